What follows belongs to an exercise in optimizing a design on an open flow for small area, a short achievable clock period and few clock cycles; a production flow would make more cautious choices.
RTL that was checked went through simulation tests only; none was proved equivalent to the original.
Order is by start time. A run may have started before the one above it ended, and the first run may already hold edits.
The series may have gaps, and a smaller design here may also do less where the tests do not look.
For runs 5 to 7, 19 and 22, only the layout was checked, not whether the RTL still works.

### flow/run.sh
#!/bin/bash
# synth_recipe.tcl (not shown) runs the flow's synth.tcl, then flattens the netlist and writes it again
# the make line also repeats each setting of config.mk as NAME=value (left out here)
make -C /OpenROAD-flow-scripts/flow DESIGN_CONFIG=/design/flow/config.mk WORK_HOME=/design/flow/orfs CLKGATE_MAP_FILE= SYNTH_SCRIPT=/design/flow/synth_recipe.tcl finish
### flow/config.mk
export PLATFORM = sky130hd
export DESIGN_NAME = hex2dec
export DESIGN_NICKNAME = hex2dec
export VERILOG_FILES = /design/flow/design.v
export SDC_FILE = /design/flow/constraint.sdc
export NUM_CORES = 4
export LEC_CHECK = 0
export CAP_MARGIN = 20
export CORE_MARGIN = 2
export CORE_UTILIZATION = 40
export SLEW_MARGIN = 20
### flow/constraint.sdc
create_clock -name core_clock -period 6.0 [get_ports {clk}]
set_input_delay 1.2000 -clock core_clock [delete_from_list [all_inputs] [get_ports {clk}]]
set_output_delay 1.2000 -clock core_clock [all_outputs]
set_load 0.01 [all_outputs]
### flow/design.v
`timescale 1 ns / 100 ps
module div10 (
    input ap_clk,
    input ap_rst,
    input ap_start,
    output reg ap_done,
    output reg ap_idle,
    output reg ap_ready,
    input [31:0] n,
    output [31:0] ap_return
);
parameter    ap_ST_fsm_state1 = 3'd1;
parameter    ap_ST_fsm_state2 = 3'd2;
parameter    ap_ST_fsm_state3 = 3'd4;
reg   [2:0] ap_CS_fsm;
wire    ap_CS_fsm_state1;
wire   [31:0] q_2_fu_122_p2;
reg   [31:0] q_2_reg_214;
reg   [15:0] tmp_4_reg_219;
wire   [28:0] tmp_12_fu_146_p4;
reg   [28:0] tmp_12_reg_224;
wire    ap_CS_fsm_state2;
wire   [31:0] r_fu_181_p2;
reg   [31:0] r_reg_229;
wire   [30:0] tmp_fu_54_p4;
wire   [29:0] tmp_1_fu_68_p4;
wire   [31:0] tmp_5_fu_64_p1;
wire   [31:0] tmp_8_fu_78_p1;
wire   [31:0] q_fu_82_p2;
wire   [27:0] tmp_2_fu_88_p4;
wire   [31:0] tmp_s_fu_98_p1;
wire   [31:0] q_1_fu_102_p2;
wire   [23:0] tmp_3_fu_108_p4;
wire   [31:0] tmp_10_fu_118_p1;
wire   [31:0] tmp_11_fu_138_p1;
wire   [31:0] q_3_fu_141_p2;
wire   [29:0] tmp_6_fu_156_p3;
wire   [31:0] q_assign_3_mask_fu_168_p3;
wire   [31:0] p_neg1_fu_176_p2;
wire   [31:0] tmp_6_cast_fu_164_p1;
wire    ap_CS_fsm_state3;
wire   [0:0] tmp_7_fu_190_p2;
wire   [29:0] q_4_cast_fu_187_p1;
wire   [29:0] tmp_8_cast_fu_195_p1;
wire   [29:0] tmp_9_fu_199_p2;
reg   [2:0] ap_NS_fsm;
always @ (posedge ap_clk) begin
    if (ap_rst == 1'b1) begin
        ap_CS_fsm <= ap_ST_fsm_state1;
    end else begin
        ap_CS_fsm <= ap_NS_fsm;
    end
end
always @ (posedge ap_clk) begin
    if (((ap_start == 1'b1) & (1'b1 == ap_CS_fsm_state1))) begin
        q_2_reg_214 <= q_2_fu_122_p2;
        tmp_4_reg_219 <= {{q_2_fu_122_p2[31:16]}};
    end
end
always @ (posedge ap_clk) begin
    if ((1'b1 == ap_CS_fsm_state2)) begin
        r_reg_229 <= r_fu_181_p2;
        tmp_12_reg_224 <= {{q_3_fu_141_p2[31:3]}};
    end
end
always @ (*) begin
    if ((1'b1 == ap_CS_fsm_state3)) begin
        ap_done = 1'b1;
    end else begin
        ap_done = 1'b0;
    end
end
always @ (*) begin
    if (((ap_start == 1'b0) & (1'b1 == ap_CS_fsm_state1))) begin
        ap_idle = 1'b1;
    end else begin
        ap_idle = 1'b0;
    end
end
always @ (*) begin
    if ((1'b1 == ap_CS_fsm_state3)) begin
        ap_ready = 1'b1;
    end else begin
        ap_ready = 1'b0;
    end
end
always @ (*) begin
    case (ap_CS_fsm)
        ap_ST_fsm_state1 : begin
            if (((ap_start == 1'b1) & (1'b1 == ap_CS_fsm_state1))) begin
                ap_NS_fsm = ap_ST_fsm_state2;
            end else begin
                ap_NS_fsm = ap_ST_fsm_state1;
            end
        end
        ap_ST_fsm_state2 : begin
            ap_NS_fsm = ap_ST_fsm_state3;
        end
        ap_ST_fsm_state3 : begin
            ap_NS_fsm = ap_ST_fsm_state1;
        end
        default : begin
            ap_NS_fsm = 'bx;
        end
    endcase
end
assign ap_CS_fsm_state1 = ap_CS_fsm[32'd0];
assign ap_CS_fsm_state2 = ap_CS_fsm[32'd1];
assign ap_CS_fsm_state3 = ap_CS_fsm[32'd2];
assign ap_return = tmp_9_fu_199_p2;
assign p_neg1_fu_176_p2 = (n - q_assign_3_mask_fu_168_p3);
assign q_1_fu_102_p2 = (tmp_s_fu_98_p1 + q_fu_82_p2);
assign q_2_fu_122_p2 = (tmp_10_fu_118_p1 + q_1_fu_102_p2);
assign q_3_fu_141_p2 = (tmp_11_fu_138_p1 + q_2_reg_214);
assign q_4_cast_fu_187_p1 = tmp_12_reg_224;
assign q_assign_3_mask_fu_168_p3 = {{tmp_12_fu_146_p4}, {3'd0}};
assign q_fu_82_p2 = (tmp_5_fu_64_p1 + tmp_8_fu_78_p1);
assign r_fu_181_p2 = (p_neg1_fu_176_p2 - tmp_6_cast_fu_164_p1);
assign tmp_10_fu_118_p1 = tmp_3_fu_108_p4;
assign tmp_11_fu_138_p1 = tmp_4_reg_219;
assign tmp_12_fu_146_p4 = {{q_3_fu_141_p2[31:3]}};
assign tmp_1_fu_68_p4 = {{n[31:2]}};
assign tmp_2_fu_88_p4 = {{q_fu_82_p2[31:4]}};
assign tmp_3_fu_108_p4 = {{q_1_fu_102_p2[31:8]}};
assign tmp_5_fu_64_p1 = tmp_fu_54_p4;
assign tmp_6_cast_fu_164_p1 = tmp_6_fu_156_p3;
assign tmp_6_fu_156_p3 = {{tmp_12_fu_146_p4}, {1'd0}};
assign tmp_7_fu_190_p2 = ((r_reg_229 > 32'd9) ? 1'b1 : 1'b0);
assign tmp_8_cast_fu_195_p1 = tmp_7_fu_190_p2;
assign tmp_8_fu_78_p1 = tmp_1_fu_68_p4;
assign tmp_9_fu_199_p2 = (q_4_cast_fu_187_p1 + tmp_8_cast_fu_195_p1);
assign tmp_fu_54_p4 = {{n[31:1]}};
assign tmp_s_fu_98_p1 = tmp_2_fu_88_p4;
endmodule  
`timescale 1 ns / 100 ps
module mul10(
    input ap_clk,
    input ap_rst,
    input ap_start,
    output reg ap_ready,
    output reg ap_done,
    input [15:0] n,
    output reg [31:0] ap_return
);
    logic [19:0] mul8;
    logic [16:0] mul2;
    logic [1:0]mul_state;
    always @(posedge ap_clk or posedge ap_rst)
        if(ap_rst) begin
            ap_ready <= 1'b0;
            ap_return <= 32'h00000000;
            mul_state <= 2'b00;
            ap_done <= 1'b0;
        end else begin
            case (mul_state)
                2'b00 : begin
                    if(ap_start) begin
                        ap_ready <= 1'b0;
                        mul8 <= n*8;
                        mul2 <= n*2;
                        mul_state <= 2'b01;
                    end else
                        ap_ready <= 1'b1;
                end
                2'b01 : begin
                    ap_return <= mul8 + mul2;
                    mul_state <= 2'b10;
                end
                2'b10, 2'b11 : begin
                    if(ap_start == 0) begin
                        mul_state <= 2'b00;
                        ap_done <= 1'b0;
                    end else
                        ap_done <= 1'b1;
                end
            endcase
        end
endmodule
`timescale 1 ns / 100 ps
module hex2dec (
    input start,
    input [15:0] hex_data,
    output reg [7:0] ascii_data,
    output reg valid,
    output reg ready,
    input clk,
    input rstn
);
    reg div10_start;
    wire div10_done;
    wire div10_idle, div10_ready;
    reg [31:0] div10_data_in;
    wire [31:0] div10_data_out;
    div10 div10_instance(
        .ap_clk(clk),
        .ap_rst(!rstn),
        .ap_start(div10_start),
        .ap_done(div10_done),
        .ap_idle(div10_idle),
        .ap_ready(div10_ready),
        .n(div10_data_in),
        .ap_return(div10_data_out)
    );
    reg mul10_start;
    reg [15:0] mul10_data_in;
    wire [31:0] mul10_data_out;
    wire mul10_ready;
    wire mul10_done;
    mul10 mul10_instance(
        .ap_clk(clk),
        .ap_rst(!rstn),
        .ap_ready(mul10_ready),
        .ap_start(mul10_start),
        .ap_done(mul10_done),
        .n(mul10_data_in),
        .ap_return(mul10_data_out)
    );
    localparam IDLE = 3'd0;
    localparam DIV_STATE_INIT = 3'd1;
    localparam DIV_STATE_WAIT = 3'd2;
    localparam MUL10_STATE_INIT = 3'd3;
    localparam MUL10_STATE_WAIT = 3'd4;
    localparam CALC_COMPLETE = 3'd5;
    logic [2:0] h2d_state;
    logic [15:0] temp16;
    logic [2:0] div_count;
    logic [7:0] ascii_buf [0:4];
    logic [7:0]substraction;
    always @(posedge clk or negedge rstn) begin
        if(!rstn) begin
            h2d_state <= IDLE;
            ready <= 1'b0;
            div10_start <= 1'b0;
            mul10_start <= 1'b0;
            ascii_buf[0] <= 8'h00;
            ascii_buf[1] <= 8'h00;
            ascii_buf[2] <= 8'h00;
            ascii_buf[3] <= 8'h00;
            ascii_buf[4] <= 8'h00;
        end else begin
            case (h2d_state)
                IDLE : begin
                    if(start && ready) begin
                        temp16 <= hex_data;
                        h2d_state <= DIV_STATE_INIT;
                        div_count <= 0;
                        ready <= 1'b0;
                    end else
                        ready <= 1'b1;
                end
                DIV_STATE_INIT: begin
                    if(div10_idle) begin
                        div10_data_in <= {16'h00000, temp16};
                        div10_start <= 1'b1;
                        h2d_state <= DIV_STATE_WAIT;
                    end
                end
                DIV_STATE_WAIT: begin
                    if(div10_done)begin
                        div10_start <= 1'b0;
                        h2d_state <= MUL10_STATE_INIT;
                        mul10_data_in <= div10_data_out;
                    end
                end
                MUL10_STATE_INIT : begin
                    if(mul10_ready) begin
                        mul10_start <= 1'b1;
                        h2d_state <= MUL10_STATE_WAIT;
                    end
                end
                MUL10_STATE_WAIT : begin
                    if(mul10_done) begin
                        mul10_start <= 1'b0;
                        ascii_buf[div_count] <= (temp16 - mul10_data_out) + 8'h30;
                        substraction <= temp16 - mul10_data_out;
                        div_count <= div_count + 1'b1;
                        temp16 <= div10_data_out;
                        h2d_state <= div_count >= 4 ? CALC_COMPLETE : DIV_STATE_INIT;
                    end
                end
                CALC_COMPLETE : begin
                    if(div_count > 0)
                        div_count <= div_count - 1'b1;
                    else begin
                        h2d_state <= IDLE;
                        ready <= 1'b1;
                    end
                end
            endcase
        end
    end
    always @(posedge clk or negedge rstn)
        if(!rstn)
            valid <= 1'b0;
        else if(h2d_state == CALC_COMPLETE)
            valid <= (div_count > 0) ? 1'b1 : 1'b0;
        else
            valid <= 1'b0;
    always @(posedge clk)
        if(h2d_state == CALC_COMPLETE)
            ascii_data <= ascii_buf[div_count-1'b1];
endmodule
==> tab_implementation.tex, run 1 <==
\begin{tabular}{lr}
\hline
Metric & Value \\
\hline
\multicolumn{2}{l}{\textbf{Timing}} \\
Hold violation count in the final report & 0 \\
Crit path setup slack, layout & 0.365 ns \\
Post-Route Skew & 0.0195 ns \\
Pins Over Slew Limit & 0 \\
Min Tclk post-route & roughly 5.6 ns \\
RSZ-0062 raised after global routing & yes \\
Fmax & roughly 180 MHz \\
WHS & around 0.42 ns \\
Relative slew slack & 0.293 \\
Transition time of the tightest slew-check pin & 1.06 ns \\
Final setup violation count & 0 \\
Part of the cycle the worst path needs & 0.939 \\
\multicolumn{2}{l}{\textbf{Global routing}} \\
Total Routing Usage GR & 0.172 \\
Global-route wire length before repair & 38700 um \\
Number of antenna violations at the first check in global routing & 0 \\
Gr ovfl total & 0 \\
Largest net degree at the start of global routing & 49 \\
Vias in the first global route & 7355 \\
\multicolumn{2}{l}{\textbf{Placement}} \\
Detailed Place HPWL & 18600 um \\
Port-buffer cells & 28 \\
Placed cell areas & 11700 sq um \\
Routability-driven placement congestion ratio & 0.899 \\
Worst slack at placement & 0.233 ns \\
\multicolumn{2}{l}{\textbf{Job}} \\
Max\_cap viols & 0 \\
\multicolumn{2}{l}{\textbf{Detailed routing}} \\
Total Wirelength & 23900 um \\
Avg Vias per Cell & 5.30 \\
Number of DRC violations after detailed routing & 0 \\
Routed via count & 7432 \\
Initial drt markers & around 480 \\
Routed len/inst & 17.1 um \\
Number of optimization iterations in the first detailed-route pass & 5 \\
Count of antenna-violating nets left after detailed routing & 0 \\
\multicolumn{2}{l}{\textbf{Clock tree}} \\
Level count of the clock H-tree & 4 \\
Root buf cell & sky130\_fd\_sc\_hd\_\_clkbuf\_16 \\
Clock Path Buffers & 2 \\
Clock tree from TritonCTS & built \\
Num CTS Buffers & 17 \\
Source-to-sink clock delay at the later pin of the worst-skew pair & 0.44 ns \\
\# clock sinks & 183 \\
Clock transition at the register clock pins on the worst setup and hold paths after CTS & 0.08 ns \\
Total of hold buffers inserted after clock tree synthesis & 0 \\
\multicolumn{2}{l}{\textbf{Layout}} \\
Net count reported at finish & 1168 \\
Layout cell share with drive strength beyond 1 & 0.0991 \\
Final standard cell area without fillers & 12300 sq um \\
\# diodes & 0 \\
Top library cells by usage in the layout, fill and taps aside & 122 x sky130\_fd\_sc\_hd\_\_edfxtp\_1, 84 x sky130\_fd\_sc\_hd\_\_ha\_1, 82 x sky130\_fd\_sc\_hd\_\_nor2\_1 \\
Share of the core filled with cells in the final layout & 0.457 \\
Relative area change from synthesis to final layout & 12.4\% \\
Most common cell after layout, fill and taps aside & sky130\_fd\_sc\_hd\_\_edfxtp\_1 \\
\multicolumn{2}{l}{\textbf{Setup path}} \\
Origin of the critical flop-to-flop path & div10\_data\_in[1]\$\_DFFE\_PP\_ \\
Crit end category & flip-flop \\
CP max stage cell & sky130\_fd\_sc\_hd\_\_edfxtp\_1 \\
Reg2Reg Depth & 25 \\
Family with the most delay on the worst path & compound AO/OA/AOI/OAI gates \\
Worst-path fanout max & 8 \\
CP Class & reg2reg \\
Sort of element at the start of the critical path & flip-flop \\
Peak per-stage delay on the critical path & 0.39 ns \\
Signal arrival time at the worst endpoint & around 5.8 ns \\
Sum of buffers and inverters on the critical path & 3 \\
Reg-to-reg slack, setup & 0.37 ns \\
Terminus of the critical flop-to-flop path & div10\_instance.q\_2\_reg\_214[14]\$\_DFFE\_PP\_ \\
Req. time, crit path & approximately 6.2 ns \\
\multicolumn{2}{l}{\textbf{Logic synthesis}} \\
Number of flops mapped to enable cells by yosys & about 120 \\
Number of distinct library cells after synthesis & 73 \\
Part of the Yosys area used for sequential elements & 0.472 \\
Post-synthesis sequential element count & 183 \\
Async set-or-reset flop fraction in the synthesized netlist & 0.317 \\
Total standard cell area after synthesis & roughly 11000 sq um \\
Post-Synthesis Mean Instance Area & 10.9 sq um \\
Yosys warnings & 4 \\
Post-synthesis instance total & 1011 \\
Main synth FF type & sky130\_fd\_sc\_hd\_\_edfxtp\_1 \\
\multicolumn{2}{l}{\textbf{Floorplan}} \\
Height of the die & 170 um \\
Die area & 28800 sq um \\
Floorplan die width & 170 um \\
Top-Level Pins & 29 \\
Cell Rows & 60 \\
Std-Cell Core Area & 27000 sq um \\
Starting density of the core & 0.407 \\
\multicolumn{2}{l}{\textbf{Min path}} \\
Endpoint, Worst Hold & mul10\_instance.mul8[4]\$\_DFFE\_PP\_ \\
Startpoint of the worst hold path & mul10\_data\_in[1]\$\_DFFE\_PP\_ \\
Hold path cells & 0 \\
Path type of the worst min-delay path & reg2reg \\
\multicolumn{2}{l}{\textbf{Status}} \\
Run status & timing/DRC/antenna clean \\
\hline
\end{tabular}
[worst reg2reg max path: stages, from the launching register on]
cell and delay (ns):
sky130_fd_sc_hd__edfxtp_1 0.39, sky130_fd_sc_hd__ha_1 0.21, sky130_fd_sc_hd__inv_1 0.06, sky130_fd_sc_hd__fa_1 0.39, sky130_fd_sc_hd__nand2b_1 0.19, sky130_fd_sc_hd__a21oi_2 0.21
sky130_fd_sc_hd__nor2_1 0.07, sky130_fd_sc_hd__nor2_1 0.12, sky130_fd_sc_hd__o21ai_0 0.10, sky130_fd_sc_hd__nand2b_1 0.12, sky130_fd_sc_hd__xor2_1 0.25, sky130_fd_sc_hd__ha_1 0.33
sky130_fd_sc_hd__o21a_1 0.19, sky130_fd_sc_hd__a2111oi_4 0.39, sky130_fd_sc_hd__o21ai_1 0.15, sky130_fd_sc_hd__a31o_1 0.23, sky130_fd_sc_hd__a21oi_2 0.18, sky130_fd_sc_hd__xor2_2 0.26
sky130_fd_sc_hd__inv_2 0.14, sky130_fd_sc_hd__ha_1 0.35, sky130_fd_sc_hd__inv_1 0.05, sky130_fd_sc_hd__o21bai_1 0.15, sky130_fd_sc_hd__a21oi_1 0.11, sky130_fd_sc_hd__nand2b_1 0.23
sky130_fd_sc_hd__o41a_1 0.39, sky130_fd_sc_hd__xnor2_1 0.14
[flip-flops by register name, indices dropped and copies added (netlist names), 2 cells and up]
signal / count
div10_data_in: 16
temp16: 16
div_count: 3
div10_instance.tmp_12_reg_224: 16
div10_instance.q_2_reg_214: 18
mul10_instance.mul_state: 2
ascii_buf: 40
h2d_state: 3
div10_instance.ap_CS_fsm: 3
mul10_instance.mul8: 7
ascii_data: 8
mul10_data_in: 7
div10_instance.r_reg_229: 31
mul10_instance.ap_return: 7
[per-stage QoR]
step	cells	setup TNS, ns
floorplan	1011	0
global placement	1367	0
detailed placement	1367	0
CTS	1399	0
global route	1401	-0.0989
finish	1401	0
[cell type report]
| cell class | count | area [sq um] |
|---|---|---|
| fill | 2466 | 14600 |
| multi-input combinational | 737 | 5510 |
| sequential | 183 | 5180 |
| tap | 341 | 427 |
| clock buffer | 17 | 425 |
| timing repair buffer | 38 | 350 |
| inverter | 70 | 263 |
| clock inverter | 15 | 174 |
[cells by family (layout without fill, tap and decap cells)]
logic type               Yosys count  in the layout  synth area share
other                              1              1          0.000342
multiplexers                      30             30            0.0308
AND/OR/NAND/NOR                  287            287             0.128
XOR/XNOR                          91             91            0.0744
flip-flops                       183            183             0.472
buffers and inverters             91            140            0.0312
AO/OA/AOI/OAI                    226            226             0.135
adder cells (fa/ha/maj)          102            102             0.129
[timing repair]
item | CTS | global route
gates resized for setup | 0 | 8
endpoints found under the setup margin | 0 | 10
setup buffers | 0 | 2
[layer usage]
metal  track usage  wire length (um)  vias to the layer above
met4        0.0386               272                        0
met2         0.296             11900                       91
li1              -                 -                     3725
met1         0.231             11300                     3599
met3        0.0229               472                       17
met5             0                 0                        -
[how the worst max path moves through the flow]
stage	slack, ns	depth (start not counted)	startpoint	to
2_1_floorplan	0.71	24	div10_data_in[1]$_DFFE_PP_	div10_instance.q_2_reg_214[15]$_DFFE_PP_
3_3_place_gp	0.36	25	div10_data_in[1]$_DFFE_PP_	div10_instance.q_2_reg_214[14]$_DFFE_PP_
3_5_place_dp	0.23	25	div10_data_in[2]$_DFFE_PP_	div10_instance.q_2_reg_214[14]$_DFFE_PP_
4_1_cts	0.19	25	div10_data_in[2]$_DFFE_PP_	div10_instance.q_2_reg_214[14]$_DFFE_PP_
5_1_grt	-0.06	25	div10_data_in[1]$_DFFE_PP_	div10_instance.q_2_reg_214[14]$_DFFE_PP_
6_report	0.37	25	div10_data_in[1]$_DFFE_PP_	div10_instance.q_2_reg_214[14]$_DFFE_PP_
[synth_stat cells (17+ instances only)]
| cell | count | area share |
|---|---|---|
| sky130_fd_sc_hd__xor2_1 | 39 | 0.031 |
| sky130_fd_sc_hd__a21oi_1 | 71 | 0.032 |
| sky130_fd_sc_hd__nor2_1 | 82 | 0.028 |
| sky130_fd_sc_hd__inv_1 | 68 | 0.023 |
| sky130_fd_sc_hd__nand2_1 | 72 | 0.025 |
| sky130_fd_sc_hd__ha_1 | 84 | 0.096 |
| sky130_fd_sc_hd__edfxtp_1 | 122 | 0.33 |
| sky130_fd_sc_hd__o21ai_0 | 38 | 0.017 |
| sky130_fd_sc_hd__nand3_1 | 27 | 0.012 |
| sky130_fd_sc_hd__mux2_2 | 30 | 0.031 |
| sky130_fd_sc_hd__dfrtp_1 | 58 | 0.13 |
| sky130_fd_sc_hd__a21o_1 | 17 | 0.012 |
| sky130_fd_sc_hd__fa_1 | 18 | 0.033 |
| sky130_fd_sc_hd__nor3_1 | 19 | 0.0087 |
| sky130_fd_sc_hd__xnor2_1 | 51 | 0.041 |
| sky130_fd_sc_hd__clkbuf_1 | 18 | 0.0062 |
Testbench counts, summed over its fixed seeds: cycles 19,968.
Power of run 1 is not shown: the default activity estimate is doubtful for this run.
==> run 2: changes to the inputs <==
==> flow/design.v (replaced) <==
`timescale 1 ns / 100 ps
module hex2dec (
    input start,
    input [15:0] hex_data,
    output [7:0] ascii_data,
    output reg valid,
    output reg ready,
    input clk,
    input rstn
);
    reg [16:0] r;
    reg [3:0]  dig;
    reg [2:0]  ph;       
    wire accept = start & ready;
    wire [12:0] rh = r[16:4];
    wire [3:0] q = (rh >= 13'd5625) ? 4'd9 :
                   (rh >= 13'd5000) ? 4'd8 :
                   (rh >= 13'd4375) ? 4'd7 :
                   (rh >= 13'd3750) ? 4'd6 :
                   (rh >= 13'd3125) ? 4'd5 :
                   (rh >= 13'd2500) ? 4'd4 :
                   (rh >= 13'd1875) ? 4'd3 :
                   (rh >= 13'd1250) ? 4'd2 :
                   (rh >= 13'd625)  ? 4'd1 : 4'd0;
    wire [9:0]  mh = rh[9:0] - q * 10'd625;
    wire [13:0] m  = {mh, r[3:0]};
    wire [16:0] r_next = {m, 1'b0} + {m, 3'b000};
    always @(posedge clk)
        r <= accept ? {1'b0, hex_data} : r_next;
    always @(posedge clk)
        dig <= q;
    always @(posedge clk or negedge rstn)
        if (!rstn) begin
            ph <= 3'd7;
            valid <= 1'b0;
            ready <= 1'b0;
        end else begin
            valid <= (ph != 3'd7);
            if (accept)
                ph <= 3'd0;
            else if (ph == 3'd4)
                ph <= 3'd7;
            else if (ph != 3'd7)
                ph <= ph + 3'd1;
            ready <= ~accept & (ph == 3'd3 || ph == 3'd4 || ph == 3'd7);
        end
    assign ascii_data = {4'h3, dig};
endmodule
==> run 2 against run 1 <==
  * Utilization decreased by 0.35 points
  * Maximum frequency increased by 2.9%
  * Die area is 75% lower
  * Critical path type unchanged
  * Critical endpoint is now r[15]$_DFF_P_
  * Largest cell class unchanged
==> tab_implementation.tex, run 2 <==
\begin{tabular}{lr}
\hline
Metric & Value \\
\hline
\multicolumn{2}{l}{\textbf{Status}} \\
Run status & timing/DRC/antenna clean \\
\multicolumn{2}{l}{\textbf{Layout}} \\
Final std cells w/o fill & 403 \\
Most common cell after layout, fill and taps aside & sky130\_fd\_sc\_hd\_\_inv\_1 \\
Net count reported at finish & 386 \\
Top library cells by usage in the layout, fill and taps aside & 37 x sky130\_fd\_sc\_hd\_\_inv\_1, 32 x sky130\_fd\_sc\_hd\_\_ha\_1, 24 x sky130\_fd\_sc\_hd\_\_clkdlybuf4s50\_1 \\
Register containing the most flip-flops in the final layout & r \\
\# diodes & 0 \\
Relative area change from synthesis to final layout & 9.93\% \\
Biggest regs & r: 17 flops, dig: 4 flops, ph: 3 flops \\
Layout cell share with drive strength beyond 1 & 0.0644 \\
Max reg flops & 17 \\
\multicolumn{2}{l}{\textbf{Logic synthesis}} \\
Post-Synth Simple-Gate Area & 0.158 \\
Top post-synthesis cells by area & sky130\_fd\_sc\_hd\_\_dfxtp\_1 16\%, sky130\_fd\_sc\_hd\_\_ha\_1 15\%, sky130\_fd\_sc\_hd\_\_fa\_1 6.1\% \\
Mux share of post-synthesis cell area & 0.0254 \\
Top cells by count, synth & 37 x sky130\_fd\_sc\_hd\_\_inv\_1, 32 x sky130\_fd\_sc\_hd\_\_ha\_1, 21 x sky130\_fd\_sc\_hd\_\_dfxtp\_1, 21 x sky130\_fd\_sc\_hd\_\_nand2\_1 \\
Main combinational cell family by area after synthesis & compound AO/OA/AOI/OAI gates \\
Number of distinct library cells after synthesis & 58 \\
Post-synth top area cell & sky130\_fd\_sc\_hd\_\_dfxtp\_1 \\
Number of flops mapped to enable cells by yosys & 0 \\
Post-Synthesis Mean Instance Area & approximately 8.3 sq um \\
Part of the Yosys area used for sequential elements & 0.211 \\
Adder and majority cell fraction of the synthesized area & 0.215 \\
Yosys warnings & 1 \\
Most frequent cell after synthesis & sky130\_fd\_sc\_hd\_\_inv\_1 \\
Post-synthesis instance total & approximately 320 \\
Total standard cell area after synthesis & 2610 sq um \\
Yosys top cell area share & 0.161 \\
Main synth FF type & sky130\_fd\_sc\_hd\_\_dfxtp\_1 \\
Post-synthesis sequential element count & 26 \\
Xor-xnor portion of the synthesized cell area & 0.0672 \\
Async set-or-reset flop fraction in the synthesized netlist & 0.192 \\
Synthesized-area fraction occupied by ao, oa, aoi and oai cells & 0.217 \\
\multicolumn{2}{l}{\textbf{Placement}} \\
Detailed Place HPWL & 4630 um \\
Worst slack at placement & 0.377 ns \\
Routability-driven placement congestion ratio & 0.906 \\
Port-buffer cells & 24 \\
Number of placed instances, taps included & between 300 and 400 \\
\multicolumn{2}{l}{\textbf{Setup path}} \\
Req. time, crit path & 6.13 ns \\
Crit end category & flip-flop \\
Origin of the critical flop-to-flop path & r[13]\$\_DFF\_P\_ \\
WP depth & 22 \\
Worst-path fanout max & 11 \\
CP Class & reg2reg \\
Signal arrival time at the worst endpoint & around 5.6 ns \\
Peak per-stage delay on the critical path & $\sim$0.56 ns \\
Terminus of the critical flop-to-flop path & r[15]\$\_DFF\_P\_ \\
Family with the most delay on the worst path & adder cells \\
Sum of buffers and inverters on the critical path & 3 \\
Reg-to-reg slack, setup & $\sim$0.53 ns \\
Reg2Reg Depth & 22 \\
Sort of element at the start of the critical path & flip-flop \\
Start point of the critical path & r[13]\$\_DFF\_P\_ \\
CP max stage cell & sky130\_fd\_sc\_hd\_\_dfxtp\_1 \\
Worst setup path end & r[15]\$\_DFF\_P\_ \\
CP Cell Sequence & nand3\_1 > o21ai\_1 > and2\_1 > inv\_1 > o21ai\_1 > inv\_1 > fa\_1 > ha\_1 > fa\_1 > inv\_1 > ha\_1 > or2\_2 > a21oi\_1 > a21oi\_2 > xnor2\_1 > xnor2\_1 > ha\_1 > o21ai\_0 > a22oi\_1 > a41oi\_1 > xor2\_1 > o21ai\_0 \\
\multicolumn{2}{l}{\textbf{Timing}} \\
Relative slew slack & 0.470 \\
Crit path setup slack, layout & 0.525 ns \\
Fmax & 183 MHz \\
Post-Route Skew & 0.00449 ns \\
Final setup violation count & 0 \\
Part of the cycle the worst path needs & 0.912 \\
Pins Over Slew Limit & 0 \\
Transition time of the tightest slew-check pin & 0.795 ns \\
Min Tclk post-route & 5.47 ns \\
RSZ-0062 raised after global routing & no \\
Setup Total Neg Slack & 0 ns \\
Hold violation count in the final report & 0 \\
\multicolumn{2}{l}{\textbf{Clock tree}} \\
Root buf cell & sky130\_fd\_sc\_hd\_\_clkbuf\_8 \\
Clock transition at the register clock pins on the worst setup and hold paths after CTS & 0.09 ns \\
Level count of the clock H-tree & 1 \\
Clock Path Buffers & 2 \\
\# clock sinks & 26 \\
Clock tree from TritonCTS & built \\
Source-to-sink clock delay at the later pin of the worst-skew pair & roughly 0.27 ns \\
Num CTS Buffers & 3 \\
Total of hold buffers inserted after clock tree synthesis & 0 \\
\multicolumn{2}{l}{\textbf{Global routing}} \\
Vias in the first global route & roughly 2200 \\
Total Routing Usage GR & 0.166 \\
Global route hottest layer & met2 \\
Met3 Resource Use GR & 0.0305 \\
Number of antenna violations at the first check in global routing & 0 \\
Global-route met2 utilization & 0.283 \\
Gr ovfl total & 0 \\
Global-route wire length before repair & a little under 10000 um \\
Largest net degree at the start of global routing & 26 \\
Grt met1 use & 0.218 \\
\multicolumn{2}{l}{\textbf{Job}} \\
Max\_cap viols & 0 \\
\multicolumn{2}{l}{\textbf{Detailed routing}} \\
Routed via count & 2146 \\
Avg Vias per Cell & 5.33 \\
Count of antenna-violating nets left after detailed routing & 0 \\
Routed len/inst & between 10 and 15 um \\
Number of optimization iterations in the first detailed-route pass & 4 \\
Initial drt markers & 64 \\
Number of DRC violations after detailed routing & 0 \\
Total Wirelength & 5630 um \\
\multicolumn{2}{l}{\textbf{Floorplan}} \\
Std-Cell Core Area & 6310 sq um \\
Height of the die & 84.7 um \\
Starting density of the core & 0.413 \\
Die area & 7180 sq um \\
Floorplan die width & 84.7 um \\
Top-Level Pins & 29 \\
Cell Rows & 29 \\
\multicolumn{2}{l}{\textbf{Min path}} \\
Path type of the worst min-delay path & reg2reg \\
\hline
\end{tabular}
-- run 2: cell count changes in the layout (fill, tap and decap cells not counted), sizes merged, moves of 48 or more --
cell / delta
ha: -52
nand2: -51
edfxtp: -122
dfrtp: -56
nor2: -64
a21oi: -48
-- run 2: metal layers --
| layer | part of all wire | wire length [um] | vias to the layer above |
|---|---|---|---|
| met5 | 0 | 0 | - |
| met4 | 0.016 | 90 | 0 |
| met3 | 0.026 | 146 | 8 |
| met2 | 0.46 | 2600 | 26 |
| met1 | 0.50 | 2790 | 1004 |
| li1 | - | - | 1108 |
-- run 2: logic make-up (layout without fill, tap and decap cells) --
kind of cell / count (synthesis) / after routing
buffers and inverters: 56 / 65
AOI/OAI and AO/OA: 84 / 84
and+or+nand+nor: 81 / 81
muxes: 6 / 6
other: 2 / 4
adders and majority gates: 40 / 40
DFF: 26 / 26
xor gates and xnor gates: 20 / 20
-- run 2: what timing repair did --
item / CTS / global route
endpoints found under the setup margin: 0 / 2
hold endpoints to repair: 0 / 0
setup buffers: 0 / 0
gates resized for setup: 0 / 3
-- run 2: tightest hold or removal path: cells and delay by family, from the launching register on --
| kind | cells | cell delay [ns] |
|---|---|---|
| flops | 1 | 0.33 |
| simple gates | 2 | 0.10 |
-- run 2: worst min path at each step --
stage	to	slack, ns	start	cells after the start
final	r[1]$_DFF_P_	0.47	r[0]$_SDFF_PN0_	2
after global routing	r[1]$_DFF_P_	0.48	r[0]$_SDFF_PN0_	2
after CTS	r[1]$_DFF_P_	0.48	r[0]$_SDFF_PN0_	2
after detailed placement	r[1]$_DFF_P_	0.46	r[0]$_SDFF_PN0_	2
after global placement	r[1]$_DFF_P_	0.46	r[0]$_SDFF_PN0_	2
after floorplan	r[1]$_DFF_P_	0.43	r[0]$_SDFF_PN0_	2
-- run 2: stage by stage --
step | hold slack [ns] | util | cell area, sq um
after floorplan | 0.427 | - | 2620
after global placement | 0.463 | 0.447 | 2820
after detailed placement | 0.460 | 0.447 | 2820
after CTS | 0.476 | 0.454 | 2870
after global routing | 0.484 | 0.454 | 2870
final | 0.468 | 0.454 | 2870
-- run 2: final cells by class --
type / count / area, sq um
sequential: 26 / 551
inverter: 37 / 139
multi-input combinational: 235 / 1800
fill: 659 / 3450
tap: 77 / 96.3
clock buffer: 4 / 45.0
timing repair buffer: 24 / 240
Testbench counts for the RTL of run 2, summed over its fixed seeds: cycles 1,936.
Power of run 2 is left out: the tool's default activity adds up to more than one toggle a clock period on the data nets, which glitch-free logic cannot reach.
==> run 3: changes to the inputs <==
--- a/flow/design.v
+++ b/flow/design.v
@@ -9,21 +9,25 @@
     input rstn
 );
-    reg [16:0] r;
     reg [3:0]  dig;
     reg [2:0]  ph;       
     wire accept = start & ready;
+    reg [16:0] r;        
     wire [12:0] rh = r[16:4];
-    wire [3:0] q = (rh >= 13'd5625) ? 4'd9 :
-                   (rh >= 13'd5000) ? 4'd8 :
-                   (rh >= 13'd4375) ? 4'd7 :
-                   (rh >= 13'd3750) ? 4'd6 :
-                   (rh >= 13'd3125) ? 4'd5 :
-                   (rh >= 13'd2500) ? 4'd4 :
-                   (rh >= 13'd1875) ? 4'd3 :
-                   (rh >= 13'd1250) ? 4'd2 :
-                   (rh >= 13'd625)  ? 4'd1 : 4'd0;
-    wire [9:0]  mh = rh[9:0] - q * 10'd625;
-    wire [13:0] m  = {mh, r[3:0]};
-    wire [16:0] r_next = {m, 1'b0} + {m, 3'b000};
+    reg [3:0] q;
+    reg [11:0] c;        
+    always @(*) begin
+        if      (rh >= 13'd5625) begin q = 4'd9; c = 12'(9*3125); end
+        else if (rh >= 13'd5000) begin q = 4'd8; c = 12'(8*3125); end
+        else if (rh >= 13'd4375) begin q = 4'd7; c = 12'(7*3125); end
+        else if (rh >= 13'd3750) begin q = 4'd6; c = 12'(6*3125); end
+        else if (rh >= 13'd3125) begin q = 4'd5; c = 12'(5*3125); end
+        else if (rh >= 13'd2500) begin q = 4'd4; c = 12'(4*3125); end
+        else if (rh >= 13'd1875) begin q = 4'd3; c = 12'(3*3125); end
+        else if (rh >= 13'd1250) begin q = 4'd2; c = 12'(2*3125); end
+        else if (rh >= 13'd625)  begin q = 4'd1; c = 12'(1*3125); end
+        else                     begin q = 4'd0; c = 12'd0; end
+    end
+    wire [16:0] t = {r[15:0], 1'b0} + {r[13:0], 3'b000};    
+    wire [16:0] r_next = {t[16:5] - c, t[4:0]};
     always @(posedge clk)
         r <= accept ? {1'b0, hex_data} : r_next;
==> run 3 against run 2 <==
  * Via count is 0.84% lower
  * Still clean
  * Highest routed layer unchanged
  * Global-route usage is 1.9 points higher
  * Register-to-register slack better by 1.6 ns
  * Clock skew up 0.0039 ns
  * Synthesized area decreased by 9.7%
  * Largest cell class unchanged
  * Routed wire length down 1.5%
==> tab_implementation.tex, run 3 <==
\begin{tabular}{lr}
\hline
Metric & Value \\
\hline
\multicolumn{2}{l}{\textbf{Clock tree}} \\
Clock tree from TritonCTS & built \\
Num CTS Buffers & 3 \\
Level count of the clock H-tree & 1 \\
Source-to-sink clock delay at the later pin of the worst-skew pair & 0.28 ns \\
\# clock sinks & 26 \\
Clock transition at the register clock pins on the worst setup and hold paths after CTS & 0.10 ns \\
CTS-repair resized insts & 0 \\
Root buf cell & sky130\_fd\_sc\_hd\_\_clkbuf\_8 \\
Total of hold buffers inserted after clock tree synthesis & 0 \\
Post-CTS setup buffer count & 0 \\
Clock Path Buffers & 2 \\
\multicolumn{2}{l}{\textbf{Logic synthesis}} \\
Xor-xnor portion of the synthesized cell area & 0.0707 \\
Post-Synthesis Mean Instance Area & between 8 and 9 sq um \\
Number of distinct library cells after synthesis & between 50 and 60 \\
Mux share of post-synthesis cell area & 0.00851 \\
Main combinational cell family by area after synthesis & compound AO/OA/AOI/OAI gates \\
Post-synthesis sequential element count & 26 \\
Post-Synth Simple-Gate Area & 0.188 \\
Async set-or-reset flop fraction in the synthesized netlist & 0.192 \\
Most frequent cell after synthesis & sky130\_fd\_sc\_hd\_\_a21oi\_1 \\
Post-synth top area cell & sky130\_fd\_sc\_hd\_\_dfxtp\_1 \\
Top post-synthesis cells by area & sky130\_fd\_sc\_hd\_\_dfxtp\_1 18\%, sky130\_fd\_sc\_hd\_\_ha\_1 14\%, sky130\_fd\_sc\_hd\_\_a21oi\_1 6.0\% \\
Yosys top cell area share & 0.179 \\
Post-synthesis instance total & just under 300 \\
Synthesized-area fraction occupied by ao, oa, aoi and oai cells & 0.265 \\
Top cells by count, synth & 28 x sky130\_fd\_sc\_hd\_\_a21oi\_1, 27 x sky130\_fd\_sc\_hd\_\_nor2\_1, 26 x sky130\_fd\_sc\_hd\_\_ha\_1 \\
Total standard cell area after synthesis & 2350 sq um \\
Yosys warnings & 1 \\
Main synth FF type & sky130\_fd\_sc\_hd\_\_dfxtp\_1 \\
Number of flops mapped to enable cells by yosys & 0 \\
Part of the Yosys area used for sequential elements & 0.233 \\
Adder and majority cell fraction of the synthesized area & 0.155 \\
\multicolumn{2}{l}{\textbf{Floorplan}} \\
Top-Level Pins & 29 \\
Height of the die & 80.7 um \\
Floorplan die width & roughly 81 um \\
Die area & $\sim$6500 sq um \\
Std-Cell Core Area & 5610 sq um \\
Cell Rows & 27 \\
Starting density of the core & 0.420 \\
\multicolumn{2}{l}{\textbf{Detailed routing}} \\
Routed len/inst & between 10 and 15 um \\
Total Wirelength & 5540 um \\
Avg Vias per Cell & 5.63 \\
Number of optimization iterations in the first detailed-route pass & 4 \\
Count of antenna-violating nets left after detailed routing & 0 \\
Number of DRC violations after detailed routing & 0 \\
Initial drt markers & roughly 210 \\
Routed via count & 2128 \\
\multicolumn{2}{l}{\textbf{Timing}} \\
Final setup violation count & 0 \\
Relative slew slack & 0.604 \\
Setup Total Neg Slack & 0 ns \\
Pins Over Slew Limit & 0 \\
Fmax & about 260 MHz \\
Hold violation count in the final report & 0 \\
RSZ-0062 raised after global routing & no \\
Transition time of the tightest slew-check pin & 0.593 ns \\
Part of the cycle the worst path needs & 0.647 \\
Post-Route Skew & 0.00837 ns \\
Min Tclk post-route & 3.88 ns \\
\multicolumn{2}{l}{\textbf{Placement}} \\
Detailed Place HPWL & $\sim$4300 um \\
Port-buffer cells & 24 \\
Routability-driven placement congestion ratio & roughly 0.86 \\
Number of placed instances, taps included & 374 \\
\multicolumn{2}{l}{\textbf{Setup path}} \\
Reg-to-reg slack, setup & roughly 2.1 ns \\
Req. time, crit path & 6.19 ns \\
Crit end category & flip-flop \\
CP Class & reg2reg \\
Signal arrival time at the worst endpoint & 4.07 ns \\
Sort of element at the start of the critical path & flip-flop \\
Worst-path fanout max & 10 \\
\multicolumn{2}{l}{\textbf{Layout}} \\
Share of the core filled with cells in the final layout & 0.466 \\
\# diodes & 0 \\
Net count reported at finish & approximately 350 \\
Final std cells w/o fill & 378 \\
Register containing the most flip-flops in the final layout & r \\
Biggest regs & r: 17 flops, dig: 4 flops, ph: 3 flops \\
Most common cell after layout, fill and taps aside & sky130\_fd\_sc\_hd\_\_a21oi\_1 \\
Relative area change from synthesis to final layout & 11.1\% \\
Top library cells by usage in the layout, fill and taps aside & 28 x sky130\_fd\_sc\_hd\_\_a21oi\_1, 27 x sky130\_fd\_sc\_hd\_\_nor2\_1, 26 x sky130\_fd\_sc\_hd\_\_ha\_1 \\
Max reg flops & 17 \\
Layout cell share with drive strength beyond 1 & 0.0588 \\
\multicolumn{2}{l}{\textbf{Status}} \\
Run status & timing/DRC/antenna clean \\
\multicolumn{2}{l}{\textbf{Job}} \\
Max\_cap viols & 0 \\
\multicolumn{2}{l}{\textbf{Global routing}} \\
Largest net degree at the start of global routing & 20 \\
Number of antenna violations at the first check in global routing & 0 \\
Gr ovfl total & 0 \\
Total Routing Usage GR & 0.185 \\
Vias in the first global route & about 2000 \\
Global-route wire length before repair & 9340 um \\
\multicolumn{2}{l}{\textbf{Min path}} \\
Path type of the worst min-delay path & reg2reg \\
\hline
\end{tabular}
==> run 3: routing by layer <==
layer | global-route usage | up-vias | share of wire | wire, um
li1 | - | 1072 | - | -
met1 | 0.254 | 977 | 0.48 | 2640
met2 | 0.303 | 69 | 0.47 | 2580
met3 | 0.0202 | 10 | 0.043 | 240
met4 | 0.0610 | 0 | 0.016 | 86
met5 | 0 | - | 0 | 0
==> run 3: stage by stage <==
step           hold slack [ns]  setup slack, ns  instance area (sq um)
5_1_grt                  0.497             1.87                   2610
3_5_place_dp             0.450             2.19                   2570
4_1_cts                  0.464             2.17                   2610
6_report                 0.458             2.12                   2610
2_1_floorplan            0.427             2.63                   2360
3_3_place_gp             0.452             2.22                   2570
==> run 3: cells by family after synthesis <==
family	count (synthesis)
other	2
xor gates and xnor gates	19
muxes	2
adders and majority gates	28
buffers and inverters	29
DFF	26
and+or+nand+nor	91
AOI/OAI and AO/OA	93
==> run 3: final timing paths <==
check	start	endpoint	cells after the start
worst min-delay path	r[0]$_SDFF_PN0_	r[1]$_DFF_P_	2
worst max register to register	r[6]$_DFF_P_	r[15]$_DFF_P_	15
worst max-delay path	r[6]$_DFF_P_	r[15]$_DFF_P_	15
min in group asynchronous	rstn	valid$_DFF_PN0_	1
worst min register to register	r[0]$_SDFF_PN0_	r[1]$_DFF_P_	2
max in group asynchronous	rstn	ph[0]$_DFFE_PN1P_	1
==> run 3: area by class of cell <==
type                    count  area [sq um]
clock buffers               4          45.0
fillers                   594          2990
inverters                  15          56.3
multi-input cells         237          1630
flip-flops and latches     26           549
well taps                  72          90.1
repair buffers             24           240
==> run 3: worst max-delay path: stages, from the launching register on <==
cell,delay (ns)
sky130_fd_sc_hd__dfxtp_1,0.43
sky130_fd_sc_hd__a211o_1,0.33
sky130_fd_sc_hd__a21o_1,0.19
sky130_fd_sc_hd__a21o_1,0.17
sky130_fd_sc_hd__a31oi_1,0.42
sky130_fd_sc_hd__o21ai_1,0.17
sky130_fd_sc_hd__a21boi_0,0.31
sky130_fd_sc_hd__ha_1,0.33
sky130_fd_sc_hd__nor2b_1,0.15
sky130_fd_sc_hd__o21ai_1,0.15
sky130_fd_sc_hd__a21boi_1,0.11
sky130_fd_sc_hd__o311a_1,0.31
sky130_fd_sc_hd__o21ai_1,0.15
sky130_fd_sc_hd__a21oi_1,0.12
sky130_fd_sc_hd__o31a_1,0.25
sky130_fd_sc_hd__o31ai_1,0.21
Testbench counts for the RTL of run 3, summed over its fixed seeds: cycles 1,936.
Power of run 3 is left out for the same reason.
==> run 4: changes to the inputs <==
--- a/flow/config.mk
+++ b/flow/config.mk
@@ -6,4 +6,5 @@
 export NUM_CORES = 4
 export LEC_CHECK = 0
+export ABC_AREA = 1
 export CAP_MARGIN = 20
 export CORE_MARGIN = 2
==> run 4 against run 3 <==
  * Maximum frequency grew 18%
  * First-iteration DRC count shrank 41%
  * Die area grew 11%
  * Worst setup slack gained 0.59 ns
  * Routed wire length grew 19%
  * Largest cell class unchanged
==> tab_implementation.tex, run 4 <==
\begin{tabular}{lr}
\hline
Metric & Value \\
\hline
\multicolumn{2}{l}{\textbf{Clock tree}} \\
Post-CTS setup buffer count & 0 \\
CTS-repair resized insts & 0 \\
\# clock sinks & 26 \\
Root buf cell & sky130\_fd\_sc\_hd\_\_clkbuf\_8 \\
Clock Path Buffers & 2 \\
Level count of the clock H-tree & 1 \\
Source-to-sink clock delay at the later pin of the worst-skew pair & 0.27 ns \\
Clock transition at the register clock pins on the worst setup and hold paths after CTS & 0.09 ns \\
Total of hold buffers inserted after clock tree synthesis & 0 \\
Clock tree from TritonCTS & built \\
Num CTS Buffers & 3 \\
\multicolumn{2}{l}{\textbf{Layout}} \\
Relative area change from synthesis to final layout & 13.7\% \\
Biggest regs & r: 17 flops, dig: 4 flops, ph: 3 flops \\
Register containing the most flip-flops in the final layout & r \\
Max reg flops & 17 \\
Top library cells by usage in the layout, fill and taps aside & 137 x sky130\_fd\_sc\_hd\_\_nand2\_1, 63 x sky130\_fd\_sc\_hd\_\_inv\_1, 38 x sky130\_fd\_sc\_hd\_\_nor2\_1 \\
Most common cell after layout, fill and taps aside & sky130\_fd\_sc\_hd\_\_nand2\_1 \\
Layout cell share with drive strength beyond 1 & 0.0664 \\
Net count reported at finish & 500 \\
\# diodes & 0 \\
Number of inserted filler cells in the final layout & 684 \\
\multicolumn{2}{l}{\textbf{Setup path}} \\
Origin of the critical flop-to-flop path & r[0]\$\_SDFF\_PN0\_ \\
Family with the most delay on the worst path & simple AND/OR/NAND/NOR gates \\
Signal arrival time at the worst endpoint & roughly 3.5 ns \\
CP dominant cell by count & sky130\_fd\_sc\_hd\_\_nand2\_1 \\
Terminus of the critical flop-to-flop path & r[16]\$\_SDFF\_PP0\_ \\
Crit end category & flip-flop \\
WP depth & 25 \\
Peak per-stage delay on the critical path & 0.40 ns \\
CP Class & reg2reg \\
Worst setup path end & r[16]\$\_SDFF\_PP0\_ \\
Sum of buffers and inverters on the critical path & 3 \\
Sort of element at the start of the critical path & flip-flop \\
Reg-to-reg slack, setup & between 2 and 3 ns \\
Worst-path fanout max & 4 \\
Reg2Reg Depth & 25 \\
Req. time, crit path & a little over 6 ns \\
Start point of the critical path & r[0]\$\_SDFF\_PN0\_ \\
CP max stage cell & sky130\_fd\_sc\_hd\_\_fa\_1 \\
\multicolumn{2}{l}{\textbf{Timing}} \\
Min Tclk post-route & 3.30 ns \\
Transition time of the tightest slew-check pin & 0.583 ns \\
Crit path setup slack, layout & 2.70 ns \\
Setup Total Neg Slack & 0 ns \\
Relative slew slack & 0.611 \\
Hold violation count in the final report & 0 \\
Post-Route Skew & 0.00234 ns \\
RSZ-0062 raised after global routing & no \\
Final setup violation count & 0 \\
Fmax & 303 MHz \\
Part of the cycle the worst path needs & 0.549 \\
Pins Over Slew Limit & 0 \\
\multicolumn{2}{l}{\textbf{Placement}} \\
Worst slack at placement & 2.76 ns \\
Detailed Place HPWL & 5460 um \\
Port-buffer cells & 24 \\
Routability-driven placement congestion ratio & 0.892 \\
\multicolumn{2}{l}{\textbf{Logic synthesis}} \\
Main synth FF type & sky130\_fd\_sc\_hd\_\_dfxtp\_1 \\
Most frequent cell after synthesis & sky130\_fd\_sc\_hd\_\_nand2\_1 \\
Async set-or-reset flop fraction in the synthesized netlist & 0.192 \\
Post-Synthesis Mean Instance Area & roughly 6.1 sq um \\
Top post-synthesis cells by area & sky130\_fd\_sc\_hd\_\_nand2\_1 20\%, sky130\_fd\_sc\_hd\_\_dfxtp\_1 16\%, sky130\_fd\_sc\_hd\_\_ha\_1 12\% \\
Yosys warnings & 1 \\
Total standard cell area after synthesis & 2630 sq um \\
Post-synthesis sequential element count & 26 \\
Number of flops mapped to enable cells by yosys & 0 \\
Part of the Yosys area used for sequential elements & 0.209 \\
Post-synthesis instance total & 430 \\
Top cells by count, synth & 137 x sky130\_fd\_sc\_hd\_\_nand2\_1, 63 x sky130\_fd\_sc\_hd\_\_inv\_1, 38 x sky130\_fd\_sc\_hd\_\_nor2\_1 \\
Yosys top cell area share & 0.196 \\
Post-synth top area cell & sky130\_fd\_sc\_hd\_\_nand2\_1 \\
Number of distinct library cells after synthesis & 39 \\
\multicolumn{2}{l}{\textbf{Floorplan}} \\
Cell Rows & 29 \\
Die area & between 7000 and 8000 sq um \\
Std-Cell Core Area & 6350 sq um \\
Top-Level Pins & 29 \\
Floorplan die width & 85.0 um \\
Starting density of the core & 0.414 \\
Height of the die & roughly 85 um \\
\multicolumn{2}{l}{\textbf{Detailed routing}} \\
Routed len/inst & 12.5 um \\
Initial drt markers & 125 \\
Routed via count & 2648 \\
Number of DRC violations after detailed routing & 0 \\
Total Wirelength & 6620 um \\
Avg Vias per Cell & $\sim$5.0 \\
Count of antenna-violating nets left after detailed routing & 0 \\
Number of optimization iterations in the first detailed-route pass & 4 \\
\multicolumn{2}{l}{\textbf{Min path}} \\
Path type of the worst min-delay path & reg2reg \\
\multicolumn{2}{l}{\textbf{Global routing}} \\
Gr ovfl total & 0 \\
Total Routing Usage GR & 0.193 \\
Number of antenna violations at the first check in global routing & 0 \\
Global-route met2 utilization & 0.337 \\
Vias in the first global route & approximately 2500 \\
Global-route wire length before repair & 11300 um \\
Grt met1 use & 0.249 \\
Largest net degree at the start of global routing & 23 \\
Global route hottest layer & met2 \\
Met3 Resource Use GR & 0.0224 \\
\multicolumn{2}{l}{\textbf{Job}} \\
Max\_cap viols & 0 \\
\multicolumn{2}{l}{\textbf{Status}} \\
Run status & timing/DRC/antenna clean \\
\hline
\end{tabular}
-- run 4: worst min-delay path by stage --
stage | startpoint | to | slack (ns) | cells after the start
finish | r[0]$_SDFF_PN0_ | r[1]$_DFF_P_ | 0.48 | 2
global placement | r[0]$_SDFF_PN0_ | r[1]$_DFF_P_ | 0.45 | 2
detailed placement | r[0]$_SDFF_PN0_ | r[1]$_DFF_P_ | 0.46 | 2
CTS | r[0]$_SDFF_PN0_ | r[1]$_DFF_P_ | 0.48 | 2
global route | r[0]$_SDFF_PN0_ | r[1]$_DFF_P_ | 0.50 | 2
floorplan | r[0]$_SDFF_PN0_ | r[1]$_DFF_P_ | 0.43 | 2
-- run 4: cells by family after synthesis --
kind of cell               count (synthesis)  synth area share
DFF                                       26             0.209
xor gates and xnor gates                  11            0.0367
adders and majority gates                 28             0.139
buffers and inverters                     82             0.128
and+or+nand+nor                          213             0.337
AOI/OAI and AO/OA                         68             0.147
other                                      2           0.00286
-- run 4: final cells by class --
class	instances	area [sq um]	share of cell area
multi-input combinational	324	1750	0.586
sequential	26	549	0.184
inverter	74	280	0.0939
timing repair buffer	24	240	0.0805
tap	77	96.3	0.0323
clock buffer	3	41.3	0.0138
clock inverter	1	30.0	0.0101
-- run 4: stage by stage --
stage | cells | hold WS (ns) | cell area, sq um | util
floorplan | 432 | 0.432 | 2630 | -
global placement | 525 | 0.455 | 2910 | 0.459
detailed placement | 525 | 0.464 | 2910 | 0.459
CTS | 529 | 0.479 | 2990 | 0.470
global route | 529 | 0.497 | 2990 | 0.470
finish | 529 | 0.477 | 2990 | 0.470
-- run 4: worst register-to-register path, cell delays in order (launching register included) --
cell,delay [ns]
sky130_fd_sc_hd__dfxtp_1,0.35
sky130_fd_sc_hd__ha_1,0.17
sky130_fd_sc_hd__inv_1,0.06
sky130_fd_sc_hd__fa_1,0.40
sky130_fd_sc_hd__o21ai_1,0.27
sky130_fd_sc_hd__nand2_1,0.08
sky130_fd_sc_hd__nand2_1,0.07
sky130_fd_sc_hd__a21oi_1,0.08
sky130_fd_sc_hd__o21ai_1,0.19
sky130_fd_sc_hd__nand2_1,0.09
sky130_fd_sc_hd__nand2_1,0.07
sky130_fd_sc_hd__nand2_1,0.04
sky130_fd_sc_hd__nand2_1,0.06
sky130_fd_sc_hd__inv_1,0.04
sky130_fd_sc_hd__ha_1,0.33
sky130_fd_sc_hd__nand2_1,0.10
sky130_fd_sc_hd__inv_1,0.04
sky130_fd_sc_hd__a21oi_1,0.14
sky130_fd_sc_hd__nand2_1,0.06
sky130_fd_sc_hd__nor2_1,0.13
sky130_fd_sc_hd__nand3_1,0.11
sky130_fd_sc_hd__nand2_1,0.07
sky130_fd_sc_hd__nand2_1,0.06
sky130_fd_sc_hd__nand2_1,0.06
sky130_fd_sc_hd__nand2_1,0.04
sky130_fd_sc_hd__nor2_1,0.10
-- run 4: metal layers --
layer | share of wire | vias to the layer above | routed length (um)
met1 | 0.47 | 1176 | 3100
met3 | 0.031 | 15 | 206
met2 | 0.47 | 55 | 3140
met4 | 0.026 | 0 | 173
met5 | 0 | - | 0
li1 | - | 1402 | -
Power of run 4 is left out for the same reason.
==> run 5: changes to the inputs <==
==> flow/design.v (replaced) <==
`timescale 1 ns / 100 ps
module hex2dec (
    input start,
    input [15:0] hex_data,
    output [7:0] ascii_data,
    output valid,
    output ready,
    input clk,
    input rstn
);
    localparam IDLE = 3'd5;
    reg [16:0] r;
    reg [2:0]  ph;       
    assign ready = ph[2];                  
    assign valid = (ph != IDLE);
    wire accept = start & ready;
    function automatic [16:0] padd(input [16:0] a, input [16:0] b, input cin);
        reg [16:0] g, p, gg, pp;
        integer i, d;
        begin
            g = a & b;
            p = a ^ b;
            gg = g;
            pp = p;
            for (d = 1; d < 17; d = d * 2)
                for (i = 0; i < 17; i = i + 1)
                    if ((i / d) % 2 == 1) begin
                        gg[i] = gg[i] | (pp[i] & gg[(i / d) * d - 1]);
                        pp[i] = pp[i] & pp[(i / d) * d - 1];
                    end
            padd = p ^ {gg[15:0] | (pp[15:0] & {16{cin}}), cin};
        end
    endfunction
    wire [12:0] rh = r[16:4];
    reg [3:0] q;
    reg [11:0] c;        
    always @(*) begin
        if      (rh >= 13'd5625) begin q = 4'd9; c = 12'(9*3125); end
        else if (rh >= 13'd5000) begin q = 4'd8; c = 12'(8*3125); end
        else if (rh >= 13'd4375) begin q = 4'd7; c = 12'(7*3125); end
        else if (rh >= 13'd3750) begin q = 4'd6; c = 12'(6*3125); end
        else if (rh >= 13'd3125) begin q = 4'd5; c = 12'(5*3125); end
        else if (rh >= 13'd2500) begin q = 4'd4; c = 12'(4*3125); end
        else if (rh >= 13'd1875) begin q = 4'd3; c = 12'(3*3125); end
        else if (rh >= 13'd1250) begin q = 4'd2; c = 12'(2*3125); end
        else if (rh >= 13'd625)  begin q = 4'd1; c = 12'(1*3125); end
        else                     begin q = 4'd0; c = 12'd0; end
    end
    wire [16:0] t = padd({r[15:0], 1'b0}, {r[13:0], 3'b000}, 1'b0);
    wire [16:0] s = padd({5'd0, t[16:5]}, {5'h1f, ~c}, 1'b1);
    wire [16:0] r_next = {s[11:0], t[4:0]};
    always @(posedge clk)
        r <= accept ? {1'b0, hex_data} : r_next;
    always @(posedge clk or negedge rstn)
        if (!rstn)
            ph <= IDLE;
        else if (accept)
            ph <= 3'd0;
        else if (ph == 3'd4)
            ph <= IDLE;
        else if (ph != IDLE)
            ph <= ph + 3'd1;
    assign ascii_data = {4'h3, q};
endmodule
--- a/flow/config.mk
+++ b/flow/config.mk
@@ -10,3 +10,4 @@
 export CORE_MARGIN = 2
 export CORE_UTILIZATION = 40
+export SETUP_SLACK_MARGIN = 3.5
 export SLEW_MARGIN = 20
==> run 5 against run 4 <==
  * Design area rose by 17%
  * Utilization rose by 16 points
  * First-iteration DRC count rose by 9.6%
  * Global-route usage rose by 2.9 points
  * Die area fell by 12%
  * Worst hold slack got worse by 0.025 ns
  * Via count fell by 1.7%
  * Worst setup slack improved by 0.30 ns
  * Clock-buffer cell count rose by 1
==> tab_implementation.tex, run 5 <==
\begin{tabular}{lr}
\hline
Metric & Value \\
\hline
\multicolumn{2}{l}{\textbf{Logic synthesis}} \\
Part of the Yosys area used for sequential elements & 0.181 \\
Post-Synth Simple-Gate Area & 0.368 \\
Number of distinct library cells after synthesis & 39 \\
Post-Synthesis Mean Instance Area & 6.07 sq um \\
Synthesized-area fraction occupied by ao, oa, aoi and oai cells & 0.132 \\
Number of flops mapped to enable cells by yosys & 0 \\
Post-synthesis instance total & 380 \\
Post-synthesis sequential element count & 20 \\
Adder and majority cell fraction of the synthesized area & 0.164 \\
Post-synth top area cell & sky130\_fd\_sc\_hd\_\_nand2\_1 \\
Main synth FF type & sky130\_fd\_sc\_hd\_\_dfxtp\_1 \\
Total standard cell area after synthesis & roughly 2300 sq um \\
Async set-or-reset flop fraction in the synthesized netlist & 0.150 \\
Xor-xnor portion of the synthesized cell area & 0.0493 \\
Yosys warnings & 1 \\
Mux share of post-synthesis cell area & 0 \\
Top post-synthesis cells by area & sky130\_fd\_sc\_hd\_\_nand2\_1 20\%, sky130\_fd\_sc\_hd\_\_dfxtp\_1 15\%, sky130\_fd\_sc\_hd\_\_ha\_1 15\% \\
Yosys top cell area share & 0.205 \\
Top cells by count, synth & 126 x sky130\_fd\_sc\_hd\_\_nand2\_1, 48 x sky130\_fd\_sc\_hd\_\_inv\_1, 42 x sky130\_fd\_sc\_hd\_\_nor2\_1 \\
Most frequent cell after synthesis & sky130\_fd\_sc\_hd\_\_nand2\_1 \\
Main combinational cell family by area after synthesis & simple AND/OR/NAND/NOR gates \\
\multicolumn{2}{l}{\textbf{Global routing}} \\
Largest net degree at the start of global routing & 19 \\
Number of antenna violations at the first check in global routing & 0 \\
Global-route wire length before repair & between 10000 and 15000 um \\
Total Routing Usage GR & 0.222 \\
Vias in the first global route & 2560 \\
Gr ovfl total & 0 \\
\multicolumn{2}{l}{\textbf{Status}} \\
Run status & timing/DRC/antenna clean \\
\multicolumn{2}{l}{\textbf{Clock tree}} \\
Num CTS Buffers & 3 \\
Root buf cell & sky130\_fd\_sc\_hd\_\_clkbuf\_8 \\
Clock Path Buffers & 2 \\
Total of hold buffers inserted after clock tree synthesis & 0 \\
Level count of the clock H-tree & 1 \\
Clock tree from TritonCTS & built \\
\# clock sinks & 20 \\
Source-to-sink clock delay at the later pin of the worst-skew pair & 0.26 ns \\
Clock transition at the register clock pins on the worst setup and hold paths after CTS & 0.08 ns \\
\multicolumn{2}{l}{\textbf{Placement}} \\
Detailed Place HPWL & 4750 um \\
Number of placed instances, taps included & 471 \\
Routability-driven placement congestion ratio & 0.878 \\
Port-buffer cells & 24 \\
\multicolumn{2}{l}{\textbf{Timing}} \\
Fmax & about 330 MHz \\
Part of the cycle the worst path needs & 0.500 \\
Final setup violation count & 0 \\
RSZ-0062 raised after global routing & yes \\
Setup Total Neg Slack & 0 ns \\
Min Tclk post-route & roughly 3.0 ns \\
Hold violation count in the final report & 0 \\
Post-Route Skew & 0.00239 ns \\
Pins Over Slew Limit & 0 \\
\multicolumn{2}{l}{\textbf{Setup path}} \\
Signal arrival time at the worst endpoint & $\sim$1.8 ns \\
Worst-path fanout max & 7 \\
Start point of the critical path & r[6]\$\_DFF\_P\_ \\
CP Class & reg2out \\
Sort of element at the start of the critical path & flip-flop \\
Origin of the critical flop-to-flop path & r[4]\$\_DFF\_P\_ \\
Req. time, crit path & approximately 4.8 ns \\
Crit end category & output pin \\
\multicolumn{2}{l}{\textbf{Floorplan}} \\
Height of the die & around 80 um \\
Cell Rows & 27 \\
Starting density of the core & 0.416 \\
Top-Level Pins & 29 \\
Std-Cell Core Area & 5540 sq um \\
Floorplan die width & 79.9 um \\
Die area & 6390 sq um \\
\multicolumn{2}{l}{\textbf{Layout}} \\
Most common cell after layout, fill and taps aside & sky130\_fd\_sc\_hd\_\_nand2\_1 \\
Area used by sequential logic in the layout & 473 sq um \\
Net count reported at finish & 496 \\
Biggest regs & r: 17 flops, ph: 3 flops \\
Top library cells by usage in the layout, fill and taps aside & 97 x sky130\_fd\_sc\_hd\_\_nand2\_1, 37 x sky130\_fd\_sc\_hd\_\_inv\_1, 37 x sky130\_fd\_sc\_hd\_\_buf\_4 \\
Register containing the most flip-flops in the final layout & r \\
Layout cell share with drive strength beyond 1 & 0.398 \\
Multi-input gate area in the final layout & 2090 sq um \\
\# diodes & 0 \\
Number of inserted filler cells in the final layout & 520 \\
Relative area change from synthesis to final layout & 51.6\% \\
Max reg flops & 17 \\
Final std cells w/o fill & 519 \\
\multicolumn{2}{l}{\textbf{Detailed routing}} \\
Avg Vias per Cell & about 5.0 \\
Number of DRC violations after detailed routing & 0 \\
Count of antenna-violating nets left after detailed routing & 0 \\
Initial drt markers & around 140 \\
Number of optimization iterations in the first detailed-route pass & 6 \\
Routed via count & 2603 \\
Total Wirelength & 7070 um \\
Routed len/inst & 13.6 um \\
\multicolumn{2}{l}{\textbf{Min path}} \\
Path type of the worst min-delay path & reg2reg \\
Startpoint of the worst hold path & r[0]\$\_SDFF\_PN0\_ \\
\multicolumn{2}{l}{\textbf{Job}} \\
Max\_cap viols & 0 \\
\hline
\end{tabular}
[run 5: cell types whose count changed after synthesis, moves of 4 or more]
cell	change
sky130_fd_sc_hd__o21ai_1	-5
sky130_fd_sc_hd__inv_2	-7
sky130_fd_sc_hd__a21oi_1	-7
sky130_fd_sc_hd__nor2_1	+4
sky130_fd_sc_hd__o21ai_0	-7
sky130_fd_sc_hd__dfxtp_1	-4
sky130_fd_sc_hd__inv_1	-15
sky130_fd_sc_hd__xnor2_1	+5
sky130_fd_sc_hd__nand2_1	-11
[run 5: cells by family after synthesis]
group                    count (synthesis)
AND/OR/NAND/NOR                        206
XOR/XNOR                                13
adder cells (fa/ha/maj)                 29
buffers and inverters                   59
flip-flops                              20
AO/OA/AOI/OAI                           51
other                                    2
[run 5: per-stage QoR]
step                utilization  hold slack [ns]  instance area [sq um]  worst slack [ns]
floorplan                     -            0.432                   2400              3.24
global placement          0.485            0.449                   2690              2.70
finish                    0.631            0.451                   3500              3.00
global route              0.631            0.460                   3500              2.84
CTS                       0.572            0.457                   3170              3.03
detailed placement        0.485            0.452                   2690              2.71
[run 5: layer usage]
metal	share of wire	vias to the layer above	GRT usage	wire length [um]
met5	0	-	0	0
met2	0.51	44	0.393	3630
met3	0.026	11	0.0215	185
met1	0.45	1212	0.282	3160
li1	-	1336	-	-
met4	0.014	0	0.0678	97
[run 5: final timing paths]
kind                                     endpoint  slack (ns)  depth (start not counted)
worst max-delay path                ascii_data[0]        3.00                         11
worst min-delay path                 r[1]$_DFF_P_        0.45                          2
worst max register to register   r[16]$_SDFF_PP0_        3.02                         18
worst min register to register       r[1]$_DFF_P_        0.45                          2
max in group asynchronous       ph[2]$_DFFE_PN1P_        4.66                          1
min in group asynchronous       ph[1]$_DFFE_PN0P_        1.11                          1
[run 5: worst max-delay path, stage by stage, from the launching register on]
cell                      delay, ns
sky130_fd_sc_hd__dfxtp_4       0.40
sky130_fd_sc_hd__nor2_4        0.11
sky130_fd_sc_hd__nor2_1        0.05
sky130_fd_sc_hd__nor2_1        0.12
sky130_fd_sc_hd__nor2_2        0.05
sky130_fd_sc_hd__nor2_2        0.13
sky130_fd_sc_hd__nand2_2       0.08
sky130_fd_sc_hd__a21oi_2       0.18
sky130_fd_sc_hd__nor2_2        0.07
sky130_fd_sc_hd__nor2_4        0.15
sky130_fd_sc_hd__inv_2         0.05
sky130_fd_sc_hd__buf_2         0.13
[run 5: final cells by class]
type	instances	share of cell area
Inverter	52	0.0569
Sequential cell	20	0.135
Tap cell	72	0.0258
Clock buffer	4	0.0157
Multi-Input combinational cell	303	0.599
Timing Repair Buffer	68	0.167
[run 5: timing repair]
item | CTS | global route
pin swaps | 29 | 24
endpoints found under the setup margin | 23 | 15
resized for setup | 79 | 71
buffers inserted | 33 | 11
Power of run 5 is left out for the same reason.
==> run 6: changes to the inputs <==
--- a/flow/config.mk
+++ b/flow/config.mk
@@ -10,4 +10,3 @@
 export CORE_MARGIN = 2
 export CORE_UTILIZATION = 40
-export SETUP_SLACK_MARGIN = 3.5
 export SLEW_MARGIN = 20
==> run 6 against run 5 <==
  * Sequential cell count is the same
  * Largest cell class unchanged
  * Die area unchanged
  * Synthesized area stayed put
  * Sequential share of layout area rose by 2.2 points
  * Via count shrank 12%
  * Worst setup slack worse by 0.79 ns
  * Register-to-register slack worse by 0.20 ns
  * Maximum frequency fell by 21%
  * First-iteration DRC count is 39% lower
  * Clock skew decreased by 0.00092 ns
  * Non-clock buffer count down 44
  * Synthesized cell count unchanged
  * Critical endpoint unchanged
==> tab_implementation.tex, run 6 <==
\begin{tabular}{lr}
\hline
Metric & Value \\
\hline
\multicolumn{2}{l}{\textbf{Setup path}} \\
Worst-path fanout max & 9 \\
CP Class & reg2out \\
Crit end category & output pin \\
Signal arrival time at the worst endpoint & 2.58 ns \\
Sort of element at the start of the critical path & flip-flop \\
Req. time, crit path & 4.80 ns \\
\multicolumn{2}{l}{\textbf{Timing}} \\
RSZ-0062 raised after global routing & no \\
Setup Total Neg Slack & 0 ns \\
Part of the cycle the worst path needs & 0.631 \\
Post-Route Skew & 0.00147 ns \\
Relative slew slack & 0.589 \\
Transition time of the tightest slew-check pin & 0.615 ns \\
Fmax & between 200 and 300 MHz \\
Min Tclk post-route & 3.78 ns \\
Pins Over Slew Limit & 0 \\
Final setup violation count & 0 \\
Hold violation count in the final report & 0 \\
\multicolumn{2}{l}{\textbf{Layout}} \\
Biggest regs & r: 17 flops, ph: 3 flops \\
Max reg flops & 17 \\
\# diodes & 0 \\
Layout cell share with drive strength beyond 1 & 0.0546 \\
Number of inserted filler cells in the final layout & around 580 \\
Most common cell after layout, fill and taps aside & sky130\_fd\_sc\_hd\_\_nand2\_1 \\
Top library cells by usage in the layout, fill and taps aside & 126 x sky130\_fd\_sc\_hd\_\_nand2\_1, 48 x sky130\_fd\_sc\_hd\_\_inv\_1, 42 x sky130\_fd\_sc\_hd\_\_nor2\_1 \\
Register containing the most flip-flops in the final layout & r \\
Net count reported at finish & about 450 \\
Relative area change from synthesis to final layout & 15.2\% \\
\multicolumn{2}{l}{\textbf{Clock tree}} \\
Clock transition at the register clock pins on the worst setup and hold paths after CTS & around 0.080 ns \\
Level count of the clock H-tree & 1 \\
Source-to-sink clock delay at the later pin of the worst-skew pair & 0.27 ns \\
Clock Path Buffers & 2 \\
CTS-repair resized insts & 0 \\
Root buf cell & sky130\_fd\_sc\_hd\_\_clkbuf\_8 \\
Total of hold buffers inserted after clock tree synthesis & 0 \\
Post-CTS setup buffer count & 0 \\
Num CTS Buffers & 3 \\
Clock tree from TritonCTS & built \\
\# clock sinks & 20 \\
\multicolumn{2}{l}{\textbf{Logic synthesis}} \\
Most frequent cell after synthesis & sky130\_fd\_sc\_hd\_\_nand2\_1 \\
Total standard cell area after synthesis & $\sim$2300 sq um \\
Main synth FF type & sky130\_fd\_sc\_hd\_\_dfxtp\_1 \\
Post-synthesis sequential element count & 20 \\
Top post-synthesis cells by area & sky130\_fd\_sc\_hd\_\_nand2\_1 20\%, sky130\_fd\_sc\_hd\_\_dfxtp\_1 15\%, sky130\_fd\_sc\_hd\_\_ha\_1 15\% \\
Post-synth top area cell & sky130\_fd\_sc\_hd\_\_nand2\_1 \\
Post-Synthesis Mean Instance Area & 6.07 sq um \\
Post-synthesis instance total & 380 \\
Part of the Yosys area used for sequential elements & 0.181 \\
Top cells by count, synth & 126 x sky130\_fd\_sc\_hd\_\_nand2\_1, 48 x sky130\_fd\_sc\_hd\_\_inv\_1, 42 x sky130\_fd\_sc\_hd\_\_nor2\_1 \\
Number of distinct library cells after synthesis & 39 \\
Number of flops mapped to enable cells by yosys & 0 \\
Async set-or-reset flop fraction in the synthesized netlist & 0.150 \\
Yosys warnings & 1 \\
Yosys top cell area share & 0.205 \\
\multicolumn{2}{l}{\textbf{Detailed routing}} \\
Number of optimization iterations in the first detailed-route pass & 4 \\
Routed len/inst & approximately 12 um \\
Routed via count & 2287 \\
Total Wirelength & 5650 um \\
Initial drt markers & 83 \\
Avg Vias per Cell & 4.81 \\
Count of antenna-violating nets left after detailed routing & 0 \\
Number of DRC violations after detailed routing & 0 \\
\multicolumn{2}{l}{\textbf{Floorplan}} \\
Floorplan die width & 79.9 um \\
Height of the die & about 80 um \\
Top-Level Pins & 29 \\
Cell Rows & 27 \\
Die area & 6390 sq um \\
Starting density of the core & 0.416 \\
Std-Cell Core Area & 5540 sq um \\
\multicolumn{2}{l}{\textbf{Placement}} \\
Detailed Place HPWL & 4690 um \\
Routability-driven placement congestion ratio & 0.958 \\
Port-buffer cells & 24 \\
\multicolumn{2}{l}{\textbf{Global routing}} \\
Vias in the first global route & between 2000 and 2500 \\
Global-route wire length before repair & 10100 um \\
Total Routing Usage GR & 0.199 \\
Largest net degree at the start of global routing & 19 \\
Number of antenna violations at the first check in global routing & 0 \\
Gr ovfl total & 0 \\
\multicolumn{2}{l}{\textbf{Status}} \\
Run status & timing/DRC/antenna clean \\
\multicolumn{2}{l}{\textbf{Job}} \\
Max\_cap viols & 0 \\
\multicolumn{2}{l}{\textbf{Min path}} \\
Path type of the worst min-delay path & reg2reg \\
\hline
\end{tabular}
[run 6: cell counts after synthesis]
No cell type changed its count.
[run 6: logic make-up after synthesis]
family,Yosys count,synth area share
simple gates,206,0.368
buf+inv,59,0.103
compound gates,51,0.132
fa+ha+maj,29,0.164
flops,20,0.181
xor+xnor,13,0.0493
other cells,2,0.00326
[run 6: final timing paths]
path | start | to | slack [ns] | cells past startpoint
worst max-delay path | r[12]$_DFF_P_ | ascii_data[0] | 2.22 | 8
worst min-delay path | r[0]$_SDFF_PN0_ | r[1]$_DFF_P_ | 0.48 | 2
worst max register to register | r[4]$_DFF_P_ | r[11]$_DFF_P_ | 2.82 | 13
worst min register to register | r[0]$_SDFF_PN0_ | r[1]$_DFF_P_ | 0.48 | 2
max in group asynchronous | rstn | ph[0]$_DFFE_PN1P_ | 4.67 | 1
min in group asynchronous | rstn | ph[1]$_DFFE_PN0P_ | 1.11 | 1
[run 6: critical path: stages (launching register included)]
cell and delay [ns]:
sky130_fd_sc_hd__dfxtp_1 0.56, sky130_fd_sc_hd__nand2_2 0.14, sky130_fd_sc_hd__inv_1 0.10, sky130_fd_sc_hd__nand2_1 0.06, sky130_fd_sc_hd__a21oi_1 0.47, sky130_fd_sc_hd__o21ai_2 0.16
sky130_fd_sc_hd__nor2_2 0.28, sky130_fd_sc_hd__inv_2 0.07, sky130_fd_sc_hd__clkdlybuf4s50_1 0.48
[run 6: cell type report]
type                       instances  area (sq um)  share of cell area
clock buffer                       4          55.1              0.0207
inverter                          52           195              0.0734
multi-input combinational        303          1660               0.624
sequential                        20           418               0.157
tap                               72          90.1              0.0339
timing repair buffer              24           240              0.0904
[run 6: stage by stage]
step | std cells | utilization | setup WS, ns | area, sq um | hold slack, ns
2_1_floorplan | 382 | - | 3.11 | 2310 | 0.432
3_3_place_gp | 471 | 0.470 | 2.48 | 2600 | 0.466
3_5_place_dp | 471 | 0.470 | 2.55 | 2600 | 0.467
4_1_cts | 475 | 0.480 | 2.24 | 2660 | 0.481
5_1_grt | 475 | 0.480 | 2.00 | 2660 | 0.519
6_report | 475 | 0.480 | 2.22 | 2660 | 0.479
[run 6: metal layers]
| layer | wire length (um) | global-route usage | vias to the layer above |
|---|---|---|---|
| met5 | 0 | 0 | - |
| met4 | 98 | 0.0542 | 0 |
| met3 | 154 | 0.0170 | 10 |
| met2 | 2600 | 0.341 | 45 |
| met1 | 2800 | 0.265 | 979 |
| li1 | - | - | 1253 |
Power of run 6 is left out for the same reason.
==> run 7: changes to the inputs <==
==> flow/flow/run.sh (new file) <==
#!/bin/bash
# Own layout flow: the standard synthesis, then its combinational logic mapped
# again by ABC for area (flip-flops kept as the standard synthesis made them:
# same instances, names and cells), then the standard flow from floorplan on.
set -euo pipefail
W=$(pwd)
R=$W/orfs/results/$FLOW_PLATFORM/hex2dec/base
L=$W/orfs/logs/$FLOW_PLATFORM/hex2dec/base
LIB=$FLOW_HOME/platforms/$FLOW_PLATFORM/lib/sky130_fd_sc_hd__tt_025C_1v80.lib
YOSYS=yosys
[[ -x $FLOW_HOME/../tools/install/yosys/bin/yosys ]] && YOSYS=$FLOW_HOME/../tools/install/yosys/bin/yosys
ABC_ARGS=${ABC_ARGS:-}
[[ -f $W/flow/abc_args ]] && ABC_ARGS=$(cat $W/flow/abc_args)

bash standard.sh synth > $W/log_standard_synth.txt 2>&1
cp $R/1_2_yosys.v $W/standard_1_2_yosys.v

$YOSYS -q -l $W/log_cells.txt -p "read_liberty -ignore_miss_func $LIB; write_verilog -noattr $W/cells_all.v" > /dev/null
python3 $W/flow/comb_cells.py $W/cells_all.v $W/cells_comb.v

DU=$(grep -o -- "-dont_use [^ ]*" $L/1_2_yosys.log | sort -u | tr '\n' ' ')
cat > $W/resynth.ys <<EOY
read_liberty -lib $LIB
read_verilog $W/standard_1_2_yosys.v
hierarchy -top $FLOW_TOP
techmap -map $W/cells_comb.v
techmap
opt -fast
opt -purge
abc $ABC_ARGS -liberty $LIB $DU
opt_clean -purge
hilomap -singleton -hicell sky130_fd_sc_hd__conb_1 HI -locell sky130_fd_sc_hd__conb_1 LO
insbuf -buf sky130_fd_sc_hd__buf_4 A X
opt_clean -purge
stat -liberty $LIB
check -assert -mapped
write_verilog -noattr -nohex -nodec $W/resynth.v
EOY
$YOSYS -l $W/log_resynth.txt $W/resynth.ys > /dev/null
cp $W/resynth.v $R/1_2_yosys.v
rm -f $R/1_synth.odb
bash standard.sh finish > $W/log_standard_finish.txt 2>&1
==> flow/flow/comb_cells.py (new file) <==
# Keep the combinational cells from Yosys's functional models of the
# library (read_liberty output): no flip-flops, latches, tie or tristate cells.
import re, sys
src = open(sys.argv[1]).read()
out = []
for body, name in re.findall(r'(module (\S+?)\(.*?endmodule)', src, re.S):
    if 'always' in body or ' reg ' in body or 'conb' in name or "'z" in body or 'bz' in body:
        continue
    if 'assign' not in body:
        continue
    out.append(body)
open(sys.argv[2], 'w').write('\n\n'.join(out) + '\n')
==> flow/standard.sh (new file) <==
#!/bin/bash
# synth_recipe.tcl (not shown) runs the flow's synth.tcl, then flattens the netlist and writes it again
# the make line also repeats each setting of config.mk as NAME=value (left out here)
make -C /OpenROAD-flow-scripts/flow DESIGN_CONFIG=/design/flow/config.mk WORK_HOME=/design/flow/orfs CLKGATE_MAP_FILE= SYNTH_SCRIPT=/design/flow/synth_recipe.tcl "${@:-finish}"
--- a/flow/config.mk
+++ b/flow/config.mk
@@ -6,5 +6,4 @@
 export NUM_CORES = 4
 export LEC_CHECK = 0
-export ABC_AREA = 1
 export CAP_MARGIN = 20
 export CORE_MARGIN = 2
removed: flow/run.sh
==> run 7 against run 6 <==
  * Still clean on timing, DRC and antenna
  * Critical path depth up 6
  * Global-route usage down 1.4 points
  * Clock-buffer cell count unchanged
  * Non-clock buffer count unchanged
  * Design area down 20%
  * Die area down 20%
  * Register-to-register slack worse by 1.2 ns
  * Maximum frequency down 13%
  * First-iteration DRC count up 130%
  * Routed wire length down 22%
  * Worst hold slack better by 0.056 ns
  * Highest routed layer unchanged
==> tab_implementation.tex, run 7 <==
\begin{tabular}{lr}
\hline
Metric & Value \\
\hline
\multicolumn{2}{l}{\textbf{Status}} \\
Run status & timing/DRC/antenna clean \\
\multicolumn{2}{l}{\textbf{Global routing}} \\
Vias in the first global route & 1630 \\
Total Routing Usage GR & 0.185 \\
Global-route wire length before repair & between 7000 and 8000 um \\
Largest net degree at the start of global routing & 27 \\
Number of antenna violations at the first check in global routing & 0 \\
Gr ovfl total & 0 \\
\multicolumn{2}{l}{\textbf{Clock tree}} \\
Post-CTS setup buffer count & 0 \\
Root buf cell & sky130\_fd\_sc\_hd\_\_clkbuf\_8 \\
Clock Path Buffers & 2 \\
Num CTS Buffers & 3 \\
\# clock sinks & 20 \\
Clock tree from TritonCTS & built \\
Level count of the clock H-tree & 1 \\
Source-to-sink clock delay at the later pin of the worst-skew pair & 0.26 ns \\
CTS-repair resized insts & 0 \\
Total of hold buffers inserted after clock tree synthesis & 0 \\
Clock transition at the register clock pins on the worst setup and hold paths after CTS & 0.08 ns \\
\multicolumn{2}{l}{\textbf{Timing}} \\
RSZ-0062 raised after global routing & no \\
Relative slew slack & 0.405 \\
Post-Route Skew & 0.00201 ns \\
Fmax & about 230 MHz \\
Hold violation count in the final report & 0 \\
Part of the cycle the worst path needs & 0.723 \\
Min Tclk post-route & 4.34 ns \\
Transition time of the tightest slew-check pin & 0.890 ns \\
Setup Total Neg Slack & 0 ns \\
Pins Over Slew Limit & 0 \\
Final setup violation count & 0 \\
WHS & 0.535 ns \\
\multicolumn{2}{l}{\textbf{Floorplan}} \\
Floorplan die width & slightly above 70 um \\
Top-Level Pins & 29 \\
Cell Rows & 24 \\
Std-Cell Core Area & about 4400 sq um \\
Die area & 5090 sq um \\
Height of the die & 71.4 um \\
Starting density of the core & 0.417 \\
\multicolumn{2}{l}{\textbf{Detailed routing}} \\
Initial drt markers & 194 \\
Avg Vias per Cell & 5.51 \\
Routed len/inst & 13.9 um \\
Routed via count & 1748 \\
Total Wirelength & roughly 4400 um \\
Number of optimization iterations in the first detailed-route pass & 4 \\
Count of antenna-violating nets left after detailed routing & 0 \\
Number of DRC violations after detailed routing & 0 \\
\multicolumn{2}{l}{\textbf{Layout}} \\
Layout cell share with drive strength beyond 1 & 0.0189 \\
Relative area change from synthesis to final layout & 16.4\% \\
Most common cell after layout, fill and taps aside & sky130\_fd\_sc\_hd\_\_nor2\_1 \\
\# diodes & 0 \\
Net count reported at finish & 285 \\
Share of the core filled with cells in the final layout & 0.485 \\
Biggest regs & r: 17 flops, ph: 3 flops \\
Final std cells w/o fill & 317 \\
Max reg flops & 17 \\
Register containing the most flip-flops in the final layout & r \\
Top library cells by usage in the layout, fill and taps aside & 36 x sky130\_fd\_sc\_hd\_\_nor2\_1, 24 x sky130\_fd\_sc\_hd\_\_clkdlybuf4s50\_1, 23 x sky130\_fd\_sc\_hd\_\_xnor2\_1 \\
\multicolumn{2}{l}{\textbf{Setup path}} \\
Signal arrival time at the worst endpoint & 4.45 ns \\
Reg2Reg Depth & 14 \\
Reg-to-reg slack, setup & 1.66 ns \\
Terminus of the critical flop-to-flop path & r[15]\$\_DFF\_P\_ \\
Start point of the critical path & r[12]\$\_DFF\_P\_ \\
CP Class & reg2reg \\
Sort of element at the start of the critical path & flip-flop \\
Req. time, crit path & 6.11 ns \\
Crit end category & flip-flop \\
Worst setup path end & r[15]\$\_DFF\_P\_ \\
Worst-path fanout max & 15 \\
Origin of the critical flop-to-flop path & r[12]\$\_DFF\_P\_ \\
\multicolumn{2}{l}{\textbf{Job}} \\
Max\_cap viols & 0 \\
\multicolumn{2}{l}{\textbf{Logic synthesis}} \\
Yosys warnings & 1 \\
Post-Synthesis Mean Instance Area & 7.47 sq um \\
Total standard cell area after synthesis & 1820 sq um \\
Post-synthesis instance total & approximately 240 \\
\multicolumn{2}{l}{\textbf{Placement}} \\
Port-buffer cells & 24 \\
Number of placed instances, taps included & 313 \\
Detailed Place HPWL & $\sim$3300 um \\
Routability-driven placement congestion ratio & 0.902 \\
\multicolumn{2}{l}{\textbf{Min path}} \\
Path type of the worst min-delay path & reg2reg \\
\hline
\end{tabular}
-- run 7: layer usage --
layer	global-route usage	wire length [um]
met1	0.259	2180
met2	0.284	1910
met3	0.0323	246
met4	0.0671	73
met5	0	0
-- run 7: critical path, cell delays in order (launching register included) --
cell and delay [ns]:
sky130_fd_sc_hd__dfxtp_1 0.62, sky130_fd_sc_hd__nand2_1 0.19, sky130_fd_sc_hd__o311ai_0 0.60, sky130_fd_sc_hd__nand2_1 0.17, sky130_fd_sc_hd__o22ai_1 0.24, sky130_fd_sc_hd__o21ba_1 0.23, sky130_fd_sc_hd__o41ai_1 0.14, sky130_fd_sc_hd__o211ai_1 0.23
sky130_fd_sc_hd__a31oi_1 0.17, sky130_fd_sc_hd__maj3_1 0.44, sky130_fd_sc_hd__o21a_1 0.23, sky130_fd_sc_hd__maj3_1 0.42, sky130_fd_sc_hd__o211ai_1 0.26, sky130_fd_sc_hd__xor2_1 0.17, sky130_fd_sc_hd__a21oi_1 0.08
-- run 7: stage by stage --
step / setup WS, ns / area, sq um
2_1_floorplan: 2.11 / 1820
3_3_place_gp: 1.82 / 2070
3_5_place_dp: 1.75 / 2070
4_1_cts: 1.72 / 2110
5_1_grt: 1.31 / 2110
6_report: 1.66 / 2110
-- run 7: how the worst min path moves through the flow --
stage	slack [ns]	cells past startpoint	startpoint	to
2_1_floorplan	0.49	2	ph[0]$_DFFE_PN1P_	ph[2]$_DFFE_PN1P_
3_3_place_gp	0.53	2	ph[0]$_DFFE_PN1P_	ph[2]$_DFFE_PN1P_
3_5_place_dp	0.52	2	ph[0]$_DFFE_PN1P_	ph[2]$_DFFE_PN1P_
4_1_cts	0.54	2	ph[0]$_DFFE_PN1P_	ph[2]$_DFFE_PN1P_
5_1_grt	0.59	2	ph[0]$_DFFE_PN1P_	ph[2]$_DFFE_PN1P_
6_report	0.53	2	ph[0]$_DFFE_PN1P_	ph[2]$_DFFE_PN1P_
-- run 7: area by class of cell --
| type | instances | area [sq um] |
|---|---|---|
| tap | 52 | 65.1 |
| timing repair buffer | 24 | 240 |
| clock buffer | 4 | 45.0 |
| multi-input combinational | 212 | 1330 |
| inverter | 5 | 18.8 |
| sequential | 20 | 418 |
| fill | 426 | 2240 |
Power of run 7 is left out for the same reason.
==> run 8: changes to the inputs <==
==> flow/design.v (replaced) <==
`timescale 1 ns / 100 ps
module hex2dec (
    input start,
    input [15:0] hex_data,
    output [7:0] ascii_data,
    output reg valid,
    output reg ready,
    input clk,
    input rstn
);
    reg [3:0]  dig;
    reg [2:0]  ph;       
    wire accept = start & ready;
    reg [16:0] r;        
    wire [12:0] rh = r[16:4];
    reg [3:0] q;
    reg [11:0] c;        
    always @(*) begin
        if      (rh >= 13'd5625) begin q = 4'd9; c = 12'(9*3125); end
        else if (rh >= 13'd5000) begin q = 4'd8; c = 12'(8*3125); end
        else if (rh >= 13'd4375) begin q = 4'd7; c = 12'(7*3125); end
        else if (rh >= 13'd3750) begin q = 4'd6; c = 12'(6*3125); end
        else if (rh >= 13'd3125) begin q = 4'd5; c = 12'(5*3125); end
        else if (rh >= 13'd2500) begin q = 4'd4; c = 12'(4*3125); end
        else if (rh >= 13'd1875) begin q = 4'd3; c = 12'(3*3125); end
        else if (rh >= 13'd1250) begin q = 4'd2; c = 12'(2*3125); end
        else if (rh >= 13'd625)  begin q = 4'd1; c = 12'(1*3125); end
        else                     begin q = 4'd0; c = 12'd0; end
    end
    wire [16:0] t = {r[15:0], 1'b0} + {r[13:0], 3'b000};    
    wire [16:0] r_next = {t[16:5] - c, t[4:0]};
    always @(posedge clk)
        r <= accept ? {1'b0, hex_data} : r_next;
    always @(posedge clk)
        dig <= q;
    always @(posedge clk or negedge rstn)
        if (!rstn) begin
            ph <= 3'd7;
            valid <= 1'b0;
            ready <= 1'b0;
        end else begin
            valid <= (ph != 3'd7);
            if (accept)
                ph <= 3'd0;
            else if (ph == 3'd4)
                ph <= 3'd7;
            else if (ph != 3'd7)
                ph <= ph + 3'd1;
            ready <= ~accept & (ph == 3'd3 || ph == 3'd4 || ph == 3'd7);
        end
    assign ascii_data = {4'h3, dig};
endmodule
--- a/flow/flow/run.sh
+++ b/flow/flow/run.sh
@@ -10,6 +10,6 @@
 YOSYS=yosys
 [[ -x $FLOW_HOME/../tools/install/yosys/bin/yosys ]] && YOSYS=$FLOW_HOME/../tools/install/yosys/bin/yosys
-ABC_ARGS=${ABC_ARGS:-}
-[[ -f $W/flow/abc_args ]] && ABC_ARGS=$(cat $W/flow/abc_args)
+# ABC script for the second mapping: delay-targeted mapping with gate sizing
+ABC_ARGS="-script $W/flow/abc.script"
 
 bash standard.sh synth > $W/log_standard_synth.txt 2>&1
==> flow/flow/abc.script (new file) <==
strash
dch -f
map -D 2000
buffer
upsize -D 2000
dnsize -D 2000
==> run 8 against run 7 <==
  * Still clean on timing, DRC and antenna
  * Maximum frequency up 34%
  * Synthesized cell count up 49%
  * Non-clock buffer count up 1
  * Die area up 22%
  * Synthesized area up 23%
  * Worst setup slack better by 1.1 ns
  * Global-route usage up 0.79 points
  * Clock skew about the same
  * Sequential cell count up 6
  * Worst hold slack worse by 0.035 ns
  * Clock-buffer cell count unchanged
  * Critical endpoint is now r[16]$_SDFF_PP0_
==> tab_implementation.tex, run 8 <==
\begin{tabular}{lr}
\hline
Metric & Value \\
\hline
\multicolumn{2}{l}{\textbf{Clock tree}} \\
Level count of the clock H-tree & 1 \\
Total of hold buffers inserted after clock tree synthesis & 0 \\
Post-CTS setup buffer count & 0 \\
Clock tree from TritonCTS & built \\
CTS-repair resized insts & 0 \\
Clock transition at the register clock pins on the worst setup and hold paths after CTS & around 0.09 ns \\
\# clock sinks & 26 \\
Clock Path Buffers & 2 \\
Source-to-sink clock delay at the later pin of the worst-skew pair & between 0.2 and 0.3 ns \\
Root buf cell & sky130\_fd\_sc\_hd\_\_clkbuf\_8 \\
Num CTS Buffers & 3 \\
\multicolumn{2}{l}{\textbf{Setup path}} \\
Origin of the critical flop-to-flop path & r[13]\$\_DFF\_P\_ \\
Start point of the critical path & r[13]\$\_DFF\_P\_ \\
Crit end category & flip-flop \\
Req. time, crit path & 6.16 ns \\
CP Class & reg2reg \\
Worst-path fanout max & 6 \\
Sort of element at the start of the critical path & flip-flop \\
Signal arrival time at the worst endpoint & 3.40 ns \\
\multicolumn{2}{l}{\textbf{Layout}} \\
\# diodes & 0 \\
Biggest regs & r: 17 flops, dig: 4 flops, ph: 3 flops \\
Relative area change from synthesis to final layout & 15.5\% \\
Layout cell share with drive strength beyond 1 & 0.0909 \\
Register containing the most flip-flops in the final layout & r \\
Number of inserted filler cells in the final layout & 579 \\
Most common cell after layout, fill and taps aside & sky130\_fd\_sc\_hd\_\_nand2\_1 \\
Max reg flops & 17 \\
Top library cells by usage in the layout, fill and taps aside & 90 x sky130\_fd\_sc\_hd\_\_nand2\_1, 60 x sky130\_fd\_sc\_hd\_\_nor2\_1, 48 x sky130\_fd\_sc\_hd\_\_inv\_1 \\
Net count reported at finish & 405 \\
Area used by sequential logic in the layout & 549 sq um \\
Multi-input gate area in the final layout & 1470 sq um \\
\multicolumn{2}{l}{\textbf{Placement}} \\
Routability-driven placement congestion ratio & about 0.92 \\
Detailed Place HPWL & 4680 um \\
Port-buffer cells & 24 \\
\multicolumn{2}{l}{\textbf{Logic synthesis}} \\
Post-Synthesis Mean Instance Area & just over 6 sq um \\
Post-synthesis instance total & roughly 360 \\
Total standard cell area after synthesis & 2240 sq um \\
Yosys warnings & 1 \\
\multicolumn{2}{l}{\textbf{Floorplan}} \\
Die area & 6210 sq um \\
Std-Cell Core Area & 5440 sq um \\
Cell Rows & 27 \\
Floorplan die width & around 79 um \\
Starting density of the core & 0.412 \\
Top-Level Pins & 29 \\
Height of the die & 78.8 um \\
\multicolumn{2}{l}{\textbf{Timing}} \\
Fmax & 309 MHz \\
Part of the cycle the worst path needs & 0.540 \\
Hold violation count in the final report & 0 \\
Setup Total Neg Slack & 0 ns \\
Final setup violation count & 0 \\
Pins Over Slew Limit & 0 \\
Post-Route Skew & 0.00190 ns \\
Min Tclk post-route & 3.24 ns \\
RSZ-0062 raised after global routing & no \\
\multicolumn{2}{l}{\textbf{Global routing}} \\
Total Routing Usage GR & 0.192 \\
Number of antenna violations at the first check in global routing & 0 \\
Gr ovfl total & 0 \\
Vias in the first global route & 2142 \\
Largest net degree at the start of global routing & 26 \\
Global-route wire length before repair & 9650 um \\
\multicolumn{2}{l}{\textbf{Status}} \\
Run status & timing/DRC/antenna clean \\
\multicolumn{2}{l}{\textbf{Min path}} \\
Path type of the worst min-delay path & reg2reg \\
Startpoint of the worst hold path & r[1]\$\_DFF\_P\_ \\
\multicolumn{2}{l}{\textbf{Detailed routing}} \\
Avg Vias per Cell & 5.01 \\
Routed via count & 2290 \\
Initial drt markers & roughly 160 \\
Routed len/inst & 12.4 um \\
Count of antenna-violating nets left after detailed routing & 0 \\
Number of optimization iterations in the first detailed-route pass & 4 \\
Total Wirelength & 5660 um \\
Number of DRC violations after detailed routing & 0 \\
\multicolumn{2}{l}{\textbf{Job}} \\
Max\_cap viols & 0 \\
\hline
\end{tabular}
[run 8: layout make-up]
cell class,instances,share of cell area
flip-flops and latches,26,0.212
well taps,72,0.0348
clock buffers,4,0.0174
inverters,48,0.0697
repair buffers,25,0.0958
multi-input cells,282,0.570
[run 8: through the flow]
step	setup slack [ns]	hold slack [ns]	std cells	instance area, sq um	util
2_1_floorplan	3.32	0.454	363	2250	-
6_report	2.76	0.500	457	2590	0.476
3_5_place_dp	2.80	0.492	453	2540	0.467
5_1_grt	2.45	0.531	457	2590	0.476
4_1_cts	2.78	0.509	457	2590	0.476
3_3_place_gp	2.87	0.488	453	2540	0.467
[run 8: critical path, stage by stage (launching register included)]
cell and delay, ns:
sky130_fd_sc_hd__dfxtp_1 0.53, sky130_fd_sc_hd__nand2_8 0.09, sky130_fd_sc_hd__nor2_4 0.12, sky130_fd_sc_hd__nand2_1 0.05
sky130_fd_sc_hd__a21oi_1 0.35, sky130_fd_sc_hd__inv_1 0.17, sky130_fd_sc_hd__a21oi_2 0.24, sky130_fd_sc_hd__inv_1 0.06
sky130_fd_sc_hd__nor2_1 0.21, sky130_fd_sc_hd__a21oi_1 0.12, sky130_fd_sc_hd__nor3_1 0.29, sky130_fd_sc_hd__o2111ai_2 0.22
sky130_fd_sc_hd__a41oi_4 0.25, sky130_fd_sc_hd__nand2_2 0.11, sky130_fd_sc_hd__nand3_2 0.10, sky130_fd_sc_hd__nand2_1 0.07
sky130_fd_sc_hd__nand4_1 0.06, sky130_fd_sc_hd__o21ai_0 0.08
[run 8: final timing paths]
check,slack (ns),cells after the start,to
worst max-delay path,2.76,17,r[16]$_SDFF_PP0_
worst min-delay path,0.50,2,r[2]$_DFF_P_
worst max register to register,2.76,17,r[16]$_SDFF_PP0_
worst min register to register,0.50,2,r[2]$_DFF_P_
max in group asynchronous,4.62,1,ph[0]$_DFFE_PN1P_
min in group asynchronous,1.13,1,ready$_DFF_PN0_
[run 8: per-layer routing]
metal  track usage  wire (um)
met5             0          0
met4        0.0386         50
met3        0.0227        284
met2         0.326       2570
met1         0.264       2750
Testbench counts for the RTL of run 8, summed over its fixed seeds: cycles 1,936.
Power of run 8 is left out for the same reason.
==> run 9: changes to the inputs <==
--- a/flow/config.mk
+++ b/flow/config.mk
@@ -9,3 +9,4 @@
 export CORE_MARGIN = 2
 export CORE_UTILIZATION = 40
+export SETUP_SLACK_MARGIN = 3.5
 export SLEW_MARGIN = 20
==> run 9 against run 8 <==
  * Still clean
  * First-iteration DRC count fell by 9.9%
  * Global-route usage rose by 2.6 points
  * Synthesized area did not move
  * Synthesized cell count did not move
  * Die area did not move
  * Sequential share of layout area fell by 3.9 points
  * Clock-buffer cell count did not move
  * Largest cell class unchanged
==> tab_implementation.tex, run 9 <==
\begin{tabular}{lr}
\hline
Metric & Value \\
\hline
\multicolumn{2}{l}{\textbf{Setup path}} \\
Signal arrival time at the worst endpoint & 2.97 ns \\
CP Cell Sequence & nand2\_4 > o21a\_1 > nand2\_1 > nand4\_1 > nand2\_2 > nand2\_2 > a21oi\_4 > nor2\_4 > a21oi\_4 > o211ai\_1 > a21o\_1 > nand2\_1 > nand2\_2 > a41oi\_4 > nand2\_2 > nand3\_4 > nand2\_4 > nand4\_1 > o21ai\_1 \\
CP dominant cell by count & sky130\_fd\_sc\_hd\_\_nand2\_2 \\
CP Class & reg2reg \\
Peak per-stage delay on the critical path & about 0.38 ns \\
Worst-path fanout max & 4 \\
Req. time, crit path & 6.16 ns \\
CP max stage cell & sky130\_fd\_sc\_hd\_\_dfxtp\_4 \\
Reg2Reg Depth & 19 \\
Crit end category & flip-flop \\
Sort of element at the start of the critical path & flip-flop \\
\multicolumn{2}{l}{\textbf{Status}} \\
Run status & timing/DRC/antenna clean \\
\multicolumn{2}{l}{\textbf{Floorplan}} \\
Die area & between 6000 and 7000 sq um \\
Floorplan die width & 78.8 um \\
Top-Level Pins & 29 \\
Cell Rows & 27 \\
Height of the die & 78.8 um \\
Starting density of the core & 0.412 \\
Std-Cell Core Area & roughly 5400 sq um \\
\multicolumn{2}{l}{\textbf{Detailed routing}} \\
Total Wirelength & approximately 7100 um \\
Number of DRC violations after detailed routing & 0 \\
Avg Vias per Cell & 5.23 \\
Count of antenna-violating nets left after detailed routing & 0 \\
Routed len/inst & 14.0 um \\
Number of optimization iterations in the first detailed-route pass & 6 \\
Routed via count & 2665 \\
Initial drt markers & 145 \\
\multicolumn{2}{l}{\textbf{Global routing}} \\
Gr ovfl total & 0 \\
Global-route wire length before repair & roughly 11000 um \\
Number of antenna violations at the first check in global routing & 0 \\
Vias in the first global route & $\sim$2500 \\
Largest net degree at the start of global routing & 26 \\
Total Routing Usage GR & 0.219 \\
\multicolumn{2}{l}{\textbf{Min path}} \\
Hold path cells & 2 \\
Path type of the worst min-delay path & reg2reg \\
\multicolumn{2}{l}{\textbf{Timing}} \\
Part of the cycle the worst path needs & 0.468 \\
Fmax & 356 MHz \\
RSZ-0062 raised after global routing & yes \\
Post-Route Skew & 0.00289 ns \\
Final setup violation count & 0 \\
Hold violation count in the final report & 0 \\
Setup Total Neg Slack & 0 ns \\
Min Tclk post-route & 2.81 ns \\
Pins Over Slew Limit & 0 \\
\multicolumn{2}{l}{\textbf{Layout}} \\
Area used by sequential logic in the layout & 599 sq um \\
Register containing the most flip-flops in the final layout & r \\
Biggest regs & r: 17 flops, dig: 4 flops, ph: 3 flops \\
Layout cell share with drive strength beyond 1 & 0.388 \\
Net count reported at finish & between 400 and 500 \\
Top library cells by usage in the layout, fill and taps aside & 76 x sky130\_fd\_sc\_hd\_\_nand2\_1, 48 x sky130\_fd\_sc\_hd\_\_nor2\_1, 48 x sky130\_fd\_sc\_hd\_\_buf\_4 \\
\# diodes & 0 \\
Number of inserted filler cells in the final layout & 464 \\
Most common cell after layout, fill and taps aside & sky130\_fd\_sc\_hd\_\_nand2\_1 \\
Max reg flops & 17 \\
Multi-input gate area in the final layout & 1850 sq um \\
Relative area change from synthesis to final layout & 54.1\% \\
\multicolumn{2}{l}{\textbf{Clock tree}} \\
Clock transition at the register clock pins on the worst setup and hold paths after CTS & 0.09 ns \\
Level count of the clock H-tree & 1 \\
Source-to-sink clock delay at the later pin of the worst-skew pair & 0.27 ns \\
Root buf cell & sky130\_fd\_sc\_hd\_\_clkbuf\_8 \\
\# clock sinks & 26 \\
Num CTS Buffers & 3 \\
Clock Path Buffers & 2 \\
Total of hold buffers inserted after clock tree synthesis & 0 \\
Clock tree from TritonCTS & built \\
\multicolumn{2}{l}{\textbf{Logic synthesis}} \\
Post-Synthesis Mean Instance Area & 6.20 sq um \\
Yosys warnings & 1 \\
Post-synthesis instance total & $\sim$360 \\
Total standard cell area after synthesis & 2240 sq um \\
\multicolumn{2}{l}{\textbf{Placement}} \\
Port-buffer cells & 24 \\
Detailed Place HPWL & 4570 um \\
Routability-driven placement congestion ratio & between 0.9 and 1 \\
\multicolumn{2}{l}{\textbf{Job}} \\
Max\_cap viols & 0 \\
\hline
\end{tabular}
## run 9: area by class of cell
class,count,share of cell area
multi-input combinational,282,0.536
timing repair buffer,78,0.194
sequential,26,0.174
inverter,48,0.0540
tap,72,0.0261
clock buffer,4,0.0160
## run 9: critical path: cells and delay by family, from the launching register on
| family | cells | cell delay [ns] |
|---|---|---|
| DFF | 1 | 0.38 |
| and+or+nand+nor | 12 | 0.99 |
| AOI/OAI and AO/OA | 7 | 1.32 |
## run 9: metrics by stage
stage / util / setup slack (ns) / area [sq um] / instances / hold WS, ns
5_1_grt: 0.634 / 3.04 / 3450 / 510 / 0.515
2_1_floorplan: - / 3.49 / 2280 / 363 / 0.454
4_1_cts: 0.574 / 3.25 / 3120 / 490 / 0.490
3_5_place_dp: 0.474 / 2.93 / 2580 / 453 / 0.480
3_3_place_gp: 0.474 / 2.87 / 2580 / 453 / 0.477
6_report: 0.634 / 3.19 / 3450 / 510 / 0.500
## run 9: layer usage
metal | GRT usage | vias to the layer above | wire (um)
li1 | - | 1319 | -
met1 | 0.277 | 1211 | 3020
met2 | 0.387 | 115 | 3530
met3 | 0.0205 | 20 | 429
met4 | 0.0737 | 0 | 163
met5 | 0 | - | 0
## run 9: worst paths after layout
| path | start | endpoint | slack (ns) |
|---|---|---|---|
| min in group asynchronous | rstn | ready$_DFF_PN0_ | 1.14 |
| min | r[1]$_DFF_P_ | r[2]$_DFF_P_ | 0.50 |
| max | r[2]$_DFF_P_ | r[16]$_SDFF_PP0_ | 3.19 |
| max in group asynchronous | rstn | ph[2]$_DFFE_PN1P_ | 4.61 |
| max reg2reg | r[2]$_DFF_P_ | r[16]$_SDFF_PP0_ | 3.19 |
| min reg2reg | r[1]$_DFF_P_ | r[2]$_DFF_P_ | 0.50 |
## run 9: what timing repair did
| action | in CTS | in global routing |
|---|---|---|
| gates resized for setup | 74 | 54 |
| pin swaps | 38 | 38 |
| setup endpoints to repair | 11 | 11 |
| setup buffers | 33 | 20 |
Power of run 9 is left out for the same reason.
==> run 10: changes to the inputs <==
--- a/flow/config.mk
+++ b/flow/config.mk
@@ -9,4 +9,4 @@
 export CORE_MARGIN = 2
 export CORE_UTILIZATION = 40
-export SETUP_SLACK_MARGIN = 3.5
+export SETUP_SLACK_MARGIN = 3.0
 export SLEW_MARGIN = 20
==> run 10 against run 9 <==
  * Still clean
  * Utilization shrank 11 points
  * Maximum frequency down 2.4%
  * Global-route usage decreased by 2.5 points
  * Non-clock buffer count decreased by 43
  * Synthesized cell count unchanged
  * Design area down 17%
  * Sequential share of layout area grew 2.9 points
==> tab_implementation.tex, run 10 <==
\begin{tabular}{lr}
\hline
Metric & Value \\
\hline
\multicolumn{2}{l}{\textbf{Status}} \\
Run status & timing/DRC/antenna clean \\
\multicolumn{2}{l}{\textbf{Setup path}} \\
Worst-path fanout max & 4 \\
Sum of buffers and inverters on the critical path & 1 \\
CP Class & reg2reg \\
Crit end category & flip-flop \\
Peak per-stage delay on the critical path & 0.38 ns \\
CP max stage cell & sky130\_fd\_sc\_hd\_\_dfxtp\_4 \\
CP dominant cell by count & sky130\_fd\_sc\_hd\_\_nand2\_1 \\
CP Cell Sequence & nand2\_4 > o21a\_1 > nand2\_1 > nand4\_1 > nand2\_2 > nand2\_4 > a21oi\_4 > nor2\_4 > a21oi\_4 > o211ai\_1 > a21o\_1 > nand2\_1 > nand2\_1 > a41oi\_4 > nand2\_2 > buf\_4 > nand2\_1 > o21ai\_1 > a31oi\_1 \\
Sort of element at the start of the critical path & flip-flop \\
Req. time, crit path & between 6 and 7 ns \\
Signal arrival time at the worst endpoint & 3.07 ns \\
Family with the most delay on the worst path & compound AO/OA/AOI/OAI gates \\
\multicolumn{2}{l}{\textbf{Layout}} \\
Biggest regs & r: 17 flops, dig: 4 flops, ph: 3 flops \\
Max reg flops & 17 \\
Register containing the most flip-flops in the final layout & r \\
Relative area change from synthesis to final layout & 28.0\% \\
Final standard cell area without fillers & 2870 sq um \\
\# diodes & 0 \\
Most common cell after layout, fill and taps aside & sky130\_fd\_sc\_hd\_\_nand2\_1 \\
Net count reported at finish & $\sim$420 \\
Layout cell share with drive strength beyond 1 & 0.225 \\
Top library cells by usage in the layout, fill and taps aside & 85 x sky130\_fd\_sc\_hd\_\_nand2\_1, 51 x sky130\_fd\_sc\_hd\_\_nor2\_1, 47 x sky130\_fd\_sc\_hd\_\_inv\_1 \\
\multicolumn{2}{l}{\textbf{Clock tree}} \\
Clock Path Buffers & 2 \\
\# clock sinks & 26 \\
Num CTS Buffers & 3 \\
Source-to-sink clock delay at the later pin of the worst-skew pair & between 0.2 and 0.3 ns \\
Root buf cell & sky130\_fd\_sc\_hd\_\_clkbuf\_8 \\
Level count of the clock H-tree & 1 \\
Clock tree from TritonCTS & built \\
Clock transition at the register clock pins on the worst setup and hold paths after CTS & roughly 0.090 ns \\
Total of hold buffers inserted after clock tree synthesis & 0 \\
\multicolumn{2}{l}{\textbf{Logic synthesis}} \\
Yosys warnings & 1 \\
Total standard cell area after synthesis & 2240 sq um \\
Post-Synthesis Mean Instance Area & 6.20 sq um \\
Post-synthesis instance total & 361 \\
\multicolumn{2}{l}{\textbf{Global routing}} \\
Largest net degree at the start of global routing & 26 \\
Number of antenna violations at the first check in global routing & 0 \\
Global-route wire length before repair & roughly 9700 um \\
Gr ovfl total & 0 \\
Total Routing Usage GR & 0.194 \\
Vias in the first global route & 2164 \\
\multicolumn{2}{l}{\textbf{Floorplan}} \\
Std-Cell Core Area & 5440 sq um \\
Cell Rows & 27 \\
Height of the die & 78.8 um \\
Starting density of the core & 0.412 \\
Top-Level Pins & 29 \\
Die area & 6210 sq um \\
Floorplan die width & 78.8 um \\
\multicolumn{2}{l}{\textbf{Placement}} \\
Detailed Place HPWL & 4680 um \\
Placed cell areas & 2540 sq um \\
Port-buffer cells & 24 \\
Routability-driven placement congestion ratio & 0.923 \\
\multicolumn{2}{l}{\textbf{Timing}} \\
Post-Route Skew & 0.00406 ns \\
Setup Total Neg Slack & 0 ns \\
Fmax & 348 MHz \\
Pins Over Slew Limit & 0 \\
Final setup violation count & 0 \\
Hold violation count in the final report & 0 \\
Part of the cycle the worst path needs & 0.479 \\
Min Tclk post-route & between 2 and 3 ns \\
RSZ-0062 raised after global routing & no \\
\multicolumn{2}{l}{\textbf{Detailed routing}} \\
Number of DRC violations after detailed routing & 0 \\
Initial drt markers & 118 \\
Count of antenna-violating nets left after detailed routing & 0 \\
Number of optimization iterations in the first detailed-route pass & 4 \\
Total Wirelength & $\sim$6200 um \\
Routed via count & about 2400 \\
Avg Vias per Cell & $\sim$5 \\
Routed len/inst & approximately 13 um \\
\multicolumn{2}{l}{\textbf{Min path}} \\
Path type of the worst min-delay path & reg2reg \\
\multicolumn{2}{l}{\textbf{Job}} \\
Max\_cap viols & 0 \\
\hline
\end{tabular}
-- run 10: area by class of cell --
| type | instances | area [sq um] |
|---|---|---|
| Fill cell | 575 | 2570 |
| Multi-Input combinational cell | 282 | 1650 |
| Sequential cell | 26 | 582 |
| Timing Repair Buffer | 35 | 323 |
| Inverter | 48 | 180 |
| Tap cell | 72 | 90.1 |
| Clock buffer | 4 | 45.0 |
-- run 10: timing repair --
item	4_1_cts	5_1_grt
setup endpoints to repair	7	9
endpoints found under the hold margin	0	0
pin swaps	0	17
gates resized for setup	5	59
cloned	0	0
buffers inserted	0	10
-- run 10: worst paths after layout --
kind                              start                 to  slack (ns)  depth (start not counted)
hold / removal             r[1]$_DFF_P_       r[2]$_DFF_P_        0.49                          2
min in group asynchronous          rstn    valid$_DFF_PN0_        1.13                          1
max in group asynchronous          rstn  ph[1]$_DFFE_PN1P_        4.62                          1
setup reg to reg           r[2]$_DFF_P_      r[14]$_DFF_P_        3.13                         19
setup / recovery           r[2]$_DFF_P_      r[14]$_DFF_P_        3.13                         19
hold reg to reg            r[1]$_DFF_P_       r[2]$_DFF_P_        0.49                          2
-- run 10: stage by stage --
step / hold slack (ns) / worst slack (ns) / cells / utilization
floorplan: 0.454 / 3.32 / 363 / -
detailed placement: 0.492 / 2.80 / 453 / 0.467
global route: 0.523 / 2.94 / 467 / 0.527
finish: 0.490 / 3.13 / 467 / 0.527
global placement: 0.488 / 2.87 / 453 / 0.467
CTS: 0.509 / 3.00 / 457 / 0.478
-- run 10: routing by layer --
| metal | wire length (um) | share of wire | global-route usage |
|---|---|---|---|
| met1 | 2840 | 0.46 | 0.265 |
| met2 | 2900 | 0.47 | 0.326 |
| met3 | 308 | 0.050 | 0.0205 |
| met4 | 110 | 0.018 | 0.0474 |
| met5 | 0 | 0 | 0 |
-- run 10: worst min-delay path: cells and delay by family, from the launching register on --
kind                   cells  cell delay [ns]
flip-flops                 1             0.34
AO/OA/AOI/OAI              1             0.06
buffers and inverters      1             0.05
Power of run 10 is left out for the same reason.
==> run 11: changes to the inputs <==
--- a/flow/design.v
+++ b/flow/design.v
@@ -9,22 +9,36 @@
     input rstn
 );
+    reg [16:0] r;
     reg [3:0]  dig;
     reg [2:0]  ph;       
     wire accept = start & ready;
-    reg [16:0] r;        
+    function automatic ge(input [12:0] x, input [12:0] k);
+        integer i;
+        begin
+            ge = 1'b1;
+            for (i = 0; i < 13; i = i + 1)
+                ge = k[i] ? (x[i] & ge) : (x[i] | ge);
+        end
+    endfunction
     wire [12:0] rh = r[16:4];
-    reg [3:0] q;
+    wire [9:0] g;
+    assign g[0] = 1'b1;
+    genvar k;
+    generate
+        for (k = 1; k < 10; k = k + 1) begin : cmp
+            assign g[k] = ge(rh, 625 * k);
+        end
+    endgenerate
+    wire [9:0] oh = g & ~{1'b0, g[9:1]};     
+    reg [3:0]  q;
     reg [11:0] c;        
+    integer j;
     always @(*) begin
-        if      (rh >= 13'd5625) begin q = 4'd9; c = 12'(9*3125); end
-        else if (rh >= 13'd5000) begin q = 4'd8; c = 12'(8*3125); end
-        else if (rh >= 13'd4375) begin q = 4'd7; c = 12'(7*3125); end
-        else if (rh >= 13'd3750) begin q = 4'd6; c = 12'(6*3125); end
-        else if (rh >= 13'd3125) begin q = 4'd5; c = 12'(5*3125); end
-        else if (rh >= 13'd2500) begin q = 4'd4; c = 12'(4*3125); end
-        else if (rh >= 13'd1875) begin q = 4'd3; c = 12'(3*3125); end
-        else if (rh >= 13'd1250) begin q = 4'd2; c = 12'(2*3125); end
-        else if (rh >= 13'd625)  begin q = 4'd1; c = 12'(1*3125); end
-        else                     begin q = 4'd0; c = 12'd0; end
+        q = 4'd0;
+        c = 12'd0;
+        for (j = 1; j < 10; j = j + 1) begin
+            q = q | ({4{oh[j]}} & j[3:0]);
+            c = c | ({12{oh[j]}} & 12'((j * 3125) % 4096));
+        end
     end
     wire [16:0] t = {r[15:0], 1'b0} + {r[13:0], 3'b000};    
--- a/flow/config.mk
+++ b/flow/config.mk
@@ -9,4 +9,3 @@
 export CORE_MARGIN = 2
 export CORE_UTILIZATION = 40
-export SETUP_SLACK_MARGIN = 3.0
 export SLEW_MARGIN = 20
==> run 11 against run 10 <==
  * Sequential cell count unchanged
  * Die area shrank 4.4%
  * Design area is 13% lower
  * Maximum frequency shrank 7.2%
  * Synthesized area decreased by 4.6%
  * Non-clock buffer count decreased by 11
  * Critical path depth shrank 4
  * Register-to-register slack worse by 0.22 ns
  * First-iteration DRC count up 120%
  * Routed wire length fell by 6.4%
  * Worst setup slack got worse by 0.22 ns
  * Utilization decreased by 4.0 points
  * Critical path type unchanged
  * Critical endpoint is now r[16]$_SDFF_PP0_
  * Highest routed layer unchanged
==> tab_implementation.tex, run 11 <==
\begin{tabular}{lr}
\hline
Metric & Value \\
\hline
\multicolumn{2}{l}{\textbf{Status}} \\
Run status & timing/DRC/antenna clean \\
\multicolumn{2}{l}{\textbf{Min path}} \\
Endpoint, Worst Hold & valid\$\_DFF\_PN0\_ \\
Path type of the worst min-delay path & reg2reg \\
Startpoint of the worst hold path & ph[2]\$\_DFFE\_PN1P\_ \\
Hold path cells & 1 \\
\multicolumn{2}{l}{\textbf{Setup path}} \\
Signal arrival time at the worst endpoint & 3.28 ns \\
Terminus of the critical flop-to-flop path & r[16]\$\_SDFF\_PP0\_ \\
CP max stage cell & sky130\_fd\_sc\_hd\_\_dfxtp\_1 \\
Req. time, crit path & 6.18 ns \\
Peak per-stage delay on the critical path & 0.49 ns \\
Sum of buffers and inverters on the critical path & 1 \\
Worst-path fanout max & 7 \\
Sort of element at the start of the critical path & flip-flop \\
Crit end category & flip-flop \\
Reg-to-reg slack, setup & around 2.9 ns \\
Origin of the critical flop-to-flop path & r[7]\$\_DFF\_P\_ \\
Family with the most delay on the worst path & simple AND/OR/NAND/NOR gates \\
CP dominant cell by count & sky130\_fd\_sc\_hd\_\_nor2\_1 \\
CP Class & reg2reg \\
CP Cell Sequence & inv\_1 > nor2\_1 > nand2\_1 > a311oi\_1 > or2\_2 > nor2\_1 > nor3\_1 > nor2\_1 > nand2\_1 > o21ai\_2 > and3\_4 > o2111ai\_2 > nand4\_1 > a21oi\_1 > nor2\_1 \\
Reg2Reg Depth & 15 \\
\multicolumn{2}{l}{\textbf{Timing}} \\
Final setup violation count & 0 \\
Part of the cycle the worst path needs & 0.516 \\
Fmax & 323 MHz \\
Post-Route Skew & $\sim$0.0035 ns \\
Pins Over Slew Limit & 0 \\
RSZ-0062 raised after global routing & no \\
Setup Total Neg Slack & 0 ns \\
Relative slew slack & 0.612 \\
Min Tclk post-route & 3.10 ns \\
Hold violation count in the final report & 0 \\
Transition time of the tightest slew-check pin & 0.580 ns \\
\multicolumn{2}{l}{\textbf{Layout}} \\
Biggest regs & r: 17 flops, dig: 4 flops, ph: 3 flops \\
Layout cell share with drive strength beyond 1 & 0.0604 \\
Max reg flops & 17 \\
\# diodes & 0 \\
Relative area change from synthesis to final layout & 17.1\% \\
Net count reported at finish & approximately 400 \\
Top library cells by usage in the layout, fill and taps aside & 88 x sky130\_fd\_sc\_hd\_\_nand2\_1, 62 x sky130\_fd\_sc\_hd\_\_nor2\_1, 41 x sky130\_fd\_sc\_hd\_\_inv\_1 \\
Most common cell after layout, fill and taps aside & sky130\_fd\_sc\_hd\_\_nand2\_1 \\
Register containing the most flip-flops in the final layout & r \\
\multicolumn{2}{l}{\textbf{Global routing}} \\
Global-route wire length before repair & slightly below 10000 um \\
Grt met1 use & 0.288 \\
Largest net degree at the start of global routing & 21 \\
Gr ovfl total & 0 \\
Vias in the first global route & around 2200 \\
Global route hottest layer & met2 \\
Total Routing Usage GR & 0.203 \\
Met3 Resource Use GR & 0.0318 \\
Global-route met2 utilization & 0.324 \\
Number of antenna violations at the first check in global routing & 0 \\
\multicolumn{2}{l}{\textbf{Placement}} \\
Routability-driven placement congestion ratio & a little under 0.9 \\
Detailed Place HPWL & 4720 um \\
Port-buffer cells & 24 \\
\multicolumn{2}{l}{\textbf{Detailed routing}} \\
Initial drt markers & about 260 \\
Routed len/inst & 12.8 um \\
Number of optimization iterations in the first detailed-route pass & 5 \\
Routed via count & around 2400 \\
Total Wirelength & just under 6000 um \\
Number of DRC violations after detailed routing & 0 \\
Avg Vias per Cell & 5.27 \\
Count of antenna-violating nets left after detailed routing & 0 \\
\multicolumn{2}{l}{\textbf{Floorplan}} \\
Height of the die & 77.1 um \\
Top-Level Pins & 29 \\
Starting density of the core & 0.416 \\
Cell Rows & 26 \\
Die area & 5940 sq um \\
Std-Cell Core Area & 5140 sq um \\
Floorplan die width & 77.1 um \\
\multicolumn{2}{l}{\textbf{Clock tree}} \\
Source-to-sink clock delay at the later pin of the worst-skew pair & 0.28 ns \\
Root buf cell & sky130\_fd\_sc\_hd\_\_clkbuf\_8 \\
\# clock sinks & 26 \\
Clock Path Buffers & 2 \\
Num CTS Buffers & 3 \\
Post-CTS setup buffer count & 0 \\
CTS-repair resized insts & 0 \\
Total of hold buffers inserted after clock tree synthesis & 0 \\
Clock tree from TritonCTS & built \\
Clock transition at the register clock pins on the worst setup and hold paths after CTS & $\sim$0.1 ns \\
Level count of the clock H-tree & 1 \\
\multicolumn{2}{l}{\textbf{Job}} \\
Max\_cap viols & 0 \\
\multicolumn{2}{l}{\textbf{Logic synthesis}} \\
Post-Synthesis Mean Instance Area & 5.97 sq um \\
Total standard cell area after synthesis & 2140 sq um \\
Post-synthesis instance total & $\sim$360 \\
Yosys warnings & 1 \\
\hline
\end{tabular}
## run 11: final cells by class
type,count,area [sq um]
well taps,70,87.6
clock buffers,3,41.3
inverters,45,169
fillers,548,2640
repair buffers,24,240
flip-flops and latches,26,549
clock inverters,1,30.0
multi-input cells,282,1380
## run 11: how the worst max path moves through the flow
stage                            start               end  slack [ns]  cells past startpoint
after CTS                 r[7]$_DFF_P_  r[16]$_SDFF_PP0_        2.97                     16
after detailed placement         start      r[8]$_DFF_P_        2.89                      4
after global routing      r[7]$_DFF_P_  r[16]$_SDFF_PP0_        2.54                     16
after global placement           start      r[8]$_DFF_P_        2.86                      4
after floorplan           r[6]$_DFF_P_     r[15]$_DFF_P_        3.46                     15
final                     r[7]$_DFF_P_  r[16]$_SDFF_PP0_        2.90                     15
## run 11: metal layers
layer / routed length [um] / part of all wire
met4: 74 / 0.013
met5: 0 / 0
met2: 2510 / 0.43
met1: 2780 / 0.48
met3: 404 / 0.070
## run 11: metrics by stage
step / worst slack (ns) / util / cell area (sq um) / cells / hold slack (ns)
finish: 2.90 / 0.487 / 2500 / 451 / 0.500
CTS: 2.97 / 0.487 / 2500 / 451 / 0.500
detailed placement: 2.89 / 0.473 / 2430 / 447 / 0.474
global placement: 2.86 / 0.473 / 2430 / 447 / 0.474
global route: 2.54 / 0.487 / 2500 / 451 / 0.523
floorplan: 3.46 / - / 2140 / 360 / 0.444
Testbench counts for the RTL of run 11, summed over its fixed seeds: cycles 1,936.
Power of run 11 is left out for the same reason.
==> run 12: changes to the inputs <==
==> flow/flow/abc.script (replaced) <==
strash
dch -f
map -D 1800
buffer
upsize -D 1800
dnsize -D 1800
==> run 12 against run 11 <==
  * Critical path depth fell by 1
  * First-iteration DRC count fell by 43%
  * Routed wire length rose by 6.0%
  * Worst setup slack improved by 0.12 ns
  * Utilization fell by 1.4 points
  * Critical path type unchanged
  * Critical endpoint is now r[12]$_DFF_P_
  * Highest routed layer unchanged
==> tab_implementation.tex, run 12 <==
\begin{tabular}{lr}
\hline
Metric & Value \\
\hline
\multicolumn{2}{l}{\textbf{Timing}} \\
Final setup violation count & 0 \\
Relative slew slack & 0.609 \\
Transition time of the tightest slew-check pin & roughly 0.58 ns \\
Part of the cycle the worst path needs & 0.497 \\
Pins Over Slew Limit & 0 \\
Min Tclk post-route & 2.98 ns \\
Hold violation count in the final report & 0 \\
Setup Total Neg Slack & 0 ns \\
Post-Route Skew & 0.00492 ns \\
RSZ-0062 raised after global routing & no \\
Fmax & 335 MHz \\
\multicolumn{2}{l}{\textbf{Setup path}} \\
Signal arrival time at the worst endpoint & 3.15 ns \\
Reg-to-reg slack, setup & 3.02 ns \\
Reg2Reg Depth & 14 \\
Terminus of the critical flop-to-flop path & r[12]\$\_DFF\_P\_ \\
CP Class & reg2reg \\
Crit end category & flip-flop \\
Origin of the critical flop-to-flop path & r[6]\$\_DFF\_P\_ \\
Worst-path fanout max & 5 \\
Sort of element at the start of the critical path & flip-flop \\
Req. time, crit path & 6.17 ns \\
\multicolumn{2}{l}{\textbf{Layout}} \\
Relative area change from synthesis to final layout & 15.7\% \\
Max reg flops & 17 \\
Top library cells by usage in the layout, fill and taps aside & 91 x sky130\_fd\_sc\_hd\_\_nand2\_1, 59 x sky130\_fd\_sc\_hd\_\_nor2\_1, 43 x sky130\_fd\_sc\_hd\_\_inv\_1 \\
Biggest regs & r: 17 flops, dig: 4 flops, ph: 3 flops \\
Layout cell share with drive strength beyond 1 & 0.0685 \\
\# diodes & 0 \\
Most common cell after layout, fill and taps aside & sky130\_fd\_sc\_hd\_\_nand2\_1 \\
Net count reported at finish & 414 \\
Register containing the most flip-flops in the final layout & r \\
\multicolumn{2}{l}{\textbf{Global routing}} \\
Gr ovfl total & 0 \\
Total Routing Usage GR & 0.204 \\
Largest net degree at the start of global routing & 21 \\
Vias in the first global route & 2279 \\
Number of antenna violations at the first check in global routing & 0 \\
Global-route wire length before repair & 10300 um \\
\multicolumn{2}{l}{\textbf{Logic synthesis}} \\
Yosys warnings & 1 \\
Post-Synthesis Mean Instance Area & 5.99 sq um \\
Post-synthesis instance total & 371 \\
Total standard cell area after synthesis & $\sim$2200 sq um \\
\multicolumn{2}{l}{\textbf{Floorplan}} \\
Height of the die & 78.5 um \\
Floorplan die width & 78.5 um \\
Top-Level Pins & 29 \\
Die area & 6160 sq um \\
Cell Rows & 27 \\
Starting density of the core & 0.408 \\
Std-Cell Core Area & 5440 sq um \\
\multicolumn{2}{l}{\textbf{Detailed routing}} \\
Avg Vias per Cell & 5.15 \\
Total Wirelength & 6110 um \\
Count of antenna-violating nets left after detailed routing & 0 \\
Routed via count & 2402 \\
Number of DRC violations after detailed routing & 0 \\
Routed len/inst & 13.1 um \\
Number of optimization iterations in the first detailed-route pass & 4 \\
Initial drt markers & 148 \\
\multicolumn{2}{l}{\textbf{Min path}} \\
Startpoint of the worst hold path & r[1]\$\_DFF\_P\_ \\
Endpoint, Worst Hold & r[2]\$\_DFF\_P\_ \\
Path type of the worst min-delay path & reg2reg \\
Hold path cells & 2 \\
\multicolumn{2}{l}{\textbf{Status}} \\
Run status & timing/DRC/antenna clean \\
\multicolumn{2}{l}{\textbf{Clock tree}} \\
Clock transition at the register clock pins on the worst setup and hold paths after CTS & 0.09 ns \\
Root buf cell & sky130\_fd\_sc\_hd\_\_clkbuf\_8 \\
Clock Path Buffers & 2 \\
Post-CTS setup buffer count & 0 \\
CTS-repair resized insts & 0 \\
Total of hold buffers inserted after clock tree synthesis & 0 \\
Source-to-sink clock delay at the later pin of the worst-skew pair & 0.27 ns \\
\# clock sinks & 26 \\
Level count of the clock H-tree & 1 \\
Clock tree from TritonCTS & built \\
Num CTS Buffers & 3 \\
\multicolumn{2}{l}{\textbf{Placement}} \\
Routability-driven placement congestion ratio & approximately 0.95 \\
Port-buffer cells & 24 \\
Detailed Place HPWL & 5070 um \\
\multicolumn{2}{l}{\textbf{Job}} \\
Max\_cap viols & 0 \\
\hline
\end{tabular}
==> run 12: critical path, cell delays in order (launching register included) <==
cell and delay (ns):
sky130_fd_sc_hd__dfxtp_1 0.51, sky130_fd_sc_hd__inv_2 0.08, sky130_fd_sc_hd__nor2_1 0.19, sky130_fd_sc_hd__o211ai_1 0.13, sky130_fd_sc_hd__a311oi_1 0.39, sky130_fd_sc_hd__or2_4 0.23, sky130_fd_sc_hd__o21ai_1 0.13, sky130_fd_sc_hd__nor3_1 0.29
sky130_fd_sc_hd__o21ai_2 0.14, sky130_fd_sc_hd__nand3_1 0.12, sky130_fd_sc_hd__nand3b_1 0.15, sky130_fd_sc_hd__nand3_1 0.12, sky130_fd_sc_hd__nor2_1 0.16, sky130_fd_sc_hd__nor2_1 0.05, sky130_fd_sc_hd__a22o_1 0.20
==> run 12: how the worst max path moves through the flow <==
stage          cells past startpoint    startpoint            end
3_5_place_dp                       5         start  r[13]$_DFF_P_
5_1_grt                           14  r[6]$_DFF_P_  r[12]$_DFF_P_
6_report                          14  r[6]$_DFF_P_  r[12]$_DFF_P_
4_1_cts                           14  r[6]$_DFF_P_  r[12]$_DFF_P_
3_3_place_gp                       5         start  r[13]$_DFF_P_
2_1_floorplan                     14  r[6]$_DFF_P_  r[12]$_DFF_P_
==> run 12: per-layer routing <==
layer	routed length [um]	vias to the layer above	GRT usage	part of all wire
li1	-	1259	-	-
met1	3020	1078	0.274	0.49
met2	2830	61	0.355	0.46
met3	213	4	0.0207	0.035
met4	50	0	0.0421	0.0082
met5	0	-	0	0
==> run 12: final cells by class <==
class                      instances  area (sq um)
clock buffer                       4          55.1
sequential                        26           549
tap                               72          90.1
fill                             585          2870
multi-input combinational        291          1450
inverter                          49           184
timing repair buffer              24           240
==> run 12: metrics by stage <==
step	area, sq um	utilization	worst slack, ns	cells	hold slack (ns)
global route	2570	0.472	2.74	466	0.508
CTS	2570	0.472	3.03	466	0.476
global placement	2510	0.462	2.92	462	0.460
floorplan	2230	-	3.58	373	0.433
detailed placement	2510	0.462	2.93	462	0.462
finish	2570	0.472	3.02	466	0.473
Power of run 12 is left out for the same reason.
==> run 13: changes to the inputs <==
--- a/flow/flow/run.sh
+++ b/flow/flow/run.sh
@@ -40,3 +40,3 @@
 cp $W/resynth.v $R/1_2_yosys.v
 rm -f $R/1_synth.odb
-bash standard.sh finish > $W/log_standard_finish.txt 2>&1
+bash standard.sh "BUFFER_PORTS_ARGS=-buffer_cell sky130_fd_sc_hd__buf_1" finish > $W/log_standard_finish.txt 2>&1
==> run 13 against run 12 <==
  * Synthesized cell count unchanged
  * Clock-buffer cell count stayed put
  * Clock skew down 0.0014 ns
  * Sequential cell count is the same
  * Critical path type unchanged
==> tab_implementation.tex, run 13 <==
\begin{tabular}{lr}
\hline
Metric & Value \\
\hline
\multicolumn{2}{l}{\textbf{Status}} \\
Run status & timing/DRC/antenna clean \\
\multicolumn{2}{l}{\textbf{Clock tree}} \\
\# clock sinks & 26 \\
Total of hold buffers inserted after clock tree synthesis & 0 \\
Clock Path Buffers & 2 \\
Root buf cell & sky130\_fd\_sc\_hd\_\_clkbuf\_8 \\
Post-CTS setup buffer count & 0 \\
Source-to-sink clock delay at the later pin of the worst-skew pair & around 0.27 ns \\
Clock tree from TritonCTS & built \\
CTS-repair resized insts & 0 \\
Num CTS Buffers & 3 \\
Level count of the clock H-tree & 1 \\
Clock transition at the register clock pins on the worst setup and hold paths after CTS & $\sim$0.090 ns \\
\multicolumn{2}{l}{\textbf{Global routing}} \\
Number of antenna violations at the first check in global routing & 0 \\
Global-route wire length before repair & slightly above 10000 um \\
Vias in the first global route & 2222 \\
Gr ovfl total & 0 \\
Total Routing Usage GR & 0.205 \\
Largest net degree at the start of global routing & 21 \\
\multicolumn{2}{l}{\textbf{Floorplan}} \\
Cell Rows & 27 \\
Top-Level Pins & 29 \\
Std-Cell Core Area & 5440 sq um \\
Starting density of the core & 0.408 \\
Floorplan die width & 78.5 um \\
Die area & 6160 sq um \\
Height of the die & a little under 80 um \\
\multicolumn{2}{l}{\textbf{Timing}} \\
Part of the cycle the worst path needs & 0.502 \\
RSZ-0062 raised after global routing & no \\
Relative slew slack & 0.616 \\
Fmax & approximately 330 MHz \\
Post-Route Skew & 0.00352 ns \\
Final setup violation count & 0 \\
Pins Over Slew Limit & 0 \\
Min Tclk post-route & 3.01 ns \\
Transition time of the tightest slew-check pin & 0.576 ns \\
Setup Total Neg Slack & 0 ns \\
Hold violation count in the final report & 0 \\
\multicolumn{2}{l}{\textbf{Layout}} \\
Most common cell after layout, fill and taps aside & sky130\_fd\_sc\_hd\_\_nand2\_1 \\
\# diodes & 0 \\
Biggest regs & r: 17 flops, dig: 4 flops, ph: 3 flops \\
Max reg flops & 17 \\
Register containing the most flip-flops in the final layout & r \\
Layout cell share with drive strength beyond 1 & 0.0685 \\
Net count reported at finish & 414 \\
Relative area change from synthesis to final layout & 8.90\% \\
Top library cells by usage in the layout, fill and taps aside & 91 x sky130\_fd\_sc\_hd\_\_nand2\_1, 59 x sky130\_fd\_sc\_hd\_\_nor2\_1, 43 x sky130\_fd\_sc\_hd\_\_inv\_1 \\
\multicolumn{2}{l}{\textbf{Placement}} \\
Detailed Place HPWL & roughly 5000 um \\
Routability-driven placement congestion ratio & 0.862 \\
Port-buffer cells & 24 \\
\multicolumn{2}{l}{\textbf{Detailed routing}} \\
Avg Vias per Cell & 5.30 \\
Total Wirelength & 6050 um \\
Count of antenna-violating nets left after detailed routing & 0 \\
Number of optimization iterations in the first detailed-route pass & 5 \\
Routed len/inst & roughly 13 um \\
Number of DRC violations after detailed routing & 0 \\
Initial drt markers & $\sim$230 \\
Routed via count & 2468 \\
\multicolumn{2}{l}{\textbf{Min path}} \\
Path type of the worst min-delay path & reg2reg \\
Hold path cells & 2 \\
\multicolumn{2}{l}{\textbf{Logic synthesis}} \\
Post-synthesis instance total & between 300 and 400 \\
Yosys warnings & 1 \\
Total standard cell area after synthesis & 2220 sq um \\
Post-Synthesis Mean Instance Area & 5.99 sq um \\
\multicolumn{2}{l}{\textbf{Setup path}} \\
Terminus of the critical flop-to-flop path & r[15]\$\_DFF\_P\_ \\
Start point of the critical path & r[6]\$\_DFF\_P\_ \\
Crit end category & flip-flop \\
Worst setup path end & r[15]\$\_DFF\_P\_ \\
Sort of element at the start of the critical path & flip-flop \\
Reg-to-reg slack, setup & 2.99 ns \\
CP Class & reg2reg \\
Worst-path fanout max & 5 \\
Signal arrival time at the worst endpoint & 3.19 ns \\
Req. time, crit path & 6.17 ns \\
Origin of the critical flop-to-flop path & r[6]\$\_DFF\_P\_ \\
Reg2Reg Depth & 15 \\
\multicolumn{2}{l}{\textbf{Job}} \\
Max\_cap viols & 0 \\
\hline
\end{tabular}
run 13: stage by stage:
stage | hold slack (ns) | worst slack (ns) | utilization | cell area (sq um) | std cells
after floorplan | 0.433 | 3.58 | - | 2230 | 373
after global placement | 0.454 | 3.00 | 0.435 | 2360 | 462
after detailed placement | 0.455 | 3.05 | 0.435 | 2360 | 462
after CTS | 0.468 | 3.01 | 0.445 | 2420 | 466
after global routing | 0.494 | 2.67 | 0.445 | 2420 | 466
final | 0.464 | 2.99 | 0.445 | 2420 | 466
run 13: cell type report:
type	instances	area (sq um)
fill	587	3020
multi-input combinational	291	1450
sequential	26	549
inverter	49	184
timing repair buffer	24	90.1
tap	72	90.1
clock buffer	4	55.1
run 13: worst min-delay path by stage:
| stage | from | end | slack [ns] |
|---|---|---|---|
| after global routing | r[1]$_DFF_P_ | r[2]$_DFF_P_ | 0.49 |
| after global placement | r[1]$_DFF_P_ | r[2]$_DFF_P_ | 0.45 |
| after floorplan | r[1]$_DFF_P_ | r[2]$_DFF_P_ | 0.43 |
| after detailed placement | r[1]$_DFF_P_ | r[2]$_DFF_P_ | 0.45 |
| final | r[1]$_DFF_P_ | r[2]$_DFF_P_ | 0.46 |
| after CTS | r[1]$_DFF_P_ | r[2]$_DFF_P_ | 0.47 |
run 13: metal layers:
layer	part of all wire	GRT usage
met1	0.47	0.281
met2	0.46	0.344
met3	0.048	0.0161
met4	0.020	0.0614
met5	0	0
run 13: critical path, stage by stage, from the launching register on:
cell	delay [ns]
sky130_fd_sc_hd__dfxtp_1	0.54
sky130_fd_sc_hd__inv_2	0.07
sky130_fd_sc_hd__nor2_1	0.20
sky130_fd_sc_hd__o211ai_1	0.15
sky130_fd_sc_hd__a311oi_1	0.34
sky130_fd_sc_hd__or2_4	0.21
sky130_fd_sc_hd__o21ai_1	0.12
sky130_fd_sc_hd__nor3_1	0.33
sky130_fd_sc_hd__o21ai_2	0.15
sky130_fd_sc_hd__nand3_1	0.13
sky130_fd_sc_hd__nand3b_1	0.15
sky130_fd_sc_hd__nand4_1	0.17
sky130_fd_sc_hd__nand3_1	0.13
sky130_fd_sc_hd__nand3_1	0.08
sky130_fd_sc_hd__nand3_1	0.08
sky130_fd_sc_hd__nand2_1	0.06
Power of run 13 is left out for the same reason.
==> run 14: changes to the inputs <==
--- a/flow/flow/run.sh
+++ b/flow/flow/run.sh
@@ -40,3 +40,3 @@
 cp $W/resynth.v $R/1_2_yosys.v
 rm -f $R/1_synth.odb
-bash standard.sh "BUFFER_PORTS_ARGS=-buffer_cell sky130_fd_sc_hd__buf_1" finish > $W/log_standard_finish.txt 2>&1
+bash standard.sh "BUFFER_PORTS_ARGS=-buffer_cell sky130_fd_sc_hd__buf_2" finish > $W/log_standard_finish.txt 2>&1
==> run 14 against run 13 <==
  * Synthesized area did not move
  * Routed wire length rose by 1.0%
  * Critical path depth fell by 1
  * Clock-buffer cell count did not move
  * Worst hold slack improved by 0.011 ns
  * Clock skew rose by 0.0042 ns
  * Via count rose by 1.8%
  * Utilization rose by 0.37 points
  * Maximum frequency rose by 0.71%
  * Highest routed layer unchanged
==> tab_implementation.tex, run 14 <==
\begin{tabular}{lr}
\hline
Metric & Value \\
\hline
\multicolumn{2}{l}{\textbf{Setup path}} \\
CP dominant cell by count & sky130\_fd\_sc\_hd\_\_nor2\_1 \\
Crit end category & flip-flop \\
Signal arrival time at the worst endpoint & between 3 and 4 ns \\
Worst-path fanout max & 5 \\
CP Class & reg2reg \\
CP Cell Sequence & inv\_2 > nor2\_1 > nand3\_1 > a32oi\_1 > o21ai\_1 > a21boi\_1 > a22oi\_1 > nor2\_1 > nand4\_1 > nand3b\_1 > nand3\_1 > nor2\_1 > nor2\_1 > a22o\_1 \\
Origin of the critical flop-to-flop path & r[6]\$\_DFF\_P\_ \\
CP max stage cell & sky130\_fd\_sc\_hd\_\_dfxtp\_1 \\
Req. time, crit path & 6.17 ns \\
Terminus of the critical flop-to-flop path & r[12]\$\_DFF\_P\_ \\
Sort of element at the start of the critical path & flip-flop \\
Peak per-stage delay on the critical path & 0.54 ns \\
Sum of buffers and inverters on the critical path & 1 \\
Family with the most delay on the worst path & simple AND/OR/NAND/NOR gates \\
Reg2Reg Depth & 14 \\
Reg-to-reg slack, setup & around 3 ns \\
\multicolumn{2}{l}{\textbf{Clock tree}} \\
Level count of the clock H-tree & 1 \\
Clock Path Buffers & 2 \\
Num CTS Buffers & 3 \\
Clock transition at the register clock pins on the worst setup and hold paths after CTS & about 0.09 ns \\
Post-CTS setup buffer count & 0 \\
Clock tree from TritonCTS & built \\
CTS-repair resized insts & 0 \\
\# clock sinks & 26 \\
Source-to-sink clock delay at the later pin of the worst-skew pair & 0.27 ns \\
Total of hold buffers inserted after clock tree synthesis & 0 \\
Root buf cell & sky130\_fd\_sc\_hd\_\_clkbuf\_8 \\
\multicolumn{2}{l}{\textbf{Layout}} \\
Max reg flops & 17 \\
\# diodes & 0 \\
Biggest regs & r: 17 flops, dig: 4 flops, ph: 3 flops \\
Relative area change from synthesis to final layout & 9.80\% \\
Net count reported at finish & 414 \\
Most common cell after layout, fill and taps aside & sky130\_fd\_sc\_hd\_\_nand2\_1 \\
Top library cells by usage in the layout, fill and taps aside & 91 x sky130\_fd\_sc\_hd\_\_nand2\_1, 59 x sky130\_fd\_sc\_hd\_\_nor2\_1, 43 x sky130\_fd\_sc\_hd\_\_inv\_1 \\
Register containing the most flip-flops in the final layout & r \\
Layout cell share with drive strength beyond 1 & 0.127 \\
\multicolumn{2}{l}{\textbf{Global routing}} \\
Largest net degree at the start of global routing & 21 \\
Global-route wire length before repair & 9960 um \\
Vias in the first global route & 2228 \\
Total Routing Usage GR & 0.203 \\
Number of antenna violations at the first check in global routing & 0 \\
Gr ovfl total & 0 \\
\multicolumn{2}{l}{\textbf{Floorplan}} \\
Floorplan die width & around 80 um \\
Die area & 6160 sq um \\
Std-Cell Core Area & around 5400 sq um \\
Starting density of the core & 0.408 \\
Height of the die & 78.5 um \\
Cell Rows & 27 \\
Top-Level Pins & 29 \\
\multicolumn{2}{l}{\textbf{Logic synthesis}} \\
Post-synthesis instance total & 371 \\
Post-Synthesis Mean Instance Area & 5.99 sq um \\
Total standard cell area after synthesis & 2220 sq um \\
Yosys warnings & 1 \\
\multicolumn{2}{l}{\textbf{Timing}} \\
Hold violation count in the final report & 0 \\
Part of the cycle the worst path needs & 0.499 \\
Relative slew slack & 0.597 \\
Post-Route Skew & 0.00772 ns \\
Min Tclk post-route & 2.99 ns \\
Fmax & 334 MHz \\
Setup Total Neg Slack & 0 ns \\
Final setup violation count & 0 \\
RSZ-0062 raised after global routing & no \\
Transition time of the tightest slew-check pin & 0.603 ns \\
Pins Over Slew Limit & 0 \\
\multicolumn{2}{l}{\textbf{Min path}} \\
Hold path cells & 2 \\
Startpoint of the worst hold path & r[1]\$\_DFF\_P\_ \\
Path type of the worst min-delay path & reg2reg \\
Endpoint, Worst Hold & r[2]\$\_DFF\_P\_ \\
\multicolumn{2}{l}{\textbf{Placement}} \\
Routability-driven placement congestion ratio & about 0.87 \\
Detailed Place HPWL & between 4000 and 5000 um \\
Port-buffer cells & 24 \\
\multicolumn{2}{l}{\textbf{Detailed routing}} \\
Count of antenna-violating nets left after detailed routing & 0 \\
Number of DRC violations after detailed routing & 0 \\
Number of optimization iterations in the first detailed-route pass & 5 \\
Total Wirelength & about 6100 um \\
Routed via count & between 2000 and 3000 \\
Routed len/inst & 13.1 um \\
Initial drt markers & 214 \\
Avg Vias per Cell & 5.39 \\
\multicolumn{2}{l}{\textbf{Job}} \\
Max\_cap viols & 0 \\
\multicolumn{2}{l}{\textbf{Status}} \\
Run status & timing/DRC/antenna clean \\
\hline
\end{tabular}
## run 14: tightest hold or removal path: cells and delay by family, from the launching register on
family / cells / cell delay, ns
buffers and inverters: 1 / 0.05
AOI/OAI and AO/OA: 1 / 0.05
DFF: 1 / 0.34
## run 14: routing by layer
layer	global-route usage	vias up	wire length (um)
li1	-	1263	-
met1	0.267	1120	2750
met2	0.344	118	2830
met3	0.0172	12	395
met4	0.0754	0	138
met5	0	-	0
## run 14: layout make-up
class	count	area (sq um)
multi-input combinational	291	1450
timing repair buffer	24	120
sequential	26	549
tap	72	90.1
clock buffer	4	45.0
inverter	49	184
fill	573	3000
## run 14: worst max-delay path by stage
| stage | to | slack, ns | cells past startpoint | from |
|---|---|---|---|---|
| detailed placement | r[15]$_DFF_P_ | 3.11 | 15 | r[6]$_DFF_P_ |
| global route | r[15]$_DFF_P_ | 2.69 | 15 | r[11]$_DFF_P_ |
| floorplan | r[12]$_DFF_P_ | 3.58 | 14 | r[6]$_DFF_P_ |
| CTS | r[15]$_DFF_P_ | 3.07 | 15 | r[6]$_DFF_P_ |
| global placement | r[15]$_DFF_P_ | 3.05 | 15 | r[6]$_DFF_P_ |
| finish | r[12]$_DFF_P_ | 3.01 | 14 | r[6]$_DFF_P_ |
## run 14: through the flow
stage                      util  instance area (sq um)  hold WS, ns  setup WS [ns]  cells
final                     0.448                   2440        0.475           3.01    466
after global routing      0.448                   2440        0.510           2.69    466
after CTS                 0.448                   2440        0.475           3.07    466
after detailed placement  0.440                   2390        0.462           3.11    462
after global placement    0.440                   2390        0.459           3.05    462
after floorplan               -                   2230        0.433           3.58    373
Power of run 14 is left out for the same reason.
==> run 15: changes to the inputs <==
--- a/flow/flow/run.sh
+++ b/flow/flow/run.sh
@@ -40,3 +40,3 @@
 cp $W/resynth.v $R/1_2_yosys.v
 rm -f $R/1_synth.odb
-bash standard.sh "BUFFER_PORTS_ARGS=-buffer_cell sky130_fd_sc_hd__buf_2" finish > $W/log_standard_finish.txt 2>&1
+bash standard.sh "BUFFER_PORTS_ARGS=-buffer_cell sky130_fd_sc_hd__buf_1" finish > $W/log_standard_finish.txt 2>&1
==> flow/flow/abc.script (replaced) <==
strash
ifraig
balance
rewrite
refactor
balance
rewrite
rewrite -z
balance
refactor -z
rewrite -z
balance
dch -f
map -D 2000
buffer
upsize -D 2000
dnsize -D 2000
==> run 15 against run 14 <==
  * Still clean
  * Via count down 13%
  * Design area is 9.6% lower
  * Worst hold slack improved by 0.020 ns
  * Routed wire length fell by 15%
  * Die area is 8.6% lower
  * Sequential cell count did not move
  * Maximum frequency is 4.4% lower
  * Global-route usage is 0.11 points higher
  * Final cell count is 8.8% lower
  * Synthesized cell count fell by 9.7%
  * Critical path type unchanged
  * Critical endpoint is now r[14]$_DFF_P_
  * Highest routed layer unchanged
==> tab_implementation.tex, run 15 <==
\begin{tabular}{lr}
\hline
Metric & Value \\
\hline
\multicolumn{2}{l}{\textbf{Timing}} \\
Hold violation count in the final report & 0 \\
Post-Route Skew & 0.00295 ns \\
WHS & roughly 0.50 ns \\
Setup Total Neg Slack & 0 ns \\
RSZ-0062 raised after global routing & no \\
Transition time of the tightest slew-check pin & 0.611 ns \\
Final setup violation count & 0 \\
Min Tclk post-route & around 3.1 ns \\
Pins Over Slew Limit & 0 \\
Fmax & 320 MHz \\
Part of the cycle the worst path needs & 0.521 \\
Relative slew slack & 0.592 \\
\multicolumn{2}{l}{\textbf{Clock tree}} \\
Level count of the clock H-tree & 1 \\
CTS-repair resized insts & 0 \\
Clock Path Buffers & 2 \\
Clock transition at the register clock pins on the worst setup and hold paths after CTS & 0.09 ns \\
Num CTS Buffers & 3 \\
Source-to-sink clock delay at the later pin of the worst-skew pair & 0.27 ns \\
Root buf cell & sky130\_fd\_sc\_hd\_\_clkbuf\_8 \\
\# clock sinks & 26 \\
Post-CTS setup buffer count & 0 \\
Total of hold buffers inserted after clock tree synthesis & 0 \\
Clock tree from TritonCTS & built \\
\multicolumn{2}{l}{\textbf{Placement}} \\
Number of placed instances, taps included & 421 \\
Detailed Place HPWL & 4250 um \\
Port-buffer cells & 24 \\
Routability-driven placement congestion ratio & 0.875 \\
\multicolumn{2}{l}{\textbf{Setup path}} \\
Reg-to-reg slack, setup & 2.87 ns \\
WP depth & 21 \\
CP Cell Sequence & inv\_1 > nor2\_1 > inv\_1 > a211oi\_1 > o21ai\_1 > nand2\_1 > nand3\_1 > nor2\_2 > nor2\_1 > nor2\_1 > nor2\_1 > nor2\_1 > nand2\_1 > nand3\_1 > nand3\_1 > nand4\_1 > nand4\_2 > nand2\_1 > a21oi\_1 > o21ai\_0 > nand2\_1 \\
Family with the most delay on the worst path & simple AND/OR/NAND/NOR gates \\
Worst-path fanout max & 5 \\
CP dominant cell by count & sky130\_fd\_sc\_hd\_\_nor2\_1 \\
Crit end category & flip-flop \\
Req. time, crit path & 6.16 ns \\
CP Class & reg2reg \\
Peak per-stage delay on the critical path & 0.47 ns \\
Reg2Reg Depth & 21 \\
Sum of buffers and inverters on the critical path & 2 \\
Sort of element at the start of the critical path & flip-flop \\
Origin of the critical flop-to-flop path & r[10]\$\_DFF\_P\_ \\
Signal arrival time at the worst endpoint & 3.29 ns \\
Terminus of the critical flop-to-flop path & r[14]\$\_DFF\_P\_ \\
CP max stage cell & sky130\_fd\_sc\_hd\_\_dfxtp\_1 \\
\multicolumn{2}{l}{\textbf{Floorplan}} \\
Die area & around 5600 sq um \\
Height of the die & 75.1 um \\
Floorplan die width & between 70 and 80 um \\
Std-Cell Core Area & approximately 4800 sq um \\
Top-Level Pins & 29 \\
Cell Rows & 25 \\
Starting density of the core & 0.422 \\
\multicolumn{2}{l}{\textbf{Min path}} \\
Hold path cells & 2 \\
Endpoint, Worst Hold & r[1]\$\_DFF\_P\_ \\
Startpoint of the worst hold path & r[0]\$\_SDFF\_PN0\_ \\
Path type of the worst min-delay path & reg2reg \\
\multicolumn{2}{l}{\textbf{Detailed routing}} \\
Initial drt markers & 129 \\
Number of optimization iterations in the first detailed-route pass & 4 \\
Count of antenna-violating nets left after detailed routing & 0 \\
Avg Vias per Cell & slightly above 5 \\
Routed via count & 2179 \\
Number of DRC violations after detailed routing & 0 \\
Routed len/inst & 12.2 um \\
Total Wirelength & 5190 um \\
\multicolumn{2}{l}{\textbf{Global routing}} \\
Global-route wire length before repair & 8850 um \\
Largest net degree at the start of global routing & 23 \\
Number of antenna violations at the first check in global routing & 0 \\
Vias in the first global route & 2006 \\
Total Routing Usage GR & 0.204 \\
Gr ovfl total & 0 \\
\multicolumn{2}{l}{\textbf{Logic synthesis}} \\
Total standard cell area after synthesis & 2020 sq um \\
Yosys warnings & 1 \\
Post-Synthesis Mean Instance Area & between 6 and 7 sq um \\
Post-synthesis instance total & 335 \\
\multicolumn{2}{l}{\textbf{Layout}} \\
Final std cells w/o fill & 425 \\
Most common cell after layout, fill and taps aside & sky130\_fd\_sc\_hd\_\_nand2\_1 \\
Net count reported at finish & between 300 and 400 \\
Top library cells by usage in the layout, fill and taps aside & 79 x sky130\_fd\_sc\_hd\_\_nand2\_1, 58 x sky130\_fd\_sc\_hd\_\_nor2\_1, 38 x sky130\_fd\_sc\_hd\_\_inv\_1 \\
Share of the core filled with cells in the final layout & 0.461 \\
Max reg flops & 17 \\
Number of inserted filler cells in the final layout & 537 \\
Register containing the most flip-flops in the final layout & r \\
Biggest regs & r: 17 flops, dig: 4 flops, ph: 3 flops \\
\# diodes & 0 \\
Relative area change from synthesis to final layout & 9.17\% \\
Layout cell share with drive strength beyond 1 & 0.0503 \\
\multicolumn{2}{l}{\textbf{Status}} \\
Run status & timing/DRC/antenna clean \\
\multicolumn{2}{l}{\textbf{Job}} \\
Max\_cap viols & 0 \\
\hline
\end{tabular}
run 15: worst max-delay path by stage:
| stage | slack (ns) | start | end |
|---|---|---|---|
| CTS | 2.89 | r[8]$_DFF_P_ | r[14]$_DFF_P_ |
| floorplan | 3.50 | r[7]$_DFF_P_ | r[16]$_SDFF_PP0_ |
| detailed placement | 2.91 | r[10]$_DFF_P_ | r[14]$_DFF_P_ |
| global placement | 2.94 | r[8]$_DFF_P_ | r[14]$_DFF_P_ |
| finish | 2.87 | r[10]$_DFF_P_ | r[14]$_DFF_P_ |
| global route | 2.37 | r[8]$_DFF_P_ | r[14]$_DFF_P_ |
run 15: metal layers:
layer,GRT usage,vias to the layer above,share of wire
met5,0,-,0
met2,0.334,57,0.46
met4,0.0615,0,0.018
li1,-,1140,-
met3,0.0228,9,0.050
met1,0.282,973,0.48
run 15: worst reg2reg max path: stages, from the launching register on:
cell                       delay [ns]
sky130_fd_sc_hd__dfxtp_1         0.47
sky130_fd_sc_hd__inv_1           0.10
sky130_fd_sc_hd__nor2_1          0.13
sky130_fd_sc_hd__inv_1           0.10
sky130_fd_sc_hd__a211oi_1        0.23
sky130_fd_sc_hd__o21ai_1         0.15
sky130_fd_sc_hd__nand2_1         0.16
sky130_fd_sc_hd__nand3_1         0.11
sky130_fd_sc_hd__nor2_2          0.20
sky130_fd_sc_hd__nor2_1          0.09
sky130_fd_sc_hd__nor2_1          0.14
sky130_fd_sc_hd__nor2_1          0.06
sky130_fd_sc_hd__nor2_1          0.12
sky130_fd_sc_hd__nand2_1         0.10
sky130_fd_sc_hd__nand3_1         0.10
sky130_fd_sc_hd__nand3_1         0.11
sky130_fd_sc_hd__nand4_1         0.16
sky130_fd_sc_hd__nand4_2         0.14
sky130_fd_sc_hd__nand2_1         0.11
sky130_fd_sc_hd__a21oi_1         0.06
sky130_fd_sc_hd__o21ai_0         0.10
sky130_fd_sc_hd__nand2_1         0.09
run 15: per-stage QoR:
step	setup WS [ns]	instance area (sq um)
6_report	2.87	2200
5_1_grt	2.37	2200
4_1_cts	2.89	2200
3_5_place_dp	2.91	2160
3_3_place_gp	2.94	2160
2_1_floorplan	3.50	2030
run 15: cell type report:
type | instances | area, sq um | share of cell area
multi-input cells | 262 | 1280 | 0.579
well taps | 67 | 83.8 | 0.0380
clock buffers | 4 | 45.0 | 0.0204
inverters | 42 | 159 | 0.0721
flip-flops and latches | 26 | 549 | 0.249
repair buffers | 24 | 90.1 | 0.0409
Power of run 15 is left out for the same reason.
==> run 16: changes to the inputs <==
--- a/flow/config.mk
+++ b/flow/config.mk
@@ -9,3 +9,4 @@
 export CORE_MARGIN = 2
 export CORE_UTILIZATION = 40
+export SETUP_SLACK_MARGIN = 3.2
 export SLEW_MARGIN = 20
==> run 16 against run 15 <==
  * Routed wire length grew 17%
  * Sequential cell count unchanged
  * Final cell count up 6.1%
  * Critical path type unchanged
  * Highest routed layer unchanged
==> tab_implementation.tex, run 16 <==
\begin{tabular}{lr}
\hline
Metric & Value \\
\hline
\multicolumn{2}{l}{\textbf{Setup path}} \\
Start point of the critical path & r[10]\$\_DFF\_P\_ \\
Crit end category & flip-flop \\
Sort of element at the start of the critical path & flip-flop \\
Req. time, crit path & 6.16 ns \\
Worst-path fanout max & 5 \\
Signal arrival time at the worst endpoint & between 2 and 3 ns \\
CP Class & reg2reg \\
Origin of the critical flop-to-flop path & r[10]\$\_DFF\_P\_ \\
Reg2Reg Depth & 19 \\
\multicolumn{2}{l}{\textbf{Placement}} \\
Detailed Place HPWL & between 4000 and 5000 um \\
Routability-driven placement congestion ratio & 0.875 \\
Number of placed instances, taps included & 421 \\
Port-buffer cells & 24 \\
\multicolumn{2}{l}{\textbf{Floorplan}} \\
Cell Rows & 25 \\
Top-Level Pins & 29 \\
Starting density of the core & 0.422 \\
Std-Cell Core Area & 4790 sq um \\
Height of the die & 75.1 um \\
Die area & 5630 sq um \\
Floorplan die width & 75.1 um \\
\multicolumn{2}{l}{\textbf{Logic synthesis}} \\
Post-synthesis instance total & 335 \\
Yosys warnings & 1 \\
Post-Synthesis Mean Instance Area & 6.03 sq um \\
Total standard cell area after synthesis & 2020 sq um \\
\multicolumn{2}{l}{\textbf{Timing}} \\
Transition time of the tightest slew-check pin & 0.641 ns \\
Pins Over Slew Limit & 0 \\
Relative slew slack & 0.572 \\
Min Tclk post-route & 2.76 ns \\
Fmax & $\sim$360 MHz \\
Setup Total Neg Slack & 0 ns \\
Final setup violation count & 0 \\
RSZ-0062 raised after global routing & yes \\
Part of the cycle the worst path needs & 0.460 \\
Post-Route Skew & 0.00215 ns \\
Hold violation count in the final report & 0 \\
\multicolumn{2}{l}{\textbf{Clock tree}} \\
Root buf cell & sky130\_fd\_sc\_hd\_\_clkbuf\_8 \\
Clock transition at the register clock pins on the worst setup and hold paths after CTS & around 0.09 ns \\
Clock tree from TritonCTS & built \\
Total of hold buffers inserted after clock tree synthesis & 0 \\
Level count of the clock H-tree & 1 \\
Num CTS Buffers & 3 \\
\# clock sinks & 26 \\
Clock Path Buffers & 2 \\
Source-to-sink clock delay at the later pin of the worst-skew pair & 0.27 ns \\
\multicolumn{2}{l}{\textbf{Detailed routing}} \\
Number of DRC violations after detailed routing & 0 \\
Initial drt markers & 160 \\
Number of optimization iterations in the first detailed-route pass & 4 \\
Count of antenna-violating nets left after detailed routing & 0 \\
Routed via count & 2386 \\
Total Wirelength & 6060 um \\
Routed len/inst & about 13 um \\
Avg Vias per Cell & approximately 5.3 \\
\multicolumn{2}{l}{\textbf{Layout}} \\
Most common cell after layout, fill and taps aside & sky130\_fd\_sc\_hd\_\_nand2\_1 \\
Final std cells w/o fill & 451 \\
Layout cell share with drive strength beyond 1 & 0.349 \\
Register containing the most flip-flops in the final layout & r \\
Biggest regs & r: 17 flops, dig: 4 flops, ph: 3 flops \\
\# diodes & 0 \\
Top library cells by usage in the layout, fill and taps aside & 65 x sky130\_fd\_sc\_hd\_\_nand2\_1, 40 x sky130\_fd\_sc\_hd\_\_nor2\_1, 32 x sky130\_fd\_sc\_hd\_\_inv\_1 \\
Net count reported at finish & 404 \\
Max reg flops & 17 \\
Share of the core filled with cells in the final layout & 0.586 \\
Relative area change from synthesis to final layout & 38.9\% \\
\multicolumn{2}{l}{\textbf{Job}} \\
Max\_cap viols & 0 \\
\multicolumn{2}{l}{\textbf{Status}} \\
Run status & timing/DRC/antenna clean \\
\multicolumn{2}{l}{\textbf{Global routing}} \\
Global-route wire length before repair & between 9000 and 10000 um \\
Gr ovfl total & 0 \\
Total Routing Usage GR & 0.217 \\
Vias in the first global route & 2144 \\
Number of antenna violations at the first check in global routing & 0 \\
Largest net degree at the start of global routing & 23 \\
\multicolumn{2}{l}{\textbf{Min path}} \\
Startpoint of the worst hold path & r[0]\$\_SDFF\_PN0\_ \\
Hold path cells & 2 \\
Path type of the worst min-delay path & reg2reg \\
\hline
\end{tabular}
## run 16: stage by stage
stage | setup WS (ns) | hold WS (ns) | area (sq um)
2_1_floorplan | 3.50 | 0.454 | 2030
3_3_place_gp | 2.94 | 0.478 | 2160
3_5_place_dp | 2.91 | 0.484 | 2160
4_1_cts | 3.18 | 0.477 | 2400
5_1_grt | 2.97 | 0.502 | 2810
6_report | 3.24 | 0.474 | 2810
## run 16: layer usage
layer / vias up / track usage / share of wire / wire length [um]
met4: 0 / 0.0794 / 0.031 / 185
met3: 17 / 0.0281 / 0.048 / 289
met1: 1118 / 0.282 / 0.44 / 2650
met5: - / 0 / 0 / 0
met2: 62 / 0.369 / 0.49 / 2940
li1: 1189 / - / - / -
## run 16: repair_timing
item | in CTS | in global routing
gates resized for setup | 39 | 87
pin swaps | 10 | 35
setup buffers | 12 | 14
cloned | 0 | 0
setup endpoints to repair | 7 | 8
## run 16: final cells by class
cell class / instances / area, sq um
multi-input combinational: 262 / 1620
fill: 482 / 1980
tap: 67 / 83.8
timing repair buffer: 50 / 289
sequential: 26 / 597
clock buffer: 4 / 45.0
inverter: 42 / 173
## run 16: critical path, cell delays in order (launching register included)
cell and delay (ns):
sky130_fd_sc_hd__dfxtp_4 0.41, sky130_fd_sc_hd__inv_4 0.05, sky130_fd_sc_hd__nor2_4 0.12, sky130_fd_sc_hd__inv_2 0.07, sky130_fd_sc_hd__a211oi_2 0.24, sky130_fd_sc_hd__o21ai_2 0.11, sky130_fd_sc_hd__nand2_2 0.11, sky130_fd_sc_hd__buf_6 0.14
sky130_fd_sc_hd__nand2_4 0.05, sky130_fd_sc_hd__nor3_4 0.26, sky130_fd_sc_hd__xor2_2 0.19, sky130_fd_sc_hd__nand2_2 0.09, sky130_fd_sc_hd__nand3_2 0.08, sky130_fd_sc_hd__nand3_2 0.08, sky130_fd_sc_hd__nand4_1 0.16, sky130_fd_sc_hd__nand4_4 0.14
sky130_fd_sc_hd__nand2_2 0.11, sky130_fd_sc_hd__a21oi_2 0.05, sky130_fd_sc_hd__o21ai_1 0.10, sky130_fd_sc_hd__nand2_1 0.08
## run 16: path summary, 6_finish.rpt
kind / to / slack (ns)
min: r[1]$_DFF_P_ / 0.47
min reg2reg: r[1]$_DFF_P_ / 0.47
min in group asynchronous: ready$_DFF_PN0_ / 0.76
max reg2reg: r[14]$_DFF_P_ / 3.24
max in group asynchronous: ph[1]$_DFFE_PN1P_ / 4.97
max: r[14]$_DFF_P_ / 3.24
Power of run 16 is left out for the same reason.
==> run 17: changes to the inputs <==
==> flow/flow/abc.script (replaced) <==
strash
balance
rewrite
refactor
balance
rewrite
rewrite -z
balance
refactor -z
rewrite -z
balance
balance
rewrite
refactor
balance
rewrite
rewrite -z
balance
refactor -z
rewrite -z
balance
dch -f
map -D 1800
buffer
upsize -D 1800
dnsize -D 1800
--- a/flow/config.mk
+++ b/flow/config.mk
@@ -9,4 +9,3 @@
 export CORE_MARGIN = 2
 export CORE_UTILIZATION = 40
-export SETUP_SLACK_MARGIN = 3.2
 export SLEW_MARGIN = 20
==> run 17 against run 16 <==
  * Via count down 5.2%
  * Sequential share of layout area rose by 2.4 points
  * Global-route usage decreased by 2.7 points
  * Utilization fell by 13 points
  * Critical path type unchanged
  * Worst setup slack got worse by 0.15 ns
  * Synthesized area increased by 4.8%
  * Final cell count shrank 1.6%
==> tab_implementation.tex, run 17 <==
\begin{tabular}{lr}
\hline
Metric & Value \\
\hline
\multicolumn{2}{l}{\textbf{Clock tree}} \\
\# clock sinks & 26 \\
Clock Path Buffers & 2 \\
Clock transition at the register clock pins on the worst setup and hold paths after CTS & around 0.09 ns \\
Level count of the clock H-tree & 1 \\
Post-CTS setup buffer count & 0 \\
CTS-repair resized insts & 0 \\
Source-to-sink clock delay at the later pin of the worst-skew pair & 0.28 ns \\
Num CTS Buffers & 3 \\
Root buf cell & sky130\_fd\_sc\_hd\_\_clkbuf\_8 \\
Clock tree from TritonCTS & built \\
Total of hold buffers inserted after clock tree synthesis & 0 \\
\multicolumn{2}{l}{\textbf{Logic synthesis}} \\
Post-synthesis instance total & 350 \\
Total standard cell area after synthesis & 2120 sq um \\
Post-Synthesis Mean Instance Area & 6.05 sq um \\
Yosys warnings & 1 \\
\multicolumn{2}{l}{\textbf{Global routing}} \\
Vias in the first global route & approximately 2100 \\
Number of antenna violations at the first check in global routing & 0 \\
Largest net degree at the start of global routing & 19 \\
Total Routing Usage GR & 0.191 \\
Global-route wire length before repair & 9160 um \\
Gr ovfl total & 0 \\
\multicolumn{2}{l}{\textbf{Layout}} \\
Relative area change from synthesis to final layout & 9.52\% \\
Layout cell share with drive strength beyond 1 & 0.0722 \\
Max reg flops & 17 \\
Biggest regs & r: 17 flops, dig: 4 flops, ph: 3 flops \\
Net count reported at finish & between 300 and 400 \\
Top library cells by usage in the layout, fill and taps aside & 102 x sky130\_fd\_sc\_hd\_\_nand2\_1, 49 x sky130\_fd\_sc\_hd\_\_nor2\_1, 40 x sky130\_fd\_sc\_hd\_\_inv\_1 \\
Most common cell after layout, fill and taps aside & sky130\_fd\_sc\_hd\_\_nand2\_1 \\
\# diodes & 0 \\
Register containing the most flip-flops in the final layout & r \\
\multicolumn{2}{l}{\textbf{Placement}} \\
Routability-driven placement congestion ratio & 0.900 \\
Port-buffer cells & 24 \\
Detailed Place HPWL & about 4500 um \\
\multicolumn{2}{l}{\textbf{Detailed routing}} \\
Count of antenna-violating nets left after detailed routing & 0 \\
Routed len/inst & between 10 and 15 um \\
Routed wire length on met3 & 302 um \\
Total Wirelength & 5490 um \\
Metal1 wirelength & 2720 um \\
Avg Vias per Cell & 5.09 \\
Number of DRC violations after detailed routing & 0 \\
Routed via count & 2261 \\
Detail Route met2 WL & 2440 um \\
Initial drt markers & between 150 and 200 \\
Number of optimization iterations in the first detailed-route pass & 4 \\
Uppermost signal routing layer after detailed routing & met4 \\
\multicolumn{2}{l}{\textbf{Setup path}} \\
Reg2Reg Depth & 16 \\
Worst-path fanout max & 6 \\
CP Class & reg2reg \\
Worst setup path end & r[15]\$\_DFF\_P\_ \\
Crit end category & flip-flop \\
Terminus of the critical flop-to-flop path & r[15]\$\_DFF\_P\_ \\
Sort of element at the start of the critical path & flip-flop \\
Signal arrival time at the worst endpoint & between 3 and 4 ns \\
Start point of the critical path & r[12]\$\_DFF\_P\_ \\
Req. time, crit path & 6.16 ns \\
Reg-to-reg slack, setup & 3.09 ns \\
Origin of the critical flop-to-flop path & r[12]\$\_DFF\_P\_ \\
\multicolumn{2}{l}{\textbf{Floorplan}} \\
Height of the die & 76.7 um \\
Die area & 5890 sq um \\
Cell Rows & 26 \\
Floorplan die width & 76.7 um \\
Starting density of the core & 0.414 \\
Top-Level Pins & 29 \\
Std-Cell Core Area & 5110 sq um \\
\multicolumn{2}{l}{\textbf{Timing}} \\
Fmax & roughly 340 MHz \\
Hold violation count in the final report & 0 \\
Final setup violation count & 0 \\
Post-Route Skew & 0.00907 ns \\
RSZ-0062 raised after global routing & no \\
Pins Over Slew Limit & 0 \\
Setup Total Neg Slack & 0 ns \\
Min Tclk post-route & 2.91 ns \\
Relative slew slack & 0.595 \\
Part of the cycle the worst path needs & 0.485 \\
Transition time of the tightest slew-check pin & 0.606 ns \\
\multicolumn{2}{l}{\textbf{Min path}} \\
Hold path cells & 1 \\
Path type of the worst min-delay path & reg2reg \\
\multicolumn{2}{l}{\textbf{Status}} \\
Run status & timing/DRC/antenna clean \\
\multicolumn{2}{l}{\textbf{Job}} \\
Max\_cap viols & 0 \\
\hline
\end{tabular}
-- run 17: worst max-delay path, stage by stage (launching register included) --
cell                        delay (ns)
sky130_fd_sc_hd__dfxtp_1          0.49
sky130_fd_sc_hd__nand2_1          0.15
sky130_fd_sc_hd__nor2_1           0.18
sky130_fd_sc_hd__o2111ai_1        0.14
sky130_fd_sc_hd__a21oi_1          0.29
sky130_fd_sc_hd__inv_1            0.13
sky130_fd_sc_hd__and3_4           0.21
sky130_fd_sc_hd__nand3_2          0.14
sky130_fd_sc_hd__nand3_2          0.10
sky130_fd_sc_hd__nand4_1          0.12
sky130_fd_sc_hd__nand3_1          0.13
sky130_fd_sc_hd__a21oi_2          0.24
sky130_fd_sc_hd__o21bai_2         0.09
sky130_fd_sc_hd__nand4_2          0.10
sky130_fd_sc_hd__nand2_1          0.09
sky130_fd_sc_hd__a21oi_1          0.13
sky130_fd_sc_hd__a21oi_1          0.08
-- run 17: how the worst min path moves through the flow --
stage | slack (ns) | from | to
after CTS | 0.49 | ph[2]$_DFFE_PN1P_ | valid$_DFF_PN0_
after detailed placement | 0.47 | ph[2]$_DFFE_PN1P_ | valid$_DFF_PN0_
after global placement | 0.47 | ph[2]$_DFFE_PN1P_ | valid$_DFF_PN0_
after floorplan | 0.44 | ph[2]$_DFFE_PN1P_ | valid$_DFF_PN0_
after global routing | 0.50 | ph[2]$_DFFE_PN1P_ | valid$_DFF_PN0_
final | 0.49 | ph[2]$_DFFE_PN1P_ | valid$_DFF_PN0_
-- run 17: layout make-up --
cell class / instances / area (sq um)
well taps: 70 / 87.6
inverters: 43 / 161
multi-input cells: 277 / 1370
repair buffers: 24 / 90.1
fillers: 556 / 2790
flip-flops and latches: 26 / 549
clock buffers: 4 / 55.1
-- run 17: layer usage --
| metal | global-route usage | vias up |
|---|---|---|
| li1 | - | 1196 |
| met1 | 0.276 | 1007 |
| met2 | 0.300 | 56 |
| met3 | 0.0235 | 2 |
| met4 | 0.0491 | 0 |
| met5 | 0 | - |
-- run 17: stage by stage --
step	utilization	hold WS, ns	cells	instance area, sq um	worst slack, ns
floorplan	-	0.438	352	2120	3.61
global placement	0.443	0.472	440	2260	3.11
detailed placement	0.443	0.472	440	2260	3.06
CTS	0.454	0.494	444	2320	3.12
global route	0.454	0.504	444	2320	2.75
finish	0.454	0.488	444	2320	3.09
Power of run 17 is left out for the same reason.
==> run 18: changes to the inputs <==
--- a/flow/config.mk
+++ b/flow/config.mk
@@ -9,3 +9,4 @@
 export CORE_MARGIN = 2
 export CORE_UTILIZATION = 40
+export PLACE_DENSITY = 0.85
 export SLEW_MARGIN = 20
==> run 18 against run 17 <==
  * Clock-buffer cell count unchanged
  * Routed wire length decreased by 0.38%
  * Worst hold slack got worse by 0.020 ns
  * Via count increased by 3.8%
  * Critical endpoint is now r[16]$_SDFF_PP0_
  * Still clean on timing, DRC and antenna
  * Highest routed layer unchanged
==> tab_implementation.tex, run 18 <==
\begin{tabular}{lr}
\hline
Metric & Value \\
\hline
\multicolumn{2}{l}{\textbf{Detailed routing}} \\
Number of DRC violations after detailed routing & 0 \\
Total Wirelength & 5470 um \\
Number of optimization iterations in the first detailed-route pass & 5 \\
Avg Vias per Cell & 5.29 \\
Routed via count & roughly 2300 \\
Initial drt markers & 207 \\
Count of antenna-violating nets left after detailed routing & 0 \\
Routed len/inst & 12.3 um \\
\multicolumn{2}{l}{\textbf{Timing}} \\
Pins Over Slew Limit & 0 \\
Final setup violation count & 0 \\
Transition time of the tightest slew-check pin & 0.596 ns \\
Min Tclk post-route & 2.88 ns \\
Setup Total Neg Slack & 0 ns \\
RSZ-0062 raised after global routing & no \\
Post-Route Skew & approximately 0.0016 ns \\
Part of the cycle the worst path needs & 0.480 \\
Hold violation count in the final report & 0 \\
Relative slew slack & 0.602 \\
Fmax & 347 MHz \\
\multicolumn{2}{l}{\textbf{Setup path}} \\
Origin of the critical flop-to-flop path & r[13]\$\_DFF\_P\_ \\
Terminus of the critical flop-to-flop path & r[16]\$\_SDFF\_PP0\_ \\
Signal arrival time at the worst endpoint & $\sim$3.1 ns \\
Reg-to-reg slack, setup & 3.12 ns \\
Worst-path fanout max & 8 \\
Worst setup path end & r[16]\$\_SDFF\_PP0\_ \\
Reg2Reg Depth & 18 \\
Crit end category & flip-flop \\
Sort of element at the start of the critical path & flip-flop \\
CP Class & reg2reg \\
Req. time, crit path & approximately 6.2 ns \\
Start point of the critical path & r[13]\$\_DFF\_P\_ \\
\multicolumn{2}{l}{\textbf{Clock tree}} \\
Post-CTS setup buffer count & 0 \\
\# clock sinks & 26 \\
Source-to-sink clock delay at the later pin of the worst-skew pair & 0.27 ns \\
Root buf cell & sky130\_fd\_sc\_hd\_\_clkbuf\_8 \\
CTS-repair resized insts & 0 \\
Total of hold buffers inserted after clock tree synthesis & 0 \\
Clock Path Buffers & 2 \\
Clock tree from TritonCTS & built \\
Level count of the clock H-tree & 1 \\
Num CTS Buffers & 3 \\
Clock transition at the register clock pins on the worst setup and hold paths after CTS & 0.09 ns \\
\multicolumn{2}{l}{\textbf{Floorplan}} \\
Die area & about 5900 sq um \\
Std-Cell Core Area & $\sim$5000 sq um \\
Top-Level Pins & 29 \\
Floorplan die width & 76.7 um \\
Cell Rows & 26 \\
Starting density of the core & 0.414 \\
Height of the die & 76.7 um \\
\multicolumn{2}{l}{\textbf{Global routing}} \\
Global-route wire length before repair & a little over 9000 um \\
Total Routing Usage GR & 0.185 \\
Largest net degree at the start of global routing & 19 \\
Global-route met2 utilization & 0.325 \\
Grt met1 use & 0.239 \\
Met3 Resource Use GR & 0.0188 \\
Vias in the first global route & 2142 \\
Gr ovfl total & 0 \\
Number of antenna violations at the first check in global routing & 0 \\
Global route hottest layer & met2 \\
\multicolumn{2}{l}{\textbf{Logic synthesis}} \\
Post-Synthesis Mean Instance Area & 6.05 sq um \\
Post-synthesis instance total & 350 \\
Total standard cell area after synthesis & 2120 sq um \\
Yosys warnings & 1 \\
\multicolumn{2}{l}{\textbf{Placement}} \\
Detailed Place HPWL & $\sim$4400 um \\
Port-buffer cells & 24 \\
Routability-driven placement congestion ratio & 1.02 \\
\multicolumn{2}{l}{\textbf{Layout}} \\
Relative area change from synthesis to final layout & 9.52\% \\
\# diodes & 0 \\
Net count reported at finish & between 300 and 400 \\
Register containing the most flip-flops in the final layout & r \\
Layout cell share with drive strength beyond 1 & 0.0722 \\
Max reg flops & 17 \\
Top library cells by usage in the layout, fill and taps aside & 102 x sky130\_fd\_sc\_hd\_\_nand2\_1, 49 x sky130\_fd\_sc\_hd\_\_nor2\_1, 40 x sky130\_fd\_sc\_hd\_\_inv\_1 \\
Biggest regs & r: 17 flops, dig: 4 flops, ph: 3 flops \\
Share of the core filled with cells in the final layout & 0.454 \\
Most common cell after layout, fill and taps aside & sky130\_fd\_sc\_hd\_\_nand2\_1 \\
\multicolumn{2}{l}{\textbf{Min path}} \\
Path type of the worst min-delay path & reg2reg \\
\multicolumn{2}{l}{\textbf{Job}} \\
Max\_cap viols & 0 \\
\multicolumn{2}{l}{\textbf{Status}} \\
Run status & timing/DRC/antenna clean \\
\hline
\end{tabular}
run 18: layer usage:
metal  vias up  share of wire
met3        16          0.067
met2        98           0.46
met4         0          0.022
li1       1192              -
met5         -              0
met1      1041           0.45
run 18: area by class of cell:
type / instances / area (sq um)
multi-input cells: 277 / 1370
fillers: 529 / 2790
well taps: 70 / 87.6
flip-flops and latches: 26 / 549
clock buffers: 4 / 55.1
inverters: 43 / 161
repair buffers: 24 / 90.1
run 18: critical path: stages (launching register included):
cell                       delay, ns
sky130_fd_sc_hd__dfxtp_1        0.51
sky130_fd_sc_hd__inv_1          0.10
sky130_fd_sc_hd__nor2_1         0.24
sky130_fd_sc_hd__a31oi_1        0.18
sky130_fd_sc_hd__inv_1          0.08
sky130_fd_sc_hd__nand2_1        0.10
sky130_fd_sc_hd__nand2_1        0.08
sky130_fd_sc_hd__nand3_1        0.13
sky130_fd_sc_hd__or2_1          0.30
sky130_fd_sc_hd__nand3_2        0.09
sky130_fd_sc_hd__nand4_1        0.13
sky130_fd_sc_hd__nand3_1        0.15
sky130_fd_sc_hd__a21oi_2        0.10
sky130_fd_sc_hd__o21bai_2       0.16
sky130_fd_sc_hd__nand4_2        0.14
sky130_fd_sc_hd__nand3_1        0.13
sky130_fd_sc_hd__nand3_1        0.07
sky130_fd_sc_hd__nand2_1        0.07
sky130_fd_sc_hd__nor2_1         0.05
run 18: metrics by stage:
stage                     worst slack (ns)  hold slack (ns)  instance area, sq um  std cells
after floorplan                       3.61            0.438                  2120        352
after global placement                3.18            0.448                  2260        440
after detailed placement              3.12            0.448                  2260        440
after CTS                             3.18            0.470                  2320        444
after global routing                  2.85            0.486                  2320        444
final                                 3.12            0.468                  2320        444
run 18: how the worst min path moves through the flow:
stage / from / endpoint / depth (start not counted) / slack, ns
finish: ph[2]$_DFFE_PN1P_ / valid$_DFF_PN0_ / 1 / 0.47
floorplan: ph[2]$_DFFE_PN1P_ / valid$_DFF_PN0_ / 1 / 0.44
global route: ph[2]$_DFFE_PN1P_ / valid$_DFF_PN0_ / 1 / 0.49
global placement: ph[2]$_DFFE_PN1P_ / valid$_DFF_PN0_ / 1 / 0.45
CTS: ph[2]$_DFFE_PN1P_ / valid$_DFF_PN0_ / 1 / 0.47
detailed placement: ph[2]$_DFFE_PN1P_ / valid$_DFF_PN0_ / 1 / 0.45
Power of run 18 is left out for the same reason.
==> run 19: changes to the inputs <==
--- a/flow/design.v
+++ b/flow/design.v
@@ -5,5 +5,5 @@
     output [7:0] ascii_data,
     output reg valid,
-    output reg ready,
+    output ready,
     input clk,
     input rstn
@@ -12,4 +12,5 @@
     reg [3:0]  dig;
     reg [2:0]  ph;       
+    assign ready = (ph == 3'd4) || (ph == 3'd7);
     wire accept = start & ready;
     function automatic ge(input [12:0] x, input [12:0] k);
@@ -50,16 +51,14 @@
     always @(posedge clk or negedge rstn)
         if (!rstn) begin
-            ph <= 3'd7;
+            ph <= 3'd6;
             valid <= 1'b0;
-            ready <= 1'b0;
         end else begin
-            valid <= (ph != 3'd7);
+            valid <= (ph <= 3'd4);
             if (accept)
                 ph <= 3'd0;
-            else if (ph == 3'd4)
+            else if (ph >= 3'd4)
                 ph <= 3'd7;
-            else if (ph != 3'd7)
+            else
                 ph <= ph + 3'd1;
-            ready <= ~accept & (ph == 3'd3 || ph == 3'd4 || ph == 3'd7);
         end
     assign ascii_data = {4'h3, dig};
--- a/flow/config.mk
+++ b/flow/config.mk
@@ -9,4 +9,3 @@
 export CORE_MARGIN = 2
 export CORE_UTILIZATION = 40
-export PLACE_DENSITY = 0.85
 export SLEW_MARGIN = 20
==> run 19 against run 18 <==
  * Synthesized cell count decreased by 2.0%
  * Clock skew up 0.00073 ns
  * Die area up 1.6%
  * Design area up 0.76%
  * Still clean on timing, DRC and antenna
  * Synthesized area grew 1.7%
  * Worst hold slack better by 0.00059 ns
  * Via count shrank 5.5%
  * Routed wire length rose by 2.0%
  * Critical path depth down 1
  * Sequential cell count decreased by 1
==> tab_implementation.tex, run 19 <==
\begin{tabular}{lr}
\hline
Metric & Value \\
\hline
\multicolumn{2}{l}{\textbf{Detailed routing}} \\
Routed len/inst & about 13 um \\
Total Wirelength & 5580 um \\
Number of optimization iterations in the first detailed-route pass & 4 \\
Initial drt markers & 119 \\
Number of DRC violations after detailed routing & 0 \\
Count of antenna-violating nets left after detailed routing & 0 \\
Routed via count & 2219 \\
Avg Vias per Cell & 5.10 \\
\multicolumn{2}{l}{\textbf{Timing}} \\
Final setup violation count & 0 \\
WHS & between 0.4 and 0.5 ns \\
Relative slew slack & 0.518 \\
Pins Over Slew Limit & 0 \\
RSZ-0062 raised after global routing & no \\
Hold violation count in the final report & 0 \\
Part of the cycle the worst path needs & 0.498 \\
Transition time of the tightest slew-check pin & 0.721 ns \\
Fmax & approximately 330 MHz \\
Min Tclk post-route & between 2 and 3 ns \\
Setup Total Neg Slack & 0 ns \\
Crit path setup slack, layout & 3.01 ns \\
Post-Route Skew & 0.00232 ns \\
\multicolumn{2}{l}{\textbf{Clock tree}} \\
Total of hold buffers inserted after clock tree synthesis & 0 \\
\# clock sinks & 25 \\
Root buf cell & sky130\_fd\_sc\_hd\_\_clkbuf\_8 \\
Clock tree from TritonCTS & built \\
Post-CTS setup buffer count & 0 \\
Clock transition at the register clock pins on the worst setup and hold paths after CTS & 0.10 ns \\
Level count of the clock H-tree & 1 \\
Num CTS Buffers & 3 \\
CTS-repair resized insts & 0 \\
Clock Path Buffers & 2 \\
Source-to-sink clock delay at the later pin of the worst-skew pair & 0.28 ns \\
\multicolumn{2}{l}{\textbf{Layout}} \\
Max reg flops & 17 \\
\# diodes & 0 \\
Biggest regs & r: 17 flops, dig: 4 flops, ph: 3 flops \\
Net count reported at finish & slightly below 400 \\
Number of inserted filler cells in the final layout & a little under 600 \\
Layout cell share with drive strength beyond 1 & 0.101 \\
Final std cells w/o fill & 435 \\
Relative area change from synthesis to final layout & 8.55\% \\
Register containing the most flip-flops in the final layout & r \\
Top library cells by usage in the layout, fill and taps aside & 87 x sky130\_fd\_sc\_hd\_\_nand2\_1, 52 x sky130\_fd\_sc\_hd\_\_nor2\_1, 40 x sky130\_fd\_sc\_hd\_\_inv\_1 \\
Most common cell after layout, fill and taps aside & sky130\_fd\_sc\_hd\_\_nand2\_1 \\
\multicolumn{2}{l}{\textbf{Floorplan}} \\
Std-Cell Core Area & around 5100 sq um \\
Starting density of the core & 0.418 \\
Cell Rows & 26 \\
Height of the die & 77.3 um \\
Top-Level Pins & 29 \\
Floorplan die width & 77.3 um \\
Die area & 5980 sq um \\
\multicolumn{2}{l}{\textbf{Global routing}} \\
Vias in the first global route & 2061 \\
Gr ovfl total & 0 \\
Global-route wire length before repair & between 9000 and 10000 um \\
Largest net degree at the start of global routing & 21 \\
Number of antenna violations at the first check in global routing & 0 \\
Total Routing Usage GR & 0.198 \\
\multicolumn{2}{l}{\textbf{Setup path}} \\
CP max stage cell & sky130\_fd\_sc\_hd\_\_dfxtp\_1 \\
CP Cell Sequence & nand2\_2 > nor2\_1 > o21ai\_1 > a31o\_2 > nand3\_1 > nand4\_2 > or2\_1 > nand2\_1 > nand4\_2 > nand3\_2 > nand3\_4 > nand2\_1 > nand3\_2 > nand3\_1 > nand3\_1 > nand2\_1 > o22ai\_1 \\
Crit end category & flip-flop \\
Worst-path fanout max & 7 \\
CP Class & reg2reg \\
Reg-to-reg slack, setup & about 3.0 ns \\
Signal arrival time at the worst endpoint & 3.14 ns \\
Sort of element at the start of the critical path & flip-flop \\
Req. time, crit path & a little over 6 ns \\
Peak per-stage delay on the critical path & 0.60 ns \\
\multicolumn{2}{l}{\textbf{Placement}} \\
Number of placed instances, taps included & about 430 \\
Detailed Place HPWL & 4540 um \\
Port-buffer cells & 24 \\
Worst slack at placement & approximately 3.0 ns \\
Routability-driven placement congestion ratio & a little over 0.9 \\
\multicolumn{2}{l}{\textbf{Logic synthesis}} \\
Total standard cell area after synthesis & approximately 2200 sq um \\
Yosys warnings & 1 \\
Post-synthesis instance total & around 340 \\
Post-Synthesis Mean Instance Area & about 6.3 sq um \\
\multicolumn{2}{l}{\textbf{Min path}} \\
Path type of the worst min-delay path & reg2reg \\
\multicolumn{2}{l}{\textbf{Job}} \\
Max\_cap viols & 0 \\
\multicolumn{2}{l}{\textbf{Status}} \\
Run status & timing/DRC/antenna clean \\
\hline
\end{tabular}
[run 19: cell count changes in the layout (fill, tap and decap cells not counted), moves of 3 or more]
cell / change
sky130_fd_sc_hd__a21oi_1: +3
sky130_fd_sc_hd__a22oi_1: -3
sky130_fd_sc_hd__inv_2: +3
sky130_fd_sc_hd__nand2_1: -15
sky130_fd_sc_hd__nand3b_1: -3
sky130_fd_sc_hd__nor2_1: +3
sky130_fd_sc_hd__o21ai_0: -8
sky130_fd_sc_hd__xor2_1: +3
[run 19: metrics by stage]
stage | utilization | cell area [sq um]
final | 0.454 | 2330
after floorplan | - | 2160
after detailed placement | 0.445 | 2290
after CTS | 0.454 | 2330
after global routing | 0.454 | 2330
after global placement | 0.445 | 2290
[run 19: critical path: cells and delay by family (launching register included)]
kind | cells | cell delay, ns
AO/OA/AOI/OAI | 3 | 0.40
flip-flops | 1 | 0.60
AND/OR/NAND/NOR | 14 | 1.86
[run 19: final timing paths]
check / from / to / depth (start not counted)
max: r[12]$_DFF_P_ / r[15]$_DFF_P_ / 17
min: ph[2]$_DFF_PN1_ / valid$_DFF_PN0_ / 1
max reg2reg: r[12]$_DFF_P_ / r[15]$_DFF_P_ / 17
min reg2reg: ph[2]$_DFF_PN1_ / valid$_DFF_PN0_ / 1
max in group asynchronous: rstn / ph[1]$_DFF_PN1_ / 1
min in group asynchronous: rstn / valid$_DFF_PN0_ / 1
[run 19: cell type report]
class / instances / area (sq um) / area share
multi-input cells: 265 / 1400 / 0.601
inverters: 47 / 181 / 0.0777
well taps: 70 / 87.6 / 0.0375
clock buffers: 3 / 41.3 / 0.0177
repair buffers: 24 / 90.1 / 0.0386
clock inverters: 1 / 7.51 / 0.00322
flip-flops and latches: 25 / 523 / 0.224
[run 19: routing by layer]
layer,track usage,up-vias,wire (um)
li1,-,1171,-
met2,0.345,55,2650
met3,0.0233,15,270
met5,0,-,0
met4,0.0679,0,174
met1,0.253,978,2490
Power of run 19 is left out for the same reason.
==> run 20: changes to the inputs <==
--- a/flow/design.v
+++ b/flow/design.v
@@ -5,5 +5,5 @@
     output [7:0] ascii_data,
     output reg valid,
-    output ready,
+    output reg ready,
     input clk,
     input rstn
@@ -12,5 +12,4 @@
     reg [3:0]  dig;
     reg [2:0]  ph;       
-    assign ready = (ph == 3'd4) || (ph == 3'd7);
     wire accept = start & ready;
     function automatic ge(input [12:0] x, input [12:0] k);
@@ -51,14 +50,16 @@
     always @(posedge clk or negedge rstn)
         if (!rstn) begin
-            ph <= 3'd6;
+            ph <= 3'd7;
             valid <= 1'b0;
+            ready <= 1'b0;
         end else begin
-            valid <= (ph <= 3'd4);
+            valid <= (ph != 3'd7);
             if (accept)
                 ph <= 3'd0;
-            else if (ph >= 3'd4)
+            else if (ph == 3'd4)
                 ph <= 3'd7;
-            else
+            else if (ph != 3'd7)
                 ph <= ph + 3'd1;
+            ready <= ~accept & (ph == 3'd3 || ph == 3'd4 || ph == 3'd7);
         end
     assign ascii_data = {4'h3, dig};
--- a/flow/flow/abc.script
+++ b/flow/flow/abc.script
@@ -21,6 +21,6 @@
 balance
 dch -f
-map -D 1800
+map -D 2200
 buffer
-upsize -D 1800
-dnsize -D 1800
+upsize -D 2200
+dnsize -D 2200
==> run 20 against run 19 <==
  * Sequential cell count rose by 1
  * Utilization is 0.23 points higher
  * Final cell count is 3.4% lower
  * Worst hold slack better by 0.012 ns
  * Synthesized cell count shrank 3.8%
  * Register-to-register slack got worse by 0.33 ns
  * Critical path type unchanged
  * Critical endpoint is now r[13]$_DFF_P_
  * Largest cell class unchanged
==> tab_implementation.tex, run 20 <==
\begin{tabular}{lr}
\hline
Metric & Value \\
\hline
\multicolumn{2}{l}{\textbf{Layout}} \\
\# diodes & 0 \\
Layout cell share with drive strength beyond 1 & 0.0425 \\
Most common cell after layout, fill and taps aside & sky130\_fd\_sc\_hd\_\_nand2\_1 \\
Relative area change from synthesis to final layout & 9.81\% \\
Number of inserted filler cells in the final layout & 521 \\
Max reg flops & 17 \\
Top library cells by usage in the layout, fill and taps aside & 89 x sky130\_fd\_sc\_hd\_\_nand2\_1, 59 x sky130\_fd\_sc\_hd\_\_nor2\_1, 37 x sky130\_fd\_sc\_hd\_\_inv\_1 \\
Register containing the most flip-flops in the final layout & r \\
Biggest regs & r: 17 flops, dig: 4 flops, ph: 3 flops \\
Net count reported at finish & $\sim$370 \\
\multicolumn{2}{l}{\textbf{Setup path}} \\
Worst-path fanout max & 5 \\
Reg-to-reg slack, setup & around 2.7 ns \\
Crit end category & flip-flop \\
CP max stage cell & sky130\_fd\_sc\_hd\_\_dfxtp\_1 \\
Peak per-stage delay on the critical path & 0.42 ns \\
CP dominant cell by count & sky130\_fd\_sc\_hd\_\_nor2\_1 \\
Terminus of the critical flop-to-flop path & r[13]\$\_DFF\_P\_ \\
Start point of the critical path & r[9]\$\_DFF\_P\_ \\
Reg2Reg Depth & 21 \\
Origin of the critical flop-to-flop path & r[9]\$\_DFF\_P\_ \\
CP Cell Sequence & inv\_1 > nor2\_1 > o211ai\_1 > a21oi\_1 > a311oi\_1 > nor2\_1 > nand2\_1 > nor2\_1 > nor2\_1 > nand2\_1 > nand2\_1 > nor2\_1 > nor2\_1 > nor2\_1 > inv\_1 > a21oi\_1 > nor2\_1 > o211ai\_1 > nand3\_1 > nand2\_1 > o21ai\_0 \\
Sort of element at the start of the critical path & flip-flop \\
Worst setup path end & r[13]\$\_DFF\_P\_ \\
Req. time, crit path & 6.15 ns \\
Signal arrival time at the worst endpoint & 3.47 ns \\
CP Class & reg2reg \\
\multicolumn{2}{l}{\textbf{Detailed routing}} \\
Count of antenna-violating nets left after detailed routing & 0 \\
Routed len/inst & roughly 12 um \\
Total Wirelength & 4870 um \\
Routed via count & between 2000 and 2500 \\
Avg Vias per Cell & just under 5 \\
Initial drt markers & 160 \\
Number of optimization iterations in the first detailed-route pass & 6 \\
Number of DRC violations after detailed routing & 0 \\
\multicolumn{2}{l}{\textbf{Timing}} \\
Post-Route Skew & 0.00269 ns \\
Final setup violation count & 0 \\
Setup Total Neg Slack & 0 ns \\
Relative slew slack & 0.603 \\
RSZ-0062 raised after global routing & no \\
Transition time of the tightest slew-check pin & 0.595 ns \\
Part of the cycle the worst path needs & 0.553 \\
Hold violation count in the final report & 0 \\
Crit path setup slack, layout & roughly 2.7 ns \\
Pins Over Slew Limit & 0 \\
Min Tclk post-route & 3.32 ns \\
Fmax & 301 MHz \\
\multicolumn{2}{l}{\textbf{Clock tree}} \\
Num CTS Buffers & 3 \\
Root buf cell & sky130\_fd\_sc\_hd\_\_clkbuf\_8 \\
Clock Path Buffers & 2 \\
Clock tree from TritonCTS & built \\
Post-CTS setup buffer count & 0 \\
Level count of the clock H-tree & 1 \\
Clock transition at the register clock pins on the worst setup and hold paths after CTS & 0.09 ns \\
Total of hold buffers inserted after clock tree synthesis & 0 \\
CTS-repair resized insts & 0 \\
\# clock sinks & 26 \\
Source-to-sink clock delay at the later pin of the worst-skew pair & 0.27 ns \\
\multicolumn{2}{l}{\textbf{Floorplan}} \\
Top-Level Pins & 29 \\
Floorplan die width & 74.3 um \\
Starting density of the core & 0.416 \\
Die area & 5520 sq um \\
Std-Cell Core Area & 4750 sq um \\
Cell Rows & 25 \\
Height of the die & 74.3 um \\
\multicolumn{2}{l}{\textbf{Global routing}} \\
Total Routing Usage GR & 0.198 \\
Gr ovfl total & 0 \\
Global-route wire length before repair & 8490 um \\
Largest net degree at the start of global routing & 22 \\
Number of antenna violations at the first check in global routing & 0 \\
Vias in the first global route & between 1500 and 2000 \\
\multicolumn{2}{l}{\textbf{Logic synthesis}} \\
Yosys warnings & 1 \\
Post-Synthesis Mean Instance Area & between 5 and 6 sq um \\
Total standard cell area after synthesis & 1980 sq um \\
Post-synthesis instance total & 330 \\
\multicolumn{2}{l}{\textbf{Min path}} \\
Path type of the worst min-delay path & reg2reg \\
\multicolumn{2}{l}{\textbf{Job}} \\
Max\_cap viols & 0 \\
\multicolumn{2}{l}{\textbf{Placement}} \\
Worst slack at placement & approximately 2.8 ns \\
Routability-driven placement congestion ratio & $\sim$0.9 \\
Detailed Place HPWL & 3920 um \\
Port-buffer cells & 24 \\
\multicolumn{2}{l}{\textbf{Status}} \\
Run status & timing/DRC/antenna clean \\
\hline
\end{tabular}
## run 20: cell type report
type                    count  area (sq um)  share of cell area
clock buffers               4          55.1              0.0254
flip-flops and latches     26           549               0.253
well taps                  67          83.8              0.0386
inverters                  37           139              0.0640
multi-input cells         262          1250               0.578
repair buffers             24          90.1              0.0415
## run 20: metrics by stage
stage	area, sq um	hold slack, ns	utilization	cells
finish	2170	0.481	0.457	420
detailed placement	2120	0.466	0.445	416
global placement	2120	0.455	0.445	416
CTS	2170	0.482	0.457	420
global route	2170	0.500	0.457	420
floorplan	1980	0.438	-	332
## run 20: how the worst min path moves through the flow
stage                       from              end  slack, ns  cells after the start
3_5_place_dp   ph[2]$_DFFE_PN1P_  valid$_DFF_PN0_       0.47                      1
3_3_place_gp   ph[2]$_DFFE_PN1P_  valid$_DFF_PN0_       0.46                      1
5_1_grt        ph[2]$_DFFE_PN1P_  valid$_DFF_PN0_       0.50                      1
6_report         r[0]$_SDFF_PN0_     r[1]$_DFF_P_       0.48                      2
2_1_floorplan  ph[2]$_DFFE_PN1P_  valid$_DFF_PN0_       0.44                      1
4_1_cts          r[0]$_SDFF_PN0_     r[1]$_DFF_P_       0.48                      2
## run 20: metal layers
layer / global-route usage / part of all wire
met5: 0 / 0
met3: 0.0217 / 0.069
met4: 0.0675 / 0.020
met1: 0.277 / 0.48
met2: 0.318 / 0.43
## run 20: worst max-delay path: cells and delay by family (launching register included)
kind / cells / cell delay [ns]
AND/OR/NAND/NOR: 13 / 1.63
flip-flops: 1 / 0.42
AO/OA/AOI/OAI: 6 / 0.96
buffers and inverters: 2 / 0.18
Testbench counts for the RTL of run 20, summed over its fixed seeds: cycles 1,936.
Power of run 20 is left out for the same reason.
==> run 21: changes to the inputs <==
--- a/flow/flow/abc.script
+++ b/flow/flow/abc.script
@@ -21,6 +21,6 @@
 balance
 dch -f
-map -D 2200
+map -D 1600
 buffer
-upsize -D 2200
-dnsize -D 2200
+upsize -D 1600
+dnsize -D 1600
==> run 21 against run 20 <==
  * Still clean on timing, DRC and antenna
  * Clock skew is 0.0070 ns higher
  * Utilization decreased by 0.30 points
  * Global-route usage grew 0.69 points
  * Critical path type unchanged
  * Largest cell class unchanged
==> tab_implementation.tex, run 21 <==
\begin{tabular}{lr}
\hline
Metric & Value \\
\hline
\multicolumn{2}{l}{\textbf{Logic synthesis}} \\
Post-Synthesis Mean Instance Area & 6.64 sq um \\
Total standard cell area after synthesis & 2480 sq um \\
Yosys warnings & 1 \\
Post-synthesis instance total & 373 \\
\multicolumn{2}{l}{\textbf{Setup path}} \\
CP max stage cell & sky130\_fd\_sc\_hd\_\_dfxtp\_1 \\
Req. time, crit path & 6.17 ns \\
Sum of buffers and inverters on the critical path & 0 \\
CP Cell Sequence & nand2\_1 > nor3\_1 > o21ai\_2 > nand2\_1 > nand2\_2 > nand4\_2 > nand3\_2 > nand4\_2 > nand3\_1 > a21oi\_2 > o21bai\_2 > nand3\_2 > nand2\_1 > o21ai\_0 \\
Sort of element at the start of the critical path & flip-flop \\
CP Class & reg2reg \\
Crit end category & flip-flop \\
CP dominant cell by count & sky130\_fd\_sc\_hd\_\_nand2\_1 \\
Worst-path fanout max & 7 \\
Signal arrival time at the worst endpoint & 3.10 ns \\
Peak per-stage delay on the critical path & 0.67 ns \\
Family with the most delay on the worst path & simple AND/OR/NAND/NOR gates \\
\multicolumn{2}{l}{\textbf{Floorplan}} \\
Cell Rows & 28 \\
Std-Cell Core Area & between 5000 and 6000 sq um \\
Height of the die & roughly 83 um \\
Top-Level Pins & 29 \\
Starting density of the core & 0.416 \\
Floorplan die width & 82.7 um \\
Die area & 6840 sq um \\
\multicolumn{2}{l}{\textbf{Timing}} \\
Pins Over Slew Limit & 0 \\
RSZ-0062 raised after global routing & no \\
Post-Route Skew & 0.00968 ns \\
Transition time of the tightest slew-check pin & between 0.6 and 0.7 ns \\
Relative slew slack & 0.584 \\
Setup Total Neg Slack & 0 ns \\
Min Tclk post-route & about 2.9 ns \\
Final setup violation count & 0 \\
Part of the cycle the worst path needs & 0.488 \\
Hold violation count in the final report & 0 \\
Fmax & between 300 and 400 MHz \\
\multicolumn{2}{l}{\textbf{Placement}} \\
Port-buffer cells & 24 \\
Detailed Place HPWL & 5340 um \\
Routability-driven placement congestion ratio & 0.953 \\
\multicolumn{2}{l}{\textbf{Min path}} \\
Path type of the worst min-delay path & reg2reg \\
\multicolumn{2}{l}{\textbf{Clock tree}} \\
Root buf cell & sky130\_fd\_sc\_hd\_\_clkbuf\_8 \\
Source-to-sink clock delay at the later pin of the worst-skew pair & 0.28 ns \\
Num CTS Buffers & 3 \\
CTS-repair resized insts & 0 \\
Level count of the clock H-tree & 1 \\
Total of hold buffers inserted after clock tree synthesis & 0 \\
\# clock sinks & 26 \\
Clock Path Buffers & 2 \\
Clock tree from TritonCTS & built \\
Post-CTS setup buffer count & 0 \\
Clock transition at the register clock pins on the worst setup and hold paths after CTS & 0.11 ns \\
\multicolumn{2}{l}{\textbf{Detailed routing}} \\
Number of optimization iterations in the first detailed-route pass & 4 \\
Routed len/inst & 13.8 um \\
Number of DRC violations after detailed routing & 0 \\
Avg Vias per Cell & 5.40 \\
Routed via count & about 2500 \\
Total Wirelength & 6510 um \\
Count of antenna-violating nets left after detailed routing & 0 \\
Initial drt markers & approximately 170 \\
\multicolumn{2}{l}{\textbf{Layout}} \\
Most common cell after layout, fill and taps aside & sky130\_fd\_sc\_hd\_\_nand2\_1 \\
Top library cells by usage in the layout, fill and taps aside & 95 x sky130\_fd\_sc\_hd\_\_nand2\_1, 35 x sky130\_fd\_sc\_hd\_\_nor2\_1, 34 x sky130\_fd\_sc\_hd\_\_inv\_1 \\
Area used by sequential logic in the layout & 549 sq um \\
Relative area change from synthesis to final layout & 9.04\% \\
Register containing the most flip-flops in the final layout & r \\
Multi-input gate area in the final layout & 1740 sq um \\
Layout cell share with drive strength beyond 1 & 0.171 \\
Biggest regs & r: 17 flops, dig: 4 flops, ph: 3 flops \\
Max reg flops & 17 \\
Net count reported at finish & 417 \\
Number of inserted filler cells in the final layout & about 640 \\
\# diodes & 0 \\
\multicolumn{2}{l}{\textbf{Global routing}} \\
Global-route wire length before repair & 10900 um \\
Number of antenna violations at the first check in global routing & 0 \\
Vias in the first global route & $\sim$2300 \\
Total Routing Usage GR & 0.205 \\
Largest net degree at the start of global routing & 20 \\
Gr ovfl total & 0 \\
\multicolumn{2}{l}{\textbf{Status}} \\
Run status & timing/DRC/antenna clean \\
\multicolumn{2}{l}{\textbf{Job}} \\
Max\_cap viols & 0 \\
\hline
\end{tabular}
[run 21: worst paths after layout]
kind / from / to / slack [ns] / depth (start not counted)
worst min register to register: ph[2]$_DFFE_PN1P_ / valid$_DFF_PN0_ / 0.47 / 1
worst max register to register: r[12]$_DFF_P_ / r[13]$_DFF_P_ / 3.07 / 14
max in group asynchronous: rstn / ph[1]$_DFFE_PN1P_ / 4.99 / 1
min in group asynchronous: rstn / ready$_DFF_PN0_ / 0.75 / 1
worst max-delay path: r[12]$_DFF_P_ / r[13]$_DFF_P_ / 3.07 / 14
worst min-delay path: ph[2]$_DFFE_PN1P_ / valid$_DFF_PN0_ / 0.47 / 1
[run 21: through the flow]
step | utilization | instances | instance area [sq um] | hold WS [ns] | worst slack, ns
2_1_floorplan | - | 375 | 2480 | 0.438 | 3.62
3_3_place_gp | 0.442 | 468 | 2630 | 0.447 | 3.05
5_1_grt | 0.454 | 472 | 2700 | 0.485 | 2.77
6_report | 0.454 | 472 | 2700 | 0.474 | 3.07
4_1_cts | 0.454 | 472 | 2700 | 0.474 | 3.07
3_5_place_dp | 0.442 | 468 | 2630 | 0.450 | 3.09
[run 21: area by class of cell]
cell class                      count  area share
Clock buffer                        3      0.0153
Clock inverter                      1      0.0111
Inverter                           41      0.0588
Multi-Input combinational cell    302       0.643
Sequential cell                    26       0.203
Tap cell                           75      0.0347
Timing Repair Buffer               24      0.0333
[run 21: worst reg2reg max path: cells and delay by family (launching register included)]
family,cells,cell delay [ns]
and+or+nand+nor,10,1.44
AOI/OAI and AO/OA,4,0.72
DFF,1,0.67
[run 21: metal layers]
metal | track usage | routed length, um | part of all wire
met1 | 0.290 | 3150 | 0.48
met5 | 0 | 0 | 0
met2 | 0.328 | 2950 | 0.45
met4 | 0.0459 | 94 | 0.014
met3 | 0.0293 | 315 | 0.048
Power of run 21 is left out for the same reason.
==> run 22: changes to the inputs <==
--- a/flow/design.v
+++ b/flow/design.v
@@ -10,5 +10,4 @@
 );
     reg [16:0] r;
-    reg [3:0]  dig;
     reg [2:0]  ph;       
     wire accept = start & ready;
@@ -46,6 +45,12 @@
     always @(posedge clk)
         r <= accept ? {1'b0, hex_data} : r_next;
-    always @(posedge clk)
-        dig <= q;
+    reg [2:0] ph_next;
+    always @(*)
+        if (accept)
+            ph_next = 3'd0;
+        else if (ph >= 3'd4)
+            ph_next = 3'd7;
+        else
+            ph_next = ph + 3'd1;
     always @(posedge clk or negedge rstn)
         if (!rstn) begin
@@ -54,13 +59,8 @@
             ready <= 1'b0;
         end else begin
-            valid <= (ph != 3'd7);
-            if (accept)
-                ph <= 3'd0;
-            else if (ph == 3'd4)
-                ph <= 3'd7;
-            else if (ph != 3'd7)
-                ph <= ph + 3'd1;
-            ready <= ~accept & (ph == 3'd3 || ph == 3'd4 || ph == 3'd7);
+            ph <= ph_next;
+            valid <= (ph_next != 3'd7);
+            ready <= (ph_next == 3'd4) || (ph_next == 3'd7);
         end
-    assign ascii_data = {4'h3, dig};
+    assign ascii_data = {4'h3, q};
 endmodule
--- a/flow/flow/abc.script
+++ b/flow/flow/abc.script
@@ -21,6 +21,6 @@
 balance
 dch -f
-map -D 1600
+map -D 1800
 buffer
-upsize -D 1600
-dnsize -D 1600
+upsize -D 1800
+dnsize -D 1800
==> run 22 against run 21 <==
  * Worst setup slack worse by 0.51 ns
  * Global-route usage is 0.45 points lower
  * Largest cell class unchanged
  * Design area is 13% lower
==> tab_implementation.tex, run 22 <==
\begin{tabular}{lr}
\hline
Metric & Value \\
\hline
\multicolumn{2}{l}{\textbf{Setup path}} \\
CP dominant cell by count & sky130\_fd\_sc\_hd\_\_nand3\_1 \\
CP max stage cell & sky130\_fd\_sc\_hd\_\_dfxtp\_1 \\
Reg-to-reg slack, setup & 2.94 ns \\
Worst-path fanout max & 7 \\
Sort of element at the start of the critical path & flip-flop \\
Crit end category & output pin \\
CP Class & reg2out \\
CP Cell Sequence & nand2\_1 > nand3\_1 > nand3\_1 > a311oi\_2 > nor2\_2 > a22oi\_2 > nand3\_1 > buf\_1 \\
Signal arrival time at the worst endpoint & 2.23 ns \\
Peak per-stage delay on the critical path & about 0.60 ns \\
Req. time, crit path & 4.80 ns \\
\multicolumn{2}{l}{\textbf{Min path}} \\
Path type of the worst min-delay path & reg2reg \\
\multicolumn{2}{l}{\textbf{Detailed routing}} \\
Metal1 wirelength & $\sim$2800 um \\
Number of DRC violations after detailed routing & 0 \\
Avg Vias per Cell & 5.12 \\
Total Wirelength & 5750 um \\
Initial drt markers & 140 \\
Count of antenna-violating nets left after detailed routing & 0 \\
Routed len/inst & 13.0 um \\
Number of optimization iterations in the first detailed-route pass & 4 \\
Uppermost signal routing layer after detailed routing & met4 \\
Routed wire length on met3 & roughly 300 um \\
Routed via count & 2266 \\
Detail Route met2 WL & 2530 um \\
\multicolumn{2}{l}{\textbf{Layout}} \\
Top library cells by usage in the layout, fill and taps aside & 88 x sky130\_fd\_sc\_hd\_\_nand2\_1, 57 x sky130\_fd\_sc\_hd\_\_nor2\_1, 42 x sky130\_fd\_sc\_hd\_\_inv\_1 \\
Register containing the most flip-flops in the final layout & r \\
Biggest regs & r: 17 flops, ph: 3 flops \\
Max reg flops & 17 \\
Most common cell after layout, fill and taps aside & sky130\_fd\_sc\_hd\_\_nand2\_1 \\
Relative area change from synthesis to final layout & 7.62\% \\
Net count reported at finish & between 300 and 400 \\
Number of inserted filler cells in the final layout & 571 \\
Layout cell share with drive strength beyond 1 & 0.0938 \\
\# diodes & 0 \\
\multicolumn{2}{l}{\textbf{Global routing}} \\
Vias in the first global route & 2154 \\
Gr ovfl total & 0 \\
Number of antenna violations at the first check in global routing & 0 \\
Total Routing Usage GR & 0.200 \\
Global-route wire length before repair & around 10000 um \\
Largest net degree at the start of global routing & 23 \\
\multicolumn{2}{l}{\textbf{Clock tree}} \\
Level count of the clock H-tree & 1 \\
Source-to-sink clock delay at the later pin of the worst-skew pair & 0.26 ns \\
Num CTS Buffers & 3 \\
Clock Path Buffers & 2 \\
Clock transition at the register clock pins on the worst setup and hold paths after CTS & around 0.08 ns \\
Clock tree from TritonCTS & built \\
\# clock sinks & 22 \\
Total of hold buffers inserted after clock tree synthesis & 0 \\
Post-CTS setup buffer count & 0 \\
Root buf cell & sky130\_fd\_sc\_hd\_\_clkbuf\_8 \\
CTS-repair resized insts & 0 \\
\multicolumn{2}{l}{\textbf{Logic synthesis}} \\
Post-synthesis instance total & between 300 and 400 \\
Post-Synthesis Mean Instance Area & roughly 6.2 sq um \\
Total standard cell area after synthesis & 2180 sq um \\
Yosys warnings & 1 \\
\multicolumn{2}{l}{\textbf{Timing}} \\
Hold violation count in the final report & 0 \\
Part of the cycle the worst path needs & 0.572 \\
Pins Over Slew Limit & 0 \\
RSZ-0062 raised after global routing & no \\
Post-Route Skew & 0.00341 ns \\
Setup Total Neg Slack & 0 ns \\
Fmax & 291 MHz \\
Relative slew slack & 0.548 \\
Min Tclk post-route & 3.43 ns \\
Transition time of the tightest slew-check pin & between 0.6 and 0.7 ns \\
Final setup violation count & 0 \\
\multicolumn{2}{l}{\textbf{Floorplan}} \\
Floorplan die width & 77.9 um \\
Std-Cell Core Area & around 5200 sq um \\
Die area & slightly above 6000 sq um \\
Top-Level Pins & 29 \\
Cell Rows & 26 \\
Height of the die & 77.9 um \\
Starting density of the core & 0.420 \\
\multicolumn{2}{l}{\textbf{Job}} \\
Max\_cap viols & 0 \\
\multicolumn{2}{l}{\textbf{Placement}} \\
Routability-driven placement congestion ratio & slightly above 0.9 \\
Port-buffer cells & 24 \\
Detailed Place HPWL & 4850 um \\
\multicolumn{2}{l}{\textbf{Status}} \\
Run status & timing/DRC/antenna clean \\
\hline
\end{tabular}
==> run 22: stage by stage <==
step / cells / setup WS (ns) / area [sq um] / utilization / hold slack, ns
2_1_floorplan: 355 / 3.22 / 2190 / - / 0.440
3_3_place_gp: 439 / 2.84 / 2310 / 0.443 / 0.457
3_5_place_dp: 439 / 2.90 / 2310 / 0.443 / 0.463
4_1_cts: 443 / 2.58 / 2350 / 0.452 / 0.476
5_1_grt: 443 / 2.38 / 2350 / 0.452 / 0.494
6_report: 443 / 2.57 / 2350 / 0.452 / 0.468
==> run 22: worst max-delay path, delay by kind of cell (launching register included) <==
kind / cells / cell delay, ns
AND/OR/NAND/NOR: 5 / 0.59
buffers and inverters: 1 / 0.15
flip-flops: 1 / 0.60
AO/OA/AOI/OAI: 2 / 0.62
==> run 22: layout make-up <==
class | count | area, sq um | share of cell area
clock buffer | 4 | 45.0 | 0.0192
multi-input combinational | 276 | 1480 | 0.628
timing repair buffer | 25 | 97.6 | 0.0415
sequential | 22 | 469 | 0.200
tap | 70 | 87.6 | 0.0373
inverter | 46 | 175 | 0.0745
==> run 22: worst paths after layout <==
check / from / end / depth (start not counted)
max in group asynchronous: rstn / ph[2]$_DFF_PN1_ / 1
min reg2reg: r[1]$_DFF_P_ / r[2]$_DFF_P_ / 2
min: r[1]$_DFF_P_ / r[2]$_DFF_P_ / 2
max: r[5]$_DFF_P_ / ascii_data[2] / 8
min in group asynchronous: rstn / valid$_DFF_PN0_ / 1
max reg2reg: r[5]$_DFF_P_ / r[14]$_DFF_P_ / 15
==> run 22: per-layer routing <==
| layer | up-vias | GRT usage |
|---|---|---|
| li1 | 1192 | - |
| met1 | 1009 | 0.282 |
| met2 | 59 | 0.324 |
| met3 | 6 | 0.0267 |
| met4 | 0 | 0.0456 |
| met5 | - | 0 |
Power of run 22 is left out for the same reason.
==> run 23: changes to the inputs <==
--- a/flow/design.v
+++ b/flow/design.v
@@ -10,4 +10,5 @@
 );
     reg [16:0] r;
+    reg [3:0]  dig;
     reg [2:0]  ph;       
     wire accept = start & ready;
@@ -45,12 +46,6 @@
     always @(posedge clk)
         r <= accept ? {1'b0, hex_data} : r_next;
-    reg [2:0] ph_next;
-    always @(*)
-        if (accept)
-            ph_next = 3'd0;
-        else if (ph >= 3'd4)
-            ph_next = 3'd7;
-        else
-            ph_next = ph + 3'd1;
+    always @(posedge clk)
+        dig <= q;
     always @(posedge clk or negedge rstn)
         if (!rstn) begin
@@ -59,8 +54,13 @@
             ready <= 1'b0;
         end else begin
-            ph <= ph_next;
-            valid <= (ph_next != 3'd7);
-            ready <= (ph_next == 3'd4) || (ph_next == 3'd7);
+            valid <= (ph != 3'd7);
+            if (accept)
+                ph <= 3'd0;
+            else if (ph == 3'd4)
+                ph <= 3'd7;
+            else if (ph != 3'd7)
+                ph <= ph + 3'd1;
+            ready <= ~accept & (ph == 3'd3 || ph == 3'd4 || ph == 3'd7);
         end
-    assign ascii_data = {4'h3, q};
+    assign ascii_data = {4'h3, dig};
 endmodule
--- a/flow/config.mk
+++ b/flow/config.mk
@@ -9,3 +9,4 @@
 export CORE_MARGIN = 2
 export CORE_UTILIZATION = 40
+export GPL_TIMING_DRIVEN = 0
 export SLEW_MARGIN = 20
==> run 23 against run 22 <==
  * Non-clock buffer count up 5
  * Global-route usage down 0.32 points
  * Maximum frequency up 15%
  * Synthesized area down 3.2%
  * Critical endpoint is now r[16]$_SDFF_PP0_
==> tab_implementation.tex, run 23 <==
\begin{tabular}{lr}
\hline
Metric & Value \\
\hline
\multicolumn{2}{l}{\textbf{Status}} \\
Run status & timing/DRC/antenna clean \\
\multicolumn{2}{l}{\textbf{Clock tree}} \\
CTS-repair resized insts & 0 \\
Post-CTS setup buffer count & 0 \\
\# clock sinks & 26 \\
Clock tree from TritonCTS & built \\
Clock Path Buffers & 2 \\
Level count of the clock H-tree & 1 \\
Source-to-sink clock delay at the later pin of the worst-skew pair & 0.28 ns \\
Num CTS Buffers & 3 \\
Total of hold buffers inserted after clock tree synthesis & 0 \\
Clock transition at the register clock pins on the worst setup and hold paths after CTS & about 0.1 ns \\
Root buf cell & sky130\_fd\_sc\_hd\_\_clkbuf\_8 \\
\multicolumn{2}{l}{\textbf{Floorplan}} \\
Cell Rows & 26 \\
Top-Level Pins & 29 \\
Floorplan die width & 76.7 um \\
Die area & 5890 sq um \\
Std-Cell Core Area & 5110 sq um \\
Height of the die & about 77 um \\
Starting density of the core & 0.414 \\
\multicolumn{2}{l}{\textbf{Job}} \\
Max\_cap viols & 0 \\
\multicolumn{2}{l}{\textbf{Global routing}} \\
Largest net degree at the start of global routing & 16 \\
Total Routing Usage GR & 0.197 \\
Gr ovfl total & 0 \\
Met3 Resource Use GR & 0.0188 \\
Grt met1 use & 0.273 \\
Global route hottest layer & met2 \\
Global-route wire length before repair & 9490 um \\
Number of antenna violations at the first check in global routing & 0 \\
Global-route met2 utilization & 0.329 \\
Vias in the first global route & around 2100 \\
\multicolumn{2}{l}{\textbf{Detailed routing}} \\
Total Wirelength & 5610 um \\
Routed len/inst & 12.5 um \\
Number of DRC violations after detailed routing & 0 \\
Count of antenna-violating nets left after detailed routing & 0 \\
Routed via count & 2276 \\
Avg Vias per Cell & 5.06 \\
Number of optimization iterations in the first detailed-route pass & 5 \\
Initial drt markers & 200 \\
\multicolumn{2}{l}{\textbf{Logic synthesis}} \\
Post-Synthesis Mean Instance Area & 6.05 sq um \\
Yosys warnings & 1 \\
Total standard cell area after synthesis & 2120 sq um \\
Post-synthesis instance total & 350 \\
\multicolumn{2}{l}{\textbf{Timing}} \\
Min Tclk post-route & 3.00 ns \\
Final setup violation count & 0 \\
Hold violation count in the final report & 0 \\
Relative slew slack & 0.625 \\
RSZ-0062 raised after global routing & no \\
Fmax & 333 MHz \\
Transition time of the tightest slew-check pin & 0.548 ns \\
Part of the cycle the worst path needs & 0.500 \\
Setup Total Neg Slack & 0 ns \\
Pins Over Slew Limit & 0 \\
Post-Route Skew & 0.00650 ns \\
\multicolumn{2}{l}{\textbf{Placement}} \\
Detailed Place HPWL & approximately 4600 um \\
Port-buffer cells & 24 \\
Routability-driven placement congestion ratio & 0.907 \\
\multicolumn{2}{l}{\textbf{Layout}} \\
Register containing the most flip-flops in the final layout & r \\
Net count reported at finish & 400 \\
Multi-input gate area in the final layout & 1370 sq um \\
Most common cell after layout, fill and taps aside & sky130\_fd\_sc\_hd\_\_nand2\_1 \\
\# diodes & 0 \\
Area used by sequential logic in the layout & 549 sq um \\
Top library cells by usage in the layout, fill and taps aside & 102 x sky130\_fd\_sc\_hd\_\_nand2\_1, 49 x sky130\_fd\_sc\_hd\_\_nor2\_1, 40 x sky130\_fd\_sc\_hd\_\_inv\_1 \\
Biggest regs & r: 17 flops, dig: 4 flops, ph: 3 flops \\
Max reg flops & 17 \\
Relative area change from synthesis to final layout & 12.1\% \\
Number of inserted filler cells in the final layout & 561 \\
Layout cell share with drive strength beyond 1 & 0.0842 \\
\multicolumn{2}{l}{\textbf{Setup path}} \\
CP dominant cell by count & sky130\_fd\_sc\_hd\_\_nand3\_1 \\
Crit end category & flip-flop \\
CP Cell Sequence & nand2\_1 > nor2\_1 > a2111oi\_0 > nor2\_1 > nand3\_1 > nand3\_2 > nand3\_2 > nand4\_1 > nand3\_1 > a21oi\_2 > o21bai\_2 > nand4\_2 > nand3\_1 > nand3\_1 > nand2\_1 > nor2\_1 \\
Signal arrival time at the worst endpoint & between 3 and 4 ns \\
CP max stage cell & sky130\_fd\_sc\_hd\_\_a2111oi\_0 \\
CP Class & reg2reg \\
Req. time, crit path & a little over 6 ns \\
Peak per-stage delay on the critical path & 0.51 ns \\
Worst-path fanout max & 6 \\
Sort of element at the start of the critical path & flip-flop \\
\multicolumn{2}{l}{\textbf{Min path}} \\
Path type of the worst min-delay path & reg2reg \\
\hline
\end{tabular}
[run 23: per-layer routing]
layer	wire, um	up-vias
met3	230	7
li1	-	1209
met5	0	-
met4	61	0
met1	2790	1010
met2	2530	50
[run 23: area by class of cell]
class                           instances  area share
Buffer                                  6      0.0164
Clock buffer                            3      0.0174
Clock inverter                          1      0.0127
Inverter                               43      0.0680
Multi-Input combinational cell        277       0.579
Sequential cell                        26       0.232
Tap cell                               70      0.0369
Timing Repair Buffer                   24      0.0380
[run 23: worst paths after layout]
path / startpoint / endpoint / slack [ns] / depth (start not counted)
max in group asynchronous: rstn / ph[0]$_DFFE_PN1P_ / 5.00 / 1
max reg2reg: r[8]$_DFF_P_ / r[16]$_SDFF_PP0_ / 3.00 / 16
min in group asynchronous: rstn / ready$_DFF_PN0_ / 0.74 / 1
min reg2reg: ph[2]$_DFFE_PN1P_ / valid$_DFF_PN0_ / 0.49 / 1
max: r[8]$_DFF_P_ / r[16]$_SDFF_PP0_ / 3.00 / 16
min: ph[2]$_DFFE_PN1P_ / valid$_DFF_PN0_ / 0.49 / 1
[run 23: worst max-delay path, delay by kind of cell (launching register included)]
family           cells  cell delay [ns]
flip-flops           1             0.41
AO/OA/AOI/OAI        3             0.76
AND/OR/NAND/NOR     13             1.73
[run 23: stage by stage]
step,std cells,hold slack [ns],util,setup WS (ns),instance area [sq um]
after floorplan,352,0.438,-,3.61,2120
after global placement,446,0.464,0.451,3.08,2300
after detailed placement,446,0.454,0.451,3.06,2300
after CTS,450,0.484,0.464,3.04,2370
after global routing,450,0.500,0.464,2.67,2370
final,450,0.486,0.464,3.00,2370
Testbench counts for the RTL of run 23, summed over its fixed seeds: cycles 1,936.
Power of run 23 is left out for the same reason.
==> run 24: changes to the inputs <==
--- a/flow/config.mk
+++ b/flow/config.mk
@@ -8,5 +8,4 @@
 export CAP_MARGIN = 20
 export CORE_MARGIN = 2
-export CORE_UTILIZATION = 40
-export GPL_TIMING_DRIVEN = 0
+export CORE_UTILIZATION = 50
 export SLEW_MARGIN = 20
==> run 24 against run 23 <==
  * Maximum frequency rose by 2.8%
  * Utilization rose by 10 points
  * Clock skew up 0.0012 ns
  * Sequential share of layout area is 0.81 points higher
  * Synthesized area is the same
  * Final cell count down 5.8%
  * Die area is 19% lower
  * Still clean
  * Critical endpoint unchanged
  * Via count up 1.5%
  * Sequential cell count did not move
==> tab_implementation.tex, run 24 <==
\begin{tabular}{lr}
\hline
Metric & Value \\
\hline
\multicolumn{2}{l}{\textbf{Timing}} \\
RSZ-0062 raised after global routing & no \\
Transition time of the tightest slew-check pin & 0.600 ns \\
Pins Over Slew Limit & 0 \\
Crit path setup slack, layout & 3.08 ns \\
Relative slew slack & 0.599 \\
Min Tclk post-route & 2.92 ns \\
Final setup violation count & 0 \\
Hold violation count in the final report & 0 \\
Post-Route Skew & between 0.007 and 0.008 ns \\
Part of the cycle the worst path needs & 0.486 \\
Setup Total Neg Slack & 0 ns \\
Fmax & between 300 and 400 MHz \\
\multicolumn{2}{l}{\textbf{Layout}} \\
Share of the core filled with cells in the final layout & 0.569 \\
Net count reported at finish & 394 \\
Max reg flops & 17 \\
Layout cell share with drive strength beyond 1 & 0.0722 \\
Biggest regs & r: 17 flops, dig: 4 flops, ph: 3 flops \\
\# diodes & 0 \\
Register containing the most flip-flops in the final layout & r \\
Relative area change from synthesis to final layout & 8.34\% \\
Top library cells by usage in the layout, fill and taps aside & 102 x sky130\_fd\_sc\_hd\_\_nand2\_1, 49 x sky130\_fd\_sc\_hd\_\_nor2\_1, 40 x sky130\_fd\_sc\_hd\_\_inv\_1 \\
Final standard cell area without fillers & around 2300 sq um \\
Most common cell after layout, fill and taps aside & sky130\_fd\_sc\_hd\_\_nand2\_1 \\
\multicolumn{2}{l}{\textbf{Logic synthesis}} \\
Yosys warnings & 1 \\
Post-synthesis instance total & 350 \\
Post-Synthesis Mean Instance Area & 6.05 sq um \\
Total standard cell area after synthesis & 2120 sq um \\
\multicolumn{2}{l}{\textbf{Global routing}} \\
Global-route wire length before repair & between 9000 and 10000 um \\
Gr ovfl total & 0 \\
Vias in the first global route & 2159 \\
Largest net degree at the start of global routing & 19 \\
Number of antenna violations at the first check in global routing & 0 \\
Total Routing Usage GR & 0.241 \\
\multicolumn{2}{l}{\textbf{Placement}} \\
Placed cell areas & 2240 sq um \\
Worst slack at placement & 3.10 ns \\
Detailed Place HPWL & 4440 um \\
Routability-driven placement congestion ratio & 0.956 \\
Port-buffer cells & 24 \\
\multicolumn{2}{l}{\textbf{Detailed routing}} \\
Total Wirelength & 5430 um \\
Count of antenna-violating nets left after detailed routing & 0 \\
Number of DRC violations after detailed routing & 0 \\
Routed len/inst & 12.8 um \\
Avg Vias per Cell & 5.45 \\
Initial drt markers & 139 \\
Number of optimization iterations in the first detailed-route pass & 5 \\
Routed via count & 2311 \\
\multicolumn{2}{l}{\textbf{Floorplan}} \\
Std-Cell Core Area & 4030 sq um \\
Floorplan die width & 69.1 um \\
Cell Rows & 23 \\
Die area & between 4000 and 5000 sq um \\
Height of the die & 69.1 um \\
Starting density of the core & 0.525 \\
Top-Level Pins & 29 \\
\multicolumn{2}{l}{\textbf{Clock tree}} \\
Clock tree from TritonCTS & built \\
Source-to-sink clock delay at the later pin of the worst-skew pair & 0.28 ns \\
Root buf cell & sky130\_fd\_sc\_hd\_\_clkbuf\_8 \\
Total of hold buffers inserted after clock tree synthesis & 0 \\
Post-CTS setup buffer count & 0 \\
Clock Path Buffers & 2 \\
\# clock sinks & 26 \\
Level count of the clock H-tree & 1 \\
Clock transition at the register clock pins on the worst setup and hold paths after CTS & 0.09 ns \\
Num CTS Buffers & 3 \\
CTS-repair resized insts & 0 \\
\multicolumn{2}{l}{\textbf{Setup path}} \\
CP Class & reg2reg \\
Signal arrival time at the worst endpoint & 3.09 ns \\
Req. time, crit path & 6.17 ns \\
Sort of element at the start of the critical path & flip-flop \\
Reg-to-reg slack, setup & 3.08 ns \\
Crit end category & flip-flop \\
Worst-path fanout max & 6 \\
\multicolumn{2}{l}{\textbf{Min path}} \\
Path type of the worst min-delay path & reg2reg \\
\multicolumn{2}{l}{\textbf{Job}} \\
Max\_cap viols & 0 \\
\multicolumn{2}{l}{\textbf{Status}} \\
Run status & timing/DRC/antenna clean \\
\hline
\end{tabular}
-- run 24: critical path: stages, from the launching register on --
cell and delay (ns):
sky130_fd_sc_hd__dfxtp_1 0.41, sky130_fd_sc_hd__nand2_1 0.23, sky130_fd_sc_hd__nor2_1 0.08, sky130_fd_sc_hd__a2111oi_0 0.48, sky130_fd_sc_hd__nor2_1 0.11, sky130_fd_sc_hd__nand3_1 0.19
sky130_fd_sc_hd__nand3_2 0.21, sky130_fd_sc_hd__nand3_2 0.13, sky130_fd_sc_hd__nand4_1 0.13, sky130_fd_sc_hd__nand3_1 0.14, sky130_fd_sc_hd__a21oi_2 0.10, sky130_fd_sc_hd__o21bai_2 0.15
sky130_fd_sc_hd__nand4_2 0.14, sky130_fd_sc_hd__nand3_1 0.13, sky130_fd_sc_hd__nand3_1 0.07, sky130_fd_sc_hd__nand2_1 0.06, sky130_fd_sc_hd__nor2_1 0.05
-- run 24: final timing paths --
path | startpoint | endpoint | cells after the start
max | r[8]$_DFF_P_ | r[16]$_SDFF_PP0_ | 16
min | ph[2]$_DFFE_PN1P_ | valid$_DFF_PN0_ | 1
max reg2reg | r[8]$_DFF_P_ | r[16]$_SDFF_PP0_ | 16
min reg2reg | ph[2]$_DFFE_PN1P_ | valid$_DFF_PN0_ | 1
max in group asynchronous | rstn | ph[2]$_DFFE_PN1P_ | 1
min in group asynchronous | rstn | valid$_DFF_PN0_ | 1
-- run 24: per-layer routing --
metal / GRT usage / vias to the layer above / part of all wire / wire [um]
met2: 0.375 / 76 / 0.42 / 2300
met4: 0.0850 / 0 / 0.018 / 99
li1: - / 1197 / - / -
met5: 0 / - / 0 / 0
met3: 0.0234 / 9 / 0.049 / 267
met1: 0.346 / 1029 / 0.51 / 2770
-- run 24: per-stage QoR --
step / instances / hold slack (ns)
finish: 424 / 0.471
global route: 424 / 0.500
CTS: 424 / 0.478
detailed placement: 420 / 0.456
global placement: 420 / 0.449
floorplan: 352 / 0.438
-- run 24: area by class of cell --
cell class	count	area (sq um)
tap	50	62.6
sequential	26	549
inverter	43	161
timing repair buffer	24	90.1
multi-input combinational	277	1370
fill	427	1740
clock buffer	4	55.1
Power of run 24 is left out for the same reason.
==> run 25: changes to the inputs <==
--- a/flow/config.mk
+++ b/flow/config.mk
@@ -8,4 +8,6 @@
 export CAP_MARGIN = 20
 export CORE_MARGIN = 2
-export CORE_UTILIZATION = 50
+export CORE_UTILIZATION = 40
+export CTS_CLUSTER_DIAMETER = 100
+export CTS_CLUSTER_SIZE = 30
 export SLEW_MARGIN = 20
==> run 25 against run 24 <==
  * Non-clock buffer count unchanged
  * Highest routed layer unchanged
  * Global-route usage decreased by 5.0 points
  * Sequential cell count unchanged
  * Maximum frequency increased by 0.20%
  * Utilization decreased by 12 points
  * Largest cell class unchanged
  * Critical path depth unchanged
  * Via count decreased by 2.2%
  * Final cell count increased by 4.7%
  * Synthesized cell count unchanged
  * Clock skew increased by 0.0013 ns
  * Critical path type unchanged
  * Die area increased by 23%
==> tab_implementation.tex, run 25 <==
\begin{tabular}{lr}
\hline
Metric & Value \\
\hline
\multicolumn{2}{l}{\textbf{Status}} \\
Run status & timing/DRC/antenna clean \\
\multicolumn{2}{l}{\textbf{Logic synthesis}} \\
Post-Synthesis Mean Instance Area & 6.05 sq um \\
Post-synthesis instance total & 350 \\
Total standard cell area after synthesis & 2120 sq um \\
Yosys warnings & 1 \\
\multicolumn{2}{l}{\textbf{Layout}} \\
Share of the core filled with cells in the final layout & 0.454 \\
Most common cell after layout, fill and taps aside & sky130\_fd\_sc\_hd\_\_nand2\_1 \\
Max reg flops & 17 \\
Layout cell share with drive strength beyond 1 & 0.0722 \\
Net count reported at finish & 394 \\
Register containing the most flip-flops in the final layout & r \\
Relative area change from synthesis to final layout & 9.52\% \\
Final std cells w/o fill & 444 \\
Biggest regs & r: 17 flops, dig: 4 flops, ph: 3 flops \\
Number of inserted filler cells in the final layout & 556 \\
Top library cells by usage in the layout, fill and taps aside & 102 x sky130\_fd\_sc\_hd\_\_nand2\_1, 49 x sky130\_fd\_sc\_hd\_\_nor2\_1, 40 x sky130\_fd\_sc\_hd\_\_inv\_1 \\
\# diodes & 0 \\
\multicolumn{2}{l}{\textbf{Min path}} \\
Startpoint of the worst hold path & ph[2]\$\_DFFE\_PN1P\_ \\
Hold path cells & 1 \\
Path type of the worst min-delay path & reg2reg \\
\multicolumn{2}{l}{\textbf{Placement}} \\
Number of placed instances, taps included & 440 \\
Detailed Place HPWL & 4520 um \\
Worst slack at placement & 3.06 ns \\
Port-buffer cells & 24 \\
Routability-driven placement congestion ratio & approximately 0.9 \\
\multicolumn{2}{l}{\textbf{Clock tree}} \\
Num CTS Buffers & 3 \\
Level count of the clock H-tree & 1 \\
Clock Path Buffers & 2 \\
Clock transition at the register clock pins on the worst setup and hold paths after CTS & 0.09 ns \\
\# clock sinks & 26 \\
Clock tree from TritonCTS & built \\
Source-to-sink clock delay at the later pin of the worst-skew pair & 0.28 ns \\
Total of hold buffers inserted after clock tree synthesis & 0 \\
Post-CTS setup buffer count & 0 \\
CTS-repair resized insts & 0 \\
Root buf cell & sky130\_fd\_sc\_hd\_\_clkbuf\_8 \\
\multicolumn{2}{l}{\textbf{Detailed routing}} \\
Detail Route met2 WL & 2440 um \\
Avg Vias per Cell & 5.09 \\
Uppermost signal routing layer after detailed routing & met4 \\
Routed len/inst & 12.4 um \\
Initial drt markers & 165 \\
Number of DRC violations after detailed routing & 0 \\
Routed via count & 2261 \\
Routed wire length on met3 & 302 um \\
Metal1 wirelength & 2720 um \\
Total Wirelength & 5490 um \\
Number of optimization iterations in the first detailed-route pass & 4 \\
Count of antenna-violating nets left after detailed routing & 0 \\
\multicolumn{2}{l}{\textbf{Global routing}} \\
Largest net degree at the start of global routing & 19 \\
Gr ovfl total & 0 \\
Global-route wire length before repair & 9160 um \\
Total Routing Usage GR & 0.191 \\
Number of antenna violations at the first check in global routing & 0 \\
Vias in the first global route & 2069 \\
\multicolumn{2}{l}{\textbf{Timing}} \\
Fmax & 344 MHz \\
Setup Total Neg Slack & 0 ns \\
Transition time of the tightest slew-check pin & slightly above 0.6 ns \\
Pins Over Slew Limit & 0 \\
Crit path setup slack, layout & 3.09 ns \\
RSZ-0062 raised after global routing & no \\
Relative slew slack & 0.595 \\
Hold violation count in the final report & 0 \\
Part of the cycle the worst path needs & 0.485 \\
Post-Route Skew & between 0.009 and 0.01 ns \\
Final setup violation count & 0 \\
Min Tclk post-route & 2.91 ns \\
\multicolumn{2}{l}{\textbf{Setup path}} \\
Peak per-stage delay on the critical path & 0.49 ns \\
CP Class & reg2reg \\
CP Cell Sequence & nand2\_1 > nor2\_1 > o2111ai\_1 > a21oi\_1 > inv\_1 > and3\_4 > nand3\_2 > nand3\_2 > nand4\_1 > nand3\_1 > a21oi\_2 > o21bai\_2 > nand4\_2 > nand2\_1 > a21oi\_1 > a21oi\_1 \\
CP max stage cell & sky130\_fd\_sc\_hd\_\_dfxtp\_1 \\
CP dominant cell by count & sky130\_fd\_sc\_hd\_\_a21oi\_1 \\
Crit end category & flip-flop \\
Sort of element at the start of the critical path & flip-flop \\
Signal arrival time at the worst endpoint & 3.07 ns \\
Req. time, crit path & 6.16 ns \\
Reg2Reg Depth & 16 \\
Worst-path fanout max & 6 \\
Start point of the critical path & r[12]\$\_DFF\_P\_ \\
Origin of the critical flop-to-flop path & r[12]\$\_DFF\_P\_ \\
\multicolumn{2}{l}{\textbf{Floorplan}} \\
Top-Level Pins & 29 \\
Cell Rows & 26 \\
Floorplan die width & around 77 um \\
Std-Cell Core Area & 5110 sq um \\
Die area & approximately 6000 sq um \\
Starting density of the core & 0.414 \\
Height of the die & around 77 um \\
\multicolumn{2}{l}{\textbf{Job}} \\
Max\_cap viols & 0 \\
\hline
\end{tabular}
## run 25: per-stage QoR
stage	hold slack, ns	cell area [sq um]
2_1_floorplan	0.438	2120
3_3_place_gp	0.472	2260
3_5_place_dp	0.472	2260
4_1_cts	0.494	2320
5_1_grt	0.504	2320
6_report	0.488	2320
## run 25: critical path, delay by kind of cell, from the launching register on
family                 cells  cell delay (ns)
and+or+nand+nor            9             1.22
AOI/OAI and AO/OA          6             0.97
DFF                        1             0.49
buffers and inverters      1             0.13
## run 25: final cells by class
| type | count | area [sq um] | share of cell area |
|---|---|---|---|
| Inverter | 43 | 161 | 0.0697 |
| Sequential cell | 26 | 549 | 0.237 |
| Tap cell | 70 | 87.6 | 0.0378 |
| Multi-Input combinational cell | 277 | 1370 | 0.593 |
| Clock buffer | 4 | 55.1 | 0.0238 |
| Timing Repair Buffer | 24 | 90.1 | 0.0389 |
## run 25: path summary, 6_finish.rpt
kind / slack, ns / endpoint
worst min register to register: 0.49 / valid$_DFF_PN0_
worst max register to register: 3.09 / r[15]$_DFF_P_
worst max-delay path: 3.09 / r[15]$_DFF_P_
worst min-delay path: 0.49 / valid$_DFF_PN0_
min in group asynchronous: 0.75 / valid$_DFF_PN0_
max in group asynchronous: 4.99 / ph[0]$_DFFE_PN1P_
## run 25: layer usage
layer,up-vias,global-route usage
li1,1196,-
met1,1007,0.276
met4,0,0.0491
met3,2,0.0235
met2,56,0.300
met5,-,0
Power of run 25 is left out for the same reason.
==> run 26: changes to the inputs <==
--- a/flow/flow/run.sh
+++ b/flow/flow/run.sh
@@ -11,5 +11,6 @@
 [[ -x $FLOW_HOME/../tools/install/yosys/bin/yosys ]] && YOSYS=$FLOW_HOME/../tools/install/yosys/bin/yosys
 # ABC script for the second mapping: delay-targeted mapping with gate sizing
-ABC_ARGS="-script $W/flow/abc.script"
+printf 'set_driving_cell sky130_fd_sc_hd__dfxtp_1\nset_load 10\n' > $W/abc.constr
+ABC_ARGS="-script $W/flow/abc.script -constr $W/abc.constr"
 
 bash standard.sh synth > $W/log_standard_synth.txt 2>&1
--- a/flow/config.mk
+++ b/flow/config.mk
@@ -9,5 +9,3 @@
 export CORE_MARGIN = 2
 export CORE_UTILIZATION = 40
-export CTS_CLUSTER_DIAMETER = 100
-export CTS_CLUSTER_SIZE = 30
 export SLEW_MARGIN = 20
==> run 26 against run 25 <==
  * Synthesized area rose by 15%
  * Worst hold slack worse by 0.0066 ns
  * Clock-buffer cell count down 1
  * Die area up 14%
  * Critical path depth is 1 lower
  * Via count up 0.66%
  * Final cell count grew 1.1%
  * Worst setup slack gained 0.018 ns
  * Utilization fell by 0.37 points
  * Largest cell class unchanged
==> tab_implementation.tex, run 26 <==
\begin{tabular}{lr}
\hline
Metric & Value \\
\hline
\multicolumn{2}{l}{\textbf{Timing}} \\
RSZ-0062 raised after global routing & no \\
Fmax & 346 MHz \\
Pins Over Slew Limit & 0 \\
WHS & 0.481 ns \\
Setup Total Neg Slack & 0 ns \\
Min Tclk post-route & a little under 3 ns \\
Post-Route Skew & 0.0209 ns \\
Final setup violation count & 0 \\
Relative slew slack & 0.560 \\
Hold violation count in the final report & 0 \\
Part of the cycle the worst path needs & 0.482 \\
Transition time of the tightest slew-check pin & roughly 0.65 ns \\
\multicolumn{2}{l}{\textbf{Logic synthesis}} \\
Post-Synthesis Mean Instance Area & 6.94 sq um \\
Total standard cell area after synthesis & approximately 2400 sq um \\
Post-synthesis instance total & 350 \\
Yosys warnings & 1 \\
\multicolumn{2}{l}{\textbf{Clock tree}} \\
Clock tree from TritonCTS & built \\
Clock transition at the register clock pins on the worst setup and hold paths after CTS & around 0.12 ns \\
Source-to-sink clock delay at the later pin of the worst-skew pair & 0.29 ns \\
Root buf cell & sky130\_fd\_sc\_hd\_\_clkbuf\_8 \\
Post-CTS setup buffer count & 0 \\
Level count of the clock H-tree & 1 \\
Clock Path Buffers & 2 \\
\# clock sinks & 26 \\
Total of hold buffers inserted after clock tree synthesis & 0 \\
Num CTS Buffers & 3 \\
CTS-repair resized insts & 0 \\
\multicolumn{2}{l}{\textbf{Layout}} \\
Biggest regs & r: 17 flops, dig: 4 flops, ph: 3 flops \\
Most common cell after layout, fill and taps aside & sky130\_fd\_sc\_hd\_\_nand2\_1 \\
Top library cells by usage in the layout, fill and taps aside & 96 x sky130\_fd\_sc\_hd\_\_nand2\_1, 39 x sky130\_fd\_sc\_hd\_\_nor2\_1, 26 x sky130\_fd\_sc\_hd\_\_inv\_1 \\
Share of the core filled with cells in the final layout & 0.450 \\
Max reg flops & 17 \\
Layout cell share with drive strength beyond 1 & 0.222 \\
Net count reported at finish & 394 \\
Final std cells w/o fill & 449 \\
Register containing the most flip-flops in the final layout & r \\
Number of inserted filler cells in the final layout & roughly 630 \\
\# diodes & 0 \\
Relative area change from synthesis to final layout & 9.12\% \\
\multicolumn{2}{l}{\textbf{Job}} \\
Max\_cap viols & 0 \\
\multicolumn{2}{l}{\textbf{Setup path}} \\
Reg2Reg Depth & 15 \\
CP Cell Sequence & nand2\_2 > nor2\_1 > a2111oi\_2 > nor2\_1 > nand2\_1 > a22oi\_4 > nand3\_2 > a21o\_4 > o211a\_2 > a21oi\_4 > o21bai\_4 > nand4\_4 > nand3\_2 > a21oi\_1 > nor2\_2 \\
Req. time, crit path & 6.18 ns \\
Worst-path fanout max & 6 \\
CP Class & reg2reg \\
Sort of element at the start of the critical path & flip-flop \\
Signal arrival time at the worst endpoint & 3.07 ns \\
Crit end category & flip-flop \\
Peak per-stage delay on the critical path & 0.65 ns \\
CP max stage cell & sky130\_fd\_sc\_hd\_\_dfxtp\_1 \\
\multicolumn{2}{l}{\textbf{Detailed routing}} \\
Count of antenna-violating nets left after detailed routing & 0 \\
Routed via count & 2276 \\
Avg Vias per Cell & 5.07 \\
Routed len/inst & 12.8 um \\
Number of DRC violations after detailed routing & 0 \\
Number of optimization iterations in the first detailed-route pass & 4 \\
Total Wirelength & approximately 5700 um \\
Initial drt markers & $\sim$160 \\
\multicolumn{2}{l}{\textbf{Placement}} \\
Port-buffer cells & 24 \\
Detailed Place HPWL & 4710 um \\
Number of placed instances, taps included & 445 \\
Routability-driven placement congestion ratio & 0.895 \\
\multicolumn{2}{l}{\textbf{Floorplan}} \\
Height of the die & between 80 and 90 um \\
Starting density of the core & 0.412 \\
Floorplan die width & 81.9 um \\
Top-Level Pins & 29 \\
Std-Cell Core Area & a little under 6000 sq um \\
Die area & 6710 sq um \\
Cell Rows & 28 \\
\multicolumn{2}{l}{\textbf{Min path}} \\
Path type of the worst min-delay path & reg2reg \\
Hold path cells & 1 \\
\multicolumn{2}{l}{\textbf{Global routing}} \\
Gr ovfl total & 0 \\
Total Routing Usage GR & 0.184 \\
Number of antenna violations at the first check in global routing & 0 \\
Vias in the first global route & 2073 \\
Largest net degree at the start of global routing & 19 \\
Global-route wire length before repair & 9540 um \\
\multicolumn{2}{l}{\textbf{Status}} \\
Run status & timing/DRC/antenna clean \\
\hline
\end{tabular}
-- run 26: path summary, 6_finish.rpt --
path	from	to	slack [ns]
setup / recovery	r[8]$_DFF_P_	r[16]$_SDFF_PP0_	3.11
hold / removal	ph[2]$_DFFE_PN1P_	valid$_DFF_PN0_	0.48
setup reg to reg	r[8]$_DFF_P_	r[16]$_SDFF_PP0_	3.11
hold reg to reg	ph[2]$_DFFE_PN1P_	valid$_DFF_PN0_	0.48
max in group asynchronous	rstn	ph[0]$_DFFE_PN1P_	4.98
min in group asynchronous	rstn	ready$_DFF_PN0_	0.73
-- run 26: cell type report --
| class | count | area (sq um) | share of cell area |
|---|---|---|---|
| clock buffer | 3 | 41.3 | 0.0156 |
| clock inverter | 1 | 30.0 | 0.0113 |
| inverter | 43 | 171 | 0.0647 |
| multi-input combinational | 277 | 1670 | 0.632 |
| sequential | 26 | 549 | 0.207 |
| tap | 75 | 93.8 | 0.0354 |
| timing repair buffer | 24 | 90.1 | 0.0340 |
-- run 26: metal layers --
layer | global-route usage | routed length [um] | vias up
li1 | - | - | 1203
met3 | 0.0220 | 242 | 4
met5 | 0 | 0 | -
met1 | 0.270 | 2880 | 1027
met4 | 0.0367 | 51 | 0
met2 | 0.289 | 2570 | 42
-- run 26: per-stage QoR --
| stage | cell area, sq um | setup slack (ns) |
|---|---|---|
| 2_1_floorplan | 2430 | 3.45 |
| 3_3_place_gp | 2580 | 3.11 |
| 6_report | 2650 | 3.11 |
| 3_5_place_dp | 2580 | 3.01 |
| 4_1_cts | 2650 | 3.13 |
| 5_1_grt | 2650 | 2.84 |
-- run 26: critical path: cells and delay by family, from the launching register on --
family | cells | cell delay [ns]
compound gates | 7 | 1.08
flops | 1 | 0.65
simple gates | 8 | 1.04
Power of run 26 is left out for the same reason.
==> run 27: changes to the inputs <==
==> flow/design.v (replaced) <==
`timescale 1 ns / 100 ps
module hex2dec (
    input start,
    input [15:0] hex_data,
    output [7:0] ascii_data,
    output reg valid,
    output reg ready,
    input clk,
    input rstn
);
    reg [16:0] r;
    reg [3:0]  q;
    reg [2:0]  ph;       
    wire accept = start & ready;
    function automatic ge(input [15:0] x, input [15:0] k);
        integer i;
        begin
            ge = 1'b1;
            for (i = 0; i < 16; i = i + 1)
                ge = k[i] ? (x[i] & ge) : (x[i] | ge);
        end
    endfunction
    reg [9:0] c;
    integer j;
    always @(*) begin
        c = 10'd0;
        for (j = 1; j < 10; j = j + 1)
            if (q == j[3:0])
                c = 10'((j * 625) % 1024);
    end
    wire [13:0] m = {r[13:4] - c, r[3:0]};
    wire [16:0] r_step = {2'b00, m, 1'b0} + {m, 3'b000};
    wire [9:0] gm;
    wire [6:0] gx;
    assign gm[0] = 1'b1;
    assign gx[0] = 1'b1;
    genvar k;
    generate
        for (k = 1; k < 10; k = k + 1) begin : cmpm
            assign gm[k] = ge({5'd0, m[13:3]}, 125 * k);
        end
        for (k = 1; k < 7; k = k + 1) begin : cmpx
            assign gx[k] = ge({4'd0, hex_data[15:4]}, 625 * k);
        end
    endgenerate
    wire [9:0] ohm = gm & ~{1'b0, gm[9:1]};
    wire [6:0] ohx = gx & ~{1'b0, gx[6:1]};
    reg [3:0] qm, qx;
    always @(*) begin
        qm = 4'd0;
        qx = 4'd0;
        for (j = 1; j < 10; j = j + 1)
            qm = qm | ({4{ohm[j]}} & j[3:0]);
        for (j = 1; j < 7; j = j + 1)
            qx = qx | ({4{ohx[j]}} & j[3:0]);
    end
    always @(posedge clk) begin
        r <= accept ? {1'b0, hex_data} : r_step;
        q <= accept ? qx : qm;
    end
    reg [2:0] ph_next;
    always @(*)
        if (accept)
            ph_next = 3'd0;
        else if (ph >= 3'd4)
            ph_next = 3'd7;
        else
            ph_next = ph + 3'd1;
    always @(posedge clk or negedge rstn)
        if (!rstn) begin
            ph <= 3'd7;
            valid <= 1'b0;
            ready <= 1'b0;
        end else begin
            ph <= ph_next;
            valid <= (ph_next != 3'd7);
            ready <= (ph_next == 3'd4) || (ph_next == 3'd7);
        end
    assign ascii_data = {4'h3, q};
endmodule
--- a/flow/flow/run.sh
+++ b/flow/flow/run.sh
@@ -11,6 +11,5 @@
 [[ -x $FLOW_HOME/../tools/install/yosys/bin/yosys ]] && YOSYS=$FLOW_HOME/../tools/install/yosys/bin/yosys
 # ABC script for the second mapping: delay-targeted mapping with gate sizing
-printf 'set_driving_cell sky130_fd_sc_hd__dfxtp_1\nset_load 10\n' > $W/abc.constr
-ABC_ARGS="-script $W/flow/abc.script -constr $W/abc.constr"
+ABC_ARGS="-script $W/flow/abc.script"
 
 bash standard.sh synth > $W/log_standard_synth.txt 2>&1
==> run 27 against run 26 <==
  * Clock skew shrank 0.011 ns
  * Utilization down 0.97 points
  * Worst hold slack got worse by 0.0056 ns
==> tab_implementation.tex, run 27 <==
\begin{tabular}{lr}
\hline
Metric & Value \\
\hline
\multicolumn{2}{l}{\textbf{Status}} \\
Run status & timing/DRC/antenna clean \\
\multicolumn{2}{l}{\textbf{Timing}} \\
Min Tclk post-route & 2.88 ns \\
Part of the cycle the worst path needs & 0.481 \\
Fmax & 347 MHz \\
Relative slew slack & 0.441 \\
Transition time of the tightest slew-check pin & 0.836 ns \\
Hold violation count in the final report & 0 \\
Pins Over Slew Limit & 0 \\
Crit path setup slack, layout & 3.12 ns \\
Post-Route Skew & around 0.0097 ns \\
Setup Total Neg Slack & 0 ns \\
Final setup violation count & 0 \\
RSZ-0062 raised after global routing & no \\
\multicolumn{2}{l}{\textbf{Layout}} \\
Final std cells w/o fill & $\sim$450 \\
Top library cells by usage in the layout, fill and taps aside & 79 x sky130\_fd\_sc\_hd\_\_nand2\_1, 44 x sky130\_fd\_sc\_hd\_\_inv\_1, 38 x sky130\_fd\_sc\_hd\_\_nor2\_1 \\
Biggest regs & r: 14 flops, q: 4 flops, ph: 3 flops \\
Number of inserted filler cells in the final layout & 572 \\
Register containing the most flip-flops in the final layout & r \\
Layout cell share with drive strength beyond 1 & 0.114 \\
Net count reported at finish & 396 \\
Relative area change from synthesis to final layout & 8.14\% \\
Most common cell after layout, fill and taps aside & sky130\_fd\_sc\_hd\_\_nand2\_1 \\
Max reg flops & 14 \\
\# diodes & 0 \\
\multicolumn{2}{l}{\textbf{Detailed routing}} \\
Number of optimization iterations in the first detailed-route pass & 6 \\
Uppermost signal routing layer after detailed routing & met4 \\
Avg Vias per Cell & about 5.3 \\
Total Wirelength & 5720 um \\
Routed wire length on met3 & 338 um \\
Count of antenna-violating nets left after detailed routing & 0 \\
Initial drt markers & 183 \\
Routed via count & 2352 \\
Number of DRC violations after detailed routing & 0 \\
Metal1 wirelength & 2840 um \\
Routed len/inst & 12.8 um \\
Detail Route met2 WL & 2480 um \\
\multicolumn{2}{l}{\textbf{Floorplan}} \\
Starting density of the core & 0.407 \\
Floorplan die width & 78.4 um \\
Top-Level Pins & 29 \\
Height of the die & 78.4 um \\
Die area & between 6000 and 7000 sq um \\
Cell Rows & 27 \\
Std-Cell Core Area & 5440 sq um \\
\multicolumn{2}{l}{\textbf{Logic synthesis}} \\
Yosys warnings & 1 \\
Post-Synthesis Mean Instance Area & slightly above 6 sq um \\
Post-synthesis instance total & roughly 360 \\
Total standard cell area after synthesis & 2210 sq um \\
\multicolumn{2}{l}{\textbf{Clock tree}} \\
Clock tree from TritonCTS & built \\
Post-CTS setup buffer count & 0 \\
Clock transition at the register clock pins on the worst setup and hold paths after CTS & 0.10 ns \\
Root buf cell & sky130\_fd\_sc\_hd\_\_clkbuf\_8 \\
Num CTS Buffers & 3 \\
Level count of the clock H-tree & 1 \\
Source-to-sink clock delay at the later pin of the worst-skew pair & 0.28 ns \\
CTS-repair resized insts & 0 \\
Total of hold buffers inserted after clock tree synthesis & 0 \\
\# clock sinks & 23 \\
Clock Path Buffers & 2 \\
\multicolumn{2}{l}{\textbf{Setup path}} \\
Signal arrival time at the worst endpoint & between 3 and 4 ns \\
CP Cell Sequence & inv\_2 > nor2\_2 > nand2\_2 > a21oi\_4 > nand2\_2 > nand3\_1 > a31o\_4 > nand2\_1 > nand2\_2 > nand3\_1 > a21oi\_1 > o21ai\_0 > nand2\_1 > nand2\_1 > nand2\_1 > nand4\_1 > a31oi\_1 \\
Worst-path fanout max & 6 \\
Peak per-stage delay on the critical path & 0.46 ns \\
CP dominant cell by count & sky130\_fd\_sc\_hd\_\_nand2\_1 \\
Crit end category & flip-flop \\
Req. time, crit path & 6.18 ns \\
CP max stage cell & sky130\_fd\_sc\_hd\_\_dfxtp\_1 \\
Sort of element at the start of the critical path & flip-flop \\
CP Class & reg2reg \\
\multicolumn{2}{l}{\textbf{Global routing}} \\
Total Routing Usage GR & 0.195 \\
Number of antenna violations at the first check in global routing & 0 \\
Gr ovfl total & 0 \\
Largest net degree at the start of global routing & 27 \\
Vias in the first global route & 2040 \\
Global-route wire length before repair & between 9000 and 10000 um \\
\multicolumn{2}{l}{\textbf{Placement}} \\
Port-buffer cells & 24 \\
Worst slack at placement & 2.93 ns \\
Detailed Place HPWL & $\sim$4600 um \\
Number of placed instances, taps included & about 440 \\
Routability-driven placement congestion ratio & 0.941 \\
\multicolumn{2}{l}{\textbf{Job}} \\
Max\_cap viols & 0 \\
\multicolumn{2}{l}{\textbf{Min path}} \\
Path type of the worst min-delay path & reg2reg \\
\hline
\end{tabular}
==> run 27: area by class of cell <==
type                    instances  area, sq um  share of cell area
flip-flops and latches         23          489               0.204
clock buffers                   3         41.3              0.0172
repair buffers                 24         90.1              0.0376
inverters                      49          184              0.0768
well taps                      72         90.1              0.0376
multi-input cells             276         1490               0.623
clock inverters                 1         7.51             0.00313
==> run 27: metal layers <==
metal	GRT usage	vias up
met1	0.292	1044
li1	-	1222
met3	0.0207	11
met2	0.299	75
met5	0	-
met4	0.0491	0
==> run 27: critical path: cells and delay by family, from the launching register on <==
family | cells | cell delay, ns
flops | 1 | 0.46
simple gates | 11 | 1.29
compound gates | 5 | 1.00
buf+inv | 1 | 0.06
==> run 27: worst paths after layout <==
path                                       from               to  slack (ns)  cells after the start
worst min-delay path            ph[2]$_DFF_PN1_  ph[0]$_DFF_PN1_        0.48                      2
worst min register to register  ph[2]$_DFF_PN1_  ph[0]$_DFF_PN1_        0.48                      2
worst max-delay path               q[1]$_DFF_P_     q[1]$_DFF_P_        3.12                     17
worst max register to register     q[1]$_DFF_P_     q[1]$_DFF_P_        3.12                     17
max in group asynchronous                  rstn  ph[2]$_DFF_PN1_        5.00                      1
min in group asynchronous                  rstn  valid$_DFF_PN0_        0.74                      1
==> run 27: per-stage QoR <==
step | utilization | area [sq um] | hold slack, ns
global route | 0.440 | 2390 | 0.510
CTS | 0.440 | 2390 | 0.483
global placement | 0.431 | 2350 | 0.468
finish | 0.440 | 2390 | 0.475
detailed placement | 0.431 | 2350 | 0.468
floorplan | - | 2220 | 0.445
Testbench counts for the RTL of run 27, summed over its fixed seeds: cycles 1,928.
Power of run 27 is left out for the same reason.
==> run 28: changes to the inputs <==
==> flow/flow/abc.script (replaced) <==
strash
ifraig
balance
rewrite
refactor
balance
rewrite
rewrite -z
balance
refactor -z
rewrite -z
balance
dch -f
map -D 2000
buffer
upsize -D 2000
dnsize -D 2000
==> run 28 against run 27 <==
  * First-iteration DRC count is 14% lower
  * Synthesized area is 6.1% lower
  * Via count is 5.9% lower
  * Clock skew is 0.0070 ns lower
  * Design area is 5.9% lower
  * Maximum frequency is 7.4% lower
  * Global-route usage is 0.48 points lower
  * Final cell count is 3.3% lower
  * Routed wire length is 6.7% lower
  * Worst setup slack worse by 0.23 ns
  * Worst hold slack worse by 0.0033 ns
  * Critical path type unchanged
  * Highest routed layer unchanged
==> tab_implementation.tex, run 28 <==
\begin{tabular}{lr}
\hline
Metric & Value \\
\hline
\multicolumn{2}{l}{\textbf{Timing}} \\
Hold violation count in the final report & 0 \\
Final setup violation count & 0 \\
WHS & 0.472 ns \\
RSZ-0062 raised after global routing & no \\
Fmax & between 300 and 400 MHz \\
Transition time of the tightest slew-check pin & 0.814 ns \\
Post-Route Skew & 0.00269 ns \\
Min Tclk post-route & 3.12 ns \\
Part of the cycle the worst path needs & 0.519 \\
Relative slew slack & 0.456 \\
Setup Total Neg Slack & 0 ns \\
Pins Over Slew Limit & 0 \\
\multicolumn{2}{l}{\textbf{Layout}} \\
Number of inserted filler cells in the final layout & 570 \\
Multi-input gate area in the final layout & 1350 sq um \\
Layout cell share with drive strength beyond 1 & 0.0634 \\
Register containing the most flip-flops in the final layout & r \\
Top library cells by usage in the layout, fill and taps aside & 75 x sky130\_fd\_sc\_hd\_\_nand2\_1, 50 x sky130\_fd\_sc\_hd\_\_inv\_1, 44 x sky130\_fd\_sc\_hd\_\_nor2\_1 \\
\# diodes & 0 \\
Most common cell after layout, fill and taps aside & sky130\_fd\_sc\_hd\_\_nand2\_1 \\
Final std cells w/o fill & approximately 430 \\
Relative area change from synthesis to final layout & 8.42\% \\
Biggest regs & r: 14 flops, q: 4 flops, ph: 3 flops \\
Max reg flops & 14 \\
Area used by sequential logic in the layout & 489 sq um \\
Net count reported at finish & 383 \\
\multicolumn{2}{l}{\textbf{Setup path}} \\
Req. time, crit path & $\sim$6.2 ns \\
CP dominant cell by count & sky130\_fd\_sc\_hd\_\_nor2\_1 \\
CP Class & reg2reg \\
CP Cell Sequence & inv\_1 > nor2\_1 > nor2\_1 > o21bai\_1 > xnor2\_1 > inv\_1 > nand2\_1 > nand3\_1 > a31oi\_1 > o21ai\_0 > o21ai\_1 > nor2\_1 > nor3\_1 > nor2\_1 > and3\_1 > o31ai\_1 \\
CP max stage cell & sky130\_fd\_sc\_hd\_\_dfxtp\_1 \\
Reg-to-reg slack, setup & 2.88 ns \\
Reg2Reg Depth & 16 \\
Crit end category & flip-flop \\
Signal arrival time at the worst endpoint & 3.30 ns \\
Sort of element at the start of the critical path & flip-flop \\
Terminus of the critical flop-to-flop path & r[13]\$\_DFF\_P\_ \\
Worst-path fanout max & 9 \\
Peak per-stage delay on the critical path & 0.45 ns \\
Family with the most delay on the worst path & simple AND/OR/NAND/NOR gates \\
Sum of buffers and inverters on the critical path & 2 \\
Origin of the critical flop-to-flop path & q[1]\$\_DFF\_P\_ \\
\multicolumn{2}{l}{\textbf{Global routing}} \\
Global-route wire length before repair & between 9000 and 10000 um \\
Total Routing Usage GR & 0.190 \\
Number of antenna violations at the first check in global routing & 0 \\
Met3 Resource Use GR & 0.0237 \\
Global-route met2 utilization & 0.308 \\
Gr ovfl total & 0 \\
Grt met1 use & 0.271 \\
Largest net degree at the start of global routing & 26 \\
Vias in the first global route & $\sim$2000 \\
Global route hottest layer & met2 \\
\multicolumn{2}{l}{\textbf{Detailed routing}} \\
Routed via count & 2214 \\
Initial drt markers & between 150 and 200 \\
Routed len/inst & approximately 12 um \\
Avg Vias per Cell & roughly 5.1 \\
Number of optimization iterations in the first detailed-route pass & 5 \\
Total Wirelength & about 5300 um \\
Count of antenna-violating nets left after detailed routing & 0 \\
Number of DRC violations after detailed routing & 0 \\
\multicolumn{2}{l}{\textbf{Clock tree}} \\
Source-to-sink clock delay at the later pin of the worst-skew pair & 0.26 ns \\
Total of hold buffers inserted after clock tree synthesis & 0 \\
Post-CTS setup buffer count & 0 \\
Clock transition at the register clock pins on the worst setup and hold paths after CTS & around 0.08 ns \\
Clock tree from TritonCTS & built \\
Num CTS Buffers & 3 \\
\# clock sinks & 23 \\
Root buf cell & sky130\_fd\_sc\_hd\_\_clkbuf\_8 \\
Clock Path Buffers & 2 \\
CTS-repair resized insts & 0 \\
Level count of the clock H-tree & 1 \\
\multicolumn{2}{l}{\textbf{Logic synthesis}} \\
Total standard cell area after synthesis & 2080 sq um \\
Post-Synthesis Mean Instance Area & between 6 and 7 sq um \\
Post-synthesis instance total & 342 \\
Yosys warnings & 1 \\
\multicolumn{2}{l}{\textbf{Floorplan}} \\
Top-Level Pins & 29 \\
Floorplan die width & 76.1 um \\
Cell Rows & 26 \\
Die area & 5790 sq um \\
Std-Cell Core Area & 5070 sq um \\
Starting density of the core & 0.410 \\
Height of the die & 76.1 um \\
\multicolumn{2}{l}{\textbf{Placement}} \\
Routability-driven placement congestion ratio & 0.901 \\
Detailed Place HPWL & approximately 4300 um \\
Port-buffer cells & 24 \\
Number of placed instances, taps included & 429 \\
\multicolumn{2}{l}{\textbf{Min path}} \\
Endpoint, Worst Hold & ph[0]\$\_DFF\_PN1\_ \\
Hold path cells & 2 \\
Path type of the worst min-delay path & reg2reg \\
Startpoint of the worst hold path & ph[2]\$\_DFF\_PN1\_ \\
\multicolumn{2}{l}{\textbf{Job}} \\
Max\_cap viols & 0 \\
\multicolumn{2}{l}{\textbf{Status}} \\
Run status & timing/DRC/antenna clean \\
\hline
\end{tabular}
run 28: final cells by class:
| type | count | area share |
|---|---|---|
| inverter | 51 | 0.0849 |
| clock buffer | 3 | 0.0183 |
| sequential | 23 | 0.217 |
| clock inverter | 1 | 0.00222 |
| multi-input combinational | 261 | 0.599 |
| tap | 70 | 0.0388 |
| timing repair buffer | 24 | 0.0400 |
run 28: how the worst max path moves through the flow:
stage | start | depth (start not counted) | endpoint | slack [ns]
after floorplan | q[3]$_SDFF_PP0_ | 15 | q[0]$_DFF_P_ | 3.40
after global placement | start | 6 | q[0]$_DFF_P_ | 2.81
after detailed placement | start | 6 | q[0]$_DFF_P_ | 2.84
after CTS | q[1]$_DFF_P_ | 15 | r[13]$_DFF_P_ | 2.91
after global routing | q[1]$_DFF_P_ | 16 | r[12]$_DFF_P_ | 2.50
final | q[1]$_DFF_P_ | 16 | r[13]$_DFF_P_ | 2.88
run 28: stage by stage:
stage,cell area (sq um),util,setup slack (ns)
floorplan,2090,-,3.40
global placement,2210,0.435,2.81
detailed placement,2210,0.435,2.84
CTS,2250,0.444,2.91
global route,2250,0.444,2.50
finish,2250,0.444,2.88
run 28: metal layers:
metal  wire (um)  up-vias
met2        2330       64
met4          81        0
li1            -     1175
met3         255       10
met1        2670      965
met5           0        -
run 28: worst min-delay path, stage by stage, from the launching register on:
cell	delay (ns)
sky130_fd_sc_hd__dfstp_2	0.38
sky130_fd_sc_hd__inv_1	0.04
sky130_fd_sc_hd__a21oi_1	0.06
Power of run 28 is left out for the same reason.
==> run 29: changes to the inputs <==
==> flow/design.v (replaced) <==
`timescale 1 ns / 100 ps
module hex2dec (
    input start,
    input [15:0] hex_data,
    output [7:0] ascii_data,
    output reg valid,
    output reg ready,
    input clk,
    input rstn
);
    reg [16:0] r;
    reg [3:0]  dig;
    reg [2:0]  ph;       
    wire accept = start & ready;
    function automatic ge(input [12:0] x, input [12:0] k);
        integer i;
        begin
            ge = 1'b1;
            for (i = 0; i < 13; i = i + 1)
                ge = k[i] ? (x[i] & ge) : (x[i] | ge);
        end
    endfunction
    wire [12:0] rh = r[16:4];
    wire [9:0] g;
    assign g[0] = 1'b1;
    genvar k;
    generate
        for (k = 1; k < 10; k = k + 1) begin : cmp
            assign g[k] = ge(rh, 625 * k);
        end
    endgenerate
    wire [9:0] oh = g & ~{1'b0, g[9:1]};     
    reg [3:0]  q;
    reg [11:0] c;        
    integer j;
    always @(*) begin
        q = 4'd0;
        c = 12'd0;
        for (j = 1; j < 10; j = j + 1) begin
            q = q | ({4{oh[j]}} & j[3:0]);
            c = c | ({12{oh[j]}} & 12'((j * 3125) % 4096));
        end
    end
    wire [16:0] t = {r[15:0], 1'b0} + {r[13:0], 3'b000};    
    wire [16:0] r_next = {t[16:5] - c, t[4:0]};
    always @(posedge clk)
        r <= accept ? {1'b0, hex_data} : r_next;
    always @(posedge clk)
        dig <= q;
    always @(posedge clk or negedge rstn)
        if (!rstn) begin
            ph <= 3'd7;
            valid <= 1'b0;
            ready <= 1'b0;
        end else begin
            valid <= (ph != 3'd7);
            if (accept)
                ph <= 3'd0;
            else if (ph == 3'd4)
                ph <= 3'd7;
            else if (ph != 3'd7)
                ph <= ph + 3'd1;
            ready <= ~accept & (ph == 3'd3 || ph == 3'd4 || ph == 3'd7);
        end
    assign ascii_data = {4'h3, dig};
endmodule
==> flow/flow/abc.script (replaced) <==
strash
balance
rewrite
refactor
balance
rewrite
rewrite -z
balance
refactor -z
rewrite -z
balance
balance
rewrite
refactor
balance
rewrite
rewrite -z
balance
refactor -z
rewrite -z
balance
dch -f
map -D 1800
buffer
upsize -D 1800
dnsize -D 1800
--- a/flow/config.mk
+++ b/flow/config.mk
@@ -9,3 +9,4 @@
 export CORE_MARGIN = 2
 export CORE_UTILIZATION = 40
+export SETUP_SLACK_MARGIN = 3.2
 export SLEW_MARGIN = 20
==> run 29 against run 28 <==
  * Die area is 1.7% higher
  * Synthesized area grew 1.7%
  * Clock-buffer cell count rose by 1
  * Largest cell class unchanged
  * Register-to-register slack improved by 0.44 ns
  * First-iteration DRC count down 14%
  * Worst setup slack improved by 0.44 ns
  * Critical path type unchanged
  * Via count increased by 7.2%
==> tab_implementation.tex, run 29 <==
\begin{tabular}{lr}
\hline
Metric & Value \\
\hline
\multicolumn{2}{l}{\textbf{Timing}} \\
Relative slew slack & 0.553 \\
Post-Route Skew & 0.00455 ns \\
Crit path setup slack, layout & between 3 and 4 ns \\
Fmax & around 370 MHz \\
Hold violation count in the final report & 0 \\
RSZ-0062 raised after global routing & no \\
Min Tclk post-route & 2.67 ns \\
Setup Total Neg Slack & 0 ns \\
Part of the cycle the worst path needs & 0.446 \\
Pins Over Slew Limit & 0 \\
Final setup violation count & 0 \\
Transition time of the tightest slew-check pin & 0.670 ns \\
\multicolumn{2}{l}{\textbf{Placement}} \\
Worst slack at placement & 3.06 ns \\
Detailed Place HPWL & 4520 um \\
Routability-driven placement congestion ratio & 0.900 \\
Number of placed instances, taps included & 440 \\
Port-buffer cells & 24 \\
\multicolumn{2}{l}{\textbf{Layout}} \\
Biggest regs & r: 17 flops, dig: 4 flops, ph: 3 flops \\
Multi-input gate area in the final layout & 1520 sq um \\
Number of inserted filler cells in the final layout & 539 \\
\# diodes & 0 \\
Final std cells w/o fill & $\sim$450 \\
Top library cells by usage in the layout, fill and taps aside & 98 x sky130\_fd\_sc\_hd\_\_nand2\_1, 40 x sky130\_fd\_sc\_hd\_\_nor2\_1, 39 x sky130\_fd\_sc\_hd\_\_inv\_1 \\
Max reg flops & 17 \\
Area used by sequential logic in the layout & 582 sq um \\
Net count reported at finish & 403 \\
Most common cell after layout, fill and taps aside & sky130\_fd\_sc\_hd\_\_nand2\_1 \\
Register containing the most flip-flops in the final layout & r \\
Relative area change from synthesis to final layout & 21.5\% \\
Layout cell share with drive strength beyond 1 & 0.206 \\
\multicolumn{2}{l}{\textbf{Setup path}} \\
Sort of element at the start of the critical path & flip-flop \\
Terminus of the critical flop-to-flop path & r[14]\$\_DFF\_P\_ \\
Reg2Reg Depth & 16 \\
Start point of the critical path & r[11]\$\_DFF\_P\_ \\
CP Cell Sequence & inv\_2 > nor2\_2 > o21ai\_2 > a31o\_2 > nand2\_2 > and3\_4 > nand3\_4 > nand3\_2 > nand4\_1 > nor2\_2 > nand2\_1 > nand3\_1 > nand4\_1 > nand3\_1 > nand3\_1 > a31oi\_1 \\
Peak per-stage delay on the critical path & 0.40 ns \\
CP dominant cell by count & sky130\_fd\_sc\_hd\_\_nand3\_1 \\
Worst-path fanout max & 7 \\
Crit end category & flip-flop \\
Signal arrival time at the worst endpoint & 2.87 ns \\
Origin of the critical flop-to-flop path & r[11]\$\_DFF\_P\_ \\
CP Class & reg2reg \\
Req. time, crit path & 6.19 ns \\
Reg-to-reg slack, setup & around 3.3 ns \\
CP max stage cell & sky130\_fd\_sc\_hd\_\_dfxtp\_1 \\
\multicolumn{2}{l}{\textbf{Min path}} \\
Path type of the worst min-delay path & reg2reg \\
Startpoint of the worst hold path & r[1]\$\_DFF\_P\_ \\
Hold path cells & 2 \\
Endpoint, Worst Hold & r[2]\$\_DFF\_P\_ \\
\multicolumn{2}{l}{\textbf{Global routing}} \\
Total Routing Usage GR & 0.192 \\
Number of antenna violations at the first check in global routing & 0 \\
Vias in the first global route & 2089 \\
Largest net degree at the start of global routing & 19 \\
Global-route wire length before repair & a little over 9000 um \\
Gr ovfl total & 0 \\
\multicolumn{2}{l}{\textbf{Detailed routing}} \\
Routed len/inst & 13.3 um \\
Number of optimization iterations in the first detailed-route pass & 4 \\
Routed via count & 2374 \\
Number of DRC violations after detailed routing & 0 \\
Avg Vias per Cell & 5.24 \\
Total Wirelength & 6010 um \\
Initial drt markers & 135 \\
Count of antenna-violating nets left after detailed routing & 0 \\
\multicolumn{2}{l}{\textbf{Logic synthesis}} \\
Total standard cell area after synthesis & 2120 sq um \\
Post-synthesis instance total & between 300 and 400 \\
Yosys warnings & 1 \\
Post-Synthesis Mean Instance Area & approximately 6 sq um \\
\multicolumn{2}{l}{\textbf{Clock tree}} \\
Total of hold buffers inserted after clock tree synthesis & 0 \\
\# clock sinks & 26 \\
Level count of the clock H-tree & 1 \\
Num CTS Buffers & 3 \\
Clock tree from TritonCTS & built \\
Clock Path Buffers & 2 \\
Root buf cell & sky130\_fd\_sc\_hd\_\_clkbuf\_8 \\
Source-to-sink clock delay at the later pin of the worst-skew pair & 0.28 ns \\
Clock transition at the register clock pins on the worst setup and hold paths after CTS & 0.10 ns \\
\multicolumn{2}{l}{\textbf{Floorplan}} \\
Starting density of the core & 0.414 \\
Die area & between 5000 and 6000 sq um \\
Floorplan die width & 76.7 um \\
Top-Level Pins & 29 \\
Height of the die & around 77 um \\
Std-Cell Core Area & just over 5000 sq um \\
Cell Rows & 26 \\
\multicolumn{2}{l}{\textbf{Status}} \\
Run status & timing/DRC/antenna clean \\
\multicolumn{2}{l}{\textbf{Job}} \\
Max\_cap viols & 0 \\
\hline
\end{tabular}
==> run 29: through the flow <==
stage                     hold slack (ns)   util  area, sq um
after floorplan                     0.438      -         2120
after global placement              0.472  0.443         2260
after detailed placement            0.472  0.443         2260
after CTS                           0.494  0.456         2330
after global routing                0.504  0.503         2570
final                               0.478  0.503         2570
==> run 29: critical path: cells and delay by family, from the launching register on <==
kind	cells	cell delay, ns
flip-flops	1	0.40
AO/OA/AOI/OAI	3	0.52
AND/OR/NAND/NOR	12	1.54
buffers and inverters	1	0.12
==> run 29: worst max path at each step <==
stage / endpoint / cells past startpoint
6_report: r[14]$_DFF_P_ / 16
4_1_cts: r[16]$_SDFF_PP0_ / 16
3_5_place_dp: ready$_DFF_PN0_ / 5
5_1_grt: r[16]$_SDFF_PP0_ / 17
2_1_floorplan: r[16]$_SDFF_PP0_ / 15
3_3_place_gp: ready$_DFF_PN0_ / 5
==> run 29: final cells by class <==
cell class,count,share of cell area
Sequential cell,26,0.226
Timing Repair Buffer,33,0.0613
Multi-Input combinational cell,277,0.593
Tap cell,70,0.0341
Inverter,43,0.0642
Clock buffer,4,0.0214
==> run 29: what timing repair did <==
| item | CTS | global route |
|---|---|---|
| buffers inserted | 0 | 9 |
| setup endpoints to repair | 3 | 10 |
| pin swaps | 0 | 11 |
| gates resized for setup | 5 | 55 |
==> run 29: per-layer routing <==
| metal | vias up | GRT usage | part of all wire |
|---|---|---|---|
| met1 | 1088 | 0.277 | 0.48 |
| met2 | 62 | 0.303 | 0.46 |
| li1 | 1218 | - | - |
| met4 | 0 | 0.0509 | 0.0082 |
| met3 | 6 | 0.0235 | 0.057 |
| met5 | - | 0 | 0 |
Testbench counts for the RTL of run 29, summed over its fixed seeds: cycles 1,936.
Power of run 29 is left out for the same reason.
==> run 30: changes to the inputs <==
--- a/flow/config.mk
+++ b/flow/config.mk
@@ -9,4 +9,4 @@
 export CORE_MARGIN = 2
 export CORE_UTILIZATION = 40
-export SETUP_SLACK_MARGIN = 3.2
+export SETUP_SLACK_MARGIN = 3.3
 export SLEW_MARGIN = 20
==> run 30 against run 29 <==
  * Still clean on timing, DRC and antenna
  * Via count rose by 1.2%
  * Clock skew rose by 0.0011 ns
  * Sequential share of layout area fell by 0.29 points
  * Sequential cell count did not move
  * First-iteration DRC count rose by 14%
==> tab_implementation.tex, run 30 <==
\begin{tabular}{lr}
\hline
Metric & Value \\
\hline
\multicolumn{2}{l}{\textbf{Status}} \\
Run status & timing/DRC/antenna clean \\
\multicolumn{2}{l}{\textbf{Clock tree}} \\
\# clock sinks & 26 \\
Clock transition at the register clock pins on the worst setup and hold paths after CTS & 0.09 ns \\
Source-to-sink clock delay at the later pin of the worst-skew pair & between 0.2 and 0.3 ns \\
Root buf cell & sky130\_fd\_sc\_hd\_\_clkbuf\_8 \\
Clock tree from TritonCTS & built \\
Clock Path Buffers & 2 \\
Total of hold buffers inserted after clock tree synthesis & 0 \\
Num CTS Buffers & 3 \\
Level count of the clock H-tree & 1 \\
\multicolumn{2}{l}{\textbf{Detailed routing}} \\
Total Wirelength & 6050 um \\
Initial drt markers & 154 \\
Routed via count & 2402 \\
Avg Vias per Cell & approximately 5.3 \\
Routed len/inst & 13.3 um \\
Count of antenna-violating nets left after detailed routing & 0 \\
Number of optimization iterations in the first detailed-route pass & 5 \\
Number of DRC violations after detailed routing & 0 \\
\multicolumn{2}{l}{\textbf{Timing}} \\
Pins Over Slew Limit & 0 \\
Final setup violation count & 0 \\
Crit path setup slack, layout & $\sim$3.3 ns \\
RSZ-0062 raised after global routing & yes \\
Part of the cycle the worst path needs & 0.450 \\
Min Tclk post-route & 2.70 ns \\
Fmax & about 370 MHz \\
Setup Total Neg Slack & 0 ns \\
Hold violation count in the final report & 0 \\
Relative slew slack & 0.562 \\
Transition time of the tightest slew-check pin & 0.650 ns \\
Post-Route Skew & 0.00567 ns \\
\multicolumn{2}{l}{\textbf{Floorplan}} \\
Starting density of the core & 0.414 \\
Height of the die & 76.7 um \\
Std-Cell Core Area & 5110 sq um \\
Top-Level Pins & 29 \\
Floorplan die width & about 77 um \\
Die area & 5890 sq um \\
Cell Rows & 26 \\
\multicolumn{2}{l}{\textbf{Logic synthesis}} \\
Yosys warnings & 1 \\
Total standard cell area after synthesis & 2120 sq um \\
Post-Synthesis Mean Instance Area & between 6 and 7 sq um \\
Post-synthesis instance total & 350 \\
\multicolumn{2}{l}{\textbf{Placement}} \\
Worst slack at placement & 3.06 ns \\
Routability-driven placement congestion ratio & 0.900 \\
Detailed Place HPWL & 4520 um \\
Placed cell areas & 2260 sq um \\
Port-buffer cells & 24 \\
\multicolumn{2}{l}{\textbf{Setup path}} \\
Sum of buffers and inverters on the critical path & 1 \\
Req. time, crit path & 6.19 ns \\
Peak per-stage delay on the critical path & 0.38 ns \\
Origin of the critical flop-to-flop path & r[12]\$\_DFF\_P\_ \\
Sort of element at the start of the critical path & flip-flop \\
WP depth & 16 \\
CP max stage cell & sky130\_fd\_sc\_hd\_\_dfxtp\_4 \\
Family with the most delay on the worst path & simple AND/OR/NAND/NOR gates \\
Reg-to-reg slack, setup & 3.30 ns \\
Crit end category & flip-flop \\
CP Class & reg2reg \\
Worst-path fanout max & 6 \\
Signal arrival time at the worst endpoint & 2.89 ns \\
Reg2Reg Depth & 16 \\
CP Cell Sequence & nor2\_2 > inv\_1 > o21ai\_1 > nand2\_1 > nand2\_1 > nand3\_2 > or2\_4 > nand3\_2 > nand4\_1 > nor2\_2 > nand2\_1 > nand3\_2 > nand4\_1 > nand3\_1 > nand3\_1 > a31oi\_1 \\
Terminus of the critical flop-to-flop path & r[14]\$\_DFF\_P\_ \\
\multicolumn{2}{l}{\textbf{Layout}} \\
Top library cells by usage in the layout, fill and taps aside & 97 x sky130\_fd\_sc\_hd\_\_nand2\_1, 40 x sky130\_fd\_sc\_hd\_\_nor2\_1, 38 x sky130\_fd\_sc\_hd\_\_inv\_1 \\
Most common cell after layout, fill and taps aside & sky130\_fd\_sc\_hd\_\_nand2\_1 \\
Share of the core filled with cells in the final layout & 0.510 \\
Register containing the most flip-flops in the final layout & r \\
\# diodes & 0 \\
Relative area change from synthesis to final layout & 23.1\% \\
Net count reported at finish & 403 \\
Max reg flops & 17 \\
Layout cell share with drive strength beyond 1 & 0.217 \\
Final standard cell area without fillers & about 2600 sq um \\
Biggest regs & r: 17 flops, dig: 4 flops, ph: 3 flops \\
\multicolumn{2}{l}{\textbf{Global routing}} \\
Largest net degree at the start of global routing & 19 \\
Gr ovfl total & 0 \\
Global-route wire length before repair & between 9000 and 10000 um \\
Total Routing Usage GR & 0.196 \\
Vias in the first global route & between 2000 and 2500 \\
Number of antenna violations at the first check in global routing & 0 \\
\multicolumn{2}{l}{\textbf{Min path}} \\
Endpoint, Worst Hold & r[2]\$\_DFF\_P\_ \\
Hold path cells & 2 \\
Path type of the worst min-delay path & reg2reg \\
Startpoint of the worst hold path & r[1]\$\_DFF\_P\_ \\
\multicolumn{2}{l}{\textbf{Job}} \\
Max\_cap viols & 0 \\
\hline
\end{tabular}
## run 30: metrics by stage
| stage | hold WS (ns) | cells |
|---|---|---|
| 3_3_place_gp | 0.472 | 440 |
| 2_1_floorplan | 0.438 | 352 |
| 3_5_place_dp | 0.472 | 440 |
| 4_1_cts | 0.488 | 445 |
| 5_1_grt | 0.504 | 453 |
| 6_report | 0.477 | 453 |
## run 30: timing repair
action,CTS,global route
buffers inserted,1,8
endpoints found under the setup margin,4,14
pin swaps,2,18
resized for setup,18,52
## run 30: worst max path at each step
| stage | from | end | slack (ns) |
|---|---|---|---|
| 6_report | r[12]$_DFF_P_ | r[14]$_DFF_P_ | 3.30 |
| 5_1_grt | r[12]$_DFF_P_ | r[14]$_DFF_P_ | 3.15 |
| 4_1_cts | r[9]$_DFF_P_ | r[16]$_SDFF_PP0_ | 3.30 |
| 3_5_place_dp | start | ready$_DFF_PN0_ | 3.06 |
| 3_3_place_gp | start | ready$_DFF_PN0_ | 3.11 |
| 2_1_floorplan | r[6]$_DFF_P_ | r[16]$_SDFF_PP0_ | 3.61 |
## run 30: cell type report
cell class              instances  area (sq um)
fillers                       541          2500
multi-input cells             277          1560
flip-flops and latches         26           582
inverters                      43           168
repair buffers                 33           158
well taps                      70          87.6
clock buffers                   4          55.1
## run 30: layer usage
layer / part of all wire / track usage
met2: 0.45 / 0.313
met5: 0 / 0
met4: 0.017 / 0.0491
met1: 0.49 / 0.280
met3: 0.049 / 0.0235
## run 30: tightest hold or removal path: cells and delay by family, from the launching register on
kind | cells | cell delay (ns)
flip-flops | 1 | 0.33
AND/OR/NAND/NOR | 2 | 0.12
Power of run 30 is left out for the same reason.
==> run 31: changes to the inputs <==
--- a/flow/config.mk
+++ b/flow/config.mk
@@ -9,4 +9,4 @@
 export CORE_MARGIN = 2
 export CORE_UTILIZATION = 40
-export SETUP_SLACK_MARGIN = 3.3
+export SETUP_SLACK_MARGIN = 3.1
 export SLEW_MARGIN = 20
==> run 31 against run 30 <==
  * Worst setup slack worse by 0.0076 ns
  * Synthesized area unchanged
  * Die area unchanged
  * Maximum frequency down 0.28%
  * Still clean
==> tab_implementation.tex, run 31 <==
\begin{tabular}{lr}
\hline
Metric & Value \\
\hline
\multicolumn{2}{l}{\textbf{Timing}} \\
Final setup violation count & 0 \\
Hold violation count in the final report & 0 \\
Min Tclk post-route & between 2 and 3 ns \\
Part of the cycle the worst path needs & 0.451 \\
RSZ-0062 raised after global routing & no \\
Fmax & 369 MHz \\
Pins Over Slew Limit & 0 \\
Relative slew slack & 0.595 \\
Setup Total Neg Slack & 0 ns \\
Transition time of the tightest slew-check pin & 0.607 ns \\
Post-Route Skew & between 0.009 and 0.01 ns \\
\multicolumn{2}{l}{\textbf{Floorplan}} \\
Starting density of the core & 0.414 \\
Floorplan die width & 76.7 um \\
Cell Rows & 26 \\
Die area & 5890 sq um \\
Height of the die & about 77 um \\
Top-Level Pins & 29 \\
Std-Cell Core Area & 5110 sq um \\
\multicolumn{2}{l}{\textbf{Placement}} \\
Routability-driven placement congestion ratio & 0.900 \\
Detailed Place HPWL & 4520 um \\
Port-buffer cells & 24 \\
\multicolumn{2}{l}{\textbf{Logic synthesis}} \\
Yosys warnings & 1 \\
Total standard cell area after synthesis & 2120 sq um \\
Post-synthesis instance total & 350 \\
Post-Synthesis Mean Instance Area & slightly above 6 sq um \\
\multicolumn{2}{l}{\textbf{Layout}} \\
Max reg flops & 17 \\
Most common cell after layout, fill and taps aside & sky130\_fd\_sc\_hd\_\_nand2\_1 \\
Layout cell share with drive strength beyond 1 & 0.159 \\
Net count reported at finish & 397 \\
Relative area change from synthesis to final layout & 16.0\% \\
\# diodes & 0 \\
Top library cells by usage in the layout, fill and taps aside & 99 x sky130\_fd\_sc\_hd\_\_nand2\_1, 43 x sky130\_fd\_sc\_hd\_\_nor2\_1, 40 x sky130\_fd\_sc\_hd\_\_inv\_1 \\
Biggest regs & r: 17 flops, dig: 4 flops, ph: 3 flops \\
Register containing the most flip-flops in the final layout & r \\
\multicolumn{2}{l}{\textbf{Global routing}} \\
Total Routing Usage GR & 0.191 \\
Gr ovfl total & 0 \\
Number of antenna violations at the first check in global routing & 0 \\
Global-route wire length before repair & about 9000 um \\
Vias in the first global route & roughly 2100 \\
Largest net degree at the start of global routing & 19 \\
\multicolumn{2}{l}{\textbf{Detailed routing}} \\
Avg Vias per Cell & $\sim$5.2 \\
Routed via count & 2318 \\
Number of DRC violations after detailed routing & 0 \\
Initial drt markers & between 150 and 200 \\
Number of optimization iterations in the first detailed-route pass & 4 \\
Routed len/inst & 12.8 um \\
Total Wirelength & 5730 um \\
Count of antenna-violating nets left after detailed routing & 0 \\
\multicolumn{2}{l}{\textbf{Setup path}} \\
Worst-path fanout max & 5 \\
Start point of the critical path & r[4]\$\_DFF\_P\_ \\
Crit end category & flip-flop \\
Sort of element at the start of the critical path & flip-flop \\
CP Class & reg2reg \\
Reg2Reg Depth & 15 \\
Reg-to-reg slack, setup & $\sim$3.3 ns \\
Origin of the critical flop-to-flop path & r[4]\$\_DFF\_P\_ \\
Terminus of the critical flop-to-flop path & r[15]\$\_DFF\_P\_ \\
Worst setup path end & r[15]\$\_DFF\_P\_ \\
Signal arrival time at the worst endpoint & 2.87 ns \\
Req. time, crit path & 6.16 ns \\
\multicolumn{2}{l}{\textbf{Clock tree}} \\
Source-to-sink clock delay at the later pin of the worst-skew pair & roughly 0.28 ns \\
Level count of the clock H-tree & 1 \\
Clock transition at the register clock pins on the worst setup and hold paths after CTS & around 0.1 ns \\
Root buf cell & sky130\_fd\_sc\_hd\_\_clkbuf\_8 \\
Num CTS Buffers & 3 \\
Clock Path Buffers & 2 \\
\# clock sinks & 26 \\
Clock tree from TritonCTS & built \\
\multicolumn{2}{l}{\textbf{Min path}} \\
Path type of the worst min-delay path & reg2reg \\
\multicolumn{2}{l}{\textbf{Job}} \\
Max\_cap viols & 0 \\
\multicolumn{2}{l}{\textbf{Status}} \\
Run status & timing/DRC/antenna clean \\
\hline
\end{tabular}
[run 31: layer usage]
metal,vias up,GRT usage,wire length (um)
met1,1033,0.276,2720
li1,1203,-,-
met3,8,0.0235,402
met2,74,0.300,2540
met5,-,0,0
met4,0,0.0491,68
[run 31: per-stage QoR]
stage | hold WS (ns) | cell area, sq um | instances | util | setup WS (ns)
5_1_grt | 0.504 | 2450 | 447 | 0.480 | 3.09
3_3_place_gp | 0.472 | 2260 | 440 | 0.443 | 3.11
4_1_cts | 0.494 | 2320 | 444 | 0.454 | 3.12
3_5_place_dp | 0.472 | 2260 | 440 | 0.443 | 3.06
2_1_floorplan | 0.438 | 2120 | 352 | - | 3.61
6_report | 0.485 | 2450 | 447 | 0.480 | 3.29
[run 31: how the worst min path moves through the flow]
stage                 endpoint              start  slack (ns)  cells after the start
6_report          r[2]$_DFF_P_       r[1]$_DFF_P_        0.49                      2
3_3_place_gp   valid$_DFF_PN0_  ph[2]$_DFFE_PN1P_        0.47                      1
4_1_cts        valid$_DFF_PN0_  ph[2]$_DFFE_PN1P_        0.49                      1
2_1_floorplan  valid$_DFF_PN0_  ph[2]$_DFFE_PN1P_        0.44                      1
3_5_place_dp   valid$_DFF_PN0_  ph[2]$_DFFE_PN1P_        0.47                      1
5_1_grt        valid$_DFF_PN0_  ph[2]$_DFFE_PN1P_        0.50                      1
[run 31: timing repair]
item                                    in CTS  in global routing
hold buffers                                 0                  0
buffers inserted                             0                  3
gates resized for setup                      0                 41
endpoints found under the setup margin       0                  6
[run 31: cell type report]
class / count / area [sq um]
Clock buffer: 4 / 55.1
Timing Repair Buffer: 27 / 113
Tap cell: 70 / 87.6
Inverter: 43 / 161
Fill cell: 544 / 2650
Multi-Input combinational cell: 277 / 1460
Sequential cell: 26 / 573
[run 31: critical path: stages, from the launching register on]
cell and delay (ns):
sky130_fd_sc_hd__dfxtp_2 0.42, sky130_fd_sc_hd__inv_1 0.07, sky130_fd_sc_hd__o211ai_1 0.19, sky130_fd_sc_hd__nand3_1 0.12
sky130_fd_sc_hd__a31oi_2 0.20, sky130_fd_sc_hd__nor2_1 0.13, sky130_fd_sc_hd__a22oi_2 0.27, sky130_fd_sc_hd__nand3_1 0.14
sky130_fd_sc_hd__a21o_1 0.21, sky130_fd_sc_hd__o211a_1 0.16, sky130_fd_sc_hd__a21oi_4 0.19, sky130_fd_sc_hd__o21bai_2 0.09
sky130_fd_sc_hd__nand4_2 0.11, sky130_fd_sc_hd__nand2_2 0.07, sky130_fd_sc_hd__a21oi_1 0.12, sky130_fd_sc_hd__a21oi_1 0.08
Power of run 31 is left out for the same reason.
==> run 32: changes to the inputs <==
--- a/flow/config.mk
+++ b/flow/config.mk
@@ -9,4 +9,4 @@
 export CORE_MARGIN = 2
 export CORE_UTILIZATION = 40
-export SETUP_SLACK_MARGIN = 3.1
+export SETUP_SLACK_MARGIN = 3.0
 export SLEW_MARGIN = 20
==> run 32 against run 31 <==
  * Still clean on timing, DRC and antenna
  * Synthesized area unchanged
  * Utilization down 1.5 points
  * Die area unchanged
  * Clock-buffer cell count unchanged
  * Synthesized cell count did not move
  * Via count down 1.6%
==> tab_implementation.tex, run 32 <==
\begin{tabular}{lr}
\hline
Metric & Value \\
\hline
\multicolumn{2}{l}{\textbf{Status}} \\
Run status & timing/DRC/antenna clean \\
\multicolumn{2}{l}{\textbf{Placement}} \\
Detailed Place HPWL & 4520 um \\
Number of placed instances, taps included & 440 \\
Port-buffer cells & 24 \\
Routability-driven placement congestion ratio & 0.900 \\
\multicolumn{2}{l}{\textbf{Floorplan}} \\
Height of the die & between 70 and 80 um \\
Cell Rows & 26 \\
Die area & 5890 sq um \\
Std-Cell Core Area & 5110 sq um \\
Starting density of the core & 0.414 \\
Top-Level Pins & 29 \\
Floorplan die width & 76.7 um \\
\multicolumn{2}{l}{\textbf{Layout}} \\
Biggest regs & r: 17 flops, dig: 4 flops, ph: 3 flops \\
Max reg flops & 17 \\
Net count reported at finish & about 390 \\
Top library cells by usage in the layout, fill and taps aside & 102 x sky130\_fd\_sc\_hd\_\_nand2\_1, 46 x sky130\_fd\_sc\_hd\_\_nor2\_1, 40 x sky130\_fd\_sc\_hd\_\_inv\_1 \\
Final std cells w/o fill & 444 \\
Layout cell share with drive strength beyond 1 & 0.126 \\
Most common cell after layout, fill and taps aside & sky130\_fd\_sc\_hd\_\_nand2\_1 \\
Register containing the most flip-flops in the final layout & r \\
Relative area change from synthesis to final layout & 12.2\% \\
\# diodes & 0 \\
\multicolumn{2}{l}{\textbf{Detailed routing}} \\
Total Wirelength & 5670 um \\
Avg Vias per Cell & 5.14 \\
Initial drt markers & $\sim$170 \\
Routed via count & 2282 \\
Number of optimization iterations in the first detailed-route pass & 4 \\
Count of antenna-violating nets left after detailed routing & 0 \\
Routed len/inst & approximately 13 um \\
Number of DRC violations after detailed routing & 0 \\
\multicolumn{2}{l}{\textbf{Clock tree}} \\
Source-to-sink clock delay at the later pin of the worst-skew pair & 0.28 ns \\
Level count of the clock H-tree & 1 \\
Clock Path Buffers & 2 \\
Num CTS Buffers & 3 \\
Clock transition at the register clock pins on the worst setup and hold paths after CTS & 0.10 ns \\
Clock tree from TritonCTS & built \\
Root buf cell & sky130\_fd\_sc\_hd\_\_clkbuf\_8 \\
\# clock sinks & 26 \\
Total of hold buffers inserted after clock tree synthesis & 0 \\
\multicolumn{2}{l}{\textbf{Setup path}} \\
Sum of buffers and inverters on the critical path & 0 \\
CP Class & reg2reg \\
Family with the most delay on the worst path & simple AND/OR/NAND/NOR gates \\
CP Cell Sequence & nand2\_1 > nor2\_1 > o21ai\_1 > a31o\_2 > nand2\_1 > and3\_4 > nand3\_2 > nand3\_2 > nand4\_1 > nor2\_2 > nand2\_1 > nand3\_1 > nand4\_1 > nand3\_1 > nand3\_1 > a31oi\_1 \\
Signal arrival time at the worst endpoint & 2.96 ns \\
Reg-to-reg slack, setup & 3.23 ns \\
Worst-path fanout max & 6 \\
Terminus of the critical flop-to-flop path & r[14]\$\_DFF\_P\_ \\
Req. time, crit path & 6.18 ns \\
Peak per-stage delay on the critical path & 0.41 ns \\
Origin of the critical flop-to-flop path & r[12]\$\_DFF\_P\_ \\
CP max stage cell & sky130\_fd\_sc\_hd\_\_dfxtp\_2 \\
Crit end category & flip-flop \\
Sort of element at the start of the critical path & flip-flop \\
Reg2Reg Depth & 16 \\
\multicolumn{2}{l}{\textbf{Min path}} \\
Startpoint of the worst hold path & r[1]\$\_DFF\_P\_ \\
Path type of the worst min-delay path & reg2reg \\
Endpoint, Worst Hold & r[2]\$\_DFF\_P\_ \\
Hold path cells & 2 \\
\multicolumn{2}{l}{\textbf{Logic synthesis}} \\
Post-Synthesis Mean Instance Area & 6.05 sq um \\
Post-synthesis instance total & 350 \\
Yosys warnings & 1 \\
Total standard cell area after synthesis & 2120 sq um \\
\multicolumn{2}{l}{\textbf{Timing}} \\
Pins Over Slew Limit & 0 \\
Relative slew slack & 0.591 \\
Final setup violation count & 0 \\
Setup Total Neg Slack & 0 ns \\
RSZ-0062 raised after global routing & yes \\
Min Tclk post-route & 2.77 ns \\
Fmax & roughly 360 MHz \\
Part of the cycle the worst path needs & 0.462 \\
Transition time of the tightest slew-check pin & between 0.6 and 0.7 ns \\
Post-Route Skew & 0.00998 ns \\
Hold violation count in the final report & 0 \\
\multicolumn{2}{l}{\textbf{Global routing}} \\
Total Routing Usage GR & 0.191 \\
Global-route wire length before repair & 9160 um \\
Number of antenna violations at the first check in global routing & 0 \\
Gr ovfl total & 0 \\
Vias in the first global route & 2069 \\
Largest net degree at the start of global routing & 19 \\
\multicolumn{2}{l}{\textbf{Job}} \\
Max\_cap viols & 0 \\
\hline
\end{tabular}
[run 32: metal layers]
metal / vias to the layer above / wire, um / GRT usage
met5: - / 0 / 0
met2: 57 / 2490 / 0.300
met1: 1026 / 2840 / 0.276
met4: 0 / 88 / 0.0491
met3: 6 / 252 / 0.0235
li1: 1193 / - / -
[run 32: layout make-up]
type / count / area [sq um]
repair buffers: 24 / 90.1
flip-flops and latches: 26 / 564
inverters: 43 / 161
clock buffers: 4 / 55.1
fillers: 552 / 2730
well taps: 70 / 87.6
multi-input cells: 277 / 1420
[run 32: per-stage QoR]
stage                     utilization  setup WS [ns]  hold WS [ns]  cell area [sq um]
after floorplan                     -           3.61         0.438               2120
after global placement          0.443           3.11         0.472               2260
after detailed placement        0.443           3.06         0.472               2260
after CTS                       0.454           3.12         0.494               2320
after global routing            0.465           2.98         0.504               2370
final                           0.465           3.23         0.480               2370
[run 32: tightest hold or removal path, stage by stage (launching register included)]
cell and delay [ns]:
sky130_fd_sc_hd__dfxtp_1 0.34, sky130_fd_sc_hd__nand2_1 0.07, sky130_fd_sc_hd__nand2_1 0.05
[run 32: repair_timing]
action	CTS	global route
endpoints found under the hold margin	0	0
buffers inserted	0	0
gates resized for setup	0	22
setup endpoints to repair	0	5
[run 32: worst max-delay path by stage]
stage	from	endpoint	slack, ns	cells past startpoint
2_1_floorplan	r[6]$_DFF_P_	r[16]$_SDFF_PP0_	3.61	15
3_3_place_gp	start	ready$_DFF_PN0_	3.11	5
5_1_grt	r[12]$_DFF_P_	r[16]$_SDFF_PP0_	2.98	17
4_1_cts	r[12]$_DFF_P_	r[15]$_DFF_P_	3.12	16
6_report	r[12]$_DFF_P_	r[14]$_DFF_P_	3.23	16
3_5_place_dp	start	ready$_DFF_PN0_	3.06	5
Power of run 32 is left out for the same reason.
==> run 33: changes to the inputs <==
--- a/flow/flow/abc.script
+++ b/flow/flow/abc.script
@@ -21,6 +21,6 @@
 balance
 dch -f
-map -D 1800
+map -D 2200
 buffer
-upsize -D 1800
-dnsize -D 1800
+upsize -D 2200
+dnsize -D 2200
--- a/flow/config.mk
+++ b/flow/config.mk
@@ -9,4 +9,4 @@
 export CORE_MARGIN = 2
 export CORE_UTILIZATION = 40
-export SETUP_SLACK_MARGIN = 3.0
+export SETUP_SLACK_MARGIN = 3.1
 export SLEW_MARGIN = 20
==> run 33 against run 32 <==
  * Routed wire length is 8.5% higher
  * Sequential cell count unchanged
  * Critical endpoint is now r[16]$_SDFF_PP0_
  * Final cell count decreased by 0.23%
  * Utilization grew 13 points
  * Maximum frequency shrank 6.2%
  * Non-clock buffer count rose by 23
  * Register-to-register slack got worse by 0.18 ns
==> tab_implementation.tex, run 33 <==
\begin{tabular}{lr}
\hline
Metric & Value \\
\hline
\multicolumn{2}{l}{\textbf{Min path}} \\
Path type of the worst min-delay path & reg2reg \\
Hold path cells & 2 \\
\multicolumn{2}{l}{\textbf{Placement}} \\
Routability-driven placement congestion ratio & 0.910 \\
Port-buffer cells & 24 \\
Detailed Place HPWL & 3920 um \\
\multicolumn{2}{l}{\textbf{Setup path}} \\
WP depth & 20 \\
Sum of buffers and inverters on the critical path & 3 \\
CP Class & reg2reg \\
Crit end category & flip-flop \\
CP max stage cell & sky130\_fd\_sc\_hd\_\_dfxtp\_4 \\
Family with the most delay on the worst path & simple AND/OR/NAND/NOR gates \\
Worst-path fanout max & 4 \\
Peak per-stage delay on the critical path & 0.39 ns \\
CP Cell Sequence & inv\_4 > o211ai\_1 > nand3\_2 > a31oi\_4 > nor2\_4 > inv\_2 > o2111ai\_2 > or2\_1 > or2\_4 > nand2\_4 > inv\_2 > nand4\_1 > nand3\_2 > nand3\_4 > a21oi\_4 > nor2\_4 > nand2\_1 > nand3\_1 > nand2\_1 > nor2\_1 \\
Sort of element at the start of the critical path & flip-flop \\
Reg2Reg Depth & 20 \\
Req. time, crit path & 6.22 ns \\
Signal arrival time at the worst endpoint & $\sim$3.2 ns \\
\multicolumn{2}{l}{\textbf{Detailed routing}} \\
Routed len/inst & 13.9 um \\
Initial drt markers & 150 \\
Total Wirelength & just over 6000 um \\
Routed via count & 2342 \\
Avg Vias per Cell & 5.29 \\
Number of optimization iterations in the first detailed-route pass & 5 \\
Count of antenna-violating nets left after detailed routing & 0 \\
Number of DRC violations after detailed routing & 0 \\
\multicolumn{2}{l}{\textbf{Layout}} \\
\# diodes & 0 \\
Layout cell share with drive strength beyond 1 & 0.362 \\
Most common cell after layout, fill and taps aside & sky130\_fd\_sc\_hd\_\_nand2\_1 \\
Biggest regs & r: 17 flops, dig: 4 flops, ph: 3 flops \\
Top library cells by usage in the layout, fill and taps aside & 70 x sky130\_fd\_sc\_hd\_\_nand2\_1, 42 x sky130\_fd\_sc\_hd\_\_nor2\_1, 26 x sky130\_fd\_sc\_hd\_\_inv\_1 \\
Net count reported at finish & 396 \\
Relative area change from synthesis to final layout & 43.1\% \\
Multi-input gate area in the final layout & 1680 sq um \\
Max reg flops & 17 \\
Register containing the most flip-flops in the final layout & r \\
Number of inserted filler cells in the final layout & 434 \\
Area used by sequential logic in the layout & 592 sq um \\
\multicolumn{2}{l}{\textbf{Global routing}} \\
Number of antenna violations at the first check in global routing & 0 \\
Vias in the first global route & 2102 \\
Global-route wire length before repair & 9240 um \\
Total Routing Usage GR & 0.216 \\
Largest net degree at the start of global routing & 22 \\
Gr ovfl total & 0 \\
\multicolumn{2}{l}{\textbf{Timing}} \\
Final setup violation count & 0 \\
Transition time of the tightest slew-check pin & just over 0.6 ns \\
Min Tclk post-route & 2.96 ns \\
Post-Route Skew & 0.00317 ns \\
Pins Over Slew Limit & 0 \\
Hold violation count in the final report & 0 \\
RSZ-0062 raised after global routing & yes \\
Fmax & 338 MHz \\
Relative slew slack & 0.594 \\
Setup Total Neg Slack & 0 ns \\
Part of the cycle the worst path needs & 0.493 \\
\multicolumn{2}{l}{\textbf{Clock tree}} \\
\# clock sinks & 26 \\
Root buf cell & sky130\_fd\_sc\_hd\_\_clkbuf\_8 \\
Clock transition at the register clock pins on the worst setup and hold paths after CTS & 0.09 ns \\
Level count of the clock H-tree & 1 \\
Num CTS Buffers & 3 \\
Clock tree from TritonCTS & built \\
Source-to-sink clock delay at the later pin of the worst-skew pair & approximately 0.27 ns \\
Clock Path Buffers & 2 \\
\multicolumn{2}{l}{\textbf{Logic synthesis}} \\
Yosys warnings & 1 \\
Post-synthesis instance total & 330 \\
Post-Synthesis Mean Instance Area & 5.99 sq um \\
Total standard cell area after synthesis & 1980 sq um \\
\multicolumn{2}{l}{\textbf{Floorplan}} \\
Starting density of the core & 0.416 \\
Height of the die & 74.3 um \\
Cell Rows & 25 \\
Die area & 5520 sq um \\
Std-Cell Core Area & 4750 sq um \\
Floorplan die width & 74.3 um \\
Top-Level Pins & 29 \\
\multicolumn{2}{l}{\textbf{Status}} \\
Run status & timing/DRC/antenna clean \\
\multicolumn{2}{l}{\textbf{Job}} \\
Max\_cap viols & 0 \\
\hline
\end{tabular}
## run 33: changes by cell type in the layout (fill, tap and decap cells not counted), moves of 5 or more
cell	change
sky130_fd_sc_hd__buf_4	+22
sky130_fd_sc_hd__nand3_1	-16
sky130_fd_sc_hd__nor2_4	+8
sky130_fd_sc_hd__dfxtp_4	+9
sky130_fd_sc_hd__nand2_2	+13
sky130_fd_sc_hd__nand2_1	-32
sky130_fd_sc_hd__dfxtp_2	-5
sky130_fd_sc_hd__inv_1	-14
## run 33: final timing paths
kind | end | slack, ns | startpoint
max | r[16]$_SDFF_PP0_ | 3.04 | r[6]$_DFF_P_
min | r[2]$_DFF_P_ | 0.47 | r[1]$_DFF_P_
max reg2reg | r[16]$_SDFF_PP0_ | 3.04 | r[6]$_DFF_P_
min reg2reg | r[2]$_DFF_P_ | 0.47 | r[1]$_DFF_P_
max in group asynchronous | ph[0]$_DFFE_PN1P_ | 5.00 | rstn
min in group asynchronous | ready$_DFF_PN0_ | 0.75 | rstn
## run 33: per-layer routing
| layer | vias up | part of all wire | GRT usage | wire, um |
|---|---|---|---|---|
| li1 | 1154 | - | - | - |
| met1 | 1052 | 0.43 | 0.284 | 2650 |
| met2 | 112 | 0.48 | 0.354 | 2960 |
| met3 | 24 | 0.060 | 0.0352 | 371 |
| met4 | 0 | 0.029 | 0.0853 | 181 |
| met5 | - | 0 | 0 | 0 |
## run 33: layout make-up
type                    instances  area share
well taps                      67      0.0296
multi-input cells             262       0.592
clock buffers                   4      0.0195
inverters                      37      0.0553
repair buffers                 47      0.0942
flip-flops and latches         26       0.209
## run 33: worst reg2reg max path, cell delays in order (launching register included)
cell	delay [ns]
sky130_fd_sc_hd__dfxtp_4	0.39
sky130_fd_sc_hd__inv_4	0.06
sky130_fd_sc_hd__o211ai_1	0.26
sky130_fd_sc_hd__nand3_2	0.15
sky130_fd_sc_hd__a31oi_4	0.25
sky130_fd_sc_hd__nor2_4	0.05
sky130_fd_sc_hd__inv_2	0.08
sky130_fd_sc_hd__o2111ai_2	0.16
sky130_fd_sc_hd__or2_1	0.28
sky130_fd_sc_hd__or2_4	0.26
sky130_fd_sc_hd__nand2_4	0.07
sky130_fd_sc_hd__inv_2	0.05
sky130_fd_sc_hd__nand4_1	0.11
sky130_fd_sc_hd__nand3_2	0.14
sky130_fd_sc_hd__nand3_4	0.10
sky130_fd_sc_hd__a21oi_4	0.07
sky130_fd_sc_hd__nor2_4	0.11
sky130_fd_sc_hd__nand2_1	0.07
sky130_fd_sc_hd__nand3_1	0.07
sky130_fd_sc_hd__nand2_1	0.06
sky130_fd_sc_hd__nor2_1	0.11
## run 33: metrics by stage
stage	std cells	utilization	hold slack [ns]	area (sq um)	setup slack (ns)
after floorplan	332	-	0.438	1980	3.30
after detailed placement	416	0.445	0.466	2120	2.78
final	443	0.595	0.471	2830	3.04
after CTS	429	0.495	0.475	2350	3.11
after global placement	416	0.445	0.455	2120	2.77
after global routing	443	0.595	0.494	2830	2.84
## run 33: timing repair
action	4_1_cts	5_1_grt
pin swaps	10	44
gates resized for setup	43	104
buffers inserted	9	14
endpoints found under the setup margin	6	8
hold buffers	0	0
Power of run 33 is left out for the same reason.
==> run 34: changes to the inputs <==
==> flow/design.v (replaced) <==
`timescale 1 ns / 100 ps
module hex2dec (
    input start,
    input [15:0] hex_data,
    output [7:0] ascii_data,
    output reg valid,
    output reg ready,
    input clk,
    input rstn
);
    reg [16:0] r;
    reg [3:0]  q;
    reg [2:0]  ph;       
    wire accept = start & ready;
    function automatic ge(input [15:0] x, input [15:0] k);
        integer i;
        begin
            ge = 1'b1;
            for (i = 0; i < 16; i = i + 1)
                ge = k[i] ? (x[i] & ge) : (x[i] | ge);
        end
    endfunction
    reg [9:0] c;
    integer j;
    always @(*) begin
        c = 10'd0;
        for (j = 1; j < 10; j = j + 1)
            if (q == j[3:0])
                c = 10'((j * 625) % 1024);
    end
    wire [13:0] m = {r[13:4] - c, r[3:0]};
    wire [16:0] r_step = {2'b00, m, 1'b0} + {m, 3'b000};
    wire [9:0] gm;
    wire [6:0] gx;
    assign gm[0] = 1'b1;
    assign gx[0] = 1'b1;
    genvar k;
    generate
        for (k = 1; k < 10; k = k + 1) begin : cmpm
            assign gm[k] = ge({5'd0, m[13:3]}, 125 * k);
        end
        for (k = 1; k < 7; k = k + 1) begin : cmpx
            assign gx[k] = ge({4'd0, hex_data[15:4]}, 625 * k);
        end
    endgenerate
    wire [9:0] ohm = gm & ~{1'b0, gm[9:1]};
    wire [6:0] ohx = gx & ~{1'b0, gx[6:1]};
    reg [3:0] qm, qx;
    always @(*) begin
        qm = 4'd0;
        qx = 4'd0;
        for (j = 1; j < 10; j = j + 1)
            qm = qm | ({4{ohm[j]}} & j[3:0]);
        for (j = 1; j < 7; j = j + 1)
            qx = qx | ({4{ohx[j]}} & j[3:0]);
    end
    always @(posedge clk) begin
        r <= accept ? {1'b0, hex_data} : r_step;
        q <= accept ? qx : qm;
    end
    reg [2:0] ph_next;
    always @(*)
        if (accept)
            ph_next = 3'd0;
        else if (ph >= 3'd4)
            ph_next = 3'd7;
        else
            ph_next = ph + 3'd1;
    always @(posedge clk or negedge rstn)
        if (!rstn) begin
            ph <= 3'd7;
            valid <= 1'b0;
            ready <= 1'b0;
        end else begin
            ph <= ph_next;
            valid <= (ph_next != 3'd7);
            ready <= (ph_next == 3'd4) || (ph_next == 3'd7);
        end
    assign ascii_data = {4'h3, q};
endmodule
--- a/flow/flow/abc.script
+++ b/flow/flow/abc.script
@@ -21,6 +21,6 @@
 balance
 dch -f
-map -D 2200
+map -D 1800
 buffer
-upsize -D 2200
-dnsize -D 2200
+upsize -D 1800
+dnsize -D 1800
==> run 34 against run 33 <==
  * Design area decreased by 14%
  * Register-to-register slack improved by 0.25 ns
  * Worst setup slack improved by 0.25 ns
  * Global-route usage decreased by 2.0 points
  * Clock-buffer cell count decreased by 1
  * Non-clock buffer count decreased by 22
  * Die area increased by 11%
  * Via count increased by 1.3%
  * Final cell count increased by 1.4%
  * Sequential share of layout area decreased by 0.67 points
  * Sequential cell count decreased by 3
  * Critical path depth decreased by 2
==> tab_implementation.tex, run 34 <==
\begin{tabular}{lr}
\hline
Metric & Value \\
\hline
\multicolumn{2}{l}{\textbf{Min path}} \\
Path type of the worst min-delay path & reg2reg \\
Hold path cells & 2 \\
\multicolumn{2}{l}{\textbf{Layout}} \\
Layout cell share with drive strength beyond 1 & 0.141 \\
Most common cell after layout, fill and taps aside & sky130\_fd\_sc\_hd\_\_nand2\_1 \\
\# diodes & 0 \\
Relative area change from synthesis to final layout & 10.2\% \\
Net count reported at finish & 397 \\
Area used by sequential logic in the layout & 494 sq um \\
Number of inserted filler cells in the final layout & 567 \\
Register containing the most flip-flops in the final layout & r \\
Top library cells by usage in the layout, fill and taps aside & 77 x sky130\_fd\_sc\_hd\_\_nand2\_1, 43 x sky130\_fd\_sc\_hd\_\_inv\_1, 37 x sky130\_fd\_sc\_hd\_\_nor2\_1 \\
Max reg flops & 14 \\
Biggest regs & r: 14 flops, q: 4 flops, ph: 3 flops \\
Multi-input gate area in the final layout & 1520 sq um \\
\multicolumn{2}{l}{\textbf{Floorplan}} \\
Std-Cell Core Area & 5440 sq um \\
Height of the die & 78.4 um \\
Floorplan die width & around 78 um \\
Top-Level Pins & 29 \\
Cell Rows & 27 \\
Die area & 6150 sq um \\
Starting density of the core & 0.407 \\
\multicolumn{2}{l}{\textbf{Timing}} \\
Fmax & 369 MHz \\
Part of the cycle the worst path needs & 0.452 \\
Transition time of the tightest slew-check pin & 0.510 ns \\
RSZ-0062 raised after global routing & no \\
Final setup violation count & 0 \\
Min Tclk post-route & 2.71 ns \\
Pins Over Slew Limit & 0 \\
Post-Route Skew & 0.0114 ns \\
Setup Total Neg Slack & 0 ns \\
Relative slew slack & 0.659 \\
Hold violation count in the final report & 0 \\
\multicolumn{2}{l}{\textbf{Global routing}} \\
Number of antenna violations at the first check in global routing & 0 \\
Largest net degree at the start of global routing & 27 \\
Global-route wire length before repair & 9630 um \\
Gr ovfl total & 0 \\
Vias in the first global route & approximately 2000 \\
Total Routing Usage GR & 0.195 \\
\multicolumn{2}{l}{\textbf{Setup path}} \\
Reg2Reg Depth & 18 \\
Req. time, crit path & 6.18 ns \\
Sort of element at the start of the critical path & flip-flop \\
Crit end category & flip-flop \\
Worst-path fanout max & 6 \\
Signal arrival time at the worst endpoint & 2.89 ns \\
CP Class & reg2reg \\
\multicolumn{2}{l}{\textbf{Logic synthesis}} \\
Post-synthesis instance total & 355 \\
Total standard cell area after synthesis & roughly 2200 sq um \\
Post-Synthesis Mean Instance Area & 6.24 sq um \\
Yosys warnings & 1 \\
\multicolumn{2}{l}{\textbf{Clock tree}} \\
Level count of the clock H-tree & 1 \\
Root buf cell & sky130\_fd\_sc\_hd\_\_clkbuf\_8 \\
Source-to-sink clock delay at the later pin of the worst-skew pair & 0.28 ns \\
Clock transition at the register clock pins on the worst setup and hold paths after CTS & 0.10 ns \\
Clock Path Buffers & 2 \\
Num CTS Buffers & 3 \\
\# clock sinks & 23 \\
Clock tree from TritonCTS & built \\
\multicolumn{2}{l}{\textbf{Detailed routing}} \\
Number of DRC violations after detailed routing & 0 \\
Routed len/inst & approximately 13 um \\
Number of optimization iterations in the first detailed-route pass & 5 \\
Routed via count & roughly 2400 \\
Count of antenna-violating nets left after detailed routing & 0 \\
Total Wirelength & 5810 um \\
Initial drt markers & about 130 \\
Avg Vias per Cell & around 5.3 \\
\multicolumn{2}{l}{\textbf{Status}} \\
Run status & timing/DRC/antenna clean \\
\multicolumn{2}{l}{\textbf{Placement}} \\
Port-buffer cells & 24 \\
Routability-driven placement congestion ratio & 0.941 \\
Detailed Place HPWL & 4620 um \\
\multicolumn{2}{l}{\textbf{Job}} \\
Max\_cap viols & 0 \\
\hline
\end{tabular}
-- run 34: final timing paths --
check / start / endpoint / slack [ns]
min in group asynchronous: rstn / valid$_DFF_PN0_ / 0.74
worst min-delay path: ph[2]$_DFF_PN1_ / ph[0]$_DFF_PN1_ / 0.48
worst max-delay path: q[3]$_SDFF_PP0_ / q[0]$_DFF_P_ / 3.29
worst max register to register: q[3]$_SDFF_PP0_ / q[0]$_DFF_P_ / 3.29
max in group asynchronous: rstn / ph[2]$_DFF_PN1_ / 4.99
worst min register to register: ph[2]$_DFF_PN1_ / ph[0]$_DFF_PN1_ / 0.48
-- run 34: per-stage QoR --
stage	hold WS (ns)	utilization	instance area, sq um	setup slack (ns)	std cells
2_1_floorplan	0.445	-	2220	3.57	357
4_1_cts	0.483	0.440	2390	3.18	448
3_5_place_dp	0.468	0.431	2350	2.93	444
6_report	0.476	0.449	2440	3.29	449
3_3_place_gp	0.468	0.431	2350	3.11	444
5_1_grt	0.510	0.449	2440	3.10	449
-- run 34: per-layer routing --
layer / vias to the layer above / share of wire / track usage
li1: 1225 / - / -
met1: 1058 / 0.50 / 0.292
met2: 81 / 0.43 / 0.299
met3: 9 / 0.055 / 0.0207
met4: 0 / 0.012 / 0.0491
met5: - / 0 / 0
-- run 34: timing repair --
action / CTS / global route
hold buffers: 0 / 0
buffers inserted: 0 / 1
gates resized for setup: 0 / 11
endpoints found under the setup margin: 0 / 8
-- run 34: worst max-delay path, stage by stage, from the launching register on --
cell and delay [ns]:
sky130_fd_sc_hd__dfxtp_2 0.42, sky130_fd_sc_hd__o21ai_2 0.09, sky130_fd_sc_hd__nand2_2 0.11, sky130_fd_sc_hd__inv_2 0.04, sky130_fd_sc_hd__nand2_2 0.10, sky130_fd_sc_hd__a21oi_4 0.07
sky130_fd_sc_hd__nand2_2 0.07, sky130_fd_sc_hd__and3_4 0.20, sky130_fd_sc_hd__nor2_2 0.05, sky130_fd_sc_hd__or2_2 0.29, sky130_fd_sc_hd__nand2_2 0.14, sky130_fd_sc_hd__nand3_1 0.14
sky130_fd_sc_hd__a21oi_1 0.20, sky130_fd_sc_hd__o21ai_0 0.14, sky130_fd_sc_hd__nand2_1 0.10, sky130_fd_sc_hd__nand2_1 0.05, sky130_fd_sc_hd__nand2_1 0.06, sky130_fd_sc_hd__nand4_1 0.11
sky130_fd_sc_hd__a41oi_1 0.23
-- run 34: layout make-up --
type | instances | share of cell area
well taps | 72 | 0.0369
inverters | 49 | 0.0769
clock inverters | 1 | 0.00308
clock buffers | 3 | 0.0169
repair buffers | 25 | 0.0400
flip-flops and latches | 23 | 0.202
multi-input cells | 276 | 0.624
Testbench counts for the RTL of run 34, summed over its fixed seeds: cycles 1,928.
Power of run 34 is left out for the same reason.
==> run 35: changes to the inputs <==
==> flow/design.v (replaced) <==
`timescale 1 ns / 100 ps
module hex2dec (
    input start,
    input [15:0] hex_data,
    output [7:0] ascii_data,
    output reg valid,
    output reg ready,
    input clk,
    input rstn
);
    reg [16:0] r;
    reg [3:0]  dig;
    reg [2:0]  ph;       
    wire accept = start & ready;
    function automatic ge(input [12:0] x, input [12:0] k);
        integer i;
        begin
            ge = 1'b1;
            for (i = 0; i < 13; i = i + 1)
                ge = k[i] ? (x[i] & ge) : (x[i] | ge);
        end
    endfunction
    wire [12:0] rh = r[16:4];
    wire [9:0] g;
    assign g[0] = 1'b1;
    genvar k;
    generate
        for (k = 1; k < 10; k = k + 1) begin : cmp
            assign g[k] = ge(rh, 625 * k);
        end
    endgenerate
    wire [9:0] oh = g & ~{1'b0, g[9:1]};     
    reg [3:0]  q;
    reg [11:0] c;        
    integer j;
    always @(*) begin
        q = 4'd0;
        c = 12'd0;
        for (j = 1; j < 10; j = j + 1) begin
            q = q | ({4{oh[j]}} & j[3:0]);
            c = c | ({12{oh[j]}} & 12'((j * 3125) % 4096));
        end
    end
    wire [16:0] t = {r[15:0], 1'b0} + {r[13:0], 3'b000};    
    wire [16:0] r_next = {t[16:5] - c, t[4:0]};
    always @(posedge clk)
        r <= accept ? {1'b0, hex_data} : r_next;
    always @(posedge clk)
        dig <= q;
    always @(posedge clk or negedge rstn)
        if (!rstn) begin
            ph <= 3'd7;
            valid <= 1'b0;
            ready <= 1'b0;
        end else begin
            valid <= (ph != 3'd7);
            if (accept)
                ph <= 3'd0;
            else if (ph == 3'd4)
                ph <= 3'd7;
            else if (ph != 3'd7)
                ph <= ph + 3'd1;
            ready <= ~accept & (ph == 3'd3 || ph == 3'd4 || ph == 3'd7);
        end
    assign ascii_data = {4'h3, dig};
endmodule
--- a/flow/flow/abc.script
+++ b/flow/flow/abc.script
@@ -22,5 +22,2 @@
 dch -f
 map -D 1800
-buffer
-upsize -D 1800
-dnsize -D 1800
==> run 35 against run 34 <==
  * Final cell count up 0.89%
  * Non-clock buffer count up 8
  * First-iteration DRC count is 83% higher
  * Sequential share of layout area rose by 2.5 points
  * Clock-buffer cell count increased by 1
  * Synthesized cell count fell by 2.0%
  * Clock skew barely moved
  * Maximum frequency shrank 7.1%
  * Global-route usage increased by 0.62 points
  * Synthesized area down 7.6%
  * Utilization rose by 6.2 points
  * Register-to-register slack worse by 0.21 ns
==> tab_implementation.tex, run 35 <==
\begin{tabular}{lr}
\hline
Metric & Value \\
\hline
\multicolumn{2}{l}{\textbf{Clock tree}} \\
Root buf cell & sky130\_fd\_sc\_hd\_\_clkbuf\_8 \\
Clock tree from TritonCTS & built \\
\# clock sinks & 26 \\
Clock Path Buffers & 2 \\
Total of hold buffers inserted after clock tree synthesis & 0 \\
Source-to-sink clock delay at the later pin of the worst-skew pair & $\sim$0.28 ns \\
Num CTS Buffers & 3 \\
Clock transition at the register clock pins on the worst setup and hold paths after CTS & 0.10 ns \\
Level count of the clock H-tree & 1 \\
\multicolumn{2}{l}{\textbf{Placement}} \\
Port-buffer cells & 24 \\
Routability-driven placement congestion ratio & 0.904 \\
Placed cell areas & 2200 sq um \\
Worst slack at placement & 2.89 ns \\
Detailed Place HPWL & 4420 um \\
\multicolumn{2}{l}{\textbf{Layout}} \\
Max reg flops & 17 \\
Most common cell after layout, fill and taps aside & sky130\_fd\_sc\_hd\_\_nand2\_1 \\
Number of inserted filler cells in the final layout & 536 \\
Relative area change from synthesis to final layout & 25.1\% \\
Top library cells by usage in the layout, fill and taps aside & 98 x sky130\_fd\_sc\_hd\_\_nand2\_1, 42 x sky130\_fd\_sc\_hd\_\_nor2\_1, 36 x sky130\_fd\_sc\_hd\_\_clkinv\_1 \\
Biggest regs & r: 17 flops, dig: 4 flops, ph: 3 flops \\
\# diodes & 0 \\
Net count reported at finish & between 400 and 500 \\
Layout cell share with drive strength beyond 1 & 0.211 \\
Register containing the most flip-flops in the final layout & r \\
Final standard cell area without fillers & $\sim$2600 sq um \\
\multicolumn{2}{l}{\textbf{Timing}} \\
RSZ-0062 raised after global routing & yes \\
Crit path setup slack, layout & 3.08 ns \\
Fmax & $\sim$340 MHz \\
Part of the cycle the worst path needs & 0.486 \\
Pins Over Slew Limit & 0 \\
Hold violation count in the final report & 0 \\
Relative slew slack & 0.587 \\
Final setup violation count & 0 \\
Min Tclk post-route & roughly 2.9 ns \\
Transition time of the tightest slew-check pin & 0.619 ns \\
Post-Route Skew & 0.0116 ns \\
Setup Total Neg Slack & 0 ns \\
\multicolumn{2}{l}{\textbf{Global routing}} \\
Largest net degree at the start of global routing & 19 \\
Number of antenna violations at the first check in global routing & 0 \\
Total Routing Usage GR & 0.201 \\
Global-route wire length before repair & 8920 um \\
Gr ovfl total & 0 \\
Vias in the first global route & $\sim$2100 \\
\multicolumn{2}{l}{\textbf{Floorplan}} \\
Cell Rows & 26 \\
Std-Cell Core Area & 5010 sq um \\
Top-Level Pins & 29 \\
Starting density of the core & 0.408 \\
Height of the die & 75.5 um \\
Die area & 5700 sq um \\
Floorplan die width & 75.5 um \\
\multicolumn{2}{l}{\textbf{Setup path}} \\
CP Class & reg2reg \\
Crit end category & flip-flop \\
Worst-path fanout max & 5 \\
CP Cell Sequence & clkinvlp\_4 > o211ai\_1 > nand3\_1 > a31oi\_4 > nor2\_4 > a22oi\_2 > nand3b\_1 > nand4\_1 > nand3\_2 > a21oi\_4 > o21bai\_1 > nand4\_1 > nand2\_1 > a21oi\_1 > a21oi\_1 \\
Sort of element at the start of the critical path & flip-flop \\
CP max stage cell & sky130\_fd\_sc\_hd\_\_dfxtp\_4 \\
Peak per-stage delay on the critical path & 0.41 ns \\
Signal arrival time at the worst endpoint & between 3 and 4 ns \\
Req. time, crit path & 6.17 ns \\
\multicolumn{2}{l}{\textbf{Detailed routing}} \\
Number of DRC violations after detailed routing & 0 \\
Count of antenna-violating nets left after detailed routing & 0 \\
Number of optimization iterations in the first detailed-route pass & 5 \\
Total Wirelength & 5940 um \\
Avg Vias per Cell & 5.28 \\
Routed via count & 2393 \\
Routed len/inst & 13.1 um \\
Initial drt markers & 229 \\
\multicolumn{2}{l}{\textbf{Min path}} \\
Path type of the worst min-delay path & reg2reg \\
\multicolumn{2}{l}{\textbf{Logic synthesis}} \\
Post-Synthesis Mean Instance Area & 5.88 sq um \\
Total standard cell area after synthesis & 2050 sq um \\
Yosys warnings & 1 \\
Post-synthesis instance total & $\sim$350 \\
\multicolumn{2}{l}{\textbf{Job}} \\
Max\_cap viols & 0 \\
\multicolumn{2}{l}{\textbf{Status}} \\
Run status & timing/DRC/antenna clean \\
\hline
\end{tabular}
run 35: cell count changes in the layout (fill, tap and decap cells not counted), moves of 8 or more:
cell / delta
sky130_fd_sc_hd__buf_4: +8
sky130_fd_sc_hd__clkinv_1: +36
sky130_fd_sc_hd__inv_1: -43
sky130_fd_sc_hd__nand2_1: +21
sky130_fd_sc_hd__nand3_2: +9
sky130_fd_sc_hd__o21ai_0: -9
run 35: stage by stage:
stage | cells | hold WS [ns] | utilization
after global routing | 453 | 0.503 | 0.511
final | 453 | 0.470 | 0.511
after CTS | 444 | 0.480 | 0.458
after detailed placement | 440 | 0.465 | 0.439
after floorplan | 350 | 0.440 | -
after global placement | 440 | 0.466 | 0.439
run 35: final timing paths:
kind | startpoint | end | slack, ns | depth (start not counted)
max | r[6]$_DFF_P_ | r[15]$_DFF_P_ | 3.08 | 15
min | r[1]$_DFF_P_ | r[2]$_DFF_P_ | 0.47 | 2
max reg2reg | r[6]$_DFF_P_ | r[15]$_DFF_P_ | 3.08 | 15
min reg2reg | r[1]$_DFF_P_ | r[2]$_DFF_P_ | 0.47 | 2
max in group asynchronous | rstn | ph[0]$_DFFE_PN1P_ | 4.99 | 1
min in group asynchronous | rstn | valid$_DFF_PN0_ | 0.75 | 1
run 35: worst max-delay path: cells and delay by family (launching register included):
kind / cells / cell delay (ns)
AO/OA/AOI/OAI: 7 / 1.25
flip-flops: 1 / 0.41
buffers and inverters: 1 / 0.12
AND/OR/NAND/NOR: 7 / 1.04
run 35: cell type report:
class                           instances  area (sq um)  area share
Clock buffer                            4          45.0      0.0176
Inverter                               43           173      0.0674
Multi-Input combinational cell        277          1520       0.592
Sequential cell                        26           582       0.227
Tap cell                               70          87.6      0.0342
Timing Repair Buffer                   33           158      0.0616
run 35: per-layer routing:
metal  track usage  part of all wire  vias up  wire length [um]
li1              -                 -     1225                 -
met1         0.288              0.46     1064              2710
met2         0.323              0.47       83              2770
met3        0.0172             0.050       21               298
met4        0.0604             0.028        0               165
met5             0                 0        -                 0
run 35: repair_timing:
| action | 4_1_cts | 5_1_grt |
|---|---|---|
| buffers inserted | 0 | 9 |
| setup endpoints to repair | 4 | 5 |
| gates resized for setup | 22 | 60 |
| pin swaps | 2 | 29 |
Testbench counts for the RTL of run 35, summed over its fixed seeds: cycles 1,936.
Power of run 35 is left out for the same reason.
==> run 36: changes to the inputs <==
==> flow/design.v (replaced) <==
`timescale 1 ns / 100 ps
module hex2dec (
    input start,
    input [15:0] hex_data,
    output [7:0] ascii_data,
    output reg valid,
    output reg ready,
    input clk,
    input rstn
);
    reg [16:0] r;
    reg [3:0]  q;
    reg [2:0]  ph;       
    wire accept = start & ready;
    function automatic ge(input [15:0] x, input [15:0] k);
        integer i;
        begin
            ge = 1'b1;
            for (i = 0; i < 16; i = i + 1)
                ge = k[i] ? (x[i] & ge) : (x[i] | ge);
        end
    endfunction
    reg [9:0] c;
    integer j;
    always @(*) begin
        c = 10'd0;
        for (j = 1; j < 10; j = j + 1)
            if (q == j[3:0])
                c = 10'((j * 625) % 1024);
    end
    wire [13:0] m = {r[13:4] - c, r[3:0]};
    wire [16:0] r_step = {2'b00, m, 1'b0} + {m, 3'b000};
    wire [9:0] gm;
    wire [6:0] gx;
    assign gm[0] = 1'b1;
    assign gx[0] = 1'b1;
    genvar k;
    generate
        for (k = 1; k < 10; k = k + 1) begin : cmpm
            assign gm[k] = ge({5'd0, m[13:3]}, 125 * k);
        end
        for (k = 1; k < 7; k = k + 1) begin : cmpx
            assign gx[k] = ge({4'd0, hex_data[15:4]}, 625 * k);
        end
    endgenerate
    wire [9:0] ohm = gm & ~{1'b0, gm[9:1]};
    wire [6:0] ohx = gx & ~{1'b0, gx[6:1]};
    reg [3:0] qm, qx;
    always @(*) begin
        qm = 4'd0;
        qx = 4'd0;
        for (j = 1; j < 10; j = j + 1)
            qm = qm | ({4{ohm[j]}} & j[3:0]);
        for (j = 1; j < 7; j = j + 1)
            qx = qx | ({4{ohx[j]}} & j[3:0]);
    end
    always @(posedge clk) begin
        r <= accept ? {1'b0, hex_data} : r_step;
        q <= accept ? qx : qm;
    end
    reg [2:0] ph_next;
    always @(*)
        if (accept)
            ph_next = 3'd0;
        else if (ph >= 3'd4)
            ph_next = 3'd7;
        else
            ph_next = ph + 3'd1;
    always @(posedge clk or negedge rstn)
        if (!rstn) begin
            ph <= 3'd7;
            valid <= 1'b0;
            ready <= 1'b0;
        end else begin
            ph <= ph_next;
            valid <= (ph_next != 3'd7);
            ready <= (ph_next == 3'd4) || (ph_next == 3'd7);
        end
    assign ascii_data = {4'h3, q};
endmodule
--- a/flow/flow/abc.script
+++ b/flow/flow/abc.script
@@ -22,2 +22,5 @@
 dch -f
 map -D 1800
+buffer
+upsize -D 1800
+dnsize -D 1800
--- a/flow/config.mk
+++ b/flow/config.mk
@@ -9,4 +9,4 @@
 export CORE_MARGIN = 2
 export CORE_UTILIZATION = 40
-export SETUP_SLACK_MARGIN = 3.1
+export SETUP_SLACK_MARGIN = 3.2
 export SLEW_MARGIN = 20
==> run 36 against run 35 <==
  * Still clean
  * Register-to-register slack improved by 0.19 ns
  * Die area rose by 7.8%
  * Global-route usage fell by 0.54 points
  * Maximum frequency rose by 7.1%
  * Synthesized area rose by 8.3%
  * Highest routed layer unchanged
==> tab_implementation.tex, run 36 <==
\begin{tabular}{lr}
\hline
Metric & Value \\
\hline
\multicolumn{2}{l}{\textbf{Status}} \\
Run status & timing/DRC/antenna clean \\
\multicolumn{2}{l}{\textbf{Detailed routing}} \\
Count of antenna-violating nets left after detailed routing & 0 \\
Routed via count & 2461 \\
Initial drt markers & 177 \\
Avg Vias per Cell & 5.37 \\
Number of DRC violations after detailed routing & 0 \\
Total Wirelength & approximately 6000 um \\
Routed len/inst & between 10 and 15 um \\
Number of optimization iterations in the first detailed-route pass & 5 \\
\multicolumn{2}{l}{\textbf{Clock tree}} \\
Root buf cell & sky130\_fd\_sc\_hd\_\_clkbuf\_8 \\
Total of hold buffers inserted after clock tree synthesis & 0 \\
Num CTS Buffers & 3 \\
Clock transition at the register clock pins on the worst setup and hold paths after CTS & 0.10 ns \\
Level count of the clock H-tree & 1 \\
Source-to-sink clock delay at the later pin of the worst-skew pair & 0.28 ns \\
Clock tree from TritonCTS & built \\
\# clock sinks & 23 \\
Clock Path Buffers & 2 \\
\multicolumn{2}{l}{\textbf{Logic synthesis}} \\
Post-synthesis instance total & 355 \\
Yosys warnings & 1 \\
Total standard cell area after synthesis & 2210 sq um \\
Post-Synthesis Mean Instance Area & 6.24 sq um \\
\multicolumn{2}{l}{\textbf{Global routing}} \\
Gr ovfl total & 0 \\
Global-route met2 utilization & 0.302 \\
Total Routing Usage GR & 0.196 \\
Met3 Resource Use GR & 0.0207 \\
Global route hottest layer & met2 \\
Global-route wire length before repair & 9670 um \\
Number of antenna violations at the first check in global routing & 0 \\
Vias in the first global route & approximately 2000 \\
Largest net degree at the start of global routing & 27 \\
Grt met1 use & 0.292 \\
\multicolumn{2}{l}{\textbf{Job}} \\
Max\_cap viols & 0 \\
\multicolumn{2}{l}{\textbf{Timing}} \\
Part of the cycle the worst path needs & 0.454 \\
Min Tclk post-route & approximately 2.7 ns \\
Relative slew slack & 0.652 \\
Final setup violation count & 0 \\
Transition time of the tightest slew-check pin & between 0.5 and 0.6 ns \\
Pins Over Slew Limit & 0 \\
Post-Route Skew & a little under 0.008 ns \\
RSZ-0062 raised after global routing & yes \\
Setup Total Neg Slack & 0 ns \\
Hold violation count in the final report & 0 \\
Fmax & 367 MHz \\
\multicolumn{2}{l}{\textbf{Setup path}} \\
Worst-path fanout max & 6 \\
CP Cell Sequence & o21ai\_2 > nand2\_2 > inv\_2 > nand2\_4 > a21oi\_4 > nand2\_2 > nand3\_1 > a31o\_4 > o21ai\_4 > nand2\_1 > nand2\_1 > or2\_1 > and2\_4 > o21ai\_0 > nand3\_1 > a31oi\_2 \\
CP max stage cell & sky130\_fd\_sc\_hd\_\_dfxtp\_4 \\
Req. time, crit path & 6.19 ns \\
Crit end category & flip-flop \\
Sort of element at the start of the critical path & flip-flop \\
Signal arrival time at the worst endpoint & 2.91 ns \\
Peak per-stage delay on the critical path & 0.38 ns \\
CP Class & reg2reg \\
\multicolumn{2}{l}{\textbf{Layout}} \\
Register containing the most flip-flops in the final layout & r \\
Biggest regs & r: 14 flops, q: 4 flops, ph: 3 flops \\
Number of inserted filler cells in the final layout & $\sim$560 \\
Relative area change from synthesis to final layout & 16.4\% \\
\# diodes & 0 \\
Most common cell after layout, fill and taps aside & sky130\_fd\_sc\_hd\_\_nand2\_1 \\
Area used by sequential logic in the layout & 502 sq um \\
Multi-input gate area in the final layout & 1580 sq um \\
Top library cells by usage in the layout, fill and taps aside & 72 x sky130\_fd\_sc\_hd\_\_nand2\_1, 43 x sky130\_fd\_sc\_hd\_\_inv\_1, 37 x sky130\_fd\_sc\_hd\_\_nor2\_1 \\
Net count reported at finish & 406 \\
Max reg flops & 14 \\
Layout cell share with drive strength beyond 1 & 0.189 \\
\multicolumn{2}{l}{\textbf{Floorplan}} \\
Cell Rows & 27 \\
Floorplan die width & 78.4 um \\
Height of the die & 78.4 um \\
Starting density of the core & 0.407 \\
Std-Cell Core Area & around 5400 sq um \\
Die area & 6150 sq um \\
Top-Level Pins & 29 \\
\multicolumn{2}{l}{\textbf{Placement}} \\
Routability-driven placement congestion ratio & 0.941 \\
Detailed Place HPWL & roughly 4600 um \\
Port-buffer cells & 24 \\
\multicolumn{2}{l}{\textbf{Min path}} \\
Path type of the worst min-delay path & reg2reg \\
\hline
\end{tabular}
run 36: final timing paths:
kind | startpoint | endpoint | slack, ns | cells past startpoint
worst max register to register | q[2]$_DFF_P_ | q[1]$_DFF_P_ | 3.28 | 16
worst max-delay path | q[2]$_DFF_P_ | q[1]$_DFF_P_ | 3.28 | 16
max in group asynchronous | rstn | ph[2]$_DFF_PN1_ | 4.99 | 1
worst min-delay path | ph[2]$_DFF_PN1_ | ph[0]$_DFF_PN1_ | 0.48 | 2
worst min register to register | ph[2]$_DFF_PN1_ | ph[0]$_DFF_PN1_ | 0.48 | 2
min in group asynchronous | rstn | valid$_DFF_PN0_ | 0.75 | 1
run 36: metal layers:
layer,part of all wire,routed length [um]
met5,0,0
met4,0.013,77
met3,0.063,377
met2,0.45,2710
met1,0.48,2870
run 36: what timing repair did:
item                       CTS  global route
pin swaps                    0             9
setup buffers                0            10
setup endpoints to repair    1             8
resized for setup            2            25
run 36: worst max-delay path: cells and delay by family (launching register included):
kind            cells  cell delay [ns]
compound gates      6             1.06
buf+inv             1             0.08
flops               1             0.38
simple gates        9             1.11
run 36: layout make-up:
cell class / count / area share
inverter: 49 / 0.0728
tap: 72 / 0.0350
clock inverter: 1 / 0.00291
timing repair buffer: 34 / 0.0641
multi-input combinational: 276 / 0.615
clock buffer: 3 / 0.0160
sequential: 23 / 0.195
run 36: per-stage QoR:
step           worst slack [ns]  std cells  hold slack, ns  instance area (sq um)  utilization
4_1_cts                    3.21        448           0.483                   2400        0.441
6_report                   3.28        458           0.475                   2580        0.474
3_5_place_dp               2.93        444           0.468                   2350        0.431
5_1_grt                    3.13        458           0.510                   2580        0.474
2_1_floorplan              3.57        357           0.445                   2220            -
3_3_place_gp               3.11        444           0.468                   2350        0.431
Testbench counts for the RTL of run 36, summed over its fixed seeds: cycles 1,928.
Power of run 36 is left out for the same reason.
==> run 37: changes to the inputs <==
--- a/flow/config.mk
+++ b/flow/config.mk
@@ -9,4 +9,4 @@
 export CORE_MARGIN = 2
 export CORE_UTILIZATION = 40
-export SETUP_SLACK_MARGIN = 3.2
+export SETUP_SLACK_MARGIN = 3.0
 export SLEW_MARGIN = 20
==> run 37 against run 36 <==
  * Maximum frequency fell by 2.1%
  * Via count fell by 4.6%
  * Synthesized area did not move
  * Die area did not move
  * Utilization fell by 3.2 points
  * Routed wire length fell by 4.9%
  * Clock skew rose by 0.0023 ns
  * Critical path depth rose by 2
  * Worst setup slack got worse by 0.059 ns
  * Register-to-register slack got worse by 0.06 ns
==> tab_implementation.tex, run 37 <==
\begin{tabular}{lr}
\hline
Metric & Value \\
\hline
\multicolumn{2}{l}{\textbf{Job}} \\
Max\_cap viols & 0 \\
\multicolumn{2}{l}{\textbf{Setup path}} \\
Reg-to-reg slack, setup & 3.22 ns \\
Reg2Reg Depth & 18 \\
Start point of the critical path & q[1]\$\_DFF\_P\_ \\
CP Class & reg2reg \\
CP dominant cell by count & sky130\_fd\_sc\_hd\_\_nand2\_2 \\
Sort of element at the start of the critical path & flip-flop \\
Family with the most delay on the worst path & simple AND/OR/NAND/NOR gates \\
CP max stage cell & sky130\_fd\_sc\_hd\_\_dfxtp\_1 \\
Signal arrival time at the worst endpoint & 2.96 ns \\
CP Cell Sequence & o21ai\_2 > nand2\_2 > inv\_2 > nand2\_2 > a21oi\_4 > nand2\_2 > and3\_4 > nor2\_2 > or2\_2 > nand2\_2 > nand3\_1 > a21oi\_1 > o21ai\_0 > nand2\_1 > nand2\_1 > nand2\_1 > nand4\_1 > a31oi\_1 \\
Crit end category & flip-flop \\
Sum of buffers and inverters on the critical path & 1 \\
Peak per-stage delay on the critical path & 0.46 ns \\
Req. time, crit path & around 6.2 ns \\
Terminus of the critical flop-to-flop path & q[1]\$\_DFF\_P\_ \\
Worst-path fanout max & 6 \\
Origin of the critical flop-to-flop path & q[1]\$\_DFF\_P\_ \\
\multicolumn{2}{l}{\textbf{Layout}} \\
Share of the core filled with cells in the final layout & 0.442 \\
Net count reported at finish & 396 \\
Top library cells by usage in the layout, fill and taps aside & 79 x sky130\_fd\_sc\_hd\_\_nand2\_1, 44 x sky130\_fd\_sc\_hd\_\_inv\_1, 37 x sky130\_fd\_sc\_hd\_\_nor2\_1 \\
Multi-input gate area in the final layout & roughly 1500 sq um \\
Final standard cell area without fillers & between 2000 and 2500 sq um \\
Most common cell after layout, fill and taps aside & sky130\_fd\_sc\_hd\_\_nand2\_1 \\
\# diodes & 0 \\
Register containing the most flip-flops in the final layout & r \\
Relative area change from synthesis to final layout & 8.59\% \\
Number of inserted filler cells in the final layout & between 500 and 600 \\
Max reg flops & 14 \\
Layout cell share with drive strength beyond 1 & 0.122 \\
Area used by sequential logic in the layout & 492 sq um \\
Biggest regs & r: 14 flops, q: 4 flops, ph: 3 flops \\
\multicolumn{2}{l}{\textbf{Placement}} \\
Detailed Place HPWL & 4620 um \\
Placed cell areas & 2350 sq um \\
Routability-driven placement congestion ratio & 0.941 \\
Port-buffer cells & 24 \\
Worst slack at placement & 2.93 ns \\
\multicolumn{2}{l}{\textbf{Min path}} \\
Path type of the worst min-delay path & reg2reg \\
Endpoint, Worst Hold & ph[0]\$\_DFF\_PN1\_ \\
Hold path cells & 2 \\
Startpoint of the worst hold path & ph[2]\$\_DFF\_PN1\_ \\
\multicolumn{2}{l}{\textbf{Logic synthesis}} \\
Post-synthesis instance total & 355 \\
Total standard cell area after synthesis & 2210 sq um \\
Post-Synthesis Mean Instance Area & 6.24 sq um \\
Yosys warnings & 1 \\
\multicolumn{2}{l}{\textbf{Timing}} \\
Hold violation count in the final report & 0 \\
Pins Over Slew Limit & 0 \\
Setup Total Neg Slack & 0 ns \\
Min Tclk post-route & 2.78 ns \\
Final setup violation count & 0 \\
Crit path setup slack, layout & 3.22 ns \\
Post-Route Skew & 0.0102 ns \\
Relative slew slack & 0.437 \\
Part of the cycle the worst path needs & 0.464 \\
RSZ-0062 raised after global routing & no \\
Fmax & 359 MHz \\
Transition time of the tightest slew-check pin & 0.843 ns \\
\multicolumn{2}{l}{\textbf{Global routing}} \\
Largest net degree at the start of global routing & 27 \\
Vias in the first global route & 2040 \\
Total Routing Usage GR & 0.195 \\
Number of antenna violations at the first check in global routing & 0 \\
Gr ovfl total & 0 \\
Global-route wire length before repair & 9630 um \\
\multicolumn{2}{l}{\textbf{Detailed routing}} \\
Uppermost signal routing layer after detailed routing & met4 \\
Routed len/inst & 12.8 um \\
Routed via count & 2347 \\
Initial drt markers & 149 \\
Detail Route met2 WL & around 2500 um \\
Routed wire length on met3 & 323 um \\
Number of DRC violations after detailed routing & 0 \\
Avg Vias per Cell & around 5.2 \\
Count of antenna-violating nets left after detailed routing & 0 \\
Metal1 wirelength & between 2000 and 3000 um \\
Number of optimization iterations in the first detailed-route pass & 5 \\
Total Wirelength & 5740 um \\
\multicolumn{2}{l}{\textbf{Clock tree}} \\
Post-CTS setup buffer count & 0 \\
Root buf cell & sky130\_fd\_sc\_hd\_\_clkbuf\_8 \\
Clock tree from TritonCTS & built \\
Clock transition at the register clock pins on the worst setup and hold paths after CTS & $\sim$0.10 ns \\
Source-to-sink clock delay at the later pin of the worst-skew pair & $\sim$0.28 ns \\
Level count of the clock H-tree & 1 \\
Clock Path Buffers & 2 \\
\# clock sinks & 23 \\
Num CTS Buffers & 3 \\
\multicolumn{2}{l}{\textbf{Floorplan}} \\
Height of the die & 78.4 um \\
Cell Rows & 27 \\
Std-Cell Core Area & 5440 sq um \\
Floorplan die width & 78.4 um \\
Starting density of the core & 0.407 \\
Die area & 6150 sq um \\
Top-Level Pins & 29 \\
\multicolumn{2}{l}{\textbf{Status}} \\
Run status & timing/DRC/antenna clean \\
\hline
\end{tabular}
==> run 37: worst min-delay path, cell delays in order (launching register included) <==
cell	delay, ns
sky130_fd_sc_hd__dfstp_2	0.38
sky130_fd_sc_hd__inv_1	0.04
sky130_fd_sc_hd__a21oi_1	0.06
==> run 37: how the worst max path moves through the flow <==
stage	depth (start not counted)	slack, ns	to
finish	18	3.22	q[1]$_DFF_P_
global route	17	2.99	r[13]$_DFF_P_
CTS	15	3.18	r[13]$_DFF_P_
detailed placement	6	2.93	q[0]$_DFF_P_
global placement	6	3.11	q[0]$_DFF_P_
floorplan	16	3.57	r[13]$_DFF_P_
==> run 37: cell type report <==
type / instances / share of cell area
multi-input combinational: 276 / 0.624
inverter: 49 / 0.0765
tap: 72 / 0.0375
clock buffer: 3 / 0.0172
sequential: 23 / 0.204
clock inverter: 1 / 0.00312
timing repair buffer: 24 / 0.0375
==> run 37: per-stage QoR <==
| stage | hold WS, ns | instances |
|---|---|---|
| final | 0.475 | 448 |
| after global routing | 0.510 | 448 |
| after CTS | 0.483 | 448 |
| after detailed placement | 0.468 | 444 |
| after global placement | 0.468 | 444 |
| after floorplan | 0.445 | 357 |
==> run 37: routing by layer <==
metal,up-vias,GRT usage
li1,1223,-
met2,72,0.299
met5,-,0
met4,0,0.0491
met1,1043,0.292
met3,9,0.0207
==> run 37: repair_timing <==
action / CTS / global route
hold buffers: 0 / 0
setup endpoints to repair: 0 / 6
resized for setup: 0 / 4
Power of run 37 is left out for the same reason.
==> run 38: changes to the inputs <==
--- a/flow/design.v
+++ b/flow/design.v
@@ -4,6 +4,6 @@
     input [15:0] hex_data,
     output [7:0] ascii_data,
-    output reg valid,
-    output reg ready,
+    output valid,
+    output ready,
     input clk,
     input rstn
@@ -12,4 +12,6 @@
     reg [3:0]  q;
     reg [2:0]  ph;       
+    assign valid = (ph <= 3'd4);
+    assign ready = (ph == 3'd4) || (ph == 3'd7);
     wire accept = start & ready;
     function automatic ge(input [15:0] x, input [15:0] k);
@@ -68,13 +70,8 @@
             ph_next = ph + 3'd1;
     always @(posedge clk or negedge rstn)
-        if (!rstn) begin
-            ph <= 3'd7;
-            valid <= 1'b0;
-            ready <= 1'b0;
-        end else begin
+        if (!rstn)
+            ph <= 3'd6;
+        else
             ph <= ph_next;
-            valid <= (ph_next != 3'd7);
-            ready <= (ph_next == 3'd4) || (ph_next == 3'd7);
-        end
     assign ascii_data = {4'h3, q};
 endmodule
--- a/flow/config.mk
+++ b/flow/config.mk
@@ -9,4 +9,4 @@
 export CORE_MARGIN = 2
 export CORE_UTILIZATION = 40
-export SETUP_SLACK_MARGIN = 3.0
+export SETUP_SLACK_MARGIN = 3.1
 export SLEW_MARGIN = 20
==> run 38 against run 37 <==
  * Still clean
  * Synthesized area fell by 3.2%
  * Non-clock buffer count grew 4
  * Via count up 3.1%
  * Design area rose by 0.21%
  * Critical path type unchanged
  * Critical endpoint is now r[12]$_DFF_P_
==> tab_implementation.tex, run 38 <==
\begin{tabular}{lr}
\hline
Metric & Value \\
\hline
\multicolumn{2}{l}{\textbf{Status}} \\
Run status & timing/DRC/antenna clean \\
\multicolumn{2}{l}{\textbf{Timing}} \\
Transition time of the tightest slew-check pin & 0.777 ns \\
Pins Over Slew Limit & 0 \\
Hold violation count in the final report & 0 \\
Final setup violation count & 0 \\
RSZ-0062 raised after global routing & no \\
Min Tclk post-route & 2.74 ns \\
Setup Total Neg Slack & 0 ns \\
Post-Route Skew & 0.00810 ns \\
Fmax & 365 MHz \\
Part of the cycle the worst path needs & 0.457 \\
Relative slew slack & 0.481 \\
\multicolumn{2}{l}{\textbf{Clock tree}} \\
\# clock sinks & 21 \\
Level count of the clock H-tree & 1 \\
Clock Path Buffers & 2 \\
Clock tree from TritonCTS & built \\
Num CTS Buffers & 3 \\
Total of hold buffers inserted after clock tree synthesis & 0 \\
Source-to-sink clock delay at the later pin of the worst-skew pair & 0.27 ns \\
Root buf cell & sky130\_fd\_sc\_hd\_\_clkbuf\_8 \\
Clock transition at the register clock pins on the worst setup and hold paths after CTS & 0.08 ns \\
\multicolumn{2}{l}{\textbf{Layout}} \\
Number of inserted filler cells in the final layout & a little under 600 \\
\# diodes & 0 \\
Area used by sequential logic in the layout & between 400 and 500 sq um \\
Biggest regs & r: 14 flops, q: 4 flops, ph: 3 flops \\
Relative area change from synthesis to final layout & 12.4\% \\
Layout cell share with drive strength beyond 1 & 0.113 \\
Most common cell after layout, fill and taps aside & sky130\_fd\_sc\_hd\_\_nand2\_1 \\
Multi-input gate area in the final layout & 1510 sq um \\
Top library cells by usage in the layout, fill and taps aside & 88 x sky130\_fd\_sc\_hd\_\_nand2\_1, 60 x sky130\_fd\_sc\_hd\_\_nor2\_1, 48 x sky130\_fd\_sc\_hd\_\_inv\_1 \\
Net count reported at finish & $\sim$420 \\
Register containing the most flip-flops in the final layout & r \\
Max reg flops & 14 \\
\multicolumn{2}{l}{\textbf{Floorplan}} \\
Height of the die & 77.2 um \\
Starting density of the core & 0.417 \\
Die area & 5960 sq um \\
Cell Rows & 26 \\
Std-Cell Core Area & slightly above 5000 sq um \\
Floorplan die width & 77.2 um \\
Top-Level Pins & 29 \\
\multicolumn{2}{l}{\textbf{Setup path}} \\
CP Class & reg2reg \\
Reg2Reg Depth & 14 \\
Sort of element at the start of the critical path & flip-flop \\
Crit end category & flip-flop \\
Signal arrival time at the worst endpoint & 2.87 ns \\
Req. time, crit path & 6.12 ns \\
Worst-path fanout max & 7 \\
\multicolumn{2}{l}{\textbf{Global routing}} \\
Largest net degree at the start of global routing & 22 \\
Vias in the first global route & 2196 \\
Global-route wire length before repair & 9760 um \\
Total Routing Usage GR & 0.200 \\
Gr ovfl total & 0 \\
Number of antenna violations at the first check in global routing & 0 \\
\multicolumn{2}{l}{\textbf{Placement}} \\
Routability-driven placement congestion ratio & 0.828 \\
Port-buffer cells & 24 \\
Detailed Place HPWL & between 4000 and 5000 um \\
\multicolumn{2}{l}{\textbf{Logic synthesis}} \\
Total standard cell area after synthesis & 2140 sq um \\
Yosys warnings & 1 \\
Post-Synthesis Mean Instance Area & 5.72 sq um \\
Post-synthesis instance total & 375 \\
\multicolumn{2}{l}{\textbf{Job}} \\
Max\_cap viols & 0 \\
\multicolumn{2}{l}{\textbf{Detailed routing}} \\
Count of antenna-violating nets left after detailed routing & 0 \\
Avg Vias per Cell & around 5.2 \\
Number of optimization iterations in the first detailed-route pass & 4 \\
Number of DRC violations after detailed routing & 0 \\
Total Wirelength & 5690 um \\
Routed via count & 2420 \\
Initial drt markers & 140 \\
Routed len/inst & 12.2 um \\
\multicolumn{2}{l}{\textbf{Min path}} \\
Path type of the worst min-delay path & reg2reg \\
Hold path cells & 2 \\
\hline
\end{tabular}
[run 38: final timing paths]
| kind | start | end | slack [ns] |
|---|---|---|---|
| max reg2reg | q[3]$_SDFF_PP0_ | r[12]$_DFF_P_ | 3.26 |
| max | q[3]$_SDFF_PP0_ | r[12]$_DFF_P_ | 3.26 |
| min in group asynchronous | rstn | ph[0]$_DFF_PN0_ | 0.72 |
| max in group asynchronous | rstn | ph[2]$_DFF_PN1_ | 5.06 |
| min reg2reg | r[1]$_DFF_P_ | r[2]$_DFF_P_ | 0.48 |
| min | r[1]$_DFF_P_ | r[2]$_DFF_P_ | 0.48 |
[run 38: layout make-up]
| cell class | instances | area share |
|---|---|---|
| Clock inverter | 1 | 0.00208 |
| Multi-Input combinational cell | 293 | 0.626 |
| Tap cell | 70 | 0.0363 |
| Inverter | 52 | 0.0836 |
| Sequential cell | 21 | 0.185 |
| Clock buffer | 3 | 0.0171 |
| Timing Repair Buffer | 28 | 0.0498 |
[run 38: critical path, cell delays in order (launching register included)]
cell	delay, ns
sky130_fd_sc_hd__dfxtp_4	0.38
sky130_fd_sc_hd__inv_2	0.09
sky130_fd_sc_hd__nand2_2	0.08
sky130_fd_sc_hd__or2_1	0.25
sky130_fd_sc_hd__nand4_1	0.12
sky130_fd_sc_hd__nand2_2	0.14
sky130_fd_sc_hd__inv_1	0.14
sky130_fd_sc_hd__nand2_2	0.11
sky130_fd_sc_hd__a311oi_2	0.32
sky130_fd_sc_hd__a21oi_2	0.12
sky130_fd_sc_hd__o311ai_2	0.33
sky130_fd_sc_hd__o21a_1	0.20
sky130_fd_sc_hd__inv_1	0.07
sky130_fd_sc_hd__a21oi_1	0.16
sky130_fd_sc_hd__o22ai_2	0.10
[run 38: through the flow]
step | cell area, sq um | instances | hold WS [ns] | util | worst slack, ns
floorplan | 2150 | 377 | 0.445 | - | 3.68
global placement | 2260 | 460 | 0.458 | 0.439 | 3.02
detailed placement | 2260 | 460 | 0.464 | 0.439 | 3.05
CTS | 2300 | 464 | 0.472 | 0.448 | 3.13
global route | 2410 | 468 | 0.493 | 0.469 | 3.08
finish | 2410 | 468 | 0.476 | 0.469 | 3.26
[run 38: timing repair]
item                                    4_1_cts  5_1_grt
endpoints found under the setup margin        0        7
gates resized for setup                       0       26
setup buffers                                 0        4
[run 38: routing by layer]
layer	global-route usage	wire length [um]	vias to the layer above	share of wire
met4	0.0589	94	0	0.017
li1	-	-	1276	-
met3	0.0235	292	10	0.051
met1	0.267	2680	1069	0.47
met5	0	0	-	0
met2	0.337	2620	65	0.46
Testbench counts for the RTL of run 38, summed over its fixed seeds: cycles 1,928.
Power of run 38 is left out for the same reason.
==> run 39: changes to the inputs <==
--- a/flow/config.mk
+++ b/flow/config.mk
@@ -9,4 +9,3 @@
 export CORE_MARGIN = 2
 export CORE_UTILIZATION = 40
-export SETUP_SLACK_MARGIN = 3.1
 export SLEW_MARGIN = 20
==> run 39 against run 38 <==
  * Design area shrank 4.4%
  * Routed wire length is 3.2% lower
  * Clock-buffer cell count unchanged
  * Non-clock buffer count is 4 lower
  * Sequential cell count did not move
  * Maximum frequency down 5.6%
  * Worst setup slack got worse by 0.16 ns
  * Sequential share of layout area rose by 0.53 points
  * Via count decreased by 2.0%
  * Clock skew down 0.0047 ns
  * First-iteration DRC count unchanged
==> tab_implementation.tex, run 39 <==
\begin{tabular}{lr}
\hline
Metric & Value \\
\hline
\multicolumn{2}{l}{\textbf{Timing}} \\
WHS & 0.471 ns \\
Fmax & 344 MHz \\
Transition time of the tightest slew-check pin & 0.661 ns \\
Post-Route Skew & 0.00343 ns \\
Pins Over Slew Limit & 0 \\
Part of the cycle the worst path needs & 0.484 \\
Hold violation count in the final report & 0 \\
Setup Total Neg Slack & 0 ns \\
RSZ-0062 raised after global routing & no \\
Relative slew slack & 0.558 \\
Final setup violation count & 0 \\
Min Tclk post-route & between 2 and 3 ns \\
\multicolumn{2}{l}{\textbf{Global routing}} \\
Global-route met2 utilization & 0.337 \\
Global-route wire length before repair & 9760 um \\
Number of antenna violations at the first check in global routing & 0 \\
Total Routing Usage GR & 0.200 \\
Met3 Resource Use GR & 0.0235 \\
Largest net degree at the start of global routing & 22 \\
Grt met1 use & 0.267 \\
Gr ovfl total & 0 \\
Global route hottest layer & met2 \\
Vias in the first global route & 2196 \\
\multicolumn{2}{l}{\textbf{Logic synthesis}} \\
Yosys warnings & 1 \\
Post-synthesis instance total & 375 \\
Post-Synthesis Mean Instance Area & 5.72 sq um \\
Total standard cell area after synthesis & 2140 sq um \\
\multicolumn{2}{l}{\textbf{Floorplan}} \\
Die area & 5960 sq um \\
Top-Level Pins & 29 \\
Cell Rows & 26 \\
Std-Cell Core Area & 5140 sq um \\
Starting density of the core & 0.417 \\
Floorplan die width & 77.2 um \\
Height of the die & 77.2 um \\
\multicolumn{2}{l}{\textbf{Clock tree}} \\
Level count of the clock H-tree & 1 \\
Clock transition at the register clock pins on the worst setup and hold paths after CTS & 0.08 ns \\
Total of hold buffers inserted after clock tree synthesis & 0 \\
Post-CTS setup buffer count & 0 \\
\# clock sinks & 21 \\
Num CTS Buffers & 3 \\
Clock tree from TritonCTS & built \\
Source-to-sink clock delay at the later pin of the worst-skew pair & 0.26 ns \\
CTS-repair resized insts & 0 \\
Root buf cell & sky130\_fd\_sc\_hd\_\_clkbuf\_8 \\
Clock Path Buffers & 2 \\
\multicolumn{2}{l}{\textbf{Layout}} \\
Net count reported at finish & 414 \\
Relative area change from synthesis to final layout & 7.47\% \\
Top library cells by usage in the layout, fill and taps aside & 91 x sky130\_fd\_sc\_hd\_\_nand2\_1, 65 x sky130\_fd\_sc\_hd\_\_nor2\_1, 50 x sky130\_fd\_sc\_hd\_\_inv\_1 \\
Biggest regs & r: 14 flops, q: 4 flops, ph: 3 flops \\
Max reg flops & 14 \\
Register containing the most flip-flops in the final layout & r \\
Number of inserted filler cells in the final layout & 584 \\
Area used by sequential logic in the layout & 438 sq um \\
Layout cell share with drive strength beyond 1 & 0.0584 \\
Multi-input gate area in the final layout & 1450 sq um \\
\# diodes & 0 \\
Share of the core filled with cells in the final layout & 0.448 \\
Most common cell after layout, fill and taps aside & sky130\_fd\_sc\_hd\_\_nand2\_1 \\
\multicolumn{2}{l}{\textbf{Setup path}} \\
Worst-path fanout max & 7 \\
Origin of the critical flop-to-flop path & q[3]\$\_SDFF\_PP0\_ \\
CP Class & reg2reg \\
Start point of the critical path & q[3]\$\_SDFF\_PP0\_ \\
Req. time, crit path & $\sim$6.1 ns \\
Signal arrival time at the worst endpoint & approximately 3 ns \\
Crit end category & flip-flop \\
Sort of element at the start of the critical path & flip-flop \\
\multicolumn{2}{l}{\textbf{Detailed routing}} \\
Number of optimization iterations in the first detailed-route pass & 4 \\
Routed via count & 2371 \\
Initial drt markers & 140 \\
Avg Vias per Cell & 5.11 \\
Count of antenna-violating nets left after detailed routing & 0 \\
Number of DRC violations after detailed routing & 0 \\
Routed len/inst & 11.9 um \\
Total Wirelength & 5510 um \\
\multicolumn{2}{l}{\textbf{Min path}} \\
Path type of the worst min-delay path & reg2reg \\
Startpoint of the worst hold path & r[1]\$\_DFF\_P\_ \\
\multicolumn{2}{l}{\textbf{Placement}} \\
Port-buffer cells & 24 \\
Detailed Place HPWL & 4530 um \\
Routability-driven placement congestion ratio & 0.828 \\
\multicolumn{2}{l}{\textbf{Status}} \\
Run status & timing/DRC/antenna clean \\
\multicolumn{2}{l}{\textbf{Job}} \\
Max\_cap viols & 0 \\
\hline
\end{tabular}
[run 39: cell count changes in the layout (fill, tap and decap cells not counted), moves of 2 or more]
| cell | delta |
|---|---|
| sky130_fd_sc_hd__nand2_1 | +3 |
| sky130_fd_sc_hd__dfxtp_2 | -3 |
| sky130_fd_sc_hd__inv_1 | +2 |
| sky130_fd_sc_hd__nor2_2 | -2 |
| sky130_fd_sc_hd__buf_4 | -4 |
| sky130_fd_sc_hd__nor2_4 | -3 |
| sky130_fd_sc_hd__nand2_2 | -3 |
| sky130_fd_sc_hd__dfxtp_1 | +4 |
| sky130_fd_sc_hd__o21ai_0 | +2 |
| sky130_fd_sc_hd__nor2_1 | +5 |
[run 39: final timing paths]
| kind | to | slack (ns) | cells after the start |
|---|---|---|---|
| worst max-delay path | r[12]$_DFF_P_ | 3.10 | 16 |
| worst min-delay path | r[2]$_DFF_P_ | 0.47 | 2 |
| worst max register to register | r[12]$_DFF_P_ | 3.10 | 16 |
| worst min register to register | r[2]$_DFF_P_ | 0.47 | 2 |
| max in group asynchronous | ph[2]$_DFF_PN1_ | 5.06 | 1 |
| min in group asynchronous | ph[0]$_DFF_PN0_ | 0.72 | 1 |
[run 39: worst max-delay path, stage by stage (launching register included)]
cell                       delay, ns
sky130_fd_sc_hd__dfxtp_1        0.51
sky130_fd_sc_hd__inv_2          0.10
sky130_fd_sc_hd__nand2_1        0.16
sky130_fd_sc_hd__or2_1          0.17
sky130_fd_sc_hd__nand2_1        0.11
sky130_fd_sc_hd__nand2_1        0.09
sky130_fd_sc_hd__nand2_2        0.12
sky130_fd_sc_hd__inv_1          0.12
sky130_fd_sc_hd__nand2_2        0.09
sky130_fd_sc_hd__a311oi_1       0.31
sky130_fd_sc_hd__a21oi_1        0.16
sky130_fd_sc_hd__o22ai_1        0.13
sky130_fd_sc_hd__nand2_1        0.14
sky130_fd_sc_hd__o21ai_0        0.27
sky130_fd_sc_hd__nand3_1        0.11
sky130_fd_sc_hd__nand2_1        0.07
sky130_fd_sc_hd__o22ai_1        0.10
[run 39: metal layers]
layer	vias up	share of wire
met4	0	0.013
li1	1269	-
met3	6	0.040
met5	-	0
met1	1034	0.50
met2	62	0.45
[run 39: per-stage QoR]
step	instance area, sq um	worst slack, ns	instances
final	2300	3.10	464
after global routing	2300	2.74	464
after CTS	2300	3.13	464
after detailed placement	2260	3.05	460
after global placement	2260	3.02	460
after floorplan	2150	3.68	377
[run 39: final cells by class]
type | count | area share
Tap cell | 70 | 0.0380
Multi-Input combinational cell | 293 | 0.628
Timing Repair Buffer | 24 | 0.0391
Inverter | 52 | 0.0847
Clock buffer | 3 | 0.0179
Clock inverter | 1 | 0.00217
Sequential cell | 21 | 0.190
Power of run 39 is left out for the same reason.
==> run 40: changes to the inputs <==
--- a/flow/config.mk
+++ b/flow/config.mk
@@ -9,3 +9,4 @@
 export CORE_MARGIN = 2
 export CORE_UTILIZATION = 40
+export SETUP_SLACK_MARGIN = 2.9
 export SLEW_MARGIN = 20
==> run 40 against run 39 <==
  * Critical path depth rose by 1
  * First-iteration DRC count decreased by 0.71%
  * Worst setup slack improved by 0.15 ns
  * Critical endpoint is now q[2]$_DFF_P_
  * Die area stayed put
  * Highest routed layer unchanged
==> tab_implementation.tex, run 40 <==
\begin{tabular}{lr}
\hline
Metric & Value \\
\hline
\multicolumn{2}{l}{\textbf{Global routing}} \\
Total Routing Usage GR & 0.200 \\
Vias in the first global route & 2196 \\
Largest net degree at the start of global routing & 22 \\
Number of antenna violations at the first check in global routing & 0 \\
Global-route wire length before repair & 9760 um \\
Gr ovfl total & 0 \\
\multicolumn{2}{l}{\textbf{Timing}} \\
Hold violation count in the final report & 0 \\
Post-Route Skew & around 0.007 ns \\
Transition time of the tightest slew-check pin & 0.660 ns \\
Setup Total Neg Slack & 0 ns \\
Final setup violation count & 0 \\
Pins Over Slew Limit & 0 \\
Part of the cycle the worst path needs & 0.459 \\
Min Tclk post-route & 2.75 ns \\
Fmax & roughly 360 MHz \\
RSZ-0062 raised after global routing & no \\
Relative slew slack & 0.559 \\
\multicolumn{2}{l}{\textbf{Layout}} \\
Final std cells w/o fill & $\sim$460 \\
Net count reported at finish & a little over 400 \\
Max reg flops & 14 \\
Relative area change from synthesis to final layout & 8.00\% \\
Biggest regs & r: 14 flops, q: 4 flops, ph: 3 flops \\
Register containing the most flip-flops in the final layout & r \\
Top library cells by usage in the layout, fill and taps aside & 91 x sky130\_fd\_sc\_hd\_\_nand2\_1, 64 x sky130\_fd\_sc\_hd\_\_nor2\_1, 49 x sky130\_fd\_sc\_hd\_\_inv\_1 \\
Share of the core filled with cells in the final layout & 0.450 \\
Final standard cell area without fillers & 2310 sq um \\
Most common cell after layout, fill and taps aside & sky130\_fd\_sc\_hd\_\_nand2\_1 \\
\# diodes & 0 \\
Layout cell share with drive strength beyond 1 & 0.0711 \\
\multicolumn{2}{l}{\textbf{Setup path}} \\
Start point of the critical path & q[1]\$\_DFF\_P\_ \\
Reg2Reg Depth & 17 \\
Sum of buffers and inverters on the critical path & 1 \\
Crit end category & flip-flop \\
Sort of element at the start of the critical path & flip-flop \\
Peak per-stage delay on the critical path & 0.43 ns \\
Reg-to-reg slack, setup & 3.25 ns \\
CP Cell Sequence & nand2\_1 > or2\_1 > nand2\_1 > nand2\_1 > nand2\_1 > nand2\_1 > nand3\_1 > and2\_1 > nand2\_1 > a31o\_2 > nand2\_1 > nand2\_1 > inv\_2 > nand2\_1 > o21ai\_0 > nand4\_1 > o21ai\_0 \\
CP dominant cell by count & sky130\_fd\_sc\_hd\_\_nand2\_1 \\
WP depth & 17 \\
Family with the most delay on the worst path & simple AND/OR/NAND/NOR gates \\
Terminus of the critical flop-to-flop path & q[2]\$\_DFF\_P\_ \\
Origin of the critical flop-to-flop path & q[1]\$\_DFF\_P\_ \\
Worst-path fanout max & 6 \\
Req. time, crit path & between 6 and 7 ns \\
Worst setup path end & q[2]\$\_DFF\_P\_ \\
Signal arrival time at the worst endpoint & a little under 3 ns \\
CP Class & reg2reg \\
CP max stage cell & sky130\_fd\_sc\_hd\_\_dfxtp\_1 \\
\multicolumn{2}{l}{\textbf{Clock tree}} \\
Level count of the clock H-tree & 1 \\
Clock Path Buffers & 2 \\
Num CTS Buffers & 3 \\
Root buf cell & sky130\_fd\_sc\_hd\_\_clkbuf\_8 \\
\# clock sinks & 21 \\
Source-to-sink clock delay at the later pin of the worst-skew pair & about 0.26 ns \\
Clock transition at the register clock pins on the worst setup and hold paths after CTS & around 0.080 ns \\
Clock tree from TritonCTS & built \\
Total of hold buffers inserted after clock tree synthesis & 0 \\
\multicolumn{2}{l}{\textbf{Min path}} \\
Hold path cells & 2 \\
Startpoint of the worst hold path & r[1]\$\_DFF\_P\_ \\
Path type of the worst min-delay path & reg2reg \\
\multicolumn{2}{l}{\textbf{Floorplan}} \\
Cell Rows & 26 \\
Top-Level Pins & 29 \\
Floorplan die width & 77.2 um \\
Die area & 5960 sq um \\
Starting density of the core & 0.417 \\
Height of the die & 77.2 um \\
Std-Cell Core Area & 5140 sq um \\
\multicolumn{2}{l}{\textbf{Placement}} \\
Detailed Place HPWL & between 4000 and 5000 um \\
Number of placed instances, taps included & 460 \\
Placed cell areas & 2260 sq um \\
Port-buffer cells & 24 \\
Routability-driven placement congestion ratio & 0.828 \\
\multicolumn{2}{l}{\textbf{Detailed routing}} \\
Number of DRC violations after detailed routing & 0 \\
Count of antenna-violating nets left after detailed routing & 0 \\
Total Wirelength & 5530 um \\
Initial drt markers & 139 \\
Routed len/inst & 11.9 um \\
Number of optimization iterations in the first detailed-route pass & 4 \\
Routed via count & 2384 \\
Avg Vias per Cell & roughly 5 \\
\multicolumn{2}{l}{\textbf{Logic synthesis}} \\
Yosys warnings & 1 \\
Post-Synthesis Mean Instance Area & 5.72 sq um \\
Total standard cell area after synthesis & 2140 sq um \\
Post-synthesis instance total & roughly 380 \\
\multicolumn{2}{l}{\textbf{Job}} \\
Max\_cap viols & 0 \\
\multicolumn{2}{l}{\textbf{Status}} \\
Run status & timing/DRC/antenna clean \\
\hline
\end{tabular}
-- run 40: worst reg2reg max path: cells and delay by family (launching register included) --
family	cells	cell delay, ns
and+or+nand+nor	13	1.48
AOI/OAI and AO/OA	3	0.56
DFF	1	0.43
buffers and inverters	1	0.16
-- run 40: cell type report --
cell class                      count  area [sq um]
Fill cell                         578          2830
Multi-Input combinational cell    293          1460
Tap cell                           70          87.6
Inverter                           52           195
Clock inverter                      1          5.00
Sequential cell                    21           440
Clock buffer                        3          41.3
Timing Repair Buffer               24          90.1
-- run 40: routing by layer --
metal	vias up	GRT usage	routed length [um]	part of all wire
met5	-	0	0	0
met4	0	0.0589	72	0.013
met3	6	0.0235	235	0.043
met2	55	0.337	2500	0.45
met1	1055	0.267	2710	0.49
li1	1268	-	-	-
-- run 40: metrics by stage --
step	hold slack [ns]	setup WS, ns
4_1_cts	0.472	3.13
3_3_place_gp	0.458	3.02
3_5_place_dp	0.464	3.05
6_report	0.472	3.25
2_1_floorplan	0.445	3.68
5_1_grt	0.494	2.91
-- run 40: timing repair --
action	CTS	global route
setup buffers	0	0
setup endpoints to repair	0	6
gates resized for setup	0	5
-- run 40: worst min-delay path by stage --
stage                     slack (ns)      endpoint
after global routing            0.49  r[2]$_DFF_P_
after CTS                       0.47  r[2]$_DFF_P_
after global placement          0.46  r[1]$_DFF_P_
after floorplan                 0.44  r[1]$_DFF_P_
final                           0.47  r[2]$_DFF_P_
after detailed placement        0.46  r[1]$_DFF_P_
Power of run 40 is left out for the same reason.
==> run 41: changes to the inputs <==
--- a/flow/config.mk
+++ b/flow/config.mk
@@ -9,4 +9,4 @@
 export CORE_MARGIN = 2
 export CORE_UTILIZATION = 40
-export SETUP_SLACK_MARGIN = 2.9
+export SETUP_SLACK_MARGIN = 3.0
 export SLEW_MARGIN = 20
==> run 41 against run 40 <==
  * Worst setup slack better by 0.038 ns
  * Clock skew down 0.00062 ns
  * Routed wire length up 1.3%
  * Sequential cell count unchanged
  * Design area up 1.5%
  * Maximum frequency up 1.4%
  * Global-route usage unchanged
  * Non-clock buffer count up 3
  * Register-to-register slack better by 0.04 ns
  * Worst hold slack better by 0.0026 ns
==> tab_implementation.tex, run 41 <==
\begin{tabular}{lr}
\hline
Metric & Value \\
\hline
\multicolumn{2}{l}{\textbf{Layout}} \\
Layout cell share with drive strength beyond 1 & 0.0882 \\
Top library cells by usage in the layout, fill and taps aside & 90 x sky130\_fd\_sc\_hd\_\_nand2\_1, 63 x sky130\_fd\_sc\_hd\_\_nor2\_1, 48 x sky130\_fd\_sc\_hd\_\_inv\_1 \\
Relative area change from synthesis to final layout & 9.63\% \\
Register containing the most flip-flops in the final layout & r \\
Net count reported at finish & 417 \\
\# diodes & 0 \\
Max reg flops & 14 \\
Biggest regs & r: 14 flops, q: 4 flops, ph: 3 flops \\
Most common cell after layout, fill and taps aside & sky130\_fd\_sc\_hd\_\_nand2\_1 \\
Final std cells w/o fill & 467 \\
\multicolumn{2}{l}{\textbf{Clock tree}} \\
Clock transition at the register clock pins on the worst setup and hold paths after CTS & $\sim$0.080 ns \\
\# clock sinks & 21 \\
Level count of the clock H-tree & 1 \\
Clock tree from TritonCTS & built \\
Root buf cell & sky130\_fd\_sc\_hd\_\_clkbuf\_8 \\
Clock Path Buffers & 2 \\
Source-to-sink clock delay at the later pin of the worst-skew pair & 0.26 ns \\
Total of hold buffers inserted after clock tree synthesis & 0 \\
Num CTS Buffers & 3 \\
\multicolumn{2}{l}{\textbf{Setup path}} \\
Family with the most delay on the worst path & compound AO/OA/AOI/OAI gates \\
Reg-to-reg slack, setup & roughly 3.3 ns \\
CP Cell Sequence & inv\_2 > nand2\_1 > or2\_1 > nand2\_1 > nand2\_1 > nand2\_2 > inv\_1 > nand2\_2 > a311oi\_2 > a21oi\_1 > o311ai\_2 > o21a\_1 > inv\_1 > a21oi\_1 > o22ai\_1 \\
CP Class & reg2reg \\
Crit end category & flip-flop \\
CP max stage cell & sky130\_fd\_sc\_hd\_\_dfxtp\_2 \\
Sort of element at the start of the critical path & flip-flop \\
Req. time, crit path & 6.11 ns \\
Sum of buffers and inverters on the critical path & 3 \\
Origin of the critical flop-to-flop path & q[3]\$\_SDFF\_PP0\_ \\
Peak per-stage delay on the critical path & 0.43 ns \\
Signal arrival time at the worst endpoint & about 2.8 ns \\
Worst-path fanout max & 7 \\
Start point of the critical path & q[3]\$\_SDFF\_PP0\_ \\
Reg2Reg Depth & 15 \\
Terminus of the critical flop-to-flop path & r[12]\$\_DFF\_P\_ \\
CP dominant cell by count & sky130\_fd\_sc\_hd\_\_nand2\_1 \\
\multicolumn{2}{l}{\textbf{Detailed routing}} \\
Number of DRC violations after detailed routing & 0 \\
Routed wire length on met3 & 252 um \\
Uppermost signal routing layer after detailed routing & met4 \\
Detail Route met2 WL & 2530 um \\
Routed via count & 2391 \\
Metal1 wirelength & 2730 um \\
Number of optimization iterations in the first detailed-route pass & 4 \\
Total Wirelength & $\sim$5600 um \\
Avg Vias per Cell & approximately 5.1 \\
Initial drt markers & 104 \\
Routed len/inst & 12.0 um \\
Count of antenna-violating nets left after detailed routing & 0 \\
\multicolumn{2}{l}{\textbf{Logic synthesis}} \\
Post-synthesis instance total & 375 \\
Total standard cell area after synthesis & 2140 sq um \\
Post-Synthesis Mean Instance Area & about 5.7 sq um \\
Yosys warnings & 1 \\
\multicolumn{2}{l}{\textbf{Timing}} \\
Fmax & 368 MHz \\
Pins Over Slew Limit & 0 \\
Final setup violation count & 0 \\
Setup Total Neg Slack & 0 ns \\
Relative slew slack & 0.501 \\
Crit path setup slack, layout & approximately 3.3 ns \\
Hold violation count in the final report & 0 \\
Part of the cycle the worst path needs & 0.453 \\
Min Tclk post-route & 2.72 ns \\
Transition time of the tightest slew-check pin & 0.747 ns \\
RSZ-0062 raised after global routing & yes \\
Post-Route Skew & 0.00650 ns \\
WHS & between 0.4 and 0.5 ns \\
\multicolumn{2}{l}{\textbf{Floorplan}} \\
Height of the die & 77.2 um \\
Floorplan die width & $\sim$77 um \\
Cell Rows & 26 \\
Top-Level Pins & 29 \\
Starting density of the core & 0.417 \\
Die area & just under 6000 sq um \\
Std-Cell Core Area & 5140 sq um \\
\multicolumn{2}{l}{\textbf{Min path}} \\
Startpoint of the worst hold path & r[0]\$\_SDFF\_PN0\_ \\
Hold path cells & 2 \\
Path type of the worst min-delay path & reg2reg \\
Endpoint, Worst Hold & r[1]\$\_DFF\_P\_ \\
\multicolumn{2}{l}{\textbf{Global routing}} \\
Total Routing Usage GR & 0.200 \\
Largest net degree at the start of global routing & 22 \\
Vias in the first global route & 2196 \\
Global-route wire length before repair & 9760 um \\
Number of antenna violations at the first check in global routing & 0 \\
Gr ovfl total & 0 \\
\multicolumn{2}{l}{\textbf{Placement}} \\
Routability-driven placement congestion ratio & slightly above 0.8 \\
Number of placed instances, taps included & 460 \\
Detailed Place HPWL & around 4500 um \\
Worst slack at placement & 3.05 ns \\
Port-buffer cells & 24 \\
\multicolumn{2}{l}{\textbf{Status}} \\
Run status & timing/DRC/antenna clean \\
\multicolumn{2}{l}{\textbf{Job}} \\
Max\_cap viols & 0 \\
\hline
\end{tabular}
[run 41: cell count changes in the layout (fill, tap and decap cells not counted)]
cell,before,now
sky130_fd_sc_hd__nor2_1,64,63
sky130_fd_sc_hd__nand2_2,6,7
sky130_fd_sc_hd__clkinvlp_4,0,1
sky130_fd_sc_hd__buf_4,0,3
sky130_fd_sc_hd__nor2_2,3,4
sky130_fd_sc_hd__nand2_1,91,90
sky130_fd_sc_hd__o21ai_0,25,23
sky130_fd_sc_hd__inv_1,49,48
sky130_fd_sc_hd__o21ai_2,1,2
sky130_fd_sc_hd__o21ai_1,0,1
[run 41: how the worst max path moves through the flow]
stage | cells past startpoint | slack [ns] | end
final | 15 | 3.28 | r[12]$_DFF_P_
after global placement | 7 | 3.02 | q[0]$_DFF_P_
after detailed placement | 7 | 3.05 | q[0]$_DFF_P_
after CTS | 16 | 3.13 | r[12]$_DFF_P_
after floorplan | 19 | 3.68 | q[0]$_DFF_P_
after global routing | 18 | 2.99 | q[0]$_DFF_P_
[run 41: area by class of cell]
class,count,area (sq um)
fillers,580,2790
flip-flops and latches,21,440
inverters,52,199
clock inverters,1,5.00
clock buffers,3,41.3
multi-input cells,293,1460
repair buffers,27,113
well taps,70,87.6
[run 41: metal layers]
metal  vias up  global-route usage
met5         -                   0
met4         0              0.0589
met3         8              0.0235
met2        57               0.337
met1      1053               0.267
li1       1273                   -
[run 41: through the flow]
step                       util  area, sq um
final                     0.457         2350
after global routing      0.457         2350
after CTS                 0.448         2300
after detailed placement  0.439         2260
after global placement    0.439         2260
after floorplan               -         2150
[run 41: worst reg2reg max path, stage by stage (launching register included)]
cell and delay, ns:
sky130_fd_sc_hd__dfxtp_2 0.43, sky130_fd_sc_hd__inv_2 0.08, sky130_fd_sc_hd__nand2_1 0.15, sky130_fd_sc_hd__or2_1 0.17
sky130_fd_sc_hd__nand2_1 0.11, sky130_fd_sc_hd__nand2_1 0.09, sky130_fd_sc_hd__nand2_2 0.11, sky130_fd_sc_hd__inv_1 0.12
sky130_fd_sc_hd__nand2_2 0.10, sky130_fd_sc_hd__a311oi_2 0.25, sky130_fd_sc_hd__a21oi_1 0.14, sky130_fd_sc_hd__o311ai_2 0.31
sky130_fd_sc_hd__o21a_1 0.20, sky130_fd_sc_hd__inv_1 0.06, sky130_fd_sc_hd__a21oi_1 0.13, sky130_fd_sc_hd__o22ai_1 0.11
[run 41: timing repair]
action / 4_1_cts / 5_1_grt
endpoints found under the hold margin: 0 / 0
gates resized for setup: 0 / 11
setup endpoints to repair: 0 / 6
setup buffers: 0 / 3
Power of run 41 is left out for the same reason.
==> run 42: changes to the inputs <==
--- a/flow/flow/abc.script
+++ b/flow/flow/abc.script
@@ -21,6 +21,6 @@
 balance
 dch -f
-map -D 1800
+map -D 2000
 buffer
-upsize -D 1800
-dnsize -D 1800
+upsize -D 2000
+dnsize -D 2000
==> run 42 against run 41 <==
  * Synthesized cell count down 5.9%
  * Critical endpoint is now q[1]$_DFF_P_
  * Die area is 4.4% lower
  * Still clean on timing, DRC and antenna
  * First-iteration DRC count grew 76%
==> tab_implementation.tex, run 42 <==
\begin{tabular}{lr}
\hline
Metric & Value \\
\hline
\multicolumn{2}{l}{\textbf{Layout}} \\
Max reg flops & 14 \\
Share of the core filled with cells in the final layout & 0.480 \\
Number of inserted filler cells in the final layout & around 540 \\
Net count reported at finish & roughly 400 \\
Most common cell after layout, fill and taps aside & sky130\_fd\_sc\_hd\_\_nand2\_1 \\
Top library cells by usage in the layout, fill and taps aside & 67 x sky130\_fd\_sc\_hd\_\_nand2\_1, 53 x sky130\_fd\_sc\_hd\_\_nor2\_1, 44 x sky130\_fd\_sc\_hd\_\_inv\_1 \\
Biggest regs & r: 14 flops, q: 4 flops, ph: 3 flops \\
Relative area change from synthesis to final layout & 17.6\% \\
Final standard cell area without fillers & around 2400 sq um \\
Register containing the most flip-flops in the final layout & r \\
Layout cell share with drive strength beyond 1 & 0.155 \\
Area used by sequential logic in the layout & 445 sq um \\
Multi-input gate area in the final layout & 1480 sq um \\
\# diodes & 0 \\
\multicolumn{2}{l}{\textbf{Clock tree}} \\
Root buf cell & sky130\_fd\_sc\_hd\_\_clkbuf\_8 \\
Total of hold buffers inserted after clock tree synthesis & 0 \\
Clock Path Buffers & 2 \\
Level count of the clock H-tree & 1 \\
Clock tree from TritonCTS & built \\
Clock transition at the register clock pins on the worst setup and hold paths after CTS & 0.08 ns \\
Source-to-sink clock delay at the later pin of the worst-skew pair & between 0.2 and 0.3 ns \\
\# clock sinks & 21 \\
Num CTS Buffers & 3 \\
\multicolumn{2}{l}{\textbf{Setup path}} \\
Terminus of the critical flop-to-flop path & q[1]\$\_DFF\_P\_ \\
Req. time, crit path & 6.17 ns \\
Sum of buffers and inverters on the critical path & 1 \\
Family with the most delay on the worst path & simple AND/OR/NAND/NOR gates \\
CP dominant cell by count & sky130\_fd\_sc\_hd\_\_nand2\_1 \\
CP max stage cell & sky130\_fd\_sc\_hd\_\_dfxtp\_2 \\
Reg2Reg Depth & 19 \\
CP Class & reg2reg \\
Origin of the critical flop-to-flop path & q[1]\$\_DFF\_P\_ \\
Crit end category & flip-flop \\
Signal arrival time at the worst endpoint & between 2 and 3 ns \\
Reg-to-reg slack, setup & 3.22 ns \\
Peak per-stage delay on the critical path & 0.37 ns \\
Worst-path fanout max & 7 \\
Sort of element at the start of the critical path & flip-flop \\
CP Cell Sequence & inv\_2 > nand2\_4 > nand2\_1 > nand2\_2 > nor2\_2 > o21ai\_2 > nand2\_2 > nand2\_1 > nand3\_1 > and2\_1 > nand2\_1 > and2\_4 > nand2\_1 > or2\_1 > o21a\_1 > o21ai\_1 > and3\_1 > o21ai\_1 > a32oi\_2 \\
\multicolumn{2}{l}{\textbf{Logic synthesis}} \\
Yosys warnings & 1 \\
Total standard cell area after synthesis & 2040 sq um \\
Post-synthesis instance total & between 300 and 400 \\
Post-Synthesis Mean Instance Area & about 5.8 sq um \\
\multicolumn{2}{l}{\textbf{Timing}} \\
RSZ-0062 raised after global routing & no \\
Min Tclk post-route & 2.78 ns \\
Transition time of the tightest slew-check pin & about 0.66 ns \\
Part of the cycle the worst path needs & 0.463 \\
WHS & roughly 0.47 ns \\
Final setup violation count & 0 \\
Setup Total Neg Slack & 0 ns \\
Relative slew slack & 0.559 \\
Pins Over Slew Limit & 0 \\
Hold violation count in the final report & 0 \\
Post-Route Skew & 0.00390 ns \\
Fmax & 360 MHz \\
\multicolumn{2}{l}{\textbf{Detailed routing}} \\
Avg Vias per Cell & 5.28 \\
Detail Route met2 WL & between 2000 and 3000 um \\
Routed len/inst & 12.6 um \\
Initial drt markers & roughly 180 \\
Routed via count & between 2000 and 2500 \\
Metal1 wirelength & 2650 um \\
Number of optimization iterations in the first detailed-route pass & 6 \\
Uppermost signal routing layer after detailed routing & met4 \\
Total Wirelength & 5690 um \\
Routed wire length on met3 & 303 um \\
Number of DRC violations after detailed routing & 0 \\
Count of antenna-violating nets left after detailed routing & 0 \\
\multicolumn{2}{l}{\textbf{Floorplan}} \\
Die area & 5700 sq um \\
Cell Rows & 26 \\
Height of the die & 75.5 um \\
Std-Cell Core Area & 5010 sq um \\
Floorplan die width & 75.5 um \\
Top-Level Pins & 29 \\
Starting density of the core & 0.408 \\
\multicolumn{2}{l}{\textbf{Placement}} \\
Routability-driven placement congestion ratio & 0.923 \\
Placed cell areas & 2160 sq um \\
Detailed Place HPWL & approximately 4400 um \\
Port-buffer cells & 24 \\
\multicolumn{2}{l}{\textbf{Min path}} \\
Startpoint of the worst hold path & r[1]\$\_DFF\_P\_ \\
Endpoint, Worst Hold & r[2]\$\_DFF\_P\_ \\
Path type of the worst min-delay path & reg2reg \\
Hold path cells & 2 \\
\multicolumn{2}{l}{\textbf{Global routing}} \\
Vias in the first global route & just under 2000 \\
Gr ovfl total & 0 \\
Global-route wire length before repair & 8930 um \\
Number of antenna violations at the first check in global routing & 0 \\
Largest net degree at the start of global routing & 24 \\
Total Routing Usage GR & 0.205 \\
\multicolumn{2}{l}{\textbf{Status}} \\
Run status & timing/DRC/antenna clean \\
\multicolumn{2}{l}{\textbf{Job}} \\
Max\_cap viols & 0 \\
\hline
\end{tabular}
run 42: what timing repair did:
action / 4_1_cts / 5_1_grt
endpoints found under the setup margin: 3 / 7
buffers inserted: 0 / 9
pin swaps: 1 / 7
resized for setup: 4 / 39
run 42: how the worst max path moves through the flow:
| stage | cells past startpoint | startpoint | to |
|---|---|---|---|
| after detailed placement | 20 | q[2]$_DFF_P_ | q[1]$_DFF_P_ |
| after global routing | 19 | q[1]$_DFF_P_ | q[1]$_DFF_P_ |
| after CTS | 19 | q[1]$_DFF_P_ | q[1]$_DFF_P_ |
| final | 19 | q[1]$_DFF_P_ | q[1]$_DFF_P_ |
| after floorplan | 20 | q[2]$_DFF_P_ | q[1]$_DFF_P_ |
| after global placement | 20 | q[2]$_DFF_P_ | q[1]$_DFF_P_ |
run 42: worst min-delay path, stage by stage, from the launching register on:
cell and delay [ns]:
sky130_fd_sc_hd__dfxtp_1 0.32, sky130_fd_sc_hd__nand2_1 0.06, sky130_fd_sc_hd__nand2_1 0.04
run 42: area by class of cell:
| cell class | instances | share of cell area |
|---|---|---|
| Multi-Input combinational cell | 273 | 0.614 |
| Clock buffer | 3 | 0.0172 |
| Sequential cell | 21 | 0.185 |
| Inverter | 50 | 0.0791 |
| Timing Repair Buffer | 33 | 0.0656 |
| Tap cell | 70 | 0.0364 |
| Clock inverter | 1 | 0.00208 |
run 42: per-stage QoR:
step,setup slack [ns],std cells
after global routing,2.95,451
final,3.22,451
after detailed placement,2.82,438
after global placement,2.87,438
after floorplan,3.50,355
after CTS,3.02,442
run 42: metal layers:
metal | GRT usage | up-vias
li1 | - | 1222
met1 | 0.280 | 1051
met2 | 0.329 | 90
met3 | 0.0278 | 19
met4 | 0.0741 | 0
met5 | 0 | -
Power of run 42 is left out for the same reason.
==> run 43: changes to the inputs <==
==> flow/flow/abc.script (replaced) <==
strash
ifraig
balance
rewrite
refactor
balance
rewrite
rewrite -z
balance
refactor -z
rewrite -z
balance
dch -f
map -D 2000
buffer
upsize -D 2000
dnsize -D 2000
==> run 43 against run 42 <==
  * Global-route usage is 2.0 points lower
  * Sequential share of layout area is 0.17 points lower
  * Routed wire length is 3.8% lower
  * Critical path type unchanged
==> tab_implementation.tex, run 43 <==
\begin{tabular}{lr}
\hline
Metric & Value \\
\hline
\multicolumn{2}{l}{\textbf{Setup path}} \\
Peak per-stage delay on the critical path & 0.36 ns \\
CP Cell Sequence & o21ai\_4 > nand2\_4 > nor2\_4 > inv\_1 > a21oi\_2 > or2\_1 > nand2\_2 > nand2\_4 > nand3\_2 > o21a\_1 > nand2\_2 > nand2\_4 > nor2\_4 > nand2\_2 > o21ai\_2 > nand2\_1 > nand2\_1 > nand2\_1 > a21oi\_2 > a21oi\_1 > a31oi\_1 \\
Family with the most delay on the worst path & simple AND/OR/NAND/NOR gates \\
Sum of buffers and inverters on the critical path & 1 \\
Sort of element at the start of the critical path & flip-flop \\
Crit end category & flip-flop \\
CP max stage cell & sky130\_fd\_sc\_hd\_\_dfxtp\_2 \\
Signal arrival time at the worst endpoint & 2.95 ns \\
Reg-to-reg slack, setup & 3.21 ns \\
Req. time, crit path & 6.16 ns \\
Origin of the critical flop-to-flop path & q[2]\$\_DFF\_P\_ \\
CP Class & reg2reg \\
Worst-path fanout max & 5 \\
Reg2Reg Depth & 21 \\
Terminus of the critical flop-to-flop path & q[1]\$\_DFF\_P\_ \\
\multicolumn{2}{l}{\textbf{Global routing}} \\
Global-route wire length before repair & 9180 um \\
Vias in the first global route & about 2000 \\
Total Routing Usage GR & 0.184 \\
Gr ovfl total & 0 \\
Largest net degree at the start of global routing & 26 \\
Number of antenna violations at the first check in global routing & 0 \\
\multicolumn{2}{l}{\textbf{Logic synthesis}} \\
Total standard cell area after synthesis & 2190 sq um \\
Yosys warnings & 1 \\
Post-Synthesis Mean Instance Area & slightly above 6 sq um \\
Post-synthesis instance total & 360 \\
\multicolumn{2}{l}{\textbf{Detailed routing}} \\
Number of DRC violations after detailed routing & 0 \\
Routed via count & $\sim$2300 \\
Number of optimization iterations in the first detailed-route pass & 4 \\
Avg Vias per Cell & 5.15 \\
Routed len/inst & 12.1 um \\
Count of antenna-violating nets left after detailed routing & 0 \\
Initial drt markers & 111 \\
Total Wirelength & $\sim$5500 um \\
\multicolumn{2}{l}{\textbf{Min path}} \\
Path type of the worst min-delay path & reg2reg \\
Hold path cells & 2 \\
Startpoint of the worst hold path & r[0]\$\_SDFF\_PN0\_ \\
Endpoint, Worst Hold & r[1]\$\_DFF\_P\_ \\
\multicolumn{2}{l}{\textbf{Timing}} \\
Final setup violation count & 0 \\
RSZ-0062 raised after global routing & yes \\
Min Tclk post-route & between 2 and 3 ns \\
Post-Route Skew & 0.00208 ns \\
Fmax & 358 MHz \\
Setup Total Neg Slack & 0 ns \\
Relative slew slack & 0.467 \\
Hold violation count in the final report & 0 \\
Pins Over Slew Limit & 0 \\
Transition time of the tightest slew-check pin & 0.798 ns \\
Part of the cycle the worst path needs & 0.465 \\
\multicolumn{2}{l}{\textbf{Layout}} \\
Net count reported at finish & 401 \\
Register containing the most flip-flops in the final layout & r \\
Number of inserted filler cells in the final layout & 576 \\
Top library cells by usage in the layout, fill and taps aside & 68 x sky130\_fd\_sc\_hd\_\_nand2\_1, 53 x sky130\_fd\_sc\_hd\_\_nor2\_1, 52 x sky130\_fd\_sc\_hd\_\_inv\_1 \\
Most common cell after layout, fill and taps aside & sky130\_fd\_sc\_hd\_\_nand2\_1 \\
Layout cell share with drive strength beyond 1 & 0.142 \\
\# diodes & 0 \\
Relative area change from synthesis to final layout & 10.4\% \\
Max reg flops & 14 \\
Biggest regs & r: 14 flops, q: 4 flops, ph: 3 flops \\
\multicolumn{2}{l}{\textbf{Clock tree}} \\
Num CTS Buffers & 3 \\
Clock Path Buffers & 2 \\
Total of hold buffers inserted after clock tree synthesis & 0 \\
Source-to-sink clock delay at the later pin of the worst-skew pair & 0.26 ns \\
Root buf cell & sky130\_fd\_sc\_hd\_\_clkbuf\_8 \\
Clock transition at the register clock pins on the worst setup and hold paths after CTS & 0.08 ns \\
Level count of the clock H-tree & 1 \\
Clock tree from TritonCTS & built \\
\# clock sinks & 21 \\
\multicolumn{2}{l}{\textbf{Floorplan}} \\
Std-Cell Core Area & between 5000 and 6000 sq um \\
Starting density of the core & 0.420 \\
Cell Rows & 26 \\
Top-Level Pins & 29 \\
Die area & 6070 sq um \\
Floorplan die width & 77.9 um \\
Height of the die & 77.9 um \\
\multicolumn{2}{l}{\textbf{Placement}} \\
Detailed Place HPWL & 4350 um \\
Port-buffer cells & 24 \\
Routability-driven placement congestion ratio & 0.903 \\
\multicolumn{2}{l}{\textbf{Job}} \\
Max\_cap viols & 0 \\
\multicolumn{2}{l}{\textbf{Status}} \\
Run status & timing/DRC/antenna clean \\
\hline
\end{tabular}
==> run 43: timing repair <==
action	CTS	global route
endpoints found under the setup margin	1	6
resized for setup	2	18
buffers inserted	0	2
pin swaps	0	4
==> run 43: worst max-delay path by stage <==
stage,startpoint,end,slack [ns],cells past startpoint
after floorplan,q[3]$_SDFF_PP0_,q[0]$_DFF_P_,3.40,18
after global placement,q[3]$_SDFF_PP0_,q[0]$_DFF_P_,2.95,18
after detailed placement,q[3]$_SDFF_PP0_,q[0]$_DFF_P_,2.96,18
after CTS,q[2]$_DFF_P_,q[0]$_DFF_P_,3.01,20
after global routing,q[1]$_DFF_P_,q[0]$_DFF_P_,2.96,19
final,q[2]$_DFF_P_,q[1]$_DFF_P_,3.21,21
==> run 43: per-stage QoR <==
step / cells / hold slack [ns] / setup WS (ns) / instance area, sq um / utilization
2_1_floorplan: 362 / 0.445 / 3.40 / 2190 / -
3_3_place_gp: 445 / 0.482 / 2.95 / 2300 / 0.442
3_5_place_dp: 445 / 0.478 / 2.96 / 2300 / 0.442
4_1_cts: 449 / 0.488 / 3.01 / 2340 / 0.450
5_1_grt: 451 / 0.534 / 2.96 / 2410 / 0.463
6_report: 451 / 0.482 / 3.21 / 2410 / 0.463
==> run 43: tightest hold or removal path: stages, from the launching register on <==
cell and delay [ns]:
sky130_fd_sc_hd__dfxtp_1 0.32, sky130_fd_sc_hd__inv_1 0.07, sky130_fd_sc_hd__a21oi_1 0.06
==> run 43: area by class of cell <==
cell class / count / area (sq um) / area share
clock buffer: 4 / 45.0 / 0.0187
multi-input combinational: 274 / 1520 / 0.631
timing repair buffer: 26 / 105 / 0.0436
inverter: 56 / 210 / 0.0871
tap: 70 / 87.6 / 0.0363
sequential: 21 / 443 / 0.184
==> run 43: per-layer routing <==
| metal | up-vias | wire (um) | GRT usage |
|---|---|---|---|
| li1 | 1221 | - | - |
| met1 | 1042 | 2780 | 0.282 |
| met2 | 57 | 2420 | 0.281 |
| met3 | 4 | 227 | 0.0116 |
| met4 | 0 | 44 | 0.0421 |
| met5 | - | 0 | 0 |
Power of run 43 is left out for the same reason.
==> run 44: changes to the inputs <==
==> flow/flow/abc.script (replaced) <==
strash
balance
rewrite
refactor
balance
rewrite
rewrite -z
balance
refactor -z
rewrite -z
balance
balance
rewrite
refactor
balance
rewrite
rewrite -z
balance
refactor -z
rewrite -z
balance
dch -f
map -D 1700
buffer
upsize -D 1700
dnsize -D 1700
==> run 44 against run 43 <==
  * Routed wire length increased by 5.2%
  * Register-to-register slack improved by 0.11 ns
  * Synthesized cell count grew 6.4%
  * Sequential cell count unchanged
  * Via count rose by 5.2%
  * Clock-buffer cell count decreased by 1
  * Maximum frequency increased by 4.0%
  * Worst hold slack worse by 0.0067 ns
  * Critical path depth fell by 4
  * Synthesized area up 0.97%
  * Critical endpoint unchanged
  * Largest cell class unchanged
==> tab_implementation.tex, run 44 <==
\begin{tabular}{lr}
\hline
Metric & Value \\
\hline
\multicolumn{2}{l}{\textbf{Timing}} \\
Min Tclk post-route & 2.68 ns \\
Fmax & $\sim$370 MHz \\
Post-Route Skew & around 0.0034 ns \\
WHS & roughly 0.47 ns \\
Part of the cycle the worst path needs & 0.447 \\
Relative slew slack & 0.538 \\
Hold violation count in the final report & 0 \\
Transition time of the tightest slew-check pin & between 0.6 and 0.7 ns \\
RSZ-0062 raised after global routing & no \\
Setup Total Neg Slack & 0 ns \\
Pins Over Slew Limit & 0 \\
Final setup violation count & 0 \\
\multicolumn{2}{l}{\textbf{Layout}} \\
\# diodes & 0 \\
Layout cell share with drive strength beyond 1 & 0.0823 \\
Top library cells by usage in the layout, fill and taps aside & 102 x sky130\_fd\_sc\_hd\_\_nand2\_1, 54 x sky130\_fd\_sc\_hd\_\_nor2\_1, 45 x sky130\_fd\_sc\_hd\_\_inv\_1 \\
Final std cells w/o fill & 473 \\
Most common cell after layout, fill and taps aside & sky130\_fd\_sc\_hd\_\_nand2\_1 \\
Net count reported at finish & 421 \\
Max reg flops & 14 \\
Relative area change from synthesis to final layout & 7.31\% \\
Share of the core filled with cells in the final layout & 0.438 \\
Register containing the most flip-flops in the final layout & r \\
Biggest regs & r: 14 flops, q: 4 flops, ph: 3 flops \\
\multicolumn{2}{l}{\textbf{Global routing}} \\
Global-route wire length before repair & 9660 um \\
Largest net degree at the start of global routing & 25 \\
Number of antenna violations at the first check in global routing & 0 \\
Vias in the first global route & around 2100 \\
Gr ovfl total & 0 \\
Total Routing Usage GR & 0.195 \\
\multicolumn{2}{l}{\textbf{Floorplan}} \\
Cell Rows & 27 \\
Std-Cell Core Area & 5410 sq um \\
Floorplan die width & 78.3 um \\
Top-Level Pins & 29 \\
Starting density of the core & 0.408 \\
Die area & about 6100 sq um \\
Height of the die & 78.3 um \\
\multicolumn{2}{l}{\textbf{Setup path}} \\
CP Class & reg2reg \\
Crit end category & flip-flop \\
Req. time, crit path & approximately 6.2 ns \\
Sort of element at the start of the critical path & flip-flop \\
Signal arrival time at the worst endpoint & roughly 2.9 ns \\
Worst-path fanout max & 6 \\
\multicolumn{2}{l}{\textbf{Clock tree}} \\
Level count of the clock H-tree & 1 \\
Clock tree from TritonCTS & built \\
Clock Path Buffers & 2 \\
Source-to-sink clock delay at the later pin of the worst-skew pair & around 0.27 ns \\
Clock transition at the register clock pins on the worst setup and hold paths after CTS & $\sim$0.08 ns \\
Root buf cell & sky130\_fd\_sc\_hd\_\_clkbuf\_8 \\
Total of hold buffers inserted after clock tree synthesis & 0 \\
Num CTS Buffers & 3 \\
\# clock sinks & 21 \\
\multicolumn{2}{l}{\textbf{Min path}} \\
Path type of the worst min-delay path & reg2reg \\
\multicolumn{2}{l}{\textbf{Detailed routing}} \\
Total Wirelength & 5760 um \\
Count of antenna-violating nets left after detailed routing & 0 \\
Number of DRC violations after detailed routing & 0 \\
Routed via count & about 2400 \\
Initial drt markers & 164 \\
Routed len/inst & 12.2 um \\
Number of optimization iterations in the first detailed-route pass & 4 \\
Avg Vias per Cell & 5.17 \\
\multicolumn{2}{l}{\textbf{Status}} \\
Run status & timing/DRC/antenna clean \\
\multicolumn{2}{l}{\textbf{Placement}} \\
Port-buffer cells & 24 \\
Detailed Place HPWL & 4700 um \\
Number of placed instances, taps included & 469 \\
Routability-driven placement congestion ratio & around 0.86 \\
\multicolumn{2}{l}{\textbf{Logic synthesis}} \\
Post-synthesis instance total & around 380 \\
Total standard cell area after synthesis & 2210 sq um \\
Yosys warnings & 1 \\
Post-Synthesis Mean Instance Area & 5.76 sq um \\
\multicolumn{2}{l}{\textbf{Job}} \\
Max\_cap viols & 0 \\
\hline
\end{tabular}
[run 44: cell count changes in the layout (fill, tap and decap cells not counted), sizes merged, moves of 5 or more]
cell	change
a311oi	-5
a31oi	+7
inv	-6
nand2	+27
nand3	+13
nand4	+5
nor2	-5
o21ai	-7
[run 44: final timing paths]
path                                  from               to  slack, ns  cells after the start
hold / removal             r[0]$_SDFF_PN0_     r[1]$_DFF_P_       0.47                      2
min in group asynchronous             rstn  ph[0]$_DFF_PN0_       0.71                      1
hold reg to reg            r[0]$_SDFF_PN0_     r[1]$_DFF_P_       0.47                      2
max in group asynchronous             rstn  ph[2]$_DFF_PN1_       5.07                      1
setup / recovery           q[3]$_SDFF_PP0_     q[1]$_DFF_P_       3.32                     17
setup reg to reg           q[3]$_SDFF_PP0_     q[1]$_DFF_P_       3.32                     17
[run 44: metrics by stage]
stage | setup slack, ns | area [sq um]
3_3_place_gp | 3.24 | 2310
2_1_floorplan | 3.77 | 2210
3_5_place_dp | 3.15 | 2310
5_1_grt | 3.03 | 2370
6_report | 3.32 | 2370
4_1_cts | 3.28 | 2360
[run 44: layout make-up]
cell class	instances	area, sq um
clock buffers	3	41.3
clock inverters	1	5.00
fillers	602	3040
inverters	49	189
multi-input cells	303	1510
flip-flops and latches	21	440
well taps	72	90.1
repair buffers	24	90.1
[run 44: worst max-delay path, stage by stage, from the launching register on]
cell                      delay (ns)
sky130_fd_sc_hd__dfxtp_1        0.45
sky130_fd_sc_hd__inv_2          0.10
sky130_fd_sc_hd__nand2_1        0.13
sky130_fd_sc_hd__nand2_1        0.12
sky130_fd_sc_hd__nand2_2        0.10
sky130_fd_sc_hd__nand2_2        0.06
sky130_fd_sc_hd__nor2_1         0.18
sky130_fd_sc_hd__nand2_1        0.14
sky130_fd_sc_hd__nand2_1        0.11
sky130_fd_sc_hd__o21a_1         0.22
sky130_fd_sc_hd__nand4_1        0.21
sky130_fd_sc_hd__o22ai_2        0.22
sky130_fd_sc_hd__o21ai_1        0.09
sky130_fd_sc_hd__nand2_1        0.08
sky130_fd_sc_hd__nand3_2        0.07
sky130_fd_sc_hd__nand2_1        0.06
sky130_fd_sc_hd__nand2_1        0.05
sky130_fd_sc_hd__a21oi_1        0.20
[run 44: timing repair]
action / 4_1_cts / 5_1_grt
setup buffers: 0 / 0
gates resized for setup: 0 / 4
endpoints found under the setup margin: 0 / 2
[run 44: layer usage]
metal / vias up / GRT usage / share of wire
li1: 1296 / - / -
met1: 1075 / 0.268 / 0.49
met2: 67 / 0.327 / 0.43
met3: 8 / 0.0207 / 0.062
met4: 0 / 0.0491 / 0.015
met5: - / 0 / 0
Power of run 44 is left out for the same reason.
==> run 45: changes to the inputs <==
--- a/flow/flow/abc.script
+++ b/flow/flow/abc.script
@@ -21,6 +21,6 @@
 balance
 dch -f
-map -D 1700
+map -D 1600
 buffer
-upsize -D 1700
-dnsize -D 1700
+upsize -D 1600
+dnsize -D 1600
==> run 45 against run 44 <==
  * Design area is 6.7% higher
  * Synthesized area increased by 7.7%
  * Non-clock buffer count is the same
  * Routed wire length up 12%
  * Via count is 5.9% higher
==> tab_implementation.tex, run 45 <==
\begin{tabular}{lr}
\hline
Metric & Value \\
\hline
\multicolumn{2}{l}{\textbf{Status}} \\
Run status & timing/DRC/antenna clean \\
\multicolumn{2}{l}{\textbf{Global routing}} \\
Global route hottest layer & met2 \\
Vias in the first global route & 2317 \\
Global-route wire length before repair & 10700 um \\
Global-route met2 utilization & 0.354 \\
Gr ovfl total & 0 \\
Total Routing Usage GR & 0.211 \\
Largest net degree at the start of global routing & 26 \\
Met3 Resource Use GR & 0.0167 \\
Grt met1 use & 0.297 \\
Number of antenna violations at the first check in global routing & 0 \\
\multicolumn{2}{l}{\textbf{Timing}} \\
Pins Over Slew Limit & 0 \\
Hold violation count in the final report & 0 \\
RSZ-0062 raised after global routing & no \\
Fmax & 383 MHz \\
Part of the cycle the worst path needs & 0.435 \\
Setup Total Neg Slack & 0 ns \\
Crit path setup slack, layout & 3.39 ns \\
Min Tclk post-route & 2.61 ns \\
Final setup violation count & 0 \\
Post-Route Skew & approximately 0.0062 ns \\
\multicolumn{2}{l}{\textbf{Layout}} \\
Relative area change from synthesis to final layout & 6.32\% \\
Max reg flops & 14 \\
Top library cells by usage in the layout, fill and taps aside & 90 x sky130\_fd\_sc\_hd\_\_nand2\_1, 54 x sky130\_fd\_sc\_hd\_\_nor2\_1, 46 x sky130\_fd\_sc\_hd\_\_inv\_1 \\
Most common cell after layout, fill and taps aside & sky130\_fd\_sc\_hd\_\_nand2\_1 \\
Layout cell share with drive strength beyond 1 & 0.103 \\
Net count reported at finish & 436 \\
Register containing the most flip-flops in the final layout & r \\
Number of inserted filler cells in the final layout & 648 \\
Biggest regs & r: 14 flops, q: 4 flops, ph: 3 flops \\
\# diodes & 0 \\
Share of the core filled with cells in the final layout & 0.435 \\
\multicolumn{2}{l}{\textbf{Setup path}} \\
CP Cell Sequence & inv\_4 > nand2\_4 > o21ai\_1 > o22ai\_1 > inv\_1 > nor2\_1 > inv\_1 > nand4\_2 > nand2\_4 > o21ai\_1 > o2bb2ai\_1 > nand3\_1 > o2bb2ai\_1 > a21oi\_1 \\
Sort of element at the start of the critical path & flip-flop \\
Req. time, crit path & 6.20 ns \\
CP Class & reg2reg \\
CP max stage cell & sky130\_fd\_sc\_hd\_\_dfxtp\_1 \\
Worst-path fanout max & 10 \\
Signal arrival time at the worst endpoint & between 2 and 3 ns \\
Crit end category & flip-flop \\
Start point of the critical path & q[1]\$\_DFF\_P\_ \\
Peak per-stage delay on the critical path & 0.49 ns \\
Reg-to-reg slack, setup & 3.39 ns \\
Reg2Reg Depth & 14 \\
Terminus of the critical flop-to-flop path & q[1]\$\_DFF\_P\_ \\
Origin of the critical flop-to-flop path & q[1]\$\_DFF\_P\_ \\
Worst setup path end & q[1]\$\_DFF\_P\_ \\
\multicolumn{2}{l}{\textbf{Floorplan}} \\
Top-Level Pins & 29 \\
Std-Cell Core Area & 5820 sq um \\
Height of the die & 81.1 um \\
Die area & 6580 sq um \\
Starting density of the core & 0.409 \\
Floorplan die width & approximately 80 um \\
Cell Rows & 28 \\
\multicolumn{2}{l}{\textbf{Clock tree}} \\
Clock tree from TritonCTS & built \\
Level count of the clock H-tree & 1 \\
Num CTS Buffers & 3 \\
Clock Path Buffers & 2 \\
Source-to-sink clock delay at the later pin of the worst-skew pair & 0.27 ns \\
Post-CTS setup buffer count & 0 \\
\# clock sinks & 21 \\
Root buf cell & sky130\_fd\_sc\_hd\_\_clkbuf\_8 \\
Clock transition at the register clock pins on the worst setup and hold paths after CTS & 0.09 ns \\
\multicolumn{2}{l}{\textbf{Logic synthesis}} \\
Post-synthesis instance total & 399 \\
Post-Synthesis Mean Instance Area & 5.96 sq um \\
Yosys warnings & 1 \\
Total standard cell area after synthesis & 2380 sq um \\
\multicolumn{2}{l}{\textbf{Detailed routing}} \\
Routed via count & 2590 \\
Total Wirelength & 6440 um \\
Initial drt markers & 245 \\
Number of optimization iterations in the first detailed-route pass & 4 \\
Count of antenna-violating nets left after detailed routing & 0 \\
Number of DRC violations after detailed routing & 0 \\
Avg Vias per Cell & 5.27 \\
Routed len/inst & 13.1 um \\
\multicolumn{2}{l}{\textbf{Placement}} \\
Port-buffer cells & 24 \\
Detailed Place HPWL & 5320 um \\
Routability-driven placement congestion ratio & around 0.90 \\
Worst slack at placement & between 2 and 3 ns \\
\multicolumn{2}{l}{\textbf{Min path}} \\
Path type of the worst min-delay path & reg2reg \\
\multicolumn{2}{l}{\textbf{Job}} \\
Max\_cap viols & 0 \\
\hline
\end{tabular}
## run 45: worst min path at each step
| stage | startpoint | endpoint | slack (ns) | cells after the start |
|---|---|---|---|---|
| detailed placement | r[0]$_SDFF_PN0_ | r[1]$_DFF_P_ | 0.47 | 2 |
| global placement | r[0]$_SDFF_PN0_ | r[1]$_DFF_P_ | 0.47 | 2 |
| floorplan | r[0]$_SDFF_PN0_ | r[1]$_DFF_P_ | 0.44 | 2 |
| global route | r[0]$_SDFF_PN0_ | r[1]$_DFF_P_ | 0.51 | 2 |
| finish | r[0]$_SDFF_PN0_ | r[1]$_DFF_P_ | 0.48 | 2 |
| CTS | r[0]$_SDFF_PN0_ | r[1]$_DFF_P_ | 0.49 | 2 |
## run 45: stage by stage
stage,instance area (sq um),hold WS (ns),cells
global route,2530,0.506,491
detailed placement,2470,0.471,487
global placement,2470,0.472,487
CTS,2520,0.487,491
finish,2530,0.477,491
floorplan,2380,0.443,401
## run 45: what timing repair did
action	in CTS	in global routing
setup endpoints to repair	0	7
endpoints found under the hold margin	0	0
gates resized for setup	0	4
hold buffers	0	0
## run 45: final cells by class
type / instances / area [sq um] / area share
flip-flops and latches: 21 / 439 / 0.174
multi-input cells: 313 / 1640 / 0.650
clock inverters: 1 / 7.51 / 0.00297
well taps: 75 / 93.8 / 0.0371
inverters: 54 / 211 / 0.0837
repair buffers: 24 / 90.1 / 0.0356
clock buffers: 3 / 41.3 / 0.0163
## run 45: critical path: cells and delay by family (launching register included)
family	cells	cell delay [ns]
compound gates	6	0.88
buf+inv	3	0.31
flops	1	0.49
simple gates	5	0.86
## run 45: metal layers
metal,up-vias,share of wire
li1,1355,-
met1,1158,0.48
met2,72,0.46
met3,5,0.051
met4,0,0.0075
met5,-,0
Power of run 45 is left out for the same reason.
==> run 46: changes to the inputs <==
--- a/flow/flow/abc.script
+++ b/flow/flow/abc.script
@@ -21,6 +21,6 @@
 balance
 dch -f
-map -D 1600
+map -D 1700
 buffer
-upsize -D 1600
-dnsize -D 1600
+upsize -D 1700
+dnsize -D 1700
--- a/flow/config.mk
+++ b/flow/config.mk
@@ -9,4 +9,4 @@
 export CORE_MARGIN = 2
 export CORE_UTILIZATION = 40
-export SETUP_SLACK_MARGIN = 3.0
+export SETUP_SLACK_MARGIN = 2.9
 export SLEW_MARGIN = 20
==> run 46 against run 45 <==
  * Clock skew down 0.0031 ns
  * Critical path type unchanged
  * Sequential cell count did not move
  * Via count fell by 4.8%
  * Routed wire length fell by 10%
==> tab_implementation.tex, run 46 <==
\begin{tabular}{lr}
\hline
Metric & Value \\
\hline
\multicolumn{2}{l}{\textbf{Setup path}} \\
Origin of the critical flop-to-flop path & q[2]\$\_DFF\_P\_ \\
Worst setup path end & q[1]\$\_DFF\_P\_ \\
CP Cell Sequence & inv\_2 > nand2\_2 > a21oi\_2 > nand2\_1 > nand2\_1 > nand2\_2 > nand2\_2 > nor2\_1 > nand2\_1 > nand2\_1 > o21a\_1 > nand4\_1 > o22ai\_2 > o21ai\_1 > nand2\_1 > nand3\_2 > nand2\_1 > nand2\_1 > a21oi\_1 \\
Reg2Reg Depth & 19 \\
Reg-to-reg slack, setup & 3.29 ns \\
Signal arrival time at the worst endpoint & 2.89 ns \\
CP dominant cell by count & sky130\_fd\_sc\_hd\_\_nand2\_1 \\
Start point of the critical path & q[2]\$\_DFF\_P\_ \\
CP Class & reg2reg \\
Family with the most delay on the worst path & simple AND/OR/NAND/NOR gates \\
Crit end category & flip-flop \\
CP max stage cell & sky130\_fd\_sc\_hd\_\_dfxtp\_1 \\
Peak per-stage delay on the critical path & about 0.46 ns \\
Sort of element at the start of the critical path & flip-flop \\
Req. time, crit path & 6.18 ns \\
Sum of buffers and inverters on the critical path & 1 \\
Worst-path fanout max & 6 \\
WP depth & 19 \\
Terminus of the critical flop-to-flop path & q[1]\$\_DFF\_P\_ \\
\multicolumn{2}{l}{\textbf{Min path}} \\
Startpoint of the worst hold path & r[0]\$\_SDFF\_PN0\_ \\
Path type of the worst min-delay path & reg2reg \\
\multicolumn{2}{l}{\textbf{Placement}} \\
Port-buffer cells & 24 \\
Detailed Place HPWL & 4700 um \\
Routability-driven placement congestion ratio & 0.859 \\
Number of placed instances, taps included & 469 \\
\multicolumn{2}{l}{\textbf{Global routing}} \\
Total Routing Usage GR & 0.195 \\
Global-route wire length before repair & just under 10000 um \\
Largest net degree at the start of global routing & 25 \\
Gr ovfl total & 0 \\
Vias in the first global route & 2146 \\
Number of antenna violations at the first check in global routing & 0 \\
\multicolumn{2}{l}{\textbf{Timing}} \\
Relative slew slack & 0.540 \\
Min Tclk post-route & 2.71 ns \\
Part of the cycle the worst path needs & 0.452 \\
Setup Total Neg Slack & 0 ns \\
Post-Route Skew & 0.00313 ns \\
Hold violation count in the final report & 0 \\
RSZ-0062 raised after global routing & no \\
Transition time of the tightest slew-check pin & 0.688 ns \\
Final setup violation count & 0 \\
Fmax & 369 MHz \\
Pins Over Slew Limit & 0 \\
\multicolumn{2}{l}{\textbf{Clock tree}} \\
Num CTS Buffers & 3 \\
Source-to-sink clock delay at the later pin of the worst-skew pair & between 0.2 and 0.3 ns \\
Level count of the clock H-tree & 1 \\
Root buf cell & sky130\_fd\_sc\_hd\_\_clkbuf\_8 \\
Total of hold buffers inserted after clock tree synthesis & 0 \\
Clock Path Buffers & 2 \\
Post-CTS setup buffer count & 0 \\
\# clock sinks & 21 \\
Clock tree from TritonCTS & built \\
Clock transition at the register clock pins on the worst setup and hold paths after CTS & 0.08 ns \\
\multicolumn{2}{l}{\textbf{Logic synthesis}} \\
Total standard cell area after synthesis & 2210 sq um \\
Post-synthesis instance total & 383 \\
Post-Synthesis Mean Instance Area & 5.76 sq um \\
Yosys warnings & 1 \\
\multicolumn{2}{l}{\textbf{Layout}} \\
Most common cell after layout, fill and taps aside & sky130\_fd\_sc\_hd\_\_nand2\_1 \\
Net count reported at finish & 421 \\
Number of inserted filler cells in the final layout & $\sim$600 \\
Layout cell share with drive strength beyond 1 & 0.0773 \\
Top library cells by usage in the layout, fill and taps aside & 102 x sky130\_fd\_sc\_hd\_\_nand2\_1, 54 x sky130\_fd\_sc\_hd\_\_nor2\_1, 45 x sky130\_fd\_sc\_hd\_\_inv\_1 \\
Max reg flops & 14 \\
Register containing the most flip-flops in the final layout & r \\
Relative area change from synthesis to final layout & 7.20\% \\
Biggest regs & r: 14 flops, q: 4 flops, ph: 3 flops \\
\# diodes & 0 \\
Final std cells w/o fill & 473 \\
Share of the core filled with cells in the final layout & 0.438 \\
\multicolumn{2}{l}{\textbf{Floorplan}} \\
Std-Cell Core Area & roughly 5400 sq um \\
Die area & 6130 sq um \\
Floorplan die width & 78.3 um \\
Top-Level Pins & 29 \\
Cell Rows & 27 \\
Height of the die & 78.3 um \\
Starting density of the core & 0.408 \\
\multicolumn{2}{l}{\textbf{Detailed routing}} \\
Initial drt markers & 174 \\
Avg Vias per Cell & 5.21 \\
Number of optimization iterations in the first detailed-route pass & 7 \\
Routed len/inst & 12.2 um \\
Number of DRC violations after detailed routing & 0 \\
Count of antenna-violating nets left after detailed routing & 0 \\
Routed via count & between 2000 and 2500 \\
Total Wirelength & about 5800 um \\
\multicolumn{2}{l}{\textbf{Job}} \\
Max\_cap viols & 0 \\
\multicolumn{2}{l}{\textbf{Status}} \\
Run status & timing/DRC/antenna clean \\
\hline
\end{tabular}
-- run 46: per-stage QoR --
| stage | setup WS, ns | hold WS, ns | instance area [sq um] |
|---|---|---|---|
| finish | 3.29 | 0.475 | 2370 |
| global route | 2.94 | 0.501 | 2370 |
| CTS | 3.28 | 0.478 | 2360 |
| detailed placement | 3.15 | 0.465 | 2310 |
| global placement | 3.24 | 0.465 | 2310 |
| floorplan | 3.77 | 0.445 | 2210 |
-- run 46: repair_timing --
item                                    4_1_cts  5_1_grt
gates resized for setup                       0        2
endpoints found under the setup margin        0        1
hold endpoints to repair                      0        0
-- run 46: worst reg2reg max path: stages, from the launching register on --
cell	delay, ns
sky130_fd_sc_hd__dfxtp_1	0.46
sky130_fd_sc_hd__inv_2	0.07
sky130_fd_sc_hd__nand2_2	0.10
sky130_fd_sc_hd__a21oi_2	0.08
sky130_fd_sc_hd__nand2_1	0.10
sky130_fd_sc_hd__nand2_1	0.07
sky130_fd_sc_hd__nand2_2	0.07
sky130_fd_sc_hd__nand2_2	0.06
sky130_fd_sc_hd__nor2_1	0.18
sky130_fd_sc_hd__nand2_1	0.14
sky130_fd_sc_hd__nand2_1	0.11
sky130_fd_sc_hd__o21a_1	0.22
sky130_fd_sc_hd__nand4_1	0.21
sky130_fd_sc_hd__o22ai_2	0.22
sky130_fd_sc_hd__o21ai_1	0.09
sky130_fd_sc_hd__nand2_1	0.08
sky130_fd_sc_hd__nand3_2	0.07
sky130_fd_sc_hd__nand2_1	0.06
sky130_fd_sc_hd__nand2_1	0.05
sky130_fd_sc_hd__a21oi_1	0.19
-- run 46: final cells by class --
cell class	instances	area [sq um]	area share
clock buffers	3	41.3	0.0175
inverters	49	189	0.0799
multi-input cells	303	1510	0.639
repair buffers	24	90.1	0.0381
flip-flops and latches	21	439	0.186
well taps	72	90.1	0.0381
clock inverters	1	5.00	0.00212
-- run 46: layer usage --
| layer | global-route usage | wire, um | vias to the layer above |
|---|---|---|---|
| li1 | - | - | 1296 |
| met5 | 0 | 0 | - |
| met2 | 0.327 | 2520 | 72 |
| met1 | 0.268 | 2870 | 1090 |
| met3 | 0.0207 | 307 | 8 |
| met4 | 0.0491 | 86 | 0 |
-- run 46: worst min path at each step --
stage | slack [ns] | end | cells past startpoint
2_1_floorplan | 0.44 | r[1]$_DFF_P_ | 2
3_3_place_gp | 0.47 | r[1]$_DFF_P_ | 2
3_5_place_dp | 0.46 | r[1]$_DFF_P_ | 2
4_1_cts | 0.48 | r[1]$_DFF_P_ | 2
5_1_grt | 0.50 | r[2]$_DFF_P_ | 2
6_report | 0.47 | r[1]$_DFF_P_ | 2
Power of run 46 is left out for the same reason.

==> afterwards: timing with drivers on the ports <==
How much do the figures lean on ideal ports? The routed layouts below were timed once more, with nothing changed but the port constraints.
Step 1, drivers: a clkbuf_16 drives clk and a buf_2 each remaining input, both assumed.
Step 2, shift: input delay + t, output delay - t, t = (earliest + latest rising clock arrival at the registers) / 2. This alone moves slack from input paths to output paths.
Three values: ideal, step 1, step 2; two values: the first two.
run | t (ns) | setup slack, ns | latest minus earliest clock arrival (ns)
run 1 | 0.475 | 0.365 / 0.365 / 0.365 | 0.020 / 0.020
run 2 | 0.298 | 0.525 / 0.525 / 0.525 | 0.005 / 0.005
run 3 | 0.298 | 2.117 / 2.117 / 2.117 | 0.008 / 0.008
run 4 | 0.296 | 2.704 / 2.704 / 2.704 | 0.002 / 0.002
run 5 | 0.288 | 3.001 / 2.976 / 3.018 | 0.003 / 0.002
run 6 | 0.290 | 2.215 / 2.190 / 2.480 | 0.001 / 0.002
run 7 | 0.290 | 1.659 / 1.659 / 1.659 | 0.002 / 0.002
run 8 | 0.291 | 2.760 / 2.760 / 2.760 | 0.002 / 0.002
run 9 | 0.297 | 3.194 / 3.194 / 3.194 | 0.003 / 0.003
run 10 | 0.295 | 3.126 / 3.126 / 3.126 | 0.004 / 0.004
run 11 | 0.301 | 2.903 / 2.903 / 2.903 | 0.003 / 0.003
run 12 | 0.291 | 3.018 / 3.018 / 2.950 | 0.005 / 0.005
run 13 | 0.296 | 2.987 / 2.987 / 2.987 | 0.004 / 0.004
run 14 | 0.293 | 3.008 / 3.008 / 3.008 | 0.008 / 0.008
run 15 | 0.292 | 2.871 / 2.871 / 2.871 | 0.003 / 0.003
run 16 | 0.295 | 3.238 / 3.238 / 3.238 | 0.002 / 0.002
run 17 | 0.299 | 3.089 / 3.089 / 3.089 | 0.009 / 0.009
run 18 | 0.294 | 3.117 / 3.117 / 3.117 | 0.001 / 0.001
run 19 | 0.305 | 3.011 / 3.011 / 3.011 | 0.003 / 0.002
run 20 | 0.291 | 2.681 / 2.681 / 2.681 | 0.002 / 0.002
run 21 | 0.296 | 3.071 / 3.071 / 3.071 | 0.010 / 0.009
run 22 | 0.282 | 2.565 / 2.542 / 2.824 | 0.004 / 0.004
run 23 | 0.304 | 3.001 / 3.001 / 3.001 | 0.007 / 0.007
run 24 | 0.300 | 3.083 / 3.083 / 3.083 | 0.008 / 0.007
run 25 | 0.299 | 3.089 / 3.089 / 3.089 | 0.009 / 0.009
run 26 | 0.311 | 3.107 / 3.107 / 3.073 | 0.020 / 0.021
run 27 | 0.302 | 3.116 / 3.116 / 2.933 | 0.010 / 0.009
run 28 | 0.286 | 2.885 / 2.885 / 2.801 | 0.003 / 0.003
run 29 | 0.303 | 3.325 / 3.325 / 3.218 | 0.005 / 0.005
run 30 | 0.302 | 3.300 / 3.300 / 3.300 | 0.006 / 0.006
run 31 | 0.301 | 3.292 / 3.292 / 3.119 | 0.010 / 0.010
run 32 | 0.298 | 3.228 / 3.228 / 3.122 | 0.010 / 0.010
run 33 | 0.296 | 3.044 / 3.044 / 3.044 | 0.003 / 0.003
run 34 | 0.301 | 3.291 / 3.291 / 3.291 | 0.011 / 0.011
run 35 | 0.295 | 3.082 / 3.082 / 3.082 | 0.012 / 0.012
run 36 | 0.301 | 3.277 / 3.277 / 3.277 | 0.008 / 0.008
run 37 | 0.303 | 3.217 / 3.217 / 2.920 | 0.010 / 0.010
run 38 | 0.292 | 3.257 / 3.257 / 3.220 | 0.008 / 0.008
run 39 | 0.290 | 3.095 / 3.095 / 3.051 | 0.004 / 0.004
run 40 | 0.289 | 3.245 / 3.245 / 3.039 | 0.007 / 0.007
run 41 | 0.289 | 3.284 / 3.284 / 3.240 | 0.007 / 0.007
run 42 | 0.289 | 3.224 / 3.224 / 3.205 | 0.004 / 0.004
run 43 | 0.285 | 3.210 / 3.210 / 3.136 | 0.002 / 0.002
run 44 | 0.294 | 3.318 / 3.318 / 3.200 | 0.003 / 0.004
run 45 | 0.294 | 3.389 / 3.389 / 3.248 | 0.006 / 0.006
run 46 | 0.295 | 3.289 / 3.289 / 3.198 | 0.003 / 0.003
After both steps setup and hold are still met in every run listed. For run 37, which loses most, drivers alone change the setup slack by 0.000 ns; drivers and shift together by -0.297 ns.
